Background: an optimization exercise with open tools, aiming at small area and a short achievable clock period. Do not read the settings as production practice. Function was checked by simulation only, so behaviour that the tests miss may differ from the original. Order is by start time. A run may have started before the one above it ended, and the first run may already hold edits. The series may have gaps, and a smaller design here may also do less where the tests do not look. The clock port is modelled as an ideal driver, which makes a skipped or thinned clock tree look cheaper than it is; a real chip needs a root buffer or a tree. Power figures rest on the tool's default switching activity, not on a simulated workload.

`flow/config.mk`:
```
export PLATFORM = sky130hd
export DESIGN_NAME = conv_top
export DESIGN_NICKNAME = conv_top
export VERILOG_FILES = /design/flow/design.v
export SDC_FILE = /design/flow/constraint.sdc
export NUM_CORES = 8
export LEC_CHECK = 0
export CAP_MARGIN = 20
export CORE_MARGIN = 2
export CORE_UTILIZATION = 40
export SLEW_MARGIN = 20
```
`flow/constraint.sdc`:
```
create_clock -name core_clock -period 18.0 [get_ports {clk}]
set_input_delay 3.6000 -clock core_clock [delete_from_list [all_inputs] [get_ports {clk}]]
set_output_delay 3.6000 -clock core_clock [all_outputs]
set_load 0.01 [all_outputs]
```
`flow/design.v`:
```
module mult_booth(
	input [15:0] A,
	input [15:0] B,
	output [31:0] P
);
wire [7:0] neg;
wire [7:0] zero;
wire [7:0] one;
wire [7:0] two;
wire [15:0] B_com;
wire [15:0] A_com;
assign B_com = B;
assign A_com = A;
genvar i;
generate 
	for(i=0; i<8;i=i+1) begin
		if(i==0) 
			booth_enc u_booth_enc(
				.code ({B_com[1:0],1'b0}),
				.neg  (neg[i]    ),
				.zero (zero[i]   ),
				.one  (one[i]	 ),
				.two  (two[i]	 )
			);
		else
			booth_enc u_booth_enc(
				.code (B_com[i*2+1:i*2-1]),
				.neg  (neg[i]    ),
				.zero (zero[i]   ),
				.one  (one[i]	 ),
				.two  (two[i]	 )
			);
	end
endgenerate
wire [32*8-1:0] prod;
generate 
	for(i=0; i<8; i=i+1)begin
		gen_prod u_gen_prod (
			.A_com    ( A_com       ),
			.neg  ( neg[i]  ),
			.zero ( zero[i] ),
			.one  ( one[i]  ),
			.two  ( two[i]  ),
			.prod ( prod[32*i +: 32] )
		);
	end
endgenerate
wallace_tree u_watree(
    .prod(prod),
    .P(P)
);
endmodule
module booth_enc(
	input [2:0] code,
	output neg,
	output zero,
	output one,
	output two
);
assign neg  = code[2];
assign zero = (code==3'b000) || (code==3'b111);
assign two  = (code==3'b100) || (code==3'b011);
assign one  = !zero & !two;
endmodule
module gen_prod (
	input [15:0] A_com,
	input neg,
	input zero,
	input one,
	input two,
	output [31:0] prod
);
reg [31:0] prod_pre;
always @ (*) begin
	prod_pre = 32'd0;
	if (zero)
		prod_pre = 32'd0; 
	else if (one)
		prod_pre = { { 16{A_com[15]} }, A_com};
	else if (two)
		prod_pre = { { 15{A_com[15]} }, A_com, 1'b0};
end
assign prod = neg ? ( ~prod_pre+1'b1 ) : prod_pre;
endmodule
module wallace_tree (
	input [32*8-1:0] prod,
    output [31:0] P
);
wire [31:0] s_lev01;
wire [31:0] c_lev01;
wire [31:0] s_lev02;
wire [31:0] c_lev02;
wire [31:0] s_lev11;
wire [31:0] c_lev11;
wire [31:0] s_lev12;
wire [31:0] c_lev12;
wire [31:0] s_lev21;
wire [31:0] c_lev21;
wire [31:0] s_lev31;
wire [31:0] c_lev31;
csa  csa_lev01(
	.op1( prod[0*32 +: 32]      ),
	.op2( prod[1*32 +: 32] << 2 ), 
	.op3( prod[2*32 +: 32] << 4 ),
	.S	( s_lev01      ),
	.C	( c_lev01      )
);
csa  csa_lev02(
	.op1( prod[3*32 +: 32] << 6 ),
	.op2( prod[4*32 +: 32] << 8 ),
	.op3( prod[5*32 +: 32] << 10 ),
	.S	( s_lev02      ),
	.C	( c_lev02      )
);
csa  csa_lev11(
	.op1( s_lev01      ),
	.op2( c_lev01 << 1 ),
	.op3( s_lev02      ),
	.S	( s_lev11      ),
	.C	( c_lev11      )
);
csa  csa_lev12(
	.op1( c_lev02 << 1 ),
	.op2( prod[6*32 +: 32] << 12),
	.op3( prod[7*32 +: 32] << 14),
	.S	( s_lev12      ),
	.C	( c_lev12      )
);
csa  csa_lev21(
	.op1( s_lev11      ),
	.op2( c_lev11 << 1 ),
	.op3( s_lev12      ),
	.S	( s_lev21      ),
	.C	( c_lev21      )
);
csa  csa_lev31(
	.op1( s_lev21 ),
	.op2( c_lev21 << 1 ),
	.op3( c_lev12 << 1 ),
	.S	( s_lev31),
	.C	( c_lev31)
);
rca  u_rca (
    .op1 ( s_lev31  ), 
    .op2 ( c_lev31 << 1  ),
    .cin ( 1'b0   ),
    .sum ( P      ),
    .cout(        ) 
);
endmodule
module csa  (
	input [31:0] op1,
	input [31:0] op2,
	input [31:0] op3,
	output [31:0] S,
	output [31:0] C
);
genvar i;
generate
	for(i=0; i<32; i=i+1) begin
		full_adder u_full_adder(
			.a      (   op1[i]    ),
			.b      (   op2[i]    ),
			.cin    (   op3[i]    ),
			.cout   (   C[i]	  ),
			.s      (   S[i]      )
		);
	end
endgenerate
endmodule
module rca  (
    input  [31:0] op1,
    input  [31:0] op2,
    input  cin,
    output [31:0] sum,
    output cout
);
wire [32:0] temp;
assign temp[0] = cin;
assign cout = temp[32];
genvar i;
for( i=0; i<32; i=i+1) begin
    full_adder u_full_adder(
        .a      (   op1[i]     ),
        .b      (   op2[i]     ),
        .cin    (   temp[i]    ),
        .cout   (   temp[i+1]  ),
        .s      (   sum[i]     )
    );
end
endmodule
module full_adder(
    input a,
    input b,
    input cin,
    output cout,
    output s
);
assign s = a ^ b ^ cin;
assign cout = a & b | (cin & (a ^ b));
endmodule
module vector_mult
(
input  [16*3-1:0] A,
input  [16*3-1:0] B,
output  [15:0] RES
);
wire [15:0] psum [0:2];
genvar i;
generate
    for(i = 0; i < 3; i = i + 1) begin : g_mult
        mult m1(.a(A[16*i +: 16]),.b(B[16*i +: 16]),.res(psum[i]));
    end
endgenerate
assign RES = psum[0] + psum[1] + psum[2];
endmodule
module mult
#(
    parameter INWIDTH = 16
)
(
input  [15:0] a,
input  [15:0] b,
output  [15:0] res
);
wire  [31:0] P ;
mult_booth booth_0
(
    .A(a),
    .B(b),
    .P(P)
);
truncated truncated_0
(
    .din(P),
    .dout(res)
);
endmodule
module truncated(
    input [31:0] din,
    output [15:0] dout
);
assign dout = din[27:12];
endmodule
`timescale 1ns / 1ns
module PE
(
    input clk,rst,en,
    input   [16*3-1:0] FILTER_IN,
    input   [16*7-1:0] DATA_IN,
    input   [16*5-1:0] PSUM_IN,
    output  [16*3-1:0] FILTER_OUT,
    output  [16*7-1:0] DATA_OUT,
    output  [16*5-1:0] PSUM_OUT,
    output             DONE
);
reg  [15:0]data_in     [0:6];
reg  [15:0]filter   [0:2];
reg  [15:0]psum     [0:4];
reg [15:0] data [0:2];
wire [15:0]res;
reg done;
reg [1:0] state,state_next;
reg [1:0] state_next_hold;  
parameter [1:0] IDLE = 2'd0,
                INPT = 2'd1,
                COMP = 2'd2,
                OUPT = 2'd3;
reg [2:0]counter;
integer i;
reg flag;
always @(posedge clk) begin
    if(rst) flag <= 0;
    else if(en) flag <= 1;
    else if(done) flag <= 0;
end
always @(posedge clk) begin
    if(rst||en) begin
        state <= IDLE;
    end
    else begin
        state <= state_next;
    end
end
always @(posedge clk) state_next_hold <= state_next;
always @(*) begin
    state_next = state_next_hold;
    if(rst) state_next = IDLE;
    else begin
    case (state)
         IDLE: if(en) state_next = INPT ;
         INPT: if(flag) state_next = COMP;
         COMP: if(counter == 4) state_next = OUPT;
         OUPT: state_next = IDLE;
        default: state_next = IDLE;
    endcase
    end
end
always @(posedge clk) begin
    if(rst) begin
        for (i = 0; i < 7; i = i + 1) data_in[i] <= 16'd0;
        for (i = 0; i < 3; i = i + 1) filter[i]  <= 16'd0;
    end
    else if(state_next == INPT) begin
        for (i = 0; i < 7; i = i + 1) data_in[i] <= DATA_IN[16*i +: 16];
        for (i = 0; i < 3; i = i + 1) filter[i]  <= FILTER_IN[16*i +: 16];
    end
end
always @(posedge clk) begin
    if(rst||en) begin
        counter <= 0;
    end
    else if((state_next ==  COMP) && flag) begin
        counter <= counter + 1;
    end
end
always @(*) begin
    if(rst) begin data[0] = 16'd0; data[1] = 16'd0; data[2] = 16'd0; end
    else begin
    case (counter)
        0: begin data[0] = data_in[0]; data[1] = data_in[1]; data[2] = data_in[2]; end
        1: begin data[0] = data_in[1]; data[1] = data_in[2]; data[2] = data_in[3]; end
        2: begin data[0] = data_in[2]; data[1] = data_in[3]; data[2] = data_in[4]; end
        3: begin data[0] = data_in[3]; data[1] = data_in[4]; data[2] = data_in[5]; end
        4: begin data[0] = data_in[4]; data[1] = data_in[5]; data[2] = data_in[6]; end
        default: begin data[0] = 16'd0; data[1] = 16'd0; data[2] = 16'd0; end
    endcase
    end
end
always @(posedge clk) begin
    if(rst) for (i = 0; i < 5; i = i + 1) psum[i] <= 16'd0;
    else if(state_next == INPT) for (i = 0; i < 5; i = i + 1) psum[i] <= PSUM_IN[16*i +: 16];
    else
    case(counter)
        0: if(state_next == COMP)psum[0] <= psum[0] + res;
        1: psum[1] <= psum[1] + res;
        2: psum[2] <= psum[2] + res;
        3: psum[3] <= psum[3] + res;
        4: if(state_next == OUPT) psum[4] <= psum[4] + res;
        default: for (i = 0; i < 5; i = i + 1) psum[i] <= 16'd0;
    endcase
end
vector_mult m1(.A({filter[2],filter[1],filter[0]}),.B({data[2],data[1],data[0]}),.RES(res));
always @(posedge clk) begin
    if(rst) done <= 0;
    else  if(state_next == OUPT)
        done <= 1;
    else
        done <= 0;
end
assign  DATA_OUT = {data_in[6],data_in[5],data_in[4],data_in[3],data_in[2],data_in[1],data_in[0]};
assign  PSUM_OUT = {psum[4],psum[3],psum[2],psum[1],psum[0]};
assign  FILTER_OUT = {filter[2],filter[1],filter[0]};
assign  DONE = done;
endmodule
module conv_top  (
    input clk,rst,en,
    input    [15:0] din,
    output   [15:0] DATA_OUT,
    output          VALID
);
wire   [16*3-1:0] filter_1_1 ;
wire   [16*3-1:0] filter_1_2 ;
wire   [16*3-1:0] filter_1_3 ;
wire   [16*3-1:0] filter_1_4 ;
wire   [16*3-1:0] filter_1_5 ;
wire   [16*3-1:0] filter_2_1 ;
wire   [16*3-1:0] filter_2_2 ;
wire   [16*3-1:0] filter_2_3 ;
wire   [16*3-1:0] filter_2_4 ;
wire   [16*3-1:0] filter_2_5 ;
wire   [16*3-1:0] filter_3_1 ;
wire   [16*3-1:0] filter_3_2 ;
wire   [16*3-1:0] filter_3_3 ;
wire   [16*3-1:0] filter_3_4 ;
wire   [16*3-1:0] filter_3_5 ;
wire   [16*7-1:0] data_1_1 ;
wire   [16*7-1:0] data_1_2 ;
wire   [16*7-1:0] data_1_3 ;
wire   [16*7-1:0] data_1_4 ;
wire   [16*7-1:0] data_1_5 ;
wire   [16*7-1:0] data_2_1 ;
wire   [16*7-1:0] data_2_2 ;
wire   [16*7-1:0] data_2_3 ;
wire   [16*7-1:0] data_2_4 ;
wire   [16*7-1:0] data_2_5 ;
wire   [16*7-1:0] data_3_1 ;
wire   [16*7-1:0] data_3_2 ;
wire   [16*7-1:0] data_3_3 ;
wire   [16*7-1:0] data_3_4 ;
wire   [16*7-1:0] data_3_5 ;
wire   [16*5-1:0] psum_1_1 ;
wire   [16*5-1:0] psum_1_2 ;
wire   [16*5-1:0] psum_1_3 ;
wire   [16*5-1:0] psum_1_4 ;
wire   [16*5-1:0] psum_1_5 ;
wire   [16*5-1:0] psum_2_1 ;
wire   [16*5-1:0] psum_2_2 ;
wire   [16*5-1:0] psum_2_3 ;
wire   [16*5-1:0] psum_2_4 ;
wire   [16*5-1:0] psum_2_5 ;
wire   [16*5-1:0] psum_3_1 ;
wire   [16*5-1:0] psum_3_2 ;
wire   [16*5-1:0] psum_3_3 ;
wire   [16*5-1:0] psum_3_4 ;
wire   [16*5-1:0] psum_3_5 ;
wire    done_1_1,done_1_2,done_1_3,done_1_4,done_1_5,
        done_2_1,done_2_2,done_2_3,done_2_4,done_2_5,
        done_3_1,done_3_2,done_3_3,done_3_4,done_3_5;
reg en1,en2,en3,en4,en5,en6,en7;
reg [15:0]filter_buff[0:2];
reg [15:0]data_buff[0:6];
wire    [15:0]data_in;
reg     [15:0]data_out;
reg     [15:0]din_q;
always @(posedge clk) din_q <= din;
assign data_in = din_q;
wire en_c;
reg en_d,en_dd;
reg [3:0]counter; 
always @(posedge clk) begin
    en_d <= en;
    en_dd <= en_d; 
end
assign en_c = en_dd||en1||en2||en3||en4||en5||en6||en7;
always @(posedge clk) begin
    if(rst||en||en_c) counter <= 0;  
    else  counter <= counter + 1;
end
always @(posedge clk) begin
    if(rst||en) begin
    data_buff[0] <= 16'd0;
    data_buff[1] <= 16'd0;
    data_buff[2] <= 16'd0;
    data_buff[3] <= 16'd0;
    data_buff[4] <= 16'd0;
    data_buff[5] <= 16'd0;
    data_buff[6] <= 16'd0;
    filter_buff[0] <= 16'd0;
    filter_buff[1] <= 16'd0;
    filter_buff[2] <= 16'd0;        
    end
    else if(counter < 7) begin 
        data_buff[0] <= data_buff[1];
        data_buff[1] <= data_buff[2];
        data_buff[2] <= data_buff[3];
        data_buff[3] <= data_buff[4];
        data_buff[4] <= data_buff[5];
        data_buff[5] <= data_buff[6];
        data_buff[6] <= data_in;
    end
    else if(counter < 10) begin
        filter_buff[0] <= filter_buff[1];
        filter_buff[1] <= filter_buff[2];
        filter_buff[2] <= data_in;       
    end
end
reg [3:0] state,state_next;
parameter   IDLE = 4'd0,
            READ1 = 4'd1,
            READ2 = 4'd2,
            READ3 = 4'd3,
            READ4 = 4'd4,
            READ5 = 4'd5,
            READ6 = 4'd6,
            READ7 = 4'd7,
            COMP  = 4'd8,
            OUPT  = 4'd9;
always @(posedge clk) begin
    if(rst)
    state <= IDLE;
    else
    state <= state_next;
end
always @(*) begin
    state_next = state;
    if(rst)
    state_next = IDLE;
    else begin
    case (state)
        IDLE: if(en) state_next = READ1; 
        READ1: if(counter == 10) state_next = READ2; 
        READ2: if(counter == 10) state_next = READ3; 
        READ3: if(counter == 10) state_next = READ4; 
        READ4: if(counter == 7)  state_next = READ5; 
        READ5: if(counter == 7)  state_next = READ6; 
        READ6: if(counter == 7) state_next = READ7; 
        READ7: if(counter == 7) state_next = COMP; 
        COMP:if(done_1_5) state_next = OUPT;
        OUPT: state_next = IDLE;
        default: state_next = IDLE;
    endcase
    end
end
always @(posedge clk) begin
    if(rst||en) begin
        en1 <= 0;
        en2 <= 0;
        en3 <= 0;
        en4 <= 0;
        en5 <= 0;
        en6 <= 0;
        en7 <= 0;
    end
    else begin
     en1 <= (state == READ1 && state_next == READ2); 
     en2 <= (state == READ2 && state_next == READ3);
     en3 <= (state == READ3 && state_next == READ4);
     en4 <= (state == READ4 && state_next == READ5);
     en5 <= (state == READ5 && state_next == READ6);
     en6 <= (state == READ6 && state_next == READ7);
     en7 <= (state == READ7 && state_next == COMP);
    end
end
PE u_PE_1_1( 
    .clk(clk),
    .rst(rst),
    .en(en3),
    .FILTER_IN({filter_buff[2],filter_buff[1],filter_buff[0]}), 
    .DATA_IN({data_buff[6],data_buff[5],data_buff[4],data_buff[3],data_buff[2],data_buff[1],data_buff[0]}),
    .PSUM_IN(psum_2_1),
    .FILTER_OUT(filter_1_1),
    .DATA_OUT(data_1_1),
    .PSUM_OUT(psum_1_1),
    .DONE(done_1_1)
);
PE u_PE_2_1( 
    .clk(clk),
    .rst(rst),
    .en(en2),
    .FILTER_IN({filter_buff[2],filter_buff[1],filter_buff[0]}),
    .DATA_IN({data_buff[6],data_buff[5],data_buff[4],data_buff[3],data_buff[2],data_buff[1],data_buff[0]}),
    .PSUM_IN(psum_3_1),
    .FILTER_OUT(filter_2_1),
    .DATA_OUT(data_2_1),
    .PSUM_OUT(psum_2_1),
    .DONE(done_2_1)
);
PE u_PE_3_1( 
    .clk(clk),
    .rst(rst),
    .en(en1),
    .FILTER_IN({filter_buff[2],filter_buff[1],filter_buff[0]}),
    .DATA_IN({data_buff[6],data_buff[5],data_buff[4],data_buff[3],data_buff[2],data_buff[1],data_buff[0]}),
    .PSUM_IN(80'd0),  
    .FILTER_OUT(filter_3_1),
    .DATA_OUT(data_3_1),
    .PSUM_OUT(psum_3_1),
    .DONE(done_3_1)
);
PE u_PE_3_2( 
    .clk(clk),
    .rst(rst),
    .en(en4),
    .FILTER_IN(filter_3_1),
    .DATA_IN({data_buff[6],data_buff[5],data_buff[4],data_buff[3],data_buff[2],data_buff[1],data_buff[0]}),
    .PSUM_IN(80'd0),
    .FILTER_OUT(filter_3_2),
    .DATA_OUT(data_3_2),
    .PSUM_OUT(psum_3_2),
    .DONE(done_3_2)
);
PE u_PE_3_3( 
    .clk(clk),
    .rst(rst),
    .en(en5),
    .FILTER_IN(filter_3_2),
    .DATA_IN({data_buff[6],data_buff[5],data_buff[4],data_buff[3],data_buff[2],data_buff[1],data_buff[0]}),
    .PSUM_IN(80'd0),
    .FILTER_OUT(filter_3_3),
    .DATA_OUT(data_3_3),
    .PSUM_OUT(psum_3_3),
    .DONE(done_3_3)
);
PE u_PE_3_4( 
    .clk(clk),
    .rst(rst),
    .en(en6),
    .FILTER_IN(filter_3_3),
    .DATA_IN({data_buff[6],data_buff[5],data_buff[4],data_buff[3],data_buff[2],data_buff[1],data_buff[0]}),
    .PSUM_IN(80'd0),
    .FILTER_OUT(filter_3_4),
    .DATA_OUT(data_3_4),
    .PSUM_OUT(psum_3_4),
    .DONE(done_3_4)
);
PE u_PE_3_5( 
    .clk(clk),
    .rst(rst),
    .en(en7),
    .FILTER_IN(filter_3_4),
    .DATA_IN({data_buff[6],data_buff[5],data_buff[4],data_buff[3],data_buff[2],data_buff[1],data_buff[0]}),
    .PSUM_IN(80'd0),
    .FILTER_OUT(filter_3_5),
    .DATA_OUT(data_3_5),
    .PSUM_OUT(psum_3_5),
    .DONE(done_3_5)
);
PE u_PE_2_2( 
    .clk(clk),
    .rst(rst),
    .en(en5),
    .FILTER_IN(filter_2_1),
    .DATA_IN(data_3_1),
    .PSUM_IN(psum_3_2),
    .FILTER_OUT(filter_2_2),
    .DATA_OUT(data_2_2),
    .PSUM_OUT(psum_2_2),
    .DONE(done_2_2)
);
PE u_PE_2_3( 
    .clk(clk),
    .rst(rst),
    .en(en6),
    .FILTER_IN(filter_2_2),
    .DATA_IN(data_3_2),
    .PSUM_IN(psum_3_3),
    .FILTER_OUT(filter_2_3),
    .DATA_OUT(data_2_3),
    .PSUM_OUT(psum_2_3),
    .DONE(done_2_3)
);
PE u_PE_2_4( 
    .clk(clk),
    .rst(rst),
    .en(en7),
    .FILTER_IN(filter_2_3),
    .DATA_IN(data_3_3),
    .PSUM_IN(psum_3_4),
    .FILTER_OUT(filter_2_4),
    .DATA_OUT(data_2_4),
    .PSUM_OUT(psum_2_4),
    .DONE(done_2_4)
);
PE u_PE_2_5( 
    .clk(clk),
    .rst(rst),
    .en(done_2_4 && done_3_5),
    .FILTER_IN(filter_2_4),
    .DATA_IN(data_3_4),
    .PSUM_IN(psum_3_5),
    .FILTER_OUT(filter_2_5),
    .DATA_OUT(data_2_5),
    .PSUM_OUT(psum_2_5),
    .DONE(done_2_5)
);
PE u_PE_1_2( 
    .clk(clk),
    .rst(rst),
    .en(en6),
    .FILTER_IN(filter_1_1),
    .DATA_IN(data_2_1),
    .PSUM_IN(psum_2_2),
    .FILTER_OUT(filter_1_2),
    .DATA_OUT(data_1_2),
    .PSUM_OUT(psum_1_2),
    .DONE(done_1_2)
);
PE u_PE_1_3( 
    .clk(clk),
    .rst(rst),
    .en(en7),
    .FILTER_IN(filter_1_2),
    .DATA_IN(data_2_2),
    .PSUM_IN(psum_2_3),
    .FILTER_OUT(filter_1_3),
    .DATA_OUT(data_1_3),
    .PSUM_OUT(psum_1_3),
    .DONE(done_1_3)
);
PE u_PE_1_4( 
    .clk(clk),
    .rst(rst),
    .en(done_1_3 && done_2_4),
    .FILTER_IN(filter_1_3),
    .DATA_IN(data_2_3),
    .PSUM_IN(psum_2_4),
    .FILTER_OUT(filter_1_4),
    .DATA_OUT(data_1_4),
    .PSUM_OUT(psum_1_4),
    .DONE(done_1_4)
);
PE u_PE_1_5( 
    .clk(clk),
    .rst(rst),
    .en(done_1_4 && done_2_5),
    .FILTER_IN(filter_1_4),
    .DATA_IN(data_2_4),
    .PSUM_IN(psum_2_5),
    .FILTER_OUT(filter_1_5),
    .DATA_OUT(data_1_5),
    .PSUM_OUT(psum_1_5),
    .DONE(done_1_5)
);
reg [4:0]num1;
reg [2:0]num2;
wire valid;
always @(posedge clk) begin
    if(rst||en) begin    num1 <=5'd31; num2<=0;    end
        else if(done_1_1||done_1_2||done_1_3||done_1_4||done_1_5) begin num1 <=0; num2 <= num2+1; end
    else    begin
        if(num1 != 5'd31) num1 <= num1 + 1;
    if(num2==1) begin
        case (num1)
            1: begin data_out <= psum_1_1[0 +: 16]; end
            2: data_out <= psum_1_1[16 +: 16]; 
            3: data_out <= psum_1_1[32 +: 16]; 
            4: data_out <= psum_1_1[48 +: 16]; 
            5: data_out <= psum_1_1[64 +: 16]; 
            default: data_out <= 16'h0000;
        endcase
    end
    else if(num2==2) begin
        case (num1)
            1: begin data_out <= psum_1_2[0 +: 16]; end
            2: data_out <= psum_1_2[16 +: 16]; 
            3: data_out <= psum_1_2[32 +: 16]; 
            4: data_out <= psum_1_2[48 +: 16]; 
            5: data_out <= psum_1_2[64 +: 16]; 
            default: data_out <= 16'h0000;
        endcase
    end
    else if(num2==3) begin
        case (num1)
            1: begin data_out <= psum_1_3[0 +: 16];  end
            2: data_out <= psum_1_3[16 +: 16]; 
            3: data_out <= psum_1_3[32 +: 16]; 
            4: data_out <= psum_1_3[48 +: 16]; 
            5: data_out <= psum_1_3[64 +: 16]; 
            default: data_out <= 16'h0000;
        endcase
    end
    else if(num2==4) begin
        case (num1)
            1: begin data_out <= psum_1_4[0 +: 16];  end
            2: data_out <= psum_1_4[16 +: 16]; 
            3: data_out <= psum_1_4[32 +: 16]; 
            4: data_out <= psum_1_4[48 +: 16]; 
            5: data_out <= psum_1_4[64 +: 16]; 
            default: data_out <= 16'h0000;
        endcase
    end
    if(num2==5) begin
        case (num1)
            1: begin data_out <= psum_1_5[0 +: 16];  end
            2: data_out <= psum_1_5[16 +: 16]; 
            3: data_out <= psum_1_5[32 +: 16]; 
            4: data_out <= psum_1_5[48 +: 16]; 
            5: data_out <= psum_1_5[64 +: 16]; 
            default: data_out <= 16'h0000;
        endcase
    end
    end
end
assign valid = (num1==2||num1==3||num1==4||num1==5||num1==6);
assign DATA_OUT = data_out;
assign VALID = valid;
endmodule
```
`flow/run.sh`:
```
#!/bin/bash
# synth_recipe.tcl (not shown) runs the flow's synth.tcl, then flattens the netlist and writes it again
# the make line also repeats each setting of config.mk as NAME=value (left out here)
make -C /OpenROAD-flow-scripts/flow DESIGN_CONFIG=/design/flow/config.mk WORK_HOME=/design/flow/orfs CLKGATE_MAP_FILE= SYNTH_SCRIPT=/design/flow/synth_recipe.tcl finish
```
==> metrics.md, run 1 <==
| Metric | Value |
|---|---|
| Most used cell, CP | fa_1 |
| Final Hold Viols | 0 |
| Total die area | ~1,600,000 sq um |
| RSZ-0062 raised after global routing | yes |
| Fraction of registers with async set/reset | 0% |
| WP data arrival | around 19 ns |
| Clock skew | 0.216 ns |
| Synth area leader | fa_1 |
| Largest stage delay, worst path | 0.54 ns |
| I/O Buffers | 35 |
| Top-Level Pins | 36 |
| WL/cell | about 31 microns |
| Pin count of the biggest net entering global routing | between 150 and 200 |
| Post-synthesis cell type count | 128 |
| Row count | between 400 and 500 |
| Num CTS Buffers | between 400 and 500 |
| Initial drt markers | 117k |
| Syn-to-layout area delta | 12.7% |
| Register area share after synthesis | ~12% |
| H-tree depth | 5 |
| CP Data Required Time | 19.05 ns |
| Final ANT Viol Nets | 0 |
| Cts-stage hold buffer count | 0 |
| Vias in the first global route | ~670k |
| Clock slew at reported path FFs | around 0.06 ns |
| Slew Viols, Final | 0 |
| HP Class | flip-flop to flip-flop |
| Synth top area share | 17.7% |
| Post-synth top flop | dfxtp_1 |
| Drt pass-1 iters | 14 |
| CTS tree | done |
| Slew HR | between 4 and 5% |
| Syn_nets | ~100k |
| Hpwl dp | about 2800 mm |
| Fin crit share | 98.1% |
| Kind of critical path | primary input to flip-flop |
| Most frequent cell after synthesis | nand2_1 |
| Gpl congestion | between 1 and 1.5 |
| Synthesized instance count | roughly 94k |
| CP Launch Type | primary input |
| CTS max path bufs | 5 |
| Worst Slack Setup Final | ~0.34 ns |
| Slowest stage cell, crit path | fa_1 |
| Yosys Warn Count | 10 |
| Die H | ~1.3 mm |
| Nets | 103k |
| Synth area leaders | fa_1, dfxtp_1, nand2_1 |
| Clk sink count | a little under 4k |
| Post-Place Setup Slack | -1.63 ns |
| WL final | 3630 mm |
| Mapped cell area | approximately 650,000 sq um |
| Vias per inst | roughly 6.4 |
| Initial antenna violation count | approximately 340 |
| Total number of vias | approximately 750k |
| Status | complete, no violations |
| CP max FO | 6 |
| Die W | ~1.3 mm |
| Drt drc | 0 |
| GRT Util Overall | around 42% |
| GR Overflow Total | 0 |
| Post-synthesis register bit count | 3,952 |
| Core area | between 1,500,000 and 2,000,000 sq um |
| Fin crit period | about 18 ns |
| Final setup fails | 0 |
| Achievable Freq | 56.6 MHz |
| Initial Util | roughly 40% |
| Syn Area/Cell | slightly below 7 sq um |
| Clock latency (worst-skew pair) | 1.34 ns |
| Post-synth EDFFs | 16 |
| Synth cell count leaders | nand2_1, a21oi_1, clkbuf_1, nor2_1, inv_1 |
| Max cap viols | 0 |
| Root buf cell | clkbuf_16 |
| Worst-Margin Slew | between 1 and 1.5 ns |
| Critical path endpoint category | flip-flop |
| Layout cell share with drive strength beyond 1 | roughly 11% |
| First-pass GRT wire length | around 5100 mm |
state kept, by name, summed over array words and instances (netlist names), 112 cells and up:
signal,count
u_PE_3_1.data_in,112
data_buff,112
u_PE_2_4.data_in,112
u_PE_1_5.data_in,112
u_PE_2_5.data_in,112
u_PE_3_3.data_in,112
u_PE_1_3.data_in,112
u_PE_1_2.data_in,112
u_PE_1_4.data_in,112
u_PE_2_2.data_in,112
u_PE_3_4.data_in,112
u_PE_1_1.data_in,112
u_PE_3_5.data_in,112
u_PE_2_3.data_in,112
u_PE_3_2.data_in,112
u_PE_2_1.data_in,112
routing by layer:
metal | GRT usage (%) | share of wire [%] | wire length (microns) | vias to the layer above
li1 | - | - | - | 326000
met1 | 55.5 | 39 | 1410000 | 359000
met2 | 56.2 | 38 | 1390000 | 51400
met3 | 18.0 | 15 | 561000 | 9025
met4 | 26.1 | 7.3 | 264000 | 188
met5 | 0.627 | 0.066 | 2410 | -
cell families (layout without fill, tap and decap cells):
family,count (synthesis),in the layout,synth area share (%)
compound gates,29200,29200,27.8
xor+xnor,4573,4573,6.36
fa+ha+maj,8533,8533,23.0
buf+inv,14500,15500,8.49
flops,3952,3952,12.2
mux,596,596,0.940
other cells,0,435,0
simple gates,32200,32200,21.2
placed cells by master, fill, tap and decap left out, types with 323 or more instances in the layout:
| cell type | n |
|---|---|
| nor3_1 | 1823 |
| nand2_1 | 17200 |
| o22ai_1 | 368 |
| buf_4 | 7987 |
| a2111oi_0 | 884 |
| nor2b_1 | 326 |
| a22oi_1 | 2668 |
| a21oi_1 | 10900 |
| ha_1 | 2711 |
| xor2_1 | 1645 |
| diode_2 | 435 |
| o211ai_1 | 350 |
| nand2b_1 | 438 |
| or3_1 | 345 |
| and3_1 | 501 |
| clkbuf_16 | 504 |
| fa_1 | 5660 |
| inv_1 | 6349 |
| a211oi_1 | 1413 |
| a222oi_1 | 425 |
| a31oi_1 | 1344 |
| a21boi_0 | 421 |
| xnor2_1 | 2748 |
| nor2_1 | 6567 |
| mux2i_1 | 458 |
| a21o_1 | 710 |
| nand3_1 | 2218 |
| a22o_1 | 344 |
| and2_1 | 612 |
| or2_2 | 341 |
| o21ai_0 | 5766 |
| a32oi_1 | 323 |
| nand3b_1 | 627 |
| o21a_1 | 431 |
| dfxtp_1 | 3833 |
worst max-delay path, delay by kind of cell:
family          cells  cell delay (ns)
xor+xnor           15             3.09
buf+inv             9             1.17
compound gates      4             0.85
fa+ha+maj          22             8.82
simple gates        8             1.09
path summary, 6_finish.rpt:
kind,startpoint,depth (start not counted),slack [ns],to
worst min register to register,en_d$_DFF_P_,0,0.33,en_dd$_DFF_P_
worst min-delay path,en_d$_DFF_P_,0,0.33,en_dd$_DFF_P_
worst max-delay path,rst,58,0.34,u_PE_2_2.psum[4][15]$_SDFFE_PP0P_
worst max register to register,u_PE_3_2.counter[1]$_SDFFE_PP0P_,55,0.57,u_PE_3_2.psum[0][15]$_SDFFE_PP0P_
timing repair:
action | 4_1_cts | 5_1_grt
setup endpoints to repair | 7 | 70
pin swaps | 1 | 42
gates resized for setup | 5 | 185
gates cloned | 0 | 2
setup buffers | 2 | 11
layout make-up:
type	count	area, sq um
Antenna cell	435	1090
Clock buffer	655	14000
Clock inverter	258	3520
Fill cell	167000	890000
Inverter	6408	24100
Multi-Input combinational cell	75100	521000
Sequential cell	3952	79400
Tap cell	21600	27100
Timing Repair Buffer	8191	63500
metrics by stage:
step	utilization, %	instances	hold WS, ns	setup TNS (ns)	instance area, sq um
2_1_floorplan	-	93500	0.310	-0.113	653000
3_3_place_gp	44.0	115000	0.311	-72.61	714000
3_5_place_dp	44.0	115000	0.313	-69.90	714000
4_1_cts	45.1	116000	0.327	0	732000
5_1_grt	45.1	116000	0.332	-0.121	733000
6_report	45.2	117000	0.329	0	734000
Power of run 1 is not shown: the default activity estimate is doubtful for this run.
--- run 2: outline of the changes from run 1 ---
flow/design.v: 758 -> 1416 lines; modules unchanged: 0
  rdp_core: new, 1213 lines, shown in part
  ctl_rom: new, 104 lines
  conv_top: edited, 403 -> 99 lines
  removed: mult_booth, booth_enc, gen_prod, wallace_tree, csa, rca, full_adder, vector_mult, mult, truncated, PE
  code outside the modules changed too, not shown
==> module rdp_core as of run 2, first 31 of 1213 lines <==
module rdp_core (
  input  [15:0] f0, f1, f2,
  input  [15:0] a0, a1, a2,
  output [15:0] s, c
);
  wire one0_0_0 = f0[0] ^ 1'b0;
  wire two0_0_1 = (f0[1] & ~f0[0] & ~1'b0) | (~f0[1] & f0[0] & 1'b0);
  wire pp0_0_2 = (one0_0_0 & a0[0]) ^ f0[1];
  wire pp0_0_3 = ((one0_0_0 & a0[1]) | (two0_0_1 & a0[0])) ^ f0[1];
  wire pp0_0_4 = ((one0_0_0 & a0[2]) | (two0_0_1 & a0[1])) ^ f0[1];
  wire pp0_0_5 = ((one0_0_0 & a0[3]) | (two0_0_1 & a0[2])) ^ f0[1];
  wire pp0_0_6 = ((one0_0_0 & a0[4]) | (two0_0_1 & a0[3])) ^ f0[1];
  wire pp0_0_7 = ((one0_0_0 & a0[5]) | (two0_0_1 & a0[4])) ^ f0[1];
  wire pp0_0_8 = ((one0_0_0 & a0[6]) | (two0_0_1 & a0[5])) ^ f0[1];
  wire pp0_0_9 = ((one0_0_0 & a0[7]) | (two0_0_1 & a0[6])) ^ f0[1];
  wire pp0_0_10 = ((one0_0_0 & a0[8]) | (two0_0_1 & a0[7])) ^ f0[1];
  wire pp0_0_11 = ((one0_0_0 & a0[9]) | (two0_0_1 & a0[8])) ^ f0[1];
  wire pp0_0_12 = ((one0_0_0 & a0[10]) | (two0_0_1 & a0[9])) ^ f0[1];
  wire pp0_0_13 = ((one0_0_0 & a0[11]) | (two0_0_1 & a0[10])) ^ f0[1];
  wire pp0_0_14 = ((one0_0_0 & a0[12]) | (two0_0_1 & a0[11])) ^ f0[1];
  wire pp0_0_15 = ((one0_0_0 & a0[13]) | (two0_0_1 & a0[12])) ^ f0[1];
  wire pp0_0_16 = ((one0_0_0 & a0[14]) | (two0_0_1 & a0[13])) ^ f0[1];
  wire pp0_0_17 = ((one0_0_0 & a0[15]) | (two0_0_1 & a0[14])) ^ f0[1];
  wire pp0_0_18 = ((one0_0_0 & a0[15]) | (two0_0_1 & a0[15])) ^ f0[1];
  wire pp0_0_19 = ~(((one0_0_0 & a0[15]) | (two0_0_1 & a0[15])) ^ f0[1]);
  wire one0_1_20 = f0[2] ^ f0[1];
  wire two0_1_21 = (f0[3] & ~f0[2] & ~f0[1]) | (~f0[3] & f0[2] & f0[1]);
  wire pp0_1_22 = (one0_1_20 & a0[0]) ^ f0[3];
  wire pp0_1_23 = ((one0_1_20 & a0[1]) | (two0_1_21 & a0[0])) ^ f0[3];
  wire pp0_1_24 = ((one0_1_20 & a0[2]) | (two0_1_21 & a0[1])) ^ f0[3];
  wire pp0_1_25 = ((one0_1_20 & a0[3]) | (two0_1_21 & a0[2])) ^ f0[3];
==> module ctl_rom as of run 2 <==
module ctl_rom (input [6:0] k, output reg [30:0] c);
always @(*) begin
    case (k)
    7'd1: c = 31'b0000000000000000000000000000001;
    7'd2: c = 31'b0000000000000000000000000000001;
    7'd3: c = 31'b0000001000000000000000000000001;
    7'd4: c = 31'b0000010000000000000000000000001;
    7'd5: c = 31'b0000000000000000000000000000001;
    7'd6: c = 31'b0000000000000000000000000000010;
    7'd7: c = 31'b0000000000000000000000000000100;
    7'd8: c = 31'b0000001000000000000100000000000;
    7'd9: c = 31'b0000010000000000000100000000000;
    7'd10: c = 31'b0000000000000000000100000000000;
    7'd13: c = 31'b0000001000000000000000000001000;
    7'd14: c = 31'b0000010000000000000000000001000;
    7'd15: c = 31'b0000000100110001000000000001000;
    7'd16: c = 31'b0000000100110001000000000001000;
    7'd17: c = 31'b0000000100110001000000000001000;
    7'd18: c = 31'b0000001100110001000000001000000;
    7'd19: c = 31'b0000010100110001000000010000000;
    7'd20: c = 31'b0000000000000000001000000000000;
    7'd21: c = 31'b0000000000000000001000000000000;
    7'd22: c = 31'b0000000000000000001000000000000;
    7'd23: c = 31'b0000001000000000000000000000000;
    7'd24: c = 31'b0000010000000000000000000000000;
    7'd25: c = 31'b0000000000101000100000100000000;
    7'd26: c = 31'b0000000000101000100000100000000;
    7'd27: c = 31'b0000000000101000100000100000000;
    7'd28: c = 31'b0000001000101000100000100000000;
    7'd29: c = 31'b0000010000101000100000100000000;
    7'd30: c = 31'b0000000101001001000001000000000;
    7'd31: c = 31'b0000000101001001000010000000000;
    7'd32: c = 31'b0000000101001001010000000000000;
    7'd33: c = 31'b0000001101001001010000000000000;
    7'd34: c = 31'b0000010101001001010000000000000;
    7'd35: c = 31'b0000000001000100100000000000000;
    7'd36: c = 31'b0000000001000100100000000000000;
    7'd37: c = 31'b0000000001000100100000000010000;
    7'd38: c = 31'b0000001001000100100000000010000;
    7'd39: c = 31'b0000010001000100100000000010000;
    7'd40: c = 31'b0000000000100110000000000010000;
    7'd41: c = 31'b0000000000100110000000000010000;
    7'd42: c = 31'b0000000000100110000000001000000;
    7'd43: c = 31'b0000001000100110000000010000000;
    7'd44: c = 31'b0000010000100110000000000000000;
    7'd45: c = 31'b0000000110000101000000000000000;
    7'd46: c = 31'b0000100110000101000000000000001;
    7'd47: c = 31'b0000100110000101000000000000001;
    7'd48: c = 31'b0000101110000101000000000000001;
    7'd49: c = 31'b0000110110000101000000000000001;
    7'd50: c = 31'b0000100001010000100000000000001;
    7'd51: c = 31'b0000000001010000100000000000010;
    7'd52: c = 31'b0000000001010000100000000000100;
    7'd53: c = 31'b0000001001010000100000000000000;
    7'd54: c = 31'b0000010001010000100000000000000;
    7'd55: c = 31'b0000000010001000100000100000000;
    7'd56: c = 31'b0000000010001000100000100000000;
    7'd57: c = 31'b0000000010001000100000100000000;
    7'd58: c = 31'b0000001010001000100000100000000;
    7'd59: c = 31'b0000010010001000100000100000000;
    7'd60: c = 31'b0000000100100100100001000000000;
    7'd61: c = 31'b0000000100100100100010000000000;
    7'd62: c = 31'b0000000100100100100000000000000;
    7'd63: c = 31'b0000001100100100100000000000000;
    7'd64: c = 31'b0000010100100100100000000100000;
    7'd65: c = 31'b0000000010010001000000000100000;
    7'd66: c = 31'b0000000010010001000000000100000;
    7'd67: c = 31'b0000000010010001000000000100000;
    7'd68: c = 31'b0000001010010001000000000100000;
    7'd69: c = 31'b0000010010010001000000001000000;
    7'd70: c = 31'b0000000000101001000000010000000;
    7'd71: c = 31'b0000000000101001000000000000000;
    7'd72: c = 31'b0000000000101001000000000000000;
    7'd73: c = 31'b0001001000101001000000000000000;
    7'd74: c = 31'b0001010000101001000000000000000;
    7'd75: c = 31'b0001000101000101000000000000000;
    7'd76: c = 31'b0001000101000101000000000000000;
    7'd77: c = 31'b0001000101000101000000000000000;
    7'd78: c = 31'b0000001101000101000000000000000;
    7'd79: c = 31'b0000010101000101000000000000000;
    7'd80: c = 31'b0000000000110010000000000000000;
    7'd81: c = 31'b0000000000110010000000000000000;
    7'd82: c = 31'b0010000000110010000000000000000;
    7'd83: c = 31'b0010001000110010000000000000000;
    7'd84: c = 31'b0010010000110010000000000000000;
    7'd85: c = 31'b0010000001010000100000000000000;
    7'd86: c = 31'b0010000001010000100000000000000;
    7'd87: c = 31'b0000000001010000100000000000000;
    7'd88: c = 31'b0000001001010000100000000000000;
    7'd89: c = 31'b0100010001010000100000000000000;
    7'd90: c = 31'b0100000001001010000000000000000;
    7'd91: c = 31'b0100000001001010000000000000000;
    7'd92: c = 31'b0100000001001010000000000000000;
    7'd93: c = 31'b0100001001001010000000000000000;
    7'd94: c = 31'b0000010001001010000000000000000;
    7'd96: c = 31'b1000000000000000000000000000000;
    7'd97: c = 31'b1000000000000000000000000000000;
    7'd98: c = 31'b1000000000000000000000000000000;
    7'd99: c = 31'b1000000000000000000000000000000;
    7'd100: c = 31'b1000000000000000000000000000000;
    default: c = 31'b0;
    endcase
end
endmodule
==> module conv_top as of run 2 <==
module conv_top (
    input clk, rst, en,
    input    [15:0] din,
    output   [15:0] DATA_OUT,
    output          VALID
);
reg  [6:0] cnt;                        
wire [6:0] cnt_n = rst ? 7'd127 : en ? 7'd1 : (cnt == 7'd127) ? cnt : cnt + 7'd1;
always @(posedge clk) cnt <= cnt_n;
localparam NC = 31;
wire [NC-1:0] ctl_n;
ctl_rom u_ctl (.k(cnt), .c(ctl_n));
reg [NC-1:0] ctl;
always @(posedge clk) ctl <= (rst | en) ? {NC{1'b0}} : ctl_n;
wire wy = ctl[0], wy5 = ctl[1], wy6 = ctl[2];
wire wx1 = ctl[3], wx2 = ctl[4], wx0 = ctl[5], wx5 = ctl[6], wx6 = ctl[7];
wire wz = ctl[8], wz5 = ctl[9], wz6 = ctl[10];
wire lf2 = ctl[11], lf1 = ctl[12], lf0 = ctl[13];
wire sx = ctl[14], sy = ctl[15], sz = ctl[16];
wire sf0 = ctl[17], sf1 = ctl[18], sf2 = ctl[19];
wire [2:0] tq = ctl[22:20];
wire first = ctl[23];
wire x3 = ctl[24], x4 = ctl[25];
wire [4:0] osel = ctl[30:26];
reg [15:0] X0, X1, X2, X3, X4, Xe5, Xe6;
reg [15:0] Y0, Y1, Y2, Y3, Y4, Ye5, Ye6;
reg [15:0] Z0, Z1, Z2, Z3, Z4, Ze5, Ze6;
always @(posedge clk) begin
    X0 <= wx0 ? din : X1;
    X1 <= wx1 ? din : X2;
    X2 <= wx2 ? din : X3;
    X3 <= X4;
    X4 <= X0;
    Y0 <= Y1;
    Y1 <= Y2;
    Y2 <= Y3;
    Y3 <= wy ? din : Y4;
    Y4 <= Y0;
    Z0 <= Z1;
    Z1 <= Z2;
    Z2 <= Z3;
    Z3 <= Z4;
    Z4 <= wz ? din : Z0;
    if (wx5) Xe5 <= din;
    if (wx6) Xe6 <= din;
    if (wy5) Ye5 <= din;
    if (wy6) Ye6 <= din;
    if (wz5) Ze5 <= din;
    if (wz6) Ze6 <= din;
end
reg [15:0] F00, F01, F02, F10, F11, F12, F20, F21, F22;
always @(posedge clk) begin
    if (lf0) begin F00 <= F01; F01 <= F02; F02 <= din; end
    if (lf1) begin F10 <= F11; F11 <= F12; F12 <= din; end
    if (lf2) begin F20 <= F21; F21 <= F22; F22 <= din; end
end
wire [15:0] r0 = ({16{sx}} & X0)  | ({16{sy}} & Y0)  | ({16{sz}} & Z0);
wire [15:0] r1 = ({16{sx}} & X1)  | ({16{sy}} & Y1)  | ({16{sz}} & Z1);
wire [15:0] r2 = ({16{sx}} & X2)  | ({16{sy}} & Y2)  | ({16{sz}} & Z2);
wire [15:0] r5 = ({16{sx}} & Xe5) | ({16{sy}} & Ye5) | ({16{sz}} & Ze5);
wire [15:0] r6 = ({16{sx}} & Xe6) | ({16{sy}} & Ye6) | ({16{sz}} & Ze6);
wire [15:0] a0 = r0;
wire [15:0] a1 = x4 ? r5 : r1;
wire [15:0] a2 = x3 ? r5 : x4 ? r6 : r2;
wire [15:0] f0 = ({16{sf0}} & F00) | ({16{sf1}} & F10) | ({16{sf2}} & F20);
wire [15:0] f1 = ({16{sf0}} & F01) | ({16{sf1}} & F11) | ({16{sf2}} & F21);
wire [15:0] f2 = ({16{sf0}} & F02) | ({16{sf1}} & F12) | ({16{sf2}} & F22);
wire [15:0] ts, tc;
rdp_core u_rdp (.f0(f0), .f1(f1), .f2(f2), .a0(a0), .a1(a1), .a2(a2), .s(ts), .c(tc));
reg [15:0] ps, pc;
reg [2:0]  tq2;
reg        first2;
always @(posedge clk) begin
    ps <= ts;
    pc <= tc;
    tq2 <= tq;
    first2 <= first;
end
reg [15:0] Qa0, Qa1, Qa2, Qa3, Qa4;
reg [15:0] Qb0, Qb1, Qb2, Qb3, Qb4;
reg [15:0] Qc0, Qc1, Qc2, Qc3, Qc4;
wire [15:0] head = ({16{tq2[0]}} & Qa0) | ({16{tq2[1]}} & Qb0) | ({16{tq2[2]}} & Qc0);
wire [15:0] pin = first2 ? 16'h0060 : head;
wire [15:0] res = pin + ps + pc;
always @(posedge clk) begin
    Qa0 <= Qa1; Qa1 <= Qa2; Qa2 <= Qa3; Qa3 <= Qa4; Qa4 <= tq2[0] ? res : Qa0;
    Qb0 <= Qb1; Qb1 <= Qb2; Qb2 <= Qb3; Qb3 <= Qb4; Qb4 <= tq2[1] ? res : Qb0;
    Qc0 <= Qc1; Qc1 <= Qc2; Qc2 <= Qc3; Qc3 <= Qc4; Qc4 <= tq2[2] ? res : Qc0;
end
reg [15:0] data_out;
reg        valid;
always @(posedge clk) begin
    data_out <= ({16{osel[0]}} & Qa0) | ({16{osel[1]}} & Qb3) | ({16{osel[2]}} & Qc4) |
                ({16{osel[3]}} & Qa2) | ({16{osel[4]}} & Qb0);
    valid <= ~rst & (|osel);
end
assign DATA_OUT = data_out;
assign VALID = valid;
endmodule
--- a/flow/config.mk
+++ b/flow/config.mk
@@ -6,4 +6,5 @@
 export NUM_CORES = 8
 export LEC_CHECK = 0
+export ABC_AREA = 1
 export CAP_MARGIN = 20
 export CORE_MARGIN = 2
==> run 2 against run 1 <==
  * Routed wire length is 97% lower
  * Die area is 93% lower
  * Maximum frequency grew to 2.5 times the previous value
  * Critical path depth is 39 lower
  * Final cell count is 95% lower
  * Sequential cell count is 3141 lower
  * Synthesized cell count is 95% lower
  * Core utilization is 1.5 points lower
  * Largest cell class unchanged
  * Via count is 96% lower
  * First-iteration DRC count is 98% lower
==> metrics.md, run 2 <==
| Metric | Value |
|---|---|
| Fin crit share | between 30% and 40% |
| Slew HR | around a quarter |
| Post-CTS setup buffer count | 0 |
| Final setup fails | 0 |
| Post-DP Area | ~44,000 sq um |
| Synth area leader | dfxtp_1 |
| Reg2Reg Depth | 19 |
| Leak | about 19 nW |
| Most common cell after layout, fill and taps aside | nand2_1 |
| Post-synth EDFFs | 240 |
| Initial Util | between 40% and 50% |
| Achievable Freq | between 100 and 150 MHz |
| Clock slew at reported path FFs | about 0.06 ns |
| Synth cell count leaders | nand2_1, dfxtp_1, inv_1, xor2_1, fa_1 |
| Pin count of the biggest net entering global routing | slightly below 60 |
| PostCTS Resize Cnt | 0 |
| CP Data Required Time | between 15 and 20 ns |
| Core Util, Final | a little over two fifths |
| Synthesized instance count | 4,217 |
| Critical Path Sink | pc[6]$_DFF_P_ |
| First-pass GRT wire length | ~180 mm |
| Most frequent cell after synthesis | nand2_1 |
| Critical path endpoint category | flip-flop |
| Syn-to-layout area delta | 8.69% |
| Clock skew | between 0.03 and 0.04 ns |
| Max cap viols | 0 |
| Drt pass-1 iters | 5 |
| Num CTS Buffers | 82 |
| Filler cells | roughly 10k |
| H-tree depth | 3 |
| Max reg flops | 31 |
| RSZ-0062 raised after global routing | no |
| Core area | between 100,000 and 150,000 sq um |
| WL final | approximately 120 mm |
| Fin crit period | approximately 7 ns |
| WHS | roughly 0.3 ns |
| CP max FO | 53 |
| GRT Util Overall | 21.7% |
| Gpl congestion | 0.970 |
| Post-synth top flop | dfxtp_1 |
| WP data arrival | 7.52 ns |
| Slew Viols, Final | 0 |
| Peak supply drop | roughly 0.094 mV |
| Row count | 120 |
| Layout cell share with drive strength beyond 1 | a little under a tenth |
| WL/cell | 21.3 microns |
| Fraction of registers with async set/reset | 0% |
| Drt drc | 0 |
| Mapped cell area | around 43,000 sq um |
| Vias per inst | 5.25 |
| Synth top area share | 26.6% |
| Yosys Warn Count | 2 |
| I/O Buffers | 35 |
| Synth area leaders | dfxtp_1, edfxtp_1, fa_1 |
| Cts-stage hold buffer count | 0 |
| CTS tree | done |
| CP Launch Type | flip-flop |
| Hpwl dp | a little under 90 mm |
| Final Hold Viols | 0 |
| Total number of vias | 29.5k |
| Root buf cell | clkbuf_16 |
| Die H | 332 microns |
| FF-to-FF Start | ctl[14]$_SDFF_PP0_ |
| Final ANT Viol Nets | 0 |
| GR Overflow Total | 0 |
| Critical Path Start | ctl[14]$_SDFF_PP0_ |
| Worst reg2reg setup slack | 11.01 ns |
| Post-synthesis cell type count | 58 |
| Fin cells | roughly 5.6k |
| Total negative slack | 0 ns |
| Top reg by flops | ctl |
| Clock latency (worst-skew pair) | between 0.6 and 0.7 ns |
| Initial drt markers | 2,807 |
| Most frequent cells in the layout | nand2_1, dfxtp_1, inv_1 |
| Top-Level Pins | 36 |
| Vias in the first global route | roughly 30k |
| HP Class | flip-flop to flip-flop |
| Final instance area | 46,700 sq um |
| Nets | approximately 4.6k |
| Syn_nets | between 4k and 5k |
| Clk sink count | between 800 and 900 |
| Worst-Margin Slew | between 1 and 1.5 ns |
| Total die area | 110,000 sq um |
| N_diodes | 0 |
| Post-synthesis register bit count | 811 |
| Placed insts | 5,471 |
| Status | complete, no violations |
| Die W | about 330 microns |
| Syn Area/Cell | about 10 sq um |
| Kind of critical path | flip-flop to flip-flop |
| CTS max path bufs | 3 |
| Pwr Density | ~130 nW/um^2 |
| Initial antenna violation count | 1 |
| Register area share after synthesis | a little over two fifths |
| R2r endpoint | pc[6]$_DFF_P_ |
[run 2: cell count changes in the layout (fill, tap and decap cells not counted), sizes merged, moves of 2817 or more]
cell and change:
fa -5420, a21oi -10800, nor2 -6483, nand2 -16400, buf -8119, inv -5851
o21ai -5986, dfxtp -3365, xnor2 -2817
[run 2: cell type report]
| cell class | count | area, sq um | area share (%) |
|---|---|---|---|
| clock buffers | 119 | 2340 | 5.02 |
| clock inverters | 32 | 364 | 0.779 |
| inverters | 535 | 2010 | 4.30 |
| multi-input cells | 2654 | 21000 | 45.0 |
| flip-flops and latches | 811 | 18700 | 39.9 |
| well taps | 1403 | 1760 | 3.76 |
| repair buffers | 68 | 598 | 1.28 |
[run 2: worst max-delay path, cell delays in order, from the launching register on]
cell and delay, ns:
dfxtp_2 0.46, buf_4 0.60, inv_2 0.39, o21ai_0 0.31, inv_1 0.11, a31oi_4 0.42
clkinv_1 0.47, o22ai_1 0.27, xor2_1 0.12, fa_1 0.47, fa_1 0.50, inv_1 0.05
fa_1 0.42, fa_1 0.47, fa_1 0.40, fa_1 0.48, inv_1 0.05, fa_1 0.35
inv_1 0.07, fa_1 0.41
[run 2: cells by family (layout without fill, tap and decap cells)]
logic type	count (synthesis)	in the layout	synth area share, %
buffers and inverters	752	754	7.82
DFF	811	811	43.3
muxes	62	62	1.62
xor gates and xnor gates	379	379	7.72
adders and majority gates	427	427	18.4
AOI/OAI and AO/OA	664	664	10.1
and+or+nand+nor	1122	1122	11.1
[run 2: report_power, final]
| group | switching, mW | internal (mW) | leakage (nW) | total, mW |
|---|---|---|---|---|
| clock network | 0.714 | 0.975 | 1.33 | 1.69 |
| logic | 1.17 | 0.703 | 11.2 | 1.87 |
| registers | 0.132 | 2.23 | 6.88 | 2.36 |
[run 2: per-stage QoR]
stage,power [mW],setup WS (ns)
global route,6.38,10.69
CTS,6.00,11.11
detailed placement,4.30,11.11
floorplan,3.71,12.68
finish,5.92,11.01
global placement,4.25,10.97
[run 2: worst min path at each step]
stage,to,slack [ns],startpoint,cells after the start
after detailed placement,Qa2[14]$_DFF_P_,0.31,Qa3[14]$_DFF_P_,0
after floorplan,Qa0[0]$_DFF_P_,0.31,Qa1[0]$_DFF_P_,0
after global placement,Y2[8]$_DFF_P_,0.31,Y3[8]$_DFF_P_,0
after global routing,Qb1[12]$_DFF_P_,0.30,Qb2[12]$_DFF_P_,0
final,Qb1[12]$_DFF_P_,0.30,Qb2[12]$_DFF_P_,0
after CTS,Qb1[12]$_DFF_P_,0.29,Qb2[12]$_DFF_P_,0
[run 2: metal layers]
| metal | GRT usage [%] | vias up | wire length (microns) |
|---|---|---|---|
| met1 | 29.6 | 14500 | 52500 |
| met5 | 0 | - | 13 |
| met4 | 9.02 | 2 | 4800 |
| met2 | 33.7 | 1121 | 54300 |
| met3 | 4.34 | 225 | 8410 |
| li1 | - | 13700 | - |
==> run 3: too many edits to list; what changed since run 2 <==
flow/design.v: 1416 -> 1385 lines; modules unchanged: 0
  rdp_core: edited, 1213 -> 1165 lines, shown in part
  booth_rec: new, 9 lines
  ctl_rom: edited, 104 -> 105 lines
  conv_top: edited, 99 -> 106 lines
==> module rdp_core as of run 3, first 32 of 1165 lines <==
module rdp_core (
  input  [23:0] e0, e1, e2,      
  input  [15:0] a0, a1, a2,
  output [15:0] s, c
);
  wire pp0_0_0 = (e0[0] & a0[0]) ^ e0[2];
  wire pp0_0_1 = ((e0[0] & a0[1]) | (e0[1] & a0[0])) ^ e0[2];
  wire pp0_0_2 = ((e0[0] & a0[2]) | (e0[1] & a0[1])) ^ e0[2];
  wire pp0_0_3 = ((e0[0] & a0[3]) | (e0[1] & a0[2])) ^ e0[2];
  wire pp0_0_4 = ((e0[0] & a0[4]) | (e0[1] & a0[3])) ^ e0[2];
  wire pp0_0_5 = ((e0[0] & a0[5]) | (e0[1] & a0[4])) ^ e0[2];
  wire pp0_0_6 = ((e0[0] & a0[6]) | (e0[1] & a0[5])) ^ e0[2];
  wire pp0_0_7 = ((e0[0] & a0[7]) | (e0[1] & a0[6])) ^ e0[2];
  wire pp0_0_8 = ((e0[0] & a0[8]) | (e0[1] & a0[7])) ^ e0[2];
  wire pp0_0_9 = ((e0[0] & a0[9]) | (e0[1] & a0[8])) ^ e0[2];
  wire pp0_0_10 = ((e0[0] & a0[10]) | (e0[1] & a0[9])) ^ e0[2];
  wire pp0_0_11 = ((e0[0] & a0[11]) | (e0[1] & a0[10])) ^ e0[2];
  wire pp0_0_12 = ((e0[0] & a0[12]) | (e0[1] & a0[11])) ^ e0[2];
  wire pp0_0_13 = ((e0[0] & a0[13]) | (e0[1] & a0[12])) ^ e0[2];
  wire pp0_0_14 = ((e0[0] & a0[14]) | (e0[1] & a0[13])) ^ e0[2];
  wire pp0_0_15 = ((e0[0] & a0[15]) | (e0[1] & a0[14])) ^ e0[2];
  wire pp0_0_16 = ((e0[0] & a0[15]) | (e0[1] & a0[15])) ^ e0[2];
  wire pp0_0_17 = ~(((e0[0] & a0[15]) | (e0[1] & a0[15])) ^ e0[2]);
  wire pp0_1_18 = (e0[3] & a0[0]) ^ e0[5];
  wire pp0_1_19 = ((e0[3] & a0[1]) | (e0[4] & a0[0])) ^ e0[5];
  wire pp0_1_20 = ((e0[3] & a0[2]) | (e0[4] & a0[1])) ^ e0[5];
  wire pp0_1_21 = ((e0[3] & a0[3]) | (e0[4] & a0[2])) ^ e0[5];
  wire pp0_1_22 = ((e0[3] & a0[4]) | (e0[4] & a0[3])) ^ e0[5];
  wire pp0_1_23 = ((e0[3] & a0[5]) | (e0[4] & a0[4])) ^ e0[5];
  wire pp0_1_24 = ((e0[3] & a0[6]) | (e0[4] & a0[5])) ^ e0[5];
  wire pp0_1_25 = ((e0[3] & a0[7]) | (e0[4] & a0[6])) ^ e0[5];
  wire pp0_1_26 = ((e0[3] & a0[8]) | (e0[4] & a0[7])) ^ e0[5];
==> module booth_rec as of run 3 <==
module booth_rec (input [15:0] f, output [23:0] e);
  wire [16:0] fx = {f, 1'b0};
  genvar j;
  generate for (j = 0; j < 8; j = j + 1) begin : g_d
    assign e[3*j]   = fx[2*j+1] ^ fx[2*j];
    assign e[3*j+1] = (fx[2*j+2] & ~fx[2*j+1] & ~fx[2*j]) | (~fx[2*j+2] & fx[2*j+1] & fx[2*j]);
    assign e[3*j+2] = fx[2*j+2];
  end endgenerate
endmodule
==> module ctl_rom as of run 3 <==
module ctl_rom (input [6:0] k, output reg [30:0] c);
always @(*) begin
    case (k)
    7'd1: c = 31'b0000000000000000000000000000001;
    7'd2: c = 31'b0000000000000000000000000000001;
    7'd3: c = 31'b0000001000000000000000000000001;
    7'd4: c = 31'b0000010000000000000000000000001;
    7'd5: c = 31'b0000000000000000000000000000001;
    7'd6: c = 31'b0000000000000000000000000000010;
    7'd7: c = 31'b0000000000000000000000000000100;
    7'd8: c = 31'b0000001000000000000100000000000;
    7'd9: c = 31'b0000010000000000000100000000000;
    7'd10: c = 31'b0000000000000000000100000000000;
    7'd13: c = 31'b0000001000000000000000000001000;
    7'd14: c = 31'b0000010000000000000000000001000;
    7'd15: c = 31'b0000000000010001000000000001000;
    7'd16: c = 31'b0000000000010001000000000001000;
    7'd17: c = 31'b0000000100110001000000000001000;
    7'd18: c = 31'b0000001100110001000000001000000;
    7'd19: c = 31'b0000010100110001000000010000000;
    7'd20: c = 31'b0000000100100000001000000000000;
    7'd21: c = 31'b0000000100100000001000000000000;
    7'd22: c = 31'b0000000000000000001000000000000;
    7'd23: c = 31'b0000001000000000000000000000000;
    7'd24: c = 31'b0000010000000000000000000000000;
    7'd25: c = 31'b0000000000001000100000100000000;
    7'd26: c = 31'b0000000000001000100000100000000;
    7'd27: c = 31'b0000000000101000100000100000000;
    7'd28: c = 31'b0000001000101000100000100000000;
    7'd29: c = 31'b0000010000101000100000100000000;
    7'd30: c = 31'b0000000000101001000001000000000;
    7'd31: c = 31'b0000000000101001000010000000000;
    7'd32: c = 31'b0000000101001001010000000000000;
    7'd33: c = 31'b0000001101001001010000000000000;
    7'd34: c = 31'b0000010101001001010000000000000;
    7'd35: c = 31'b0000000101000100100000000000000;
    7'd36: c = 31'b0000000101000100100000000000000;
    7'd37: c = 31'b0000000001000100100000000010000;
    7'd38: c = 31'b0000001001000100100000000010000;
    7'd39: c = 31'b0000010001000100100000000010000;
    7'd40: c = 31'b0000000001000110000000000010000;
    7'd41: c = 31'b0000000001000110000000000010000;
    7'd42: c = 31'b0000000000100110000000001000000;
    7'd43: c = 31'b0000001000100110000000010000000;
    7'd44: c = 31'b0000010000100110000000000000000;
    7'd45: c = 31'b0000000000100101000000000000000;
    7'd46: c = 31'b0000100000100101000000000000001;
    7'd47: c = 31'b0000100110000101000000000000001;
    7'd48: c = 31'b0000101110000101000000000000001;
    7'd49: c = 31'b0000110110000101000000000000001;
    7'd50: c = 31'b0000100110010000100000000000001;
    7'd51: c = 31'b0000000110010000100000000000010;
    7'd52: c = 31'b0000000001010000100000000000100;
    7'd53: c = 31'b0000001001010000100000000000000;
    7'd54: c = 31'b0000010001010000100000000000000;
    7'd55: c = 31'b0000000001001000100000100000000;
    7'd56: c = 31'b0000000001001000100000100000000;
    7'd57: c = 31'b0000000010001000100000100000000;
    7'd58: c = 31'b0000001010001000100000100000000;
    7'd59: c = 31'b0000010010001000100000100000000;
    7'd60: c = 31'b0000000010000100100001000000000;
    7'd61: c = 31'b0000000010000100100010000000000;
    7'd62: c = 31'b0000000100100100100000000000000;
    7'd63: c = 31'b0000001100100100100000000000000;
    7'd64: c = 31'b0000010100100100100000000100000;
    7'd65: c = 31'b0000000100110001000000000100000;
    7'd66: c = 31'b0000000100110001000000000100000;
    7'd67: c = 31'b0000000010010001000000000100000;
    7'd68: c = 31'b0000001010010001000000000100000;
    7'd69: c = 31'b0000010010010001000000001000000;
    7'd70: c = 31'b0000000010001001000000010000000;
    7'd71: c = 31'b0000000010001001000000000000000;
    7'd72: c = 31'b0000000000101001000000000000000;
    7'd73: c = 31'b0001001000101001000000000000000;
    7'd74: c = 31'b0001010000101001000000000000000;
    7'd75: c = 31'b0001000000100101000000000000000;
    7'd76: c = 31'b0001000000100101000000000000000;
    7'd77: c = 31'b0001000101000101000000000000000;
    7'd78: c = 31'b0000001101000101000000000000000;
    7'd79: c = 31'b0000010101000101000000000000000;
    7'd80: c = 31'b0000000101010010000000000000000;
    7'd81: c = 31'b0000000101010010000000000000000;
    7'd82: c = 31'b0010000000110010000000000000000;
    7'd83: c = 31'b0010001000110010000000000000000;
    7'd84: c = 31'b0010010000110010000000000000000;
    7'd85: c = 31'b0010000000110000100000000000000;
    7'd86: c = 31'b0010000000110000100000000000000;
    7'd87: c = 31'b0000000001010000100000000000000;
    7'd88: c = 31'b0000001001010000100000000000000;
    7'd89: c = 31'b0100010001010000100000000000000;
    7'd90: c = 31'b0100000001001010000000000000000;
    7'd91: c = 31'b0100000001001010000000000000000;
    7'd92: c = 31'b0100000001001010000000000000000;
    7'd93: c = 31'b0100001001001010000000000000000;
    7'd94: c = 31'b0000010001001010000000000000000;
    7'd95: c = 31'b0000000001000000000000000000000;
    7'd96: c = 31'b1000000001000000000000000000000;
    7'd97: c = 31'b1000000000000000000000000000000;
    7'd98: c = 31'b1000001000000000000000000000000;
    7'd99: c = 31'b1000010000000000000000000000000;
    7'd100: c = 31'b1000000000000000000000000000000;
    default: c = 31'b0;
    endcase
end
endmodule
==> module conv_top, changes in run 3 <==
@@ -19,6 +19,6 @@
 wire sx = ctl[14], sy = ctl[15], sz = ctl[16];
 wire sf0 = ctl[17], sf1 = ctl[18], sf2 = ctl[19];
-wire [2:0] tq = ctl[22:20];
-wire first = ctl[23];
+wire [2:0] tq2 = ctl[22:20];
+wire first2 = ctl[23];
 wire x3 = ctl[24], x4 = ctl[25];
 wire [4:0] osel = ctl[30:26];
@@ -60,20 +60,27 @@
 wire [15:0] r5 = ({16{sx}} & Xe5) | ({16{sy}} & Ye5) | ({16{sz}} & Ze5);
 wire [15:0] r6 = ({16{sx}} & Xe6) | ({16{sy}} & Ye6) | ({16{sz}} & Ze6);
-wire [15:0] a0 = r0;
-wire [15:0] a1 = x4 ? r5 : r1;
-wire [15:0] a2 = x3 ? r5 : x4 ? r6 : r2;
 wire [15:0] f0 = ({16{sf0}} & F00) | ({16{sf1}} & F10) | ({16{sf2}} & F20);
 wire [15:0] f1 = ({16{sf0}} & F01) | ({16{sf1}} & F11) | ({16{sf2}} & F21);
 wire [15:0] f2 = ({16{sf0}} & F02) | ({16{sf1}} & F12) | ({16{sf2}} & F22);
+wire [23:0] fe0, fe1, fe2;
+booth_rec u_rec0 (.f(f0), .e(fe0));
+booth_rec u_rec1 (.f(f1), .e(fe1));
+booth_rec u_rec2 (.f(f2), .e(fe2));
+reg [15:0] a0, a1, a2;
+reg [23:0] e0, e1, e2;
+always @(posedge clk) begin
+    a0 <= r0;
+    a1 <= x4 ? r5 : r1;
+    a2 <= x3 ? r5 : x4 ? r6 : r2;
+    e0 <= fe0;
+    e1 <= fe1;
+    e2 <= fe2;
+end
 wire [15:0] ts, tc;
-rdp_core u_rdp (.f0(f0), .f1(f1), .f2(f2), .a0(a0), .a1(a1), .a2(a2), .s(ts), .c(tc));
+rdp_core u_rdp (.e0(e0), .e1(e1), .e2(e2), .a0(a0), .a1(a1), .a2(a2), .s(ts), .c(tc));
 reg [15:0] ps, pc;
-reg [2:0]  tq2;
-reg        first2;
 always @(posedge clk) begin
     ps <= ts;
     pc <= tc;
-    tq2 <= tq;
-    first2 <= first;
 end
 reg [15:0] Qa0, Qa1, Qa2, Qa3, Qa4;
@@ -91,6 +98,6 @@
 reg        valid;
 always @(posedge clk) begin
-    data_out <= ({16{osel[0]}} & Qa0) | ({16{osel[1]}} & Qb3) | ({16{osel[2]}} & Qc4) |
-                ({16{osel[3]}} & Qa2) | ({16{osel[4]}} & Qb0);
+    data_out <= ({16{osel[0]}} & Qa1) | ({16{osel[1]}} & Qb4) | ({16{osel[2]}} & Qc0) |
+                ({16{osel[3]}} & Qa3) | ({16{osel[4]}} & Qb1);
     valid <= ~rst & (|osel);
 end
==> run 3 against run 2 <==
  * Sequential cell count grew 116
  * Synthesized cell count grew 3.9%
  * Power grew 11%
  * Sequential power grew 14%
  * Setup slack gained 1.5 ns
  * Routed wire length grew 2.7%
  * Critical path type unchanged
  * Core utilization grew 0.71 points
  * Via count grew 3.1%
  * Final cell count grew 4.4%
==> metrics.md, run 3 <==
| Metric | Value |
|---|---|
| CTS max path bufs | 3 |
| GRT Util Overall | 21.3% |
| Slew HR | between 20% and 30% |
| Clock slew at reported path FFs | 0.07 ns |
| Achievable Freq | ~180 MHz |
| Gpl congestion | 0.966 |
| Synth area leaders | dfxtp_1, edfxtp_1, fa_1 |
| Initial drt markers | roughly 3k |
| Synth top area share | 30.7% |
| H-tree depth | 3 |
| Final setup fails | 0 |
| Yosys Warn Count | 2 |
| Pwr Density | about 130 nW/um^2 |
| Syn-to-layout area delta | 10.0% |
| Pin count of the biggest net entering global routing | 65 |
| WHS | ~0.29 ns |
| Initial antenna violation count | 4 |
| Total negative slack | 0 ns |
| I/O Buffers | 35 |
| GR Overflow Total | 0 |
| Post-synth top flop | dfxtp_1 |
| Initial Util | between 40 and 50% |
| Critical path endpoint category | flip-flop |
| Die H | approximately 340 microns |
| Hold Startpoint | Z4[0]$_DFF_P_ |
| WL final | approximately 120 mm |
| Most frequent cell after synthesis | nand2_1 |
| Drt pass-1 iters | 8 |
| Syn Area/Cell | about 10 sq um |
| Synthesized instance count | 4,381 |
| Clock skew | around 0.086 ns |
| Post-CTS setup buffer count | 0 |
| Fraction of registers with async set/reset | 0% |
| Drt drc | 0 |
| Clk sink count | between 900 and 1k |
| Row count | 122 |
| Hpwl dp | 89.9 mm |
| Status | complete, no violations |
| Kind of critical path | flip-flop to flip-flop |
| Top reg by flops | ctl |
| Max cap viols | 0 |
| N_diodes | 0 |
| Vias per inst | 5.18 |
| Final Hold Viols | 0 |
| Peak supply drop | ~0.09 mV |
| Synth area leader | dfxtp_1 |
| Post-synth EDFFs | between 200 and 250 |
| Most common cell after layout, fill and taps aside | nand2_1 |
| Global Route met3 Usage | just under 4% |
| Syn_nets | 4,827 |
| Core area | 111,000 sq um |
| FF-to-FF Start | e1[11]$_DFF_P_ |
| Synth cell count leaders | nand2_1, dfxtp_1, inv_1, xor2_1, o22ai_1 |
| HP Class | flip-flop to flip-flop |
| Clock latency (worst-skew pair) | roughly 0.70 ns |
| WL/cell | 21.0 microns |
| CP Data Required Time | about 19 ns |
| Cts-stage hold buffer count | 0 |
| Layout cell share with drive strength beyond 1 | ~6.1% |
| CP max FO | 13 |
| Slew Viols, Final | 0 |
| Fin crit period | 5.51 ns |
| CP Launch Type | flip-flop |
| Total number of vias | 30.4k |
| First-pass GRT wire length | 186 mm |
| CTS tree | done |
| Post-synthesis cell type count | 56 |
| Post-synthesis register bit count | around 930 |
| RSZ-0062 raised after global routing | no |
| Die W | 339 microns |
| Final ANT Viol Nets | 0 |
| Routing usage on met2 | 32.9% |
| Most frequent cells in the layout | nand2_1, dfxtp_1, inv_1 |
| Layer with the highest usage | met2 |
| Root buf cell | clkbuf_16 |
| Leak | 20.4 nW |
| Worst Slack Setup Final | around 12 ns |
| Num CTS Buffers | 92 |
| WP data arrival | approximately 6 ns |
| Mapped cell area | 44,800 sq um |
| PostCTS Resize Cnt | 0 |
| Vias in the first global route | 29.5k |
| Fin crit share | between 30% and 40% |
| Register area share after synthesis | between 40% and 50% |
| Worst-Margin Slew | about 1.2 ns |
| Top-Level Pins | 36 |
| Post-Place Setup Slack | 12.39 ns |
| Final instance area | slightly below 50,000 sq um |
| Max reg flops | 31 |
| Post-DP Area | 46,200 sq um |
| Nets | 4,755 |
| Critical Path Start | e1[11]$_DFF_P_ |
| Total die area | approximately 110,000 sq um |
| M1 GR Usage | a little under a third |
## run 3: cell types whose count changed in the layout (fill, tap and decap cells not counted), sizes merged, moves of 12 or more
cell | before | now
clkbuf | 119 | 131
dfxtp | 571 | 687
nand3 | 160 | 174
a32oi | 1 | 16
a21oi | 73 | 120
o22ai | 333 | 347
o21ai | 162 | 146
inv | 536 | 588
o211ai | 22 | 37
mux2 | 62 | 38
nor2 | 122 | 71
nand2 | 807 | 767
xor2 | 375 | 407
a221oi | 31 | 16
## run 3: final timing paths
path                    to  slack, ns  cells past startpoint
min          Z3[0]$_DFF_P_       0.29                      0
min reg2reg  Z3[0]$_DFF_P_       0.29                      0
max reg2reg  pc[6]$_DFF_P_      12.49                     13
max          pc[6]$_DFF_P_      12.49                     13
## run 3: report_power, final
group | leakage, nW | switching, mW | internal [mW]
Clock | 1.50 | 0.825 | 1.10
Sequential | 7.83 | 0.166 | 2.52
Combinational | 11.1 | 1.22 | 0.737
Total | 20.4 | 2.21 | 4.36
## run 3: final cells by class
cell class              instances  area (sq um)
well taps                    1488          1860
inverters                     584          2200
clock buffers                 131          2620
repair buffers                 59           531
multi-input cells            2645         20600
flip-flops and latches        927         21000
fillers                     10600         61600
clock inverters                38           430
## run 3: cell families (layout without fill, tap and decap cells)
family                   Yosys count  in the layout  synth area share, %
flip-flops                       927            927                 46.8
AND/OR/NAND/NOR                 1040           1040                 9.50
AO/OA/AOI/OAI                    723            723                 9.81
XOR/XNOR                         413            413                 8.08
multiplexers                      42             42                 1.05
buffers and inverters            809            812                 7.09
adder cells (fa/ha/maj)          427            427                 17.6
## run 3: per-layer routing
| layer | part of all wire, % | wire, microns |
|---|---|---|
| met1 | 44 | 54600 |
| met2 | 45 | 55200 |
| met3 | 7.8 | 9640 |
| met4 | 3.1 | 3760 |
| met5 | 0.035 | 43 |
## run 3: metrics by stage
stage	instances	utilization [%]	total power, mW
floorplan	4381	-	4.09
CTS	5872	44.4	6.64
finish	5872	44.4	6.57
detailed placement	5703	41.7	4.71
global route	5872	44.4	7.04
global placement	5703	41.7	4.69
## run 3: critical path, stage by stage, from the launching register on
cell,delay [ns]
dfxtp_1,0.87
clkinv_1,0.48
xor2_1,0.29
fa_1,0.48
fa_1,0.44
fa_1,0.54
inv_1,0.05
fa_1,0.45
fa_1,0.40
fa_1,0.48
inv_1,0.05
fa_1,0.35
inv_1,0.07
fa_1,0.40
==> inputs of run 4 (changes only) <==
--- a/flow/design.v
+++ b/flow/design.v
@@ -2,5 +2,6 @@
   input  [23:0] e0, e1, e2,      
   input  [15:0] a0, a1, a2,
-  output [15:0] s, c
+  output [47:0] s,       
+  output [2:0] lc        
 );
   wire pp0_0_0 = (e0[0] & a0[0]) ^ e0[2];
@@ -643,524 +644,482 @@
   wire fs527 = hc167 ^ hc337 ^ hc507;
   wire fc527 = (hc167 & hc337) | (hc167 & hc507) | (hc337 & hc507);
-  wire fs528 = fs525 ^ fs526 ^ fs527;
-  wire fc528 = (fs525 & fs526) | (fs525 & fs527) | (fs526 & fs527);
-  wire fs529 = fs528 ^ lsum0[12] ^ lsum1[12];
-  wire fc529 = (fs528 & lsum0[12]) | (fs528 & lsum1[12]) | (lsum0[12] & lsum1[12]);
-  wire fs530 = pp0_0_13 ^ pp0_1_29 ^ pp0_2_45;
-  wire fc530 = (pp0_0_13 & pp0_1_29) | (pp0_0_13 & pp0_2_45) | (pp0_1_29 & pp0_2_45);
-  wire fs531 = pp0_3_61 ^ pp0_4_77 ^ pp0_5_93;
-  wire fc531 = (pp0_3_61 & pp0_4_77) | (pp0_3_61 & pp0_5_93) | (pp0_4_77 & pp0_5_93);
-  wire fs532 = pp0_6_109 ^ pp1_0_183 ^ pp1_1_199;
-  wire fc532 = (pp0_6_109 & pp1_0_183) | (pp0_6_109 & pp1_1_199) | (pp1_0_183 & pp1_1_199);
-  wire fs533 = pp1_2_215 ^ pp1_3_231 ^ pp1_4_247;
-  wire fc533 = (pp1_2_215 & pp1_3_231) | (pp1_2_215 & pp1_4_247) | (pp1_3_231 & pp1_4_247);
-  wire fs534 = pp1_5_263 ^ pp1_6_279 ^ pp2_0_353;
-  wire fc534 = (pp1_5_263 & pp1_6_279) | (pp1_5_263 & pp2_0_353) | (pp1_6_279 & pp2_0_353);
-  wire fs535 = pp2_1_369 ^ pp2_2_385 ^ pp2_3_401;
-  wire fc535 = (pp2_1_369 & pp2_2_385) | (pp2_1_369 & pp2_3_401) | (pp2_2_385 & pp2_3_401);
-  wire fs536 = pp2_4_417 ^ pp2_5_433 ^ pp2_6_449;
-  wire fc536 = (pp2_4_417 & pp2_5_433) | (pp2_4_417 & pp2_6_449) | (pp2_5_433 & pp2_6_449);
-  wire fs537 = fc510 ^ fc511 ^ fc512;
-  wire fc537 = (fc510 & fc511) | (fc510 & fc512) | (fc511 & fc512);
-  wire fs538 = fc513 ^ fc514 ^ fc515;
-  wire fc538 = (fc513 & fc514) | (fc513 & fc515) | (fc514 & fc515);
-  wire fs539 = fc516 ^ fc517 ^ fs530;
-  wire fc539 = (fc516 & fc517) | (fc516 & fs530) | (fc517 & fs530);
-  wire fs540 = fs531 ^ fs532 ^ fs533;
-  wire fc540 = (fs531 & fs532) | (fs531 & fs533) | (fs532 & fs533);
-  wire fs541 = fs534 ^ fs535 ^ fs536;
-  wire fc541 = (fs534 & fs535) | (fs534 & fs536) | (fs535 & fs536);
-  wire fs542 = fc518 ^ fc519 ^ fc520;
-  wire fc542 = (fc518 & fc519) | (fc518 & fc520) | (fc519 & fc520);
-  wire fs543 = fc521 ^ fs537 ^ fs538;
-  wire fc543 = (fc521 & fs537) | (fc521 & fs538) | (fs537 & fs538);
-  wire fs544 = fs539 ^ fs540 ^ fs541;
-  wire fc544 = (fs539 & fs540) | (fs539 & fs541) | (fs540 & fs541);
-  wire fs545 = fc522 ^ fc523 ^ fc524;
-  wire fc545 = (fc522 & fc523) | (fc522 & fc524) | (fc523 & fc524);
-  wire fs546 = fs542 ^ fs543 ^ fs544;
-  wire fc546 = (fs542 & fs543) | (fs542 & fs544) | (fs543 & fs544);
-  wire fs547 = fc525 ^ fc526 ^ fs545;
-  wire fc547 = (fc525 & fc526) | (fc525 & fs545) | (fc526 & fs545);
-  wire fs548 = fs546 ^ fc527 ^ fs547;
-  wire fc548 = (fs546 & fc527) | (fs546 & fs547) | (fc527 & fs547);
-  wire hs549 = fc528 ^ fs548;
-  wire hc549 = fc528 & fs548;
-  wire fs550 = e0[23] ^ e1[23] ^ e2[23];
-  wire fc550 = (e0[23] & e1[23]) | (e0[23] & e2[23]) | (e1[23] & e2[23]);
-  wire fs551 = pp0_0_14 ^ pp0_1_30 ^ pp0_2_46;
-  wire fc551 = (pp0_0_14 & pp0_1_30) | (pp0_0_14 & pp0_2_46) | (pp0_1_30 & pp0_2_46);
-  wire fs552 = pp0_3_62 ^ pp0_4_78 ^ pp0_5_94;
-  wire fc552 = (pp0_3_62 & pp0_4_78) | (pp0_3_62 & pp0_5_94) | (pp0_4_78 & pp0_5_94);
-  wire fs553 = pp0_6_110 ^ pp0_7_124 ^ pp1_0_184;
-  wire fc553 = (pp0_6_110 & pp0_7_124) | (pp0_6_110 & pp1_0_184) | (pp0_7_124 & pp1_0_184);
-  wire fs554 = pp1_1_200 ^ pp1_2_216 ^ pp1_3_232;
-  wire fc554 = (pp1_1_200 & pp1_2_216) | (pp1_1_200 & pp1_3_232) | (pp1_2_216 & pp1_3_232);
-  wire fs555 = pp1_4_248 ^ pp1_5_264 ^ pp1_6_280;
-  wire fc555 = (pp1_4_248 & pp1_5_264) | (pp1_4_248 & pp1_6_280) | (pp1_5_264 & pp1_6_280);
-  wire fs556 = pp1_7_294 ^ pp2_0_354 ^ pp2_1_370;
-  wire fc556 = (pp1_7_294 & pp2_0_354) | (pp1_7_294 & pp2_1_370) | (pp2_0_354 & pp2_1_370);
-  wire fs557 = pp2_2_386 ^ pp2_3_402 ^ pp2_4_418;
-  wire fc557 = (pp2_2_386 & pp2_3_402) | (pp2_2_386 & pp2_4_418) | (pp2_3_402 & pp2_4_418);
-  wire fs558 = pp2_5_434 ^ pp2_6_450 ^ pp2_7_464;
-  wire fc558 = (pp2_5_434 & pp2_6_450) | (pp2_5_434 & pp2_7_464) | (pp2_6_450 & pp2_7_464);
-  wire fs559 = fs550 ^ fc530 ^ fc531;
-  wire fc559 = (fs550 & fc530) | (fs550 & fc531) | (fc530 & fc531);
-  wire fs560 = fc532 ^ fc533 ^ fc534;
-  wire fc560 = (fc532 & fc533) | (fc532 & fc534) | (fc533 & fc534);
-  wire fs561 = fc535 ^ fc536 ^ fs551;
-  wire fc561 = (fc535 & fc536) | (fc535 & fs551) | (fc536 & fs551);
-  wire fs562 = fs552 ^ fs553 ^ fs554;
-  wire fc562 = (fs552 & fs553) | (fs552 & fs554) | (fs553 & fs554);
-  wire fs563 = fs555 ^ fs556 ^ fs557;
-  wire fc563 = (fs555 & fs556) | (fs555 & fs557) | (fs556 & fs557);
-  wire fs564 = fs558 ^ fc537 ^ fc538;
-  wire fc564 = (fs558 & fc537) | (fs558 & fc538) | (fc537 & fc538);
-  wire fs565 = fc539 ^ fc540 ^ fc541;
-  wire fc565 = (fc539 & fc540) | (fc539 & fc541) | (fc540 & fc541);
-  wire fs566 = fs559 ^ fs560 ^ fs561;
-  wire fc566 = (fs559 & fs560) | (fs559 & fs561) | (fs560 & fs561);
-  wire fs567 = fs562 ^ fs563 ^ fc542;
-  wire fc567 = (fs562 & fs563) | (fs562 & fc542) | (fs563 & fc542);
-  wire fs568 = fc543 ^ fs564 ^ fc544;
-  wire fc568 = (fc543 & fs564) | (fc543 & fc544) | (fs564 & fc544);
-  wire fs569 = fs565 ^ fs566 ^ fc545;
-  wire fc569 = (fs565 & fs566) | (fs565 & fc545) | (fs566 & fc545);
-  wire fs570 = fs567 ^ fc546 ^ fs568;
-  wire fc570 = (fs567 & fc546) | (fs567 & fs568) | (fc546 & fs568);
-  wire fs571 = fc547 ^ fs569 ^ fs570;
-  wire fc571 = (fc547 & fs569) | (fc547 & fs570) | (fs569 & fs570);
-  wire hs572 = fc548 ^ fs571;
-  wire hc572 = fc548 & fs571;
-  wire fs573 = pp0_0_15 ^ pp0_1_31 ^ pp0_2_47;
-  wire fc573 = (pp0_0_15 & pp0_1_31) | (pp0_0_15 & pp0_2_47) | (pp0_1_31 & pp0_2_47);
-  wire fs574 = pp0_3_63 ^ pp0_4_79 ^ pp0_5_95;
-  wire fc574 = (pp0_3_63 & pp0_4_79) | (pp0_3_63 & pp0_5_95) | (pp0_4_79 & pp0_5_95);
-  wire fs575 = pp0_6_111 ^ pp0_7_125 ^ pp1_0_185;
-  wire fc575 = (pp0_6_111 & pp0_7_125) | (pp0_6_111 & pp1_0_185) | (pp0_7_125 & pp1_0_185);
-  wire fs576 = pp1_1_201 ^ pp1_2_217 ^ pp1_3_233;
-  wire fc576 = (pp1_1_201 & pp1_2_217) | (pp1_1_201 & pp1_3_233) | (pp1_2_217 & pp1_3_233);
-  wire fs577 = pp1_4_249 ^ pp1_5_265 ^ pp1_6_281;
-  wire fc577 = (pp1_4_249 & pp1_5_265) | (pp1_4_249 & pp1_6_281) | (pp1_5_265 & pp1_6_281);
-  wire fs578 = pp1_7_295 ^ pp2_0_355 ^ pp2_1_371;
-  wire fc578 = (pp1_7_295 & pp2_0_355) | (pp1_7_295 & pp2_1_371) | (pp2_0_355 & pp2_1_371);
-  wire fs579 = pp2_2_387 ^ pp2_3_403 ^ pp2_4_419;
-  wire fc579 = (pp2_2_387 & pp2_3_403) | (pp2_2_387 & pp2_4_419) | (pp2_3_403 & pp2_4_419);
-  wire fs580 = pp2_5_435 ^ pp2_6_451 ^ pp2_7_465;
-  wire fc580 = (pp2_5_435 & pp2_6_451) | (pp2_5_435 & pp2_7_465) | (pp2_6_451 & pp2_7_465);
-  wire fs581 = fc550 ^ fc551 ^ fc552;
-  wire fc581 = (fc550 & fc551) | (fc550 & fc552) | (fc551 & fc552);
-  wire fs582 = fc553 ^ fc554 ^ fc555;
-  wire fc582 = (fc553 & fc554) | (fc553 & fc555) | (fc554 & fc555);
-  wire fs583 = fc556 ^ fc557 ^ fc558;
-  wire fc583 = (fc556 & fc557) | (fc556 & fc558) | (fc557 & fc558);
-  wire fs584 = fs573 ^ fs574 ^ fs575;
-  wire fc584 = (fs573 & fs574) | (fs573 & fs575) | (fs574 & fs575);
-  wire fs585 = fs576 ^ fs577 ^ fs578;
-  wire fc585 = (fs576 & fs577) | (fs576 & fs578) | (fs577 & fs578);
-  wire fs586 = fs579 ^ fs580 ^ fc559;
-  wire fc586 = (fs579 & fs580) | (fs579 & fc559) | (fs580 & fc559);
-  wire fs587 = fc560 ^ fc561 ^ fc562;
-  wire fc587 = (fc560 & fc561) | (fc560 & fc562) | (fc561 & fc562);
-  wire fs588 = fc563 ^ fs581 ^ fs582;
-  wire fc588 = (fc563 & fs581) | (fc563 & fs582) | (fs581 & fs582);
-  wire fs589 = fs583 ^ fs584 ^ fs585;
-  wire fc589 = (fs583 & fs584) | (fs583 & fs585) | (fs584 & fs585);
-  wire fs590 = fc564 ^ fc565 ^ fs586;
-  wire fc590 = (fc564 & fc565) | (fc564 & fs586) | (fc565 & fs586);
-  wire fs591 = fc566 ^ fs587 ^ fs588;
-  wire fc591 = (fc566 & fs587) | (fc566 & fs588) | (fs587 & fs588);
-  wire fs592 = fs589 ^ fc567 ^ fc568;
-  wire fc592 = (fs589 & fc567) | (fs589 & fc568) | (fc567 & fc568);
-  wire fs593 = fs590 ^ fs591 ^ fc569;
-  wire fc593 = (fs590 & fs591) | (fs590 & fc569) | (fs591 & fc569);
-  wire fs594 = fc570 ^ fs592 ^ fs593;
-  wire fc594 = (fc570 & fs592) | (fc570 & fs593) | (fs592 & fs593);
-  wire hs595 = fc571 ^ hc572;
-  wire hc595 = fc571 & hc572;
-  wire fs596 = pp0_0_16 ^ pp0_1_32 ^ pp0_2_48;
-  wire fc596 = (pp0_0_16 & pp0_1_32) | (pp0_0_16 & pp0_2_48) | (pp0_1_32 & pp0_2_48);
-  wire fs597 = pp0_3_64 ^ pp0_4_80 ^ pp0_5_96;
-  wire fc597 = (pp0_3_64 & pp0_4_80) | (pp0_3_64 & pp0_5_96) | (pp0_4_80 & pp0_5_96);
-  wire fs598 = pp0_6_112 ^ pp0_7_126 ^ pp1_0_186;
-  wire fc598 = (pp0_6_112 & pp0_7_126) | (pp0_6_112 & pp1_0_186) | (pp0_7_126 & pp1_0_186);
-  wire fs599 = pp1_1_202 ^ pp1_2_218 ^ pp1_3_234;
-  wire fc599 = (pp1_1_202 & pp1_2_218) | (pp1_1_202 & pp1_3_234) | (pp1_2_218 & pp1_3_234);
-  wire fs600 = pp1_4_250 ^ pp1_5_266 ^ pp1_6_282;
-  wire fc600 = (pp1_4_250 & pp1_5_266) | (pp1_4_250 & pp1_6_282) | (pp1_5_266 & pp1_6_282);
-  wire fs601 = pp1_7_296 ^ pp2_0_356 ^ pp2_1_372;
-  wire fc601 = (pp1_7_296 & pp2_0_356) | (pp1_7_296 & pp2_1_372) | (pp2_0_356 & pp2_1_372);
-  wire fs602 = pp2_2_388 ^ pp2_3_404 ^ pp2_4_420;
-  wire fc602 = (pp2_2_388 & pp2_3_404) | (pp2_2_388 & pp2_4_420) | (pp2_3_404 & pp2_4_420);
-  wire fs603 = pp2_5_436 ^ pp2_6_452 ^ pp2_7_466;
-  wire fc603 = (pp2_5_436 & pp2_6_452) | (pp2_5_436 & pp2_7_466) | (pp2_6_452 & pp2_7_466);
-  wire fs604 = fc573 ^ fc574 ^ fc575;
-  wire fc604 = (fc573 & fc574) | (fc573 & fc575) | (fc574 & fc575);
-  wire fs605 = fc576 ^ fc577 ^ fc578;
-  wire fc605 = (fc576 & fc577) | (fc576 & fc578) | (fc577 & fc578);
-  wire fs606 = fc579 ^ fc580 ^ fs596;
-  wire fc606 = (fc579 & fc580) | (fc579 & fs596) | (fc580 & fs596);
-  wire fs607 = fs597 ^ fs598 ^ fs599;
-  wire fc607 = (fs597 & fs598) | (fs597 & fs599) | (fs598 & fs599);
-  wire fs608 = fs600 ^ fs601 ^ fs602;
-  wire fc608 = (fs600 & fs601) | (fs600 & fs602) | (fs601 & fs602);
-  wire fs609 = fs603 ^ fc581 ^ fc582;
-  wire fc609 = (fs603 & fc581) | (fs603 & fc582) | (fc581 & fc582);
-  wire fs610 = fc583 ^ fc584 ^ fc585;
-  wire fc610 = (fc583 & fc584) | (fc583 & fc585) | (fc584 & fc585);
-  wire fs611 = fs604 ^ fs605 ^ fs606;
-  wire fc611 = (fs604 & fs605) | (fs604 & fs606) | (fs605 & fs606);
-  wire fs612 = fs607 ^ fs608 ^ fc586;
-  wire fc612 = (fs607 & fs608) | (fs607 & fc586) | (fs608 & fc586);
-  wire fs613 = fc587 ^ fc588 ^ fs609;
-  wire fc613 = (fc587 & fc588) | (fc587 & fs609) | (fc588 & fs609);
-  wire fs614 = fc589 ^ fs610 ^ fs611;
-  wire fc614 = (fc589 & fs610) | (fc589 & fs611) | (fs610 & fs611);
-  wire fs615 = fc590 ^ fs612 ^ fc591;
-  wire fc615 = (fc590 & fs612) | (fc590 & fc591) | (fs612 & fc591);
-  wire fs616 = fs613 ^ fs614 ^ fc592;
-  wire fc616 = (fs613 & fs614) | (fs613 & fc592) | (fs614 & fc592);
-  wire fs617 = fs615 ^ fc593 ^ fs616;
-  wire fc617 = (fs615 & fc593) | (fs615 & fs616) | (fc593 & fs616);
-  wire hs618 = fc594 ^ fs617;
-  wire hc618 = fc594 & fs617;
-  wire fs619 = pp0_0_17 ^ pp0_1_33 ^ pp0_2_49;
-  wire fc619 = (pp0_0_17 & pp0_1_33) | (pp0_0_17 & pp0_2_49) | (pp0_1_33 & pp0_2_49);
-  wire fs620 = pp0_3_65 ^ pp0_4_81 ^ pp0_5_97;
-  wire fc620 = (pp0_3_65 & pp0_4_81) | (pp0_3_65 & pp0_5_97) | (pp0_4_81 & pp0_5_97);
-  wire fs621 = pp0_6_113 ^ pp0_7_127 ^ pp1_0_187;
-  wire fc621 = (pp0_6_113 & pp0_7_127) | (pp0_6_113 & pp1_0_187) | (pp0_7_127 & pp1_0_187);
-  wire fs622 = pp1_1_203 ^ pp1_2_219 ^ pp1_3_235;
-  wire fc622 = (pp1_1_203 & pp1_2_219) | (pp1_1_203 & pp1_3_235) | (pp1_2_219 & pp1_3_235);
-  wire fs623 = pp1_4_251 ^ pp1_5_267 ^ pp1_6_283;
-  wire fc623 = (pp1_4_251 & pp1_5_267) | (pp1_4_251 & pp1_6_283) | (pp1_5_267 & pp1_6_283);
-  wire fs624 = pp1_7_297 ^ pp2_0_357 ^ pp2_1_373;
-  wire fc624 = (pp1_7_297 & pp2_0_357) | (pp1_7_297 & pp2_1_373) | (pp2_0_357 & pp2_1_373);
-  wire fs625 = pp2_2_389 ^ pp2_3_405 ^ pp2_4_421;
-  wire fc625 = (pp2_2_389 & pp2_3_405) | (pp2_2_389 & pp2_4_421) | (pp2_3_405 & pp2_4_421);
-  wire fs626 = pp2_5_437 ^ pp2_6_453 ^ pp2_7_467;
-  wire fc626 = (pp2_5_437 & pp2_6_453) | (pp2_5_437 & pp2_7_467) | (pp2_6_453 & pp2_7_467);
-  wire fs627 = fc596 ^ fc597 ^ fc598;
-  wire fc627 = (fc596 & fc597) | (fc596 & fc598) | (fc597 & fc598);
-  wire fs628 = fc599 ^ fc600 ^ fc601;
-  wire fc628 = (fc599 & fc600) | (fc599 & fc601) | (fc600 & fc601);
-  wire fs629 = fc602 ^ fc603 ^ fs619;
-  wire fc629 = (fc602 & fc603) | (fc602 & fs619) | (fc603 & fs619);
-  wire fs630 = fs620 ^ fs621 ^ fs622;
-  wire fc630 = (fs620 & fs621) | (fs620 & fs622) | (fs621 & fs622);
-  wire fs631 = fs623 ^ fs624 ^ fs625;
-  wire fc631 = (fs623 & fs624) | (fs623 & fs625) | (fs624 & fs625);
-  wire fs632 = fs626 ^ fc604 ^ fc605;
-  wire fc632 = (fs626 & fc604) | (fs626 & fc605) | (fc604 & fc605);
-  wire fs633 = fc606 ^ fc607 ^ fc608;
-  wire fc633 = (fc606 & fc607) | (fc606 & fc608) | (fc607 & fc608);
-  wire fs634 = fs627 ^ fs628 ^ fs629;
-  wire fc634 = (fs627 & fs628) | (fs627 & fs629) | (fs628 & fs629);
-  wire fs635 = fs630 ^ fs631 ^ fc609;
-  wire fc635 = (fs630 & fs631) | (fs630 & fc609) | (fs631 & fc609);
-  wire fs636 = fc610 ^ fs632 ^ fc611;
-  wire fc636 = (fc610 & fs632) | (fc610 & fc611) | (fs632 & fc611);
-  wire fs637 = fs633 ^ fs634 ^ fc612;
-  wire fc637 = (fs633 & fs634) | (fs633 & fc612) | (fs634 & fc612);
-  wire fs638 = fc613 ^ fs635 ^ fc614;
-  wire fc638 = (fc613 & fs635) | (fc613 & fc614) | (fs635 & fc614);
-  wire fs639 = fs636 ^ fs637 ^ fc615;
-  wire fc639 = (fs636 & fs637) | (fs636 & fc615) | (fs637 & fc615);
-  wire fs640 = fs638 ^ fc616 ^ fs639;
-  wire fc640 = (fs638 & fc616) | (fs638 & fs639) | (fc616 & fs639);
-  wire hs641 = fc617 ^ fs640;
-  wire hc641 = fc617 & fs640;
-  wire fs642 = pp0_1_34 ^ pp0_2_50 ^ pp0_3_66;
-  wire fc642 = (pp0_1_34 & pp0_2_50) | (pp0_1_34 & pp0_3_66) | (pp0_2_50 & pp0_3_66);
-  wire fs643 = pp0_4_82 ^ pp0_5_98 ^ pp0_6_114;
-  wire fc643 = (pp0_4_82 & pp0_5_98) | (pp0_4_82 & pp0_6_114) | (pp0_5_98 & pp0_6_114);
-  wire fs644 = pp0_7_128 ^ pp1_1_204 ^ pp1_2_220;
-  wire fc644 = (pp0_7_128 & pp1_1_204) | (pp0_7_128 & pp1_2_220) | (pp1_1_204 & pp1_2_220);
-  wire fs645 = pp1_3_236 ^ pp1_4_252 ^ pp1_5_268;
-  wire fc645 = (pp1_3_236 & pp1_4_252) | (pp1_3_236 & pp1_5_268) | (pp1_4_252 & pp1_5_268);
-  wire fs646 = pp1_6_284 ^ pp1_7_298 ^ pp2_1_374;
-  wire fc646 = (pp1_6_284 & pp1_7_298) | (pp1_6_284 & pp2_1_374) | (pp1_7_298 & pp2_1_374);
-  wire fs647 = pp2_2_390 ^ pp2_3_406 ^ pp2_4_422;
-  wire fc647 = (pp2_2_390 & pp2_3_406) | (pp2_2_390 & pp2_4_422) | (pp2_3_406 & pp2_4_422);
-  wire fs648 = pp2_5_438 ^ pp2_6_454 ^ pp2_7_468;
-  wire fc648 = (pp2_5_438 & pp2_6_454) | (pp2_5_438 & pp2_7_468) | (pp2_6_454 & pp2_7_468);
-  wire fs649 = fc619 ^ fc620 ^ fc621;
-  wire fc649 = (fc619 & fc620) | (fc619 & fc621) | (fc620 & fc621);
-  wire fs650 = fc622 ^ fc623 ^ fc624;
-  wire fc650 = (fc622 & fc623) | (fc622 & fc624) | (fc623 & fc624);
-  wire fs651 = fc625 ^ fc626 ^ fs642;
-  wire fc651 = (fc625 & fc626) | (fc625 & fs642) | (fc626 & fs642);
-  wire fs652 = fs643 ^ fs644 ^ fs645;
-  wire fc652 = (fs643 & fs644) | (fs643 & fs645) | (fs644 & fs645);
-  wire fs653 = fs646 ^ fs647 ^ fs648;
-  wire fc653 = (fs646 & fs647) | (fs646 & fs648) | (fs647 & fs648);
-  wire fs654 = fc627 ^ fc628 ^ fc629;
-  wire fc654 = (fc627 & fc628) | (fc627 & fc629) | (fc628 & fc629);
-  wire fs655 = fc630 ^ fc631 ^ fs649;
-  wire fc655 = (fc630 & fc631) | (fc630 & fs649) | (fc631 & fs649);
-  wire fs656 = fs650 ^ fs651 ^ fs652;
-  wire fc656 = (fs650 & fs651) | (fs650 & fs652) | (fs651 & fs652);
-  wire fs657 = fs653 ^ fc632 ^ fc633;
-  wire fc657 = (fs653 & fc632) | (fs653 & fc633) | (fc632 & fc633);
-  wire fs658 = fc634 ^ fs654 ^ fs655;
-  wire fc658 = (fc634 & fs654) | (fc634 & fs655) | (fs654 & fs655);
-  wire fs659 = fs656 ^ fc635 ^ fc636;
-  wire fc659 = (fs656 & fc635) | (fs656 & fc636) | (fc635 & fc636);
-  wire fs660 = fs657 ^ fs658 ^ fc637;
-  wire fc660 = (fs657 & fs658) | (fs657 & fc637) | (fs658 & fc637);
-  wire fs661 = fc638 ^ fs659 ^ fs660;
-  wire fc661 = (fc638 & fs659) | (fc638 & fs660) | (fs659 & fs660);
-  wire fs662 = fc639 ^ fs661 ^ fc640;
-  wire fc662 = (fc639 & fs661) | (fc639 & fc640) | (fs661 & fc640);
-  wire fs663 = pp0_1_35 ^ pp0_2_51 ^ pp0_3_67;
-  wire fc663 = (pp0_1_35 & pp0_2_51) | (pp0_1_35 & pp0_3_67) | (pp0_2_51 & pp0_3_67);
-  wire fs664 = pp0_4_83 ^ pp0_5_99 ^ pp0_6_115;
-  wire fc664 = (pp0_4_83 & pp0_5_99) | (pp0_4_83 & pp0_6_115) | (pp0_5_99 & pp0_6_115);
-  wire fs665 = pp0_7_129 ^ pp1_1_205 ^ pp1_2_221;
-  wire fc665 = (pp0_7_129 & pp1_1_205) | (pp0_7_129 & pp1_2_221) | (pp1_1_205 & pp1_2_221);
-  wire fs666 = pp1_3_237 ^ pp1_4_253 ^ pp1_5_269;
-  wire fc666 = (pp1_3_237 & pp1_4_253) | (pp1_3_237 & pp1_5_269) | (pp1_4_253 & pp1_5_269);
-  wire fs667 = pp1_6_285 ^ pp1_7_299 ^ pp2_1_375;
-  wire fc667 = (pp1_6_285 & pp1_7_299) | (pp1_6_285 & pp2_1_375) | (pp1_7_299 & pp2_1_375);
-  wire fs668 = pp2_2_391 ^ pp2_3_407 ^ pp2_4_423;
-  wire fc668 = (pp2_2_391 & pp2_3_407) | (pp2_2_391 & pp2_4_423) | (pp2_3_407 & pp2_4_423);
-  wire fs669 = pp2_5_439 ^ pp2_6_455 ^ pp2_7_469;
-  wire fc669 = (pp2_5_439 & pp2_6_455) | (pp2_5_439 & pp2_7_469) | (pp2_6_455 & pp2_7_469);
-  wire fs670 = fc642 ^ fc643 ^ fc644;
-  wire fc670 = (fc642 & fc643) | (fc642 & fc644) | (fc643 & fc644);
-  wire fs671 = fc645 ^ fc646 ^ fc647;
-  wire fc671 = (fc645 & fc646) | (fc645 & fc647) | (fc646 & fc647);
-  wire fs672 = fc648 ^ fs663 ^ fs664;
-  wire fc672 = (fc648 & fs663) | (fc648 & fs664) | (fs663 & fs664);
-  wire fs673 = fs665 ^ fs666 ^ fs667;
-  wire fc673 = (fs665 & fs666) | (fs665 & fs667) | (fs666 & fs667);
-  wire fs674 = fs668 ^ fs669 ^ fc649;
-  wire fc674 = (fs668 & fs669) | (fs668 & fc649) | (fs669 & fc649);
+  wire fs528 = pp0_0_13 ^ pp0_1_29 ^ pp0_2_45;
+  wire fc528 = (pp0_0_13 & pp0_1_29) | (pp0_0_13 & pp0_2_45) | (pp0_1_29 & pp0_2_45);
+  wire fs529 = pp0_3_61 ^ pp0_4_77 ^ pp0_5_93;
+  wire fc529 = (pp0_3_61 & pp0_4_77) | (pp0_3_61 & pp0_5_93) | (pp0_4_77 & pp0_5_93);
+  wire fs530 = pp0_6_109 ^ pp1_0_183 ^ pp1_1_199;
+  wire fc530 = (pp0_6_109 & pp1_0_183) | (pp0_6_109 & pp1_1_199) | (pp1_0_183 & pp1_1_199);
+  wire fs531 = pp1_2_215 ^ pp1_3_231 ^ pp1_4_247;
+  wire fc531 = (pp1_2_215 & pp1_3_231) | (pp1_2_215 & pp1_4_247) | (pp1_3_231 & pp1_4_247);
+  wire fs532 = pp1_5_263 ^ pp1_6_279 ^ pp2_0_353;
+  wire fc532 = (pp1_5_263 & pp1_6_279) | (pp1_5_263 & pp2_0_353) | (pp1_6_279 & pp2_0_353);
+  wire fs533 = pp2_1_369 ^ pp2_2_385 ^ pp2_3_401;
+  wire fc533 = (pp2_1_369 & pp2_2_385) | (pp2_1_369 & pp2_3_401) | (pp2_2_385 & pp2_3_401);
+  wire fs534 = pp2_4_417 ^ pp2_5_433 ^ pp2_6_449;
+  wire fc534 = (pp2_4_417 & pp2_5_433) | (pp2_4_417 & pp2_6_449) | (pp2_5_433 & pp2_6_449);
+  wire fs535 = fc510 ^ fc511 ^ fc512;
+  wire fc535 = (fc510 & fc511) | (fc510 & fc512) | (fc511 & fc512);
+  wire fs536 = fc513 ^ fc514 ^ fc515;
+  wire fc536 = (fc513 & fc514) | (fc513 & fc515) | (fc514 & fc515);
+  wire fs537 = fc516 ^ fc517 ^ fs528;
+  wire fc537 = (fc516 & fc517) | (fc516 & fs528) | (fc517 & fs528);
+  wire fs538 = fs529 ^ fs530 ^ fs531;
+  wire fc538 = (fs529 & fs530) | (fs529 & fs531) | (fs530 & fs531);
+  wire fs539 = fs532 ^ fs533 ^ fs534;
+  wire fc539 = (fs532 & fs533) | (fs532 & fs534) | (fs533 & fs534);
+  wire fs540 = fc518 ^ fc519 ^ fc520;
+  wire fc540 = (fc518 & fc519) | (fc518 & fc520) | (fc519 & fc520);
+  wire fs541 = fc521 ^ fs535 ^ fs536;
+  wire fc541 = (fc521 & fs535) | (fc521 & fs536) | (fs535 & fs536);
+  wire fs542 = fs537 ^ fs538 ^ fs539;
+  wire fc542 = (fs537 & fs538) | (fs537 & fs539) | (fs538 & fs539);
+  wire fs543 = fc522 ^ fc523 ^ fc524;
+  wire fc543 = (fc522 & fc523) | (fc522 & fc524) | (fc523 & fc524);
+  wire fs544 = fs540 ^ fs541 ^ fs542;
+  wire fc544 = (fs540 & fs541) | (fs540 & fs542) | (fs541 & fs542);
+  wire fs545 = fc525 ^ fc526 ^ fs543;
+  wire fc545 = (fc525 & fc526) | (fc525 & fs543) | (fc526 & fs543);
+  wire fs546 = e0[23] ^ e1[23] ^ e2[23];
+  wire fc546 = (e0[23] & e1[23]) | (e0[23] & e2[23]) | (e1[23] & e2[23]);
+  wire fs547 = pp0_0_14 ^ pp0_1_30 ^ pp0_2_46;
+  wire fc547 = (pp0_0_14 & pp0_1_30) | (pp0_0_14 & pp0_2_46) | (pp0_1_30 & pp0_2_46);
+  wire fs548 = pp0_3_62 ^ pp0_4_78 ^ pp0_5_94;
+  wire fc548 = (pp0_3_62 & pp0_4_78) | (pp0_3_62 & pp0_5_94) | (pp0_4_78 & pp0_5_94);
+  wire fs549 = pp0_6_110 ^ pp0_7_124 ^ pp1_0_184;
+  wire fc549 = (pp0_6_110 & pp0_7_124) | (pp0_6_110 & pp1_0_184) | (pp0_7_124 & pp1_0_184);
+  wire fs550 = pp1_1_200 ^ pp1_2_216 ^ pp1_3_232;
+  wire fc550 = (pp1_1_200 & pp1_2_216) | (pp1_1_200 & pp1_3_232) | (pp1_2_216 & pp1_3_232);
+  wire fs551 = pp1_4_248 ^ pp1_5_264 ^ pp1_6_280;
+  wire fc551 = (pp1_4_248 & pp1_5_264) | (pp1_4_248 & pp1_6_280) | (pp1_5_264 & pp1_6_280);
+  wire fs552 = pp1_7_294 ^ pp2_0_354 ^ pp2_1_370;
+  wire fc552 = (pp1_7_294 & pp2_0_354) | (pp1_7_294 & pp2_1_370) | (pp2_0_354 & pp2_1_370);
+  wire fs553 = pp2_2_386 ^ pp2_3_402 ^ pp2_4_418;
+  wire fc553 = (pp2_2_386 & pp2_3_402) | (pp2_2_386 & pp2_4_418) | (pp2_3_402 & pp2_4_418);
+  wire fs554 = pp2_5_434 ^ pp2_6_450 ^ pp2_7_464;
+  wire fc554 = (pp2_5_434 & pp2_6_450) | (pp2_5_434 & pp2_7_464) | (pp2_6_450 & pp2_7_464);
+  wire fs555 = fs546 ^ fc528 ^ fc529;
+  wire fc555 = (fs546 & fc528) | (fs546 & fc529) | (fc528 & fc529);
+  wire fs556 = fc530 ^ fc531 ^ fc532;
+  wire fc556 = (fc530 & fc531) | (fc530 & fc532) | (fc531 & fc532);
+  wire fs557 = fc533 ^ fc534 ^ fs547;
+  wire fc557 = (fc533 & fc534) | (fc533 & fs547) | (fc534 & fs547);
+  wire fs558 = fs548 ^ fs549 ^ fs550;
+  wire fc558 = (fs548 & fs549) | (fs548 & fs550) | (fs549 & fs550);
+  wire fs559 = fs551 ^ fs552 ^ fs553;
+  wire fc559 = (fs551 & fs552) | (fs551 & fs553) | (fs552 & fs553);
+  wire fs560 = fs554 ^ fc535 ^ fc536;
+  wire fc560 = (fs554 & fc535) | (fs554 & fc536) | (fc535 & fc536);
+  wire fs561 = fc537 ^ fc538 ^ fc539;
+  wire fc561 = (fc537 & fc538) | (fc537 & fc539) | (fc538 & fc539);
+  wire fs562 = fs555 ^ fs556 ^ fs557;
+  wire fc562 = (fs555 & fs556) | (fs555 & fs557) | (fs556 & fs557);
+  wire fs563 = fs558 ^ fs559 ^ fc540;
+  wire fc563 = (fs558 & fs559) | (fs558 & fc540) | (fs559 & fc540);
+  wire fs564 = fc541 ^ fs560 ^ fc542;
+  wire fc564 = (fc541 & fs560) | (fc541 & fc542) | (fs560 & fc542);
+  wire fs565 = fs561 ^ fs562 ^ fc543;
+  wire fc565 = (fs561 & fs562) | (fs561 & fc543) | (fs562 & fc543);
+  wire fs566 = fs563 ^ fc544 ^ fs564;
+  wire fc566 = (fs563 & fc544) | (fs563 & fs564) | (fc544 & fs564);
+  wire fs567 = pp0_0_15 ^ pp0_1_31 ^ pp0_2_47;
+  wire fc567 = (pp0_0_15 & pp0_1_31) | (pp0_0_15 & pp0_2_47) | (pp0_1_31 & pp0_2_47);
+  wire fs568 = pp0_3_63 ^ pp0_4_79 ^ pp0_5_95;
+  wire fc568 = (pp0_3_63 & pp0_4_79) | (pp0_3_63 & pp0_5_95) | (pp0_4_79 & pp0_5_95);
+  wire fs569 = pp0_6_111 ^ pp0_7_125 ^ pp1_0_185;
+  wire fc569 = (pp0_6_111 & pp0_7_125) | (pp0_6_111 & pp1_0_185) | (pp0_7_125 & pp1_0_185);
+  wire fs570 = pp1_1_201 ^ pp1_2_217 ^ pp1_3_233;
+  wire fc570 = (pp1_1_201 & pp1_2_217) | (pp1_1_201 & pp1_3_233) | (pp1_2_217 & pp1_3_233);
+  wire fs571 = pp1_4_249 ^ pp1_5_265 ^ pp1_6_281;
+  wire fc571 = (pp1_4_249 & pp1_5_265) | (pp1_4_249 & pp1_6_281) | (pp1_5_265 & pp1_6_281);
+  wire fs572 = pp1_7_295 ^ pp2_0_355 ^ pp2_1_371;
+  wire fc572 = (pp1_7_295 & pp2_0_355) | (pp1_7_295 & pp2_1_371) | (pp2_0_355 & pp2_1_371);
+  wire fs573 = pp2_2_387 ^ pp2_3_403 ^ pp2_4_419;
+  wire fc573 = (pp2_2_387 & pp2_3_403) | (pp2_2_387 & pp2_4_419) | (pp2_3_403 & pp2_4_419);
+  wire fs574 = pp2_5_435 ^ pp2_6_451 ^ pp2_7_465;
+  wire fc574 = (pp2_5_435 & pp2_6_451) | (pp2_5_435 & pp2_7_465) | (pp2_6_451 & pp2_7_465);
+  wire fs575 = fc546 ^ fc547 ^ fc548;
+  wire fc575 = (fc546 & fc547) | (fc546 & fc548) | (fc547 & fc548);
+  wire fs576 = fc549 ^ fc550 ^ fc551;
+  wire fc576 = (fc549 & fc550) | (fc549 & fc551) | (fc550 & fc551);
+  wire fs577 = fc552 ^ fc553 ^ fc554;
+  wire fc577 = (fc552 & fc553) | (fc552 & fc554) | (fc553 & fc554);
+  wire fs578 = fs567 ^ fs568 ^ fs569;
+  wire fc578 = (fs567 & fs568) | (fs567 & fs569) | (fs568 & fs569);
+  wire fs579 = fs570 ^ fs571 ^ fs572;
+  wire fc579 = (fs570 & fs571) | (fs570 & fs572) | (fs571 & fs572);
+  wire fs580 = fs573 ^ fs574 ^ fc555;
+  wire fc580 = (fs573 & fs574) | (fs573 & fc555) | (fs574 & fc555);
+  wire fs581 = fc556 ^ fc557 ^ fc558;
+  wire fc581 = (fc556 & fc557) | (fc556 & fc558) | (fc557 & fc558);
+  wire fs582 = fc559 ^ fs575 ^ fs576;
+  wire fc582 = (fc559 & fs575) | (fc559 & fs576) | (fs575 & fs576);
+  wire fs583 = fs577 ^ fs578 ^ fs579;
+  wire fc583 = (fs577 & fs578) | (fs577 & fs579) | (fs578 & fs579);
+  wire fs584 = fc560 ^ fc561 ^ fs580;
+  wire fc584 = (fc560 & fc561) | (fc560 & fs580) | (fc561 & fs580);
+  wire fs585 = fc562 ^ fs581 ^ fs582;
+  wire fc585 = (fc562 & fs581) | (fc562 & fs582) | (fs581 & fs582);
+  wire fs586 = fs583 ^ fc563 ^ fc564;
+  wire fc586 = (fs583 & fc563) | (fs583 & fc564) | (fc563 & fc564);
+  wire fs587 = fs584 ^ fs585 ^ fc565;
+  wire fc587 = (fs584 & fs585) | (fs584 & fc565) | (fs585 & fc565);
+  wire fs588 = pp0_0_16 ^ pp0_1_32 ^ pp0_2_48;
+  wire fc588 = (pp0_0_16 & pp0_1_32) | (pp0_0_16 & pp0_2_48) | (pp0_1_32 & pp0_2_48);
+  wire fs589 = pp0_3_64 ^ pp0_4_80 ^ pp0_5_96;
+  wire fc589 = (pp0_3_64 & pp0_4_80) | (pp0_3_64 & pp0_5_96) | (pp0_4_80 & pp0_5_96);
+  wire fs590 = pp0_6_112 ^ pp0_7_126 ^ pp1_0_186;
+  wire fc590 = (pp0_6_112 & pp0_7_126) | (pp0_6_112 & pp1_0_186) | (pp0_7_126 & pp1_0_186);
+  wire fs591 = pp1_1_202 ^ pp1_2_218 ^ pp1_3_234;
+  wire fc591 = (pp1_1_202 & pp1_2_218) | (pp1_1_202 & pp1_3_234) | (pp1_2_218 & pp1_3_234);
+  wire fs592 = pp1_4_250 ^ pp1_5_266 ^ pp1_6_282;
+  wire fc592 = (pp1_4_250 & pp1_5_266) | (pp1_4_250 & pp1_6_282) | (pp1_5_266 & pp1_6_282);
+  wire fs593 = pp1_7_296 ^ pp2_0_356 ^ pp2_1_372;
+  wire fc593 = (pp1_7_296 & pp2_0_356) | (pp1_7_296 & pp2_1_372) | (pp2_0_356 & pp2_1_372);
+  wire fs594 = pp2_2_388 ^ pp2_3_404 ^ pp2_4_420;
+  wire fc594 = (pp2_2_388 & pp2_3_404) | (pp2_2_388 & pp2_4_420) | (pp2_3_404 & pp2_4_420);
+  wire fs595 = pp2_5_436 ^ pp2_6_452 ^ pp2_7_466;
+  wire fc595 = (pp2_5_436 & pp2_6_452) | (pp2_5_436 & pp2_7_466) | (pp2_6_452 & pp2_7_466);
+  wire fs596 = fc567 ^ fc568 ^ fc569;
+  wire fc596 = (fc567 & fc568) | (fc567 & fc569) | (fc568 & fc569);
+  wire fs597 = fc570 ^ fc571 ^ fc572;
+  wire fc597 = (fc570 & fc571) | (fc570 & fc572) | (fc571 & fc572);
+  wire fs598 = fc573 ^ fc574 ^ fs588;
+  wire fc598 = (fc573 & fc574) | (fc573 & fs588) | (fc574 & fs588);
+  wire fs599 = fs589 ^ fs590 ^ fs591;
+  wire fc599 = (fs589 & fs590) | (fs589 & fs591) | (fs590 & fs591);
+  wire fs600 = fs592 ^ fs593 ^ fs594;
+  wire fc600 = (fs592 & fs593) | (fs592 & fs594) | (fs593 & fs594);
+  wire fs601 = fs595 ^ fc575 ^ fc576;
+  wire fc601 = (fs595 & fc575) | (fs595 & fc576) | (fc575 & fc576);
+  wire fs602 = fc577 ^ fc578 ^ fc579;
+  wire fc602 = (fc577 & fc578) | (fc577 & fc579) | (fc578 & fc579);
+  wire fs603 = fs596 ^ fs597 ^ fs598;
+  wire fc603 = (fs596 & fs597) | (fs596 & fs598) | (fs597 & fs598);
+  wire fs604 = fs599 ^ fs600 ^ fc580;
+  wire fc604 = (fs599 & fs600) | (fs599 & fc580) | (fs600 & fc580);
+  wire fs605 = fc581 ^ fc582 ^ fs601;
+  wire fc605 = (fc581 & fc582) | (fc581 & fs601) | (fc582 & fs601);
+  wire fs606 = fc583 ^ fs602 ^ fs603;
+  wire fc606 = (fc583 & fs602) | (fc583 & fs603) | (fs602 & fs603);
+  wire fs607 = fc584 ^ fs604 ^ fc585;
+  wire fc607 = (fc584 & fs604) | (fc584 & fc585) | (fs604 & fc585);
+  wire fs608 = fs605 ^ fs606 ^ fc586;
+  wire fc608 = (fs605 & fs606) | (fs605 & fc586) | (fs606 & fc586);
+  wire fs609 = pp0_0_17 ^ pp0_1_33 ^ pp0_2_49;
+  wire fc609 = (pp0_0_17 & pp0_1_33) | (pp0_0_17 & pp0_2_49) | (pp0_1_33 & pp0_2_49);
+  wire fs610 = pp0_3_65 ^ pp0_4_81 ^ pp0_5_97;
+  wire fc610 = (pp0_3_65 & pp0_4_81) | (pp0_3_65 & pp0_5_97) | (pp0_4_81 & pp0_5_97);
+  wire fs611 = pp0_6_113 ^ pp0_7_127 ^ pp1_0_187;
+  wire fc611 = (pp0_6_113 & pp0_7_127) | (pp0_6_113 & pp1_0_187) | (pp0_7_127 & pp1_0_187);
+  wire fs612 = pp1_1_203 ^ pp1_2_219 ^ pp1_3_235;
+  wire fc612 = (pp1_1_203 & pp1_2_219) | (pp1_1_203 & pp1_3_235) | (pp1_2_219 & pp1_3_235);
+  wire fs613 = pp1_4_251 ^ pp1_5_267 ^ pp1_6_283;
+  wire fc613 = (pp1_4_251 & pp1_5_267) | (pp1_4_251 & pp1_6_283) | (pp1_5_267 & pp1_6_283);
+  wire fs614 = pp1_7_297 ^ pp2_0_357 ^ pp2_1_373;
+  wire fc614 = (pp1_7_297 & pp2_0_357) | (pp1_7_297 & pp2_1_373) | (pp2_0_357 & pp2_1_373);
+  wire fs615 = pp2_2_389 ^ pp2_3_405 ^ pp2_4_421;
+  wire fc615 = (pp2_2_389 & pp2_3_405) | (pp2_2_389 & pp2_4_421) | (pp2_3_405 & pp2_4_421);
+  wire fs616 = pp2_5_437 ^ pp2_6_453 ^ pp2_7_467;
+  wire fc616 = (pp2_5_437 & pp2_6_453) | (pp2_5_437 & pp2_7_467) | (pp2_6_453 & pp2_7_467);
+  wire fs617 = fc588 ^ fc589 ^ fc590;
+  wire fc617 = (fc588 & fc589) | (fc588 & fc590) | (fc589 & fc590);
+  wire fs618 = fc591 ^ fc592 ^ fc593;
+  wire fc618 = (fc591 & fc592) | (fc591 & fc593) | (fc592 & fc593);
+  wire fs619 = fc594 ^ fc595 ^ fs609;
+  wire fc619 = (fc594 & fc595) | (fc594 & fs609) | (fc595 & fs609);
+  wire fs620 = fs610 ^ fs611 ^ fs612;
+  wire fc620 = (fs610 & fs611) | (fs610 & fs612) | (fs611 & fs612);
+  wire fs621 = fs613 ^ fs614 ^ fs615;
+  wire fc621 = (fs613 & fs614) | (fs613 & fs615) | (fs614 & fs615);
+  wire fs622 = fs616 ^ fc596 ^ fc597;
+  wire fc622 = (fs616 & fc596) | (fs616 & fc597) | (fc596 & fc597);
+  wire fs623 = fc598 ^ fc599 ^ fc600;
+  wire fc623 = (fc598 & fc599) | (fc598 & fc600) | (fc599 & fc600);
+  wire fs624 = fs617 ^ fs618 ^ fs619;
+  wire fc624 = (fs617 & fs618) | (fs617 & fs619) | (fs618 & fs619);
+  wire fs625 = fs620 ^ fs621 ^ fc601;
+  wire fc625 = (fs620 & fs621) | (fs620 & fc601) | (fs621 & fc601);
+  wire fs626 = fc602 ^ fs622 ^ fc603;
+  wire fc626 = (fc602 & fs622) | (fc602 & fc603) | (fs622 & fc603);
+  wire fs627 = fs623 ^ fs624 ^ fc604;
+  wire fc627 = (fs623 & fs624) | (fs623 & fc604) | (fs624 & fc604);
+  wire fs628 = fc605 ^ fs625 ^ fc606;
+  wire fc628 = (fc605 & fs625) | (fc605 & fc606) | (fs625 & fc606);
+  wire fs629 = fs626 ^ fs627 ^ fc607;
+  wire fc629 = (fs626 & fs627) | (fs626 & fc607) | (fs627 & fc607);
+  wire fs630 = pp0_1_34 ^ pp0_2_50 ^ pp0_3_66;
+  wire fc630 = (pp0_1_34 & pp0_2_50) | (pp0_1_34 & pp0_3_66) | (pp0_2_50 & pp0_3_66);
+  wire fs631 = pp0_4_82 ^ pp0_5_98 ^ pp0_6_114;
+  wire fc631 = (pp0_4_82 & pp0_5_98) | (pp0_4_82 & pp0_6_114) | (pp0_5_98 & pp0_6_114);
+  wire fs632 = pp0_7_128 ^ pp1_1_204 ^ pp1_2_220;
+  wire fc632 = (pp0_7_128 & pp1_1_204) | (pp0_7_128 & pp1_2_220) | (pp1_1_204 & pp1_2_220);
+  wire fs633 = pp1_3_236 ^ pp1_4_252 ^ pp1_5_268;
+  wire fc633 = (pp1_3_236 & pp1_4_252) | (pp1_3_236 & pp1_5_268) | (pp1_4_252 & pp1_5_268);
+  wire fs634 = pp1_6_284 ^ pp1_7_298 ^ pp2_1_374;
+  wire fc634 = (pp1_6_284 & pp1_7_298) | (pp1_6_284 & pp2_1_374) | (pp1_7_298 & pp2_1_374);
+  wire fs635 = pp2_2_390 ^ pp2_3_406 ^ pp2_4_422;
+  wire fc635 = (pp2_2_390 & pp2_3_406) | (pp2_2_390 & pp2_4_422) | (pp2_3_406 & pp2_4_422);
+  wire fs636 = pp2_5_438 ^ pp2_6_454 ^ pp2_7_468;
+  wire fc636 = (pp2_5_438 & pp2_6_454) | (pp2_5_438 & pp2_7_468) | (pp2_6_454 & pp2_7_468);
+  wire fs637 = fc609 ^ fc610 ^ fc611;
+  wire fc637 = (fc609 & fc610) | (fc609 & fc611) | (fc610 & fc611);
+  wire fs638 = fc612 ^ fc613 ^ fc614;
+  wire fc638 = (fc612 & fc613) | (fc612 & fc614) | (fc613 & fc614);
+  wire fs639 = fc615 ^ fc616 ^ fs630;
+  wire fc639 = (fc615 & fc616) | (fc615 & fs630) | (fc616 & fs630);
+  wire fs640 = fs631 ^ fs632 ^ fs633;
+  wire fc640 = (fs631 & fs632) | (fs631 & fs633) | (fs632 & fs633);
+  wire fs641 = fs634 ^ fs635 ^ fs636;
+  wire fc641 = (fs634 & fs635) | (fs634 & fs636) | (fs635 & fs636);
+  wire fs642 = fc617 ^ fc618 ^ fc619;
+  wire fc642 = (fc617 & fc618) | (fc617 & fc619) | (fc618 & fc619);
+  wire fs643 = fc620 ^ fc621 ^ fs637;
+  wire fc643 = (fc620 & fc621) | (fc620 & fs637) | (fc621 & fs637);
+  wire fs644 = fs638 ^ fs639 ^ fs640;
+  wire fc644 = (fs638 & fs639) | (fs638 & fs640) | (fs639 & fs640);
+  wire fs645 = fs641 ^ fc622 ^ fc623;
+  wire fc645 = (fs641 & fc622) | (fs641 & fc623) | (fc622 & fc623);
+  wire fs646 = fc624 ^ fs642 ^ fs643;
+  wire fc646 = (fc624 & fs642) | (fc624 & fs643) | (fs642 & fs643);
+  wire fs647 = fs644 ^ fc625 ^ fc626;
+  wire fc647 = (fs644 & fc625) | (fs644 & fc626) | (fc625 & fc626);
+  wire fs648 = fs645 ^ fs646 ^ fc627;
+  wire fc648 = (fs645 & fs646) | (fs645 & fc627) | (fs646 & fc627);
+  wire hs649 = fc628 ^ fs647;
+  wire hc649 = fc628 & fs647;
+  wire fs650 = pp0_1_35 ^ pp0_2_51 ^ pp0_3_67;
+  wire fc650 = (pp0_1_35 & pp0_2_51) | (pp0_1_35 & pp0_3_67) | (pp0_2_51 & pp0_3_67);
+  wire fs651 = pp0_4_83 ^ pp0_5_99 ^ pp0_6_115;
+  wire fc651 = (pp0_4_83 & pp0_5_99) | (pp0_4_83 & pp0_6_115) | (pp0_5_99 & pp0_6_115);
+  wire fs652 = pp0_7_129 ^ pp1_1_205 ^ pp1_2_221;
+  wire fc652 = (pp0_7_129 & pp1_1_205) | (pp0_7_129 & pp1_2_221) | (pp1_1_205 & pp1_2_221);
+  wire fs653 = pp1_3_237 ^ pp1_4_253 ^ pp1_5_269;
+  wire fc653 = (pp1_3_237 & pp1_4_253) | (pp1_3_237 & pp1_5_269) | (pp1_4_253 & pp1_5_269);
+  wire fs654 = pp1_6_285 ^ pp1_7_299 ^ pp2_1_375;
+  wire fc654 = (pp1_6_285 & pp1_7_299) | (pp1_6_285 & pp2_1_375) | (pp1_7_299 & pp2_1_375);
+  wire fs655 = pp2_2_391 ^ pp2_3_407 ^ pp2_4_423;
+  wire fc655 = (pp2_2_391 & pp2_3_407) | (pp2_2_391 & pp2_4_423) | (pp2_3_407 & pp2_4_423);
+  wire fs656 = pp2_5_439 ^ pp2_6_455 ^ pp2_7_469;
+  wire fc656 = (pp2_5_439 & pp2_6_455) | (pp2_5_439 & pp2_7_469) | (pp2_6_455 & pp2_7_469);
+  wire fs657 = fc630 ^ fc631 ^ fc632;
+  wire fc657 = (fc630 & fc631) | (fc630 & fc632) | (fc631 & fc632);
+  wire fs658 = fc633 ^ fc634 ^ fc635;
+  wire fc658 = (fc633 & fc634) | (fc633 & fc635) | (fc634 & fc635);
+  wire fs659 = fc636 ^ fs650 ^ fs651;
+  wire fc659 = (fc636 & fs650) | (fc636 & fs651) | (fs650 & fs651);
+  wire fs660 = fs652 ^ fs653 ^ fs654;
+  wire fc660 = (fs652 & fs653) | (fs652 & fs654) | (fs653 & fs654);
+  wire fs661 = fs655 ^ fs656 ^ fc637;
+  wire fc661 = (fs655 & fs656) | (fs655 & fc637) | (fs656 & fc637);
+  wire fs662 = fc638 ^ fc639 ^ fc640;
+  wire fc662 = (fc638 & fc639) | (fc638 & fc640) | (fc639 & fc640);
+  wire fs663 = fc641 ^ fs657 ^ fs658;
+  wire fc663 = (fc641 & fs657) | (fc641 & fs658) | (fs657 & fs658);
+  wire fs664 = fs659 ^ fs660 ^ fc642;
+  wire fc664 = (fs659 & fs660) | (fs659 & fc642) | (fs660 & fc642);
+  wire fs665 = fc643 ^ fs661 ^ fc644;
+  wire fc665 = (fc643 & fs661) | (fc643 & fc644) | (fs661 & fc644);
+  wire fs666 = fs662 ^ fs663 ^ fc645;
+  wire fc666 = (fs662 & fs663) | (fs662 & fc645) | (fs663 & fc645);
+  wire fs667 = fc646 ^ fs664 ^ fs665;
+  wire fc667 = (fc646 & fs664) | (fc646 & fs665) | (fs664 & fs665);
+  wire fs668 = fc647 ^ fs666 ^ fc648;
+  wire fc668 = (fc647 & fs666) | (fc647 & fc648) | (fs666 & fc648);
+  wire fs669 = pp0_2_52 ^ pp0_3_68 ^ pp0_4_84;
+  wire fc669 = (pp0_2_52 & pp0_3_68) | (pp0_2_52 & pp0_4_84) | (pp0_3_68 & pp0_4_84);
+  wire fs670 = pp0_5_100 ^ pp0_6_116 ^ pp0_7_130;
+  wire fc670 = (pp0_5_100 & pp0_6_116) | (pp0_5_100 & pp0_7_130) | (pp0_6_116 & pp0_7_130);
+  wire fs671 = pp1_2_222 ^ pp1_3_238 ^ pp1_4_254;
+  wire fc671 = (pp1_2_222 & pp1_3_238) | (pp1_2_222 & pp1_4_254) | (pp1_3_238 & pp1_4_254);
+  wire fs672 = pp1_5_270 ^ pp1_6_286 ^ pp1_7_300;
+  wire fc672 = (pp1_5_270 & pp1_6_286) | (pp1_5_270 & pp1_7_300) | (pp1_6_286 & pp1_7_300);
+  wire fs673 = pp2_2_392 ^ pp2_3_408 ^ pp2_4_424;
+  wire fc673 = (pp2_2_392 & pp2_3_408) | (pp2_2_392 & pp2_4_424) | (pp2_3_408 & pp2_4_424);
+  wire fs674 = pp2_5_440 ^ pp2_6_456 ^ pp2_7_470;
+  wire fc674 = (pp2_5_440 & pp2_6_456) | (pp2_5_440 & pp2_7_470) | (pp2_6_456 & pp2_7_470);
   wire fs675 = fc650 ^ fc651 ^ fc652;
   wire fc675 = (fc650 & fc651) | (fc650 & fc652) | (fc651 & fc652);
-  wire fs676 = fc653 ^ fs670 ^ fs671;
-  wire fc676 = (fc653 & fs670) | (fc653 & fs671) | (fs670 & fs671);
-  wire fs677 = fs672 ^ fs673 ^ fc654;
-  wire fc677 = (fs672 & fs673) | (fs672 & fc654) | (fs673 & fc654);
-  wire fs678 = fc655 ^ fs674 ^ fc656;
-  wire fc678 = (fc655 & fs674) | (fc655 & fc656) | (fs674 & fc656);
-  wire fs679 = fs675 ^ fs676 ^ fc657;
-  wire fc679 = (fs675 & fs676) | (fs675 & fc657) | (fs676 & fc657);
-  wire fs680 = fc658 ^ fs677 ^ fs678;
-  wire fc680 = (fc658 & fs677) | (fc658 & fs678) | (fs677 & fs678);
-  wire fs681 = fc659 ^ fs679 ^ fc660;
-  wire fc681 = (fc659 & fs679) | (fc659 & fc660) | (fs679 & fc660);
-  wire fs682 = fs680 ^ fc661 ^ fs681;
-  wire fc682 = (fs680 & fc661) | (fs680 & fs681) | (fc661 & fs681);
-  wire fs683 = pp0_2_52 ^ pp0_3_68 ^ pp0_4_84;
-  wire fc683 = (pp0_2_52 & pp0_3_68) | (pp0_2_52 & pp0_4_84) | (pp0_3_68 & pp0_4_84);
-  wire fs684 = pp0_5_100 ^ pp0_6_116 ^ pp0_7_130;
-  wire fc684 = (pp0_5_100 & pp0_6_116) | (pp0_5_100 & pp0_7_130) | (pp0_6_116 & pp0_7_130);
-  wire fs685 = pp1_2_222 ^ pp1_3_238 ^ pp1_4_254;
-  wire fc685 = (pp1_2_222 & pp1_3_238) | (pp1_2_222 & pp1_4_254) | (pp1_3_238 & pp1_4_254);
-  wire fs686 = pp1_5_270 ^ pp1_6_286 ^ pp1_7_300;
-  wire fc686 = (pp1_5_270 & pp1_6_286) | (pp1_5_270 & pp1_7_300) | (pp1_6_286 & pp1_7_300);
-  wire fs687 = pp2_2_392 ^ pp2_3_408 ^ pp2_4_424;
-  wire fc687 = (pp2_2_392 & pp2_3_408) | (pp2_2_392 & pp2_4_424) | (pp2_3_408 & pp2_4_424);
-  wire fs688 = pp2_5_440 ^ pp2_6_456 ^ pp2_7_470;
-  wire fc688 = (pp2_5_440 & pp2_6_456) | (pp2_5_440 & pp2_7_470) | (pp2_6_456 & pp2_7_470);
-  wire fs689 = fc663 ^ fc664 ^ fc665;
-  wire fc689 = (fc663 & fc664) | (fc663 & fc665) | (fc664 & fc665);
-  wire fs690 = fc666 ^ fc667 ^ fc668;
-  wire fc690 = (fc666 & fc667) | (fc666 & fc668) | (fc667 & fc668);
-  wire fs691 = fc669 ^ fs683 ^ fs684;
-  wire fc691 = (fc669 & fs683) | (fc669 & fs684) | (fs683 & fs684);
-  wire fs692 = fs685 ^ fs686 ^ fs687;
-  wire fc692 = (fs685 & fs686) | (fs685 & fs687) | (fs686 & fs687);
-  wire fs693 = fs688 ^ fc670 ^ fc671;
-  wire fc693 = (fs688 & fc670) | (fs688 & fc671) | (fc670 & fc671);
-  wire fs694 = fc672 ^ fc673 ^ fs689;
-  wire fc694 = (fc672 & fc673) | (fc672 & fs689) | (fc673 & fs689);
-  wire fs695 = fs690 ^ fs691 ^ fs692;
-  wire fc695 = (fs690 & fs691) | (fs690 & fs692) | (fs691 & fs692);
-  wire fs696 = fc674 ^ fc675 ^ fc676;
-  wire fc696 = (fc674 & fc675) | (fc674 & fc676) | (fc675 & fc676);
-  wire fs697 = fs693 ^ fs694 ^ fs695;
-  wire fc697 = (fs693 & fs694) | (fs693 & fs695) | (fs694 & fs695);
-  wire fs698 = fc677 ^ fc678 ^ fs696;
-  wire fc698 = (fc677 & fc678) | (fc677 & fs696) | (fc678 & fs696);
-  wire fs699 = fs697 ^ fc679 ^ fc680;
-  wire fc699 = (fs697 & fc679) | (fs697 & fc680) | (fc679 & fc680);
-  wire fs700 = fs698 ^ fc681 ^ fs699;
-  wire fc700 = (fs698 & fc681) | (fs698 & fs699) | (fc681 & fs699);
-  wire fs701 = pp0_2_53 ^ pp0_3_69 ^ pp0_4_85;
-  wire fc701 = (pp0_2_53 & pp0_3_69) | (pp0_2_53 & pp0_4_85) | (pp0_3_69 & pp0_4_85);
-  wire fs702 = pp0_5_101 ^ pp0_6_117 ^ pp0_7_131;
-  wire fc702 = (pp0_5_101 & pp0_6_117) | (pp0_5_101 & pp0_7_131) | (pp0_6_117 & pp0_7_131);
-  wire fs703 = pp1_2_223 ^ pp1_3_239 ^ pp1_4_255;
-  wire fc703 = (pp1_2_223 & pp1_3_239) | (pp1_2_223 & pp1_4_255) | (pp1_3_239 & pp1_4_255);
-  wire fs704 = pp1_5_271 ^ pp1_6_287 ^ pp1_7_301;
-  wire fc704 = (pp1_5_271 & pp1_6_287) | (pp1_5_271 & pp1_7_301) | (pp1_6_287 & pp1_7_301);
-  wire fs705 = pp2_2_393 ^ pp2_3_409 ^ pp2_4_425;
-  wire fc705 = (pp2_2_393 & pp2_3_409) | (pp2_2_393 & pp2_4_425) | (pp2_3_409 & pp2_4_425);
-  wire fs706 = pp2_5_441 ^ pp2_6_457 ^ pp2_7_471;
-  wire fc706 = (pp2_5_441 & pp2_6_457) | (pp2_5_441 & pp2_7_471) | (pp2_6_457 & pp2_7_471);
-  wire fs707 = fc683 ^ fc684 ^ fc685;
-  wire fc707 = (fc683 & fc684) | (fc683 & fc685) | (fc684 & fc685);
-  wire fs708 = fc686 ^ fc687 ^ fc688;
-  wire fc708 = (fc686 & fc687) | (fc686 & fc688) | (fc687 & fc688);
-  wire fs709 = fs701 ^ fs702 ^ fs703;
-  wire fc709 = (fs701 & fs702) | (fs701 & fs703) | (fs702 & fs703);
-  wire fs710 = fs704 ^ fs705 ^ fs706;
-  wire fc710 = (fs704 & fs705) | (fs704 & fs706) | (fs705 & fs706);
-  wire fs711 = fc689 ^ fc690 ^ fc691;
-  wire fc711 = (fc689 & fc690) | (fc689 & fc691) | (fc690 & fc691);
-  wire fs712 = fc692 ^ fs707 ^ fs708;
-  wire fc712 = (fc692 & fs707) | (fc692 & fs708) | (fs707 & fs708);
-  wire fs713 = fs709 ^ fs710 ^ fc693;
-  wire fc713 = (fs709 & fs710) | (fs709 & fc693) | (fs710 & fc693);
-  wire fs714 = fc694 ^ fc695 ^ fs711;
-  wire fc714 = (fc694 & fc695) | (fc694 & fs711) | (fc695 & fs711);
-  wire fs715 = fs712 ^ fc696 ^ fs713;
-  wire fc715 = (fs712 & fc696) | (fs712 & fs713) | (fc696 & fs713);
-  wire fs716 = fc697 ^ fs714 ^ fc698;
-  wire fc716 = (fc697 & fs714) | (fc697 & fc698) | (fs714 & fc698);
-  wire fs717 = fs715 ^ fc699 ^ fs716;
-  wire fc717 = (fs715 & fc699) | (fs715 & fs716) | (fc699 & fs716);
-  wire fs718 = pp0_3_70 ^ pp0_4_86 ^ pp0_5_102;
-  wire fc718 = (pp0_3_70 & pp0_4_86) | (pp0_3_70 & pp0_5_102) | (pp0_4_86 & pp0_5_102);
-  wire fs719 = pp0_6_118 ^ pp0_7_132 ^ pp1_3_240;
-  wire fc719 = (pp0_6_118 & pp0_7_132) | (pp0_6_118 & pp1_3_240) | (pp0_7_132 & pp1_3_240);
-  wire fs720 = pp1_4_256 ^ pp1_5_272 ^ pp1_6_288;
-  wire fc720 = (pp1_4_256 & pp1_5_272) | (pp1_4_256 & pp1_6_288) | (pp1_5_272 & pp1_6_288);
-  wire fs721 = pp1_7_302 ^ pp2_3_410 ^ pp2_4_426;
-  wire fc721 = (pp1_7_302 & pp2_3_410) | (pp1_7_302 & pp2_4_426) | (pp2_3_410 & pp2_4_426);
-  wire fs722 = pp2_5_442 ^ pp2_6_458 ^ pp2_7_472;
-  wire fc722 = (pp2_5_442 & pp2_6_458) | (pp2_5_442 & pp2_7_472) | (pp2_6_458 & pp2_7_472);
-  wire fs723 = fc701 ^ fc702 ^ fc703;
-  wire fc723 = (fc701 & fc702) | (fc701 & fc703) | (fc702 & fc703);
-  wire fs724 = fc704 ^ fc705 ^ fc706;
-  wire fc724 = (fc704 & fc705) | (fc704 & fc706) | (fc705 & fc706);
-  wire fs725 = fs718 ^ fs719 ^ fs720;
-  wire fc725 = (fs718 & fs719) | (fs718 & fs720) | (fs719 & fs720);
-  wire fs726 = fs721 ^ fs722 ^ fc707;
-  wire fc726 = (fs721 & fs722) | (fs721 & fc707) | (fs722 & fc707);
-  wire fs727 = fc708 ^ fc709 ^ fc710;
-  wire fc727 = (fc708 & fc709) | (fc708 & fc710) | (fc709 & fc710);
-  wire fs728 = fs723 ^ fs724 ^ fs725;
-  wire fc728 = (fs723 & fs724) | (fs723 & fs725) | (fs724 & fs725);
-  wire fs729 = fc711 ^ fc712 ^ fs726;
-  wire fc729 = (fc711 & fc712) | (fc711 & fs726) | (fc712 & fs726);
-  wire fs730 = fs727 ^ fs728 ^ fc713;
-  wire fc730 = (fs727 & fs728) | (fs727 & fc713) | (fs728 & fc713);
-  wire fs731 = fc714 ^ fs729 ^ fc715;
-  wire fc731 = (fc714 & fs729) | (fc714 & fc715) | (fs729 & fc715);
-  wire fs732 = fs730 ^ fc716 ^ fs731;
-  wire fc732 = (fs730 & fc716) | (fs730 & fs731) | (fc716 & fs731);
-  wire fs733 = pp0_3_71 ^ pp0_4_87 ^ pp0_5_103;
-  wire fc733 = (pp0_3_71 & pp0_4_87) | (pp0_3_71 & pp0_5_103) | (pp0_4_87 & pp0_5_103);
-  wire fs734 = pp0_6_119 ^ pp0_7_133 ^ pp1_3_241;
-  wire fc734 = (pp0_6_119 & pp0_7_133) | (pp0_6_119 & pp1_3_241) | (pp0_7_133 & pp1_3_241);
-  wire fs735 = pp1_4_257 ^ pp1_5_273 ^ pp1_6_289;
-  wire fc735 = (pp1_4_257 & pp1_5_273) | (pp1_4_257 & pp1_6_289) | (pp1_5_273 & pp1_6_289);
-  wire fs736 = pp1_7_303 ^ pp2_3_411 ^ pp2_4_427;
-  wire fc736 = (pp1_7_303 & pp2_3_411) | (pp1_7_303 & pp2_4_427) | (pp2_3_411 & pp2_4_427);
-  wire fs737 = pp2_5_443 ^ pp2_6_459 ^ pp2_7_473;
-  wire fc737 = (pp2_5_443 & pp2_6_459) | (pp2_5_443 & pp2_7_473) | (pp2_6_459 & pp2_7_473);
-  wire fs738 = fc718 ^ fc719 ^ fc720;
-  wire fc738 = (fc718 & fc719) | (fc718 & fc720) | (fc719 & fc720);
-  wire fs739 = fc721 ^ fc722 ^ fs733;
-  wire fc739 = (fc721 & fc722) | (fc721 & fs733) | (fc722 & fs733);
-  wire fs740 = fs734 ^ fs735 ^ fs736;
-  wire fc740 = (fs734 & fs735) | (fs734 & fs736) | (fs735 & fs736);
-  wire fs741 = fs737 ^ fc723 ^ fc724;
-  wire fc741 = (fs737 & fc723) | (fs737 & fc724) | (fc723 & fc724);
-  wire fs742 = fc725 ^ fs738 ^ fs739;
-  wire fc742 = (fc725 & fs738) | (fc725 & fs739) | (fs738 & fs739);
-  wire fs743 = fs740 ^ fc726 ^ fc727;
-  wire fc743 = (fs740 & fc726) | (fs740 & fc727) | (fc726 & fc727);
-  wire fs744 = fs741 ^ fc728 ^ fs742;
-  wire fc744 = (fs741 & fc728) | (fs741 & fs742) | (fc728 & fs742);
-  wire fs745 = fc729 ^ fs743 ^ fc730;
-  wire fc745 = (fc729 & fs743) | (fc729 & fc730) | (fs743 & fc730);
-  wire fs746 = fs744 ^ fc731 ^ fs745;
-  wire fc746 = (fs744 & fc731) | (fs744 & fs745) | (fc731 & fs745);
-  wire fs747 = pp0_4_88 ^ pp0_5_104 ^ pp0_6_120;
-  wire fc747 = (pp0_4_88 & pp0_5_104) | (pp0_4_88 & pp0_6_120) | (pp0_5_104 & pp0_6_120);
-  wire fs748 = pp0_7_134 ^ pp1_4_258 ^ pp1_5_274;
-  wire fc748 = (pp0_7_134 & pp1_4_258) | (pp0_7_134 & pp1_5_274) | (pp1_4_258 & pp1_5_274);
-  wire fs749 = pp1_6_290 ^ pp1_7_304 ^ pp2_4_428;
-  wire fc749 = (pp1_6_290 & pp1_7_304) | (pp1_6_290 & pp2_4_428) | (pp1_7_304 & pp2_4_428);
-  wire fs750 = pp2_5_444 ^ pp2_6_460 ^ pp2_7_474;
-  wire fc750 = (pp2_5_444 & pp2_6_460) | (pp2_5_444 & pp2_7_474) | (pp2_6_460 & pp2_7_474);
-  wire fs751 = fc733 ^ fc734 ^ fc735;
-  wire fc751 = (fc733 & fc734) | (fc733 & fc735) | (fc734 & fc735);
-  wire fs752 = fc736 ^ fc737 ^ fs747;
-  wire fc752 = (fc736 & fc737) | (fc736 & fs747) | (fc737 & fs747);
-  wire fs753 = fs748 ^ fs749 ^ fs750;
-  wire fc753 = (fs748 & fs749) | (fs748 & fs750) | (fs749 & fs750);
-  wire fs754 = fc738 ^ fc739 ^ fc740;
-  wire fc754 = (fc738 & fc739) | (fc738 & fc740) | (fc739 & fc740);
-  wire fs755 = fs751 ^ fs752 ^ fs753;
-  wire fc755 = (fs751 & fs752) | (fs751 & fs753) | (fs752 & fs753);
-  wire fs756 = fc741 ^ fc742 ^ fs754;
-  wire fc756 = (fc741 & fc742) | (fc741 & fs754) | (fc742 & fs754);
-  wire fs757 = fs755 ^ fc743 ^ fc744;
-  wire fc757 = (fs755 & fc743) | (fs755 & fc744) | (fc743 & fc744);
-  wire fs758 = fs756 ^ fc745 ^ fs757;
-  wire fc758 = (fs756 & fc745) | (fs756 & fs757) | (fc745 & fs757);
-  wire fs759 = pp0_4_89 ^ pp0_5_105 ^ pp0_6_121;
-  wire fc759 = (pp0_4_89 & pp0_5_105) | (pp0_4_89 & pp0_6_121) | (pp0_5_105 & pp0_6_121);
-  wire fs760 = pp0_7_135 ^ pp1_4_259 ^ pp1_5_275;
-  wire fc760 = (pp0_7_135 & pp1_4_259) | (pp0_7_135 & pp1_5_275) | (pp1_4_259 & pp1_5_275);
-  wire fs761 = pp1_6_291 ^ pp1_7_305 ^ pp2_4_429;
-  wire fc761 = (pp1_6_291 & pp1_7_305) | (pp1_6_291 & pp2_4_429) | (pp1_7_305 & pp2_4_429);
-  wire fs762 = pp2_5_445 ^ pp2_6_461 ^ pp2_7_475;
-  wire fc762 = (pp2_5_445 & pp2_6_461) | (pp2_5_445 & pp2_7_475) | (pp2_6_461 & pp2_7_475);
-  wire fs763 = fc747 ^ fc748 ^ fc749;
-  wire fc763 = (fc747 & fc748) | (fc747 & fc749) | (fc748 & fc749);
-  wire fs764 = fc750 ^ fs759 ^ fs760;
-  wire fc764 = (fc750 & fs759) | (fc750 & fs760) | (fs759 & fs760);
-  wire fs765 = fs761 ^ fs762 ^ fc751;
-  wire fc765 = (fs761 & fs762) | (fs761 & fc751) | (fs762 & fc751);
-  wire fs766 = fc752 ^ fc753 ^ fs763;
-  wire fc766 = (fc752 & fc753) | (fc752 & fs763) | (fc753 & fs763);
-  wire fs767 = fs764 ^ fc754 ^ fs765;
-  wire fc767 = (fs764 & fc754) | (fs764 & fs765) | (fc754 & fs765);
-  wire fs768 = fc755 ^ fs766 ^ fc756;
-  wire fc768 = (fc755 & fs766) | (fc755 & fc756) | (fs766 & fc756);
-  wire fs769 = fs767 ^ fc757 ^ fs768;
-  wire fc769 = (fs767 & fc757) | (fs767 & fs768) | (fc757 & fs768);
-  wire fs770 = pp0_5_106 ^ pp0_6_122 ^ pp0_7_136;
-  wire fc770 = (pp0_5_106 & pp0_6_122) | (pp0_5_106 & pp0_7_136) | (pp0_6_122 & pp0_7_136);
-  wire fs771 = pp1_5_276 ^ pp1_6_292 ^ pp1_7_306;
-  wire fc771 = (pp1_5_276 & pp1_6_292) | (pp1_5_276 & pp1_7_306) | (pp1_6_292 & pp1_7_306);
-  wire fs772 = pp2_5_446 ^ pp2_6_462 ^ pp2_7_476;
-  wire fc772 = (pp2_5_446 & pp2_6_462) | (pp2_5_446 & pp2_7_476) | (pp2_6_462 & pp2_7_476);
-  wire fs773 = fc759 ^ fc760 ^ fc761;
-  wire fc773 = (fc759 & fc760) | (fc759 & fc761) | (fc760 & fc761);
-  wire fs774 = fc762 ^ fs770 ^ fs771;
-  wire fc774 = (fc762 & fs770) | (fc762 & fs771) | (fs770 & fs771);
-  wire fs775 = fs772 ^ fc763 ^ fc764;
-  wire fc775 = (fs772 & fc763) | (fs772 & fc764) | (fc763 & fc764);
-  wire fs776 = fs773 ^ fs774 ^ fc765;
-  wire fc776 = (fs773 & fs774) | (fs773 & fc765) | (fs774 & fc765);
-  wire fs777 = fc766 ^ fs775 ^ fc767;
-  wire fc777 = (fc766 & fs775) | (fc766 & fc767) | (fs775 & fc767);
-  wire fs778 = fs776 ^ fc768 ^ fs777;
-  wire fc778 = (fs776 & fc768) | (fs776 & fs777) | (fc768 & fs777);
-  wire fs779 = pp0_5_107 ^ pp0_6_123 ^ pp0_7_137;
-  wire fc779 = (pp0_5_107 & pp0_6_123) | (pp0_5_107 & pp0_7_137) | (pp0_6_123 & pp0_7_137);
-  wire fs780 = pp1_5_277 ^ pp1_6_293 ^ pp1_7_307;
-  wire fc780 = (pp1_5_277 & pp1_6_293) | (pp1_5_277 & pp1_7_307) | (pp1_6_293 & pp1_7_307);
-  wire fs781 = pp2_5_447 ^ pp2_6_463 ^ pp2_7_477;
-  wire fc781 = (pp2_5_447 & pp2_6_463) | (pp2_5_447 & pp2_7_477) | (pp2_6_463 & pp2_7_477);
-  wire fs782 = fc770 ^ fc771 ^ fc772;
-  wire fc782 = (fc770 & fc771) | (fc770 & fc772) | (fc771 & fc772);
-  wire fs783 = fs779 ^ fs780 ^ fs781;
-  wire fc783 = (fs779 & fs780) | (fs779 & fs781) | (fs780 & fs781);
-  wire fs784 = fc773 ^ fc774 ^ fs782;
-  wire fc784 = (fc773 & fc774) | (fc773 & fs782) | (fc774 & fs782);
-  wire fs785 = fs783 ^ fc775 ^ fs784;
-  wire fc785 = (fs783 & fc775) | (fs783 & fs784) | (fc775 & fs784);
-  wire fs786 = fc776 ^ fs785 ^ fc777;
-  wire fc786 = (fc776 & fs785) | (fc776 & fc777) | (fs785 & fc777);
-  assign s = {fc778, fc769, fc758, fc746, fc732, fc717, fc700, fc682, fc662, hc641, hc618, hc595, fs594, hc549, fc529, lsum2[12]};
-  assign c = {fs786, fs778, fs769, fs758, fs746, fs732, fs717, fs700, fs682, fs662, hs641, hs618, hs595, hs572, hs549, fs529};
+  wire fs676 = fc653 ^ fc654 ^ fc655;
+  wire fc676 = (fc653 & fc654) | (fc653 & fc655) | (fc654 & fc655);
+  wire fs677 = fc656 ^ fs669 ^ fs670;
+  wire fc677 = (fc656 & fs669) | (fc656 & fs670) | (fs669 & fs670);
+  wire fs678 = fs671 ^ fs672 ^ fs673;
+  wire fc678 = (fs671 & fs672) | (fs671 & fs673) | (fs672 & fs673);
+  wire fs679 = fs674 ^ fc657 ^ fc658;
+  wire fc679 = (fs674 & fc657) | (fs674 & fc658) | (fc657 & fc658);
+  wire fs680 = fc659 ^ fc660 ^ fs675;
+  wire fc680 = (fc659 & fc660) | (fc659 & fs675) | (fc660 & fs675);
+  wire fs681 = fs676 ^ fs677 ^ fs678;
+  wire fc681 = (fs676 & fs677) | (fs676 & fs678) | (fs677 & fs678);
+  wire fs682 = fc661 ^ fc662 ^ fc663;
+  wire fc682 = (fc661 & fc662) | (fc661 & fc663) | (fc662 & fc663);
+  wire fs683 = fs679 ^ fs680 ^ fs681;
+  wire fc683 = (fs679 & fs680) | (fs679 & fs681) | (fs680 & fs681);
+  wire fs684 = fc664 ^ fc665 ^ fs682;
+  wire fc684 = (fc664 & fc665) | (fc664 & fs682) | (fc665 & fs682);
+  wire fs685 = fs683 ^ fc666 ^ fc667;
+  wire fc685 = (fs683 & fc666) | (fs683 & fc667) | (fc666 & fc667);
+  wire fs686 = pp0_2_53 ^ pp0_3_69 ^ pp0_4_85;
+  wire fc686 = (pp0_2_53 & pp0_3_69) | (pp0_2_53 & pp0_4_85) | (pp0_3_69 & pp0_4_85);
+  wire fs687 = pp0_5_101 ^ pp0_6_117 ^ pp0_7_131;
+  wire fc687 = (pp0_5_101 & pp0_6_117) | (pp0_5_101 & pp0_7_131) | (pp0_6_117 & pp0_7_131);
+  wire fs688 = pp1_2_223 ^ pp1_3_239 ^ pp1_4_255;
+  wire fc688 = (pp1_2_223 & pp1_3_239) | (pp1_2_223 & pp1_4_255) | (pp1_3_239 & pp1_4_255);
+  wire fs689 = pp1_5_271 ^ pp1_6_287 ^ pp1_7_301;
+  wire fc689 = (pp1_5_271 & pp1_6_287) | (pp1_5_271 & pp1_7_301) | (pp1_6_287 & pp1_7_301);
+  wire fs690 = pp2_2_393 ^ pp2_3_409 ^ pp2_4_425;
+  wire fc690 = (pp2_2_393 & pp2_3_409) | (pp2_2_393 & pp2_4_425) | (pp2_3_409 & pp2_4_425);
+  wire fs691 = pp2_5_441 ^ pp2_6_457 ^ pp2_7_471;
+  wire fc691 = (pp2_5_441 & pp2_6_457) | (pp2_5_441 & pp2_7_471) | (pp2_6_457 & pp2_7_471);
+  wire fs692 = fc669 ^ fc670 ^ fc671;
+  wire fc692 = (fc669 & fc670) | (fc669 & fc671) | (fc670 & fc671);
+  wire fs693 = fc672 ^ fc673 ^ fc674;
+  wire fc693 = (fc672 & fc673) | (fc672 & fc674) | (fc673 & fc674);
+  wire fs694 = fs686 ^ fs687 ^ fs688;
+  wire fc694 = (fs686 & fs687) | (fs686 & fs688) | (fs687 & fs688);
+  wire fs695 = fs689 ^ fs690 ^ fs691;
+  wire fc695 = (fs689 & fs690) | (fs689 & fs691) | (fs690 & fs691);
+  wire fs696 = fc675 ^ fc676 ^ fc677;
+  wire fc696 = (fc675 & fc676) | (fc675 & fc677) | (fc676 & fc677);
+  wire fs697 = fc678 ^ fs692 ^ fs693;
+  wire fc697 = (fc678 & fs692) | (fc678 & fs693) | (fs692 & fs693);
+  wire fs698 = fs694 ^ fs695 ^ fc679;
+  wire fc698 = (fs694 & fs695) | (fs694 & fc679) | (fs695 & fc679);
+  wire fs699 = fc680 ^ fc681 ^ fs696;
+  wire fc699 = (fc680 & fc681) | (fc680 & fs696) | (fc681 & fs696);
+  wire fs700 = fs697 ^ fc682 ^ fs698;
+  wire fc700 = (fs697 & fc682) | (fs697 & fs698) | (fc682 & fs698);
+  wire fs701 = fc683 ^ fs699 ^ fc684;
+  wire fc701 = (fc683 & fs699) | (fc683 & fc684) | (fs699 & fc684);
+  wire fs702 = pp0_3_70 ^ pp0_4_86 ^ pp0_5_102;
+  wire fc702 = (pp0_3_70 & pp0_4_86) | (pp0_3_70 & pp0_5_102) | (pp0_4_86 & pp0_5_102);
+  wire fs703 = pp0_6_118 ^ pp0_7_132 ^ pp1_3_240;
+  wire fc703 = (pp0_6_118 & pp0_7_132) | (pp0_6_118 & pp1_3_240) | (pp0_7_132 & pp1_3_240);
+  wire fs704 = pp1_4_256 ^ pp1_5_272 ^ pp1_6_288;
+  wire fc704 = (pp1_4_256 & pp1_5_272) | (pp1_4_256 & pp1_6_288) | (pp1_5_272 & pp1_6_288);
+  wire fs705 = pp1_7_302 ^ pp2_3_410 ^ pp2_4_426;
+  wire fc705 = (pp1_7_302 & pp2_3_410) | (pp1_7_302 & pp2_4_426) | (pp2_3_410 & pp2_4_426);
+  wire fs706 = pp2_5_442 ^ pp2_6_458 ^ pp2_7_472;
+  wire fc706 = (pp2_5_442 & pp2_6_458) | (pp2_5_442 & pp2_7_472) | (pp2_6_458 & pp2_7_472);
+  wire fs707 = fc686 ^ fc687 ^ fc688;
+  wire fc707 = (fc686 & fc687) | (fc686 & fc688) | (fc687 & fc688);
+  wire fs708 = fc689 ^ fc690 ^ fc691;
+  wire fc708 = (fc689 & fc690) | (fc689 & fc691) | (fc690 & fc691);
+  wire fs709 = fs702 ^ fs703 ^ fs704;
+  wire fc709 = (fs702 & fs703) | (fs702 & fs704) | (fs703 & fs704);
+  wire fs710 = fs705 ^ fs706 ^ fc692;
+  wire fc710 = (fs705 & fs706) | (fs705 & fc692) | (fs706 & fc692);
+  wire fs711 = fc693 ^ fc694 ^ fc695;
+  wire fc711 = (fc693 & fc694) | (fc693 & fc695) | (fc694 & fc695);
+  wire fs712 = fs707 ^ fs708 ^ fs709;
+  wire fc712 = (fs707 & fs708) | (fs707 & fs709) | (fs708 & fs709);
+  wire fs713 = fc696 ^ fc697 ^ fs710;
+  wire fc713 = (fc696 & fc697) | (fc696 & fs710) | (fc697 & fs710);
+  wire fs714 = fs711 ^ fs712 ^ fc698;
+  wire fc714 = (fs711 & fs712) | (fs711 & fc698) | (fs712 & fc698);
+  wire fs715 = fc699 ^ fs713 ^ fc700;
+  wire fc715 = (fc699 & fs713) | (fc699 & fc700) | (fs713 & fc700);
+  wire fs716 = pp0_3_71 ^ pp0_4_87 ^ pp0_5_103;
+  wire fc716 = (pp0_3_71 & pp0_4_87) | (pp0_3_71 & pp0_5_103) | (pp0_4_87 & pp0_5_103);
+  wire fs717 = pp0_6_119 ^ pp0_7_133 ^ pp1_3_241;
+  wire fc717 = (pp0_6_119 & pp0_7_133) | (pp0_6_119 & pp1_3_241) | (pp0_7_133 & pp1_3_241);
+  wire fs718 = pp1_4_257 ^ pp1_5_273 ^ pp1_6_289;
+  wire fc718 = (pp1_4_257 & pp1_5_273) | (pp1_4_257 & pp1_6_289) | (pp1_5_273 & pp1_6_289);
+  wire fs719 = pp1_7_303 ^ pp2_3_411 ^ pp2_4_427;
+  wire fc719 = (pp1_7_303 & pp2_3_411) | (pp1_7_303 & pp2_4_427) | (pp2_3_411 & pp2_4_427);
+  wire fs720 = pp2_5_443 ^ pp2_6_459 ^ pp2_7_473;
+  wire fc720 = (pp2_5_443 & pp2_6_459) | (pp2_5_443 & pp2_7_473) | (pp2_6_459 & pp2_7_473);
+  wire fs721 = fc702 ^ fc703 ^ fc704;
+  wire fc721 = (fc702 & fc703) | (fc702 & fc704) | (fc703 & fc704);
+  wire fs722 = fc705 ^ fc706 ^ fs716;
+  wire fc722 = (fc705 & fc706) | (fc705 & fs716) | (fc706 & fs716);
+  wire fs723 = fs717 ^ fs718 ^ fs719;
+  wire fc723 = (fs717 & fs718) | (fs717 & fs719) | (fs718 & fs719);
+  wire fs724 = fs720 ^ fc707 ^ fc708;
+  wire fc724 = (fs720 & fc707) | (fs720 & fc708) | (fc707 & fc708);
+  wire fs725 = fc709 ^ fs721 ^ fs722;
+  wire fc725 = (fc709 & fs721) | (fc709 & fs722) | (fs721 & fs722);
+  wire fs726 = fs723 ^ fc710 ^ fc711;
+  wire fc726 = (fs723 & fc710) | (fs723 & fc711) | (fc710 & fc711);
+  wire fs727 = fs724 ^ fc712 ^ fs725;
+  wire fc727 = (fs724 & fc712) | (fs724 & fs725) | (fc712 & fs725);
+  wire fs728 = fc713 ^ fs726 ^ fc714;
+  wire fc728 = (fc713 & fs726) | (fc713 & fc714) | (fs726 & fc714);
+  wire fs729 = pp0_4_88 ^ pp0_5_104 ^ pp0_6_120;
+  wire fc729 = (pp0_4_88 & pp0_5_104) | (pp0_4_88 & pp0_6_120) | (pp0_5_104 & pp0_6_120);
+  wire fs730 = pp0_7_134 ^ pp1_4_258 ^ pp1_5_274;
+  wire fc730 = (pp0_7_134 & pp1_4_258) | (pp0_7_134 & pp1_5_274) | (pp1_4_258 & pp1_5_274);
+  wire fs731 = pp1_6_290 ^ pp1_7_304 ^ pp2_4_428;
+  wire fc731 = (pp1_6_290 & pp1_7_304) | (pp1_6_290 & pp2_4_428) | (pp1_7_304 & pp2_4_428);
+  wire fs732 = pp2_5_444 ^ pp2_6_460 ^ pp2_7_474;
+  wire fc732 = (pp2_5_444 & pp2_6_460) | (pp2_5_444 & pp2_7_474) | (pp2_6_460 & pp2_7_474);
+  wire fs733 = fc716 ^ fc717 ^ fc718;
+  wire fc733 = (fc716 & fc717) | (fc716 & fc718) | (fc717 & fc718);
+  wire fs734 = fc719 ^ fc720 ^ fs729;
+  wire fc734 = (fc719 & fc720) | (fc719 & fs729) | (fc720 & fs729);
+  wire fs735 = fs730 ^ fs731 ^ fs732;
+  wire fc735 = (fs730 & fs731) | (fs730 & fs732) | (fs731 & fs732);
+  wire fs736 = fc721 ^ fc722 ^ fc723;
+  wire fc736 = (fc721 & fc722) | (fc721 & fc723) | (fc722 & fc723);
+  wire fs737 = fs733 ^ fs734 ^ fs735;
+  wire fc737 = (fs733 & fs734) | (fs733 & fs735) | (fs734 & fs735);
+  wire fs738 = fc724 ^ fc725 ^ fs736;
+  wire fc738 = (fc724 & fc725) | (fc724 & fs736) | (fc725 & fs736);
+  wire fs739 = fs737 ^ fc726 ^ fc727;
+  wire fc739 = (fs737 & fc726) | (fs737 & fc727) | (fc726 & fc727);
+  wire fs740 = pp0_4_89 ^ pp0_5_105 ^ pp0_6_121;
+  wire fc740 = (pp0_4_89 & pp0_5_105) | (pp0_4_89 & pp0_6_121) | (pp0_5_105 & pp0_6_121);
+  wire fs741 = pp0_7_135 ^ pp1_4_259 ^ pp1_5_275;
+  wire fc741 = (pp0_7_135 & pp1_4_259) | (pp0_7_135 & pp1_5_275) | (pp1_4_259 & pp1_5_275);
+  wire fs742 = pp1_6_291 ^ pp1_7_305 ^ pp2_4_429;
+  wire fc742 = (pp1_6_291 & pp1_7_305) | (pp1_6_291 & pp2_4_429) | (pp1_7_305 & pp2_4_429);
+  wire fs743 = pp2_5_445 ^ pp2_6_461 ^ pp2_7_475;
+  wire fc743 = (pp2_5_445 & pp2_6_461) | (pp2_5_445 & pp2_7_475) | (pp2_6_461 & pp2_7_475);
+  wire fs744 = fc729 ^ fc730 ^ fc731;
+  wire fc744 = (fc729 & fc730) | (fc729 & fc731) | (fc730 & fc731);
+  wire fs745 = fc732 ^ fs740 ^ fs741;
+  wire fc745 = (fc732 & fs740) | (fc732 & fs741) | (fs740 & fs741);
+  wire fs746 = fs742 ^ fs743 ^ fc733;
+  wire fc746 = (fs742 & fs743) | (fs742 & fc733) | (fs743 & fc733);
+  wire fs747 = fc734 ^ fc735 ^ fs744;
+  wire fc747 = (fc734 & fc735) | (fc734 & fs744) | (fc735 & fs744);
+  wire fs748 = fs745 ^ fc736 ^ fs746;
+  wire fc748 = (fs745 & fc736) | (fs745 & fs746) | (fc736 & fs746);
+  wire fs749 = fc737 ^ fs747 ^ fc738;
+  wire fc749 = (fc737 & fs747) | (fc737 & fc738) | (fs747 & fc738);
+  wire fs750 = pp0_5_106 ^ pp0_6_122 ^ pp0_7_136;
+  wire fc750 = (pp0_5_106 & pp0_6_122) | (pp0_5_106 & pp0_7_136) | (pp0_6_122 & pp0_7_136);
+  wire fs751 = pp1_5_276 ^ pp1_6_292 ^ pp1_7_306;
+  wire fc751 = (pp1_5_276 & pp1_6_292) | (pp1_5_276 & pp1_7_306) | (pp1_6_292 & pp1_7_306);
+  wire fs752 = pp2_5_446 ^ pp2_6_462 ^ pp2_7_476;
+  wire fc752 = (pp2_5_446 & pp2_6_462) | (pp2_5_446 & pp2_7_476) | (pp2_6_462 & pp2_7_476);
+  wire fs753 = fc740 ^ fc741 ^ fc742;
+  wire fc753 = (fc740 & fc741) | (fc740 & fc742) | (fc741 & fc742);
+  wire fs754 = fc743 ^ fs750 ^ fs751;
+  wire fc754 = (fc743 & fs750) | (fc743 & fs751) | (fs750 & fs751);
+  wire fs755 = fs752 ^ fc744 ^ fc745;
+  wire fc755 = (fs752 & fc744) | (fs752 & fc745) | (fc744 & fc745);
+  wire fs756 = fs753 ^ fs754 ^ fc746;
+  wire fc756 = (fs753 & fs754) | (fs753 & fc746) | (fs754 & fc746);
+  wire fs757 = fc747 ^ fs755 ^ fc748;
+  wire fc757 = (fc747 & fs755) | (fc747 & fc748) | (fs755 & fc748);
+  wire fs758 = pp0_5_107 ^ pp0_6_123 ^ pp0_7_137;
+  wire fc758 = (pp0_5_107 & pp0_6_123) | (pp0_5_107 & pp0_7_137) | (pp0_6_123 & pp0_7_137);
+  wire fs759 = pp1_5_277 ^ pp1_6_293 ^ pp1_7_307;
+  wire fc759 = (pp1_5_277 & pp1_6_293) | (pp1_5_277 & pp1_7_307) | (pp1_6_293 & pp1_7_307);
+  wire fs760 = pp2_5_447 ^ pp2_6_463 ^ pp2_7_477;
+  wire fc760 = (pp2_5_447 & pp2_6_463) | (pp2_5_447 & pp2_7_477) | (pp2_6_463 & pp2_7_477);
+  wire fs761 = fc750 ^ fc751 ^ fc752;
+  wire fc761 = (fc750 & fc751) | (fc750 & fc752) | (fc751 & fc752);
+  wire fs762 = fs758 ^ fs759 ^ fs760;
+  wire fc762 = (fs758 & fs759) | (fs758 & fs760) | (fs759 & fs760);
+  wire fs763 = fc753 ^ fc754 ^ fs761;
+  wire fc763 = (fc753 & fc754) | (fc753 & fs761) | (fc754 & fs761);
+  wire fs764 = fs762 ^ fc755 ^ fs763;
+  wire fc764 = (fs762 & fc755) | (fs762 & fs763) | (fc755 & fs763);
+  assign s[15:0] = {fc756, fs756, fs748, fs738, fs727, fs714, fs700, fs684, fs667, fs648, fs628, fs607, fc566, fc545, fs544, fs525};
+  assign s[31:16] = {fc757, fc749, fc739, fc728, fc715, fc701, fc685, fc668, hc649, fc629, fc608, fc587, fs586, fs565, fc527, fs526};
+  assign s[47:32] = {fs764, fs757, fs749, fs739, fs728, fs715, fs701, fs685, fs668, hs649, fs629, fs608, fs587, fs566, fs545, fs527};
+  assign lc = {lsum2[12], lsum1[12], lsum0[12]};
 endmodule
 module booth_rec (input [15:0] f, output [23:0] e);
@@ -1291,5 +1250,5 @@
 ctl_rom u_ctl (.k(cnt), .c(ctl_n));
 reg [NC-1:0] ctl;
-always @(posedge clk) ctl <= (rst | en) ? {NC{1'b0}} : ctl_n;
+always @(posedge clk) ctl <= ctl_n;    
 wire wy = ctl[0], wy5 = ctl[1], wy6 = ctl[2];
 wire wx1 = ctl[3], wx2 = ctl[4], wx0 = ctl[5], wx5 = ctl[6], wx6 = ctl[7];
@@ -1356,10 +1315,12 @@
     e2 <= fe2;
 end
-wire [15:0] ts, tc;
-rdp_core u_rdp (.e0(e0), .e1(e1), .e2(e2), .a0(a0), .a1(a1), .a2(a2), .s(ts), .c(tc));
-reg [15:0] ps, pc;
+wire [47:0] ts;
+wire [2:0]  tl;
+rdp_core u_rdp (.e0(e0), .e1(e1), .e2(e2), .a0(a0), .a1(a1), .a2(a2), .s(ts), .lc(tl));
+reg [47:0] ps;
+reg [2:0]  pl;
 always @(posedge clk) begin
     ps <= ts;
-    pc <= tc;
+    pl <= tl;
 end
 reg [15:0] Qa0, Qa1, Qa2, Qa3, Qa4;
@@ -1368,5 +1329,5 @@
 wire [15:0] head = ({16{tq2[0]}} & Qa0) | ({16{tq2[1]}} & Qb0) | ({16{tq2[2]}} & Qc0);
 wire [15:0] pin = first2 ? 16'h0060 : head;
-wire [15:0] res = pin + ps + pc;
+wire [15:0] res = pin + ps[15:0] + ps[31:16] + ps[47:32] + pl[0] + pl[1] + pl[2];
 always @(posedge clk) begin
     Qa0 <= Qa1; Qa1 <= Qa2; Qa2 <= Qa3; Qa3 <= Qa4; Qa4 <= tq2[0] ? res : Qa0;
@@ -1379,5 +1340,5 @@
     data_out <= ({16{osel[0]}} & Qa1) | ({16{osel[1]}} & Qb4) | ({16{osel[2]}} & Qc0) |
                 ({16{osel[3]}} & Qa3) | ({16{osel[4]}} & Qb1);
-    valid <= ~rst & (|osel);
+    valid <= ~rst & (cnt != 7'd127) & (|osel);
 end
 assign DATA_OUT = data_out;
==> flow/flow/run.sh (new file) <==
#!/bin/bash
set -euo pipefail
bash standard.sh SETUP_SLACK_MARGIN=13.3 finish > flow_orfs.log 2>&1
==> flow/standard.sh (new file) <==
#!/bin/bash
# synth_recipe.tcl (not shown) runs the flow's synth.tcl, then flattens the netlist and writes it again
# the make line also repeats each setting of config.mk as NAME=value (left out here)
make -C /OpenROAD-flow-scripts/flow DESIGN_CONFIG=/design/flow/config.mk WORK_HOME=/design/flow/orfs CLKGATE_MAP_FILE= SYNTH_SCRIPT=/design/flow/synth_recipe.tcl "${@:-finish}"
--- a/flow/config.mk
+++ b/flow/config.mk
@@ -10,3 +10,5 @@
 export CORE_MARGIN = 2
 export CORE_UTILIZATION = 40
+export CTS_CLUSTER_DIAMETER = 100
+export CTS_CLUSTER_SIZE = 30
 export SLEW_MARGIN = 20
removed: flow/run.sh
==> run 4 against run 3 <==
  * Design area is 3.3% lower
  * Via count is 0.26% lower
  * Final cell count is 2.3% lower
  * Global-route usage is 0.19 points higher
  * Synthesized cell count is 1.0% lower
  * Routed wire length is 1.7% higher
  * Register-to-register slack better by 0.96 ns
  * Synthesized area is 0.17% higher
  * Sequential cell count is 19 higher
  * Critical endpoint is now DATA_OUT[11]
==> metrics.md, run 4 <==
| Metric | Value |
|---|---|
| Nets | around 4.7k |
| Clk sink count | ~950 |
| Fin crit period | 4.70 ns |
| Layout cell share with drive strength beyond 1 | under 10% |
| Buffers and inverters on the worst path | 1 |
| Post-synth EDFFs | 240 |
| GR Overflow Total | 0 |
| CTS tree | done |
| First-pass GRT wire length | approximately 190 mm |
| Initial drt markers | 2,974 |
| Clock skew | between 0.06 and 0.07 ns |
| Gpl congestion | 0.995 |
| Slowest stage cell, crit path | dfxtp_2 |
| Initial antenna violation count | 5 |
| Row count | about 120 |
| Clock latency (worst-skew pair) | around 0.67 ns |
| Drt pass-1 iters | 6 |
| Kind of critical path | flip-flop to primary output |
| Worst-Margin Slew | 0.999 ns |
| Core area | 111,000 sq um |
| Fraction of registers with async set/reset | 0% |
| WL/cell | approximately 22 microns |
| Pin count of the biggest net entering global routing | between 60 and 70 |
| Vias in the first global route | 29.3k |
| Vias per inst | about 5.3 |
| Hold Startpoint | Qc3[3]$_DFF_P_ |
| CTS max path bufs | 3 |
| Reg2Reg Depth | 9 |
| Final setup fails | 0 |
| Die W | between 300 and 400 microns |
| Synth area leaders | dfxtp_1, edfxtp_1, fa_1 |
| Total die area | around 110,000 sq um |
| Max cap viols | 0 |
| Root buf cell | clkbuf_16 |
| Worst Hold End | Qc2[3]$_DFF_P_ |
| Status | complete, no violations |
| Yosys Warn Count | 2 |
| Achievable Freq | between 200 and 250 MHz |
| CP max FO | 1 |
| Critical path endpoint category | primary output |
| WP data arrival | 1.10 ns |
| Top-Level Pins | 36 |
| Max reg flops | 48 |
| Most frequent cells in the layout | nand2_1, dfxtp_1, inv_1 |
| Worst hold stages | 0 |
| CP delay by family, top | flip-flops |
| Cells along the critical path | buf_6 |
| WL final | 125 mm |
| Drt drc | 0 |
| Die H | about 340 microns |
| N_diodes | 0 |
| Clock slew at reported path FFs | roughly 0.11 ns |
| Most frequent cell after synthesis | nand2_1 |
| RSZ-0062 raised after global routing | yes |
| Synthesized instance count | 4,337 |
| Largest regs | ps x48, ctl x31 |
| Syn-to-layout area delta | 6.18% |
| Final Hold Viols | 0 |
| Post-synthesis register bit count | approximately 950 |
| CP Launch Type | flip-flop |
| Synth area leader | dfxtp_1 |
| Post-synthesis cell type count | between 40 and 50 |
| FF-to-FF Start | e0[17]$_DFF_P_ |
| Slew Viols, Final | 0 |
| R2r endpoint | ps[40]$_DFF_P_ |
| Largest stage delay, worst path | between 0.3 and 0.4 ns |
| GRT Util Overall | 21.5% |
| Post-CTS setup buffer count | 0 |
| HP Class | flip-flop to flip-flop |
| Total number of vias | between 30k and 40k |
| Synth cell count leaders | nand2_1, dfxtp_1, inv_1, xor2_1, o22ai_1 |
| Final ANT Viol Nets | 0 |
| Top reg by flops | ps |
| Register area share after synthesis | between 40 and 50% |
| Slew HR | between 30% and 40% |
| Post-synth top flop | dfxtp_1 |
| Hpwl dp | 90.6 mm |
| Mapped cell area | 44,800 sq um |
| CP Data Required Time | 14.40 ns |
| Total negative slack | 0 ns |
| H-tree depth | 2 |
| Synth top area share | between 30% and 40% |
| Syn_nets | ~4.8k |
| Fin crit share | 26.1% |
| I/O Buffers | 35 |
| Initial Util | ~40% |
| Most common cell after layout, fill and taps aside | nand2_1 |
| Worst reg2reg setup slack | around 13 ns |
| Syn Area/Cell | 10.3 sq um |
| Num CTS Buffers | a little over 40 |
-- run 4: changes by cell type after synthesis, moves of 6 or more --
cell     previous run  this run
buf_1              30        36
buf_2              60        49
a21oi_1           119       128
inv_1             558       522
buf_4              12         4
o21ai_1            16         1
nor2_1             65        72
nand2_2            14         3
mux2_2             38        47
nand3_1           172       163
dfxtp_1           687       706
-- run 4: per-layer routing --
metal  part of all wire (%)  wire length, microns  up-vias  track usage [%]
met5                      0                     0        -                0
met1                     43                 54100    15000             29.8
met3                    6.9                  8610      228             2.94
met4                    4.3                  5410        0             8.32
li1                       -                     -    13900                -
met2                     46                 57200     1207             34.2
-- run 4: timing repair --
action                                  4_1_cts  5_1_grt
endpoints found under the setup margin       17       17
resized for setup                            70       12
hold buffers                                  0        0
cloned                                        0        0
hold endpoints to repair                      0        0
-- run 4: cells by family after synthesis --
kind of cell    synth area share (%)
fa+ha+maj                       17.5
compound gates                  9.71
simple gates                    9.29
mux                             1.27
flops                           47.6
xor+xnor                        8.03
buf+inv                         6.65
-- run 4: stage by stage --
stage	utilization, %	setup slack, ns	std cells	instance area [sq um]	hold WS, ns
after CTS	42.9	13.25	5738	47600	0.293
after global placement	41.8	13.26	5669	46300	0.310
final	42.9	13.30	5738	47600	0.308
after detailed placement	41.8	13.21	5669	46300	0.312
after global routing	42.9	13.25	5738	47600	0.310
after floorplan	-	14.01	4337	44800	0.310
-- run 4: cell type report --
| type | instances | area [sq um] |
|---|---|---|
| fill | 10700 | 63400 |
| sequential | 946 | 21400 |
| multi-input combinational | 2626 | 20500 |
| inverter | 549 | 2060 |
| tap | 1488 | 1860 |
| clock buffer | 57 | 1090 |
| timing repair buffer | 60 | 497 |
| clock inverter | 12 | 214 |
-- run 4: how the worst max path moves through the flow --
stage	startpoint	endpoint	slack (ns)	depth (start not counted)
3_5_place_dp	din[0]	X2[0]$_DFF_P_	13.21	2
5_1_grt	data_out[11]$_DFF_P_	DATA_OUT[11]	13.25	1
6_report	data_out[11]$_DFF_P_	DATA_OUT[11]	13.30	1
2_1_floorplan	e1[14]$_DFF_P_	ps[39]$_DFF_P_	14.01	10
4_1_cts	data_out[9]$_DFF_P_	DATA_OUT[9]	13.25	1
3_3_place_gp	din[0]	X0[0]$_DFF_P_	13.26	2
Power of run 4 is left out: the tool's default activity adds up to more than one toggle a clock period on the data nets, which glitch-free logic cannot reach.
==> inputs of run 5 (changes only) <==
--- a/flow/design.v
+++ b/flow/design.v
@@ -1132,106 +1132,180 @@
   end endgenerate
 endmodule
-module ctl_rom (input [6:0] k, output reg [30:0] c);
+module ctl_rom (input [6:0] k, output reg [18:0] now, output reg [11:0] next);
 always @(*) begin
     case (k)
-    7'd1: c = 31'b0000000000000000000000000000001;
-    7'd2: c = 31'b0000000000000000000000000000001;
-    7'd3: c = 31'b0000001000000000000000000000001;
-    7'd4: c = 31'b0000010000000000000000000000001;
-    7'd5: c = 31'b0000000000000000000000000000001;
-    7'd6: c = 31'b0000000000000000000000000000010;
-    7'd7: c = 31'b0000000000000000000000000000100;
-    7'd8: c = 31'b0000001000000000000100000000000;
-    7'd9: c = 31'b0000010000000000000100000000000;
-    7'd10: c = 31'b0000000000000000000100000000000;
-    7'd13: c = 31'b0000001000000000000000000001000;
-    7'd14: c = 31'b0000010000000000000000000001000;
-    7'd15: c = 31'b0000000000010001000000000001000;
-    7'd16: c = 31'b0000000000010001000000000001000;
-    7'd17: c = 31'b0000000100110001000000000001000;
-    7'd18: c = 31'b0000001100110001000000001000000;
-    7'd19: c = 31'b0000010100110001000000010000000;
-    7'd20: c = 31'b0000000100100000001000000000000;
-    7'd21: c = 31'b0000000100100000001000000000000;
-    7'd22: c = 31'b0000000000000000001000000000000;
-    7'd23: c = 31'b0000001000000000000000000000000;
-    7'd24: c = 31'b0000010000000000000000000000000;
-    7'd25: c = 31'b0000000000001000100000100000000;
-    7'd26: c = 31'b0000000000001000100000100000000;
-    7'd27: c = 31'b0000000000101000100000100000000;
-    7'd28: c = 31'b0000001000101000100000100000000;
-    7'd29: c = 31'b0000010000101000100000100000000;
-    7'd30: c = 31'b0000000000101001000001000000000;
-    7'd31: c = 31'b0000000000101001000010000000000;
-    7'd32: c = 31'b0000000101001001010000000000000;
-    7'd33: c = 31'b0000001101001001010000000000000;
-    7'd34: c = 31'b0000010101001001010000000000000;
-    7'd35: c = 31'b0000000101000100100000000000000;
-    7'd36: c = 31'b0000000101000100100000000000000;
-    7'd37: c = 31'b0000000001000100100000000010000;
-    7'd38: c = 31'b0000001001000100100000000010000;
-    7'd39: c = 31'b0000010001000100100000000010000;
-    7'd40: c = 31'b0000000001000110000000000010000;
-    7'd41: c = 31'b0000000001000110000000000010000;
-    7'd42: c = 31'b0000000000100110000000001000000;
-    7'd43: c = 31'b0000001000100110000000010000000;
-    7'd44: c = 31'b0000010000100110000000000000000;
-    7'd45: c = 31'b0000000000100101000000000000000;
-    7'd46: c = 31'b0000100000100101000000000000001;
-    7'd47: c = 31'b0000100110000101000000000000001;
-    7'd48: c = 31'b0000101110000101000000000000001;
-    7'd49: c = 31'b0000110110000101000000000000001;
-    7'd50: c = 31'b0000100110010000100000000000001;
-    7'd51: c = 31'b0000000110010000100000000000010;
-    7'd52: c = 31'b0000000001010000100000000000100;
-    7'd53: c = 31'b0000001001010000100000000000000;
-    7'd54: c = 31'b0000010001010000100000000000000;
-    7'd55: c = 31'b0000000001001000100000100000000;
-    7'd56: c = 31'b0000000001001000100000100000000;
-    7'd57: c = 31'b0000000010001000100000100000000;
-    7'd58: c = 31'b0000001010001000100000100000000;
-    7'd59: c = 31'b0000010010001000100000100000000;
-    7'd60: c = 31'b0000000010000100100001000000000;
-    7'd61: c = 31'b0000000010000100100010000000000;
-    7'd62: c = 31'b0000000100100100100000000000000;
-    7'd63: c = 31'b0000001100100100100000000000000;
-    7'd64: c = 31'b0000010100100100100000000100000;
-    7'd65: c = 31'b0000000100110001000000000100000;
-    7'd66: c = 31'b0000000100110001000000000100000;
-    7'd67: c = 31'b0000000010010001000000000100000;
-    7'd68: c = 31'b0000001010010001000000000100000;
-    7'd69: c = 31'b0000010010010001000000001000000;
-    7'd70: c = 31'b0000000010001001000000010000000;
-    7'd71: c = 31'b0000000010001001000000000000000;
-    7'd72: c = 31'b0000000000101001000000000000000;
-    7'd73: c = 31'b0001001000101001000000000000000;
-    7'd74: c = 31'b0001010000101001000000000000000;
-    7'd75: c = 31'b0001000000100101000000000000000;
-    7'd76: c = 31'b0001000000100101000000000000000;
-    7'd77: c = 31'b0001000101000101000000000000000;
-    7'd78: c = 31'b0000001101000101000000000000000;
-    7'd79: c = 31'b0000010101000101000000000000000;
-    7'd80: c = 31'b0000000101010010000000000000000;
-    7'd81: c = 31'b0000000101010010000000000000000;
-    7'd82: c = 31'b0010000000110010000000000000000;
-    7'd83: c = 31'b0010001000110010000000000000000;
-    7'd84: c = 31'b0010010000110010000000000000000;
-    7'd85: c = 31'b0010000000110000100000000000000;
-    7'd86: c = 31'b0010000000110000100000000000000;
-    7'd87: c = 31'b0000000001010000100000000000000;
-    7'd88: c = 31'b0000001001010000100000000000000;
-    7'd89: c = 31'b0100010001010000100000000000000;
-    7'd90: c = 31'b0100000001001010000000000000000;
-    7'd91: c = 31'b0100000001001010000000000000000;
-    7'd92: c = 31'b0100000001001010000000000000000;
-    7'd93: c = 31'b0100001001001010000000000000000;
-    7'd94: c = 31'b0000010001001010000000000000000;
-    7'd95: c = 31'b0000000001000000000000000000000;
-    7'd96: c = 31'b1000000001000000000000000000000;
-    7'd97: c = 31'b1000000000000000000000000000000;
-    7'd98: c = 31'b1000001000000000000000000000000;
-    7'd99: c = 31'b1000010000000000000000000000000;
-    7'd100: c = 31'b1000000000000000000000000000000;
-    default: c = 31'b0;
+    7'd2: now = 19'b0000000000000000001;
+    7'd3: now = 19'b0000000000000000001;
+    7'd4: now = 19'b0000000000000000001;
+    7'd5: now = 19'b0000000000000000001;
+    7'd6: now = 19'b0000000000000000001;
+    7'd7: now = 19'b0000000000000000010;
+    7'd8: now = 19'b0000000000000000100;
+    7'd9: now = 19'b0000000100000000000;
+    7'd10: now = 19'b0000000100000000000;
+    7'd11: now = 19'b0000000100000000000;
+    7'd14: now = 19'b0000000000000001000;
+    7'd15: now = 19'b0000000000000001000;
+    7'd16: now = 19'b0000000000000001000;
+    7'd17: now = 19'b0000000000000001000;
+    7'd18: now = 19'b0000000000000001000;
+    7'd19: now = 19'b0000000000001000000;
+    7'd20: now = 19'b0000000000010000000;
+    7'd21: now = 19'b0000001000000000000;
+    7'd22: now = 19'b0000001000000000000;
+    7'd23: now = 19'b0000001000000000000;
+    7'd26: now = 19'b0000000000100000000;
+    7'd27: now = 19'b0000000000100000000;
+    7'd28: now = 19'b0000000000100000000;
+    7'd29: now = 19'b0000000000100000000;
+    7'd30: now = 19'b0000000000100000000;
+    7'd31: now = 19'b0000000001000000000;
+    7'd32: now = 19'b0000000010000000000;
+    7'd33: now = 19'b0000010000000000000;
+    7'd34: now = 19'b0000010000000000000;
+    7'd35: now = 19'b0000010000000000000;
+    7'd38: now = 19'b0000000000000010000;
+    7'd39: now = 19'b0000000000000010000;
+    7'd40: now = 19'b0000000000000010000;
+    7'd41: now = 19'b0000000000000010000;
+    7'd42: now = 19'b0000000000000010000;
+    7'd43: now = 19'b0000000000001000000;
+    7'd44: now = 19'b0000000000010000000;
+    7'd47: now = 19'b0000100000000000001;
+    7'd48: now = 19'b0000100000000000001;
+    7'd49: now = 19'b0000100000000000001;
+    7'd50: now = 19'b0000100000000000001;
+    7'd51: now = 19'b0000100000000000001;
+    7'd52: now = 19'b0000000000000000010;
+    7'd53: now = 19'b0000000000000000100;
+    7'd56: now = 19'b0000000000100000000;
+    7'd57: now = 19'b0000000000100000000;
+    7'd58: now = 19'b0000000000100000000;
+    7'd59: now = 19'b0000000000100000000;
+    7'd60: now = 19'b0000000000100000000;
+    7'd61: now = 19'b0000000001000000000;
+    7'd62: now = 19'b0000000010000000000;
+    7'd65: now = 19'b0000000000000100000;
+    7'd66: now = 19'b0000000000000100000;
+    7'd67: now = 19'b0000000000000100000;
+    7'd68: now = 19'b0000000000000100000;
+    7'd69: now = 19'b0000000000000100000;
+    7'd70: now = 19'b0000000000001000000;
+    7'd71: now = 19'b0000000000010000000;
+    7'd74: now = 19'b0001000000000000000;
+    7'd75: now = 19'b0001000000000000000;
+    7'd76: now = 19'b0001000000000000000;
+    7'd77: now = 19'b0001000000000000000;
+    7'd78: now = 19'b0001000000000000000;
+    7'd83: now = 19'b0010000000000000000;
+    7'd84: now = 19'b0010000000000000000;
+    7'd85: now = 19'b0010000000000000000;
+    7'd86: now = 19'b0010000000000000000;
+    7'd87: now = 19'b0010000000000000000;
+    7'd90: now = 19'b0100000000000000000;
+    7'd91: now = 19'b0100000000000000000;
+    7'd92: now = 19'b0100000000000000000;
+    7'd93: now = 19'b0100000000000000000;
+    7'd94: now = 19'b0100000000000000000;
+    7'd97: now = 19'b1000000000000000000;
+    7'd98: now = 19'b1000000000000000000;
+    7'd99: now = 19'b1000000000000000000;
+    7'd100: now = 19'b1000000000000000000;
+    7'd101: now = 19'b1000000000000000000;
+    default: now = 19'b0;
+    endcase
+end
+always @(*) begin
+    case (k)
+    7'd3: next = 12'b010000000000;
+    7'd4: next = 12'b100000000000;
+    7'd8: next = 12'b010000000000;
+    7'd9: next = 12'b100000000000;
+    7'd13: next = 12'b010000000000;
+    7'd14: next = 12'b100000000000;
+    7'd15: next = 12'b000000100010;
+    7'd16: next = 12'b000000100010;
+    7'd17: next = 12'b001001100010;
+    7'd18: next = 12'b011001100010;
+    7'd19: next = 12'b101001100010;
+    7'd20: next = 12'b001001000000;
+    7'd21: next = 12'b001001000000;
+    7'd23: next = 12'b010000000000;
+    7'd24: next = 12'b100000000000;
+    7'd25: next = 12'b000000010001;
+    7'd26: next = 12'b000000010001;
+    7'd27: next = 12'b000001010001;
+    7'd28: next = 12'b010001010001;
+    7'd29: next = 12'b100001010001;
+    7'd30: next = 12'b000001010010;
+    7'd31: next = 12'b000001010010;
+    7'd32: next = 12'b001010010010;
+    7'd33: next = 12'b011010010010;
+    7'd34: next = 12'b101010010010;
+    7'd35: next = 12'b001010001001;
+    7'd36: next = 12'b001010001001;
+    7'd37: next = 12'b000010001001;
+    7'd38: next = 12'b010010001001;
+    7'd39: next = 12'b100010001001;
+    7'd40: next = 12'b000010001100;
+    7'd41: next = 12'b000010001100;
+    7'd42: next = 12'b000001001100;
+    7'd43: next = 12'b010001001100;
+    7'd44: next = 12'b100001001100;
+    7'd45: next = 12'b000001001010;
+    7'd46: next = 12'b000001001010;
+    7'd47: next = 12'b001100001010;
+    7'd48: next = 12'b011100001010;
+    7'd49: next = 12'b101100001010;
+    7'd50: next = 12'b001100100001;
+    7'd51: next = 12'b001100100001;
+    7'd52: next = 12'b000010100001;
+    7'd53: next = 12'b010010100001;
+    7'd54: next = 12'b100010100001;
+    7'd55: next = 12'b000010010001;
+    7'd56: next = 12'b000010010001;
+    7'd57: next = 12'b000100010001;
+    7'd58: next = 12'b010100010001;
+    7'd59: next = 12'b100100010001;
+    7'd60: next = 12'b000100001001;
+    7'd61: next = 12'b000100001001;
+    7'd62: next = 12'b001001001001;
+    7'd63: next = 12'b011001001001;
+    7'd64: next = 12'b101001001001;
+    7'd65: next = 12'b001001100010;
+    7'd66: next = 12'b001001100010;
+    7'd67: next = 12'b000100100010;
+    7'd68: next = 12'b010100100010;
+    7'd69: next = 12'b100100100010;
+    7'd70: next = 12'b000100010010;
+    7'd71: next = 12'b000100010010;
+    7'd72: next = 12'b000001010010;
+    7'd73: next = 12'b010001010010;
+    7'd74: next = 12'b100001010010;
+    7'd75: next = 12'b000001001010;
+    7'd76: next = 12'b000001001010;
+    7'd77: next = 12'b001010001010;
+    7'd78: next = 12'b011010001010;
+    7'd79: next = 12'b101010001010;
+    7'd80: next = 12'b001010100100;
+    7'd81: next = 12'b001010100100;
+    7'd82: next = 12'b000001100100;
+    7'd83: next = 12'b010001100100;
+    7'd84: next = 12'b100001100100;
+    7'd85: next = 12'b000001100001;
+    7'd86: next = 12'b000001100001;
+    7'd87: next = 12'b000010100001;
+    7'd88: next = 12'b010010100001;
+    7'd89: next = 12'b100010100001;
+    7'd90: next = 12'b000010010100;
+    7'd91: next = 12'b000010010100;
+    7'd92: next = 12'b000010010100;
+    7'd93: next = 12'b010010010100;
+    7'd94: next = 12'b100010010100;
+    7'd95: next = 12'b000010000000;
+    7'd96: next = 12'b000010000000;
+    7'd98: next = 12'b010000000000;
+    7'd99: next = 12'b100000000000;
+    default: next = 12'b0;
     endcase
 end
@@ -1244,21 +1318,23 @@
 );
 reg  [6:0] cnt;                        
-wire [6:0] cnt_n = rst ? 7'd127 : en ? 7'd1 : (cnt == 7'd127) ? cnt : cnt + 7'd1;
-always @(posedge clk) cnt <= cnt_n;
-localparam NC = 31;
-wire [NC-1:0] ctl_n;
-ctl_rom u_ctl (.k(cnt), .c(ctl_n));
-reg [NC-1:0] ctl;
-always @(posedge clk) ctl <= ctl_n;    
-wire wy = ctl[0], wy5 = ctl[1], wy6 = ctl[2];
-wire wx1 = ctl[3], wx2 = ctl[4], wx0 = ctl[5], wx5 = ctl[6], wx6 = ctl[7];
-wire wz = ctl[8], wz5 = ctl[9], wz6 = ctl[10];
-wire lf2 = ctl[11], lf1 = ctl[12], lf0 = ctl[13];
-wire sx = ctl[14], sy = ctl[15], sz = ctl[16];
-wire sf0 = ctl[17], sf1 = ctl[18], sf2 = ctl[19];
-wire [2:0] tq2 = ctl[22:20];
-wire first2 = ctl[23];
-wire x3 = ctl[24], x4 = ctl[25];
-wire [4:0] osel = ctl[30:26];
+always @(posedge clk)
+    if (rst)     cnt <= 7'd127;
+    else if (en) cnt <= 7'd1;
+    else         cnt <= cnt + {6'd0, ~&cnt};
+wire [18:0] now;
+wire [11:0] ctl_n;
+ctl_rom u_ctl (.k(cnt), .now(now), .next(ctl_n));
+reg [11:0] ctl;
+always @(posedge clk) ctl <= ctl_n;
+wire wy = now[0], wy5 = now[1], wy6 = now[2];
+wire wx1 = now[3], wx2 = now[4], wx0 = now[5], wx5 = now[6], wx6 = now[7];
+wire wz = now[8], wz5 = now[9], wz6 = now[10];
+wire lf2 = now[11], lf1 = now[12], lf0 = now[13];
+wire [4:0] osel = now[18:14];
+wire sx = ctl[0], sy = ctl[1], sz = ctl[2];
+wire sf0 = ctl[3], sf1 = ctl[4], sf2 = ctl[5];
+wire [2:0] tq2 = ctl[8:6];
+wire first2 = ctl[9];
+wire x3 = ctl[10], x4 = ctl[11];
 reg [15:0] X0, X1, X2, X3, X4, Xe5, Xe6;
 reg [15:0] Y0, Y1, Y2, Y3, Y4, Ye5, Ye6;
@@ -1340,5 +1416,5 @@
     data_out <= ({16{osel[0]}} & Qa1) | ({16{osel[1]}} & Qb4) | ({16{osel[2]}} & Qc0) |
                 ({16{osel[3]}} & Qa3) | ({16{osel[4]}} & Qb1);
-    valid <= ~rst & (cnt != 7'd127) & (|osel);
+    valid <= ~rst & (|osel);
 end
 assign DATA_OUT = data_out;
==> flow/flow/run.sh (replaced) <==
#!/bin/bash
set -euo pipefail
W=$(cd "$(dirname "$0")/.." && pwd)
cd "$W"
SYN=synth_recipe.tcl
sed '1s/yosys synth -nofsm -noshare /yosys synth -nofsm -noshare -noabc /' synth_recipe.tcl > synth_recipe_noabc.tcl
if head -1 synth_recipe_noabc.tcl | grep -q -- '-noabc'; then SYN=synth_recipe_noabc.tcl; fi
echo "synthesis script: $SYN" > flow_info.log
bash standard.sh SYNTH_SCRIPT="$W/$SYN" SETUP_SLACK_MARGIN=13.3 finish > flow_orfs.log 2>&1
--- a/flow/config.mk
+++ b/flow/config.mk
@@ -9,5 +9,5 @@
 export CAP_MARGIN = 20
 export CORE_MARGIN = 2
-export CORE_UTILIZATION = 40
+export CORE_UTILIZATION = 65
 export CTS_CLUSTER_DIAMETER = 100
 export CTS_CLUSTER_SIZE = 30
==> run 5 against run 4 <==
  * Still clean
  * Register-to-register slack got worse by 0.21 ns
  * Clock-buffer cell count rose by 2
  * Clock skew is 0.013 ns lower
  * Via count grew 1.4%
  * Core utilization is 26 points higher
  * Critical path type is now flip-flop to flip-flop
  * Critical endpoint is now ps[35]$_DFF_P_
  * Largest cell class unchanged
==> metrics.md, run 5 <==
| Metric | Value |
|---|---|
| Post-synthesis register bit count | approximately 930 |
| Levels on crit path | 8 |
| Total die area | between 60,000 and 70,000 sq um |
| Final Hold Viols | 0 |
| Worst-Margin Slew | ~1.2 ns |
| Buffers and inverters on the worst path | 1 |
| Post-synth top flop | dfxtp_1 |
| CP Data Required Time | roughly 19 ns |
| Most used cell, CP | fa_1 |
| Syn_nets | about 4.5k |
| N_diodes | 0 |
| Largest stage delay, worst path | ~1 ns |
| Status | complete, no violations |
| Final setup fails | 0 |
| Mapped cell area | 43,500 sq um |
| Die H | around 260 microns |
| WP data arrival | approximately 5.3 ns |
| CP Launch Type | flip-flop |
| Yosys Warn Count | 2 |
| First-pass GRT wire length | 184 mm |
| Synth area leaders | dfxtp_1, edfxtp_1, fa_1 |
| H-tree depth | 2 |
| Reg2Reg Depth | 8 |
| Die W | 263 microns |
| CP max FO | 15 |
| FF-to-FF Start | e1[20]$_DFF_P_ |
| Core area | between 60,000 and 70,000 sq um |
| Total negative slack | 0 ns |
| Critical Path Sink | ps[35]$_DFF_P_ |
| Drt drc | 0 |
| Synthesized instance count | just over 4k |
| Filler cells | 4,898 |
| Syn Area/Cell | 10.6 sq um |
| Register area share after synthesis | between 40% and 50% |
| Fin crit share | 26.4% |
| WL/cell | roughly 25 microns |
| I/O Buffers | 35 |
| Initial drt markers | roughly 3.9k |
| Fin crit period | roughly 4.8 ns |
| Post-CTS setup buffer count | 0 |
| Slew Viols, Final | 0 |
| RSZ-0062 raised after global routing | yes |
| Max cap viols | 0 |
| Most frequent cell after synthesis | nand2_1 |
| Critical Path Start | e1[20]$_DFF_P_ |
| Total number of vias | 30.8k |
| Worst Slack Setup Final | 13.24 ns |
| Pin count of the biggest net entering global routing | 67 |
| Top reg by flops | ps |
| Kind of critical path | flip-flop to flip-flop |
| GR Overflow Total | 0 |
| R2r endpoint | ps[35]$_DFF_P_ |
| Row count | between 90 and 100 |
| Max reg flops | 48 |
| Top-Level Pins | 36 |
| Layout cell share with drive strength beyond 1 | around 4.4% |
| Worst reg2reg setup slack | between 10 and 15 ns |
| Hpwl dp | between 80 and 90 mm |
| Synth area leader | dfxtp_1 |
| Drt pass-1 iters | 8 |
| CTS max path bufs | 3 |
| Slowest stage cell, crit path | dfxtp_1 |
| Nets | between 4k and 5k |
| Post-synthesis cell type count | 50 |
| HP Class | flip-flop to flip-flop |
| Gpl congestion | around 1.1 |
| Routing usage on met2 | a little over half |
| Clk sink count | 927 |
| Fraction of registers with async set/reset | 0% |
| M1 GR Usage | approximately half |
| Final ANT Viol Nets | 0 |
| WL final | 122 mm |
| Post-synth EDFFs | between 200 and 250 |
| Clock slew at reported path FFs | 0.11 ns |
| Synth top area share | 31.6% |
| Most common cell after layout, fill and taps aside | nand2_1 |
| Initial antenna violation count | 4 |
| Global Route met3 Usage | around 6.7% |
| Root buf cell | clkbuf_16 |
| GRT Util Overall | 35.2% |
| Syn-to-layout area delta | 4.56% |
| CP delay by family, top | adder cells |
| Vias in the first global route | a little over 30k |
| Num CTS Buffers | 40 |
| Synth cell count leaders | nand2_1, dfxtp_1, xor2_1, o22ai_1, fa_1 |
| Most frequent cells in the layout | nand2_1, dfxtp_1, xor2_1 |
| Clock latency (worst-skew pair) | ~0.64 ns |
| Critical path endpoint category | flip-flop |
| Achievable Freq | between 200 and 250 MHz |
| Slew HR | 21.3% |
| Post-Place Setup Slack | 13.17 ns |
| Vias per inst | between 6 and 7 |
| Initial Util | between 60 and 70% |
| Layer with the highest usage | met2 |
| CTS tree | done |
| Cells along the critical path | inv_1, xor2_1, fa_1, fa_1, fa_1, fa_1, fa_1, fa_1 |
| Clock skew | 0.0479 ns |
-- run 5: area by class of cell --
class | count | area [sq um] | area share, %
well taps | 864 | 1080 | 2.38
clock buffers | 59 | 1100 | 2.42
inverters | 269 | 1010 | 2.22
multi-input cells | 2676 | 20600 | 45.3
clock inverters | 8 | 184 | 0.404
repair buffers | 64 | 514 | 1.13
flip-flops and latches | 927 | 21000 | 46.1
-- run 5: how the worst min path moves through the flow --
stage	startpoint	to	slack (ns)	cells past startpoint
finish	Qa2[9]$_DFF_P_	Qa1[9]$_DFF_P_	0.33	0
detailed placement	Qb2[15]$_DFF_P_	Qb1[15]$_DFF_P_	0.31	0
CTS	Qa4[5]$_DFF_P_	Qa3[5]$_DFF_P_	0.34	0
global route	Qc1[12]$_DFF_P_	Qc0[12]$_DFF_P_	0.34	0
floorplan	Qa2[0]$_DFF_P_	Qa1[0]$_DFF_P_	0.31	0
global placement	Y3[15]$_DFF_P_	Y2[15]$_DFF_P_	0.31	0
-- run 5: timing repair --
item / CTS / global route
setup endpoints to repair: 20 / 14
hold buffers: 0 / 0
gates resized for setup: 73 / 11
-- run 5: through the flow --
step / hold WS [ns] / cells / area, sq um / utilization, %
after global placement: 0.310 / 4800 / 44300 / 67.1
after global routing: 0.341 / 4867 / 45500 / 69.0
after floorplan: 0.310 / 4110 / 43500 / -
after detailed placement: 0.312 / 4800 / 44300 / 67.1
after CTS: 0.336 / 4867 / 45500 / 68.9
final: 0.334 / 4867 / 45500 / 69.0
-- run 5: per-layer routing --
| metal | up-vias | share of wire [%] |
|---|---|---|
| li1 | 13500 | - |
| met1 | 15200 | 40 |
| met2 | 1832 | 45 |
| met3 | 287 | 10 |
| met4 | 0 | 4.3 |
| met5 | - | 0 |
-- run 5: worst reg2reg max path: cells and delay by family, from the launching register on --
family                     cells  cell delay [ns]
adders and majority gates      6             2.84
DFF                            1             1.01
buffers and inverters          1             0.41
xor gates and xnor gates       1             0.37
-- run 5: cells by family (layout without fill, tap and decap cells) --
group,after synthesis,count (layout),synth area share [%]
and+or+nand+nor,1100,1100,10.5
buffers and inverters,507,400,4.61
AOI/OAI and AO/OA,741,741,10.4
adders and majority gates,419,419,17.9
DFF,927,927,48.2
muxes,1,1,0.0230
xor gates and xnor gates,415,415,8.35
Power of run 5 is left out for the same reason.
==> inputs of run 6 (changes only) <==
--- a/flow/design.v
+++ b/flow/design.v
@@ -1,146 +1,146 @@
 module rdp_core (
   input  [23:0] e0, e1, e2,      
-  input  [15:0] a0, a1, a2,
+  input  [15:0] na0, na1, na2,   
   output [47:0] s,       
   output [2:0] lc        
 );
-  wire pp0_0_0 = (e0[0] & a0[0]) ^ e0[2];
-  wire pp0_0_1 = ((e0[0] & a0[1]) | (e0[1] & a0[0])) ^ e0[2];
-  wire pp0_0_2 = ((e0[0] & a0[2]) | (e0[1] & a0[1])) ^ e0[2];
-  wire pp0_0_3 = ((e0[0] & a0[3]) | (e0[1] & a0[2])) ^ e0[2];
-  wire pp0_0_4 = ((e0[0] & a0[4]) | (e0[1] & a0[3])) ^ e0[2];
-  wire pp0_0_5 = ((e0[0] & a0[5]) | (e0[1] & a0[4])) ^ e0[2];
-  wire pp0_0_6 = ((e0[0] & a0[6]) | (e0[1] & a0[5])) ^ e0[2];
-  wire pp0_0_7 = ((e0[0] & a0[7]) | (e0[1] & a0[6])) ^ e0[2];
-  wire pp0_0_8 = ((e0[0] & a0[8]) | (e0[1] & a0[7])) ^ e0[2];
-  wire pp0_0_9 = ((e0[0] & a0[9]) | (e0[1] & a0[8])) ^ e0[2];
-  wire pp0_0_10 = ((e0[0] & a0[10]) | (e0[1] & a0[9])) ^ e0[2];
-  wire pp0_0_11 = ((e0[0] & a0[11]) | (e0[1] & a0[10])) ^ e0[2];
-  wire pp0_0_12 = ((e0[0] & a0[12]) | (e0[1] & a0[11])) ^ e0[2];
-  wire pp0_0_13 = ((e0[0] & a0[13]) | (e0[1] & a0[12])) ^ e0[2];
-  wire pp0_0_14 = ((e0[0] & a0[14]) | (e0[1] & a0[13])) ^ e0[2];
-  wire pp0_0_15 = ((e0[0] & a0[15]) | (e0[1] & a0[14])) ^ e0[2];
-  wire pp0_0_16 = ((e0[0] & a0[15]) | (e0[1] & a0[15])) ^ e0[2];
-  wire pp0_0_17 = ~(((e0[0] & a0[15]) | (e0[1] & a0[15])) ^ e0[2]);
-  wire pp0_1_18 = (e0[3] & a0[0]) ^ e0[5];
-  wire pp0_1_19 = ((e0[3] & a0[1]) | (e0[4] & a0[0])) ^ e0[5];
-  wire pp0_1_20 = ((e0[3] & a0[2]) | (e0[4] & a0[1])) ^ e0[5];
-  wire pp0_1_21 = ((e0[3] & a0[3]) | (e0[4] & a0[2])) ^ e0[5];
-  wire pp0_1_22 = ((e0[3] & a0[4]) | (e0[4] & a0[3])) ^ e0[5];
-  wire pp0_1_23 = ((e0[3] & a0[5]) | (e0[4] & a0[4])) ^ e0[5];
-  wire pp0_1_24 = ((e0[3] & a0[6]) | (e0[4] & a0[5])) ^ e0[5];
-  wire pp0_1_25 = ((e0[3] & a0[7]) | (e0[4] & a0[6])) ^ e0[5];
-  wire pp0_1_26 = ((e0[3] & a0[8]) | (e0[4] & a0[7])) ^ e0[5];
-  wire pp0_1_27 = ((e0[3] & a0[9]) | (e0[4] & a0[8])) ^ e0[5];
-  wire pp0_1_28 = ((e0[3] & a0[10]) | (e0[4] & a0[9])) ^ e0[5];
-  wire pp0_1_29 = ((e0[3] & a0[11]) | (e0[4] & a0[10])) ^ e0[5];
-  wire pp0_1_30 = ((e0[3] & a0[12]) | (e0[4] & a0[11])) ^ e0[5];
-  wire pp0_1_31 = ((e0[3] & a0[13]) | (e0[4] & a0[12])) ^ e0[5];
-  wire pp0_1_32 = ((e0[3] & a0[14]) | (e0[4] & a0[13])) ^ e0[5];
-  wire pp0_1_33 = ((e0[3] & a0[15]) | (e0[4] & a0[14])) ^ e0[5];
-  wire pp0_1_34 = ((e0[3] & a0[15]) | (e0[4] & a0[15])) ^ e0[5];
-  wire pp0_1_35 = ~(((e0[3] & a0[15]) | (e0[4] & a0[15])) ^ e0[5]);
-  wire pp0_2_36 = (e0[6] & a0[0]) ^ e0[8];
-  wire pp0_2_37 = ((e0[6] & a0[1]) | (e0[7] & a0[0])) ^ e0[8];
-  wire pp0_2_38 = ((e0[6] & a0[2]) | (e0[7] & a0[1])) ^ e0[8];
-  wire pp0_2_39 = ((e0[6] & a0[3]) | (e0[7] & a0[2])) ^ e0[8];
-  wire pp0_2_40 = ((e0[6] & a0[4]) | (e0[7] & a0[3])) ^ e0[8];
-  wire pp0_2_41 = ((e0[6] & a0[5]) | (e0[7] & a0[4])) ^ e0[8];
-  wire pp0_2_42 = ((e0[6] & a0[6]) | (e0[7] & a0[5])) ^ e0[8];
-  wire pp0_2_43 = ((e0[6] & a0[7]) | (e0[7] & a0[6])) ^ e0[8];
-  wire pp0_2_44 = ((e0[6] & a0[8]) | (e0[7] & a0[7])) ^ e0[8];
-  wire pp0_2_45 = ((e0[6] & a0[9]) | (e0[7] & a0[8])) ^ e0[8];
-  wire pp0_2_46 = ((e0[6] & a0[10]) | (e0[7] & a0[9])) ^ e0[8];
-  wire pp0_2_47 = ((e0[6] & a0[11]) | (e0[7] & a0[10])) ^ e0[8];
-  wire pp0_2_48 = ((e0[6] & a0[12]) | (e0[7] & a0[11])) ^ e0[8];
-  wire pp0_2_49 = ((e0[6] & a0[13]) | (e0[7] & a0[12])) ^ e0[8];
-  wire pp0_2_50 = ((e0[6] & a0[14]) | (e0[7] & a0[13])) ^ e0[8];
-  wire pp0_2_51 = ((e0[6] & a0[15]) | (e0[7] & a0[14])) ^ e0[8];
-  wire pp0_2_52 = ((e0[6] & a0[15]) | (e0[7] & a0[15])) ^ e0[8];
-  wire pp0_2_53 = ~(((e0[6] & a0[15]) | (e0[7] & a0[15])) ^ e0[8]);
-  wire pp0_3_54 = (e0[9] & a0[0]) ^ e0[11];
-  wire pp0_3_55 = ((e0[9] & a0[1]) | (e0[10] & a0[0])) ^ e0[11];
-  wire pp0_3_56 = ((e0[9] & a0[2]) | (e0[10] & a0[1])) ^ e0[11];
-  wire pp0_3_57 = ((e0[9] & a0[3]) | (e0[10] & a0[2])) ^ e0[11];
-  wire pp0_3_58 = ((e0[9] & a0[4]) | (e0[10] & a0[3])) ^ e0[11];
-  wire pp0_3_59 = ((e0[9] & a0[5]) | (e0[10] & a0[4])) ^ e0[11];
-  wire pp0_3_60 = ((e0[9] & a0[6]) | (e0[10] & a0[5])) ^ e0[11];
-  wire pp0_3_61 = ((e0[9] & a0[7]) | (e0[10] & a0[6])) ^ e0[11];
-  wire pp0_3_62 = ((e0[9] & a0[8]) | (e0[10] & a0[7])) ^ e0[11];
-  wire pp0_3_63 = ((e0[9] & a0[9]) | (e0[10] & a0[8])) ^ e0[11];
-  wire pp0_3_64 = ((e0[9] & a0[10]) | (e0[10] & a0[9])) ^ e0[11];
-  wire pp0_3_65 = ((e0[9] & a0[11]) | (e0[10] & a0[10])) ^ e0[11];
-  wire pp0_3_66 = ((e0[9] & a0[12]) | (e0[10] & a0[11])) ^ e0[11];
-  wire pp0_3_67 = ((e0[9] & a0[13]) | (e0[10] & a0[12])) ^ e0[11];
-  wire pp0_3_68 = ((e0[9] & a0[14]) | (e0[10] & a0[13])) ^ e0[11];
-  wire pp0_3_69 = ((e0[9] & a0[15]) | (e0[10] & a0[14])) ^ e0[11];
-  wire pp0_3_70 = ((e0[9] & a0[15]) | (e0[10] & a0[15])) ^ e0[11];
-  wire pp0_3_71 = ~(((e0[9] & a0[15]) | (e0[10] & a0[15])) ^ e0[11]);
-  wire pp0_4_72 = (e0[12] & a0[0]) ^ e0[14];
-  wire pp0_4_73 = ((e0[12] & a0[1]) | (e0[13] & a0[0])) ^ e0[14];
-  wire pp0_4_74 = ((e0[12] & a0[2]) | (e0[13] & a0[1])) ^ e0[14];
-  wire pp0_4_75 = ((e0[12] & a0[3]) | (e0[13] & a0[2])) ^ e0[14];
-  wire pp0_4_76 = ((e0[12] & a0[4]) | (e0[13] & a0[3])) ^ e0[14];
-  wire pp0_4_77 = ((e0[12] & a0[5]) | (e0[13] & a0[4])) ^ e0[14];
-  wire pp0_4_78 = ((e0[12] & a0[6]) | (e0[13] & a0[5])) ^ e0[14];
-  wire pp0_4_79 = ((e0[12] & a0[7]) | (e0[13] & a0[6])) ^ e0[14];
-  wire pp0_4_80 = ((e0[12] & a0[8]) | (e0[13] & a0[7])) ^ e0[14];
-  wire pp0_4_81 = ((e0[12] & a0[9]) | (e0[13] & a0[8])) ^ e0[14];
-  wire pp0_4_82 = ((e0[12] & a0[10]) | (e0[13] & a0[9])) ^ e0[14];
-  wire pp0_4_83 = ((e0[12] & a0[11]) | (e0[13] & a0[10])) ^ e0[14];
-  wire pp0_4_84 = ((e0[12] & a0[12]) | (e0[13] & a0[11])) ^ e0[14];
-  wire pp0_4_85 = ((e0[12] & a0[13]) | (e0[13] & a0[12])) ^ e0[14];
-  wire pp0_4_86 = ((e0[12] & a0[14]) | (e0[13] & a0[13])) ^ e0[14];
-  wire pp0_4_87 = ((e0[12] & a0[15]) | (e0[13] & a0[14])) ^ e0[14];
-  wire pp0_4_88 = ((e0[12] & a0[15]) | (e0[13] & a0[15])) ^ e0[14];
-  wire pp0_4_89 = ~(((e0[12] & a0[15]) | (e0[13] & a0[15])) ^ e0[14]);
-  wire pp0_5_90 = (e0[15] & a0[0]) ^ e0[17];
-  wire pp0_5_91 = ((e0[15] & a0[1]) | (e0[16] & a0[0])) ^ e0[17];
-  wire pp0_5_92 = ((e0[15] & a0[2]) | (e0[16] & a0[1])) ^ e0[17];
-  wire pp0_5_93 = ((e0[15] & a0[3]) | (e0[16] & a0[2])) ^ e0[17];
-  wire pp0_5_94 = ((e0[15] & a0[4]) | (e0[16] & a0[3])) ^ e0[17];
-  wire pp0_5_95 = ((e0[15] & a0[5]) | (e0[16] & a0[4])) ^ e0[17];
-  wire pp0_5_96 = ((e0[15] & a0[6]) | (e0[16] & a0[5])) ^ e0[17];
-  wire pp0_5_97 = ((e0[15] & a0[7]) | (e0[16] & a0[6])) ^ e0[17];
-  wire pp0_5_98 = ((e0[15] & a0[8]) | (e0[16] & a0[7])) ^ e0[17];
-  wire pp0_5_99 = ((e0[15] & a0[9]) | (e0[16] & a0[8])) ^ e0[17];
-  wire pp0_5_100 = ((e0[15] & a0[10]) | (e0[16] & a0[9])) ^ e0[17];
-  wire pp0_5_101 = ((e0[15] & a0[11]) | (e0[16] & a0[10])) ^ e0[17];
-  wire pp0_5_102 = ((e0[15] & a0[12]) | (e0[16] & a0[11])) ^ e0[17];
-  wire pp0_5_103 = ((e0[15] & a0[13]) | (e0[16] & a0[12])) ^ e0[17];
-  wire pp0_5_104 = ((e0[15] & a0[14]) | (e0[16] & a0[13])) ^ e0[17];
-  wire pp0_5_105 = ((e0[15] & a0[15]) | (e0[16] & a0[14])) ^ e0[17];
-  wire pp0_5_106 = ((e0[15] & a0[15]) | (e0[16] & a0[15])) ^ e0[17];
-  wire pp0_5_107 = ~(((e0[15] & a0[15]) | (e0[16] & a0[15])) ^ e0[17]);
-  wire pp0_6_108 = (e0[18] & a0[0]) ^ e0[20];
-  wire pp0_6_109 = ((e0[18] & a0[1]) | (e0[19] & a0[0])) ^ e0[20];
-  wire pp0_6_110 = ((e0[18] & a0[2]) | (e0[19] & a0[1])) ^ e0[20];
-  wire pp0_6_111 = ((e0[18] & a0[3]) | (e0[19] & a0[2])) ^ e0[20];
-  wire pp0_6_112 = ((e0[18] & a0[4]) | (e0[19] & a0[3])) ^ e0[20];
-  wire pp0_6_113 = ((e0[18] & a0[5]) | (e0[19] & a0[4])) ^ e0[20];
-  wire pp0_6_114 = ((e0[18] & a0[6]) | (e0[19] & a0[5])) ^ e0[20];
-  wire pp0_6_115 = ((e0[18] & a0[7]) | (e0[19] & a0[6])) ^ e0[20];
-  wire pp0_6_116 = ((e0[18] & a0[8]) | (e0[19] & a0[7])) ^ e0[20];
-  wire pp0_6_117 = ((e0[18] & a0[9]) | (e0[19] & a0[8])) ^ e0[20];
-  wire pp0_6_118 = ((e0[18] & a0[10]) | (e0[19] & a0[9])) ^ e0[20];
-  wire pp0_6_119 = ((e0[18] & a0[11]) | (e0[19] & a0[10])) ^ e0[20];
-  wire pp0_6_120 = ((e0[18] & a0[12]) | (e0[19] & a0[11])) ^ e0[20];
-  wire pp0_6_121 = ((e0[18] & a0[13]) | (e0[19] & a0[12])) ^ e0[20];
-  wire pp0_6_122 = ((e0[18] & a0[14]) | (e0[19] & a0[13])) ^ e0[20];
-  wire pp0_6_123 = ((e0[18] & a0[15]) | (e0[19] & a0[14])) ^ e0[20];
-  wire pp0_7_124 = (e0[21] & a0[0]) ^ e0[23];
-  wire pp0_7_125 = ((e0[21] & a0[1]) | (e0[22] & a0[0])) ^ e0[23];
-  wire pp0_7_126 = ((e0[21] & a0[2]) | (e0[22] & a0[1])) ^ e0[23];
-  wire pp0_7_127 = ((e0[21] & a0[3]) | (e0[22] & a0[2])) ^ e0[23];
-  wire pp0_7_128 = ((e0[21] & a0[4]) | (e0[22] & a0[3])) ^ e0[23];
-  wire pp0_7_129 = ((e0[21] & a0[5]) | (e0[22] & a0[4])) ^ e0[23];
-  wire pp0_7_130 = ((e0[21] & a0[6]) | (e0[22] & a0[5])) ^ e0[23];
-  wire pp0_7_131 = ((e0[21] & a0[7]) | (e0[22] & a0[6])) ^ e0[23];
-  wire pp0_7_132 = ((e0[21] & a0[8]) | (e0[22] & a0[7])) ^ e0[23];
-  wire pp0_7_133 = ((e0[21] & a0[9]) | (e0[22] & a0[8])) ^ e0[23];
-  wire pp0_7_134 = ((e0[21] & a0[10]) | (e0[22] & a0[9])) ^ e0[23];
-  wire pp0_7_135 = ((e0[21] & a0[11]) | (e0[22] & a0[10])) ^ e0[23];
-  wire pp0_7_136 = ((e0[21] & a0[12]) | (e0[22] & a0[11])) ^ e0[23];
-  wire pp0_7_137 = ((e0[21] & a0[13]) | (e0[22] & a0[12])) ^ e0[23];
+  wire pp0_0_0 = ~(e0[0] | na0[0]) ^ e0[2];
+  wire pp0_0_1 = ~((e0[0] | na0[1]) & (e0[1] | na0[0])) ^ e0[2];
+  wire pp0_0_2 = ~((e0[0] | na0[2]) & (e0[1] | na0[1])) ^ e0[2];
+  wire pp0_0_3 = ~((e0[0] | na0[3]) & (e0[1] | na0[2])) ^ e0[2];
+  wire pp0_0_4 = ~((e0[0] | na0[4]) & (e0[1] | na0[3])) ^ e0[2];
+  wire pp0_0_5 = ~((e0[0] | na0[5]) & (e0[1] | na0[4])) ^ e0[2];
+  wire pp0_0_6 = ~((e0[0] | na0[6]) & (e0[1] | na0[5])) ^ e0[2];
+  wire pp0_0_7 = ~((e0[0] | na0[7]) & (e0[1] | na0[6])) ^ e0[2];
+  wire pp0_0_8 = ~((e0[0] | na0[8]) & (e0[1] | na0[7])) ^ e0[2];
+  wire pp0_0_9 = ~((e0[0] | na0[9]) & (e0[1] | na0[8])) ^ e0[2];
+  wire pp0_0_10 = ~((e0[0] | na0[10]) & (e0[1] | na0[9])) ^ e0[2];
+  wire pp0_0_11 = ~((e0[0] | na0[11]) & (e0[1] | na0[10])) ^ e0[2];
+  wire pp0_0_12 = ~((e0[0] | na0[12]) & (e0[1] | na0[11])) ^ e0[2];
+  wire pp0_0_13 = ~((e0[0] | na0[13]) & (e0[1] | na0[12])) ^ e0[2];
+  wire pp0_0_14 = ~((e0[0] | na0[14]) & (e0[1] | na0[13])) ^ e0[2];
+  wire pp0_0_15 = ~((e0[0] | na0[15]) & (e0[1] | na0[14])) ^ e0[2];
+  wire pp0_0_16 = ~((e0[0] | na0[15]) & (e0[1] | na0[15])) ^ e0[2];
+  wire pp0_0_17 = ~(~((e0[0] | na0[15]) & (e0[1] | na0[15])) ^ e0[2]);
+  wire pp0_1_18 = ~(e0[3] | na0[0]) ^ e0[5];
+  wire pp0_1_19 = ~((e0[3] | na0[1]) & (e0[4] | na0[0])) ^ e0[5];
+  wire pp0_1_20 = ~((e0[3] | na0[2]) & (e0[4] | na0[1])) ^ e0[5];
+  wire pp0_1_21 = ~((e0[3] | na0[3]) & (e0[4] | na0[2])) ^ e0[5];
+  wire pp0_1_22 = ~((e0[3] | na0[4]) & (e0[4] | na0[3])) ^ e0[5];
+  wire pp0_1_23 = ~((e0[3] | na0[5]) & (e0[4] | na0[4])) ^ e0[5];
+  wire pp0_1_24 = ~((e0[3] | na0[6]) & (e0[4] | na0[5])) ^ e0[5];
+  wire pp0_1_25 = ~((e0[3] | na0[7]) & (e0[4] | na0[6])) ^ e0[5];
+  wire pp0_1_26 = ~((e0[3] | na0[8]) & (e0[4] | na0[7])) ^ e0[5];
+  wire pp0_1_27 = ~((e0[3] | na0[9]) & (e0[4] | na0[8])) ^ e0[5];
+  wire pp0_1_28 = ~((e0[3] | na0[10]) & (e0[4] | na0[9])) ^ e0[5];
+  wire pp0_1_29 = ~((e0[3] | na0[11]) & (e0[4] | na0[10])) ^ e0[5];
+  wire pp0_1_30 = ~((e0[3] | na0[12]) & (e0[4] | na0[11])) ^ e0[5];
+  wire pp0_1_31 = ~((e0[3] | na0[13]) & (e0[4] | na0[12])) ^ e0[5];
+  wire pp0_1_32 = ~((e0[3] | na0[14]) & (e0[4] | na0[13])) ^ e0[5];
+  wire pp0_1_33 = ~((e0[3] | na0[15]) & (e0[4] | na0[14])) ^ e0[5];
+  wire pp0_1_34 = ~((e0[3] | na0[15]) & (e0[4] | na0[15])) ^ e0[5];
+  wire pp0_1_35 = ~(~((e0[3] | na0[15]) & (e0[4] | na0[15])) ^ e0[5]);
+  wire pp0_2_36 = ~(e0[6] | na0[0]) ^ e0[8];
+  wire pp0_2_37 = ~((e0[6] | na0[1]) & (e0[7] | na0[0])) ^ e0[8];
+  wire pp0_2_38 = ~((e0[6] | na0[2]) & (e0[7] | na0[1])) ^ e0[8];
+  wire pp0_2_39 = ~((e0[6] | na0[3]) & (e0[7] | na0[2])) ^ e0[8];
+  wire pp0_2_40 = ~((e0[6] | na0[4]) & (e0[7] | na0[3])) ^ e0[8];
+  wire pp0_2_41 = ~((e0[6] | na0[5]) & (e0[7] | na0[4])) ^ e0[8];
+  wire pp0_2_42 = ~((e0[6] | na0[6]) & (e0[7] | na0[5])) ^ e0[8];
+  wire pp0_2_43 = ~((e0[6] | na0[7]) & (e0[7] | na0[6])) ^ e0[8];
+  wire pp0_2_44 = ~((e0[6] | na0[8]) & (e0[7] | na0[7])) ^ e0[8];
+  wire pp0_2_45 = ~((e0[6] | na0[9]) & (e0[7] | na0[8])) ^ e0[8];
+  wire pp0_2_46 = ~((e0[6] | na0[10]) & (e0[7] | na0[9])) ^ e0[8];
+  wire pp0_2_47 = ~((e0[6] | na0[11]) & (e0[7] | na0[10])) ^ e0[8];
+  wire pp0_2_48 = ~((e0[6] | na0[12]) & (e0[7] | na0[11])) ^ e0[8];
+  wire pp0_2_49 = ~((e0[6] | na0[13]) & (e0[7] | na0[12])) ^ e0[8];
+  wire pp0_2_50 = ~((e0[6] | na0[14]) & (e0[7] | na0[13])) ^ e0[8];
+  wire pp0_2_51 = ~((e0[6] | na0[15]) & (e0[7] | na0[14])) ^ e0[8];
+  wire pp0_2_52 = ~((e0[6] | na0[15]) & (e0[7] | na0[15])) ^ e0[8];
+  wire pp0_2_53 = ~(~((e0[6] | na0[15]) & (e0[7] | na0[15])) ^ e0[8]);
+  wire pp0_3_54 = ~(e0[9] | na0[0]) ^ e0[11];
+  wire pp0_3_55 = ~((e0[9] | na0[1]) & (e0[10] | na0[0])) ^ e0[11];
+  wire pp0_3_56 = ~((e0[9] | na0[2]) & (e0[10] | na0[1])) ^ e0[11];
+  wire pp0_3_57 = ~((e0[9] | na0[3]) & (e0[10] | na0[2])) ^ e0[11];
+  wire pp0_3_58 = ~((e0[9] | na0[4]) & (e0[10] | na0[3])) ^ e0[11];
+  wire pp0_3_59 = ~((e0[9] | na0[5]) & (e0[10] | na0[4])) ^ e0[11];
+  wire pp0_3_60 = ~((e0[9] | na0[6]) & (e0[10] | na0[5])) ^ e0[11];
+  wire pp0_3_61 = ~((e0[9] | na0[7]) & (e0[10] | na0[6])) ^ e0[11];
+  wire pp0_3_62 = ~((e0[9] | na0[8]) & (e0[10] | na0[7])) ^ e0[11];
+  wire pp0_3_63 = ~((e0[9] | na0[9]) & (e0[10] | na0[8])) ^ e0[11];
+  wire pp0_3_64 = ~((e0[9] | na0[10]) & (e0[10] | na0[9])) ^ e0[11];
+  wire pp0_3_65 = ~((e0[9] | na0[11]) & (e0[10] | na0[10])) ^ e0[11];
+  wire pp0_3_66 = ~((e0[9] | na0[12]) & (e0[10] | na0[11])) ^ e0[11];
+  wire pp0_3_67 = ~((e0[9] | na0[13]) & (e0[10] | na0[12])) ^ e0[11];
+  wire pp0_3_68 = ~((e0[9] | na0[14]) & (e0[10] | na0[13])) ^ e0[11];
+  wire pp0_3_69 = ~((e0[9] | na0[15]) & (e0[10] | na0[14])) ^ e0[11];
+  wire pp0_3_70 = ~((e0[9] | na0[15]) & (e0[10] | na0[15])) ^ e0[11];
+  wire pp0_3_71 = ~(~((e0[9] | na0[15]) & (e0[10] | na0[15])) ^ e0[11]);
+  wire pp0_4_72 = ~(e0[12] | na0[0]) ^ e0[14];
+  wire pp0_4_73 = ~((e0[12] | na0[1]) & (e0[13] | na0[0])) ^ e0[14];
+  wire pp0_4_74 = ~((e0[12] | na0[2]) & (e0[13] | na0[1])) ^ e0[14];
+  wire pp0_4_75 = ~((e0[12] | na0[3]) & (e0[13] | na0[2])) ^ e0[14];
+  wire pp0_4_76 = ~((e0[12] | na0[4]) & (e0[13] | na0[3])) ^ e0[14];
+  wire pp0_4_77 = ~((e0[12] | na0[5]) & (e0[13] | na0[4])) ^ e0[14];
+  wire pp0_4_78 = ~((e0[12] | na0[6]) & (e0[13] | na0[5])) ^ e0[14];
+  wire pp0_4_79 = ~((e0[12] | na0[7]) & (e0[13] | na0[6])) ^ e0[14];
+  wire pp0_4_80 = ~((e0[12] | na0[8]) & (e0[13] | na0[7])) ^ e0[14];
+  wire pp0_4_81 = ~((e0[12] | na0[9]) & (e0[13] | na0[8])) ^ e0[14];
+  wire pp0_4_82 = ~((e0[12] | na0[10]) & (e0[13] | na0[9])) ^ e0[14];
+  wire pp0_4_83 = ~((e0[12] | na0[11]) & (e0[13] | na0[10])) ^ e0[14];
+  wire pp0_4_84 = ~((e0[12] | na0[12]) & (e0[13] | na0[11])) ^ e0[14];
+  wire pp0_4_85 = ~((e0[12] | na0[13]) & (e0[13] | na0[12])) ^ e0[14];
+  wire pp0_4_86 = ~((e0[12] | na0[14]) & (e0[13] | na0[13])) ^ e0[14];
+  wire pp0_4_87 = ~((e0[12] | na0[15]) & (e0[13] | na0[14])) ^ e0[14];
+  wire pp0_4_88 = ~((e0[12] | na0[15]) & (e0[13] | na0[15])) ^ e0[14];
+  wire pp0_4_89 = ~(~((e0[12] | na0[15]) & (e0[13] | na0[15])) ^ e0[14]);
+  wire pp0_5_90 = ~(e0[15] | na0[0]) ^ e0[17];
+  wire pp0_5_91 = ~((e0[15] | na0[1]) & (e0[16] | na0[0])) ^ e0[17];
+  wire pp0_5_92 = ~((e0[15] | na0[2]) & (e0[16] | na0[1])) ^ e0[17];
+  wire pp0_5_93 = ~((e0[15] | na0[3]) & (e0[16] | na0[2])) ^ e0[17];
+  wire pp0_5_94 = ~((e0[15] | na0[4]) & (e0[16] | na0[3])) ^ e0[17];
+  wire pp0_5_95 = ~((e0[15] | na0[5]) & (e0[16] | na0[4])) ^ e0[17];
+  wire pp0_5_96 = ~((e0[15] | na0[6]) & (e0[16] | na0[5])) ^ e0[17];
+  wire pp0_5_97 = ~((e0[15] | na0[7]) & (e0[16] | na0[6])) ^ e0[17];
+  wire pp0_5_98 = ~((e0[15] | na0[8]) & (e0[16] | na0[7])) ^ e0[17];
+  wire pp0_5_99 = ~((e0[15] | na0[9]) & (e0[16] | na0[8])) ^ e0[17];
+  wire pp0_5_100 = ~((e0[15] | na0[10]) & (e0[16] | na0[9])) ^ e0[17];
+  wire pp0_5_101 = ~((e0[15] | na0[11]) & (e0[16] | na0[10])) ^ e0[17];
+  wire pp0_5_102 = ~((e0[15] | na0[12]) & (e0[16] | na0[11])) ^ e0[17];
+  wire pp0_5_103 = ~((e0[15] | na0[13]) & (e0[16] | na0[12])) ^ e0[17];
+  wire pp0_5_104 = ~((e0[15] | na0[14]) & (e0[16] | na0[13])) ^ e0[17];
+  wire pp0_5_105 = ~((e0[15] | na0[15]) & (e0[16] | na0[14])) ^ e0[17];
+  wire pp0_5_106 = ~((e0[15] | na0[15]) & (e0[16] | na0[15])) ^ e0[17];
+  wire pp0_5_107 = ~(~((e0[15] | na0[15]) & (e0[16] | na0[15])) ^ e0[17]);
+  wire pp0_6_108 = ~(e0[18] | na0[0]) ^ e0[20];
+  wire pp0_6_109 = ~((e0[18] | na0[1]) & (e0[19] | na0[0])) ^ e0[20];
+  wire pp0_6_110 = ~((e0[18] | na0[2]) & (e0[19] | na0[1])) ^ e0[20];
+  wire pp0_6_111 = ~((e0[18] | na0[3]) & (e0[19] | na0[2])) ^ e0[20];
+  wire pp0_6_112 = ~((e0[18] | na0[4]) & (e0[19] | na0[3])) ^ e0[20];
+  wire pp0_6_113 = ~((e0[18] | na0[5]) & (e0[19] | na0[4])) ^ e0[20];
+  wire pp0_6_114 = ~((e0[18] | na0[6]) & (e0[19] | na0[5])) ^ e0[20];
+  wire pp0_6_115 = ~((e0[18] | na0[7]) & (e0[19] | na0[6])) ^ e0[20];
+  wire pp0_6_116 = ~((e0[18] | na0[8]) & (e0[19] | na0[7])) ^ e0[20];
+  wire pp0_6_117 = ~((e0[18] | na0[9]) & (e0[19] | na0[8])) ^ e0[20];
+  wire pp0_6_118 = ~((e0[18] | na0[10]) & (e0[19] | na0[9])) ^ e0[20];
+  wire pp0_6_119 = ~((e0[18] | na0[11]) & (e0[19] | na0[10])) ^ e0[20];
+  wire pp0_6_120 = ~((e0[18] | na0[12]) & (e0[19] | na0[11])) ^ e0[20];
+  wire pp0_6_121 = ~((e0[18] | na0[13]) & (e0[19] | na0[12])) ^ e0[20];
+  wire pp0_6_122 = ~((e0[18] | na0[14]) & (e0[19] | na0[13])) ^ e0[20];
+  wire pp0_6_123 = ~((e0[18] | na0[15]) & (e0[19] | na0[14])) ^ e0[20];
+  wire pp0_7_124 = ~(e0[21] | na0[0]) ^ e0[23];
+  wire pp0_7_125 = ~((e0[21] | na0[1]) & (e0[22] | na0[0])) ^ e0[23];
+  wire pp0_7_126 = ~((e0[21] | na0[2]) & (e0[22] | na0[1])) ^ e0[23];
+  wire pp0_7_127 = ~((e0[21] | na0[3]) & (e0[22] | na0[2])) ^ e0[23];
+  wire pp0_7_128 = ~((e0[21] | na0[4]) & (e0[22] | na0[3])) ^ e0[23];
+  wire pp0_7_129 = ~((e0[21] | na0[5]) & (e0[22] | na0[4])) ^ e0[23];
+  wire pp0_7_130 = ~((e0[21] | na0[6]) & (e0[22] | na0[5])) ^ e0[23];
+  wire pp0_7_131 = ~((e0[21] | na0[7]) & (e0[22] | na0[6])) ^ e0[23];
+  wire pp0_7_132 = ~((e0[21] | na0[8]) & (e0[22] | na0[7])) ^ e0[23];
+  wire pp0_7_133 = ~((e0[21] | na0[9]) & (e0[22] | na0[8])) ^ e0[23];
+  wire pp0_7_134 = ~((e0[21] | na0[10]) & (e0[22] | na0[9])) ^ e0[23];
+  wire pp0_7_135 = ~((e0[21] | na0[11]) & (e0[22] | na0[10])) ^ e0[23];
+  wire pp0_7_136 = ~((e0[21] | na0[12]) & (e0[22] | na0[11])) ^ e0[23];
+  wire pp0_7_137 = ~((e0[21] | na0[13]) & (e0[22] | na0[12])) ^ e0[23];
   wire hs138 = e0[5] ^ pp0_0_2;
   wire hc138 = e0[5] & pp0_0_2;
@@ -206,142 +206,142 @@
   wire [11:0] loy0_169 = {hs167, hs162, hs157, hs153, hs149, hs146, hs143, hs141, hs139, hs138, 1'b0, e0[2]};
   wire [12:0] lsum0 = {1'b0, lox0_168} + {1'b0, loy0_169};
-  wire pp1_0_170 = (e1[0] & a1[0]) ^ e1[2];
-  wire pp1_0_171 = ((e1[0] & a1[1]) | (e1[1] & a1[0])) ^ e1[2];
-  wire pp1_0_172 = ((e1[0] & a1[2]) | (e1[1] & a1[1])) ^ e1[2];
-  wire pp1_0_173 = ((e1[0] & a1[3]) | (e1[1] & a1[2])) ^ e1[2];
-  wire pp1_0_174 = ((e1[0] & a1[4]) | (e1[1] & a1[3])) ^ e1[2];
-  wire pp1_0_175 = ((e1[0] & a1[5]) | (e1[1] & a1[4])) ^ e1[2];
-  wire pp1_0_176 = ((e1[0] & a1[6]) | (e1[1] & a1[5])) ^ e1[2];
-  wire pp1_0_177 = ((e1[0] & a1[7]) | (e1[1] & a1[6])) ^ e1[2];
-  wire pp1_0_178 = ((e1[0] & a1[8]) | (e1[1] & a1[7])) ^ e1[2];
-  wire pp1_0_179 = ((e1[0] & a1[9]) | (e1[1] & a1[8])) ^ e1[2];
-  wire pp1_0_180 = ((e1[0] & a1[10]) | (e1[1] & a1[9])) ^ e1[2];
-  wire pp1_0_181 = ((e1[0] & a1[11]) | (e1[1] & a1[10])) ^ e1[2];
-  wire pp1_0_182 = ((e1[0] & a1[12]) | (e1[1] & a1[11])) ^ e1[2];
-  wire pp1_0_183 = ((e1[0] & a1[13]) | (e1[1] & a1[12])) ^ e1[2];
-  wire pp1_0_184 = ((e1[0] & a1[14]) | (e1[1] & a1[13])) ^ e1[2];
-  wire pp1_0_185 = ((e1[0] & a1[15]) | (e1[1] & a1[14])) ^ e1[2];
-  wire pp1_0_186 = ((e1[0] & a1[15]) | (e1[1] & a1[15])) ^ e1[2];
-  wire pp1_0_187 = ~(((e1[0] & a1[15]) | (e1[1] & a1[15])) ^ e1[2]);
-  wire pp1_1_188 = (e1[3] & a1[0]) ^ e1[5];
-  wire pp1_1_189 = ((e1[3] & a1[1]) | (e1[4] & a1[0])) ^ e1[5];
-  wire pp1_1_190 = ((e1[3] & a1[2]) | (e1[4] & a1[1])) ^ e1[5];
-  wire pp1_1_191 = ((e1[3] & a1[3]) | (e1[4] & a1[2])) ^ e1[5];
-  wire pp1_1_192 = ((e1[3] & a1[4]) | (e1[4] & a1[3])) ^ e1[5];
-  wire pp1_1_193 = ((e1[3] & a1[5]) | (e1[4] & a1[4])) ^ e1[5];
-  wire pp1_1_194 = ((e1[3] & a1[6]) | (e1[4] & a1[5])) ^ e1[5];
-  wire pp1_1_195 = ((e1[3] & a1[7]) | (e1[4] & a1[6])) ^ e1[5];
-  wire pp1_1_196 = ((e1[3] & a1[8]) | (e1[4] & a1[7])) ^ e1[5];
-  wire pp1_1_197 = ((e1[3] & a1[9]) | (e1[4] & a1[8])) ^ e1[5];
-  wire pp1_1_198 = ((e1[3] & a1[10]) | (e1[4] & a1[9])) ^ e1[5];
-  wire pp1_1_199 = ((e1[3] & a1[11]) | (e1[4] & a1[10])) ^ e1[5];
-  wire pp1_1_200 = ((e1[3] & a1[12]) | (e1[4] & a1[11])) ^ e1[5];
-  wire pp1_1_201 = ((e1[3] & a1[13]) | (e1[4] & a1[12])) ^ e1[5];
-  wire pp1_1_202 = ((e1[3] & a1[14]) | (e1[4] & a1[13])) ^ e1[5];
-  wire pp1_1_203 = ((e1[3] & a1[15]) | (e1[4] & a1[14])) ^ e1[5];
-  wire pp1_1_204 = ((e1[3] & a1[15]) | (e1[4] & a1[15])) ^ e1[5];
-  wire pp1_1_205 = ~(((e1[3] & a1[15]) | (e1[4] & a1[15])) ^ e1[5]);
-  wire pp1_2_206 = (e1[6] & a1[0]) ^ e1[8];
-  wire pp1_2_207 = ((e1[6] & a1[1]) | (e1[7] & a1[0])) ^ e1[8];
-  wire pp1_2_208 = ((e1[6] & a1[2]) | (e1[7] & a1[1])) ^ e1[8];
-  wire pp1_2_209 = ((e1[6] & a1[3]) | (e1[7] & a1[2])) ^ e1[8];
-  wire pp1_2_210 = ((e1[6] & a1[4]) | (e1[7] & a1[3])) ^ e1[8];
-  wire pp1_2_211 = ((e1[6] & a1[5]) | (e1[7] & a1[4])) ^ e1[8];
-  wire pp1_2_212 = ((e1[6] & a1[6]) | (e1[7] & a1[5])) ^ e1[8];
-  wire pp1_2_213 = ((e1[6] & a1[7]) | (e1[7] & a1[6])) ^ e1[8];
-  wire pp1_2_214 = ((e1[6] & a1[8]) | (e1[7] & a1[7])) ^ e1[8];
-  wire pp1_2_215 = ((e1[6] & a1[9]) | (e1[7] & a1[8])) ^ e1[8];
-  wire pp1_2_216 = ((e1[6] & a1[10]) | (e1[7] & a1[9])) ^ e1[8];
-  wire pp1_2_217 = ((e1[6] & a1[11]) | (e1[7] & a1[10])) ^ e1[8];
-  wire pp1_2_218 = ((e1[6] & a1[12]) | (e1[7] & a1[11])) ^ e1[8];
-  wire pp1_2_219 = ((e1[6] & a1[13]) | (e1[7] & a1[12])) ^ e1[8];
-  wire pp1_2_220 = ((e1[6] & a1[14]) | (e1[7] & a1[13])) ^ e1[8];
-  wire pp1_2_221 = ((e1[6] & a1[15]) | (e1[7] & a1[14])) ^ e1[8];
-  wire pp1_2_222 = ((e1[6] & a1[15]) | (e1[7] & a1[15])) ^ e1[8];
-  wire pp1_2_223 = ~(((e1[6] & a1[15]) | (e1[7] & a1[15])) ^ e1[8]);
-  wire pp1_3_224 = (e1[9] & a1[0]) ^ e1[11];
-  wire pp1_3_225 = ((e1[9] & a1[1]) | (e1[10] & a1[0])) ^ e1[11];
-  wire pp1_3_226 = ((e1[9] & a1[2]) | (e1[10] & a1[1])) ^ e1[11];
-  wire pp1_3_227 = ((e1[9] & a1[3]) | (e1[10] & a1[2])) ^ e1[11];
-  wire pp1_3_228 = ((e1[9] & a1[4]) | (e1[10] & a1[3])) ^ e1[11];
-  wire pp1_3_229 = ((e1[9] & a1[5]) | (e1[10] & a1[4])) ^ e1[11];
-  wire pp1_3_230 = ((e1[9] & a1[6]) | (e1[10] & a1[5])) ^ e1[11];
-  wire pp1_3_231 = ((e1[9] & a1[7]) | (e1[10] & a1[6])) ^ e1[11];
-  wire pp1_3_232 = ((e1[9] & a1[8]) | (e1[10] & a1[7])) ^ e1[11];
-  wire pp1_3_233 = ((e1[9] & a1[9]) | (e1[10] & a1[8])) ^ e1[11];
-  wire pp1_3_234 = ((e1[9] & a1[10]) | (e1[10] & a1[9])) ^ e1[11];
-  wire pp1_3_235 = ((e1[9] & a1[11]) | (e1[10] & a1[10])) ^ e1[11];
-  wire pp1_3_236 = ((e1[9] & a1[12]) | (e1[10] & a1[11])) ^ e1[11];
-  wire pp1_3_237 = ((e1[9] & a1[13]) | (e1[10] & a1[12])) ^ e1[11];
-  wire pp1_3_238 = ((e1[9] & a1[14]) | (e1[10] & a1[13])) ^ e1[11];
-  wire pp1_3_239 = ((e1[9] & a1[15]) | (e1[10] & a1[14])) ^ e1[11];
-  wire pp1_3_240 = ((e1[9] & a1[15]) | (e1[10] & a1[15])) ^ e1[11];
-  wire pp1_3_241 = ~(((e1[9] & a1[15]) | (e1[10] & a1[15])) ^ e1[11]);
-  wire pp1_4_242 = (e1[12] & a1[0]) ^ e1[14];
-  wire pp1_4_243 = ((e1[12] & a1[1]) | (e1[13] & a1[0])) ^ e1[14];
-  wire pp1_4_244 = ((e1[12] & a1[2]) | (e1[13] & a1[1])) ^ e1[14];
-  wire pp1_4_245 = ((e1[12] & a1[3]) | (e1[13] & a1[2])) ^ e1[14];
-  wire pp1_4_246 = ((e1[12] & a1[4]) | (e1[13] & a1[3])) ^ e1[14];
-  wire pp1_4_247 = ((e1[12] & a1[5]) | (e1[13] & a1[4])) ^ e1[14];
-  wire pp1_4_248 = ((e1[12] & a1[6]) | (e1[13] & a1[5])) ^ e1[14];
-  wire pp1_4_249 = ((e1[12] & a1[7]) | (e1[13] & a1[6])) ^ e1[14];
-  wire pp1_4_250 = ((e1[12] & a1[8]) | (e1[13] & a1[7])) ^ e1[14];
-  wire pp1_4_251 = ((e1[12] & a1[9]) | (e1[13] & a1[8])) ^ e1[14];
-  wire pp1_4_252 = ((e1[12] & a1[10]) | (e1[13] & a1[9])) ^ e1[14];
-  wire pp1_4_253 = ((e1[12] & a1[11]) | (e1[13] & a1[10])) ^ e1[14];
-  wire pp1_4_254 = ((e1[12] & a1[12]) | (e1[13] & a1[11])) ^ e1[14];
-  wire pp1_4_255 = ((e1[12] & a1[13]) | (e1[13] & a1[12])) ^ e1[14];
-  wire pp1_4_256 = ((e1[12] & a1[14]) | (e1[13] & a1[13])) ^ e1[14];
-  wire pp1_4_257 = ((e1[12] & a1[15]) | (e1[13] & a1[14])) ^ e1[14];
-  wire pp1_4_258 = ((e1[12] & a1[15]) | (e1[13] & a1[15])) ^ e1[14];
-  wire pp1_4_259 = ~(((e1[12] & a1[15]) | (e1[13] & a1[15])) ^ e1[14]);
-  wire pp1_5_260 = (e1[15] & a1[0]) ^ e1[17];
-  wire pp1_5_261 = ((e1[15] & a1[1]) | (e1[16] & a1[0])) ^ e1[17];
-  wire pp1_5_262 = ((e1[15] & a1[2]) | (e1[16] & a1[1])) ^ e1[17];
-  wire pp1_5_263 = ((e1[15] & a1[3]) | (e1[16] & a1[2])) ^ e1[17];
-  wire pp1_5_264 = ((e1[15] & a1[4]) | (e1[16] & a1[3])) ^ e1[17];
-  wire pp1_5_265 = ((e1[15] & a1[5]) | (e1[16] & a1[4])) ^ e1[17];
-  wire pp1_5_266 = ((e1[15] & a1[6]) | (e1[16] & a1[5])) ^ e1[17];
-  wire pp1_5_267 = ((e1[15] & a1[7]) | (e1[16] & a1[6])) ^ e1[17];
-  wire pp1_5_268 = ((e1[15] & a1[8]) | (e1[16] & a1[7])) ^ e1[17];
-  wire pp1_5_269 = ((e1[15] & a1[9]) | (e1[16] & a1[8])) ^ e1[17];
-  wire pp1_5_270 = ((e1[15] & a1[10]) | (e1[16] & a1[9])) ^ e1[17];
-  wire pp1_5_271 = ((e1[15] & a1[11]) | (e1[16] & a1[10])) ^ e1[17];
-  wire pp1_5_272 = ((e1[15] & a1[12]) | (e1[16] & a1[11])) ^ e1[17];
-  wire pp1_5_273 = ((e1[15] & a1[13]) | (e1[16] & a1[12])) ^ e1[17];
-  wire pp1_5_274 = ((e1[15] & a1[14]) | (e1[16] & a1[13])) ^ e1[17];
-  wire pp1_5_275 = ((e1[15] & a1[15]) | (e1[16] & a1[14])) ^ e1[17];
-  wire pp1_5_276 = ((e1[15] & a1[15]) | (e1[16] & a1[15])) ^ e1[17];
-  wire pp1_5_277 = ~(((e1[15] & a1[15]) | (e1[16] & a1[15])) ^ e1[17]);
-  wire pp1_6_278 = (e1[18] & a1[0]) ^ e1[20];
-  wire pp1_6_279 = ((e1[18] & a1[1]) | (e1[19] & a1[0])) ^ e1[20];
-  wire pp1_6_280 = ((e1[18] & a1[2]) | (e1[19] & a1[1])) ^ e1[20];
-  wire pp1_6_281 = ((e1[18] & a1[3]) | (e1[19] & a1[2])) ^ e1[20];
-  wire pp1_6_282 = ((e1[18] & a1[4]) | (e1[19] & a1[3])) ^ e1[20];
-  wire pp1_6_283 = ((e1[18] & a1[5]) | (e1[19] & a1[4])) ^ e1[20];
-  wire pp1_6_284 = ((e1[18] & a1[6]) | (e1[19] & a1[5])) ^ e1[20];
-  wire pp1_6_285 = ((e1[18] & a1[7]) | (e1[19] & a1[6])) ^ e1[20];
-  wire pp1_6_286 = ((e1[18] & a1[8]) | (e1[19] & a1[7])) ^ e1[20];
-  wire pp1_6_287 = ((e1[18] & a1[9]) | (e1[19] & a1[8])) ^ e1[20];
-  wire pp1_6_288 = ((e1[18] & a1[10]) | (e1[19] & a1[9])) ^ e1[20];
-  wire pp1_6_289 = ((e1[18] & a1[11]) | (e1[19] & a1[10])) ^ e1[20];
-  wire pp1_6_290 = ((e1[18] & a1[12]) | (e1[19] & a1[11])) ^ e1[20];
-  wire pp1_6_291 = ((e1[18] & a1[13]) | (e1[19] & a1[12])) ^ e1[20];
-  wire pp1_6_292 = ((e1[18] & a1[14]) | (e1[19] & a1[13])) ^ e1[20];
-  wire pp1_6_293 = ((e1[18] & a1[15]) | (e1[19] & a1[14])) ^ e1[20];
-  wire pp1_7_294 = (e1[21] & a1[0]) ^ e1[23];
-  wire pp1_7_295 = ((e1[21] & a1[1]) | (e1[22] & a1[0])) ^ e1[23];
-  wire pp1_7_296 = ((e1[21] & a1[2]) | (e1[22] & a1[1])) ^ e1[23];
-  wire pp1_7_297 = ((e1[21] & a1[3]) | (e1[22] & a1[2])) ^ e1[23];
-  wire pp1_7_298 = ((e1[21] & a1[4]) | (e1[22] & a1[3])) ^ e1[23];
-  wire pp1_7_299 = ((e1[21] & a1[5]) | (e1[22] & a1[4])) ^ e1[23];
-  wire pp1_7_300 = ((e1[21] & a1[6]) | (e1[22] & a1[5])) ^ e1[23];
-  wire pp1_7_301 = ((e1[21] & a1[7]) | (e1[22] & a1[6])) ^ e1[23];
-  wire pp1_7_302 = ((e1[21] & a1[8]) | (e1[22] & a1[7])) ^ e1[23];
-  wire pp1_7_303 = ((e1[21] & a1[9]) | (e1[22] & a1[8])) ^ e1[23];
-  wire pp1_7_304 = ((e1[21] & a1[10]) | (e1[22] & a1[9])) ^ e1[23];
-  wire pp1_7_305 = ((e1[21] & a1[11]) | (e1[22] & a1[10])) ^ e1[23];
-  wire pp1_7_306 = ((e1[21] & a1[12]) | (e1[22] & a1[11])) ^ e1[23];
-  wire pp1_7_307 = ((e1[21] & a1[13]) | (e1[22] & a1[12])) ^ e1[23];
+  wire pp1_0_170 = ~(e1[0] | na1[0]) ^ e1[2];
+  wire pp1_0_171 = ~((e1[0] | na1[1]) & (e1[1] | na1[0])) ^ e1[2];
+  wire pp1_0_172 = ~((e1[0] | na1[2]) & (e1[1] | na1[1])) ^ e1[2];
+  wire pp1_0_173 = ~((e1[0] | na1[3]) & (e1[1] | na1[2])) ^ e1[2];
+  wire pp1_0_174 = ~((e1[0] | na1[4]) & (e1[1] | na1[3])) ^ e1[2];
+  wire pp1_0_175 = ~((e1[0] | na1[5]) & (e1[1] | na1[4])) ^ e1[2];
+  wire pp1_0_176 = ~((e1[0] | na1[6]) & (e1[1] | na1[5])) ^ e1[2];
+  wire pp1_0_177 = ~((e1[0] | na1[7]) & (e1[1] | na1[6])) ^ e1[2];
+  wire pp1_0_178 = ~((e1[0] | na1[8]) & (e1[1] | na1[7])) ^ e1[2];
+  wire pp1_0_179 = ~((e1[0] | na1[9]) & (e1[1] | na1[8])) ^ e1[2];
+  wire pp1_0_180 = ~((e1[0] | na1[10]) & (e1[1] | na1[9])) ^ e1[2];
+  wire pp1_0_181 = ~((e1[0] | na1[11]) & (e1[1] | na1[10])) ^ e1[2];
+  wire pp1_0_182 = ~((e1[0] | na1[12]) & (e1[1] | na1[11])) ^ e1[2];
+  wire pp1_0_183 = ~((e1[0] | na1[13]) & (e1[1] | na1[12])) ^ e1[2];
+  wire pp1_0_184 = ~((e1[0] | na1[14]) & (e1[1] | na1[13])) ^ e1[2];
+  wire pp1_0_185 = ~((e1[0] | na1[15]) & (e1[1] | na1[14])) ^ e1[2];
+  wire pp1_0_186 = ~((e1[0] | na1[15]) & (e1[1] | na1[15])) ^ e1[2];
+  wire pp1_0_187 = ~(~((e1[0] | na1[15]) & (e1[1] | na1[15])) ^ e1[2]);
+  wire pp1_1_188 = ~(e1[3] | na1[0]) ^ e1[5];
+  wire pp1_1_189 = ~((e1[3] | na1[1]) & (e1[4] | na1[0])) ^ e1[5];
+  wire pp1_1_190 = ~((e1[3] | na1[2]) & (e1[4] | na1[1])) ^ e1[5];
+  wire pp1_1_191 = ~((e1[3] | na1[3]) & (e1[4] | na1[2])) ^ e1[5];
+  wire pp1_1_192 = ~((e1[3] | na1[4]) & (e1[4] | na1[3])) ^ e1[5];
+  wire pp1_1_193 = ~((e1[3] | na1[5]) & (e1[4] | na1[4])) ^ e1[5];
+  wire pp1_1_194 = ~((e1[3] | na1[6]) & (e1[4] | na1[5])) ^ e1[5];
+  wire pp1_1_195 = ~((e1[3] | na1[7]) & (e1[4] | na1[6])) ^ e1[5];
+  wire pp1_1_196 = ~((e1[3] | na1[8]) & (e1[4] | na1[7])) ^ e1[5];
+  wire pp1_1_197 = ~((e1[3] | na1[9]) & (e1[4] | na1[8])) ^ e1[5];
+  wire pp1_1_198 = ~((e1[3] | na1[10]) & (e1[4] | na1[9])) ^ e1[5];
+  wire pp1_1_199 = ~((e1[3] | na1[11]) & (e1[4] | na1[10])) ^ e1[5];
+  wire pp1_1_200 = ~((e1[3] | na1[12]) & (e1[4] | na1[11])) ^ e1[5];
+  wire pp1_1_201 = ~((e1[3] | na1[13]) & (e1[4] | na1[12])) ^ e1[5];
+  wire pp1_1_202 = ~((e1[3] | na1[14]) & (e1[4] | na1[13])) ^ e1[5];
+  wire pp1_1_203 = ~((e1[3] | na1[15]) & (e1[4] | na1[14])) ^ e1[5];
+  wire pp1_1_204 = ~((e1[3] | na1[15]) & (e1[4] | na1[15])) ^ e1[5];
+  wire pp1_1_205 = ~(~((e1[3] | na1[15]) & (e1[4] | na1[15])) ^ e1[5]);
+  wire pp1_2_206 = ~(e1[6] | na1[0]) ^ e1[8];
+  wire pp1_2_207 = ~((e1[6] | na1[1]) & (e1[7] | na1[0])) ^ e1[8];
+  wire pp1_2_208 = ~((e1[6] | na1[2]) & (e1[7] | na1[1])) ^ e1[8];
+  wire pp1_2_209 = ~((e1[6] | na1[3]) & (e1[7] | na1[2])) ^ e1[8];
+  wire pp1_2_210 = ~((e1[6] | na1[4]) & (e1[7] | na1[3])) ^ e1[8];
+  wire pp1_2_211 = ~((e1[6] | na1[5]) & (e1[7] | na1[4])) ^ e1[8];
+  wire pp1_2_212 = ~((e1[6] | na1[6]) & (e1[7] | na1[5])) ^ e1[8];
+  wire pp1_2_213 = ~((e1[6] | na1[7]) & (e1[7] | na1[6])) ^ e1[8];
+  wire pp1_2_214 = ~((e1[6] | na1[8]) & (e1[7] | na1[7])) ^ e1[8];
+  wire pp1_2_215 = ~((e1[6] | na1[9]) & (e1[7] | na1[8])) ^ e1[8];
+  wire pp1_2_216 = ~((e1[6] | na1[10]) & (e1[7] | na1[9])) ^ e1[8];
+  wire pp1_2_217 = ~((e1[6] | na1[11]) & (e1[7] | na1[10])) ^ e1[8];
+  wire pp1_2_218 = ~((e1[6] | na1[12]) & (e1[7] | na1[11])) ^ e1[8];
+  wire pp1_2_219 = ~((e1[6] | na1[13]) & (e1[7] | na1[12])) ^ e1[8];
+  wire pp1_2_220 = ~((e1[6] | na1[14]) & (e1[7] | na1[13])) ^ e1[8];
+  wire pp1_2_221 = ~((e1[6] | na1[15]) & (e1[7] | na1[14])) ^ e1[8];
+  wire pp1_2_222 = ~((e1[6] | na1[15]) & (e1[7] | na1[15])) ^ e1[8];
+  wire pp1_2_223 = ~(~((e1[6] | na1[15]) & (e1[7] | na1[15])) ^ e1[8]);
+  wire pp1_3_224 = ~(e1[9] | na1[0]) ^ e1[11];
+  wire pp1_3_225 = ~((e1[9] | na1[1]) & (e1[10] | na1[0])) ^ e1[11];
+  wire pp1_3_226 = ~((e1[9] | na1[2]) & (e1[10] | na1[1])) ^ e1[11];
+  wire pp1_3_227 = ~((e1[9] | na1[3]) & (e1[10] | na1[2])) ^ e1[11];
+  wire pp1_3_228 = ~((e1[9] | na1[4]) & (e1[10] | na1[3])) ^ e1[11];
+  wire pp1_3_229 = ~((e1[9] | na1[5]) & (e1[10] | na1[4])) ^ e1[11];
+  wire pp1_3_230 = ~((e1[9] | na1[6]) & (e1[10] | na1[5])) ^ e1[11];
+  wire pp1_3_231 = ~((e1[9] | na1[7]) & (e1[10] | na1[6])) ^ e1[11];
+  wire pp1_3_232 = ~((e1[9] | na1[8]) & (e1[10] | na1[7])) ^ e1[11];
+  wire pp1_3_233 = ~((e1[9] | na1[9]) & (e1[10] | na1[8])) ^ e1[11];
+  wire pp1_3_234 = ~((e1[9] | na1[10]) & (e1[10] | na1[9])) ^ e1[11];
+  wire pp1_3_235 = ~((e1[9] | na1[11]) & (e1[10] | na1[10])) ^ e1[11];
+  wire pp1_3_236 = ~((e1[9] | na1[12]) & (e1[10] | na1[11])) ^ e1[11];
+  wire pp1_3_237 = ~((e1[9] | na1[13]) & (e1[10] | na1[12])) ^ e1[11];
+  wire pp1_3_238 = ~((e1[9] | na1[14]) & (e1[10] | na1[13])) ^ e1[11];
+  wire pp1_3_239 = ~((e1[9] | na1[15]) & (e1[10] | na1[14])) ^ e1[11];
+  wire pp1_3_240 = ~((e1[9] | na1[15]) & (e1[10] | na1[15])) ^ e1[11];
+  wire pp1_3_241 = ~(~((e1[9] | na1[15]) & (e1[10] | na1[15])) ^ e1[11]);
+  wire pp1_4_242 = ~(e1[12] | na1[0]) ^ e1[14];
+  wire pp1_4_243 = ~((e1[12] | na1[1]) & (e1[13] | na1[0])) ^ e1[14];
+  wire pp1_4_244 = ~((e1[12] | na1[2]) & (e1[13] | na1[1])) ^ e1[14];
+  wire pp1_4_245 = ~((e1[12] | na1[3]) & (e1[13] | na1[2])) ^ e1[14];
+  wire pp1_4_246 = ~((e1[12] | na1[4]) & (e1[13] | na1[3])) ^ e1[14];
+  wire pp1_4_247 = ~((e1[12] | na1[5]) & (e1[13] | na1[4])) ^ e1[14];
+  wire pp1_4_248 = ~((e1[12] | na1[6]) & (e1[13] | na1[5])) ^ e1[14];
+  wire pp1_4_249 = ~((e1[12] | na1[7]) & (e1[13] | na1[6])) ^ e1[14];
+  wire pp1_4_250 = ~((e1[12] | na1[8]) & (e1[13] | na1[7])) ^ e1[14];
+  wire pp1_4_251 = ~((e1[12] | na1[9]) & (e1[13] | na1[8])) ^ e1[14];
+  wire pp1_4_252 = ~((e1[12] | na1[10]) & (e1[13] | na1[9])) ^ e1[14];
+  wire pp1_4_253 = ~((e1[12] | na1[11]) & (e1[13] | na1[10])) ^ e1[14];
+  wire pp1_4_254 = ~((e1[12] | na1[12]) & (e1[13] | na1[11])) ^ e1[14];
+  wire pp1_4_255 = ~((e1[12] | na1[13]) & (e1[13] | na1[12])) ^ e1[14];
+  wire pp1_4_256 = ~((e1[12] | na1[14]) & (e1[13] | na1[13])) ^ e1[14];
+  wire pp1_4_257 = ~((e1[12] | na1[15]) & (e1[13] | na1[14])) ^ e1[14];
+  wire pp1_4_258 = ~((e1[12] | na1[15]) & (e1[13] | na1[15])) ^ e1[14];
+  wire pp1_4_259 = ~(~((e1[12] | na1[15]) & (e1[13] | na1[15])) ^ e1[14]);
+  wire pp1_5_260 = ~(e1[15] | na1[0]) ^ e1[17];
+  wire pp1_5_261 = ~((e1[15] | na1[1]) & (e1[16] | na1[0])) ^ e1[17];
+  wire pp1_5_262 = ~((e1[15] | na1[2]) & (e1[16] | na1[1])) ^ e1[17];
+  wire pp1_5_263 = ~((e1[15] | na1[3]) & (e1[16] | na1[2])) ^ e1[17];
+  wire pp1_5_264 = ~((e1[15] | na1[4]) & (e1[16] | na1[3])) ^ e1[17];
+  wire pp1_5_265 = ~((e1[15] | na1[5]) & (e1[16] | na1[4])) ^ e1[17];
+  wire pp1_5_266 = ~((e1[15] | na1[6]) & (e1[16] | na1[5])) ^ e1[17];
+  wire pp1_5_267 = ~((e1[15] | na1[7]) & (e1[16] | na1[6])) ^ e1[17];
+  wire pp1_5_268 = ~((e1[15] | na1[8]) & (e1[16] | na1[7])) ^ e1[17];
+  wire pp1_5_269 = ~((e1[15] | na1[9]) & (e1[16] | na1[8])) ^ e1[17];
+  wire pp1_5_270 = ~((e1[15] | na1[10]) & (e1[16] | na1[9])) ^ e1[17];
+  wire pp1_5_271 = ~((e1[15] | na1[11]) & (e1[16] | na1[10])) ^ e1[17];
+  wire pp1_5_272 = ~((e1[15] | na1[12]) & (e1[16] | na1[11])) ^ e1[17];
+  wire pp1_5_273 = ~((e1[15] | na1[13]) & (e1[16] | na1[12])) ^ e1[17];
+  wire pp1_5_274 = ~((e1[15] | na1[14]) & (e1[16] | na1[13])) ^ e1[17];
+  wire pp1_5_275 = ~((e1[15] | na1[15]) & (e1[16] | na1[14])) ^ e1[17];
+  wire pp1_5_276 = ~((e1[15] | na1[15]) & (e1[16] | na1[15])) ^ e1[17];
+  wire pp1_5_277 = ~(~((e1[15] | na1[15]) & (e1[16] | na1[15])) ^ e1[17]);
+  wire pp1_6_278 = ~(e1[18] | na1[0]) ^ e1[20];
+  wire pp1_6_279 = ~((e1[18] | na1[1]) & (e1[19] | na1[0])) ^ e1[20];
+  wire pp1_6_280 = ~((e1[18] | na1[2]) & (e1[19] | na1[1])) ^ e1[20];
+  wire pp1_6_281 = ~((e1[18] | na1[3]) & (e1[19] | na1[2])) ^ e1[20];
+  wire pp1_6_282 = ~((e1[18] | na1[4]) & (e1[19] | na1[3])) ^ e1[20];
+  wire pp1_6_283 = ~((e1[18] | na1[5]) & (e1[19] | na1[4])) ^ e1[20];
+  wire pp1_6_284 = ~((e1[18] | na1[6]) & (e1[19] | na1[5])) ^ e1[20];
+  wire pp1_6_285 = ~((e1[18] | na1[7]) & (e1[19] | na1[6])) ^ e1[20];
+  wire pp1_6_286 = ~((e1[18] | na1[8]) & (e1[19] | na1[7])) ^ e1[20];
+  wire pp1_6_287 = ~((e1[18] | na1[9]) & (e1[19] | na1[8])) ^ e1[20];
+  wire pp1_6_288 = ~((e1[18] | na1[10]) & (e1[19] | na1[9])) ^ e1[20];
+  wire pp1_6_289 = ~((e1[18] | na1[11]) & (e1[19] | na1[10])) ^ e1[20];
+  wire pp1_6_290 = ~((e1[18] | na1[12]) & (e1[19] | na1[11])) ^ e1[20];
+  wire pp1_6_291 = ~((e1[18] | na1[13]) & (e1[19] | na1[12])) ^ e1[20];
+  wire pp1_6_292 = ~((e1[18] | na1[14]) & (e1[19] | na1[13])) ^ e1[20];
+  wire pp1_6_293 = ~((e1[18] | na1[15]) & (e1[19] | na1[14])) ^ e1[20];
+  wire pp1_7_294 = ~(e1[21] | na1[0]) ^ e1[23];
+  wire pp1_7_295 = ~((e1[21] | na1[1]) & (e1[22] | na1[0])) ^ e1[23];
+  wire pp1_7_296 = ~((e1[21] | na1[2]) & (e1[22] | na1[1])) ^ e1[23];
+  wire pp1_7_297 = ~((e1[21] | na1[3]) & (e1[22] | na1[2])) ^ e1[23];
+  wire pp1_7_298 = ~((e1[21] | na1[4]) & (e1[22] | na1[3])) ^ e1[23];
+  wire pp1_7_299 = ~((e1[21] | na1[5]) & (e1[22] | na1[4])) ^ e1[23];
+  wire pp1_7_300 = ~((e1[21] | na1[6]) & (e1[22] | na1[5])) ^ e1[23];
+  wire pp1_7_301 = ~((e1[21] | na1[7]) & (e1[22] | na1[6])) ^ e1[23];
+  wire pp1_7_302 = ~((e1[21] | na1[8]) & (e1[22] | na1[7])) ^ e1[23];
+  wire pp1_7_303 = ~((e1[21] | na1[9]) & (e1[22] | na1[8])) ^ e1[23];
+  wire pp1_7_304 = ~((e1[21] | na1[10]) & (e1[22] | na1[9])) ^ e1[23];
+  wire pp1_7_305 = ~((e1[21] | na1[11]) & (e1[22] | na1[10])) ^ e1[23];
+  wire pp1_7_306 = ~((e1[21] | na1[12]) & (e1[22] | na1[11])) ^ e1[23];
+  wire pp1_7_307 = ~((e1[21] | na1[13]) & (e1[22] | na1[12])) ^ e1[23];
   wire hs308 = e1[5] ^ pp1_0_172;
   wire hc308 = e1[5] & pp1_0_172;
@@ -407,142 +407,142 @@
   wire [11:0] loy1_339 = {hs337, hs332, hs327, hs323, hs319, hs316, hs313, hs311, hs309, hs308, 1'b0, e1[2]};
   wire [12:0] lsum1 = {1'b0, lox1_338} + {1'b0, loy1_339};
-  wire pp2_0_340 = (e2[0] & a2[0]) ^ e2[2];
-  wire pp2_0_341 = ((e2[0] & a2[1]) | (e2[1] & a2[0])) ^ e2[2];
-  wire pp2_0_342 = ((e2[0] & a2[2]) | (e2[1] & a2[1])) ^ e2[2];
-  wire pp2_0_343 = ((e2[0] & a2[3]) | (e2[1] & a2[2])) ^ e2[2];
-  wire pp2_0_344 = ((e2[0] & a2[4]) | (e2[1] & a2[3])) ^ e2[2];
-  wire pp2_0_345 = ((e2[0] & a2[5]) | (e2[1] & a2[4])) ^ e2[2];
-  wire pp2_0_346 = ((e2[0] & a2[6]) | (e2[1] & a2[5])) ^ e2[2];
-  wire pp2_0_347 = ((e2[0] & a2[7]) | (e2[1] & a2[6])) ^ e2[2];
-  wire pp2_0_348 = ((e2[0] & a2[8]) | (e2[1] & a2[7])) ^ e2[2];
-  wire pp2_0_349 = ((e2[0] & a2[9]) | (e2[1] & a2[8])) ^ e2[2];
-  wire pp2_0_350 = ((e2[0] & a2[10]) | (e2[1] & a2[9])) ^ e2[2];
-  wire pp2_0_351 = ((e2[0] & a2[11]) | (e2[1] & a2[10])) ^ e2[2];
-  wire pp2_0_352 = ((e2[0] & a2[12]) | (e2[1] & a2[11])) ^ e2[2];
-  wire pp2_0_353 = ((e2[0] & a2[13]) | (e2[1] & a2[12])) ^ e2[2];
-  wire pp2_0_354 = ((e2[0] & a2[14]) | (e2[1] & a2[13])) ^ e2[2];
-  wire pp2_0_355 = ((e2[0] & a2[15]) | (e2[1] & a2[14])) ^ e2[2];
-  wire pp2_0_356 = ((e2[0] & a2[15]) | (e2[1] & a2[15])) ^ e2[2];
-  wire pp2_0_357 = ~(((e2[0] & a2[15]) | (e2[1] & a2[15])) ^ e2[2]);
-  wire pp2_1_358 = (e2[3] & a2[0]) ^ e2[5];
-  wire pp2_1_359 = ((e2[3] & a2[1]) | (e2[4] & a2[0])) ^ e2[5];
-  wire pp2_1_360 = ((e2[3] & a2[2]) | (e2[4] & a2[1])) ^ e2[5];
-  wire pp2_1_361 = ((e2[3] & a2[3]) | (e2[4] & a2[2])) ^ e2[5];
-  wire pp2_1_362 = ((e2[3] & a2[4]) | (e2[4] & a2[3])) ^ e2[5];
-  wire pp2_1_363 = ((e2[3] & a2[5]) | (e2[4] & a2[4])) ^ e2[5];
-  wire pp2_1_364 = ((e2[3] & a2[6]) | (e2[4] & a2[5])) ^ e2[5];
-  wire pp2_1_365 = ((e2[3] & a2[7]) | (e2[4] & a2[6])) ^ e2[5];
-  wire pp2_1_366 = ((e2[3] & a2[8]) | (e2[4] & a2[7])) ^ e2[5];
-  wire pp2_1_367 = ((e2[3] & a2[9]) | (e2[4] & a2[8])) ^ e2[5];
-  wire pp2_1_368 = ((e2[3] & a2[10]) | (e2[4] & a2[9])) ^ e2[5];
-  wire pp2_1_369 = ((e2[3] & a2[11]) | (e2[4] & a2[10])) ^ e2[5];
-  wire pp2_1_370 = ((e2[3] & a2[12]) | (e2[4] & a2[11])) ^ e2[5];
-  wire pp2_1_371 = ((e2[3] & a2[13]) | (e2[4] & a2[12])) ^ e2[5];
-  wire pp2_1_372 = ((e2[3] & a2[14]) | (e2[4] & a2[13])) ^ e2[5];
-  wire pp2_1_373 = ((e2[3] & a2[15]) | (e2[4] & a2[14])) ^ e2[5];
-  wire pp2_1_374 = ((e2[3] & a2[15]) | (e2[4] & a2[15])) ^ e2[5];
-  wire pp2_1_375 = ~(((e2[3] & a2[15]) | (e2[4] & a2[15])) ^ e2[5]);
-  wire pp2_2_376 = (e2[6] & a2[0]) ^ e2[8];
-  wire pp2_2_377 = ((e2[6] & a2[1]) | (e2[7] & a2[0])) ^ e2[8];
-  wire pp2_2_378 = ((e2[6] & a2[2]) | (e2[7] & a2[1])) ^ e2[8];
-  wire pp2_2_379 = ((e2[6] & a2[3]) | (e2[7] & a2[2])) ^ e2[8];
-  wire pp2_2_380 = ((e2[6] & a2[4]) | (e2[7] & a2[3])) ^ e2[8];
-  wire pp2_2_381 = ((e2[6] & a2[5]) | (e2[7] & a2[4])) ^ e2[8];
-  wire pp2_2_382 = ((e2[6] & a2[6]) | (e2[7] & a2[5])) ^ e2[8];
-  wire pp2_2_383 = ((e2[6] & a2[7]) | (e2[7] & a2[6])) ^ e2[8];
-  wire pp2_2_384 = ((e2[6] & a2[8]) | (e2[7] & a2[7])) ^ e2[8];
-  wire pp2_2_385 = ((e2[6] & a2[9]) | (e2[7] & a2[8])) ^ e2[8];
-  wire pp2_2_386 = ((e2[6] & a2[10]) | (e2[7] & a2[9])) ^ e2[8];
-  wire pp2_2_387 = ((e2[6] & a2[11]) | (e2[7] & a2[10])) ^ e2[8];
-  wire pp2_2_388 = ((e2[6] & a2[12]) | (e2[7] & a2[11])) ^ e2[8];
-  wire pp2_2_389 = ((e2[6] & a2[13]) | (e2[7] & a2[12])) ^ e2[8];
-  wire pp2_2_390 = ((e2[6] & a2[14]) | (e2[7] & a2[13])) ^ e2[8];
-  wire pp2_2_391 = ((e2[6] & a2[15]) | (e2[7] & a2[14])) ^ e2[8];
-  wire pp2_2_392 = ((e2[6] & a2[15]) | (e2[7] & a2[15])) ^ e2[8];
-  wire pp2_2_393 = ~(((e2[6] & a2[15]) | (e2[7] & a2[15])) ^ e2[8]);
-  wire pp2_3_394 = (e2[9] & a2[0]) ^ e2[11];
-  wire pp2_3_395 = ((e2[9] & a2[1]) | (e2[10] & a2[0])) ^ e2[11];
-  wire pp2_3_396 = ((e2[9] & a2[2]) | (e2[10] & a2[1])) ^ e2[11];
-  wire pp2_3_397 = ((e2[9] & a2[3]) | (e2[10] & a2[2])) ^ e2[11];
-  wire pp2_3_398 = ((e2[9] & a2[4]) | (e2[10] & a2[3])) ^ e2[11];
-  wire pp2_3_399 = ((e2[9] & a2[5]) | (e2[10] & a2[4])) ^ e2[11];
-  wire pp2_3_400 = ((e2[9] & a2[6]) | (e2[10] & a2[5])) ^ e2[11];
-  wire pp2_3_401 = ((e2[9] & a2[7]) | (e2[10] & a2[6])) ^ e2[11];
-  wire pp2_3_402 = ((e2[9] & a2[8]) | (e2[10] & a2[7])) ^ e2[11];
-  wire pp2_3_403 = ((e2[9] & a2[9]) | (e2[10] & a2[8])) ^ e2[11];
-  wire pp2_3_404 = ((e2[9] & a2[10]) | (e2[10] & a2[9])) ^ e2[11];
-  wire pp2_3_405 = ((e2[9] & a2[11]) | (e2[10] & a2[10])) ^ e2[11];
-  wire pp2_3_406 = ((e2[9] & a2[12]) | (e2[10] & a2[11])) ^ e2[11];
-  wire pp2_3_407 = ((e2[9] & a2[13]) | (e2[10] & a2[12])) ^ e2[11];
-  wire pp2_3_408 = ((e2[9] & a2[14]) | (e2[10] & a2[13])) ^ e2[11];
-  wire pp2_3_409 = ((e2[9] & a2[15]) | (e2[10] & a2[14])) ^ e2[11];
-  wire pp2_3_410 = ((e2[9] & a2[15]) | (e2[10] & a2[15])) ^ e2[11];
-  wire pp2_3_411 = ~(((e2[9] & a2[15]) | (e2[10] & a2[15])) ^ e2[11]);
-  wire pp2_4_412 = (e2[12] & a2[0]) ^ e2[14];
-  wire pp2_4_413 = ((e2[12] & a2[1]) | (e2[13] & a2[0])) ^ e2[14];
-  wire pp2_4_414 = ((e2[12] & a2[2]) | (e2[13] & a2[1])) ^ e2[14];
-  wire pp2_4_415 = ((e2[12] & a2[3]) | (e2[13] & a2[2])) ^ e2[14];
-  wire pp2_4_416 = ((e2[12] & a2[4]) | (e2[13] & a2[3])) ^ e2[14];
-  wire pp2_4_417 = ((e2[12] & a2[5]) | (e2[13] & a2[4])) ^ e2[14];
-  wire pp2_4_418 = ((e2[12] & a2[6]) | (e2[13] & a2[5])) ^ e2[14];
-  wire pp2_4_419 = ((e2[12] & a2[7]) | (e2[13] & a2[6])) ^ e2[14];
-  wire pp2_4_420 = ((e2[12] & a2[8]) | (e2[13] & a2[7])) ^ e2[14];
-  wire pp2_4_421 = ((e2[12] & a2[9]) | (e2[13] & a2[8])) ^ e2[14];
-  wire pp2_4_422 = ((e2[12] & a2[10]) | (e2[13] & a2[9])) ^ e2[14];
-  wire pp2_4_423 = ((e2[12] & a2[11]) | (e2[13] & a2[10])) ^ e2[14];
-  wire pp2_4_424 = ((e2[12] & a2[12]) | (e2[13] & a2[11])) ^ e2[14];
-  wire pp2_4_425 = ((e2[12] & a2[13]) | (e2[13] & a2[12])) ^ e2[14];
-  wire pp2_4_426 = ((e2[12] & a2[14]) | (e2[13] & a2[13])) ^ e2[14];
-  wire pp2_4_427 = ((e2[12] & a2[15]) | (e2[13] & a2[14])) ^ e2[14];
-  wire pp2_4_428 = ((e2[12] & a2[15]) | (e2[13] & a2[15])) ^ e2[14];
-  wire pp2_4_429 = ~(((e2[12] & a2[15]) | (e2[13] & a2[15])) ^ e2[14]);
-  wire pp2_5_430 = (e2[15] & a2[0]) ^ e2[17];
-  wire pp2_5_431 = ((e2[15] & a2[1]) | (e2[16] & a2[0])) ^ e2[17];
-  wire pp2_5_432 = ((e2[15] & a2[2]) | (e2[16] & a2[1])) ^ e2[17];
-  wire pp2_5_433 = ((e2[15] & a2[3]) | (e2[16] & a2[2])) ^ e2[17];
-  wire pp2_5_434 = ((e2[15] & a2[4]) | (e2[16] & a2[3])) ^ e2[17];
-  wire pp2_5_435 = ((e2[15] & a2[5]) | (e2[16] & a2[4])) ^ e2[17];
-  wire pp2_5_436 = ((e2[15] & a2[6]) | (e2[16] & a2[5])) ^ e2[17];
-  wire pp2_5_437 = ((e2[15] & a2[7]) | (e2[16] & a2[6])) ^ e2[17];
-  wire pp2_5_438 = ((e2[15] & a2[8]) | (e2[16] & a2[7])) ^ e2[17];
-  wire pp2_5_439 = ((e2[15] & a2[9]) | (e2[16] & a2[8])) ^ e2[17];
-  wire pp2_5_440 = ((e2[15] & a2[10]) | (e2[16] & a2[9])) ^ e2[17];
-  wire pp2_5_441 = ((e2[15] & a2[11]) | (e2[16] & a2[10])) ^ e2[17];
-  wire pp2_5_442 = ((e2[15] & a2[12]) | (e2[16] & a2[11])) ^ e2[17];
-  wire pp2_5_443 = ((e2[15] & a2[13]) | (e2[16] & a2[12])) ^ e2[17];
-  wire pp2_5_444 = ((e2[15] & a2[14]) | (e2[16] & a2[13])) ^ e2[17];
-  wire pp2_5_445 = ((e2[15] & a2[15]) | (e2[16] & a2[14])) ^ e2[17];
-  wire pp2_5_446 = ((e2[15] & a2[15]) | (e2[16] & a2[15])) ^ e2[17];
-  wire pp2_5_447 = ~(((e2[15] & a2[15]) | (e2[16] & a2[15])) ^ e2[17]);
-  wire pp2_6_448 = (e2[18] & a2[0]) ^ e2[20];
-  wire pp2_6_449 = ((e2[18] & a2[1]) | (e2[19] & a2[0])) ^ e2[20];
-  wire pp2_6_450 = ((e2[18] & a2[2]) | (e2[19] & a2[1])) ^ e2[20];
-  wire pp2_6_451 = ((e2[18] & a2[3]) | (e2[19] & a2[2])) ^ e2[20];
-  wire pp2_6_452 = ((e2[18] & a2[4]) | (e2[19] & a2[3])) ^ e2[20];
-  wire pp2_6_453 = ((e2[18] & a2[5]) | (e2[19] & a2[4])) ^ e2[20];
-  wire pp2_6_454 = ((e2[18] & a2[6]) | (e2[19] & a2[5])) ^ e2[20];
-  wire pp2_6_455 = ((e2[18] & a2[7]) | (e2[19] & a2[6])) ^ e2[20];
-  wire pp2_6_456 = ((e2[18] & a2[8]) | (e2[19] & a2[7])) ^ e2[20];
-  wire pp2_6_457 = ((e2[18] & a2[9]) | (e2[19] & a2[8])) ^ e2[20];
-  wire pp2_6_458 = ((e2[18] & a2[10]) | (e2[19] & a2[9])) ^ e2[20];
-  wire pp2_6_459 = ((e2[18] & a2[11]) | (e2[19] & a2[10])) ^ e2[20];
-  wire pp2_6_460 = ((e2[18] & a2[12]) | (e2[19] & a2[11])) ^ e2[20];
-  wire pp2_6_461 = ((e2[18] & a2[13]) | (e2[19] & a2[12])) ^ e2[20];
-  wire pp2_6_462 = ((e2[18] & a2[14]) | (e2[19] & a2[13])) ^ e2[20];
-  wire pp2_6_463 = ((e2[18] & a2[15]) | (e2[19] & a2[14])) ^ e2[20];
-  wire pp2_7_464 = (e2[21] & a2[0]) ^ e2[23];
-  wire pp2_7_465 = ((e2[21] & a2[1]) | (e2[22] & a2[0])) ^ e2[23];
-  wire pp2_7_466 = ((e2[21] & a2[2]) | (e2[22] & a2[1])) ^ e2[23];
-  wire pp2_7_467 = ((e2[21] & a2[3]) | (e2[22] & a2[2])) ^ e2[23];
-  wire pp2_7_468 = ((e2[21] & a2[4]) | (e2[22] & a2[3])) ^ e2[23];
-  wire pp2_7_469 = ((e2[21] & a2[5]) | (e2[22] & a2[4])) ^ e2[23];
-  wire pp2_7_470 = ((e2[21] & a2[6]) | (e2[22] & a2[5])) ^ e2[23];
-  wire pp2_7_471 = ((e2[21] & a2[7]) | (e2[22] & a2[6])) ^ e2[23];
-  wire pp2_7_472 = ((e2[21] & a2[8]) | (e2[22] & a2[7])) ^ e2[23];
-  wire pp2_7_473 = ((e2[21] & a2[9]) | (e2[22] & a2[8])) ^ e2[23];
-  wire pp2_7_474 = ((e2[21] & a2[10]) | (e2[22] & a2[9])) ^ e2[23];
-  wire pp2_7_475 = ((e2[21] & a2[11]) | (e2[22] & a2[10])) ^ e2[23];
-  wire pp2_7_476 = ((e2[21] & a2[12]) | (e2[22] & a2[11])) ^ e2[23];
-  wire pp2_7_477 = ((e2[21] & a2[13]) | (e2[22] & a2[12])) ^ e2[23];
+  wire pp2_0_340 = ~(e2[0] | na2[0]) ^ e2[2];
+  wire pp2_0_341 = ~((e2[0] | na2[1]) & (e2[1] | na2[0])) ^ e2[2];
+  wire pp2_0_342 = ~((e2[0] | na2[2]) & (e2[1] | na2[1])) ^ e2[2];
+  wire pp2_0_343 = ~((e2[0] | na2[3]) & (e2[1] | na2[2])) ^ e2[2];
+  wire pp2_0_344 = ~((e2[0] | na2[4]) & (e2[1] | na2[3])) ^ e2[2];
+  wire pp2_0_345 = ~((e2[0] | na2[5]) & (e2[1] | na2[4])) ^ e2[2];
+  wire pp2_0_346 = ~((e2[0] | na2[6]) & (e2[1] | na2[5])) ^ e2[2];
+  wire pp2_0_347 = ~((e2[0] | na2[7]) & (e2[1] | na2[6])) ^ e2[2];
+  wire pp2_0_348 = ~((e2[0] | na2[8]) & (e2[1] | na2[7])) ^ e2[2];
+  wire pp2_0_349 = ~((e2[0] | na2[9]) & (e2[1] | na2[8])) ^ e2[2];
+  wire pp2_0_350 = ~((e2[0] | na2[10]) & (e2[1] | na2[9])) ^ e2[2];
+  wire pp2_0_351 = ~((e2[0] | na2[11]) & (e2[1] | na2[10])) ^ e2[2];
+  wire pp2_0_352 = ~((e2[0] | na2[12]) & (e2[1] | na2[11])) ^ e2[2];
+  wire pp2_0_353 = ~((e2[0] | na2[13]) & (e2[1] | na2[12])) ^ e2[2];
+  wire pp2_0_354 = ~((e2[0] | na2[14]) & (e2[1] | na2[13])) ^ e2[2];
+  wire pp2_0_355 = ~((e2[0] | na2[15]) & (e2[1] | na2[14])) ^ e2[2];
+  wire pp2_0_356 = ~((e2[0] | na2[15]) & (e2[1] | na2[15])) ^ e2[2];
+  wire pp2_0_357 = ~(~((e2[0] | na2[15]) & (e2[1] | na2[15])) ^ e2[2]);
+  wire pp2_1_358 = ~(e2[3] | na2[0]) ^ e2[5];
+  wire pp2_1_359 = ~((e2[3] | na2[1]) & (e2[4] | na2[0])) ^ e2[5];
+  wire pp2_1_360 = ~((e2[3] | na2[2]) & (e2[4] | na2[1])) ^ e2[5];
+  wire pp2_1_361 = ~((e2[3] | na2[3]) & (e2[4] | na2[2])) ^ e2[5];
+  wire pp2_1_362 = ~((e2[3] | na2[4]) & (e2[4] | na2[3])) ^ e2[5];
+  wire pp2_1_363 = ~((e2[3] | na2[5]) & (e2[4] | na2[4])) ^ e2[5];
+  wire pp2_1_364 = ~((e2[3] | na2[6]) & (e2[4] | na2[5])) ^ e2[5];
+  wire pp2_1_365 = ~((e2[3] | na2[7]) & (e2[4] | na2[6])) ^ e2[5];
+  wire pp2_1_366 = ~((e2[3] | na2[8]) & (e2[4] | na2[7])) ^ e2[5];
+  wire pp2_1_367 = ~((e2[3] | na2[9]) & (e2[4] | na2[8])) ^ e2[5];
+  wire pp2_1_368 = ~((e2[3] | na2[10]) & (e2[4] | na2[9])) ^ e2[5];
+  wire pp2_1_369 = ~((e2[3] | na2[11]) & (e2[4] | na2[10])) ^ e2[5];
+  wire pp2_1_370 = ~((e2[3] | na2[12]) & (e2[4] | na2[11])) ^ e2[5];
+  wire pp2_1_371 = ~((e2[3] | na2[13]) & (e2[4] | na2[12])) ^ e2[5];
+  wire pp2_1_372 = ~((e2[3] | na2[14]) & (e2[4] | na2[13])) ^ e2[5];
+  wire pp2_1_373 = ~((e2[3] | na2[15]) & (e2[4] | na2[14])) ^ e2[5];
+  wire pp2_1_374 = ~((e2[3] | na2[15]) & (e2[4] | na2[15])) ^ e2[5];
+  wire pp2_1_375 = ~(~((e2[3] | na2[15]) & (e2[4] | na2[15])) ^ e2[5]);
+  wire pp2_2_376 = ~(e2[6] | na2[0]) ^ e2[8];
+  wire pp2_2_377 = ~((e2[6] | na2[1]) & (e2[7] | na2[0])) ^ e2[8];
+  wire pp2_2_378 = ~((e2[6] | na2[2]) & (e2[7] | na2[1])) ^ e2[8];
+  wire pp2_2_379 = ~((e2[6] | na2[3]) & (e2[7] | na2[2])) ^ e2[8];
+  wire pp2_2_380 = ~((e2[6] | na2[4]) & (e2[7] | na2[3])) ^ e2[8];
+  wire pp2_2_381 = ~((e2[6] | na2[5]) & (e2[7] | na2[4])) ^ e2[8];
+  wire pp2_2_382 = ~((e2[6] | na2[6]) & (e2[7] | na2[5])) ^ e2[8];
+  wire pp2_2_383 = ~((e2[6] | na2[7]) & (e2[7] | na2[6])) ^ e2[8];
+  wire pp2_2_384 = ~((e2[6] | na2[8]) & (e2[7] | na2[7])) ^ e2[8];
+  wire pp2_2_385 = ~((e2[6] | na2[9]) & (e2[7] | na2[8])) ^ e2[8];
+  wire pp2_2_386 = ~((e2[6] | na2[10]) & (e2[7] | na2[9])) ^ e2[8];
+  wire pp2_2_387 = ~((e2[6] | na2[11]) & (e2[7] | na2[10])) ^ e2[8];
+  wire pp2_2_388 = ~((e2[6] | na2[12]) & (e2[7] | na2[11])) ^ e2[8];
+  wire pp2_2_389 = ~((e2[6] | na2[13]) & (e2[7] | na2[12])) ^ e2[8];
+  wire pp2_2_390 = ~((e2[6] | na2[14]) & (e2[7] | na2[13])) ^ e2[8];
+  wire pp2_2_391 = ~((e2[6] | na2[15]) & (e2[7] | na2[14])) ^ e2[8];
+  wire pp2_2_392 = ~((e2[6] | na2[15]) & (e2[7] | na2[15])) ^ e2[8];
+  wire pp2_2_393 = ~(~((e2[6] | na2[15]) & (e2[7] | na2[15])) ^ e2[8]);
+  wire pp2_3_394 = ~(e2[9] | na2[0]) ^ e2[11];
+  wire pp2_3_395 = ~((e2[9] | na2[1]) & (e2[10] | na2[0])) ^ e2[11];
+  wire pp2_3_396 = ~((e2[9] | na2[2]) & (e2[10] | na2[1])) ^ e2[11];
+  wire pp2_3_397 = ~((e2[9] | na2[3]) & (e2[10] | na2[2])) ^ e2[11];
+  wire pp2_3_398 = ~((e2[9] | na2[4]) & (e2[10] | na2[3])) ^ e2[11];
+  wire pp2_3_399 = ~((e2[9] | na2[5]) & (e2[10] | na2[4])) ^ e2[11];
+  wire pp2_3_400 = ~((e2[9] | na2[6]) & (e2[10] | na2[5])) ^ e2[11];
+  wire pp2_3_401 = ~((e2[9] | na2[7]) & (e2[10] | na2[6])) ^ e2[11];
+  wire pp2_3_402 = ~((e2[9] | na2[8]) & (e2[10] | na2[7])) ^ e2[11];
+  wire pp2_3_403 = ~((e2[9] | na2[9]) & (e2[10] | na2[8])) ^ e2[11];
+  wire pp2_3_404 = ~((e2[9] | na2[10]) & (e2[10] | na2[9])) ^ e2[11];
+  wire pp2_3_405 = ~((e2[9] | na2[11]) & (e2[10] | na2[10])) ^ e2[11];
+  wire pp2_3_406 = ~((e2[9] | na2[12]) & (e2[10] | na2[11])) ^ e2[11];
+  wire pp2_3_407 = ~((e2[9] | na2[13]) & (e2[10] | na2[12])) ^ e2[11];
+  wire pp2_3_408 = ~((e2[9] | na2[14]) & (e2[10] | na2[13])) ^ e2[11];
+  wire pp2_3_409 = ~((e2[9] | na2[15]) & (e2[10] | na2[14])) ^ e2[11];
+  wire pp2_3_410 = ~((e2[9] | na2[15]) & (e2[10] | na2[15])) ^ e2[11];
+  wire pp2_3_411 = ~(~((e2[9] | na2[15]) & (e2[10] | na2[15])) ^ e2[11]);
+  wire pp2_4_412 = ~(e2[12] | na2[0]) ^ e2[14];
+  wire pp2_4_413 = ~((e2[12] | na2[1]) & (e2[13] | na2[0])) ^ e2[14];
+  wire pp2_4_414 = ~((e2[12] | na2[2]) & (e2[13] | na2[1])) ^ e2[14];
+  wire pp2_4_415 = ~((e2[12] | na2[3]) & (e2[13] | na2[2])) ^ e2[14];
+  wire pp2_4_416 = ~((e2[12] | na2[4]) & (e2[13] | na2[3])) ^ e2[14];
+  wire pp2_4_417 = ~((e2[12] | na2[5]) & (e2[13] | na2[4])) ^ e2[14];
+  wire pp2_4_418 = ~((e2[12] | na2[6]) & (e2[13] | na2[5])) ^ e2[14];
+  wire pp2_4_419 = ~((e2[12] | na2[7]) & (e2[13] | na2[6])) ^ e2[14];
+  wire pp2_4_420 = ~((e2[12] | na2[8]) & (e2[13] | na2[7])) ^ e2[14];
+  wire pp2_4_421 = ~((e2[12] | na2[9]) & (e2[13] | na2[8])) ^ e2[14];
+  wire pp2_4_422 = ~((e2[12] | na2[10]) & (e2[13] | na2[9])) ^ e2[14];
+  wire pp2_4_423 = ~((e2[12] | na2[11]) & (e2[13] | na2[10])) ^ e2[14];
+  wire pp2_4_424 = ~((e2[12] | na2[12]) & (e2[13] | na2[11])) ^ e2[14];
+  wire pp2_4_425 = ~((e2[12] | na2[13]) & (e2[13] | na2[12])) ^ e2[14];
+  wire pp2_4_426 = ~((e2[12] | na2[14]) & (e2[13] | na2[13])) ^ e2[14];
+  wire pp2_4_427 = ~((e2[12] | na2[15]) & (e2[13] | na2[14])) ^ e2[14];
+  wire pp2_4_428 = ~((e2[12] | na2[15]) & (e2[13] | na2[15])) ^ e2[14];
+  wire pp2_4_429 = ~(~((e2[12] | na2[15]) & (e2[13] | na2[15])) ^ e2[14]);
+  wire pp2_5_430 = ~(e2[15] | na2[0]) ^ e2[17];
+  wire pp2_5_431 = ~((e2[15] | na2[1]) & (e2[16] | na2[0])) ^ e2[17];
+  wire pp2_5_432 = ~((e2[15] | na2[2]) & (e2[16] | na2[1])) ^ e2[17];
+  wire pp2_5_433 = ~((e2[15] | na2[3]) & (e2[16] | na2[2])) ^ e2[17];
+  wire pp2_5_434 = ~((e2[15] | na2[4]) & (e2[16] | na2[3])) ^ e2[17];
+  wire pp2_5_435 = ~((e2[15] | na2[5]) & (e2[16] | na2[4])) ^ e2[17];
+  wire pp2_5_436 = ~((e2[15] | na2[6]) & (e2[16] | na2[5])) ^ e2[17];
+  wire pp2_5_437 = ~((e2[15] | na2[7]) & (e2[16] | na2[6])) ^ e2[17];
+  wire pp2_5_438 = ~((e2[15] | na2[8]) & (e2[16] | na2[7])) ^ e2[17];
+  wire pp2_5_439 = ~((e2[15] | na2[9]) & (e2[16] | na2[8])) ^ e2[17];
+  wire pp2_5_440 = ~((e2[15] | na2[10]) & (e2[16] | na2[9])) ^ e2[17];
+  wire pp2_5_441 = ~((e2[15] | na2[11]) & (e2[16] | na2[10])) ^ e2[17];
+  wire pp2_5_442 = ~((e2[15] | na2[12]) & (e2[16] | na2[11])) ^ e2[17];
+  wire pp2_5_443 = ~((e2[15] | na2[13]) & (e2[16] | na2[12])) ^ e2[17];
+  wire pp2_5_444 = ~((e2[15] | na2[14]) & (e2[16] | na2[13])) ^ e2[17];
+  wire pp2_5_445 = ~((e2[15] | na2[15]) & (e2[16] | na2[14])) ^ e2[17];
+  wire pp2_5_446 = ~((e2[15] | na2[15]) & (e2[16] | na2[15])) ^ e2[17];
+  wire pp2_5_447 = ~(~((e2[15] | na2[15]) & (e2[16] | na2[15])) ^ e2[17]);
+  wire pp2_6_448 = ~(e2[18] | na2[0]) ^ e2[20];
+  wire pp2_6_449 = ~((e2[18] | na2[1]) & (e2[19] | na2[0])) ^ e2[20];
+  wire pp2_6_450 = ~((e2[18] | na2[2]) & (e2[19] | na2[1])) ^ e2[20];
+  wire pp2_6_451 = ~((e2[18] | na2[3]) & (e2[19] | na2[2])) ^ e2[20];
+  wire pp2_6_452 = ~((e2[18] | na2[4]) & (e2[19] | na2[3])) ^ e2[20];
+  wire pp2_6_453 = ~((e2[18] | na2[5]) & (e2[19] | na2[4])) ^ e2[20];
+  wire pp2_6_454 = ~((e2[18] | na2[6]) & (e2[19] | na2[5])) ^ e2[20];
+  wire pp2_6_455 = ~((e2[18] | na2[7]) & (e2[19] | na2[6])) ^ e2[20];
+  wire pp2_6_456 = ~((e2[18] | na2[8]) & (e2[19] | na2[7])) ^ e2[20];
+  wire pp2_6_457 = ~((e2[18] | na2[9]) & (e2[19] | na2[8])) ^ e2[20];
+  wire pp2_6_458 = ~((e2[18] | na2[10]) & (e2[19] | na2[9])) ^ e2[20];
+  wire pp2_6_459 = ~((e2[18] | na2[11]) & (e2[19] | na2[10])) ^ e2[20];
+  wire pp2_6_460 = ~((e2[18] | na2[12]) & (e2[19] | na2[11])) ^ e2[20];
+  wire pp2_6_461 = ~((e2[18] | na2[13]) & (e2[19] | na2[12])) ^ e2[20];
+  wire pp2_6_462 = ~((e2[18] | na2[14]) & (e2[19] | na2[13])) ^ e2[20];
+  wire pp2_6_463 = ~((e2[18] | na2[15]) & (e2[19] | na2[14])) ^ e2[20];
+  wire pp2_7_464 = ~(e2[21] | na2[0]) ^ e2[23];
+  wire pp2_7_465 = ~((e2[21] | na2[1]) & (e2[22] | na2[0])) ^ e2[23];
+  wire pp2_7_466 = ~((e2[21] | na2[2]) & (e2[22] | na2[1])) ^ e2[23];
+  wire pp2_7_467 = ~((e2[21] | na2[3]) & (e2[22] | na2[2])) ^ e2[23];
+  wire pp2_7_468 = ~((e2[21] | na2[4]) & (e2[22] | na2[3])) ^ e2[23];
+  wire pp2_7_469 = ~((e2[21] | na2[5]) & (e2[22] | na2[4])) ^ e2[23];
+  wire pp2_7_470 = ~((e2[21] | na2[6]) & (e2[22] | na2[5])) ^ e2[23];
+  wire pp2_7_471 = ~((e2[21] | na2[7]) & (e2[22] | na2[6])) ^ e2[23];
+  wire pp2_7_472 = ~((e2[21] | na2[8]) & (e2[22] | na2[7])) ^ e2[23];
+  wire pp2_7_473 = ~((e2[21] | na2[9]) & (e2[22] | na2[8])) ^ e2[23];
+  wire pp2_7_474 = ~((e2[21] | na2[10]) & (e2[22] | na2[9])) ^ e2[23];
+  wire pp2_7_475 = ~((e2[21] | na2[11]) & (e2[22] | na2[10])) ^ e2[23];
+  wire pp2_7_476 = ~((e2[21] | na2[12]) & (e2[22] | na2[11])) ^ e2[23];
+  wire pp2_7_477 = ~((e2[21] | na2[13]) & (e2[22] | na2[12])) ^ e2[23];
   wire hs478 = e2[5] ^ pp2_0_342;
   wire hc478 = e2[5] & pp2_0_342;
@@ -1123,10 +1123,10 @@
   assign lc = {lsum2[12], lsum1[12], lsum0[12]};
 endmodule
-module booth_rec (input [15:0] f, output [23:0] e);
+module booth_rec (input [15:0] f, output [23:0] e);    
   wire [16:0] fx = {f, 1'b0};
   genvar j;
   generate for (j = 0; j < 8; j = j + 1) begin : g_d
-    assign e[3*j]   = fx[2*j+1] ^ fx[2*j];
-    assign e[3*j+1] = (fx[2*j+2] & ~fx[2*j+1] & ~fx[2*j]) | (~fx[2*j+2] & fx[2*j+1] & fx[2*j]);
+    assign e[3*j]   = ~(fx[2*j+1] ^ fx[2*j]);
+    assign e[3*j+1] = ~((fx[2*j+2] & ~fx[2*j+1] & ~fx[2*j]) | (~fx[2*j+2] & fx[2*j+1] & fx[2*j]));
     assign e[3*j+2] = fx[2*j+2];
   end endgenerate
@@ -1381,10 +1381,10 @@
 booth_rec u_rec1 (.f(f1), .e(fe1));
 booth_rec u_rec2 (.f(f2), .e(fe2));
-reg [15:0] a0, a1, a2;
+reg [15:0] na0, na1, na2;
 reg [23:0] e0, e1, e2;
 always @(posedge clk) begin
-    a0 <= r0;
-    a1 <= x4 ? r5 : r1;
-    a2 <= x3 ? r5 : x4 ? r6 : r2;
+    na0 <= ~r0;
+    na1 <= ~(x4 ? r5 : r1);
+    na2 <= ~(x3 ? r5 : x4 ? r6 : r2);
     e0 <= fe0;
     e1 <= fe1;
@@ -1393,5 +1393,5 @@
 wire [47:0] ts;
 wire [2:0]  tl;
-rdp_core u_rdp (.e0(e0), .e1(e1), .e2(e2), .a0(a0), .a1(a1), .a2(a2), .s(ts), .lc(tl));
+rdp_core u_rdp (.e0(e0), .e1(e1), .e2(e2), .na0(na0), .na1(na1), .na2(na2), .s(ts), .lc(tl));
 reg [47:0] ps;
 reg [2:0]  pl;
==> flow/flow/run.sh (replaced) <==
#!/bin/bash
# Layout flow: the standard ORFS flow (standard.sh) with these changes:
#  * synthesis is synth_recipe.tcl with Yosys's early "abc -fast" mapping
#    skipped (synth -noabc), so the adder cells written in the RTL reach
#    extract_fa intact; the final ABC mapping, the flip-flop mapping and the
#    register names are unchanged;
set -euo pipefail
W=$(cd "$(dirname "$0")/.." && pwd)
cd "$W"
MARGIN=13.6
SYN=synth_recipe.tcl
sed '1s/yosys synth -nofsm -noshare /yosys synth -nofsm -noshare -noabc /' synth_recipe.tcl > synth_recipe_noabc.tcl
if head -1 synth_recipe_noabc.tcl | grep -q -- '-noabc'; then SYN=synth_recipe_noabc.tcl; fi
echo "synthesis script: $SYN, setup margin: $MARGIN" > flow_info.log
bash standard.sh SYNTH_SCRIPT="$W/$SYN" SETUP_SLACK_MARGIN=$MARGIN cts > flow_orfs_cts.log 2>&1
R=orfs/results/sky130hd/conv_top/base
if ODB_IN=$R/4_cts.odb ODB_OUT=$R/4_cts_top.odb openroad -no_init -exit flow/clock_top.tcl > flow_clock_top.log 2>&1 \
   && [[ -s $R/4_cts_top.odb ]]; then
  mv -f $R/4_cts_top.odb $R/4_cts.odb
else
  echo "clock_top.tcl failed: keeping ORFS's clock tree" >> flow_info.log
fi
bash standard.sh SYNTH_SCRIPT="$W/$SYN" SETUP_SLACK_MARGIN=$MARGIN finish > flow_orfs_finish.log 2>&1
==> flow/flow/clock_top.tcl (new file) <==
read_db $::env(ODB_IN)
set block [ord::get_db_block]
set maxl1 [expr {[info exists ::env(MAXL1)] ? $::env(MAXL1) : 4}]
set clknet [$block findNet clk]
set portloads [$clknet getITerms]
if {[llength $portloads] != 1} { puts "FLATTEN: port drives [llength $portloads] pins, leaving tree"; write_db $::env(ODB_OUT); exit 0 }
set root [[lindex $portloads 0] getInst]
set rootout [[$root findITerm X] getNet]
set l1 {}
foreach it [$rootout getITerms] {
  if {[$it isOutputSignal]} continue
  lappend l1 [$it getInst]
}
puts "FLATTEN: root [$root getName] drives [llength $l1] buffers"
proc loc {inst} { set b [$inst getBBox]; return [list [expr {([$b xMin]+[$b xMax])/2.0}] [expr {([$b yMin]+[$b yMax])/2.0}]] }
# greedy: repeatedly merge the closest pair until <= maxl1 groups
set groups {}
foreach i $l1 { lappend groups [list $i] }
proc gcen {g} { set x 0; set y 0; foreach i $g { lassign [loc $i] a b; set x [expr {$x+$a}]; set y [expr {$y+$b}] }; return [list [expr {$x/[llength $g]}] [expr {$y/[llength $g]}]] }
while {[llength $groups] > $maxl1} {
  set best 1e18; set bi -1; set bj -1
  for {set i 0} {$i < [llength $groups]} {incr i} {
    for {set j [expr {$i+1}]} {$j < [llength $groups]} {incr j} {
      lassign [gcen [lindex $groups $i]] x1 y1
      lassign [gcen [lindex $groups $j]] x2 y2
      set d [expr {abs($x1-$x2)+abs($y1-$y2)}]
      if {$d < $best} { set best $d; set bi $i; set bj $j }
    }
  }
  set merged [concat [lindex $groups $bi] [lindex $groups $bj]]
  set groups [lreplace $groups $bj $bj]
  set groups [lreplace $groups $bi $bi $merged]
}
foreach g $groups {
  set keep [lindex $g 0]
  set keepnet [[$keep findITerm X] getNet]
  foreach other [lrange $g 1 end] {
    set onet [[$other findITerm X] getNet]
    foreach it [$onet getITerms] {
      if {[$it getInst] eq $other} continue
      $it disconnect
      $it connect $keepnet
    }
    [$other findITerm A] disconnect
    [$other findITerm X] disconnect
    odb::dbInst_destroy $other
    odb::dbNet_destroy $onet
  }
  # move the kept buffer to the centre of its loads
  set x 0; set y 0; set n 0
  foreach it [$keepnet getITerms] {
    if {[$it getInst] eq $keep} continue
    lassign [loc [$it getInst]] a b; set x [expr {$x+$a}]; set y [expr {$y+$b}]; incr n
  }
  set b [$keep getBBox]
  set w [expr {[$b xMax]-[$b xMin]}]; set h [expr {[$b yMax]-[$b yMin]}]
  $keep setLocation [expr {int($x/$n - $w/2)}] [expr {int($y/$n - $h/2)}]
  [$keep findITerm A] disconnect
  [$keep findITerm A] connect $clknet
  puts "FLATTEN: [$keep getName] drives $n leaf buffers"
}
[$root findITerm A] disconnect
[$root findITerm X] disconnect
odb::dbInst_destroy $root
odb::dbNet_destroy $rootout
detailed_placement
check_placement
write_db $::env(ODB_OUT)
==> run 6 against run 5 <==
  * Synthesized cell count grew 0.92%
  * Still clean on timing, DRC and antenna
  * Routed wire length is essentially flat
  * Sequential cell count is the same
  * Critical path type is now flip-flop to primary output
  * Global-route usage shrank 0.18 points
  * Final cell count shrank 0.70%
==> metrics.md, run 6 <==
| Metric | Value |
|---|---|
| CTS tree | done |
| FF+latch area | approximately 21,000 sq um |
| Critical Path Start | data_out[11]$_DFF_P_ |
| Core Util, Final | around 69% |
| Post-synthesis register bit count | 927 |
| Total negative slack | 0 ns |
| Synth area leaders | dfxtp_1, edfxtp_1, fa_1 |
| Top-Level Pins | 36 |
| Buffers and inverters on the worst path | 1 |
| Syn-to-layout area delta | 4.10% |
| H-tree depth | 2 |
| Total number of vias | around 31k |
| Total die area | 69,200 sq um |
| R2r endpoint | ps[35]$_DFF_P_ |
| Clk sink count | between 900 and 1k |
| Worst-Margin Slew | roughly 1.1 ns |
| Drt drc | 0 |
| Clock slew at reported path FFs | 0.11 ns |
| Nets | 4,379 |
| Num CTS Buffers | 40 |
| Most common cell after layout, fill and taps aside | nand2_1 |
| WL/cell | 25.3 microns |
| I/O Buffers | 35 |
| Vias in the first global route | between 30k and 40k |
| Multi-input logic area | about 20,000 sq um |
| Slew HR | 24.8% |
| Drt pass-1 iters | 6 |
| WL final | between 100 and 150 mm |
| Layout cell share with drive strength beyond 1 | 5.72% |
| Final ANT Viol Nets | 0 |
| Register area share after synthesis | between 40% and 50% |
| Most frequent cell after synthesis | nand2_1 |
| Critical Path Sink | DATA_OUT[11] |
| Slowest stage cell, crit path | dfxtp_2 |
| First-pass GRT wire length | 184 mm |
| Filler cells | 4,934 |
| Pin count of the biggest net entering global routing | just over 80 |
| HP Class | flip-flop to flip-flop |
| Core area | 66,100 sq um |
| Achievable Freq | 222 MHz |
| Initial drt markers | slightly below 4k |
| Post-CTS setup buffer count | 0 |
| CP delay by family, top | flip-flops |
| Hpwl dp | approximately 86 mm |
| Final Hold Viols | 0 |
| Max reg flops | between 40 and 50 |
| CTS max path bufs | 3 |
| Final setup fails | 0 |
| Post-synthesis cell type count | 47 |
| Synth top area share | approximately a third |
| Synth cell count leaders | nand2_1, dfxtp_1, xor2_1, o22ai_1, fa_1 |
| Cts-stage hold buffer count | 0 |
| Die H | 263 microns |
| CP Data Required Time | 14.40 ns |
| Most frequent cells in the layout | nand2_1, dfxtp_1, xor2_1 |
| Clock skew | roughly 0.068 ns |
| Top reg by flops | ps |
| Levels on crit path | 1 |
| Vias per inst | around 6.4 |
| CP max FO | 1 |
| Fraction of registers with async set/reset | 0% |
| Fin crit period | about 4.5 ns |
| Cells along the critical path | buf_6 |
| Gpl congestion | slightly below 1 |
| RSZ-0062 raised after global routing | yes |
| Reg2Reg Depth | 8 |
| Synthesized instance count | around 4.1k |
| Post-synth top flop | dfxtp_1 |
| FF-to-FF Start | na2[6]$_DFF_P_ |
| Initial Util | between 60% and 70% |
| Post-synth EDFFs | 240 |
| Root buf cell | clkbuf_16 |
| GR Overflow Total | 0 |
| Largest stage delay, worst path | about 0.34 ns |
| Kind of critical path | flip-flop to primary output |
| CP Launch Type | flip-flop |
| GRT Util Overall | 35.1% |
| Slew Viols, Final | 0 |
| Synth area leader | dfxtp_1 |
| Clock latency (worst-skew pair) | roughly 0.47 ns |
| Initial antenna violation count | 6 |
| Syn Area/Cell | around 11 sq um |
| Status | complete, no violations |
| Critical path endpoint category | primary output |
| Mapped cell area | roughly 44,000 sq um |
| Row count | 94 |
| Fin crit share | between 20% and 30% |
| Yosys Warn Count | 2 |
| Max cap viols | 0 |
| Syn_nets | roughly 4.6k |
| WP data arrival | ~0.9 ns |
| Worst reg2reg setup slack | around 14 ns |
| Die W | 263 microns |
[run 6: logic make-up (layout without fill, tap and decap cells)]
family | count (synthesis) | in the layout | share of synthesized area (%)
AOI/OAI and AO/OA | 760 | 760 | 10.5
xor gates and xnor gates | 412 | 412 | 8.27
adders and majority gates | 419 | 419 | 17.9
buffers and inverters | 535 | 355 | 4.87
DFF | 927 | 927 | 48.1
other | 0 | 1 | 0
and+or+nand+nor | 1095 | 1095 | 10.4
[run 6: worst min path at each step]
stage | startpoint | to | slack [ns] | cells past startpoint
after floorplan | Qa2[0]$_DFF_P_ | Qa1[0]$_DFF_P_ | 0.31 | 0
after global placement | Qc3[9]$_DFF_P_ | Qc2[9]$_DFF_P_ | 0.31 | 0
after detailed placement | Qc3[13]$_DFF_P_ | Qc2[13]$_DFF_P_ | 0.31 | 0
after CTS | Qa4[0]$_DFF_P_ | Qa3[0]$_DFF_P_ | 0.33 | 0
after global routing | Qa4[0]$_DFF_P_ | Qa3[0]$_DFF_P_ | 0.32 | 0
final | Qa4[0]$_DFF_P_ | Qa3[0]$_DFF_P_ | 0.32 | 0
[run 6: per-stage QoR]
stage	worst slack, ns	hold slack (ns)	cells	instance area [sq um]
2_1_floorplan	13.86	0.310	4148	43600
3_3_place_gp	13.31	0.310	4764	44100
3_5_place_dp	13.26	0.312	4764	44100
4_1_cts	13.27	0.330	4833	45300
5_1_grt	13.46	0.321	4832	45400
6_report	13.50	0.319	4833	45400
[run 6: layout make-up]
cell class                      count  share of cell area, %
Antenna cell                        1                0.00551
Clock buffer                       56                   2.29
Clock inverter                     12                  0.482
Inverter                          213                   1.76
Multi-Input combinational cell   2686                   45.3
Sequential cell                   927                   46.4
Tap cell                          864                   2.38
Timing Repair Buffer               74                   1.33
[run 6: what timing repair did]
item | CTS | global route
resized for setup | 90 | 66
hold endpoints to repair | 0 | 0
setup endpoints to repair | 26 | 54
[run 6: layer usage]
metal	part of all wire [%]	up-vias	routed length [microns]	track usage, %
li1	-	13500	-	-
met3	10	303	12500	6.57
met5	0.051	-	62	0
met1	40	15200	49500	50.0
met2	45	1812	55000	53.3
met4	4.4	8	5390	14.4
Power of run 6 is left out for the same reason.
==> inputs of run 7 (changes only) <==
--- a/flow/flow/run.sh
+++ b/flow/flow/run.sh
@@ -5,13 +5,15 @@
 #    extract_fa intact; the final ABC mapping, the flip-flop mapping and the
 #    register names are unchanged;
+#  * CTS adds no dummy loads (they only pad leaf nets for balance);
 set -euo pipefail
 W=$(cd "$(dirname "$0")/.." && pwd)
 cd "$W"
 MARGIN=13.6
+CTSARGS="-sink_clustering_enable -repair_clock_nets -sink_clustering_size 30 -sink_clustering_max_diameter 100 -dont_use_dummy_load"
 SYN=synth_recipe.tcl
 sed '1s/yosys synth -nofsm -noshare /yosys synth -nofsm -noshare -noabc /' synth_recipe.tcl > synth_recipe_noabc.tcl
 if head -1 synth_recipe_noabc.tcl | grep -q -- '-noabc'; then SYN=synth_recipe_noabc.tcl; fi
 echo "synthesis script: $SYN, setup margin: $MARGIN" > flow_info.log
-bash standard.sh SYNTH_SCRIPT="$W/$SYN" SETUP_SLACK_MARGIN=$MARGIN cts > flow_orfs_cts.log 2>&1
+bash standard.sh SYNTH_SCRIPT="$W/$SYN" SETUP_SLACK_MARGIN=$MARGIN "CTS_ARGS=$CTSARGS" cts > flow_orfs_cts.log 2>&1
 R=orfs/results/sky130hd/conv_top/base
 if ODB_IN=$R/4_cts.odb ODB_OUT=$R/4_cts_top.odb openroad -no_init -exit flow/clock_top.tcl > flow_clock_top.log 2>&1 \
==> run 7 against run 6 <==
  * Die area did not move
  * Setup slack improved by 0.055 ns
  * Clock skew grew 0.075 ns
  * Register-to-register slack improved by 0.07 ns
  * Sequential share of layout area is 0.30 points higher
  * Critical path depth did not move
  * Via count decreased by 0.51%
  * Routed wire length is essentially flat
  * Maximum frequency up 1.2%
  * Synthesized cell count did not move
  * Global-route usage about the same
  * Non-clock buffer count is the same
  * Critical endpoint is now DATA_OUT[13]
  * Largest cell class unchanged
==> metrics.md, run 7 <==
| Metric | Value |
|---|---|
| Most frequent cells in the layout | nand2_1, dfxtp_1, xor2_1 |
| Achievable Freq | approximately 220 MHz |
| Slew Viols, Final | 0 |
| First-pass GRT wire length | 184 mm |
| Core Util, Final | around two thirds |
| Largest family of logic cells by synthesized area | adder cells |
| GR Overflow Total | 0 |
| Post-synth EDFFs | 240 |
| Worst hold stages | 0 |
| Clock slew at reported path FFs | about 0.1 ns |
| Compound-Gate Fraction of Synth Area | 10.5% |
| Reg2Reg Depth | 9 |
| Synth area leaders | dfxtp_1, edfxtp_1, fa_1 |
| Fin cells | 4,805 |
| Total negative slack | 0 ns |
| Synthesized instance count | 4,148 |
| R2r endpoint | ps[39]$_DFF_P_ |
| Synth cell count leaders | nand2_1, dfxtp_1, xor2_1, o22ai_1, fa_1 |
| Fin crit period | roughly 4.4 ns |
| Clock skew | 0.143 ns |
| Core area | between 60,000 and 70,000 sq um |
| Synth Area in Adders | between 15 and 20% |
| CP delay by family, top | flip-flops |
| Vias per inst | roughly 6.4 |
| Top-Level Pins | 36 |
| Most common cell after layout, fill and taps aside | nand2_1 |
| Slowest stage cell, crit path | dfxtp_2 |
| Max cap viols | 0 |
| Clk sink count | a little over 900 |
| Placed insts | 4,764 |
| Hold Startpoint | Y3[10]$_DFF_P_ |
| RSZ-0062 raised after global routing | yes |
| Syn Area/Cell | 10.5 sq um |
| CP Launch Type | flip-flop |
| Worst reg2reg setup slack | 13.69 ns |
| XOR/XNOR Fraction of Synth Area | about 8.3% |
| Initial drt markers | approximately 4k |
| FF-to-FF Start | e0[1]$_DFF_P_ |
| Synth area leader | dfxtp_1 |
| Max reg flops | 48 |
| Status | complete, no violations |
| I/O Buffers | 35 |
| Cells along the critical path | buf_6 |
| Row count | 94 |
| Critical path endpoint category | primary output |
| Mux share of post-synthesis cell area | 0% |
| Hpwl dp | around 86 mm |
| Nets | between 4k and 5k |
| Fin crit share | between 20% and 30% |
| Mapped cell area | approximately 44,000 sq um |
| WL/cell | approximately 25 microns |
| WL final | about 120 mm |
| Syn_nets | around 4.6k |
| Post-synthesis cell type count | 47 |
| Layout cell share with drive strength beyond 1 | about 5.7% |
| Register area share after synthesis | roughly half |
| Total die area | a little under 70,000 sq um |
| Most frequent cell after synthesis | nand2_1 |
| Top reg by flops | ps |
| Synth top area share | 31.5% |
| Drt pass-1 iters | 8 |
| Final Hold Viols | 0 |
| GRT Util Overall | 35.0% |
| Simple-Gate Fraction of Synth Area | about a tenth |
| Fraction of registers with async set/reset | 0% |
| Initial antenna violation count | 5 |
| Final setup fails | 0 |
| WP data arrival | between 0.8 and 0.9 ns |
| Worst Hold End | Y2[10]$_DFF_P_ |
| Worst-Margin Slew | 1.16 ns |
| Initial Util | 66.0% |
| HP Class | flip-flop to flip-flop |
| Die W | roughly 260 microns |
| CP max FO | 1 |
| Die H | 263 microns |
| Clock latency (worst-skew pair) | about 0.47 ns |
| Vias in the first global route | ~30k |
| Yosys Warn Count | 2 |
| CP Data Required Time | ~14 ns |
| Pin count of the biggest net entering global routing | a little over 80 |
| Post-synthesis register bit count | between 900 and 1k |
| Total number of vias | just over 30k |
| Post-synth top flop | dfxtp_1 |
| Gpl congestion | between 0.9 and 1 |
| Largest stage delay, worst path | around 0.34 ns |
| Slew HR | between 20 and 25% |
| Drt drc | 0 |
| Buffers and inverters on the worst path | 1 |
| Kind of critical path | flip-flop to primary output |
| Syn-to-layout area delta | 3.52% |
| Final ANT Viol Nets | 0 |
[run 7: kinds of logic after synthesis]
family | Yosys count
buffers and inverters | 535
AND/OR/NAND/NOR | 1095
AO/OA/AOI/OAI | 760
adder cells (fa/ha/maj) | 419
XOR/XNOR | 412
flip-flops | 927
[run 7: routing by layer]
metal	part of all wire (%)	vias to the layer above	global-route usage, %
li1	-	13400	-
met1	41	15100	49.9
met2	45	1786	53.8
met3	9.9	299	6.41
met4	4.3	4	13.4
met5	0.024	-	0
[run 7: worst max-delay path by stage]
stage | from | end | slack (ns) | cells after the start
floorplan | e1[23]$_DFF_P_ | ps[39]$_DFF_P_ | 13.86 | 10
global placement | din[12] | X2[12]$_DFF_P_ | 13.31 | 4
detailed placement | din[15] | X2[15]$_DFF_P_ | 13.26 | 4
CTS | data_out[1]$_DFF_P_ | DATA_OUT[1] | 13.32 | 1
global route | data_out[7]$_DFF_P_ | DATA_OUT[7] | 13.52 | 1
finish | data_out[13]$_DFF_P_ | DATA_OUT[13] | 13.55 | 1
[run 7: through the flow]
step / instance area [sq um] / setup slack (ns) / hold WS (ns)
after detailed placement: 44100 / 13.26 / 0.312
after global placement: 44100 / 13.31 / 0.310
after floorplan: 43600 / 13.86 / 0.310
final: 45100 / 13.55 / 0.296
after CTS: 45000 / 13.32 / 0.303
after global routing: 45100 / 13.52 / 0.301
[run 7: area by class of cell]
class / instances / area, sq um
Tap cell: 864 / 1080
Sequential cell: 927 / 21100
Antenna cell: 2 / 5.00
Timing Repair Buffer: 74 / 607
Clock buffer: 39 / 976
Multi-Input combinational cell: 2686 / 20600
Fill cell: 4962 / 21000
Inverter: 213 / 800
[run 7: what timing repair did]
| action | CTS | global route |
|---|---|---|
| setup buffers | 0 | 0 |
| resized for setup | 104 | 67 |
| hold buffers | 0 | 0 |
| endpoints found under the setup margin | 33 | 55 |
| pin swaps | 0 | 0 |
Power of run 7 is left out for the same reason.
==> inputs of run 8 (changes only) <==
--- a/flow/flow/run.sh
+++ b/flow/flow/run.sh
@@ -3,6 +3,7 @@
 #  * synthesis is synth_recipe.tcl with Yosys's early "abc -fast" mapping
 #    skipped (synth -noabc), so the adder cells written in the RTL reach
-#    extract_fa intact; the final ABC mapping, the flip-flop mapping and the
-#    register names are unchanged;
+#    extract_fa intact, and with the final ABC mapping run by
+#    flow/abc_map.script (area-oriented mapping, amap); the flip-flop mapping
+#    and the register names and cells are unchanged;
 #  * CTS adds no dummy loads (they only pad leaf nets for balance);
 set -euo pipefail
@@ -12,6 +13,21 @@
 CTSARGS="-sink_clustering_enable -repair_clock_nets -sink_clustering_size 30 -sink_clustering_max_diameter 100 -dont_use_dummy_load"
 SYN=synth_recipe.tcl
-sed '1s/yosys synth -nofsm -noshare /yosys synth -nofsm -noshare -noabc /' synth_recipe.tcl > synth_recipe_noabc.tcl
-if head -1 synth_recipe_noabc.tcl | grep -q -- '-noabc'; then SYN=synth_recipe_noabc.tcl; fi
+# synth_recipe.tcl with synth -noabc, and the final ABC mapping run with flow/abc_map.script
+{
+  sed -n '1s/yosys synth -nofsm -noshare /yosys synth -nofsm -noshare -noabc /p' synth_recipe.tcl
+  cat <<'TCL'
+proc _abc_map_script {name1 name2 op} {
+  upvar #0 abc_args a
+  set i [lsearch -exact $a -script]
+  if {$i >= 0 && [lindex $a [expr {$i+1}]] ne $::env(FLOW_ABC_MAP)} {
+    set a [lreplace $a [expr {$i+1}] [expr {$i+1}] $::env(FLOW_ABC_MAP)]
+  }
+}
+trace add variable ::abc_args write _abc_map_script
+TCL
+  tail -n +2 synth_recipe.tcl
+} > synth_recipe_own.tcl
+if head -1 synth_recipe_own.tcl | grep -q -- '-noabc'; then SYN=synth_recipe_own.tcl; fi
+export FLOW_ABC_MAP="$W/flow/abc_map.script"
 echo "synthesis script: $SYN, setup margin: $MARGIN" > flow_info.log
 bash standard.sh SYNTH_SCRIPT="$W/$SYN" SETUP_SLACK_MARGIN=$MARGIN "CTS_ARGS=$CTSARGS" cts > flow_orfs_cts.log 2>&1
==> flow/flow/abc_map.script (new file) <==
strash
dch
amap
topo
stime -c
buffer -c
upsize -c
dnsize -c
==> run 8 against run 7 <==
  * Final cell count is 6.1% lower
  * Clock-buffer cell count is 2 lower
  * Synthesized cell count is 6.3% lower
  * Global-route usage is 0.20 points lower
  * First-iteration DRC count is 27% higher
  * Critical endpoint is now DATA_OUT[15]
  * Routed wire length is 4.4% lower
  * Hold slack worse by 0.0015 ns
  * Register-to-register slack worse by 0.02 ns
  * Die area is 3.7% lower
  * Core utilization is 0.27 points lower
==> metrics.md, run 8 <==
| Metric | Value |
|---|---|
| Status | complete, no violations |
| Core area | 64,100 sq um |
| Clock latency (worst-skew pair) | between 0.4 and 0.5 ns |
| Fin crit share | about a quarter |
| Initial drt markers | around 5.1k |
| Total negative slack | 0 ns |
| Achievable Freq | 224 MHz |
| Fin crit period | roughly 4.5 ns |
| Synth area leaders | dfxtp_1, edfxtp_1, fa_1 |
| Worst hold stages | 0 |
| Critical path endpoint category | primary output |
| Gpl congestion | between 0.9 and 1 |
| Largest stage delay, worst path | 0.32 ns |
| Top-Level Pins | 36 |
| GRT Util Overall | between 30% and 40% |
| Reg2Reg Depth | 10 |
| Initial Util | 65.5% |
| Clock skew | 0.0468 ns |
| Core Util, Final | about two thirds |
| Total number of vias | a little over 30k |
| CP Data Required Time | ~14 ns |
| WP data arrival | 0.86 ns |
| Total die area | approximately 67,000 sq um |
| Fraction of registers with async set/reset | 0% |
| Max cap viols | 0 |
| Vias in the first global route | 29.4k |
| Vias per inst | 6.80 |
| Post-synthesis register bit count | just over 900 |
| Register area share after synthesis | between 40% and 50% |
| First-pass GRT wire length | 177 mm |
| Worst-Margin Slew | between 1 and 1.5 ns |
| Hpwl dp | around 80 mm |
| Mapped cell area | between 40,000 and 50,000 sq um |
| Row count | 93 |
| CP delay by family, top | flip-flops |
| Clk sink count | just over 900 |
| Slew Viols, Final | 0 |
| Yosys Warn Count | 2 |
| R2r endpoint | ps[39]$_DFF_P_ |
| CP Launch Type | flip-flop |
| Most frequent cells in the layout | dfxtp_1, nor2_1, a21oi_1 |
| Levels on crit path | 1 |
| Die W | approximately 260 microns |
| Slowest stage cell, crit path | dfxtp_1 |
| Cells along the critical path | buf_2 |
| Synth top area share | about a third |
| Pin count of the biggest net entering global routing | slightly below 60 |
| Hold Startpoint | Y3[12]$_DFF_P_ |
| HP Class | flip-flop to flip-flop |
| Nets | between 4k and 5k |
| Most common cell after layout, fill and taps aside | dfxtp_1 |
| Clock slew at reported path FFs | 0.10 ns |
| FF-to-FF Start | e0[1]$_DFF_P_ |
| Worst reg2reg setup slack | about 14 ns |
| Post-synth top flop | dfxtp_1 |
| Die H | approximately 260 microns |
| Final Hold Viols | 0 |
| Syn Area/Cell | roughly 11 sq um |
| Slew HR | between 20% and 30% |
| Layout cell share with drive strength beyond 1 | between 6 and 7% |
| Synth area leader | dfxtp_1 |
| Syn-to-layout area delta | 3.92% |
| Initial antenna violation count | 4 |
| Filler cells | about 4.8k |
| Post-synth EDFFs | 240 |
| WL final | around 120 mm |
| Final ANT Viol Nets | 0 |
| Kind of critical path | flip-flop to primary output |
| Post-synthesis cell type count | 51 |
| WL/cell | about 26 microns |
| Top reg by flops | ps |
| Final setup fails | 0 |
| Drt drc | 0 |
| CP max FO | 1 |
| N_diodes | 0 |
| Syn_nets | around 4.3k |
| Synthesized instance count | slightly below 4k |
| Max reg flops | 48 |
| I/O Buffers | 35 |
| Synth cell count leaders | dfxtp_1, nor2_1, a21oi_1, o22ai_1, fa_1 |
| Most frequent cell after synthesis | dfxtp_1 |
| Cts-stage hold buffer count | 0 |
| RSZ-0062 raised after global routing | yes |
| Buffers and inverters on the worst path | 1 |
| Worst Hold End | Y2[12]$_DFF_P_ |
| Drt pass-1 iters | 14 |
| GR Overflow Total | 0 |
==> run 8: changes by cell type after synthesis, sizes merged, moves of 34 or more <==
cell / previous run / this run
nand2: 702 / 194
xor2: 398 / 18
nor2: 132 / 499
a21oi: 160 / 469
nand3: 204 / 11
a222oi: 0 / 144
inv: 212 / 121
clkbuf: 263 / 333
o211ai: 36 / 2
==> run 8: kinds of logic (layout without fill, tap and decap cells) <==
family,after synthesis,in the layout,share of synthesized area [%]
adders and majority gates,419,419,18.6
DFF,927,927,49.9
xor gates and xnor gates,18,18,0.376
and+or+nand+nor,756,756,7.10
AOI/OAI and AO/OA,1280,1280,19.6
buffers and inverters,485,257,4.38
==> run 8: timing repair <==
item / in CTS / in global routing
cloned: 0 / 1
endpoints found under the setup margin: 35 / 56
setup buffers: 0 / 0
resized for setup: 94 / 77
pin swaps: 0 / 1
==> run 8: per-stage QoR <==
stage	std cells	hold WS, ns	setup WS, ns	instance area [sq um]
after floorplan	3885	0.310	13.82	42000
after global placement	4474	0.310	13.34	42600
after detailed placement	4474	0.312	13.20	42600
after CTS	4512	0.295	13.32	43500
after global routing	4512	0.293	13.50	43600
final	4512	0.294	13.54	43600
==> run 8: layout make-up <==
type | count | area, sq um | share of cell area [%]
flip-flops and latches | 927 | 21100 | 48.3
multi-input cells | 2473 | 19300 | 44.3
well taps | 855 | 1070 | 2.45
clock buffers | 37 | 926 | 2.12
repair buffers | 96 | 767 | 1.76
inverters | 123 | 465 | 1.07
repair inverters | 1 | 5.00 | 0.0115
==> run 8: worst max-delay path by stage <==
stage | to | start | slack, ns
detailed placement | Z4[0]$_DFF_P_ | din[0] | 13.20
global placement | Z4[0]$_DFF_P_ | din[0] | 13.34
global route | DATA_OUT[12] | data_out[12]$_DFF_P_ | 13.50
CTS | DATA_OUT[14] | data_out[14]$_DFF_P_ | 13.32
floorplan | ps[39]$_DFF_P_ | e0[6]$_DFF_P_ | 13.82
finish | DATA_OUT[15] | data_out[15]$_DFF_P_ | 13.54
==> run 8: per-layer routing <==
metal  global-route usage (%)  wire, microns
met5                        0              0
met4                     15.5           5780
met3                     7.06          12700
met2                     52.3          52100
met1                     49.5          46500
Power of run 8 is left out for the same reason.
==> inputs of run 9 (changes only) <==
--- a/flow/flow/clock_top.tcl
+++ b/flow/flow/clock_top.tcl
@@ -32,4 +32,6 @@
   set groups [lreplace $groups $bi $bi $merged]
 }
+# the kept buffer of each group, after the merge
+set kept {}
 foreach g $groups {
   set keep [lindex $g 0]
@@ -59,4 +61,46 @@
   [$keep findITerm A] connect $clknet
   puts "FLATTEN: [$keep getName] drives $n leaf buffers"
+  lappend kept $keep
+}
+# rebalance: split all leaf buffers into equal halves by x, then each half into
+# equal halves by y, and give each quarter to the nearest remaining buffer
+if {[llength $kept] == 4} {
+  set leaves {}
+  foreach k $kept {
+    foreach it [[[$k findITerm X] getNet] getITerms] {
+      if {[$it getInst] eq $k} continue
+      lassign [loc [$it getInst]] x y
+      lappend leaves [list $x $y $it]
+    }
+  }
+  set leaves [lsort -real -index 0 $leaves]
+  set h [expr {[llength $leaves] / 2}]
+  set quarters {}
+  foreach half [list [lrange $leaves 0 [expr {$h-1}]] [lrange $leaves $h end]] {
+    set half [lsort -real -index 1 $half]
+    set q [expr {[llength $half] / 2}]
+    lappend quarters [lrange $half 0 [expr {$q-1}]] [lrange $half $q end]
+  }
+  set free $kept
+  foreach qt $quarters {
+    set cx 0; set cy 0
+    foreach l $qt { set cx [expr {$cx + [lindex $l 0]}]; set cy [expr {$cy + [lindex $l 1]}] }
+    set cx [expr {$cx / [llength $qt]}]; set cy [expr {$cy / [llength $qt]}]
+    set best 1e18; set bk ""
+    foreach k $free {
+      lassign [loc $k] kx ky
+      set d [expr {abs($kx-$cx)+abs($ky-$cy)}]
+      if {$d < $best} { set best $d; set bk $k }
+    }
+    set free [lsearch -all -inline -not -exact $free $bk]
+    set knet [[$bk findITerm X] getNet]
+    foreach l $qt {
+      set it [lindex $l 2]
+      if {[$it getNet] ne $knet} { $it disconnect; $it connect $knet }
+    }
+    set b [$bk getBBox]
+    $bk setLocation [expr {int($cx - ([$b xMax]-[$b xMin])/2)}] [expr {int($cy - ([$b yMax]-[$b yMin])/2)}]
+    puts "FLATTEN: [$bk getName] drives [llength $qt] leaf buffers after rebalancing"
+  }
 }
 [$root findITerm A] disconnect
==> run 9 against run 8 <==
  * Critical path type unchanged
  * Critical endpoint is now DATA_OUT[12]
  * Routed wire length rose by 0.26%
  * Sequential cell count did not move
  * Hold slack got worse by 0.0010 ns
  * Design area barely moved
  * Synthesized cell count did not move
==> metrics.md, run 9 <==
| Metric | Value |
|---|---|
| Synthesized instance count | roughly 3.9k |
| Row count | 93 |
| Syn-to-layout area delta | 3.94% |
| WL final | between 100 and 150 mm |
| Clock latency (worst-skew pair) | ~0.44 ns |
| R2r endpoint | ps[39]$_DFF_P_ |
| Critical Path Sink | DATA_OUT[12] |
| Register area share after synthesis | 49.9% |
| FF-to-FF Start | e2[7]$_DFF_P_ |
| Placed insts | between 4k and 5k |
| Total negative slack | 0 ns |
| Die H | 258 microns |
| Final ANT Viol Nets | 0 |
| CP Launch Type | flip-flop |
| Initial antenna violation count | 4 |
| Mapped cell area | ~42,000 sq um |
| Post-synth top flop | dfxtp_1 |
| Top reg by flops | ps |
| Initial drt markers | 4,978 |
| Final instance area | ~44,000 sq um |
| HP Class | flip-flop to flip-flop |
| Core area | around 64,000 sq um |
| Clk sink count | between 900 and 1k |
| WL/cell | approximately 26 microns |
| First-pass GRT wire length | roughly 180 mm |
| Fraction of registers with async set/reset | 0% |
| Synth cell count leaders | dfxtp_1, nor2_1, a21oi_1, o22ai_1, fa_1 |
| Vias in the first global route | 29.4k |
| GR Overflow Total | 0 |
| Status | complete, no violations |
| Post-DP Area | 42,600 sq um |
| GRT Util Overall | about a third |
| Hpwl dp | just over 80 mm |
| Pin count of the biggest net entering global routing | slightly below 60 |
| Metal3 WL | roughly 13 mm |
| Synth area leader | dfxtp_1 |
| Layout cell share with drive strength beyond 1 | 6.64% |
| Top-Level Pins | 36 |
| CP max FO | 1 |
| Buffers and inverters on the worst path | 1 |
| CP delay by family, top | flip-flops |
| Fin crit share | 24.7% |
| Most common cell after layout, fill and taps aside | dfxtp_1 |
| Achievable Freq | 225 MHz |
| Synth top area share | 32.8% |
| RSZ-0062 raised after global routing | yes |
| Cells along the critical path | buf_2 |
| Initial Util | between 60% and 70% |
| Slew Viols, Final | 0 |
| Vias per inst | slightly below 7 |
| Drt pass-1 iters | 11 |
| Worst reg2reg setup slack | around 14 ns |
| Max cap viols | 0 |
| Syn_nets | approximately 4.3k |
| Post-CTS setup buffer count | 0 |
| Slew HR | between 20% and 30% |
| Largest stage delay, worst path | between 0.3 and 0.4 ns |
| Drt drc | 0 |
| Clock skew | between 0.07 and 0.08 ns |
| Post-synthesis cell type count | slightly above 50 |
| Final setup fails | 0 |
| Max reg flops | 48 |
| Final Hold Viols | 0 |
| Synth area leaders | dfxtp_1, edfxtp_1, fa_1 |
| CP Data Required Time | about 14 ns |
| Most frequent cells in the layout | dfxtp_1, nor2_1, a21oi_1 |
| Die W | between 200 and 300 microns |
| Most frequent cell after synthesis | dfxtp_1 |
| Max layer used | met4 |
| N_diodes | 0 |
| I/O Buffers | 35 |
| Clock slew at reported path FFs | between 0.1 and 0.15 ns |
| M1 WL | between 40 and 50 mm |
| Critical path endpoint category | primary output |
| Length of routed met2 wiring | roughly 52 mm |
| Nets | 4,097 |
| Post-synth EDFFs | 240 |
| WP data arrival | between 0.8 and 0.9 ns |
| Slowest stage cell, crit path | dfxtp_1 |
| Fin crit period | 4.44 ns |
| Levels on crit path | 1 |
| Worst-Margin Slew | around 1.2 ns |
| Post-synthesis register bit count | 927 |
| Critical Path Start | data_out[12]$_DFF_P_ |
| Total die area | roughly 67,000 sq um |
| Gpl congestion | about 0.98 |
| Fin cells | between 4k and 5k |
| Kind of critical path | flip-flop to primary output |
| Reg2Reg Depth | 8 |
| Total number of vias | 30.7k |
| Syn Area/Cell | ~11 sq um |
| Yosys Warn Count | 2 |
[run 9: cell counts after synthesis]
No cell type changed its count.
[run 9: timing repair]
action | 4_1_cts | 5_1_grt
gates cloned | 0 | 1
resized for setup | 94 | 79
pin swaps | 0 | 1
endpoints found under the hold margin | 0 | 0
endpoints found under the setup margin | 35 | 54
hold buffers | 0 | 0
[run 9: how the worst min path moves through the flow]
stage	from	end	slack, ns	cells after the start
3_3_place_gp	Qa4[1]$_DFF_P_	Qa3[1]$_DFF_P_	0.31	0
3_5_place_dp	Qa4[10]$_DFF_P_	Qa3[10]$_DFF_P_	0.31	0
2_1_floorplan	Qa2[0]$_DFF_P_	Qa1[0]$_DFF_P_	0.31	0
5_1_grt	Y3[12]$_DFF_P_	Y2[12]$_DFF_P_	0.29	0
6_report	X4[3]$_DFF_P_	X3[3]$_DFF_P_	0.29	0
4_1_cts	Y3[12]$_DFF_P_	Y2[12]$_DFF_P_	0.29	0
[run 9: kinds of logic after synthesis]
group | share of synthesized area (%)
adders and majority gates | 18.6
and+or+nand+nor | 7.10
buffers and inverters | 4.38
AOI/OAI and AO/OA | 19.6
DFF | 49.9
xor gates and xnor gates | 0.376
[run 9: final cells by class]
type	instances	area (sq um)
tap	855	1070
clock buffer	37	926
inverter	123	465
sequential	927	21100
multi-input combinational	2473	19300
fill	4796	20500
timing repair buffer	96	767
timing repair inverter	1	5.00
[run 9: metal layers]
metal | vias to the layer above | track usage [%]
li1 | 13500 | -
met1 | 14800 | 49.2
met2 | 1982 | 52.5
met3 | 354 | 7.36
met4 | 0 | 15.6
met5 | - | 0
[run 9: stage by stage]
step                util (%)  worst slack (ns)  hold WS, ns
finish                  68.0             13.56        0.293
CTS                     67.8             13.32        0.295
global route            68.0             13.51        0.294
detailed placement      66.4             13.20        0.312
floorplan                  -             13.82        0.310
global placement        66.4             13.34        0.310
Power of run 9 is left out for the same reason.

afterwards: timing with drivers on the ports:
How much do the figures lean on ideal ports? The routed layouts below were timed once more, with nothing changed but the port constraints.
Step 1, drivers: a clkbuf_16 drives clk and a buf_2 each remaining input, both assumed.
Step 2 also shifts input and output timing later by t, the mid clock arrival at the registers, as if the neighbouring blocks saw the same clock.
Slacks: no drivers / after step 1 / after step 2; pairs: no drivers / after step 1.
run | t, ns | setup slack, ns | worst setup path at the end | slew at the worst register clock pin (ns)
run 1 | 1.437 | 0.338 / 0.331 / -1.106 | input to register | 0.11 / 0.11
run 2 | 0.716 | 11.009 / 11.009 / 11.009 | register to register | 0.06 / 0.06
run 3 | 0.722 | 12.488 / 12.488 / 12.294 | input to register | 0.08 / 0.08
run 4 | 0.711 | 13.302 / 13.232 / 13.216 | input to register | 0.12 / 0.12
run 5 | 0.686 | 13.243 / 13.243 / 13.152 | input to register | 0.12 / 0.12
run 6 | 0.572 | 13.498 / 13.364 / 13.220 | input to register | 0.12 / 0.12
run 7 | 0.536 | 13.553 / 13.419 / 13.234 | input to register | 0.11 / 0.11
run 8 | 0.524 | 13.545 / 13.411 / 13.257 | input to register | 0.11 / 0.11
run 9 | 0.543 | 13.557 / 13.420 / 13.207 | input to register | 0.11 / 0.11
Met with ideal ports but missed after step 2: setup timing in run 1. For run 1, which loses most, drivers alone change the setup slack by -0.007 ns; drivers and shift together by -1.444 ns.
